What follows belongs to an exercise in optimizing a design on an open flow for small area and a short achievable clock period; a production flow would make more cautious choices.
Where RTL was checked, it was by simulation tests only, not by an equivalence proof against the original.
Order is by start time. A run may have started before the one above it ended, and the first run may already hold edits.
Some runs may be left out. An edit can pass the tests and still lose a function that they never use.
No functional check of the RTL was part of runs 3 to 6, 9, 10, 12 to 15, 19 to 22, 25 to 30, 34 to 37, 44, 45, 48, 49 and 54.

==> design.v <==
module UnpackFP (
    input  [31:0] FP,
    output [31:0] SIG,
    output [7:0]  EXP,
    output        SIGN,
    output        isNaN,
    output        isINF,
    output        isZ,
    output        isDN
);
    wire [7:0]  exp_int = FP[30:23];
    wire [22:0] sig_int = FP[22:0];
    wire expZ  = (exp_int == 8'h00);
    wire expFF = (exp_int == 8'hFF);
    wire sigZ  = (sig_int == 23'd0);
    assign SIGN  = FP[31];
    assign EXP   = exp_int;
    assign SIG   = {8'h00, ~expZ, sig_int};
    assign isNaN = expFF & ~sigZ;
    assign isINF = expFF & sigZ;
    assign isZ   = expZ & sigZ;
    assign isDN  = expZ & ~sigZ;
endmodule
module PackFP (
    input         SIGN,
    input  [7:0]  EXP,
    input  [22:0] SIG,
    input         isNaN,
    input         isINF,
    input         isZ,
    output reg [31:0] FP
);
    always @* begin
        if (isNaN)
            FP = {SIGN, 8'hFF, 23'h400000};
        else if (isINF)
            FP = {SIGN, 8'hFF, 23'h000000};
        else if (isZ)
            FP = {SIGN, 8'h00, 23'h000000};
        else
            FP = {SIGN, EXP, SIG};
    end
endmodule
module FPswap #(parameter width = 29) (
    input  [width-1:0] A_in,
    input  [width-1:0] B_in,
    input              swap_AB,
    output [width-1:0] A_out,
    output [width-1:0] B_out
);
    assign A_out = swap_AB ? B_in : A_in;
    assign B_out = swap_AB ? A_in : B_in;
endmodule
module FPalign (
    input  [28:0] A_in,
    input  [28:0] B_in,
    input         cin,
    input  [8:0]  diff,
    output [28:0] A_out,
    output reg [28:0] B_out
);
    wire [8:0]  diff_int = (cin && diff[8]) ? (diff + 9'd2) : diff;
    wire [5:0]  shift_B  = diff_int[8] ? ((~diff_int[5:0]) + 6'd1) : diff_int[5:0];
    wire [8:0]  ndiff    = (~diff_int) + 9'd1;
    wire [28:0] B_shift  = B_in >> shift_B;
    assign A_out = A_in;
    always @* begin
        if (diff_int[8])
            B_out = (ndiff > 9'd28) ? 29'd0 : B_shift;
        else
            B_out = (diff_int > 9'd28) ? 29'd0 : B_shift;
    end
endmodule
module FPinvert #(parameter width = 29) (
    input  [width-1:0] A_in,
    input  [width-1:0] B_in,
    input              invert_A,
    input              invert_B,
    output [width-1:0] A_out,
    output [width-1:0] B_out
);
    assign A_out = invert_A ? ~A_in : A_in;
    assign B_out = invert_B ? ~B_in : B_in;
endmodule
module FPselComplement #(parameter SIG_width = 28) (
    input  [SIG_width:0]   SIG_in,
    input  [7:0]           EXP_in,
    output [SIG_width-1:0] SIG_out,
    output [7:0]           EXP_out
);
    assign EXP_out = EXP_in;
    assign SIG_out = SIG_in[SIG_width] ? ((~SIG_in[SIG_width-1:0]) + 1'b1)
                                       : SIG_in[SIG_width-1:0];
endmodule
module FPlzc (
    input  [26:0]    word,
    output reg       zero,
    output reg [4:0] count
);
    integer i;
    always @* begin
        zero  = (word == 27'd0);
        count = 5'd27;
        for (i = 0; i <= 26; i = i + 1)
            if (word[i])
                count = 5'd26 - i[4:0];
    end
endmodule
module FPadd_normalize (
    input  [7:0]  EXP_in,
    input  [27:0] SIG_in,
    output reg [7:0]  EXP_out,
    output reg [27:0] SIG_out,
    output        zero
);
    wire [4:0]  count;
    wire        zero_int;
    wire [27:0] SIG_rshift = {1'b0, SIG_in[27:2], SIG_in[1] & SIG_in[0]};
    wire [7:0]  EXP_rshift = EXP_in + 8'd1;
    wire [7:0]  EXP_lshift = EXP_in - {3'b000, count};
    wire        denormal   = ({3'b000, count} > EXP_in);
    wire [4:0]  lshift_cnt = denormal ? (EXP_in[4:0] - 5'd1) : count;
    wire [27:0] SIG_lshift = SIG_in << lshift_cnt;
    wire        isDN       = ~SIG_in[27] & ~SIG_in[26] & (EXP_in == 8'h01);
    wire        shift_RL   = ~(~SIG_in[27] & ~SIG_in[26] & (EXP_in != 8'h00));
    FPlzc I0 (.word(SIG_in[26:0]), .zero(zero_int), .count(count));
    assign zero = zero_int & ~SIG_in[27];
    always @* begin
        if (isDN) begin
            EXP_out = 8'h00;
            SIG_out = SIG_in;
        end else if (shift_RL) begin
            if (SIG_in[27]) begin
                EXP_out = EXP_rshift;
                SIG_out = SIG_rshift;
            end else begin
                EXP_out = EXP_in;
                SIG_out = SIG_in;
            end
        end else if (denormal) begin
            EXP_out = 8'h00;
            SIG_out = SIG_lshift;
        end else begin
            EXP_out = EXP_lshift;
            SIG_out = SIG_lshift;
        end
    end
endmodule
module FPround #(parameter SIG_width = 28) (
    input  [SIG_width-1:0] SIG_in,
    input  [7:0]           EXP_in,
    output [SIG_width-1:0] SIG_out,
    output [7:0]           EXP_out
);
    assign EXP_out = EXP_in;
    assign SIG_out = SIG_in[2] ? {SIG_in[SIG_width-1:3] + 1'b1, 3'b000} : SIG_in;
endmodule
module FPnormalize #(parameter SIG_width = 28) (
    input  [SIG_width-1:0] SIG_in,
    input  [7:0]           EXP_in,
    output [SIG_width-1:0] SIG_out,
    output [7:0]           EXP_out
);
    assign SIG_out = SIG_in[SIG_width-1] ? {1'b0, SIG_in[SIG_width-1:2], SIG_in[1] & SIG_in[0]} : SIG_in;
    assign EXP_out = SIG_in[SIG_width-1] ? (EXP_in + 8'd1) : EXP_in;
endmodule
module FPadd_stage1 (
    input             ADD_SUB,
    input      [31:0] FP_A,
    input      [31:0] FP_B,
    input             clk,
    output reg        ADD_SUB_out,
    output reg [7:0]  A_EXP,
    output reg        A_SIGN,
    output reg [28:0] A_in,
    output reg        A_isINF,
    output reg        A_isNaN,
    output reg        A_isZ,
    output reg [7:0]  B_EXP,
    output reg        B_XSIGN,
    output reg [28:0] B_in,
    output reg        B_isINF,
    output reg        B_isNaN,
    output reg        B_isZ,
    output reg [8:0]  EXP_diff,
    output reg        cin_sub
);
    wire [31:0] A_SIG, B_SIG;
    wire [7:0]  A_EXP_int, B_EXP_int;
    wire A_SIGN_int, A_isNaN_int, A_isINF_int, A_isZ_int, A_isDN_int;
    wire B_SIGN_int, B_isNaN_int, B_isINF_int, B_isZ_int, B_isDN_int;
    UnpackFP I1 (.FP(FP_A), .SIG(A_SIG), .EXP(A_EXP_int), .SIGN(A_SIGN_int),
                 .isNaN(A_isNaN_int), .isINF(A_isINF_int), .isZ(A_isZ_int), .isDN(A_isDN_int));
    UnpackFP I3 (.FP(FP_B), .SIG(B_SIG), .EXP(B_EXP_int), .SIGN(B_SIGN_int),
                 .isNaN(B_isNaN_int), .isINF(B_isINF_int), .isZ(B_isZ_int), .isDN(B_isDN_int));
    wire        cin_sub_int  = (A_isZ_int | A_isDN_int) ^ (B_isZ_int | B_isDN_int);
    wire [8:0]  EXP_diff_int = {1'b0, A_EXP_int} - {1'b0, B_EXP_int} - {8'd0, cin_sub_int};
    wire        B_XSIGN_int  = ~(B_SIGN_int ^ ADD_SUB);
    always @(posedge clk) begin
        A_SIGN      <= A_SIGN_int;
        B_XSIGN     <= B_XSIGN_int;
        A_in        <= {2'b00, A_SIG[23:0], 3'b000};
        B_in        <= {2'b00, B_SIG[23:0], 3'b000};
        A_EXP       <= A_EXP_int;
        B_EXP       <= B_EXP_int;
        EXP_diff    <= EXP_diff_int;
        A_isZ       <= A_isZ_int;
        B_isZ       <= B_isZ_int;
        A_isINF     <= A_isINF_int;
        B_isINF     <= B_isINF_int;
        A_isNaN     <= A_isNaN_int;
        B_isNaN     <= B_isNaN_int;
        ADD_SUB_out <= ADD_SUB;
        cin_sub     <= cin_sub_int;
    end
endmodule
module FPadd_stage2 (
    input             ADD_SUB_out,
    input      [7:0]  A_EXP,
    input             A_SIGN,
    input      [28:0] A_in,
    input             A_isINF,
    input             A_isNaN,
    input             A_isZ,
    input      [7:0]  B_EXP,
    input             B_XSIGN,
    input      [28:0] B_in,
    input             B_isINF,
    input             B_isNaN,
    input             B_isZ,
    input      [8:0]  EXP_diff,
    input             cin_sub,
    input             clk,
    output reg        A_SIGN_stage2,
    output reg [28:0] A_align,
    output reg        B_XSIGN_stage2,
    output reg [28:0] B_align,
    output reg [7:0]  EXP_base_stage2,
    output reg        cin,
    output reg        invert_A,
    output reg        invert_B,
    output reg        isINF_tab_stage2,
    output reg        isNaN_stage2,
    output reg        isZ_tab_stage2
);
    wire        swap_AB = EXP_diff[8];
    wire [28:0] A_CS, B_CS, A_align_int, B_align_int;
    reg         invert_A_int, invert_B_int;
    reg         isINF_tab_int, isNaN_int, isZ_tab_int;
    always @* begin
        case ({A_SIGN, B_XSIGN, swap_AB})
            3'b010:  begin invert_A_int = 1'b0; invert_B_int = 1'b1; end
            3'b011:  begin invert_A_int = 1'b1; invert_B_int = 1'b0; end
            3'b100:  begin invert_A_int = 1'b1; invert_B_int = 1'b0; end
            3'b101:  begin invert_A_int = 1'b0; invert_B_int = 1'b1; end
            default: begin invert_A_int = 1'b0; invert_B_int = 1'b0; end
        endcase
    end
    always @* begin
        isINF_tab_int = 1'b0;
        isNaN_int     = 1'b0;
        isZ_tab_int   = 1'b0;
        if (A_isNaN)
            isNaN_int = 1'b1;
        else if (B_isNaN)
            isNaN_int = 1'b1;
        else if (ADD_SUB_out && A_isINF && B_isINF)
            isINF_tab_int = 1'b1;
        else if (!ADD_SUB_out && A_isINF && B_isINF)
            isNaN_int = 1'b1;
        else if (A_isINF)
            isINF_tab_int = 1'b1;
        else if (B_isINF)
            isINF_tab_int = 1'b1;
        else if (A_isZ && B_isZ)
            isZ_tab_int = 1'b1;
    end
    wire [7:0] EXP_base_int = swap_AB ? B_EXP : A_EXP;
    wire       cin_int      = invert_B_int | invert_A_int;
    FPswap #(.width(29)) I3 (.A_in(A_in), .B_in(B_in), .swap_AB(swap_AB), .A_out(A_CS), .B_out(B_CS));
    FPalign I4 (.A_in(A_CS), .B_in(B_CS), .cin(cin_sub), .diff(EXP_diff), .A_out(A_align_int), .B_out(B_align_int));
    always @(posedge clk) begin
        cin              <= cin_int;
        invert_A         <= invert_A_int;
        invert_B         <= invert_B_int;
        EXP_base_stage2  <= EXP_base_int;
        A_align          <= A_align_int;
        B_align          <= B_align_int;
        A_SIGN_stage2    <= A_SIGN;
        B_XSIGN_stage2   <= B_XSIGN;
        isINF_tab_stage2 <= isINF_tab_int;
        isNaN_stage2     <= isNaN_int;
        isZ_tab_stage2   <= isZ_tab_int;
    end
endmodule
module FPadd_stage3 (
    input             A_SIGN_stage2,
    input      [28:0] A_align,
    input             B_XSIGN_stage2,
    input      [28:0] B_align,
    input      [7:0]  EXP_base_stage2,
    input             cin,
    input             clk,
    input             invert_A,
    input             invert_B,
    input             isINF_tab_stage2,
    input             isNaN_stage2,
    input             isZ_tab_stage2,
    output reg        A_SIGN_stage3,
    output reg        B_XSIGN_stage3,
    output reg [7:0]  EXP_base,
    output reg [28:0] add_out,
    output reg        isINF_tab_stage3,
    output reg        isNaN_stage3,
    output reg        isZ_tab_stage3
);
    wire [28:0] A_inv, B_inv;
    FPinvert #(.width(29)) I14 (.A_in(A_align), .B_in(B_align), .invert_A(invert_A), .invert_B(invert_B),
                                .A_out(A_inv), .B_out(B_inv));
    wire [28:0] add_out_int = A_inv + B_inv + {28'd0, cin};
    always @(posedge clk) begin
        add_out          <= add_out_int;
        EXP_base         <= EXP_base_stage2;
        A_SIGN_stage3    <= A_SIGN_stage2;
        B_XSIGN_stage3   <= B_XSIGN_stage2;
        isINF_tab_stage3 <= isINF_tab_stage2;
        isNaN_stage3     <= isNaN_stage2;
        isZ_tab_stage3   <= isZ_tab_stage2;
    end
endmodule
module FPadd_stage4 (
    input             A_SIGN_stage3,
    input             B_XSIGN_stage3,
    input      [7:0]  EXP_base,
    input      [28:0] add_out,
    input             clk,
    input             isINF_tab_stage3,
    input             isNaN_stage3,
    input             isZ_tab_stage3,
    output reg [7:0]  EXP_norm,
    output reg        OV_stage4,
    output reg [27:0] SIG_norm,
    output reg        Z_SIGN_stage4,
    output reg        isINF_tab_stage4,
    output reg        isNaN_stage4,
    output reg        isZ_tab_stage4,
    output reg        zero_stage4
);
    reg OV, Z_SIGN;
    always @* begin
        case ({A_SIGN_stage3, B_XSIGN_stage3, add_out[28]})
            3'b001:  begin OV = 1'b1; Z_SIGN = 1'b0; end
            3'b011:  begin OV = 1'b0; Z_SIGN = 1'b1; end
            3'b101:  begin OV = 1'b0; Z_SIGN = 1'b1; end
            3'b110:  begin OV = 1'b0; Z_SIGN = 1'b1; end
            3'b111:  begin OV = 1'b1; Z_SIGN = 1'b1; end
            default: begin OV = 1'b0; Z_SIGN = 1'b0; end
        endcase
    end
    wire [27:0] SIG_selC, SIG_norm_int;
    wire [7:0]  EXP_selC, EXP_norm_int;
    wire        zero;
    FPselComplement #(.SIG_width(28)) I12 (.SIG_in(add_out), .EXP_in(EXP_base), .SIG_out(SIG_selC), .EXP_out(EXP_selC));
    FPadd_normalize I8 (.EXP_in(EXP_selC), .SIG_in(SIG_selC), .EXP_out(EXP_norm_int), .SIG_out(SIG_norm_int), .zero(zero));
    always @(posedge clk) begin
        Z_SIGN_stage4    <= Z_SIGN;
        OV_stage4        <= OV;
        EXP_norm         <= EXP_norm_int;
        SIG_norm         <= SIG_norm_int;
        zero_stage4      <= zero;
        isINF_tab_stage4 <= isINF_tab_stage3;
        isNaN_stage4     <= isNaN_stage3;
        isZ_tab_stage4   <= isZ_tab_stage3;
    end
endmodule
module FPadd_stage5 (
    input      [7:0]  EXP_norm,
    input             OV_stage4,
    input      [27:0] SIG_norm,
    input             Z_SIGN_stage4,
    input             clk,
    input             isINF_tab_stage4,
    input             isNaN_stage4,
    input             isZ_tab_stage4,
    input             zero_stage4,
    output reg        OV,
    output reg [27:0] SIG_norm2,
    output reg [7:0]  Z_EXP,
    output reg        Z_SIGN,
    output reg        isINF_tab,
    output reg        isNaN,
    output reg        isZ_tab,
    output reg        zero
);
    wire [27:0] SIG_round_int, SIG_norm2_int;
    wire [7:0]  EXP_round_int, Z_EXP_int;
    FPround #(.SIG_width(28)) I10 (.SIG_in(SIG_norm), .EXP_in(EXP_norm), .SIG_out(SIG_round_int), .EXP_out(EXP_round_int));
    FPnormalize #(.SIG_width(28)) I11 (.SIG_in(SIG_round_int), .EXP_in(EXP_round_int), .SIG_out(SIG_norm2_int), .EXP_out(Z_EXP_int));
    always @(posedge clk) begin
        Z_EXP     <= Z_EXP_int;
        SIG_norm2 <= SIG_norm2_int;
        Z_SIGN    <= Z_SIGN_stage4;
        OV        <= OV_stage4;
        zero      <= zero_stage4;
        isINF_tab <= isINF_tab_stage4;
        isNaN     <= isNaN_stage4;
        isZ_tab   <= isZ_tab_stage4;
    end
endmodule
module FPadd_stage6 (
    input             OV,
    input      [27:0] SIG_norm2,
    input      [7:0]  Z_EXP,
    input             Z_SIGN,
    input             clk,
    input             isINF_tab,
    input             isNaN,
    input             isZ_tab,
    input             zero,
    output reg [31:0] FP_Z
);
    wire [22:0] Z_SIG = SIG_norm2[25:3];
    wire EXP_isINF = OV | (Z_EXP == 8'hFF);
    wire isINF = EXP_isINF | isINF_tab;
    wire isZ = zero | isZ_tab;
    wire [31:0] FP_Z_int;
    PackFP I2 (.SIGN(Z_SIGN), .EXP(Z_EXP), .SIG(Z_SIG), .isNaN(isNaN), .isINF(isINF), .isZ(isZ), .FP(FP_Z_int));
    always @(posedge clk)
        FP_Z <= FP_Z_int;
endmodule
module FPadd (
    input         ADD_SUB,
    input  [31:0] FP_A,
    input  [31:0] FP_B,
    input         clk,
    output [31:0] FP_Z
);
    wire        ADD_SUB_out, A_SIGN, A_isINF, A_isNaN, A_isZ, B_XSIGN, B_isINF, B_isNaN, B_isZ, cin_sub;
    wire [7:0]  A_EXP, B_EXP;
    wire [28:0] A_in, B_in;
    wire [8:0]  EXP_diff;
    wire        A_SIGN_stage2, B_XSIGN_stage2, cin, invert_A, invert_B;
    wire        isINF_tab_stage2, isNaN_stage2, isZ_tab_stage2;
    wire [28:0] A_align, B_align;
    wire [7:0]  EXP_base_stage2;
    wire        A_SIGN_stage3, B_XSIGN_stage3, isINF_tab_stage3, isNaN_stage3, isZ_tab_stage3;
    wire [7:0]  EXP_base;
    wire [28:0] add_out;
    wire [7:0]  EXP_norm;
    wire        OV_stage4, Z_SIGN_stage4, isINF_tab_stage4, isNaN_stage4, isZ_tab_stage4, zero_stage4;
    wire [27:0] SIG_norm;
    wire        OV, Z_SIGN, isINF_tab, isNaN, isZ_tab, zero;
    wire [27:0] SIG_norm2;
    wire [7:0]  Z_EXP;
    FPadd_stage1 I1 (.ADD_SUB(ADD_SUB), .FP_A(FP_A), .FP_B(FP_B), .clk(clk),
        .ADD_SUB_out(ADD_SUB_out), .A_EXP(A_EXP), .A_SIGN(A_SIGN), .A_in(A_in), .A_isINF(A_isINF),
        .A_isNaN(A_isNaN), .A_isZ(A_isZ), .B_EXP(B_EXP), .B_XSIGN(B_XSIGN), .B_in(B_in),
        .B_isINF(B_isINF), .B_isNaN(B_isNaN), .B_isZ(B_isZ), .EXP_diff(EXP_diff), .cin_sub(cin_sub));
    FPadd_stage2 I2 (.ADD_SUB_out(ADD_SUB_out), .A_EXP(A_EXP), .A_SIGN(A_SIGN), .A_in(A_in),
        .A_isINF(A_isINF), .A_isNaN(A_isNaN), .A_isZ(A_isZ), .B_EXP(B_EXP), .B_XSIGN(B_XSIGN),
        .B_in(B_in), .B_isINF(B_isINF), .B_isNaN(B_isNaN), .B_isZ(B_isZ), .EXP_diff(EXP_diff),
        .cin_sub(cin_sub), .clk(clk),
        .A_SIGN_stage2(A_SIGN_stage2), .A_align(A_align), .B_XSIGN_stage2(B_XSIGN_stage2),
        .B_align(B_align), .EXP_base_stage2(EXP_base_stage2), .cin(cin), .invert_A(invert_A),
        .invert_B(invert_B), .isINF_tab_stage2(isINF_tab_stage2), .isNaN_stage2(isNaN_stage2),
        .isZ_tab_stage2(isZ_tab_stage2));
    FPadd_stage3 I3 (.A_SIGN_stage2(A_SIGN_stage2), .A_align(A_align), .B_XSIGN_stage2(B_XSIGN_stage2),
        .B_align(B_align), .EXP_base_stage2(EXP_base_stage2), .cin(cin), .clk(clk),
        .invert_A(invert_A), .invert_B(invert_B), .isINF_tab_stage2(isINF_tab_stage2),
        .isNaN_stage2(isNaN_stage2), .isZ_tab_stage2(isZ_tab_stage2),
        .A_SIGN_stage3(A_SIGN_stage3), .B_XSIGN_stage3(B_XSIGN_stage3), .EXP_base(EXP_base),
        .add_out(add_out), .isINF_tab_stage3(isINF_tab_stage3), .isNaN_stage3(isNaN_stage3),
        .isZ_tab_stage3(isZ_tab_stage3));
    FPadd_stage4 I4 (.A_SIGN_stage3(A_SIGN_stage3), .B_XSIGN_stage3(B_XSIGN_stage3), .EXP_base(EXP_base),
        .add_out(add_out), .clk(clk), .isINF_tab_stage3(isINF_tab_stage3), .isNaN_stage3(isNaN_stage3),
        .isZ_tab_stage3(isZ_tab_stage3),
        .EXP_norm(EXP_norm), .OV_stage4(OV_stage4), .SIG_norm(SIG_norm), .Z_SIGN_stage4(Z_SIGN_stage4),
        .isINF_tab_stage4(isINF_tab_stage4), .isNaN_stage4(isNaN_stage4), .isZ_tab_stage4(isZ_tab_stage4),
        .zero_stage4(zero_stage4));
    FPadd_stage5 I5 (.EXP_norm(EXP_norm), .OV_stage4(OV_stage4), .SIG_norm(SIG_norm),
        .Z_SIGN_stage4(Z_SIGN_stage4), .clk(clk), .isINF_tab_stage4(isINF_tab_stage4),
        .isNaN_stage4(isNaN_stage4), .isZ_tab_stage4(isZ_tab_stage4), .zero_stage4(zero_stage4),
        .OV(OV), .SIG_norm2(SIG_norm2), .Z_EXP(Z_EXP), .Z_SIGN(Z_SIGN), .isINF_tab(isINF_tab),
        .isNaN(isNaN), .isZ_tab(isZ_tab), .zero(zero));
    FPadd_stage6 I6 (.OV(OV), .SIG_norm2(SIG_norm2), .Z_EXP(Z_EXP), .Z_SIGN(Z_SIGN), .clk(clk),
        .isINF_tab(isINF_tab), .isNaN(isNaN), .isZ_tab(isZ_tab), .zero(zero), .FP_Z(FP_Z));
endmodule
==> run.sh <==
#!/bin/bash
# synth_recipe.tcl (not shown) runs the flow's synth.tcl, then flattens the netlist and writes it again
# the make line also repeats each setting of config.mk as NAME=value (left out here)
make -C /OpenROAD-flow-scripts/flow DESIGN_CONFIG=/design/flow/config.mk WORK_HOME=/design/flow/orfs CLKGATE_MAP_FILE= SYNTH_SCRIPT=/design/flow/synth_recipe.tcl finish
==> config.mk <==
export PLATFORM = sky130hd
export DESIGN_NAME = FPadd
export DESIGN_NICKNAME = FPadd
export VERILOG_FILES = /design/flow/design.v
export SDC_FILE = /design/flow/constraint.sdc
export NUM_CORES = 4
export LEC_CHECK = 0
export CAP_MARGIN = 20
export CORE_MARGIN = 2
export CORE_UTILIZATION = 40
export SLEW_MARGIN = 20
==> constraint.sdc <==
create_clock -name core_clock -period 7.0 [get_ports {clk}]
set_input_delay 1.4000 -clock core_clock [delete_from_list [all_inputs] [get_ports {clk}]]
set_output_delay 1.4000 -clock core_clock [all_outputs]
set_load 0.01 [all_outputs]
==> flow_summary.ini, run 1 <==
[floorplan]
initial_core_util = 0.4073
die_area_sq_mm = 0.04341
row_count = 74
io_pins = 98
die_y_um = 208.4
die_x_um = 208.4
core_region_area_sq_mm = 0.04102

[setup_path]
critPathSlowestCell = or3b_1
path_max_fanout = 23
critPathMaxStageDelay_ns = 0.48
cp_cell_sequence = inv_1 > ha_1 > or3b_1 > or3_1 > buf_4 > o31a_1 > o311a_1 > nor4_4 > o21a_4 > nor2_1 > fa_1 > a21o_1 > a21oi_1 > o21ai_0 > or3_1 > buf_4 > a21o_1 > buf_12 > mux2_4 > mux2i_4 > mux2i_1 > a221oi_1 > a221oi_1
path_class = reg2reg
required_ns = 7.36
start_kind = flip-flop
cp.arrival_ns = 6.96
crit_path_end_kind = flip-flop
r2r_cells = 23

[yosys]
synth_seq_cells = 301
ys_seq_area_frac = 0.3607
synthCells = 1880
ys_types = 99
syn_area_sq_mm = 0.01670
synth_edf_count = 0
synthArstFlopShare = 0
syn_area_per_cell_sq_um = 8.886
syn_nets = 2007
yosys_most_used_dff = dfxtp_1
yosysWarnings = 10

[global_routing]
grt_pass1_vias = 13680
grt_pass1_wl_um = 76560
grt_max_degree = 65
antenna_found_initial = 1
grt_use_total = 0.2216
grt-ovfl-total = 0

[clock_network]
worstSkewPairLatency_ns = 0.54
numClockSinks = 301
cts.clk_slew.worst_paths_ns = 0.07
cts_root_buffer = clkbuf_16
clock_path_buffers = 3
htreeDepth = 2
numCtsBuffers = 34
cts_tree = yes

[layout]
diodes = 0
drive_gt1_frac = 0.1258
fillCellCount = 3938
nets = 2107
area_delta_synth_final_pct = 18.00

[sta]
hold_viol = 0
period_minus_slack_ns = 6.600
final-setup-viol-count = 0
drv_slew = 0
setup_tns_ns = 0
worst_pin_slew_ns = 1.046
fin_crit_sh = 0.9429
fin_skew_ns = 0.02033
fmax_ghz = 0.1515
slew_headroom = 0.2928
grt_setup_unrepaired = false

[route]
wl_um = 48670
vias = 14560
vias_per_cell = 5.742
antenna_left = 0
wl_per_cell_um = 19.20
drc = 0
drtPass1Iterations = 5
drtIter0Drc = 1050

[min_path]
holdPathStages = 0
min_path_type = reg2reg

[placed_design]
port-buffer-count = 97
gp_congestion = 0.9265
detailed_place_hpwl_um = 37410

[run_status]
status = complete, no violations

[flow_run]
drv_cap = 0
==> synthesized netlist by cell type, drive strengths merged (22+ instances only) <==
| master | count | area (sq um) |
|---|---|---|
| o21ai | 73 | 380.4 |
| nor4 | 30 | 193.9 |
| xor2 | 95 | 847.1 |
| nor2 | 135 | 506.7 |
| a211oi | 31 | 247.7 |
| a31oi | 29 | 181.4 |
| nand3 | 61 | 305.3 |
| a21oi | 115 | 579.3 |
| nor3 | 57 | 290.3 |
| mux2 | 45 | 521.8 |
| mux2i | 73 | 755.7 |
| a21o | 22 | 165.2 |
| and2 | 33 | 206.5 |
| dfxtp | 301 | 6026 |
| nand2 | 159 | 606.8 |
| nand4 | 25 | 156.4 |
| clkbuf | 83 | 314.1 |
| ha | 56 | 700.7 |
| buf | 33 | 182.7 |
| inv | 49 | 183.9 |
| xnor2 | 72 | 630.6 |
==> cells in the final DEF (no fill, tap or decap), drive strengths merged, types with 45 or more instances in the layout <==
cell type,count
nor2,135
clkdlybuf4s50,97
xor2,95
nand2,159
o21ai,73
nand3,61
nor3,57
clkbuf,49
inv,52
mux2i,73
mux2,45
xnor2,72
ha,56
buf,83
a21oi,115
dfxtp,301
==> sequential cells by signal, indices dropped and copies added (netlist names), 8 cells and up <==
name,cells
I5.Z_EXP,8
I5.SIG_norm2,23
I1.EXP_diff,9
I4.EXP_norm,8
I2.EXP_base_stage2,8
I3.EXP_base,8
I3.add_out,29
I4.SIG_norm,26
I6.FP_Z,32
I1.A_EXP,8
I1.B_EXP,8
I2.B_align,27
I1.A_in,24
I2.A_align,24
I1.B_in,24
==> critical path, delay by kind of cell (launching register included) <==
kind / cells / cell delay (ns)
fa+ha+maj: 2 / 0.66
flops: 1 / 0.34
mux: 3 / 0.66
buf+inv: 4 / 0.74
simple gates: 5 / 1.89
compound gates: 9 / 2.09
==> cells by family (layout without fill, tap and decap cells) <==
family,Yosys count,after routing,share of synthesized area
DFF,301,301,0.3607
xor gates and xnor gates,167,167,0.08846
buffers and inverters,165,288,0.04075
adders and majority gates,62,62,0.04854
and+or+nand+nor,608,608,0.1810
muxes,136,136,0.1007
AOI/OAI and AO/OA,441,441,0.1798
==> what timing repair did <==
item                                    CTS  global route
setup buffers                             0             1
endpoints found under the setup margin    0            21
resized for setup                         0            10
hold buffers                              0             0
==> final cells by class <==
cell class,count,area (sq um),share of cell area
tap,532,665.6,0.03377
multi-input combinational,1414,10150,0.5149
sequential,301,6028,0.3058
timing repair buffer,180,1607,0.08150
inverter,49,183.9,0.009331
clock buffer,49,978.4,0.04964
clock inverter,10,100.1,0.005078
==> path summary, 6_finish.rpt <==
kind	from	end	slack (ns)
worst max-delay path	I3.add_out[1]	I4.SIG_norm[17]	0.40
worst min register to register	I2.EXP_base_stage2[0]	I3.EXP_base[0]	0.32
worst max register to register	I3.add_out[1]	I4.SIG_norm[17]	0.40
worst min-delay path	I2.EXP_base_stage2[0]	I3.EXP_base[0]	0.32
==> through the flow <==
stage | utilization | worst slack, ns | cells | hold WS [ns] | cell area [sq um]
global placement | 0.4520 | 0.3543 | 2475 | 0.3101 | 18540
CTS | 0.4783 | 0.2222 | 2534 | 0.3185 | 19620
finish | 0.4806 | 0.3996 | 2535 | 0.3180 | 19710
floorplan | - | 0.8851 | 1880 | 0.3096 | 16700
global route | 0.4806 | 0.05189 | 2535 | 0.3242 | 19710
detailed placement | 0.4520 | 0.2818 | 2475 | 0.3121 | 18540
==> layer usage <==
metal  vias up  share of wire  track usage
met1      6944           0.46       0.3011
met4         0          0.027      0.07021
met2       520           0.45       0.3575
met5         -              0            0
met3        76          0.064      0.03864
li1       7017              -            -
Power of run 1 is not shown: the default activity estimate is doubtful for this run.
==> run 2: changes to the inputs <==
==> design.v (replaced) <==
module FPadd (
    input         ADD_SUB,
    input  [31:0] FP_A,
    input  [31:0] FP_B,
    input         clk,
    output reg [31:0] FP_Z
);
    reg [31:0] a1, b1;
    reg        op1;
    always @(posedge clk) begin
        a1  <= FP_A;
        b1  <= FP_B;
        op1 <= ADD_SUB;
    end
    wire [7:0]  eA = a1[30:23], eB = b1[30:23];
    wire        zA = (eA == 8'd0), zB = (eB == 8'd0);
    wire [23:0] mA = {~zA, a1[22:0]}, mB = {~zB, b1[22:0]};
    wire [7:0]  fA = {eA[7:1], eA[0] | zA}, fB = {eB[7:1], eB[0] | zB};
    wire        ffA = (eA == 8'hFF), ffB = (eB == 8'hFF);
    wire        nzA = |a1[22:0], nzB = |b1[22:0];
    wire        nan2 = (ffA & nzA) | (ffB & nzB) | (ffA & ffB & ~op1);
    wire        inf2 = ffA | ffB;
    wire [8:0]  dAB = {1'b0, fA} - {1'b0, fB};
    wire [8:0]  dBA = {1'b0, fB} - {1'b0, fA};
    wire        eq  = (fA == fB);
    wire        swap = dAB[8] | (eq & (mA < mB));
    wire [7:0]  sh   = dAB[8] ? dBA[7:0] : dAB[7:0];
    wire [23:0] mL = swap ? mB : mA;
    wire [23:0] mS = swap ? mA : mB;
    wire [26:0] sal = (sh > 8'd26) ? 27'd0 : ({mS, 3'b000} >> sh[4:0]);
    wire [7:0]  eL = swap ? eB : eA;
    wire        xB = b1[31] ^ ~op1;
    wire        sL = swap ? xB : a1[31];
    reg  [23:0] mL2;
    reg  [26:0] sal2;
    reg  [7:0]  e2;
    reg         sub2, s2, nan2r, inf2r;
    always @(posedge clk) begin
        mL2   <= mL;
        sal2  <= sal;
        e2    <= eL;
        sub2  <= a1[31] ^ xB;
        s2    <= sL;
        nan2r <= nan2;
        inf2r <= inf2;
    end
    wire [27:0] M = sub2 ? ({1'b0, mL2, 3'b000} - {1'b0, sal2})
                         : ({1'b0, mL2, 3'b000} + {1'b0, sal2});
    reg  [4:0]  cnt;
    integer i;
    always @* begin
        cnt = 5'd27;
        for (i = 0; i <= 26; i = i + 1)
            if (M[i]) cnt = 5'd26 - i[4:0];
    end
    wire        zeroM  = ~|M;
    wire        top    = M[27] | M[26];
    wire        isDN   = ~top & (e2 == 8'd1);
    wire        keep   = top | (e2 == 8'd0) | isDN;   
    wire        dnrm   = ({3'b000, cnt} > e2);
    wire [4:0]  lsh    = dnrm ? (e2[4:0] - 5'd1) : cnt;
    wire [7:0]  elsh   = dnrm ? 8'd0 : (e2 - {3'b000, cnt});
    reg  [27:0] M3;
    reg  [4:0]  lsh3;
    reg  [7:0]  e3;
    reg         keep3, s3, nan3, inf3, zero3;
    always @(posedge clk) begin
        M3    <= M;
        lsh3  <= keep ? 5'd0 : lsh;
        e3    <= keep ? (isDN ? 8'd0 : e2) : elsh;
        keep3 <= keep;
        s3    <= s2 & ~(sub2 & zeroM);
        nan3  <= nan2r;
        inf3  <= inf2r;
        zero3 <= zeroM;
    end
    wire        rsh  = M3[27];
    wire [27:0] Ml   = M3 << lsh3;
    wire [24:0] sig4 = rsh ? M3[27:3] : Ml[26:2];
    wire [7:0]  e4   = e3 + {7'd0, rsh};
    reg  [24:0] sig4r;
    reg  [7:0]  e4r;
    reg         s4, nan4, inf4, zero4;
    always @(posedge clk) begin
        sig4r <= sig4;
        e4r   <= e4;
        s4    <= s3;
        nan4  <= nan3;
        inf4  <= inf3;
        zero4 <= zero3;
    end
    wire [24:0] T    = {1'b0, sig4r[24:1]} + {24'd0, sig4r[0]};
    wire [7:0]  ez   = e4r + {7'd0, T[24]};
    wire        infz = inf4 | (ez == 8'hFF);
    reg  [31:0] z;
    always @* begin
        if (nan4)
            z = {s4, 8'hFF, 23'h400000};
        else if (infz)
            z = {s4, 8'hFF, 23'h000000};
        else if (zero4)
            z = {s4, 8'h00, 23'h000000};
        else
            z = {s4, ez, T[22:0]};
    end
    reg  [31:0] z5;
    always @(posedge clk) z5 <= z;
    always @(posedge clk) FP_Z <= z5;
endmodule
==> flow_summary.ini, run 2 <==
[run_status]
status = complete, no violations

[setup_path]
cpMostUsedCell = nor2_1
start_kind = flip-flop
critPathMaxStageDelay_ns = 0.63
cp.arrival_ns = 6.15
critPathSlowestCell = nor2_1
crit_path_end_kind = flip-flop
required_ns = 7.49
cp_cell_sequence = or4_1 > nor2_1 > or2_2 > ha_1 > inv_1 > fa_1 > a21o_1 > a21oi_1 > nor2_1 > nor2_1 > nor2_1 > buf_4 > nor2_2 > buf_4 > o221ai_1 > mux2_2 > a21o_1 > or3_1 > a21oi_1
path_class = reg2reg
path_max_fanout = 21

[route]
wl_um = 40240
drtIter0Drc = 786
vias = 12530
vias_per_cell = 5.531
wl_per_cell_um = 17.76
drtPass1Iterations = 7
drc = 0
antenna_left = 0

[yosys]
yosysMostFrequentCell = dfxtp_1
yosys_most_used_dff = dfxtp_1
syn_nets = 1875
synth_edf_count = 0
yosys.area.top_type = dfxtp_1
ys_top_cells_by_area = dfxtp_1 (37%), ha_1 (8.6%), nand2_1 (4.3%), o21ai_0 (4.0%), mux2i_1 (3.6%)
yosysWarnings = 1
synthArstFlopShare = 0
syn_area_per_cell_sq_um = 8.757
synth_top_cell_area_share = 0.3678
synth_seq_cells = 274
synthCells = 1703
syn_area_sq_mm = 0.01491
ys_types = 98
synthTopCellsByCount = dfxtp_1 (274), nand2_1 (169), nor2_1 (121)
ys_seq_area_frac = 0.3678

[floorplan]
core_region_area_sq_mm = 0.03670
die_x_um = 197.1
initial_core_util = 0.4064
die_area_sq_mm = 0.03884
die_y_um = 197.1
io_pins = 98
row_count = 70

[layout]
area_delta_synth_final_pct = 16.17
diodes = 0
regArea_sq_mm = 0.005485
drive_gt1_frac = 0.08565
fillCellCount = 3602
final_common_cell = dfxtp_1
layout_common_cells = dfxtp_1 (274), nand2_1 (169), nor2_1 (121)
multiInputGateArea_sq_mm = 0.008681
nets = 1947

[sta]
slew_headroom = 0.4149
worst_pin_slew_ns = 0.8767
fin_skew_ns = 0.01166
hold_viol = 0
period_minus_slack_ns = 5.666
fin_ws_ns = 1.334
grt_setup_unrepaired = false
drv_slew = 0
fin_crit_sh = 0.8094
setup_tns_ns = 0
final-setup-viol-count = 0
fmax_ghz = 0.1765

[placed_design]
detailed_place_hpwl_um = 31790
place_ws_ns = 1.409
gp_congestion = 0.9263
port-buffer-count = 97

[flow_run]
drv_cap = 0

[min_path]
min_path_type = reg2reg

[global_routing]
grt_pass1_wl_um = 64010
grt_pass1_vias = 11960
grt_use_total = 0.2052
antenna_found_initial = 0
grt_max_degree = 58
grt-ovfl-total = 0

[clock_network]
cts_setup_buffers = 0
ctsResizeCount = 0
htreeDepth = 1
numCtsBuffers = 30
cts_tree = yes
clock_path_buffers = 3
numClockSinks = 274
cts_root_buffer = clkbuf_16
cts.clk_slew.worst_paths_ns = 0.06
ctsHoldBuffers = 0
worstSkewPairLatency_ns = 0.57
-- run 2: per-stage QoR --
step,cells,cell area (sq um),util,hold slack (ns)
3_5_place_dp,2211,16330,0.4449,0.3121
5_1_grt,2266,17320,0.4721,0.3260
4_1_cts,2266,17320,0.4721,0.3224
2_1_floorplan,1703,14910,-,0.3096
3_3_place_gp,2211,16320,0.4447,0.3099
6_report,2266,17320,0.4721,0.3233
-- run 2: logic make-up (layout without fill, tap and decap cells) --
| family | count (synthesis) | after routing | synth area share |
|---|---|---|---|
| flops | 274 | 274 | 0.3678 |
| simple gates | 527 | 527 | 0.1720 |
| buf+inv | 197 | 292 | 0.05143 |
| mux | 85 | 85 | 0.07031 |
| xor+xnor | 68 | 68 | 0.03994 |
| fa+ha+maj | 106 | 106 | 0.09095 |
| compound gates | 446 | 446 | 0.2076 |
-- run 2: layout make-up --
type / instances / share of cell area
repair buffers: 118 / 0.06515
clock buffers: 42 / 0.05121
inverters: 119 / 0.02578
multi-input cells: 1232 / 0.5011
well taps: 468 / 0.03380
clock inverters: 13 / 0.006356
flip-flops and latches: 274 / 0.3166
-- run 2: worst paths after layout --
kind	from	endpoint	slack (ns)	cells past startpoint
worst max-delay path	b1[25]	sal2[4]	1.33	19
worst min-delay path	inf2r	inf3	0.32	0
worst max register to register	b1[25]	sal2[4]	1.33	19
worst min register to register	inf2r	inf3	0.32	0
-- run 2: layer usage --
| layer | wire length [um] | track usage | up-vias | part of all wire |
|---|---|---|---|---|
| met5 | 0 | 0 | - | 0 |
| met4 | 1741 | 0.08633 | 0 | 0.043 |
| met2 | 19530 | 0.3645 | 369 | 0.49 |
| li1 | - | - | 6254 | - |
| met3 | 1525 | 0.02407 | 90 | 0.038 |
| met1 | 17450 | 0.2514 | 5821 | 0.43 |
-- run 2: worst max-delay path, delay by kind of cell, from the launching register on --
family,cells,cell delay [ns]
mux,1,0.33
simple gates,8,2.74
buf+inv,3,0.66
fa+ha+maj,2,0.52
compound gates,5,0.99
flops,1,0.35
Power of run 2 is not shown: the default activity estimate is doubtful for this run.
==> run 3: changes to the inputs <==
==> design.v (replaced) <==
module FPadd (
    input         ADD_SUB,
    input  [31:0] FP_A,
    input  [31:0] FP_B,
    input         clk,
    output reg [31:0] FP_Z
);
    wire [7:0]  eA = FP_A[30:23], eB = FP_B[30:23];
    wire        zA = ~|eA, zB = ~|eB;
    wire        ffA = &eA, ffB = &eB;
    wire [7:0]  fA = {eA[7:1], eA[0] | zA}, fB = {eB[7:1], eB[0] | zB};
    wire [8:0]  dAB = {1'b0, fA} - {1'b0, fB};
    wire [7:0]  dBA = fB - fA;
    wire        dneg = dAB[8];
    wire        deq  = (fA == fB);
    wire [7:0]  sh   = dneg ? dBA : dAB[7:0];
    wire        xB   = FP_B[31] ^ ~ADD_SUB;
    reg  [22:0] fa1, fb1;
    reg         ha1, hb1, sa1, xb1, dneg1, deq1, shz1, nan1, inf1;
    reg  [4:0]  sh1;
    reg  [7:0]  e1;
    always @(posedge clk) begin
        fa1   <= FP_A[22:0];
        fb1   <= FP_B[22:0];
        ha1   <= ~zA;
        hb1   <= ~zB;
        sa1   <= FP_A[31];
        xb1   <= xB;
        dneg1 <= dneg;
        deq1  <= deq;
        sh1   <= sh[4:0];
        shz1  <= (sh > 8'd26);
        e1    <= dneg ? eB : (deq ? (eA | eB) : eA);
        nan1  <= (ffA & |FP_A[22:0]) | (ffB & |FP_B[22:0]) | (ffA & ffB & ~ADD_SUB);
        inf1  <= ffA | ffB;
    end
    wire [23:0] mA = {ha1, fa1}, mB = {hb1, fb1};
    wire [23:0] L0 = dneg1 ? mB : mA;
    wire [23:0] S0 = dneg1 ? mA : mB;
    wire [26:0] sal = shz1 ? 27'd0 : ({S0, 3'b000} >> sh1);
    reg  [23:0] l2;
    reg  [26:0] s2al;
    reg  [7:0]  e2;
    reg         cmp2, sl2, sub2, nan2, inf2;
    always @(posedge clk) begin
        l2   <= L0;
        s2al <= sal;
        cmp2 <= deq1 & (mA < mB);
        e2   <= e1;
        sl2  <= dneg1 ? xb1 : sa1;
        sub2 <= sa1 ^ xb1;
        nan2 <= nan1;
        inf2 <= inf1;
    end
    wire [26:0] opL = cmp2 ? s2al : {l2, 3'b000};
    wire [26:0] opS = cmp2 ? {l2, 3'b000} : s2al;
    wire [27:0] M   = sub2 ? ({1'b0, opL} - {1'b0, opS}) : ({1'b0, opL} + {1'b0, opS});
    reg  [27:0] m3;
    reg  [7:0]  e3;
    reg         sl3, sub3, nan3, inf3;
    always @(posedge clk) begin
        m3   <= M;
        e3   <= e2;
        sl3  <= sl2 ^ (cmp2 & sub2);
        sub3 <= sub2;
        nan3 <= nan2;
        inf3 <= inf2;
    end
    reg  [4:0]  cnt;
    integer i;
    always @* begin
        cnt = 5'd27;
        for (i = 0; i <= 26; i = i + 1)
            if (m3[i]) cnt = 5'd26 - i[4:0];
    end
    wire        zero = ~|m3;
    wire        top  = m3[27] | m3[26];
    wire        isDN = ~top & (e3 == 8'd1);
    wire        keep = top | (e3 == 8'd0) | isDN;
    wire        dnrm = ({3'b000, cnt} > e3);
    reg  [27:0] m4;
    reg  [4:0]  lsh4;
    reg  [7:0]  e4;
    reg         s4, nan4, inf4, zero4;
    always @(posedge clk) begin
        m4    <= m3;
        lsh4  <= keep ? 5'd0 : (dnrm ? (e3[4:0] - 5'd1) : cnt);
        e4    <= keep ? (isDN ? 8'd0 : (e3 + {7'd0, m3[27]}))
                      : (dnrm ? 8'd0 : (e3 - {3'b000, cnt}));
        s4    <= sl3 & ~(sub3 & zero);
        nan4  <= nan3;
        inf4  <= inf3;
        zero4 <= zero;
    end
    wire [27:0] ml = m4 << lsh4;
    reg  [24:0] sig5;
    reg  [7:0]  e5;
    reg         s5, nan5, inf5, zero5;
    always @(posedge clk) begin
        sig5  <= m4[27] ? m4[27:3] : ml[26:2];
        e5    <= e4;
        s5    <= s4;
        nan5  <= nan4;
        inf5  <= inf4;
        zero5 <= zero4;
    end
    wire [24:0] T    = {1'b0, sig5[24:1]} + {24'd0, sig5[0]};
    wire [7:0]  ez   = e5 + {7'd0, T[24]};
    wire        infz = inf5 | (ez == 8'hFF);
    always @(posedge clk) begin
        if (nan5)
            FP_Z <= {s5, 8'hFF, 23'h400000};
        else if (infz)
            FP_Z <= {s5, 8'hFF, 23'h000000};
        else if (zero5)
            FP_Z <= {s5, 8'h00, 23'h000000};
        else
            FP_Z <= {s5, ez, T[22:0]};
    end
endmodule
--- a/config.mk
+++ b/config.mk
@@ -9,3 +9,4 @@
 export CORE_MARGIN = 2
 export CORE_UTILIZATION = 40
+export SETUP_SLACK_MARGIN = 3.5
 export SLEW_MARGIN = 20
==> flow_summary.ini, run 3 <==
[run_status]
status = complete, no violations

[global_routing]
use_met2 = 0.3143
grt_pass1_wl_um = 55660
grt_use_total = 0.1753
grt_most_used_layer = met2
grt-ovfl-total = 0
use_met3 = 0.02122
grt_pass1_vias = 11200
antenna_found_initial = 0
grt_use_met1 = 0.2166
grt_max_degree = 56

[flow_run]
drv_cap = 0

[yosys]
ys_types = 79
synth_top_cell_area_share = 0.3862
yosys.area.top_type = dfxtp_1
syn_area_sq_mm = 0.01482
ys_seq_area_frac = 0.3862
synthArstFlopShare = 0
syn_area_per_cell_sq_um = 9.365
synth_edf_count = 0
synthTopCellsByCount = dfxtp_1 (286), nor2_1 (149), nand2_1 (120)
ys_top_cells_by_area = dfxtp_1 (39%), ha_1 (7.3%), mux2_2 (6.2%), mux2i_1 (4.9%), nor2_1 (3.8%)
syn_nets = 1738
yosys_most_used_dff = dfxtp_1
synthCells = 1583
synth_seq_cells = 286
yosysWarnings = 1
yosysMostFrequentCell = dfxtp_1

[clock_network]
cts_root_buffer = clkbuf_16
cts_tree = yes
numClockSinks = 286
htreeDepth = 1
cts.clk_slew.worst_paths_ns = 0.06
clock_path_buffers = 3
numCtsBuffers = 31
ctsHoldBuffers = 0
worstSkewPairLatency_ns = 0.58

[layout]
drive_gt1_frac = 0.2045
largest_reg_flops = 32
layout_common_cells = dfxtp_1 (279), nor2_1 (143), nand2_1 (116)
fin_cells = 2215
registers.top_by_ff_count = FP_Z
area_delta_synth_final_pct = 24.06
post-route-util = 0.5036
final_common_cell = dfxtp_1
nets = 1878
design_area_sq_mm = 0.01839
reg_top3 = FP_Z x32, m3 x28, m4 x28
fillCellCount = 3413

[setup_path]
critPathMaxStageDelay_ns = 0.44
required_ns = 7.45
start_kind = flip-flop
r2r_cells = 17
r2r-end = m3[27]
critPathCapture = m3[27]
critPathSlowestCell = a2111oi_4
r2r_slack_ns = 3.36
cp_cell_sequence = buf_12 > nor3_4 > a21oi_2 > buf_4 > nor4_4 > and2_4 > nor2_1 > xor2_1 > ha_4 > a21o_1 > a21oi_4 > o2111ai_4 > a2111oi_4 > nor2_2 > a211oi_2 > a21oi_1 > xnor2_1
path_class = reg2reg
crit_path_end_kind = flip-flop
cp.arrival_ns = 4.09
critPathLaunch = cmp2
path_max_fanout = 10
reg2reg_from = cmp2

[route]
wl_um = 34860
vias_per_cell = 5.215
vias = 11550
wl_per_cell_um = 15.74
drc = 0
drtIter0Drc = 558
antenna_left = 0
drtPass1Iterations = 5

[placed_design]
detailed_place_hpwl_um = 26130
place_ws_ns = 1.845
post_dp_cell_area_sq_mm = 0.01625
gp_congestion = 0.9048
placed_cells = 2092
port-buffer-count = 97

[sta]
grt_setup_unrepaired = true
drv_slew = 0
fin_ws_ns = 3.365
setup_tns_ns = 0
worst_pin_slew_ns = 1.020
period_minus_slack_ns = 3.636
final-setup-viol-count = 0
fin_crit_sh = 0.5194
fin_skew_ns = 0.007424
hold_viol = 0
whs_ns = 0.3246
fmax_ghz = 0.2751
slew_headroom = 0.3193

[floorplan]
die_y_um = 196.5
die_area_sq_mm = 0.03862
core_region_area_sq_mm = 0.03652
initial_core_util = 0.4059
io_pins = 98
row_count = 70
die_x_um = 196.5

[min_path]
min_path_type = reg2reg
[run 3: changes by cell type in the layout (fill, tap and decap cells not counted), moves of 14 or more]
cell             change
mux2_2              +68
nand3_1             -14
buf_4               +47
nor2_1              +22
ha_1                -24
inv_1               -48
nor3_1              -17
clkdlybuf4s50_1     -16
nand2_1             -53
mux2i_1             +14
xor2_1              +24
o21ai_0             -45
[run 3: per-layer routing]
metal	part of all wire	routed length, um
met3	0.029	995
met4	0.036	1251
met1	0.44	15450
met5	0	0
met2	0.49	17160
[run 3: final cells by class]
class | count | area, sq um | area share
sequential | 286 | 5737 | 0.3119
clock buffer | 46 | 942.2 | 0.05123
timing repair buffer | 170 | 1563 | 0.08497
multi-input combinational | 1159 | 9133 | 0.4966
antenna | 1 | 2.502 | 0.0001361
inverter | 75 | 281.5 | 0.01531
tap | 468 | 585.6 | 0.03184
clock inverter | 10 | 147.6 | 0.008028
[run 3: repair_timing]
action                     in CTS  in global routing
resized for setup             136                 67
setup endpoints to repair      72                 59
buffers inserted               39                 25
pin swaps                      48                 42
cloned                          1                  1
[run 3: cells by family after synthesis]
| kind of cell | synth area share |
|---|---|
| adders and majority gates | 0.07664 |
| buffers and inverters | 0.03722 |
| DFF | 0.3862 |
| AOI/OAI and AO/OA | 0.1554 |
| xor gates and xnor gates | 0.05317 |
| and+or+nand+nor | 0.1448 |
| muxes | 0.1465 |
[run 3: worst min path at each step]
stage	from	to	slack, ns	depth (start not counted)
floorplan	s5	FP_Z[31]	0.31	0
detailed placement	e1[1]	e2[1]	0.31	0
finish	inf2	inf3	0.32	0
global placement	nan2	nan3	0.31	0
global route	e1[1]	e2[1]	0.33	0
CTS	e1[1]	e2[1]	0.32	0
[run 3: worst max-delay path, delay by kind of cell, from the launching register on]
kind / cells / cell delay (ns)
DFF: 1 / 0.40
and+or+nand+nor: 5 / 0.80
buffers and inverters: 2 / 0.32
adders and majority gates: 1 / 0.25
xor gates and xnor gates: 2 / 0.36
AOI/OAI and AO/OA: 7 / 1.38
Power of run 3 is not shown: the default activity estimate is doubtful for this run.
==> run 4: changes to the inputs <==
--- a/config.mk
+++ b/config.mk
@@ -9,4 +9,4 @@
 export CORE_MARGIN = 2
 export CORE_UTILIZATION = 40
-export SETUP_SLACK_MARGIN = 3.5
+export SETUP_SLACK_MARGIN = 4.5
 export SLEW_MARGIN = 20
==> flow_summary.ini, run 4 <==
[run_status]
status = complete, no violations

[global_routing]
grt_pass1_wl_um = 59280
grt_pass1_vias = 12020
grt_max_degree = 56
antenna_found_initial = 0
grt-ovfl-total = 0
grt_use_total = 0.1873

[route]
drtIter0Drc = 519
wl_um = 37310
drc = 0
vias = 12070
vias_per_cell = 5.304
antenna_left = 0
drtPass1Iterations = 5
wl_per_cell_um = 16.40

[yosys]
ys_seq_area_frac = 0.3862
synthTopCellsByCount = dfxtp_1 (286), nor2_1 (149), nand2_1 (120)
yosys_most_used_dff = dfxtp_1
syn_area_sq_mm = 0.01482
synthCells = 1583
synth_seq_cells = 286
yosys.area.top_type = dfxtp_1
yosysWarnings = 1
ys_types = 79
syn_nets = 1738
syn_area_per_cell_sq_um = 9.365
synthArstFlopShare = 0
ys_top_cells_by_area = dfxtp_1 (39%), ha_1 (7.3%), mux2_2 (6.2%), mux2i_1 (4.9%), nor2_1 (3.8%)
yosysMostFrequentCell = dfxtp_1
synth_top_cell_area_share = 0.3862
synth_edf_count = 0

[setup_path]
cp.arrival_ns = 4.25
crit_buf_inv = 3
critPathSlowestCell = a2111oi_4
path_class = reg2reg
cp_cell_sequence = buf_6 > buf_12 > o32ai_4 > nand2_2 > nor4_4 > and2_4 > nor2_2 > xor2_1 > ha_2 > a21o_1 > a21oi_4 > buf_4 > a21boi_2 > a2111oi_4 > nor2_2 > a211oi_2 > a21oi_2 > xnor2_1
reg2reg_from = cmp2
path_max_fanout = 6
cpMostUsedCell = nor2_2
critPathCapture = m3[27]
crit_family = compound AO/OA/AOI/OAI gates
crit_path_end_kind = flip-flop
start_kind = flip-flop
r2r-end = m3[27]
r2r_slack_ns = 3.19
critPathMaxStageDelay_ns = 0.41
critPathLaunch = cmp2
r2r_cells = 18
cp.depth = 18
required_ns = 7.44

[floorplan]
die_area_sq_mm = 0.03862
row_count = 70
core_region_area_sq_mm = 0.03652
die_x_um = 196.5
initial_core_util = 0.4059
die_y_um = 196.5
io_pins = 98

[sta]
fin_ws_ns = 3.192
hold_viol = 0
fin_skew_ns = 0.01578
worst_pin_slew_ns = 0.7331
period_minus_slack_ns = 3.808
whs_ns = 0.3176
final-setup-viol-count = 0
setup_tns_ns = 0
drv_slew = 0
fmax_ghz = 0.2626
slew_headroom = 0.5106
grt_setup_unrepaired = true
fin_crit_sh = 0.5440

[layout]
diodes = 0
regArea_sq_mm = 0.005742
registers.top_by_ff_count = FP_Z
reg_top3 = FP_Z x32, m3 x28, m4 x28
fillCellCount = 3210
multiInputGateArea_sq_mm = 0.009804
layout_common_cells = dfxtp_1 (275), nor2_1 (122), nand2_1 (109)
area_delta_synth_final_pct = 32.06
largest_reg_flops = 32
final_common_cell = dfxtp_1
nets = 1942
drive_gt1_frac = 0.3105
fin_cells = 2275

[placed_design]
port-buffer-count = 97
detailed_place_hpwl_um = 26560
place_ws_ns = 1.798
placed_cells = 2093
gp_congestion = 0.9157

[min_path]
min_path_type = reg2reg

[clock_network]
ctsResizeCount = 331
cts_root_buffer = clkbuf_16
worstSkewPairLatency_ns = 0.56
cts_setup_buffers = 87
cts.clk_slew.worst_paths_ns = 0.06
ctsHoldBuffers = 0
clock_path_buffers = 3
cts_tree = yes
numCtsBuffers = 30
numClockSinks = 286
htreeDepth = 1

[flow_run]
drv_cap = 0
## run 4: layout make-up
cell class / count / share of cell area
Multi-Input combinational cell: 1161 / 0.5008
Sequential cell: 286 / 0.2933
Timing Repair Buffer: 233 / 0.1070
Clock buffer: 40 / 0.04442
Tap cell: 468 / 0.02991
Inverter: 75 / 0.01566
Clock inverter: 12 / 0.008884
## run 4: cells by family after synthesis
| family | Yosys count | synth area share |
|---|---|---|
| xor+xnor | 90 | 0.05317 |
| simple gates | 453 | 0.1448 |
| flops | 286 | 0.3862 |
| mux | 178 | 0.1465 |
| fa+ha+maj | 89 | 0.07664 |
| buf+inv | 140 | 0.03722 |
| compound gates | 347 | 0.1554 |
## run 4: per-layer routing
metal	share of wire	global-route usage	vias to the layer above
met2	0.51	0.3503	253
li1	-	-	6066
met1	0.42	0.2165	5652
met5	0	0	-
met4	0.040	0.07323	0
met3	0.031	0.02293	96
## run 4: worst register-to-register path, stage by stage (launching register included)
cell	delay, ns
dfxtp_4	0.36
buf_6	0.13
buf_12	0.13
o32ai_4	0.23
nand2_2	0.12
nor4_4	0.33
and2_4	0.21
nor2_2	0.04
xor2_1	0.15
ha_2	0.32
a21o_1	0.20
a21oi_4	0.20
buf_4	0.15
a21boi_2	0.08
a2111oi_4	0.41
nor2_2	0.09
a211oi_2	0.32
a21oi_2	0.10
xnor2_1	0.12
## run 4: worst min-delay path by stage
stage | slack, ns | depth (start not counted) | startpoint | end
2_1_floorplan | 0.31 | 0 | s5 | FP_Z[31]
3_3_place_gp | 0.31 | 0 | e4[3] | e5[3]
3_5_place_dp | 0.31 | 0 | e2[2] | e3[2]
4_1_cts | 0.32 | 0 | e2[3] | e3[3]
5_1_grt | 0.33 | 0 | e2[2] | e3[2]
6_report | 0.32 | 0 | e2[3] | e3[3]
## run 4: through the flow
| stage | util | cell area (sq um) |
|---|---|---|
| final | 0.5360 | 19580 |
| after global routing | 0.5360 | 19580 |
| after CTS | 0.5165 | 18860 |
| after detailed placement | 0.4508 | 16470 |
| after global placement | 0.4508 | 16470 |
| after floorplan | - | 15200 |
Power of run 4 is not shown: the default activity estimate is doubtful for this run.
==> run 5: changes to the inputs <==
==> design.v (replaced) <==
module FPadd (
    input         ADD_SUB,
    input  [31:0] FP_A,
    input  [31:0] FP_B,
    input         clk,
    output reg [31:0] FP_Z
);
    integer i, l;
    wire [7:0]  eA = FP_A[30:23], eB = FP_B[30:23];
    wire        zA = ~|eA, zB = ~|eB;
    wire        ffA = &eA, ffB = &eB;
    wire [7:0]  fA = {eA[7:1], eA[0] | zA}, fB = {eB[7:1], eB[0] | zB};
    wire [8:0]  dAB = {1'b0, fA} - {1'b0, fB};
    wire [7:0]  dBA = fB - fA;
    wire        dneg = dAB[8];
    wire        deq  = (fA == fB);
    wire        xB   = FP_B[31] ^ ~ADD_SUB;
    reg  [22:0] fa1, fb1;
    reg         ha1, hb1, sa1, xb1, dneg1, deq1, zab1, zba1, nan1, inf1;
    reg  [4:0]  dab1, dba1;
    reg  [7:0]  e1;
    always @(posedge clk) begin
        fa1   <= FP_A[22:0];
        fb1   <= FP_B[22:0];
        ha1   <= ~zA;
        hb1   <= ~zB;
        sa1   <= FP_A[31];
        xb1   <= xB;
        dneg1 <= dneg;
        deq1  <= deq;
        dab1  <= dAB[4:0];
        dba1  <= dBA[4:0];
        zab1  <= |dAB[7:5];
        zba1  <= |dBA[7:5];
        e1    <= (eA < eB) ? eB : eA;
        nan1  <= (ffA & |FP_A[22:0]) | (ffB & |FP_B[22:0]) | (ffA & ffB & ~ADD_SUB);
        inf1  <= ffA | ffB;
    end
    wire [23:0] mA = {ha1, fa1}, mB = {hb1, fb1};
    wire [23:0] L0 = dneg1 ? mB : mA;
    wire [23:0] S0 = dneg1 ? mA : mB;
    wire [4:0]  sh1  = dneg1 ? dba1 : dab1;
    wire        shz1 = dneg1 ? zba1 : zab1;
    wire [26:0] sal = shz1 ? 27'd0 : ({S0, 3'b000} >> sh1);
    reg  [23:0] lt, eqv;
    always @* begin
        lt  = ~mA & mB;
        eqv = ~(mA ^ mB);
        for (l = 0; (1 << l) < 24; l = l + 1)
            for (i = 0; i < 24; i = i + 1)
                if (((i >> l) & 1) == 1) begin
                    lt[i]  = lt[i] | (eqv[i] & lt[((i >> l) << l) - 1]);
                    eqv[i] = eqv[i] & eqv[((i >> l) << l) - 1];
                end
    end
    wire        cmp = deq1 & lt[23];
    wire        sub = sa1 ^ xb1;
    reg  [23:0] l2;
    reg  [26:0] s2al;
    reg  [7:0]  e2;
    reg         sl2, sub2, nan2, inf2;
    always @(posedge clk) begin
        l2    <= cmp ? mB : L0;
        s2al  <= cmp ? {mA, 3'b000} : sal;
        e2    <= e1;
        sl2   <= (dneg1 | cmp) ? xb1 : sa1;
        sub2  <= sub;
        nan2  <= nan1;
        inf2  <= inf1;
    end
    wire [27:0] xo = {1'b0, l2, 3'b000};
    wire [27:0] yo = {1'b0, s2al} ^ {28{sub2}};
    wire        ci = sub2;
    reg  [27:0] g, p;
    always @* begin
        g = xo & yo;
        p = xo ^ yo;
        g[0] = g[0] | (p[0] & ci);
        for (l = 0; (1 << l) < 28; l = l + 1)
            for (i = 0; i < 28; i = i + 1)
                if (((i >> l) & 1) == 1) begin
                    g[i] = g[i] | (p[i] & g[((i >> l) << l) - 1]);
                    p[i] = p[i] & p[((i >> l) << l) - 1];
                end
    end
    wire [27:0] M = (xo ^ yo) ^ {g[26:0], ci};
    reg  [27:0] m3;
    reg  [7:0]  e3;
    reg         sl3, sub3, nan3, inf3;
    always @(posedge clk) begin
        m3   <= M;
        e3   <= e2;
        sl3  <= sl2;
        sub3 <= sub2;
        nan3 <= nan2;
        inf3 <= inf2;
    end
    reg  [4:0]  cnt;
    always @* begin
        cnt = 5'd27;
        for (i = 0; i <= 26; i = i + 1)
            if (m3[i]) cnt = 5'd26 - i[4:0];
    end
    reg  [26:0] msk;
    always @* begin
        for (i = 0; i <= 26; i = i + 1)
            msk[i] = ({1'b0, e3} >= 9'd26 - i);
    end
    wire        zero = ~|m3;
    wire        top  = m3[27] | m3[26];
    wire        isDN = ~top & (e3 == 8'd1);
    wire        keep = top | (e3 == 8'd0) | isDN;
    wire        dnrm = ~|(m3[26:0] & msk);
    reg  [27:0] m4;
    reg  [4:0]  lsh4;
    reg  [7:0]  e4;
    reg         keep4, ez4, s4, nan4, inf4, zero4;
    always @(posedge clk) begin
        m4    <= m3;
        lsh4  <= keep ? 5'd0 : (dnrm ? (e3[4:0] - 5'd1) : cnt);
        e4    <= e3;
        keep4 <= keep;
        ez4   <= isDN | (~keep & dnrm);
        s4    <= sl3 & ~(sub3 & zero);
        nan4  <= nan3;
        inf4  <= inf3;
        zero4 <= zero;
    end
    wire [27:0] ml = m4 << lsh4;
    wire [7:0]  en = ez4 ? 8'd0 : (keep4 ? (e4 + {7'd0, m4[27]}) : (e4 - {3'b000, lsh4}));
    reg  [24:0] sig5;
    reg  [7:0]  e5;
    reg         s5, nan5, inf5, zero5;
    always @(posedge clk) begin
        sig5  <= m4[27] ? m4[27:3] : ml[26:2];
        e5    <= en;
        s5    <= s4;
        nan5  <= nan4;
        inf5  <= inf4;
        zero5 <= zero4;
    end
    reg  [24:0] a;
    always @* begin
        a = sig5;
        for (l = 0; (1 << l) < 25; l = l + 1)
            for (i = 0; i < 25; i = i + 1)
                if (((i >> l) & 1) == 1)
                    a[i] = a[i] & a[((i >> l) << l) - 1];
    end
    wire [22:0] frac = sig5[23:1] ^ a[22:0];
    wire        c    = a[24];
    wire [7:0]  ez   = c ? (e5 + 8'd1) : e5;
    wire        infz = inf5 | (ez == 8'hFF);
    always @(posedge clk) begin
        if (nan5)
            FP_Z <= {s5, 8'hFF, 23'h400000};
        else if (infz)
            FP_Z <= {s5, 8'hFF, 23'h000000};
        else if (zero5)
            FP_Z <= {s5, 8'h00, 23'h000000};
        else
            FP_Z <= {s5, ez, frac};
    end
endmodule
--- a/config.mk
+++ b/config.mk
@@ -9,4 +9,4 @@
 export CORE_MARGIN = 2
 export CORE_UTILIZATION = 40
-export SETUP_SLACK_MARGIN = 4.5
+export SETUP_SLACK_MARGIN = 4.0
 export SLEW_MARGIN = 20
==> flow_summary.ini, run 5 <==
[yosys]
ys_types = 66
yosys.area.top_type = dfxtp_1
synth_seq_cells = 292
synth_edf_count = 0
yosys_most_used_dff = dfxtp_1
syn_area_per_cell_sq_um = 9.552
ys_seq_area_frac = 0.4149
synth_top_cell_area_share = 0.4149
synthArstFlopShare = 0
yosysMostFrequentCell = dfxtp_1
yosysWarnings = 1
syn_area_sq_mm = 0.01409
synthCells = 1475
ys_top_cells_by_area = dfxtp_1 (41%), ha_1 (7.5%), mux4_2 (5.8%), mux2_2 (3.8%), nand2_1 (3.6%)
synthTopCellsByCount = dfxtp_1 (292), nand2_1 (134), nor2_1 (121)
syn_nets = 1631

[sta]
grt_setup_unrepaired = true
fin_crit_sh = 0.4196
fin_skew_ns = 0.03134
setup_tns_ns = 0
fmax_ghz = 0.3405
hold_viol = 0
fin_ws_ns = 4.063
drv_slew = 0
slew_headroom = 0.3096
period_minus_slack_ns = 2.937
whs_ns = 0.3252
worst_pin_slew_ns = 1.007
final-setup-viol-count = 0

[layout]
multiInputGateArea_sq_mm = 0.007889
drive_gt1_frac = 0.1502
fin_cells = 2059
nets = 1736
layout_common_cells = dfxtp_1 (288), nand2_1 (134), nor2_1 (119)
reg_top3 = FP_Z x32, m3 x28, m4 x28
diodes = 0
area_delta_synth_final_pct = 20.98
regArea_sq_mm = 0.005856
fillCellCount = 3258
post-route-util = 0.4922
design_area_sq_mm = 0.01705
registers.top_by_ff_count = FP_Z
final_common_cell = dfxtp_1
largest_reg_flops = 32

[clock_network]
cts_tree = yes
cts_root_buffer = clkbuf_16
ctsHoldBuffers = 0
htreeDepth = 1
clock_path_buffers = 3
numClockSinks = 292
cts.clk_slew.worst_paths_ns = 0.06
worstSkewPairLatency_ns = 0.58
numCtsBuffers = 31

[setup_path]
reg2reg_from = e3[3]
cp.arrival_ns = 3.45
required_ns = 7.51
critPathSlowestCell = fa_2
critPathLaunch = FP_B[24]
cp_cell_sequence = clkbuf_4 > nor4_4 > nand2_1 > nand2b_1 > inv_2 > ha_4 > fa_2 > inv_1 > a21oi_1 > o21bai_2 > buf_4 > buf_4 > xor2_1
path_class = in2reg
r2r-end = lsh4[4]
cpMostUsedCell = buf_4
path_max_fanout = 5
crit_path_end_kind = flip-flop
r2r_cells = 9
critPathMaxStageDelay_ns = 0.36
start_kind = input pin
r2r_slack_ns = 4.12

[global_routing]
grt_max_degree = 47
grt_use_total = 0.1989
antenna_found_initial = 2
grt_pass1_vias = 10760
grt_pass1_wl_um = 57460
grt-ovfl-total = 0

[flow_run]
drv_cap = 0

[placed_design]
placed_cells = 1976
place_ws_ns = 2.925
port-buffer-count = 97
gp_congestion = 0.9312
post_dp_cell_area_sq_mm = 0.01555
detailed_place_hpwl_um = 27830

[floorplan]
die_area_sq_mm = 0.03674
core_region_area_sq_mm = 0.03463
row_count = 68
initial_core_util = 0.4069
die_y_um = 191.7
io_pins = 98
die_x_um = 191.7

[min_path]
hp-start = e2[4]
min_path_type = reg2reg
holdPathStages = 0
hold_end = e3[4]

[route]
vias_per_cell = 5.298
wl_per_cell_um = 17.91
drtIter0Drc = 840
wl_um = 36880
drc = 0
drtPass1Iterations = 5
antenna_left = 0
vias = 10910

[run_status]
status = complete, no violations
==> run 5: cell types whose count changed after synthesis, moves of 13 or more <==
| cell | previous run | this run |
|---|---|---|
| o31ai_1 | 5 | 23 |
| mux2_2 | 82 | 47 |
| mux4_2 | 23 | 36 |
| mux2i_1 | 73 | 46 |
| inv_1 | 70 | 88 |
| nand2_1 | 120 | 134 |
| nor2_1 | 149 | 121 |
==> run 5: cell type report <==
class,count,area share
timing repair buffer,133,0.07443
tap,455,0.03340
inverter,88,0.01982
multi-input combinational,1033,0.4628
sequential,292,0.3435
clock buffer,39,0.05021
clock inverter,18,0.01549
timing repair inverter,1,0.0002936
==> run 5: layer usage <==
| metal | vias up | track usage | part of all wire |
|---|---|---|---|
| met5 | - | 0 | 0 |
| li1 | 5436 | - | - |
| met3 | 90 | 0.02832 | 0.052 |
| met1 | 5044 | 0.2541 | 0.44 |
| met2 | 338 | 0.3359 | 0.47 |
| met4 | 0 | 0.08343 | 0.040 |
==> run 5: critical path, delay by kind of cell <==
family                   cells  cell delay, ns
buffers and inverters        5            0.55
AO/OA/AOI/OAI                2            0.32
XOR/XNOR                     1            0.13
AND/OR/NAND/NOR              3            0.52
adder cells (fa/ha/maj)      2            0.53
==> run 5: cell families (layout without fill, tap and decap cells) <==
group | after synthesis | in the layout | share of synthesized area
adder cells (fa/ha/maj) | 91 | 91 | 0.08383
buffers and inverters | 150 | 279 | 0.04041
AO/OA/AOI/OAI | 310 | 310 | 0.1384
XOR/XNOR | 93 | 93 | 0.05781
flip-flops | 292 | 292 | 0.4149
AND/OR/NAND/NOR | 409 | 409 | 0.1361
multiplexers | 130 | 130 | 0.1286
==> run 5: worst max path at each step <==
stage,end,cells past startpoint,slack (ns)
after floorplan,zab1,14,3.74
after global placement,zab1,15,2.94
after detailed placement,zab1,15,2.92
after CTS,m3[27],11,3.90
after global routing,lsh4[4],9,3.94
final,dba1[4],13,4.06
==> run 5: what timing repair did <==
| item | in CTS | in global routing |
|---|---|---|
| gates cloned | 0 | 4 |
| buffers inserted | 15 | 7 |
| endpoints found under the setup margin | 58 | 73 |
| pin swaps | 8 | 20 |
| gates resized for setup | 43 | 67 |
Power of run 5 is not shown: the default activity estimate is doubtful for this run.
==> run 6: changes to the inputs <==
--- a/config.mk
+++ b/config.mk
@@ -9,4 +9,4 @@
 export CORE_MARGIN = 2
 export CORE_UTILIZATION = 40
-export SETUP_SLACK_MARGIN = 4.0
+export SETUP_SLACK_MARGIN = 4.3
 export SLEW_MARGIN = 20
==> flow_summary.ini, run 6 <==
[clock_network]
cts.clk_slew.worst_paths_ns = 0.06
numCtsBuffers = 34
ctsHoldBuffers = 0
htreeDepth = 2
worstSkewPairLatency_ns = 0.51
cts_tree = yes
clock_path_buffers = 3
numClockSinks = 292
cts_root_buffer = clkbuf_16

[min_path]
min_path_type = reg2reg

[layout]
reg_top3 = FP_Z x32, m3 x28, m4 x28
diodes = 0
nets = 1805
drive_gt1_frac = 0.2319
fillCellCount = 3169
largest_reg_flops = 32
area_delta_synth_final_pct = 29.67
layout_common_cells = dfxtp_1 (268), nand2_1 (130), nor2_1 (110)
final_common_cell = dfxtp_1
registers.top_by_ff_count = FP_Z

[floorplan]
initial_core_util = 0.4069
die_area_sq_mm = 0.03674
io_pins = 98
die_x_um = 191.7
die_y_um = 191.7
row_count = 68
core_region_area_sq_mm = 0.03463

[sta]
final-setup-viol-count = 0
grt_setup_unrepaired = true
period_minus_slack_ns = 2.926
hold_viol = 0
worst_pin_slew_ns = 0.6355
fmax_ghz = 0.3417
slew_headroom = 0.5673
fin_crit_sh = 0.4180
fin_skew_ns = 0.01158
fin_ws_ns = 4.074
setup_tns_ns = 0
drv_slew = 0

[yosys]
yosysMostFrequentCell = dfxtp_1
yosys_most_used_dff = dfxtp_1
synth_edf_count = 0
synth-simple-area-share = 0.1361
syn_nets = 1631
synth_top_family_by_area = compound AO/OA/AOI/OAI gates
syn_area_sq_mm = 0.01409
synthCells = 1475
synthAdderAreaFrac = 0.08383
synthTopCellsByCount = dfxtp_1 (292), nand2_1 (134), nor2_1 (121)
synth_top_cell_area_share = 0.4149
ys_types = 66
synth.area.mux_share = 0.1286
synth_compound_area_frac = 0.1384
yosys.area.top_type = dfxtp_1
synth_seq_cells = 292
syn_area_per_cell_sq_um = 9.552
synthXorXnorAreaFrac = 0.05781
ys_top_cells_by_area = dfxtp_1 (41%), ha_1 (7.5%), mux4_2 (5.8%), mux2_2 (3.8%), nand2_1 (3.6%)
ys_seq_area_frac = 0.4149
yosysWarnings = 1
synthArstFlopShare = 0

[placed_design]
port-buffer-count = 97
gp_congestion = 0.9030
place_ws_ns = 2.799
detailed_place_hpwl_um = 26860

[global_routing]
grt_use_total = 0.2037
grt_pass1_vias = 10850
grt_max_degree = 38
grt-ovfl-total = 0
grt_pass1_wl_um = 58950
antenna_found_initial = 0

[route]
drc = 0
wl_um = 38970
vias = 11430
drtPass1Iterations = 5
vias_per_cell = 5.371
drtIter0Drc = 773
wl_per_cell_um = 18.31
antenna_left = 0

[setup_path]
path_class = in2reg
cp.arrival_ns = 3.31
crit_path_end_kind = flip-flop
required_ns = 7.38
start_kind = input pin
path_max_fanout = 2

[flow_run]
drv_cap = 0

[run_status]
status = complete, no violations
## run 6: cell type report
cell class | count | area [sq um] | share of cell area
clock buffers | 46 | 1020 | 0.05581
flip-flops and latches | 292 | 5901 | 0.3230
repair inverters | 2 | 10.01 | 0.0005479
repair buffers | 195 | 1898 | 0.1039
multi-input cells | 1036 | 8367 | 0.4580
inverters | 88 | 341.6 | 0.01870
clock inverters | 14 | 163.9 | 0.008971
well taps | 455 | 569.3 | 0.03116
## run 6: final timing paths
path / start / end / slack [ns] / depth (start not counted)
worst max register to register: sub2 / m3[27] / 4.24 / 12
worst min register to register: inf2 / inf3 / 0.32 / 0
worst max-delay path: FP_A[30] / zab1 / 4.07 / 15
worst min-delay path: inf2 / inf3 / 0.32 / 0
## run 6: per-stage QoR
step | hold slack, ns | area (sq um) | cells | utilization
finish | 0.3216 | 18270 | 2128 | 0.5276
global route | 0.3286 | 18270 | 2128 | 0.5276
CTS | 0.3222 | 17410 | 2080 | 0.5029
detailed placement | 0.3121 | 15570 | 1976 | 0.4496
global placement | 0.3132 | 15570 | 1976 | 0.4496
floorplan | 0.3096 | 14210 | 1475 | -
## run 6: cells by family (layout without fill, tap and decap cells)
kind of cell,after synthesis,after routing
simple gates,409,411
fa+ha+maj,91,91
mux,130,131
compound gates,310,310
flops,292,292
buf+inv,150,345
xor+xnor,93,93
## run 6: repair_timing
item                       4_1_cts  5_1_grt
cloned                           8        7
buffers inserted                36       41
setup endpoints to repair      151      106
gates resized for setup        187      134
pin swaps                       49       74
## run 6: worst max-delay path, cell delays in order
cell and delay, ns:
buf_8 0.10, nor4_4 0.27, nand2_1 0.10, nand2b_1 0.14
inv_2 0.06, ha_4 0.16, fa_2 0.34, inv_2 0.06
a21oi_2 0.05, o21bai_2 0.21, a211oi_2 0.11, nor2_1 0.09
a21oi_1 0.05, nor2_1 0.10, a22oi_1 0.07
## run 6: per-layer routing
layer | vias up | wire, um | global-route usage
li1 | 5588 | - | -
met1 | 5342 | 15800 | 0.2424
met2 | 395 | 19860 | 0.3721
met3 | 105 | 1712 | 0.02485
met4 | 0 | 1597 | 0.07840
met5 | - | 0 | 0
Power of run 6 is not shown: the default activity estimate is doubtful for this run.
==> run 7: changes to the inputs <==
--- a/design.v
+++ b/design.v
@@ -15,32 +15,5 @@
     wire        dneg = dAB[8];
     wire        deq  = (fA == fB);
-    wire        xB   = FP_B[31] ^ ~ADD_SUB;
-    reg  [22:0] fa1, fb1;
-    reg         ha1, hb1, sa1, xb1, dneg1, deq1, zab1, zba1, nan1, inf1;
-    reg  [4:0]  dab1, dba1;
-    reg  [7:0]  e1;
-    always @(posedge clk) begin
-        fa1   <= FP_A[22:0];
-        fb1   <= FP_B[22:0];
-        ha1   <= ~zA;
-        hb1   <= ~zB;
-        sa1   <= FP_A[31];
-        xb1   <= xB;
-        dneg1 <= dneg;
-        deq1  <= deq;
-        dab1  <= dAB[4:0];
-        dba1  <= dBA[4:0];
-        zab1  <= |dAB[7:5];
-        zba1  <= |dBA[7:5];
-        e1    <= (eA < eB) ? eB : eA;
-        nan1  <= (ffA & |FP_A[22:0]) | (ffB & |FP_B[22:0]) | (ffA & ffB & ~ADD_SUB);
-        inf1  <= ffA | ffB;
-    end
-    wire [23:0] mA = {ha1, fa1}, mB = {hb1, fb1};
-    wire [23:0] L0 = dneg1 ? mB : mA;
-    wire [23:0] S0 = dneg1 ? mA : mB;
-    wire [4:0]  sh1  = dneg1 ? dba1 : dab1;
-    wire        shz1 = dneg1 ? zba1 : zab1;
-    wire [26:0] sal = shz1 ? 27'd0 : ({S0, 3'b000} >> sh1);
+    wire [23:0] mA = {~zA, FP_A[22:0]}, mB = {~zB, FP_B[22:0]};
     reg  [23:0] lt, eqv;
     always @* begin
@@ -54,6 +27,30 @@
                 end
     end
-    wire        cmp = deq1 & lt[23];
-    wire        sub = sa1 ^ xb1;
+    wire        swp = dneg | (deq & lt[23]);
+    wire        xB  = FP_B[31] ^ ~ADD_SUB;
+    reg  [23:0] ma1, mb1;
+    reg         sa1, xb1, dneg1, swp1, zab1, zba1, nan1, inf1;
+    reg  [4:0]  dab1, dba1;
+    reg  [7:0]  e1;
+    always @(posedge clk) begin
+        ma1   <= mA;
+        mb1   <= mB;
+        sa1   <= FP_A[31];
+        xb1   <= xB;
+        dneg1 <= dneg;
+        swp1  <= swp;
+        dab1  <= dAB[4:0];
+        dba1  <= dBA[4:0];
+        zab1  <= |dAB[7:5];
+        zba1  <= |dBA[7:5];
+        e1    <= (eA < eB) ? eB : eA;
+        nan1  <= (ffA & |FP_A[22:0]) | (ffB & |FP_B[22:0]) | (ffA & ffB & ~ADD_SUB);
+        inf1  <= ffA | ffB;
+    end
+    wire [23:0] L0  = swp1 ? mb1 : ma1;
+    wire [23:0] S0  = swp1 ? ma1 : mb1;
+    wire [4:0]  sh  = dneg1 ? dba1 : dab1;
+    wire        shz = dneg1 ? zba1 : zab1;
+    wire [26:0] sal = shz ? 27'd0 : ({S0, 3'b000} >> sh);
     reg  [23:0] l2;
     reg  [26:0] s2al;
@@ -61,9 +58,9 @@
     reg         sl2, sub2, nan2, inf2;
     always @(posedge clk) begin
-        l2    <= cmp ? mB : L0;
-        s2al  <= cmp ? {mA, 3'b000} : sal;
+        l2    <= L0;
+        s2al  <= sal;
         e2    <= e1;
-        sl2   <= (dneg1 | cmp) ? xb1 : sa1;
-        sub2  <= sub;
+        sl2   <= swp1 ? xb1 : sa1;
+        sub2  <= sa1 ^ xb1;
         nan2  <= nan1;
         inf2  <= inf1;
@@ -71,10 +68,9 @@
     wire [27:0] xo = {1'b0, l2, 3'b000};
     wire [27:0] yo = {1'b0, s2al} ^ {28{sub2}};
-    wire        ci = sub2;
     reg  [27:0] g, p;
     always @* begin
         g = xo & yo;
         p = xo ^ yo;
-        g[0] = g[0] | (p[0] & ci);
+        g[0] = g[0] | (p[0] & sub2);
         for (l = 0; (1 << l) < 28; l = l + 1)
             for (i = 0; i < 28; i = i + 1)
@@ -84,5 +80,5 @@
                 end
     end
-    wire [27:0] M = (xo ^ yo) ^ {g[26:0], ci};
+    wire [27:0] M = (xo ^ yo) ^ {g[26:0], sub2};
     reg  [27:0] m3;
     reg  [7:0]  e3;
@@ -96,9 +92,9 @@
         inf3 <= inf2;
     end
-    reg  [4:0]  cnt;
+    reg  [4:0]  cnt1;
     always @* begin
-        cnt = 5'd27;
+        cnt1 = 5'd28;
         for (i = 0; i <= 26; i = i + 1)
-            if (m3[i]) cnt = 5'd26 - i[4:0];
+            if (m3[i]) cnt1 = 5'd27 - i[4:0];
     end
     reg  [26:0] msk;
@@ -113,10 +109,10 @@
     wire        dnrm = ~|(m3[26:0] & msk);
     reg  [27:0] m4;
-    reg  [4:0]  lsh4;
+    reg  [4:0]  k4;
     reg  [7:0]  e4;
     reg         keep4, ez4, s4, nan4, inf4, zero4;
     always @(posedge clk) begin
         m4    <= m3;
-        lsh4  <= keep ? 5'd0 : (dnrm ? (e3[4:0] - 5'd1) : cnt);
+        k4    <= m3[27] ? 5'd0 : keep ? 5'd1 : dnrm ? e3[4:0] : cnt1;
         e4    <= e3;
         keep4 <= keep;
@@ -127,11 +123,11 @@
         zero4 <= zero;
     end
-    wire [27:0] ml = m4 << lsh4;
-    wire [7:0]  en = ez4 ? 8'd0 : (keep4 ? (e4 + {7'd0, m4[27]}) : (e4 - {3'b000, lsh4}));
+    wire [28:0] ml = {m4, 1'b0} << k4;
+    wire [7:0]  en = ez4 ? 8'd0 : (keep4 ? (e4 + {7'd0, m4[27]}) : (e4 + 8'd1 - {3'b000, k4}));
     reg  [24:0] sig5;
     reg  [7:0]  e5;
     reg         s5, nan5, inf5, zero5;
     always @(posedge clk) begin
-        sig5  <= m4[27] ? m4[27:3] : ml[26:2];
+        sig5  <= ml[28:4];
         e5    <= en;
         s5    <= s4;
--- a/config.mk
+++ b/config.mk
@@ -9,4 +9,4 @@
 export CORE_MARGIN = 2
 export CORE_UTILIZATION = 40
-export SETUP_SLACK_MARGIN = 4.3
+export SETUP_SLACK_MARGIN = 4.0
 export SLEW_MARGIN = 20
==> flow_summary.ini, run 7 <==
[setup_path]
crit_buf_inv = 4
cpMostUsedCell = inv_1
critPathCapture = zab1
r2r_cells = 8
path_max_fanout = 6
critPathMaxStageDelay_ns = 0.38
cp.depth = 15
crit_family = simple AND/OR/NAND/NOR gates
path_class = in2reg
reg2reg_from = sig5[0]
critPathLaunch = FP_A[24]
start_kind = input pin
r2r_slack_ns = 4.13
cp_cell_sequence = buf_2 > nor4_2 > and2_1 > inv_1 > nand2b_1 > inv_1 > ha_2 > fa_2 > inv_2 > a21oi_2 > o21bai_2 > a211oi_2 > mux2i_1 > nor2_1 > a22oi_1
required_ns = 7.50
cp.arrival_ns = 3.49
r2r-end = FP_Z[6]
crit_path_end_kind = flip-flop
critPathSlowestCell = fa_2

[sta]
final-setup-viol-count = 0
setup_tns_ns = 0
fin_ws_ns = 4.010
period_minus_slack_ns = 2.990
fin_skew_ns = 0.01582
fin_crit_sh = 0.4271
drv_slew = 0
grt_setup_unrepaired = true
hold_viol = 0
slew_headroom = 0.2891
fmax_ghz = 0.3345
worst_pin_slew_ns = 1.065

[floorplan]
core_region_area_sq_mm = 0.03446
die_x_um = 191.0
initial_core_util = 0.4058
die_area_sq_mm = 0.03647
io_pins = 98
die_y_um = 191.0
row_count = 68

[global_routing]
grt_use_met1 = 0.2347
use_met2 = 0.3392
grt-ovfl-total = 0
grt_pass1_wl_um = 55480
grt_use_total = 0.1922
grt_most_used_layer = met2
grt_max_degree = 51
grt_pass1_vias = 10600
antenna_found_initial = 0
use_met3 = 0.02717

[yosys]
yosys.area.top_type = dfxtp_1
syn_area_sq_mm = 0.01398
syn_nets = 1617
synth_edf_count = 0
yosysMostFrequentCell = dfxtp_1
synthTopCellsByCount = dfxtp_1 (292), nor2_1 (127), nand2_1 (107)
yosysWarnings = 1
ys_seq_area_frac = 0.4181
ys_top_cells_by_area = dfxtp_1 (42%), ha_1 (7.6%), mux4_2 (5.0%), mux2i_1 (3.9%), mux2_2 (3.8%)
synth_seq_cells = 292
synthCells = 1460
synthArstFlopShare = 0
ys_types = 74
synth_top_cell_area_share = 0.4181
syn_area_per_cell_sq_um = 9.577
yosys_most_used_dff = dfxtp_1

[route]
vias_per_cell = 5.304
antenna_left = 0
drtIter0Drc = 493
vias = 10810
wl_um = 35690
drc = 0
drtPass1Iterations = 5
wl_per_cell_um = 17.51

[placed_design]
gp_congestion = 0.9311
placed_cells = 1959
detailed_place_hpwl_um = 26870
port-buffer-count = 97
place_ws_ns = 2.790

[layout]
area_delta_synth_final_pct = 20.17
drive_gt1_frac = 0.1434
reg_top3 = FP_Z x32, m3 x28, m4 x28
nets = 1720
diodes = 0
final_common_cell = dfxtp_1
layout_common_cells = dfxtp_1 (287), nor2_1 (126), nand2_1 (107)
fin_cells = 2038
largest_reg_flops = 32
registers.top_by_ff_count = FP_Z

[clock_network]
cts_root_buffer = clkbuf_16
cts_tree = yes
clock_path_buffers = 3
numClockSinks = 292
worstSkewPairLatency_ns = 0.57
htreeDepth = 1
cts.clk_slew.worst_paths_ns = 0.06
numCtsBuffers = 31
ctsHoldBuffers = 0

[flow_run]
drv_cap = 0

[run_status]
status = complete, no violations

[min_path]
min_path_type = reg2reg
-- run 7: changes by cell type after synthesis, sizes merged, moves of 8 or more --
| cell | previous run | this run |
|---|---|---|
| mux2i | 46 | 54 |
| nor3 | 28 | 36 |
| nand2 | 134 | 107 |
| o21ai | 80 | 72 |
| o31ai | 23 | 1 |
| inv | 88 | 97 |
-- run 7: worst min-delay path by stage --
stage          start       end  slack [ns]  depth (start not counted)
3_3_place_gp   e2[2]     e3[2]        0.31                          0
2_1_floorplan     s5  FP_Z[31]        0.31                          0
6_report        nan2      nan3        0.33                          0
4_1_cts         inf4      inf5        0.33                          0
5_1_grt          sl2       sl3        0.34                          0
3_5_place_dp    nan3      nan4        0.31                          0
-- run 7: per-layer routing --
metal | share of wire | vias up
li1 | - | 5395
met1 | 0.43 | 5064
met4 | 0.035 | 0
met5 | 0 | -
met2 | 0.49 | 270
met3 | 0.040 | 81
-- run 7: layout make-up --
cell class / count / area (sq um)
Tap cell: 455 / 569.3
Inverter: 98 / 379.1
Fill cell: 3274 / 17660
Clock inverter: 6 / 61.31
Multi-Input combinational cell: 1014 / 7807
Clock buffer: 47 / 935.9
Sequential cell: 292 / 5857
Timing Repair Buffer: 125 / 1187
Timing Repair inverter: 1 / 5.005
-- run 7: what timing repair did --
action	in CTS	in global routing
pin swaps	18	21
gates cloned	1	5
resized for setup	65	51
endpoints found under the setup margin	60	53
buffers inserted	11	9
-- run 7: stage by stage --
step | utilization | instance area [sq um] | hold slack [ns]
floorplan | - | 14010 | 0.3096
global placement | 0.4462 | 15380 | 0.3117
detailed placement | 0.4462 | 15380 | 0.3121
CTS | 0.4805 | 16560 | 0.3256
global route | 0.4876 | 16800 | 0.3355
finish | 0.4876 | 16800 | 0.3251
-- run 7: cell families after synthesis --
logic type / synth area share
flops: 0.4181
fa+ha+maj: 0.08537
compound gates: 0.1345
mux: 0.1264
xor+xnor: 0.05262
buf+inv: 0.04358
simple gates: 0.1394
Power of run 7 is not shown: the default activity estimate is doubtful for this run.
==> run 8: changes to the inputs <==
--- a/config.mk
+++ b/config.mk
@@ -9,4 +9,6 @@
 export CORE_MARGIN = 2
 export CORE_UTILIZATION = 40
+export CTS_BUF_LIST = sky130_fd_sc_hd__clkbuf_4 sky130_fd_sc_hd__clkbuf_8
+export CTS_CLUSTER_SIZE = 30
 export SETUP_SLACK_MARGIN = 4.0
 export SLEW_MARGIN = 20
==> flow_summary.ini, run 8 <==
[clock_network]
numCtsBuffers = 48
cts_root_buffer = clkbuf_8
numClockSinks = 292
ctsHoldBuffers = 0
cts.clk_slew.worst_paths_ns = 0.06
clock_path_buffers = 3
cts_tree = yes
htreeDepth = 2
worstSkewPairLatency_ns = 0.60

[placed_design]
gp_congestion = 0.9311
port-buffer-count = 97
detailed_place_hpwl_um = 26870

[yosys]
ys_types = 74
synthArstFlopShare = 0
yosys.area.top_type = dfxtp_1
synthTopCellsByCount = dfxtp_1 (292), nor2_1 (127), nand2_1 (107)
syn_area_sq_mm = 0.01398
synth_edf_count = 0
ys_seq_area_frac = 0.4181
ys_top_cells_by_area = dfxtp_1 (42%), ha_1 (7.6%), mux4_2 (5.0%), mux2i_1 (3.9%), mux2_2 (3.8%)
synth_seq_cells = 292
yosysMostFrequentCell = dfxtp_1
yosysWarnings = 1
syn_area_per_cell_sq_um = 9.577
syn_nets = 1617
yosys_most_used_dff = dfxtp_1
synth_top_cell_area_share = 0.4181
synthCells = 1460

[global_routing]
grt_use_total = 0.1932
grt_pass1_wl_um = 55550
grt_max_degree = 51
grt-ovfl-total = 0
antenna_found_initial = 0
grt_pass1_vias = 10670

[route]
vias = 10850
vias_per_cell = 5.250
wl_um = 35600
drtIter0Drc = 548
drtPass1Iterations = 5
wl_per_cell_um = 17.22
antenna_left = 0
drc = 0

[floorplan]
io_pins = 98
core_region_area_sq_mm = 0.03446
initial_core_util = 0.4058
row_count = 68
die_y_um = 191.0
die_x_um = 191.0
die_area_sq_mm = 0.03647

[setup_path]
cp_cell_sequence = buf_8 > nor4_4 > and2_1 > inv_1 > nand2b_1 > inv_2 > ha_4 > fa_2 > inv_2 > a21oi_2 > o21bai_2 > a211oi_2 > mux2i_1 > nor2_1 > a22oi_1
r2r_cells = 10
critPathSlowestCell = fa_2
crit_path_end_kind = flip-flop
r2r_slack_ns = 4.15
path_class = in2reg
path_max_fanout = 4
cpMostUsedCell = inv_2
r2r-end = m3[17]
cp.arrival_ns = 3.44
start_kind = input pin
required_ns = 7.50
crit_buf_inv = 4
crit_family = simple AND/OR/NAND/NOR gates
critPathMaxStageDelay_ns = 0.37
reg2reg_from = sub2

[layout]
area_delta_synth_final_pct = 20.75
reg_top3 = FP_Z x32, m3 x28, m4 x28
layout_common_cells = dfxtp_1 (287), nor2_1 (126), nand2_1 (107)
regArea_sq_mm = 0.005857
largest_reg_flops = 32
diodes = 0
fillCellCount = 3277
final_common_cell = dfxtp_1
multiInputGateArea_sq_mm = 0.007786
registers.top_by_ff_count = FP_Z
drive_gt1_frac = 0.1638
nets = 1733

[sta]
period_minus_slack_ns = 2.947
grt_setup_unrepaired = true
final-setup-viol-count = 0
setup_tns_ns = 0
fmax_ghz = 0.3394
fin_crit_sh = 0.4210
drv_slew = 0
hold_viol = 0
slew_headroom = 0.2921
worst_pin_slew_ns = 1.060
fin_skew_ns = 0.04644

[flow_run]
drv_cap = 0

[min_path]
min_path_type = reg2reg
holdPathStages = 0
hp-start = nan3
hold_end = nan4

[run_status]
status = complete, no violations
-- run 8: cell count changes in the layout (fill, tap and decap cells not counted), moves of 3 or more --
cell       previous run  this run
clkbuf_8             10        65
clkbuf_16            32         1
clkbuf_1              6         0
clkbuf_4              0         6
clkinv_2              4         8
bufinv_16             1         4
-- run 8: kinds of logic after synthesis --
family / synth area share
AND/OR/NAND/NOR: 0.1394
AO/OA/AOI/OAI: 0.1345
flip-flops: 0.4181
buffers and inverters: 0.04358
multiplexers: 0.1264
adder cells (fa/ha/maj): 0.08537
XOR/XNOR: 0.05262
-- run 8: layout make-up --
cell class,instances,share of cell area
Multi-Input combinational cell,1013,0.4612
Sequential cell,292,0.3469
Timing Repair Buffer,122,0.06825
Clock buffer,71,0.05565
Tap cell,455,0.03372
Inverter,98,0.02245
Clock inverter,15,0.01156
Timing Repair inverter,1,0.0002964
-- run 8: routing by layer --
layer,vias up,GRT usage,routed length [um]
li1,5441,-,-
met1,5052,0.2347,15540
met4,0,0.07394,1027
met2,291,0.3402,17550
met3,67,0.03286,1489
met5,-,0,0
-- run 8: repair_timing --
action / CTS / global route
buffers inserted: 8 / 9
gates cloned: 1 / 4
endpoints found under the setup margin: 58 / 54
gates resized for setup: 61 / 64
pin swaps: 13 / 21
-- run 8: how the worst max path moves through the flow --
stage / from / to / slack, ns / cells past startpoint
floorplan: FP_A[28] / zab1 / 3.65 / 14
global placement: FP_A[28] / zab1 / 2.83 / 15
detailed placement: FP_A[28] / zab1 / 2.79 / 15
CTS: FP_A[30] / zab1 / 3.98 / 15
global route: FP_A[28] / zab1 / 3.93 / 15
finish: FP_A[28] / zab1 / 4.05 / 15
-- run 8: through the flow --
| step | hold slack [ns] | setup slack, ns | cells | utilization | area (sq um) |
|---|---|---|---|---|---|
| after CTS | 0.3232 | 3.975 | 2054 | 0.4828 | 16640 |
| final | 0.3228 | 4.053 | 2067 | 0.4900 | 16880 |
| after detailed placement | 0.3121 | 2.790 | 1959 | 0.4462 | 15380 |
| after floorplan | 0.3096 | 3.645 | 1460 | - | 14010 |
| after global placement | 0.3117 | 2.830 | 1959 | 0.4462 | 15380 |
| after global routing | 0.3270 | 3.927 | 2067 | 0.4900 | 16880 |
Power of run 8 is not shown: the default activity estimate is doubtful for this run.
==> run 9: changes to the inputs <==
--- a/design.v
+++ b/design.v
@@ -10,9 +10,7 @@
     wire        zA = ~|eA, zB = ~|eB;
     wire        ffA = &eA, ffB = &eB;
-    wire [7:0]  fA = {eA[7:1], eA[0] | zA}, fB = {eB[7:1], eB[0] | zB};
-    wire [8:0]  dAB = {1'b0, fA} - {1'b0, fB};
-    wire [7:0]  dBA = fB - fA;
-    wire        dneg = dAB[8];
-    wire        deq  = (fA == fB);
+    wire        lowA = ~|eA[7:1], lowB = ~|eB[7:1];
+    wire        dneg = (eA < eB) & ~lowB;
+    wire        deq  = (eA == eB) | (lowA & lowB);
     wire [23:0] mA = {~zA, FP_A[22:0]}, mB = {~zB, FP_B[22:0]};
     reg  [23:0] lt, eqv;
@@ -30,26 +28,27 @@
     wire        xB  = FP_B[31] ^ ~ADD_SUB;
     reg  [23:0] ma1, mb1;
-    reg         sa1, xb1, dneg1, swp1, zab1, zba1, nan1, inf1;
-    reg  [4:0]  dab1, dba1;
-    reg  [7:0]  e1;
+    reg  [7:0]  ea1, eb1;
+    reg         sa1, xb1, dneg1, deq1, swp1, nan1, inf1;
     always @(posedge clk) begin
         ma1   <= mA;
         mb1   <= mB;
+        ea1   <= eA;
+        eb1   <= eB;
         sa1   <= FP_A[31];
         xb1   <= xB;
         dneg1 <= dneg;
+        deq1  <= deq;
         swp1  <= swp;
-        dab1  <= dAB[4:0];
-        dba1  <= dBA[4:0];
-        zab1  <= |dAB[7:5];
-        zba1  <= |dBA[7:5];
-        e1    <= (eA < eB) ? eB : eA;
         nan1  <= (ffA & |FP_A[22:0]) | (ffB & |FP_B[22:0]) | (ffA & ffB & ~ADD_SUB);
         inf1  <= ffA | ffB;
     end
+    wire [7:0]  fA  = {ea1[7:1], ea1[0] | ~ma1[23]};
+    wire [7:0]  fB  = {eb1[7:1], eb1[0] | ~mb1[23]};
+    wire [7:0]  dAB = fA - fB;
+    wire [7:0]  dBA = fB - fA;
+    wire [4:0]  sh  = dneg1 ? dBA[4:0] : dAB[4:0];
+    wire        shz = dneg1 ? |dBA[7:5] : |dAB[7:5];
     wire [23:0] L0  = swp1 ? mb1 : ma1;
     wire [23:0] S0  = swp1 ? ma1 : mb1;
-    wire [4:0]  sh  = dneg1 ? dba1 : dab1;
-    wire        shz = dneg1 ? zba1 : zab1;
     wire [26:0] sal = shz ? 27'd0 : ({S0, 3'b000} >> sh);
     reg  [23:0] l2;
@@ -60,5 +59,5 @@
         l2    <= L0;
         s2al  <= sal;
-        e2    <= e1;
+        e2    <= dneg1 ? eb1 : (deq1 ? (ea1 | eb1) : ea1);
         sl2   <= swp1 ? xb1 : sa1;
         sub2  <= sa1 ^ xb1;
--- a/config.mk
+++ b/config.mk
@@ -9,6 +9,4 @@
 export CORE_MARGIN = 2
 export CORE_UTILIZATION = 40
-export CTS_BUF_LIST = sky130_fd_sc_hd__clkbuf_4 sky130_fd_sc_hd__clkbuf_8
-export CTS_CLUSTER_SIZE = 30
 export SETUP_SLACK_MARGIN = 4.0
 export SLEW_MARGIN = 20
==> flow_summary.ini, run 9 <==
[sta]
fmax_ghz = 0.3352
worst_pin_slew_ns = 1.048
final-setup-viol-count = 0
drv_slew = 0
hold_viol = 0
slew_headroom = 0.3005
grt_setup_unrepaired = true
period_minus_slack_ns = 2.983
fin_skew_ns = 0.01127
fin_crit_sh = 0.4261
setup_tns_ns = 0

[setup_path]
required_ns = 7.45
critPathMaxStageDelay_ns = 0.49
r2r_cells = 11
crit_path_end_kind = flip-flop
crit_buf_inv = 2
crit_family = compound AO/OA/AOI/OAI gates
r2r-end = m3[20]
path_class = in2reg
r2r_slack_ns = 4.14
critPathSlowestCell = clkdlybuf4s50_1
start_kind = input pin
cp.arrival_ns = 3.43
cp_cell_sequence = clkdlybuf4s50_1 > inv_1 > ha_1 > a21o_1 > a2111oi_2 > o21a_1 > o21ai_0 > a31oi_1 > o21ai_1
path_max_fanout = 3
cp.depth = 9
reg2reg_from = sub2

[yosys]
yosys.area.top_type = dfxtp_1
synthCells = 1494
yosysMostFrequentCell = dfxtp_1
yosysWarnings = 1
synth_seq_cells = 290
synth_top_cell_area_share = 0.4061
synthArstFlopShare = 0
syn_nets = 1665
synth_edf_count = 0
ys_top_cells_by_area = dfxtp_1 (41%), ha_1 (8.7%), mux2i_1 (5.1%), mux4_2 (4.6%), mux2_2 (3.4%)
syn_area_per_cell_sq_um = 9.570
synthTopCellsByCount = dfxtp_1 (290), nand2_1 (125), nor2_1 (119)
ys_types = 77
yosys_most_used_dff = dfxtp_1
syn_area_sq_mm = 0.01430
ys_seq_area_frac = 0.4061

[layout]
design_area_sq_mm = 0.01703
area_delta_synth_final_pct = 19.10
fillCellCount = 3357
drive_gt1_frac = 0.1248
reg_top3 = FP_Z x32, m3 x28, m4 x28
layout_common_cells = dfxtp_1 (283), nand2_1 (125), nor2_1 (118)
registers.top_by_ff_count = FP_Z
final_common_cell = dfxtp_1
nets = 1750
largest_reg_flops = 32
diodes = 0

[route]
wl_um = 33190
vias_per_cell = 5.263
wl_per_cell_um = 16.08
drtPass1Iterations = 5
drc = 0
wl_met2_um = 15700
drt-met1-wl_um = 14890
antenna_left = 0
vias = 10860
drtIter0Drc = 525
met3WireLength_um = 1479
highest_layer = met4

[run_status]
status = complete, no violations

[clock_network]
cts_tree = yes
numCtsBuffers = 31
cts.clk_slew.worst_paths_ns = 0.06
ctsHoldBuffers = 0
cts_root_buffer = clkbuf_16
worstSkewPairLatency_ns = 0.56
htreeDepth = 1
clock_path_buffers = 3
numClockSinks = 290

[global_routing]
grt_use_total = 0.1770
grt-ovfl-total = 0
antenna_found_initial = 1
grt_max_degree = 51
use_met3 = 0.02480
grt_use_met1 = 0.2245
grt_pass1_wl_um = 52990
grt_most_used_layer = met2
grt_pass1_vias = 10460
use_met2 = 0.3034

[min_path]
hp-start = e2[6]
hold_end = e3[6]
min_path_type = reg2reg
holdPathStages = 0

[placed_design]
port-buffer-count = 97
gp_congestion = 0.8991
detailed_place_hpwl_um = 25130
post_dp_cell_area_sq_mm = 0.01563

[floorplan]
initial_core_util = 0.4039
row_count = 69
core_region_area_sq_mm = 0.03540
die_area_sq_mm = 0.03727
die_x_um = 193.1
die_y_um = 193.1
io_pins = 98

[flow_run]
drv_cap = 0
[run 9: changes by cell type in the layout (fill, tap and decap cells not counted), moves of 7 or more]
cell / before / now
buf_4: 23 / 13
clkbuf_16: 1 / 31
clkbuf_2: 8 / 0
clkbuf_8: 65 / 7
clkdlybuf4s50_1: 76 / 93
ha_1: 82 / 98
mux2i_1: 52 / 71
nand2_1: 107 / 125
nor2_1: 126 / 118
nor3_1: 33 / 52
o21ai_0: 67 / 59
o21bai_1: 5 / 12
[run 9: metrics by stage]
step | util | instances | setup slack (ns) | hold WS (ns)
5_1_grt | 0.4811 | 2064 | 3.933 | 0.3309
2_1_floorplan | - | 1494 | 4.069 | 0.3096
4_1_cts | 0.4763 | 2057 | 3.855 | 0.3205
3_3_place_gp | 0.4416 | 1993 | 3.356 | 0.3112
6_report | 0.4811 | 2064 | 4.017 | 0.3220
3_5_place_dp | 0.4416 | 1993 | 3.379 | 0.3121
[run 9: cells by family (layout without fill, tap and decap cells)]
group / count (synthesis) / after routing / synth area share
buffers and inverters: 164 / 272 / 0.04699
XOR/XNOR: 89 / 89 / 0.05452
AND/OR/NAND/NOR: 428 / 428 / 0.1434
flip-flops: 290 / 290 / 0.4061
AO/OA/AOI/OAI: 271 / 271 / 0.1216
multiplexers: 146 / 147 / 0.1317
adder cells (fa/ha/maj): 106 / 106 / 0.09574
[run 9: cell type report]
type,instances,area [sq um],share of cell area
Clock buffer,41,883.3,0.05188
Tap cell,461,576.8,0.03387
Timing Repair Buffer,116,1185,0.06959
Clock inverter,16,201.4,0.01183
Timing Repair inverter,1,5.005,0.0002939
Inverter,98,374.1,0.02197
Sequential cell,290,5819,0.3418
Multi-Input combinational cell,1041,7983,0.4688
[run 9: worst max path at each step]
stage	startpoint	end	slack (ns)
after floorplan	sub2	m3[27]	4.07
after global placement	FP_A[4]	swp1	3.36
after detailed placement	FP_A[4]	swp1	3.38
after CTS	k4[0]	e5[7]	3.86
after global routing	ma1[23]	s2al[8]	3.93
final	FP_A[4]	swp1	4.02
[run 9: timing repair]
action	in CTS	in global routing
gates cloned	2	1
endpoints found under the hold margin	0	0
resized for setup	14	32
buffers inserted	5	6
endpoints found under the setup margin	37	51
pin swaps	3	11
Power of run 9 is not shown: the default activity estimate is doubtful for this run.
==> run 10: changes to the inputs <==
--- a/config.mk
+++ b/config.mk
@@ -9,4 +9,4 @@
 export CORE_MARGIN = 2
 export CORE_UTILIZATION = 40
-export SETUP_SLACK_MARGIN = 4.0
+export SETUP_SLACK_MARGIN = 4.3
 export SLEW_MARGIN = 20
==> flow_summary.ini, run 10 <==
[layout]
diodes = 0
area_delta_synth_final_pct = 26.17
registers.top_by_ff_count = FP_Z
largest_reg_flops = 32
final_common_cell = dfxtp_1
regArea_sq_mm = 0.005844
fin_cells = 2113
reg_top3 = FP_Z x32, m3 x28, m4 x28
fillCellCount = 3246
nets = 1800
drive_gt1_frac = 0.2082
multiInputGateArea_sq_mm = 0.008608
layout_common_cells = dfxtp_1 (275), nand2_1 (124), nor2_1 (110)

[route]
vias_per_cell = 5.276
vias = 11150
drtPass1Iterations = 5
drtIter0Drc = 616
wl_um = 35750
antenna_left = 0
wl_per_cell_um = 16.92
drc = 0

[floorplan]
die_x_um = 193.1
row_count = 69
die_y_um = 193.1
core_region_area_sq_mm = 0.03540
initial_core_util = 0.4039
die_area_sq_mm = 0.03727
io_pins = 98

[setup_path]
r2r-end = s2al[8]
r2r_slack_ns = 4.29
r2r_cells = 15
cp.arrival_ns = 3.16
cpMostUsedCell = inv_2
cp_cell_sequence = inv_2 > nand2_2 > inv_2 > ha_4 > inv_2 > fa_2 > nor2b_4 > o21a_1 > nor3_2 > a21oi_2 > xnor2_1 > buf_4 > mux2_4 > a22oi_2 > nor2_1
path_class = reg2reg
start_kind = flip-flop
reg2reg_from = ea1[0]
critPathMaxStageDelay_ns = 0.41
critPathSlowestCell = fa_2
path_max_fanout = 2
crit_family = adder cells
crit_path_end_kind = flip-flop
required_ns = 7.44
crit_buf_inv = 4

[clock_network]
cts.clk_slew.worst_paths_ns = 0.06
cts_tree = yes
numCtsBuffers = 31
cts_root_buffer = clkbuf_16
ctsHoldBuffers = 0
worstSkewPairLatency_ns = 0.56
clock_path_buffers = 3
numClockSinks = 290
htreeDepth = 1

[yosys]
synth_top_cell_area_share = 0.4061
yosysWarnings = 1
synth_edf_count = 0
yosys_most_used_dff = dfxtp_1
ys_top_cells_by_area = dfxtp_1 (41%), ha_1 (8.7%), mux2i_1 (5.1%), mux4_2 (4.6%), mux2_2 (3.4%)
syn_area_per_cell_sq_um = 9.570
synth_seq_cells = 290
synthCells = 1494
ys_types = 77
synthTopCellsByCount = dfxtp_1 (290), nand2_1 (125), nor2_1 (119)
syn_nets = 1665
ys_seq_area_frac = 0.4061
yosysMostFrequentCell = dfxtp_1
yosys.area.top_type = dfxtp_1
synthArstFlopShare = 0
syn_area_sq_mm = 0.01430

[sta]
final-setup-viol-count = 0
slew_headroom = 0.5366
fmax_ghz = 0.3686
period_minus_slack_ns = 2.713
grt_setup_unrepaired = true
fin_crit_sh = 0.3876
hold_viol = 0
worst_pin_slew_ns = 0.6951
drv_slew = 0
setup_tns_ns = 0
fin_skew_ns = 0.02117

[placed_design]
detailed_place_hpwl_um = 25290
placed_cells = 1994
port-buffer-count = 97
gp_congestion = 0.9040

[min_path]
hold_end = e3[0]
min_path_type = reg2reg
hp-start = e2[0]
holdPathStages = 0

[global_routing]
grt_use_total = 0.1856
antenna_found_initial = 0
grt_pass1_wl_um = 55500
grt_max_degree = 51
grt-ovfl-total = 0
grt_pass1_vias = 10810

[run_status]
status = complete, no violations

[flow_run]
drv_cap = 0
-- run 10: cell count changes in the layout (fill, tap and decap cells not counted), moves of 12 or more --
cell             previous run  this run
clkdlybuf4s50_1            93        44
ha_1                       98        86
a21oi_1                    74        61
a21oi_2                     2        14
dlygate4sd2_1               0        39
buf_4                      13        43
-- run 10: worst max path at each step --
stage / from / end / slack [ns] / cells after the start
6_report: ea1[0] / s2al[8] / 4.29 / 15
4_1_cts: k4[4] / e5[7] / 4.17 / 10
5_1_grt: eb1[0] / s2al[8] / 4.20 / 13
2_1_floorplan: sub2 / m3[27] / 4.26 / 11
3_3_place_gp: k4[0] / e5[7] / 3.51 / 13
3_5_place_dp: k4[0] / e5[7] / 3.44 / 13
-- run 10: kinds of logic (layout without fill, tap and decap cells) --
logic type      after synthesis  after routing  share of synthesized area
buf+inv                     164            317                    0.04699
mux                         146            148                     0.1317
compound gates              271            274                     0.1216
fa+ha+maj                   106            106                    0.09574
xor+xnor                     89             89                    0.05452
flops                       290            290                     0.4061
simple gates                428            428                     0.1434
-- run 10: routing by layer --
layer | wire length, um | track usage | part of all wire
met1 | 15570 | 0.2309 | 0.44
met2 | 17450 | 0.3313 | 0.49
met3 | 1413 | 0.02425 | 0.040
met4 | 1316 | 0.06090 | 0.037
met5 | 0 | 0 | 0
-- run 10: timing repair --
action | in CTS | in global routing
buffers inserted | 24 | 29
gates resized for setup | 139 | 112
gates cloned | 7 | 3
hold endpoints to repair | 0 | 0
setup endpoints to repair | 112 | 75
pin swaps | 28 | 68
-- run 10: layout make-up --
type                       instances  area share
clock buffer                      39     0.04633
clock inverter                    17    0.009156
inverter                          98     0.02116
multi-input combinational       1045      0.4772
sequential                       290      0.3240
tap                              461     0.03198
timing repair buffer             162     0.08989
timing repair inverter             1   0.0002774
-- run 10: per-stage QoR --
step	utilization	worst slack [ns]	instance area [sq um]	hold slack, ns
2_1_floorplan	-	4.259	14340	0.3096
3_3_place_gp	0.4427	3.512	15670	0.3099
3_5_place_dp	0.4427	3.442	15670	0.3121
4_1_cts	0.4894	4.171	17320	0.3120
5_1_grt	0.5096	4.201	18040	0.3224
6_report	0.5096	4.287	18040	0.3153
Power of run 10 is not shown: the default activity estimate is doubtful for this run.
==> run 11: changes to the inputs <==
--- a/design.v
+++ b/design.v
@@ -10,7 +10,9 @@
     wire        zA = ~|eA, zB = ~|eB;
     wire        ffA = &eA, ffB = &eB;
-    wire        lowA = ~|eA[7:1], lowB = ~|eB[7:1];
-    wire        dneg = (eA < eB) & ~lowB;
-    wire        deq  = (eA == eB) | (lowA & lowB);
+    wire [7:0]  fA = {eA[7:1], eA[0] | zA}, fB = {eB[7:1], eB[0] | zB};
+    wire [8:0]  dAB = {1'b0, fA} - {1'b0, fB};
+    wire [7:0]  dBA = fB - fA;
+    wire        dneg = dAB[8];
+    wire        deq  = (fA == fB);
     wire [23:0] mA = {~zA, FP_A[22:0]}, mB = {~zB, FP_B[22:0]};
     reg  [23:0] lt, eqv;
@@ -28,27 +30,26 @@
     wire        xB  = FP_B[31] ^ ~ADD_SUB;
     reg  [23:0] ma1, mb1;
-    reg  [7:0]  ea1, eb1;
-    reg         sa1, xb1, dneg1, deq1, swp1, nan1, inf1;
+    reg         sa1, xb1, dneg1, swp1, zab1, zba1, nan1, inf1;
+    reg  [4:0]  dab1, dba1;
+    reg  [7:0]  e1;
     always @(posedge clk) begin
         ma1   <= mA;
         mb1   <= mB;
-        ea1   <= eA;
-        eb1   <= eB;
         sa1   <= FP_A[31];
         xb1   <= xB;
         dneg1 <= dneg;
-        deq1  <= deq;
         swp1  <= swp;
+        dab1  <= dAB[4:0];
+        dba1  <= dBA[4:0];
+        zab1  <= |dAB[7:5];
+        zba1  <= |dBA[7:5];
+        e1    <= (eA < eB) ? eB : eA;
         nan1  <= (ffA & |FP_A[22:0]) | (ffB & |FP_B[22:0]) | (ffA & ffB & ~ADD_SUB);
         inf1  <= ffA | ffB;
     end
-    wire [7:0]  fA  = {ea1[7:1], ea1[0] | ~ma1[23]};
-    wire [7:0]  fB  = {eb1[7:1], eb1[0] | ~mb1[23]};
-    wire [7:0]  dAB = fA - fB;
-    wire [7:0]  dBA = fB - fA;
-    wire [4:0]  sh  = dneg1 ? dBA[4:0] : dAB[4:0];
-    wire        shz = dneg1 ? |dBA[7:5] : |dAB[7:5];
     wire [23:0] L0  = swp1 ? mb1 : ma1;
     wire [23:0] S0  = swp1 ? ma1 : mb1;
+    wire [4:0]  sh  = dneg1 ? dba1 : dab1;
+    wire        shz = dneg1 ? zba1 : zab1;
     wire [26:0] sal = shz ? 27'd0 : ({S0, 3'b000} >> sh);
     reg  [23:0] l2;
@@ -59,5 +60,5 @@
         l2    <= L0;
         s2al  <= sal;
-        e2    <= dneg1 ? eb1 : (deq1 ? (ea1 | eb1) : ea1);
+        e2    <= e1;
         sl2   <= swp1 ? xb1 : sa1;
         sub2  <= sa1 ^ xb1;
==> flow/run.sh (new file) <==
#!/bin/bash
# The standard layout (standard.sh: the standard ORFS synthesis through
# finish, unchanged) with one difference: the buffers that global placement
# puts on every input and output port are buf_2 cells instead of the cell
# buffer_ports picks by default (clkdlybuf4s50_1, a slow clock-delay cell).
set -euo pipefail
cd "$(dirname "$0")/.."
export BUFFER_PORTS_ARGS="-buffer_cell sky130_fd_sc_hd__buf_2"
bash standard.sh > standard.log 2>&1
==> standard.sh (new file) <==
#!/bin/bash
# synth_recipe.tcl (not shown) runs the flow's synth.tcl, then flattens the netlist and writes it again
# the make line also repeats each setting of config.mk as NAME=value (left out here)
make -C /OpenROAD-flow-scripts/flow DESIGN_CONFIG=/design/flow/config.mk WORK_HOME=/design/flow/orfs CLKGATE_MAP_FILE= SYNTH_SCRIPT=/design/flow/synth_recipe.tcl "${@:-finish}"
--- a/config.mk
+++ b/config.mk
@@ -9,4 +9,4 @@
 export CORE_MARGIN = 2
 export CORE_UTILIZATION = 40
-export SETUP_SLACK_MARGIN = 4.3
+export SETUP_SLACK_MARGIN = 4.0
 export SLEW_MARGIN = 20
removed: run.sh
==> flow_summary.ini, run 11 <==
[global_routing]
grt-ovfl-total = 0
antenna_found_initial = 0
grt_use_total = 0.1878
grt_pass1_wl_um = 54610
grt_max_degree = 51
use_met3 = 0.02662
grt_pass1_vias = 10630
use_met2 = 0.3319
grt_use_met1 = 0.2281
grt_most_used_layer = met2

[sta]
slew_headroom = 0.3387
fin_crit_sh = 0.4379
period_minus_slack_ns = 3.065
fmax_ghz = 0.3262
hold_viol = 0
grt_setup_unrepaired = true
fin_ws_ns = 3.935
worst_pin_slew_ns = 0.9727
final-setup-viol-count = 0
setup_tns_ns = 0
drv_slew = 0
fin_skew_ns = 0.02634

[setup_path]
cp.arrival_ns = 3.49
path_class = in2reg
path_max_fanout = 4
cpMostUsedCell = inv_2
crit_path_end_kind = flip-flop
crit_buf_inv = 4
required_ns = 7.42
start_kind = input pin
cp_cell_sequence = buf_8 > nor4_4 > and2_4 > inv_2 > nand2b_1 > inv_1 > ha_2 > fa_2 > inv_2 > a21oi_2 > o21bai_2 > a211oi_2 > mux2i_1 > nor2_1 > a22oi_1
crit_family = simple AND/OR/NAND/NOR gates
critPathSlowestCell = fa_2
critPathMaxStageDelay_ns = 0.37

[yosys]
yosysWarnings = 1
syn_area_per_cell_sq_um = 9.577
synthArstFlopShare = 0
syn_area_sq_mm = 0.01398
synth_edf_count = 0
synthTopCellsByCount = dfxtp_1 (292), nor2_1 (127), nand2_1 (107)
yosys.area.top_type = dfxtp_1
synthCells = 1460
synth_seq_cells = 292
ys_top_cells_by_area = dfxtp_1 (42%), ha_1 (7.6%), mux4_2 (5.0%), mux2i_1 (3.9%), mux2_2 (3.8%)
ys_types = 74
yosysMostFrequentCell = dfxtp_1
yosys_most_used_dff = dfxtp_1
syn_nets = 1617
ys_seq_area_frac = 0.4181
synth_top_cell_area_share = 0.4181

[clock_network]
cts_root_buffer = clkbuf_16
ctsHoldBuffers = 0
cts.clk_slew.worst_paths_ns = 0.06
ctsResizeCount = 35
cts_tree = yes
numCtsBuffers = 34
numClockSinks = 292
cts_setup_buffers = 19
clock_path_buffers = 3
worstSkewPairLatency_ns = 0.52
htreeDepth = 2

[floorplan]
io_pins = 98
die_y_um = 191.0
core_region_area_sq_mm = 0.03446
initial_core_util = 0.4058
die_x_um = 191.0
die_area_sq_mm = 0.03647
row_count = 68

[layout]
fin_cells = 2047
area_delta_synth_final_pct = 18.53
nets = 1724
design_area_sq_mm = 0.01657
reg_top3 = FP_Z x32, m3 x28, m4 x28
registers.top_by_ff_count = FP_Z
layout_common_cells = dfxtp_1 (285), nor2_1 (127), nand2_1 (106)
largest_reg_flops = 32
diodes = 0
fillCellCount = 3260
drive_gt1_frac = 0.2023
final_common_cell = dfxtp_1

[placed_design]
port-buffer-count = 97
place_ws_ns = 3.143
gp_congestion = 0.9119
placed_cells = 1956
detailed_place_hpwl_um = 26060
post_dp_cell_area_sq_mm = 0.01487

[route]
drt-met1-wl_um = 14860
drtIter0Drc = 590
vias = 10890
drtPass1Iterations = 5
wl_met2_um = 16960
drc = 0
wl_per_cell_um = 16.89
vias_per_cell = 5.321
wl_um = 34580
highest_layer = met4
met3WireLength_um = 1420
antenna_left = 0

[flow_run]
drv_cap = 0

[run_status]
status = complete, no violations

[min_path]
min_path_type = reg2reg
run 11: cell types whose count changed in the layout (fill, tap and decap cells not counted), moves of 17 or more:
| cell | before | now |
|---|---|---|
| buf_2 | 0 | 92 |
| clkdlybuf4s50_1 | 44 | 0 |
| nand2_1 | 124 | 106 |
| a21oi_1 | 61 | 80 |
| nor2_1 | 110 | 127 |
| dlygate4sd2_1 | 39 | 0 |
| o21ai_0 | 51 | 68 |
run 11: path summary, 6_finish.rpt:
kind | endpoint | slack, ns | startpoint | cells past startpoint
setup / recovery | zab1 | 3.93 | FP_A[30] | 15
hold / removal | inf5 | 0.32 | inf4 | 0
setup reg to reg | e5[7] | 4.11 | k4[3] | 10
hold reg to reg | inf5 | 0.32 | inf4 | 0
run 11: cell families (layout without fill, tap and decap cells):
kind of cell	Yosys count	after routing	share of synthesized area
AO/OA/AOI/OAI	297	298	0.1345
buffers and inverters	158	288	0.04358
AND/OR/NAND/NOR	405	405	0.1394
multiplexers	132	133	0.1264
XOR/XNOR	84	84	0.05262
flip-flops	292	292	0.4181
adder cells (fa/ha/maj)	92	92	0.08537
run 11: final cells by class:
class / count / area, sq um / share of cell area
repair inverters: 1 / 5.005 / 0.0003020
clock buffers: 45 / 973.4 / 0.05873
flip-flops and latches: 292 / 5857 / 0.3534
clock inverters: 16 / 227.7 / 0.01374
well taps: 455 / 569.3 / 0.03435
inverters: 98 / 379.1 / 0.02287
repair buffers: 128 / 803.3 / 0.04847
multi-input cells: 1012 / 7759 / 0.4681
run 11: stage by stage:
step	hold slack (ns)	util
4_1_cts	0.3264	0.4742
6_report	0.3230	0.4810
3_3_place_gp	0.3124	0.4315
5_1_grt	0.3363	0.4810
3_5_place_dp	0.3121	0.4315
2_1_floorplan	0.3096	-
run 11: worst reg2reg max path: cells and delay by family (launching register included):
family / cells / cell delay [ns]
and+or+nand+nor: 1 / 0.15
muxes: 1 / 0.27
adders and majority gates: 2 / 0.68
AOI/OAI and AO/OA: 5 / 0.77
DFF: 1 / 0.59
buffers and inverters: 1 / 0.32
Power of run 11 is not shown: the default activity estimate is doubtful for this run.
==> run 12: changes to the inputs <==
--- a/design.v
+++ b/design.v
@@ -30,5 +30,5 @@
     wire        xB  = FP_B[31] ^ ~ADD_SUB;
     reg  [23:0] ma1, mb1;
-    reg         sa1, xb1, dneg1, swp1, zab1, zba1, nan1, inf1;
+    reg         sa1, sub1, dneg1, swp1, zab1, zba1, nan1, inf1;
     reg  [4:0]  dab1, dba1;
     reg  [7:0]  e1;
@@ -37,5 +37,5 @@
         mb1   <= mB;
         sa1   <= FP_A[31];
-        xb1   <= xB;
+        sub1  <= FP_A[31] ^ xB;
         dneg1 <= dneg;
         swp1  <= swp;
@@ -49,8 +49,9 @@
     end
     wire [23:0] L0  = swp1 ? mb1 : ma1;
-    wire [23:0] S0  = swp1 ? ma1 : mb1;
+    wire [23:0] S0  = swp1 ? (ma1 ^ {24{sub1}}) : (mb1 ^ {24{sub1}});
     wire [4:0]  sh  = dneg1 ? dba1 : dab1;
     wire        shz = dneg1 ? zba1 : zab1;
-    wire [26:0] sal = shz ? 27'd0 : ({S0, 3'b000} >> sh);
+    wire [57:0] sw  = {{31{sub1}}, S0, {3{sub1}}} >> sh;
+    wire [26:0] sal = shz ? {27{sub1}} : sw[26:0];
     reg  [23:0] l2;
     reg  [26:0] s2al;
@@ -61,11 +62,11 @@
         s2al  <= sal;
         e2    <= e1;
-        sl2   <= swp1 ? xb1 : sa1;
-        sub2  <= sa1 ^ xb1;
+        sl2   <= sa1 ^ (swp1 & sub1);
+        sub2  <= sub1;
         nan2  <= nan1;
         inf2  <= inf1;
     end
     wire [27:0] xo = {1'b0, l2, 3'b000};
-    wire [27:0] yo = {1'b0, s2al} ^ {28{sub2}};
+    wire [27:0] yo = {sub2, s2al};
     reg  [27:0] g, p;
     always @* begin
@@ -111,10 +112,9 @@
     reg  [4:0]  k4;
     reg  [7:0]  e4;
-    reg         keep4, ez4, s4, nan4, inf4, zero4;
+    reg         ez4, s4, nan4, inf4, zero4;
     always @(posedge clk) begin
         m4    <= m3;
         k4    <= m3[27] ? 5'd0 : keep ? 5'd1 : dnrm ? e3[4:0] : cnt1;
-        e4    <= e3;
-        keep4 <= keep;
+        e4    <= e3 + 8'd1;
         ez4   <= isDN | (~keep & dnrm);
         s4    <= sl3 & ~(sub3 & zero);
@@ -124,5 +124,5 @@
     end
     wire [28:0] ml = {m4, 1'b0} << k4;
-    wire [7:0]  en = ez4 ? 8'd0 : (keep4 ? (e4 + {7'd0, m4[27]}) : (e4 + 8'd1 - {3'b000, k4}));
+    wire [7:0]  en = ez4 ? 8'd0 : (e4 - {3'b000, k4});
     reg  [24:0] sig5;
     reg  [7:0]  e5;
--- a/config.mk
+++ b/config.mk
@@ -9,4 +9,4 @@
 export CORE_MARGIN = 2
 export CORE_UTILIZATION = 40
-export SETUP_SLACK_MARGIN = 4.0
+export SETUP_SLACK_MARGIN = 4.2
 export SLEW_MARGIN = 20
==> flow_summary.ini, run 12 <==
[run_status]
status = complete, no violations

[layout]
nets = 1709
regArea_sq_mm = 0.005839
drive_gt1_frac = 0.2057
final_common_cell = dfxtp_1
area_delta_synth_final_pct = 18.03
largest_reg_flops = 32
diodes = 0
registers.top_by_ff_count = FP_Z
layout_common_cells = dfxtp_1 (284), nand2_1 (124), nor2_1 (116)
reg_top3 = FP_Z x32, m3 x28, m4 x28
multiInputGateArea_sq_mm = 0.007746
fillCellCount = 3265

[global_routing]
grt_use_total = 0.1847
grt_pass1_wl_um = 53730
antenna_found_initial = 1
grt_max_degree = 51
grt_pass1_vias = 10350
grt-ovfl-total = 0

[setup_path]
cp.arrival_ns = 3.53
cpMostUsedCell = buf_4
crit_path_end_kind = flip-flop
path_class = in2reg
path_max_fanout = 2
critPathMaxStageDelay_ns = 0.30
start_kind = input pin
cp_cell_sequence = buf_8 > nor4_4 > nand2_1 > buf_4 > buf_4 > buf_4 > buf_4 > buf_4 > buf_4 > buf_4 > buf_4 > buf_6 > buf_6 > ha_4 > nand2_1 > o21ai_1
critPathSlowestCell = nor4_4
required_ns = 7.50

[floorplan]
die_y_um = 190.7
io_pins = 98
core_region_area_sq_mm = 0.03446
initial_core_util = 0.4045
die_area_sq_mm = 0.03636
row_count = 68
die_x_um = 190.7

[yosys]
yosysMostFrequentCell = dfxtp_1
syn_area_sq_mm = 0.01394
synth_seq_cells = 291
synthTopCellsByCount = dfxtp_1 (291), nand2_1 (125), nor2_1 (116)
synth_top_cell_area_share = 0.4179
syn_nets = 1595
yosysWarnings = 1
synthCells = 1442
ys_seq_area_frac = 0.4179
yosys_most_used_dff = dfxtp_1
synthArstFlopShare = 0
yosys.area.top_type = dfxtp_1
syn_area_per_cell_sq_um = 9.667
ys_top_cells_by_area = dfxtp_1 (42%), ha_1 (7.3%), mux4_2 (5.7%), mux2i_1 (4.7%), xnor2_1 (3.6%)
ys_types = 82
synth_edf_count = 0

[sta]
fmax_ghz = 0.3298
fin_skew_ns = 0.02411
slew_headroom = 0.4719
drv_slew = 0
hold_viol = 0
fin_crit_sh = 0.4332
final-setup-viol-count = 0
grt_setup_unrepaired = true
setup_tns_ns = 0
worst_pin_slew_ns = 0.7839
period_minus_slack_ns = 3.033

[min_path]
min_path_type = reg2reg

[route]
drc = 0
drtIter0Drc = 531
drtPass1Iterations = 8
wl_um = 33800
wl_per_cell_um = 16.61
vias_per_cell = 5.213
vias = 10610
antenna_left = 0

[placed_design]
port-buffer-count = 97
gp_congestion = 0.9320
detailed_place_hpwl_um = 26040

[clock_network]
ctsHoldBuffers = 0
htreeDepth = 1
cts_tree = yes
numCtsBuffers = 31
worstSkewPairLatency_ns = 0.57
clock_path_buffers = 3
cts.clk_slew.worst_paths_ns = 0.06
numClockSinks = 291
cts_root_buffer = clkbuf_16

[flow_run]
drv_cap = 0
[run 12: cell count changes after synthesis, moves of 14 or more]
cell / change
xnor2_1: +25
inv_1: -18
nand2_1: +18
nand3_1: +16
a21oi_1: -14
mux2_2: -14
[run 12: repair_timing]
item                       4_1_cts  5_1_grt
cloned                           1        0
hold endpoints to repair         0        0
resized for setup               37       31
setup endpoints to repair       45       50
pin swaps                       23        9
buffers inserted                25       11
[run 12: final cells by class]
type,count,area share
multi-input combinational,1010,0.4708
clock inverter,19,0.01468
inverter,79,0.01848
clock buffer,38,0.05179
timing repair inverter,1,0.0003042
sequential,291,0.3549
tap,455,0.03460
timing repair buffer,142,0.05445
[run 12: cell families after synthesis]
| family | synth area share |
|---|---|
| adders and majority gates | 0.08132 |
| xor gates and xnor gates | 0.06095 |
| and+or+nand+nor | 0.1403 |
| DFF | 0.4179 |
| buffers and inverters | 0.04030 |
| muxes | 0.1299 |
| AOI/OAI and AO/OA | 0.1293 |
[run 12: per-layer routing]
metal / vias up / share of wire / track usage
li1: 5350 / - / -
met1: 4953 / 0.42 / 0.2182
met2: 232 / 0.50 / 0.3358
met3: 73 / 0.032 / 0.02356
met4: 0 / 0.039 / 0.07692
met5: - / 0 / 0
[run 12: worst paths after layout]
check                              start       to  slack, ns  cells past startpoint
worst min register to register      nan4     nan5       0.32                      0
worst min-delay path                nan4     nan5       0.32                      0
worst max-delay path            FP_B[27]     swp1       3.97                     16
worst max register to register      swp1  s2al[4]       4.30                      7
[run 12: through the flow]
step	cell area [sq um]	worst slack, ns	cells	hold slack [ns]	util
after detailed placement	14860	3.223	1941	0.3121	0.4313
after global routing	16450	3.875	2035	0.3314	0.4775
final	16450	3.967	2035	0.3238	0.4775
after floorplan	13990	3.699	1442	0.3096	-
after CTS	16270	4.033	2024	0.3284	0.4721
after global placement	14860	3.287	1941	0.3120	0.4313
[run 12: critical path: cells and delay by family]
family	cells	cell delay [ns]
and+or+nand+nor	3	0.46
AOI/OAI and AO/OA	1	0.10
adders and majority gates	1	0.26
buffers and inverters	11	1.32
Power of run 12 is not shown: the default activity estimate is doubtful for this run.
==> run 13: changes to the inputs <==
--- a/design.v
+++ b/design.v
@@ -10,9 +10,7 @@
     wire        zA = ~|eA, zB = ~|eB;
     wire        ffA = &eA, ffB = &eB;
-    wire [7:0]  fA = {eA[7:1], eA[0] | zA}, fB = {eB[7:1], eB[0] | zB};
-    wire [8:0]  dAB = {1'b0, fA} - {1'b0, fB};
-    wire [7:0]  dBA = fB - fA;
-    wire        dneg = dAB[8];
-    wire        deq  = (fA == fB);
+    wire        lowA = ~|eA[7:1], lowB = ~|eB[7:1];
+    wire        dneg = (eA < eB) & ~lowB;
+    wire        deq  = (eA == eB) | (lowA & lowB);
     wire [23:0] mA = {~zA, FP_A[22:0]}, mB = {~zB, FP_B[22:0]};
     reg  [23:0] lt, eqv;
@@ -30,26 +28,27 @@
     wire        xB  = FP_B[31] ^ ~ADD_SUB;
     reg  [23:0] ma1, mb1;
-    reg         sa1, sub1, dneg1, swp1, zab1, zba1, nan1, inf1;
-    reg  [4:0]  dab1, dba1;
-    reg  [7:0]  e1;
+    reg  [7:0]  ea1, eb1;
+    reg         sa1, sub1, dneg1, deq1, swp1, nan1, inf1;
     always @(posedge clk) begin
         ma1   <= mA;
         mb1   <= mB;
+        ea1   <= eA;
+        eb1   <= eB;
         sa1   <= FP_A[31];
         sub1  <= FP_A[31] ^ xB;
         dneg1 <= dneg;
+        deq1  <= deq;
         swp1  <= swp;
-        dab1  <= dAB[4:0];
-        dba1  <= dBA[4:0];
-        zab1  <= |dAB[7:5];
-        zba1  <= |dBA[7:5];
-        e1    <= (eA < eB) ? eB : eA;
         nan1  <= (ffA & |FP_A[22:0]) | (ffB & |FP_B[22:0]) | (ffA & ffB & ~ADD_SUB);
         inf1  <= ffA | ffB;
     end
+    wire [7:0]  fA  = {ea1[7:1], ea1[0] | ~ma1[23]};
+    wire [7:0]  fB  = {eb1[7:1], eb1[0] | ~mb1[23]};
+    wire [7:0]  dAB = fA - fB;
+    wire [7:0]  dBA = fB - fA;
+    wire [4:0]  sh  = dneg1 ? dBA[4:0] : dAB[4:0];
+    wire        shz = dneg1 ? |dBA[7:5] : |dAB[7:5];
     wire [23:0] L0  = swp1 ? mb1 : ma1;
     wire [23:0] S0  = swp1 ? (ma1 ^ {24{sub1}}) : (mb1 ^ {24{sub1}});
-    wire [4:0]  sh  = dneg1 ? dba1 : dab1;
-    wire        shz = dneg1 ? zba1 : zab1;
     wire [57:0] sw  = {{31{sub1}}, S0, {3{sub1}}} >> sh;
     wire [26:0] sal = shz ? {27{sub1}} : sw[26:0];
@@ -61,5 +60,5 @@
         l2    <= L0;
         s2al  <= sal;
-        e2    <= e1;
+        e2    <= dneg1 ? eb1 : (deq1 ? (ea1 | eb1) : ea1);
         sl2   <= sa1 ^ (swp1 & sub1);
         sub2  <= sub1;
==> flow_summary.ini, run 13 <==
[run_status]
status = complete, no violations

[clock_network]
htreeDepth = 1
cts.clk_slew.worst_paths_ns = 0.06
worstSkewPairLatency_ns = 0.56
numCtsBuffers = 30
numClockSinks = 289
ctsHoldBuffers = 0
clock_path_buffers = 3
cts_tree = yes
cts_root_buffer = clkbuf_16

[layout]
registers.top_by_ff_count = FP_Z
final_common_cell = dfxtp_1
reg_top3 = FP_Z x32, m3 x28, m4 x28
area_delta_synth_final_pct = 18.55
diodes = 0
design_area_sq_mm = 0.01710
largest_reg_flops = 32
nets = 1749
drive_gt1_frac = 0.2222
layout_common_cells = dfxtp_1 (277), nand2_1 (108), nor2_1 (99), buf_2 (99), ha_1 (91)

[yosys]
yosysWarnings = 1
syn_area_sq_mm = 0.01442
synth_seq_cells = 289
ys_top_cells_by_area = dfxtp_1 (40%), ha_1 (8.2%), mux4_2 (5.5%), mux2i_1 (5.3%), xnor2_1 (4.1%)
yosys.area.top_type = dfxtp_1
yosysMostFrequentCell = dfxtp_1
syn_area_per_cell_sq_um = 9.717
synth_top_cell_area_share = 0.4012
syn_nets = 1651
synthTopCellsByCount = dfxtp_1 (289), nand2_1 (110), nor2_1 (100)
ys_types = 74
ys_seq_area_frac = 0.4012
yosys_most_used_dff = dfxtp_1
synth_edf_count = 0
synthArstFlopShare = 0
synthCells = 1484

[flow_run]
drv_cap = 0

[setup_path]
cpMostUsedCell = inv_2
cp_cell_sequence = nand2b_4 > inv_2 > ha_4 > inv_2 > fa_2 > mux2i_4 > buf_12 > buf_4 > mux2i_2 > xnor2_1 > mux2_2 > mux2i_1 > a211oi_1 > a311o_1
critPathMaxStageDelay_ns = 0.47
cp.arrival_ns = 3.38
start_kind = flip-flop
crit_path_end_kind = flip-flop
crit_family = multiplexers
crit_buf_inv = 4
r2r_slack_ns = 4.06
path_max_fanout = 13
path_class = reg2reg
required_ns = 7.44
critPathSlowestCell = fa_2

[placed_design]
gp_congestion = 0.9174
port-buffer-count = 97
post_dp_cell_area_sq_mm = 0.01538
detailed_place_hpwl_um = 26620

[global_routing]
grt_use_total = 0.1801
grt_pass1_vias = 10710
grt-ovfl-total = 0
grt_pass1_wl_um = 55530
grt_max_degree = 51
antenna_found_initial = 1

[floorplan]
die_x_um = 193.9
row_count = 69
die_area_sq_mm = 0.03759
io_pins = 98
core_region_area_sq_mm = 0.03557
initial_core_util = 0.4054
die_y_um = 193.9

[sta]
fin_skew_ns = 0.01028
fmax_ghz = 0.3398
grt_setup_unrepaired = true
fin_crit_sh = 0.4205
final-setup-viol-count = 0
drv_slew = 0
worst_pin_slew_ns = 0.8435
slew_headroom = 0.4369
hold_viol = 0
setup_tns_ns = 0
period_minus_slack_ns = 2.943

[route]
vias = 11050
wl_um = 35160
drtPass1Iterations = 5
antenna_left = 0
drc = 0
vias_per_cell = 5.357
drtIter0Drc = 559
wl_per_cell_um = 17.04

[min_path]
min_path_type = reg2reg
[run 13: cell count changes after synthesis, sizes merged, moves of 11 or more]
cell	delta
inv	+15
nor2	-15
mux2	+14
nand3	-14
xor2	-15
mux2i	+11
xnor2	+11
ha	+14
nand2	-16
a211oi	+15
[run 13: layer usage]
metal,wire [um],track usage
met2,17530,0.3262
met3,1522,0.02261
met1,14720,0.2172
met5,0,0
met4,1387,0.06874
[run 13: through the flow]
| stage | hold WS, ns | worst slack, ns | cells | utilization |
|---|---|---|---|---|
| floorplan | 0.3096 | 4.195 | 1484 | - |
| global placement | 0.3116 | 3.233 | 1986 | 0.4325 |
| detailed placement | 0.3121 | 3.156 | 1986 | 0.4325 |
| CTS | 0.3254 | 4.071 | 2057 | 0.4727 |
| global route | 0.3292 | 3.972 | 2063 | 0.4806 |
| finish | 0.3246 | 4.057 | 2063 | 0.4806 |
[run 13: cell type report]
cell class | instances | area, sq um
fillers | 3340 | 18470
flip-flops and latches | 289 | 5803
clock inverters | 13 | 246.5
multi-input cells | 1037 | 8458
repair buffers | 129 | 804.5
clock buffers | 39 | 845.8
inverters | 95 | 360.3
well taps | 461 | 576.8
[run 13: worst paths after layout]
kind | end | startpoint | cells after the start
setup reg to reg | s2al[6] | eb1[0] | 14
setup / recovery | s2al[6] | eb1[0] | 14
hold / removal | FP_Z[31] | s5 | 0
hold reg to reg | FP_Z[31] | s5 | 0
[run 13: kinds of logic (layout without fill, tap and decap cells)]
group | count (synthesis) | in the layout | share of synthesized area
compound gates | 285 | 285 | 0.1287
xor+xnor | 93 | 93 | 0.05649
fa+ha+maj | 102 | 102 | 0.09145
buf+inv | 159 | 276 | 0.04382
flops | 289 | 289 | 0.4012
mux | 158 | 159 | 0.1444
simple gates | 398 | 398 | 0.1340
[run 13: timing repair]
item,4_1_cts,5_1_grt
endpoints found under the setup margin,55,34
gates resized for setup,32,61
cloned,1,1
pin swaps,12,6
buffers inserted,18,5
Power of run 13 is not shown: the default activity estimate is doubtful for this run.
==> run 14: changes to the inputs <==
--- a/design.v
+++ b/design.v
@@ -10,7 +10,9 @@
     wire        zA = ~|eA, zB = ~|eB;
     wire        ffA = &eA, ffB = &eB;
-    wire        lowA = ~|eA[7:1], lowB = ~|eB[7:1];
-    wire        dneg = (eA < eB) & ~lowB;
-    wire        deq  = (eA == eB) | (lowA & lowB);
+    wire [7:0]  fA = {eA[7:1], eA[0] | zA}, fB = {eB[7:1], eB[0] | zB};
+    wire [8:0]  dAB = {1'b0, fA} - {1'b0, fB};
+    wire [7:0]  dBA = fB - fA;
+    wire        dneg = dAB[8];
+    wire        deq  = (fA == fB);
     wire [23:0] mA = {~zA, FP_A[22:0]}, mB = {~zB, FP_B[22:0]};
     reg  [23:0] lt, eqv;
@@ -28,27 +30,26 @@
     wire        xB  = FP_B[31] ^ ~ADD_SUB;
     reg  [23:0] ma1, mb1;
-    reg  [7:0]  ea1, eb1;
-    reg         sa1, sub1, dneg1, deq1, swp1, nan1, inf1;
+    reg         sa1, sub1, dneg1, swp1, zab1, zba1, nan1, inf1;
+    reg  [4:0]  dab1, dba1;
+    reg  [7:0]  e1;
     always @(posedge clk) begin
         ma1   <= mA;
         mb1   <= mB;
-        ea1   <= eA;
-        eb1   <= eB;
         sa1   <= FP_A[31];
         sub1  <= FP_A[31] ^ xB;
         dneg1 <= dneg;
-        deq1  <= deq;
         swp1  <= swp;
+        dab1  <= dAB[4:0];
+        dba1  <= dBA[4:0];
+        zab1  <= |dAB[7:5];
+        zba1  <= |dBA[7:5];
+        e1    <= (eA < eB) ? eB : eA;
         nan1  <= (ffA & |FP_A[22:0]) | (ffB & |FP_B[22:0]) | (ffA & ffB & ~ADD_SUB);
         inf1  <= ffA | ffB;
     end
-    wire [7:0]  fA  = {ea1[7:1], ea1[0] | ~ma1[23]};
-    wire [7:0]  fB  = {eb1[7:1], eb1[0] | ~mb1[23]};
-    wire [7:0]  dAB = fA - fB;
-    wire [7:0]  dBA = fB - fA;
-    wire [4:0]  sh  = dneg1 ? dBA[4:0] : dAB[4:0];
-    wire        shz = dneg1 ? |dBA[7:5] : |dAB[7:5];
     wire [23:0] L0  = swp1 ? mb1 : ma1;
     wire [23:0] S0  = swp1 ? (ma1 ^ {24{sub1}}) : (mb1 ^ {24{sub1}});
+    wire [4:0]  sh  = dneg1 ? dba1 : dab1;
+    wire        shz = dneg1 ? zba1 : zab1;
     wire [57:0] sw  = {{31{sub1}}, S0, {3{sub1}}} >> sh;
     wire [26:0] sal = shz ? {27{sub1}} : sw[26:0];
@@ -60,5 +61,5 @@
         l2    <= L0;
         s2al  <= sal;
-        e2    <= dneg1 ? eb1 : (deq1 ? (ea1 | eb1) : ea1);
+        e2    <= e1;
         sl2   <= sa1 ^ (swp1 & sub1);
         sub2  <= sub1;
--- a/config.mk
+++ b/config.mk
@@ -9,4 +9,5 @@
 export CORE_MARGIN = 2
 export CORE_UTILIZATION = 40
+export CTS_BUF_LIST = sky130_fd_sc_hd__clkbuf_4
 export SETUP_SLACK_MARGIN = 4.2
 export SLEW_MARGIN = 20
==> flow_summary.ini, run 14 <==
[sta]
period_minus_slack_ns = 2.896
slew_headroom = 0.5155
fin_crit_sh = 0.4138
whs_ns = 0.3181
fin_skew_ns = 0.05029
worst_pin_slew_ns = 0.7191
fmax_ghz = 0.3453
hold_viol = 0
drv_slew = 0
setup_tns_ns = 0
grt_setup_unrepaired = true
final-setup-viol-count = 0

[yosys]
synthTopCellsByCount = dfxtp_1 (291), nand2_1 (125), nor2_1 (116)
syn_nets = 1595
syn_area_sq_mm = 0.01394
synth_edf_count = 0
synthCells = 1442
synth_seq_cells = 291
yosysWarnings = 1
synth_top_cell_area_share = 0.4179
ys_seq_area_frac = 0.4179
syn_area_per_cell_sq_um = 9.667
yosys_most_used_dff = dfxtp_1
synthArstFlopShare = 0
yosys.area.top_type = dfxtp_1
ys_types = 82
ys_top_cells_by_area = dfxtp_1 (42%), ha_1 (7.3%), mux4_2 (5.7%), mux2i_1 (4.7%), xnor2_1 (3.6%)
yosysMostFrequentCell = dfxtp_1

[floorplan]
die_area_sq_mm = 0.03636
core_region_area_sq_mm = 0.03446
row_count = 68
initial_core_util = 0.4045
die_y_um = 190.7
die_x_um = 190.7
io_pins = 98

[clock_network]
cts_tree = yes
ctsResizeCount = 16
worstSkewPairLatency_ns = 0.74
cts.clk_slew.worst_paths_ns = 0.06
cts_root_buffer = clkbuf_4
cts_setup_buffers = 16
numClockSinks = 291
ctsHoldBuffers = 0
clock_path_buffers = 3
htreeDepth = 3
numCtsBuffers = 76

[route]
drtIter0Drc = 576
drc = 0
vias_per_cell = 5.180
wl_per_cell_um = 16.28
antenna_left = 0
vias = 10840
drtPass1Iterations = 7
wl_um = 34070

[global_routing]
use_met3 = 0.04233
grt_pass1_wl_um = 54350
grt_use_total = 0.1893
grt_pass1_vias = 10670
grt_max_degree = 51
grt_most_used_layer = met2
grt-ovfl-total = 0
use_met2 = 0.3323
grt_use_met1 = 0.2141
antenna_found_initial = 2

[setup_path]
path_class = in2reg
r2r-end = s2al[4]
crit_path_end_kind = flip-flop
start_kind = input pin
required_ns = 7.63
r2r_slack_ns = 4.32
r2r_cells = 7
cp.arrival_ns = 3.52
critPathCapture = zab1
critPathLaunch = FP_A[27]
path_max_fanout = 5
reg2reg_from = swp1

[placed_design]
gp_congestion = 0.9320
detailed_place_hpwl_um = 26040
placed_cells = 1941
port-buffer-count = 97

[layout]
nets = 1742
post-route-util = 0.4710
fin_cells = 2093
fillCellCount = 3348
drive_gt1_frac = 0.2329
reg_top3 = FP_Z x32, m3 x28, m4 x28
layout_common_cells = dfxtp_1 (284), nand2_1 (123), nor2_1 (116)
area_delta_synth_final_pct = 16.43
largest_reg_flops = 32
registers.top_by_ff_count = FP_Z
final_common_cell = dfxtp_1

[flow_run]
drv_cap = 0

[min_path]
hp-start = e2[0]
holdPathStages = 0
min_path_type = reg2reg
hold_end = e3[0]

[run_status]
status = complete, no violations
==> run 14: changes by cell type after synthesis, moves of 8 or more <==
| cell | previous run | this run |
|---|---|---|
| inv_1 | 91 | 78 |
| a211oi_1 | 27 | 12 |
| nor2b_1 | 20 | 11 |
| xor2_1 | 25 | 40 |
| ha_1 | 95 | 81 |
| mux2i_1 | 76 | 65 |
| mux2_2 | 46 | 33 |
| nor2_1 | 100 | 116 |
| nand2_1 | 110 | 125 |
| nand3_1 | 21 | 35 |
| xnor2_1 | 68 | 57 |
| nand4_1 | 26 | 16 |
| a221oi_1 | 9 | 1 |
==> run 14: metrics by stage <==
step | area (sq um) | setup WS (ns)
floorplan | 13990 | 3.699
global placement | 14860 | 3.287
detailed placement | 14860 | 3.223
CTS | 15980 | 4.203
global route | 16230 | 3.980
finish | 16230 | 4.104
==> run 14: logic make-up (layout without fill, tap and decap cells) <==
| kind of cell | after synthesis | after routing | share of synthesized area |
|---|---|---|---|
| simple gates | 411 | 411 | 0.1403 |
| flops | 291 | 291 | 0.4179 |
| compound gates | 282 | 282 | 0.1293 |
| buf+inv | 141 | 335 | 0.04030 |
| mux | 133 | 133 | 0.1299 |
| xor+xnor | 97 | 97 | 0.06095 |
| fa+ha+maj | 87 | 87 | 0.08132 |
| other cells | 0 | 2 | 0 |
==> run 14: worst max-delay path: stages <==
cell      delay, ns
buf_6          0.11
nor4_4         0.28
nand2_1        0.10
nand2b_1       0.14
inv_1          0.07
ha_2           0.19
fa_2           0.35
inv_2          0.06
a21oi_2        0.04
o21bai_2       0.18
a211o_1        0.19
nor3_2         0.05
a31oi_1        0.14
nor2_1         0.05
a22oi_1        0.15
==> run 14: cell type report <==
class	count	area, sq um	share of cell area
multi-input combinational	1010	7764	0.4784
sequential	291	5839	0.3598
clock buffer	108	810.8	0.04996
timing repair buffer	130	803.3	0.04950
tap	455	569.3	0.03508
inverter	79	304.0	0.01873
clock inverter	17	128.9	0.007941
timing repair inverter	1	5.005	0.0003084
antenna	2	5.005	0.0003084
==> run 14: metal layers <==
layer / vias up / share of wire
li1: 5467 / -
met1: 5015 / 0.42
met2: 274 / 0.50
met3: 86 / 0.046
met4: 0 / 0.039
met5: - / 0
Power of run 14 is not shown: the default activity estimate is doubtful for this run.
==> run 15: changes to the inputs <==
--- a/config.mk
+++ b/config.mk
@@ -9,5 +9,5 @@
 export CORE_MARGIN = 2
 export CORE_UTILIZATION = 40
-export CTS_BUF_LIST = sky130_fd_sc_hd__clkbuf_4
+export CTS_BUF_LIST = sky130_fd_sc_hd__clkbuf_8
 export SETUP_SLACK_MARGIN = 4.2
 export SLEW_MARGIN = 20
==> flow_summary.ini, run 15 <==
[route]
wl_um = 34110
drtIter0Drc = 578
wl_per_cell_um = 16.52
vias_per_cell = 5.193
drc = 0
vias = 10720
antenna_left = 0
drtPass1Iterations = 5

[floorplan]
io_pins = 98
die_y_um = 190.7
initial_core_util = 0.4045
row_count = 68
die_area_sq_mm = 0.03636
core_region_area_sq_mm = 0.03446
die_x_um = 190.7

[setup_path]
r2r-end = s2al[4]
crit_path_end_kind = flip-flop
r2r_cells = 7
path_max_fanout = 2
path_class = in2reg
cp.arrival_ns = 3.47
start_kind = input pin
cp_cell_sequence = buf_8 > nor4_4 > nand2_1 > nand2b_1 > inv_1 > ha_2 > fa_2 > inv_1 > a21oi_1 > o21bai_1 > a21oi_1 > nand3b_1 > o311ai_2 > nand2_1
crit_family = simple AND/OR/NAND/NOR gates
critPathSlowestCell = fa_2
reg2reg_from = swp1
r2r_slack_ns = 4.30
critPathMaxStageDelay_ns = 0.35
cp.depth = 14
required_ns = 7.49
crit_buf_inv = 3

[sta]
fmax_ghz = 0.3361
worst_pin_slew_ns = 0.8187
hold_viol = 0
fin_crit_sh = 0.4251
fin_skew_ns = 0.03839
slew_headroom = 0.4484
grt_setup_unrepaired = true
drv_slew = 0
period_minus_slack_ns = 2.975
final-setup-viol-count = 0
setup_tns_ns = 0

[global_routing]
grt_pass1_wl_um = 54250
grt_use_total = 0.1872
grt_pass1_vias = 10550
grt-ovfl-total = 0
grt_max_degree = 51
antenna_found_initial = 1

[placed_design]
detailed_place_hpwl_um = 26040
gp_congestion = 0.9320
port-buffer-count = 97

[yosys]
yosysWarnings = 1
syn_area_per_cell_sq_um = 9.667
syn_area_sq_mm = 0.01394
syn_nets = 1595
yosys.area.top_type = dfxtp_1
synthCells = 1442
synth_seq_cells = 291
synth_edf_count = 0
synthArstFlopShare = 0
yosys_most_used_dff = dfxtp_1
ys_seq_area_frac = 0.4179
yosysMostFrequentCell = dfxtp_1
ys_types = 82
synthTopCellsByCount = dfxtp_1 (291), nand2_1 (125), nor2_1 (116)
ys_top_cells_by_area = dfxtp_1 (42%), ha_1 (7.3%), mux4_2 (5.7%), mux2i_1 (4.7%), xnor2_1 (3.6%)
synth_top_cell_area_share = 0.4179

[clock_network]
cts_root_buffer = clkbuf_8
worstSkewPairLatency_ns = 0.59
cts.clk_slew.worst_paths_ns = 0.07
numCtsBuffers = 50
htreeDepth = 2
cts_tree = yes
numClockSinks = 291
clock_path_buffers = 3

[layout]
final_common_cell = dfxtp_1
regArea_sq_mm = 0.005839
drive_gt1_frac = 0.2224
diodes = 0
fillCellCount = 3280
registers.top_by_ff_count = FP_Z
reg_top3 = FP_Z x32, m3 x28, m4 x28
area_delta_synth_final_pct = 18.67
nets = 1726
layout_common_cells = dfxtp_1 (284), nand2_1 (123), nor2_1 (116)
largest_reg_flops = 32
multiInputGateArea_sq_mm = 0.007764

[min_path]
min_path_type = reg2reg
holdPathStages = 0
hp-start = nan3
hold_end = nan4

[run_status]
status = complete, no violations

[flow_run]
drv_cap = 0
[run 15: cell counts after synthesis]
No cell type changed its count.
[run 15: worst max-delay path by stage]
| stage | from | to | slack [ns] |
|---|---|---|---|
| floorplan | FP_A[26] | zab1 | 3.70 |
| CTS | FP_B[27] | zba1 | 4.07 |
| detailed placement | FP_B[23] | zba1 | 3.22 |
| global route | FP_B[27] | zba1 | 3.88 |
| finish | FP_B[27] | zba1 | 4.02 |
| global placement | FP_B[23] | zba1 | 3.29 |
[run 15: final cells by class]
cell class	count	share of cell area
Clock buffer	65	0.05408
Clock inverter	24	0.01543
Inverter	79	0.01838
Multi-Input combinational cell	1010	0.4693
Sequential cell	291	0.3530
Tap cell	455	0.03441
Timing Repair Buffer	140	0.05506
Timing Repair inverter	1	0.0003025
[run 15: repair_timing]
item	CTS	global route
pin swaps	25	18
buffers inserted	26	8
gates resized for setup	38	41
gates cloned	1	0
hold buffers	0	0
endpoints found under the setup margin	45	45
[run 15: cells by family (layout without fill, tap and decap cells)]
family	Yosys count	count (layout)	share of synthesized area
and+or+nand+nor	411	411	0.1403
DFF	291	291	0.4179
AOI/OAI and AO/OA	282	282	0.1293
buffers and inverters	141	309	0.04030
muxes	133	133	0.1299
xor gates and xnor gates	97	97	0.06095
adders and majority gates	87	87	0.08132
[run 15: metrics by stage]
stage	hold slack [ns]	util	std cells	setup WS, ns	cell area, sq um
2_1_floorplan	0.3096	-	1442	3.699	13990
3_3_place_gp	0.3120	0.4313	1941	3.287	14860
3_5_place_dp	0.3121	0.4313	1941	3.223	14860
4_1_cts	0.3245	0.4742	2057	4.074	16340
5_1_grt	0.3313	0.4801	2065	3.884	16540
6_report	0.3215	0.4801	2065	4.025	16540
[run 15: layer usage]
layer	global-route usage	vias up	routed length, um
met5	0	-	0
met4	0.07633	0	1137
met3	0.02981	79	1286
met2	0.3392	271	17190
met1	0.2191	4982	14490
li1	-	5392	-
Power of run 15 is not shown: the default activity estimate is doubtful for this run.
==> run 16: changes to the inputs <==
--- a/design.v
+++ b/design.v
@@ -10,9 +10,10 @@
     wire        zA = ~|eA, zB = ~|eB;
     wire        ffA = &eA, ffB = &eB;
-    wire [7:0]  fA = {eA[7:1], eA[0] | zA}, fB = {eB[7:1], eB[0] | zB};
-    wire [8:0]  dAB = {1'b0, fA} - {1'b0, fB};
-    wire [7:0]  dBA = fB - fA;
-    wire        dneg = dAB[8];
-    wire        deq  = (fA == fB);
+    wire        lowA = ~|eA[7:1], lowB = ~|eB[7:1];
+    wire        dneg = (eA < eB) & ~lowB;
+    wire        deq  = (eA == eB) | (lowA & lowB);
+    wire [7:0]  dAB = eA - eB;
+    wire [7:0]  dBA = eB - eA;
+    wire        c   = zA ^ zB;
     wire [23:0] mA = {~zA, FP_A[22:0]}, mB = {~zB, FP_B[22:0]};
     reg  [23:0] lt, eqv;
@@ -30,5 +31,5 @@
     wire        xB  = FP_B[31] ^ ~ADD_SUB;
     reg  [23:0] ma1, mb1;
-    reg         sa1, sub1, dneg1, swp1, zab1, zba1, nan1, inf1;
+    reg         sa1, sub1, c1, swp1, zab1, zba1, nan1, inf1;
     reg  [4:0]  dab1, dba1;
     reg  [7:0]  e1;
@@ -38,10 +39,10 @@
         sa1   <= FP_A[31];
         sub1  <= FP_A[31] ^ xB;
-        dneg1 <= dneg;
+        c1    <= c;
         swp1  <= swp;
         dab1  <= dAB[4:0];
         dba1  <= dBA[4:0];
-        zab1  <= |dAB[7:5];
-        zba1  <= |dBA[7:5];
+        zab1  <= (|dAB[7:5]) & ~(c & (dAB == 8'd32));
+        zba1  <= (|dBA[7:5]) & ~(c & (dBA == 8'd32));
         e1    <= (eA < eB) ? eB : eA;
         nan1  <= (ffA & |FP_A[22:0]) | (ffB & |FP_B[22:0]) | (ffA & ffB & ~ADD_SUB);
@@ -50,6 +51,6 @@
     wire [23:0] L0  = swp1 ? mb1 : ma1;
     wire [23:0] S0  = swp1 ? (ma1 ^ {24{sub1}}) : (mb1 ^ {24{sub1}});
-    wire [4:0]  sh  = dneg1 ? dba1 : dab1;
-    wire        shz = dneg1 ? zba1 : zab1;
+    wire [4:0]  sh  = (swp1 ? dba1 : dab1) - {4'd0, c1};
+    wire        shz = swp1 ? zba1 : zab1;
     wire [57:0] sw  = {{31{sub1}}, S0, {3{sub1}}} >> sh;
     wire [26:0] sal = shz ? {27{sub1}} : sw[26:0];
@@ -145,6 +146,6 @@
     end
     wire [22:0] frac = sig5[23:1] ^ a[22:0];
-    wire        c    = a[24];
-    wire [7:0]  ez   = c ? (e5 + 8'd1) : e5;
+    wire        rc   = a[24];
+    wire [7:0]  ez   = rc ? (e5 + 8'd1) : e5;
     wire        infz = inf5 | (ez == 8'hFF);
     always @(posedge clk) begin
--- a/config.mk
+++ b/config.mk
@@ -9,5 +9,5 @@
 export CORE_MARGIN = 2
 export CORE_UTILIZATION = 40
-export CTS_BUF_LIST = sky130_fd_sc_hd__clkbuf_8
+export CTS_BUF_LIST = sky130_fd_sc_hd__clkbuf_4
 export SETUP_SLACK_MARGIN = 4.2
 export SLEW_MARGIN = 20
==> flow_summary.ini, run 16 <==
[clock_network]
worstSkewPairLatency_ns = 0.70
cts_root_buffer = clkbuf_4
cts.clk_slew.worst_paths_ns = 0.07
ctsHoldBuffers = 0
clock_path_buffers = 3
htreeDepth = 3
numCtsBuffers = 76
cts_tree = yes
numClockSinks = 291

[yosys]
syn_area_sq_mm = 0.01404
syn_area_per_cell_sq_um = 9.835
synth_compound_area_frac = 0.1302
yosys_most_used_dff = dfxtp_1
yosysWarnings = 1
ys_types = 79
ys_top_cells_by_area = dfxtp_1 (41%), ha_1 (7.4%), mux2i_1 (5.1%), mux4_2 (5.0%), xnor2_1 (4.4%)
yosys.area.top_type = dfxtp_1
ys_seq_area_frac = 0.4148
syn_nets = 1583
synth_top_cell_area_share = 0.4148
yosysMostFrequentCell = dfxtp_1
synth_seq_cells = 291
synthCells = 1428
synth_top_family_by_area = simple AND/OR/NAND/NOR gates
synthAdderAreaFrac = 0.08249
synthArstFlopShare = 0
synth.area.mux_share = 0.1310
synthTopCellsByCount = dfxtp_1 (291), nor2_1 (110), nand2_1 (94)
synth_edf_count = 0
synthXorXnorAreaFrac = 0.06298
synth-simple-area-share = 0.1342

[min_path]
min_path_type = reg2reg
hold_end = inf3
hp-start = inf2
holdPathStages = 0

[global_routing]
antenna_found_initial = 1
grt_pass1_vias = 10530
grt_pass1_wl_um = 53050
grt_use_total = 0.1810
grt-ovfl-total = 0
grt_max_degree = 36

[setup_path]
r2r_cells = 8
cp_cell_sequence = clkbuf_4 > inv_2 > ha_4 > fa_2 > o21ai_2 > a21oi_2 > xnor2_2 > nor4_2 > nor3_1 > or4_1
reg2reg_from = dba1[0]
cp.arrival_ns = 3.34
path_max_fanout = 3
r2r_slack_ns = 4.34
path_class = in2reg
r2r-end = s2al[1]
start_kind = input pin
critPathSlowestCell = fa_2
required_ns = 7.59
crit_path_end_kind = flip-flop
critPathMaxStageDelay_ns = 0.40

[layout]
final_common_cell = dfxtp_1
fillCellCount = 3366
nets = 1715
multiInputGateArea_sq_mm = 0.007860
largest_reg_flops = 32
drive_gt1_frac = 0.2243
area_delta_synth_final_pct = 15.62
regArea_sq_mm = 0.005834
reg_top3 = FP_Z x32, m3 x28, m4 x28
layout_common_cells = dfxtp_1 (288), nor2_1 (108), clkbuf_4 (102)
registers.top_by_ff_count = FP_Z

[placed_design]
port-buffer-count = 97
place_ws_ns = 3.381
detailed_place_hpwl_um = 25050
gp_congestion = 0.8894

[run_status]
status = complete, no violations

[floorplan]
die_area_sq_mm = 0.03663
io_pins = 98
die_x_um = 191.4
row_count = 68
initial_core_util = 0.4066
die_y_um = 191.4
core_region_area_sq_mm = 0.03454

[sta]
hold_viol = 0
fmax_ghz = 0.3639
final-setup-viol-count = 0
fin_skew_ns = 0.03353
grt_setup_unrepaired = true
worst_pin_slew_ns = 0.7987
fin_ws_ns = 4.252
whs_ns = 0.3031
period_minus_slack_ns = 2.748
fin_crit_sh = 0.3926
slew_headroom = 0.4668
setup_tns_ns = 0
drv_slew = 0

[route]
drtPass1Iterations = 5
vias_per_cell = 5.188
vias = 10740
wl_per_cell_um = 15.94
wl_um = 32990
drc = 0
antenna_left = 0
drtIter0Drc = 445

[flow_run]
drv_cap = 0
run 16: what timing repair did:
item                       CTS  global route
cloned                       2             1
setup endpoints to repair   60            44
pin swaps                    2            10
setup buffers                4             2
gates resized for setup     20            26
run 16: kinds of logic (layout without fill, tap and decap cells):
| group | Yosys count | after routing |
|---|---|---|
| adders and majority gates | 89 | 89 |
| muxes | 140 | 140 |
| xor gates and xnor gates | 101 | 101 |
| AOI/OAI and AO/OA | 279 | 279 |
| other | 0 | 1 |
| buffers and inverters | 144 | 330 |
| DFF | 291 | 291 |
| and+or+nand+nor | 384 | 384 |
run 16: final cells by class:
cell class | instances | area share
timing repair buffer | 113 | 0.04169
inverter | 84 | 0.02003
multi-input combinational | 993 | 0.4840
clock inverter | 31 | 0.01256
antenna | 1 | 0.0001541
sequential | 291 | 0.3593
timing repair inverter | 1 | 0.0004623
clock buffer | 101 | 0.04669
tap | 455 | 0.03506
run 16: metrics by stage:
stage / std cells / area [sq um] / util
floorplan: 1428 / 14160 / -
global placement: 1928 / 14950 / 0.4328
detailed placement: 1928 / 14950 / 0.4328
CTS: 2066 / 16070 / 0.4653
global route: 2070 / 16240 / 0.4701
finish: 2070 / 16240 / 0.4701
run 16: routing by layer:
metal	vias to the layer above	global-route usage	routed length, um
li1	5392	-	-
met4	0	0.09260	1367
met3	91	0.03305	1383
met2	303	0.3235	16550
met1	4954	0.2050	13690
met5	-	0	0
run 16: how the worst max path moves through the flow:
stage / cells after the start / slack (ns) / endpoint / from
final: 10 / 4.25 / zba1 / FP_B[23]
after global routing: 8 / 4.03 / e5[7] / k4[3]
after CTS: 10 / 4.21 / s2al[3] / swp1
after detailed placement: 9 / 3.38 / zba1 / FP_B[29]
after global placement: 9 / 3.39 / zba1 / FP_B[29]
after floorplan: 10 / 3.87 / zab1 / FP_A[30]
run 16: worst max-delay path: cells and delay by family:
kind | cells | cell delay (ns)
simple gates | 3 | 0.76
fa+ha+maj | 2 | 0.56
xor+xnor | 1 | 0.16
buf+inv | 2 | 0.21
compound gates | 2 | 0.23
Power of run 16 is not shown: the default activity estimate is doubtful for this run.
==> run 17: changes to the inputs <==
==> flow/run.sh (replaced) <==
#!/bin/bash
# The standard layout (standard.sh: the standard ORFS synthesis through
# finish, unchanged) with two differences in how the layout is made:
#  - the buffers that global placement puts on every input and output port
#    are buf_2 cells instead of the default pick (clkdlybuf4s50_1, a slow
#    clock-delay cell);
#  - clock tree synthesis inserts no dummy loads.
set -euo pipefail
cd "$(dirname "$0")/.."
export BUFFER_PORTS_ARGS="-buffer_cell sky130_fd_sc_hd__buf_2"
export CTS_ARGS="-sink_clustering_enable -repair_clock_nets -dont_use_dummy_load -buf_list sky130_fd_sc_hd__clkbuf_4"
bash standard.sh > standard.log 2>&1
==> flow_summary.ini, run 17 <==
[layout]
nets = 1715
layout_common_cells = dfxtp_1 (287), nor2_1 (108), nand2_1 (94)
final_common_cell = dfxtp_1
drive_gt1_frac = 0.2080
post-route-util = 0.4590
registers.top_by_ff_count = FP_Z
area_delta_synth_final_pct = 12.90
largest_reg_flops = 32
fillCellCount = 3369
reg_top3 = FP_Z x32, m3 x28, m4 x28

[sta]
fmax_ghz = 0.3620
drv_slew = 0
final-setup-viol-count = 0
grt_setup_unrepaired = true
slew_headroom = 0.4646
worst_pin_slew_ns = 0.8021
fin_skew_ns = 0.07114
hold_viol = 0
fin_crit_sh = 0.3946
period_minus_slack_ns = 2.762
setup_tns_ns = 0

[min_path]
min_path_type = reg2reg

[floorplan]
initial_core_util = 0.4066
row_count = 68
die_area_sq_mm = 0.03663
io_pins = 98
die_y_um = 191.4
core_region_area_sq_mm = 0.03454
die_x_um = 191.4

[yosys]
synth_top_cell_area_share = 0.4148
synthCells = 1428
synthArstFlopShare = 0
synth_edf_count = 0
yosys_most_used_dff = dfxtp_1
ys_top_cells_by_area = dfxtp_1 (41%), ha_1 (7.4%), mux2i_1 (5.1%), mux4_2 (5.0%), xnor2_1 (4.4%)
synth_seq_cells = 291
syn_area_per_cell_sq_um = 9.835
ys_seq_area_frac = 0.4148
yosysWarnings = 1
syn_area_sq_mm = 0.01404
yosysMostFrequentCell = dfxtp_1
syn_nets = 1583
ys_types = 79
yosys.area.top_type = dfxtp_1
synthTopCellsByCount = dfxtp_1 (291), nor2_1 (110), nand2_1 (94)

[route]
drtIter0Drc = 509
antenna_left = 0
wl_um = 32690
vias = 10630
drc = 0
vias_per_cell = 5.279
wl_per_cell_um = 16.23
drtPass1Iterations = 5

[run_status]
status = complete, no violations

[placed_design]
port-buffer-count = 97
gp_congestion = 0.8894
detailed_place_hpwl_um = 25050

[setup_path]
cp_cell_sequence = clkbuf_4 > inv_4 > ha_4 > fa_2 > o21ai_2 > a21oi_2 > xnor2_1 > nor4_2 > nor3_1 > or4_1
r2r_slack_ns = 4.33
path_max_fanout = 4
critPathSlowestCell = or4_1
start_kind = input pin
required_ns = 7.55
cp.arrival_ns = 3.32
critPathMaxStageDelay_ns = 0.39
crit_path_end_kind = flip-flop
path_class = in2reg

[clock_network]
cts_tree = yes
cts.clk_slew.worst_paths_ns = 0.06
numCtsBuffers = 76
clock_path_buffers = 3
htreeDepth = 3
cts_root_buffer = clkbuf_4
worstSkewPairLatency_ns = 0.69
numClockSinks = 291

[global_routing]
grt-ovfl-total = 0
antenna_found_initial = 1
grt_max_degree = 36
grt_use_total = 0.1790
grt_pass1_wl_um = 52460
grt_pass1_vias = 10410

[flow_run]
drv_cap = 0
run 17: layer usage:
| metal | vias up | track usage | share of wire |
|---|---|---|---|
| li1 | 5335 | - | - |
| met1 | 4887 | 0.2038 | 0.41 |
| met2 | 320 | 0.3171 | 0.50 |
| met3 | 90 | 0.03268 | 0.046 |
| met4 | 0 | 0.09527 | 0.043 |
| met5 | - | 0 | 0 |
run 17: worst paths after layout:
kind / from / end / cells after the start
max: FP_A[23] / zab1 / 10
min: inf2 / inf3 / 0
max reg2reg: dba1[0] / s2al[1] / 8
min reg2reg: inf2 / inf3 / 0
run 17: critical path, delay by kind of cell:
kind,cells,cell delay (ns)
AND/OR/NAND/NOR,3,0.74
adder cells (fa/ha/maj),2,0.54
AO/OA/AOI/OAI,2,0.25
buffers and inverters,2,0.21
XOR/XNOR,1,0.17
run 17: logic make-up after synthesis:
| family | Yosys count | synth area share |
|---|---|---|
| and+or+nand+nor | 384 | 0.1342 |
| DFF | 291 | 0.4148 |
| AOI/OAI and AO/OA | 279 | 0.1302 |
| buffers and inverters | 144 | 0.04437 |
| muxes | 140 | 0.1310 |
| xor gates and xnor gates | 101 | 0.06298 |
| adders and majority gates | 89 | 0.08250 |
run 17: area by class of cell:
class,count,area (sq um),share of cell area
Antenna cell,1,2.502,0.0001578
Clock buffer,76,570.5,0.03598
Inverter,84,325.3,0.02052
Multi-Input combinational cell,993,7866,0.4961
Sequential cell,291,5836,0.3680
Tap cell,455,569.3,0.03590
Timing Repair Buffer,112,674.4,0.04253
Timing Repair inverter,2,12.51,0.0007891
run 17: through the flow:
step	worst slack [ns]	hold slack [ns]	instances	area [sq um]
4_1_cts	4.207	0.2945	2009	15670
3_5_place_dp	3.381	0.3121	1928	14950
2_1_floorplan	3.871	0.3096	1428	14160
6_report	4.238	0.2986	2014	15860
3_3_place_gp	3.392	0.3139	1928	14950
5_1_grt	4.064	0.3221	2014	15860
run 17: repair_timing:
item	4_1_cts	5_1_grt
hold buffers	0	0
cloned	2	2
resized for setup	19	32
pin swaps	3	17
buffers inserted	3	2
endpoints found under the setup margin	62	50
Power of run 17 is not shown: the default activity estimate is doubtful for this run.
==> run 18: changes to the inputs <==
--- a/config.mk
+++ b/config.mk
@@ -10,4 +10,4 @@
 export CORE_UTILIZATION = 40
 export CTS_BUF_LIST = sky130_fd_sc_hd__clkbuf_4
-export SETUP_SLACK_MARGIN = 4.2
+export SETUP_SLACK_MARGIN = 4.5
 export SLEW_MARGIN = 20
==> flow_summary.ini, run 18 <==
[layout]
regArea_sq_mm = 0.005868
nets = 1762
largest_reg_flops = 32
multiInputGateArea_sq_mm = 0.008322
area_delta_synth_final_pct = 19.96
registers.top_by_ff_count = FP_Z
fillCellCount = 3288
layout_common_cells = dfxtp_1 (269), nor2_1 (101), nand2_1 (94)
reg_top3 = FP_Z x32, m3 x28, m4 x28
drive_gt1_frac = 0.2760
final_common_cell = dfxtp_1

[setup_path]
path_max_fanout = 4
cp.arrival_ns = 3.28
cp.depth = 10
r2r_slack_ns = 4.48
required_ns = 7.56
crit_family = simple AND/OR/NAND/NOR gates
critPathSlowestCell = fa_2
critPathMaxStageDelay_ns = 0.42
path_class = in2reg
reg2reg_from = s2al[8]
critPathLaunch = FP_A[23]
cp_cell_sequence = buf_12 > inv_12 > ha_4 > fa_2 > o21ai_4 > a21oi_4 > xnor2_2 > nor4_2 > nor3_1 > or4_1
r2r_cells = 10
start_kind = input pin
crit_buf_inv = 2
crit_path_end_kind = flip-flop

[floorplan]
io_pins = 98
row_count = 68
die_x_um = 191.4
die_y_um = 191.4
core_region_area_sq_mm = 0.03454
die_area_sq_mm = 0.03663
initial_core_util = 0.4066

[yosys]
synthXorXnorAreaFrac = 0.06298
synth_top_cell_area_share = 0.4148
synth_top_family_by_area = simple AND/OR/NAND/NOR gates
synth.area.mux_share = 0.1310
syn_nets = 1583
ys_seq_area_frac = 0.4148
synth_edf_count = 0
yosysMostFrequentCell = dfxtp_1
synthTopCellsByCount = dfxtp_1 (291), nor2_1 (110), nand2_1 (94)
synthArstFlopShare = 0
ys_top_cells_by_area = dfxtp_1 (41%), ha_1 (7.4%), mux2i_1 (5.1%), mux4_2 (5.0%), xnor2_1 (4.4%)
synthCells = 1428
yosys.area.top_type = dfxtp_1
synthAdderAreaFrac = 0.08249
synth_compound_area_frac = 0.1302
synth-simple-area-share = 0.1342
syn_area_sq_mm = 0.01404
synth_seq_cells = 291
syn_area_per_cell_sq_um = 9.835
yosysWarnings = 1
yosys_most_used_dff = dfxtp_1
ys_types = 79

[sta]
fmax_ghz = 0.3682
hold_viol = 0
final-setup-viol-count = 0
slew_headroom = 0.5227
period_minus_slack_ns = 2.716
setup_tns_ns = 0
worst_pin_slew_ns = 0.7095
grt_setup_unrepaired = true
fin_crit_sh = 0.3880
drv_slew = 0
fin_skew_ns = 0.07589

[run_status]
status = complete, no violations

[route]
vias = 10820
drc = 0
drtIter0Drc = 436
wl_met2_um = 18140
antenna_left = 0
vias_per_cell = 5.248
highest_layer = met4
drt-met1-wl_um = 14070
wl_um = 34700
drtPass1Iterations = 5
wl_per_cell_um = 16.83
met3WireLength_um = 1274

[min_path]
min_path_type = reg2reg
hp-start = s5
holdPathStages = 0

[placed_design]
gp_congestion = 0.8847
port-buffer-count = 97
detailed_place_hpwl_um = 25380

[clock_network]
cts_root_buffer = clkbuf_4
htreeDepth = 3
numClockSinks = 291
clock_path_buffers = 3
numCtsBuffers = 77
cts.clk_slew.worst_paths_ns = 0.05
ctsHoldBuffers = 0
cts_tree = yes
worstSkewPairLatency_ns = 0.69

[global_routing]
grt_pass1_vias = 10950
antenna_found_initial = 1
grt_pass1_wl_um = 54770
grt_max_degree = 36
grt_use_total = 0.1871
grt-ovfl-total = 0

[flow_run]
drv_cap = 0
run 18: changes by cell type in the layout (fill, tap and decap cells not counted), moves of 7 or more:
| cell | delta |
|---|---|
| a21oi_1 | -8 |
| buf_4 | +36 |
| buf_6 | +9 |
| dfxtp_1 | -18 |
| dfxtp_2 | +14 |
| ha_1 | -11 |
| ha_4 | +9 |
| nor2_1 | -7 |
| o21ai_0 | -8 |
| o21ai_1 | +9 |
run 18: cell type report:
class                   instances  area share
multi-input cells             995      0.4939
flip-flops and latches        291      0.3483
repair buffers                157     0.06877
diodes                          2   0.0002970
inverters                      84     0.02020
well taps                     455     0.03379
repair inverters                1   0.0004456
clock buffers                  77     0.03431
run 18: routing by layer:
| layer | up-vias | track usage |
|---|---|---|
| li1 | 5444 | - |
| met1 | 5029 | 0.2092 |
| met2 | 263 | 0.3425 |
| met3 | 86 | 0.03507 |
| met4 | 0 | 0.08462 |
| met5 | - | 0 |
run 18: through the flow:
step                hold WS (ns)  cells  setup WS, ns  instance area (sq um)  utilization
finish                    0.2714   2062         4.284                  16850       0.4878
global placement          0.3100   1928         3.402                  14970       0.4334
floorplan                 0.3096   1428         3.871                  14190            -
CTS                       0.2703   2043         4.349                  16280       0.4714
detailed placement        0.3121   1928         3.427                  14970       0.4334
global route              0.2634   2062         4.217                  16850       0.4878
run 18: what timing repair did:
item,4_1_cts,5_1_grt
gates cloned,4,2
endpoints found under the hold margin,0,0
setup buffers,34,15
endpoints found under the setup margin,120,101
gates resized for setup,87,93
pin swaps,33,36
run 18: path summary, 6_finish.rpt:
kind	end
max	zab1
min	FP_Z[31]
max reg2reg	m3[27]
min reg2reg	FP_Z[31]
run 18: cells by family (layout without fill, tap and decap cells):
family                     after synthesis  in the layout
and+or+nand+nor                        384            386
muxes                                  140            140
DFF                                    291            291
xor gates and xnor gates               101            101
buffers and inverters                  144            319
other                                    0              2
adders and majority gates               89             89
AOI/OAI and AO/OA                      279            279
run 18: worst register-to-register path: cells and delay by family, from the launching register on:
family | cells | cell delay [ns]
buf+inv | 2 | 0.29
compound gates | 5 | 0.95
simple gates | 2 | 0.56
fa+ha+maj | 1 | 0.24
flops | 1 | 0.36
Power of run 18 is not shown: the default activity estimate is doubtful for this run.
==> run 19: changes to the inputs <==
--- a/design.v
+++ b/design.v
@@ -16,4 +16,11 @@
     wire [7:0]  dBA = eB - eA;
     wire        c   = zA ^ zB;
+    wire [2:0]  hA = eA[7:5], hB = eB[7:5];
+    wire        geAB = (eA[4:0] >= eB[4:0]), geBA = (eB[4:0] >= eA[4:0]);
+    wire        eqL  = (eA[4:0] == eB[4:0]);
+    wire        h2AB = ({1'b0, hA} >= {1'b0, hB} + 4'd2), h2BA = ({1'b0, hB} >= {1'b0, hA} + 4'd2);
+    wire        h1AB = ({1'b0, hA} == {1'b0, hB} + 4'd1), h1BA = ({1'b0, hB} == {1'b0, hA} + 4'd1);
+    wire        zAB  = h2AB | (h1AB & geAB & ~(c & eqL));
+    wire        zBA  = h2BA | (h1BA & geBA & ~(c & eqL));
     wire [23:0] mA = {~zA, FP_A[22:0]}, mB = {~zB, FP_B[22:0]};
     reg  [23:0] lt, eqv;
@@ -43,6 +50,6 @@
         dab1  <= dAB[4:0];
         dba1  <= dBA[4:0];
-        zab1  <= (|dAB[7:5]) & ~(c & (dAB == 8'd32));
-        zba1  <= (|dBA[7:5]) & ~(c & (dBA == 8'd32));
+        zab1  <= zAB;
+        zba1  <= zBA;
         e1    <= (eA < eB) ? eB : eA;
         nan1  <= (ffA & |FP_A[22:0]) | (ffB & |FP_B[22:0]) | (ffA & ffB & ~ADD_SUB);
@@ -113,14 +120,13 @@
     reg  [4:0]  k4;
     reg  [7:0]  e4;
-    reg         ez4, s4, nan4, inf4, zero4;
+    reg         ez4, s4, nan4, inf4;
     always @(posedge clk) begin
         m4    <= m3;
         k4    <= m3[27] ? 5'd0 : keep ? 5'd1 : dnrm ? e3[4:0] : cnt1;
         e4    <= e3 + 8'd1;
-        ez4   <= isDN | (~keep & dnrm);
+        ez4   <= isDN | (~keep & dnrm) | zero;
         s4    <= sl3 & ~(sub3 & zero);
         nan4  <= nan3;
         inf4  <= inf3;
-        zero4 <= zero;
     end
     wire [28:0] ml = {m4, 1'b0} << k4;
@@ -128,5 +134,5 @@
     reg  [24:0] sig5;
     reg  [7:0]  e5;
-    reg         s5, nan5, inf5, zero5;
+    reg         s5, nan5, inf5;
     always @(posedge clk) begin
         sig5  <= ml[28:4];
@@ -135,5 +141,4 @@
         nan5  <= nan4;
         inf5  <= inf4;
-        zero5 <= zero4;
     end
     reg  [24:0] a;
@@ -154,6 +159,4 @@
         else if (infz)
             FP_Z <= {s5, 8'hFF, 23'h000000};
-        else if (zero5)
-            FP_Z <= {s5, 8'h00, 23'h000000};
         else
             FP_Z <= {s5, ez, frac};
--- a/config.mk
+++ b/config.mk
@@ -10,4 +10,4 @@
 export CORE_UTILIZATION = 40
 export CTS_BUF_LIST = sky130_fd_sc_hd__clkbuf_4
-export SETUP_SLACK_MARGIN = 4.5
+export SETUP_SLACK_MARGIN = 4.2
 export SLEW_MARGIN = 20
==> flow_summary.ini, run 19 <==
[layout]
registers.top_by_ff_count = FP_Z
fin_cells = 2038
final_common_cell = dfxtp_1
regArea_sq_mm = 0.005798
nets = 1747
largest_reg_flops = 32
fillCellCount = 3346
multiInputGateArea_sq_mm = 0.007946
design_area_sq_mm = 0.01599
reg_top3 = FP_Z x32, m3 x28, m4 x28
drive_gt1_frac = 0.2095
area_delta_synth_final_pct = 13.80
layout_common_cells = dfxtp_1 (281), nor2_1 (127), nand2_1 (105)
post-route-util = 0.4630

[min_path]
min_path_type = reg2reg
holdPathStages = 0

[setup_path]
path_class = reg2reg
required_ns = 7.57
r2r_cells = 11
cp.arrival_ns = 3.42
start_kind = flip-flop
crit_path_end_kind = flip-flop
path_max_fanout = 6

[run_status]
status = complete, no violations

[global_routing]
grt_use_total = 0.1850
grt_pass1_vias = 10810
grt_max_degree = 50
grt-ovfl-total = 0
antenna_found_initial = 2
grt_pass1_wl_um = 53910

[placed_design]
port-buffer-count = 97
post_dp_cell_area_sq_mm = 0.01498
detailed_place_hpwl_um = 24640
place_ws_ns = 3.442
placed_cells = 1938
gp_congestion = 0.9469

[clock_network]
cts_root_buffer = clkbuf_4
htreeDepth = 3
cts.clk_slew.worst_paths_ns = 0.06
cts_tree = yes
worstSkewPairLatency_ns = 0.69
numCtsBuffers = 74
ctsHoldBuffers = 0
numClockSinks = 289
clock_path_buffers = 3

[floorplan]
io_pins = 98
row_count = 68
core_region_area_sq_mm = 0.03454
initial_core_util = 0.4069
die_area_sq_mm = 0.03665
die_y_um = 191.5
die_x_um = 191.5

[route]
drtIter0Drc = 583
vias = 10820
wl_um = 33220
wl_per_cell_um = 16.30
antenna_left = 0
drc = 0
vias_per_cell = 5.308
drtPass1Iterations = 5

[sta]
grt_setup_unrepaired = true
setup_tns_ns = 0
final-setup-viol-count = 0
slew_headroom = 0.5313
worst_pin_slew_ns = 0.7031
drv_slew = 0
hold_viol = 0
fin_crit_sh = 0.4070
fin_ws_ns = 4.151
fmax_ghz = 0.3510
fin_skew_ns = 0.07014
period_minus_slack_ns = 2.849
whs_ns = 0.3171

[flow_run]
drv_cap = 0

[yosys]
ys_seq_area_frac = 0.4116
ys_top_cells_by_area = dfxtp_1 (41%), ha_1 (8.3%), mux4_2 (5.8%), mux2i_1 (5.1%), xnor2_1 (3.6%)
synth_top_cell_area_share = 0.4116
yosys.area.top_type = dfxtp_1
synth_edf_count = 0
syn_nets = 1604
syn_area_sq_mm = 0.01405
syn_area_per_cell_sq_um = 9.767
yosysWarnings = 1
ys_types = 72
synthArstFlopShare = 0
synthTopCellsByCount = dfxtp_1 (289), nor2_1 (128), nand2_1 (105)
yosys_most_used_dff = dfxtp_1
yosysMostFrequentCell = dfxtp_1
synth_seq_cells = 289
synthCells = 1439
==> run 19: repair_timing <==
action / 4_1_cts / 5_1_grt
endpoints found under the hold margin: 0 / 0
setup endpoints to repair: 68 / 61
gates resized for setup: 30 / 21
gates cloned: 4 / 1
setup buffers: 7 / 11
pin swaps: 7 / 10
==> run 19: final timing paths <==
kind / slack [ns] / end / start
worst max-delay path: 4.15 / k4[0] / e3[1]
worst min-delay path: 0.32 / inf2 / inf1
worst max register to register: 4.15 / k4[0] / e3[1]
worst min register to register: 0.32 / inf2 / inf1
==> run 19: critical path: stages, from the launching register on <==
cell       delay, ns
dfxtp_4         0.35
inv_1           0.08
ha_1            0.21
nand2b_2        0.25
maj3_1          0.37
o32ai_1         0.24
nand4_1         0.18
a2111oi_2       0.42
nand3_2         0.22
buf_4           0.19
mux2i_1         0.10
a21oi_1         0.15
==> run 19: per-layer routing <==
layer / up-vias / wire (um) / global-route usage / share of wire
li1: 5416 / - / - / -
met1: 5005 / 14520 / 0.2215 / 0.44
met2: 322 / 15810 / 0.3149 / 0.48
met3: 74 / 1831 / 0.04094 / 0.055
met4: 0 / 1061 / 0.08639 / 0.032
met5: - / 0 / 0 / 0
==> run 19: area by class of cell <==
class                   count  share of cell area
multi-input cells        1010              0.4968
well taps                 455             0.03559
diodes                      3           0.0004694
repair buffers            128             0.05030
flip-flops and latches    289              0.3625
clock buffers              74             0.03473
repair inverters            1           0.0003129
inverters                  78             0.01924
==> run 19: logic make-up (layout without fill, tap and decap cells) <==
group,after synthesis,count (layout),synth area share
AO/OA/AOI/OAI,257,259,0.1205
XOR/XNOR,104,104,0.06481
adder cells (fa/ha/maj),102,102,0.09348
buffers and inverters,142,281,0.03917
flip-flops,289,289,0.4116
multiplexers,138,138,0.1331
other,0,3,0
AND/OR/NAND/NOR,407,407,0.1373
Power of run 19 is not shown: the default activity estimate is doubtful for this run.
==> run 20: changes to the inputs <==
--- a/flow/run.sh
+++ b/flow/run.sh
@@ -9,4 +9,4 @@
 cd "$(dirname "$0")/.."
 export BUFFER_PORTS_ARGS="-buffer_cell sky130_fd_sc_hd__buf_2"
-export CTS_ARGS="-sink_clustering_enable -repair_clock_nets -dont_use_dummy_load -buf_list sky130_fd_sc_hd__clkbuf_4"
+export CTS_ARGS="-sink_clustering_enable -repair_clock_nets -dont_use_dummy_load -buf_list sky130_fd_sc_hd__clkbuf_8 -sink_clustering_size 20 -sink_clustering_max_diameter 80"
 bash standard.sh > standard.log 2>&1
--- a/config.mk
+++ b/config.mk
@@ -9,5 +9,5 @@
 export CORE_MARGIN = 2
 export CORE_UTILIZATION = 40
-export CTS_BUF_LIST = sky130_fd_sc_hd__clkbuf_4
+export CTS_BUF_LIST = sky130_fd_sc_hd__clkbuf_8
 export SETUP_SLACK_MARGIN = 4.2
 export SLEW_MARGIN = 20
==> flow_summary.ini, run 20 <==
[run_status]
status = complete, no violations

[global_routing]
grt-ovfl-total = 0
use_met2 = 0.3107
grt_use_met1 = 0.2242
antenna_found_initial = 0
grt_max_degree = 50
grt_most_used_layer = met2
grt_use_total = 0.1767
use_met3 = 0.02607
grt_pass1_vias = 10150
grt_pass1_wl_um = 52230

[route]
drtIter0Drc = 534
wl_um = 32630
vias = 10460
drtPass1Iterations = 5
drc = 0
wl_per_cell_um = 16.45
vias_per_cell = 5.272
antenna_left = 0

[setup_path]
reg2reg_from = e3[6]
start_kind = flip-flop
r2r_slack_ns = 4.26
critPathLaunch = e3[6]
cp_cell_sequence = or3_4 > or4_4 > a2111oi_4 > nand4_1 > a2111oi_2 > nand3_2 > buf_6 > mux2i_1 > nor2_1
cp.arrival_ns = 3.19
crit_buf_inv = 1
critPathMaxStageDelay_ns = 0.44
required_ns = 7.45
critPathSlowestCell = or4_4
crit_path_end_kind = flip-flop
path_class = reg2reg
crit_family = simple AND/OR/NAND/NOR gates
path_max_fanout = 4

[clock_network]
cts_root_buffer = clkbuf_8
clock_path_buffers = 3
htreeDepth = 1
cts.clk_slew.worst_paths_ns = 0.12
numClockSinks = 289
cts_tree = yes
ctsHoldBuffers = 0
worstSkewPairLatency_ns = 0.57
numCtsBuffers = 19

[yosys]
yosys.area.top_type = dfxtp_1
syn_area_per_cell_sq_um = 9.767
synth_seq_cells = 289
ys_top_cells_by_area = dfxtp_1 (41%), ha_1 (8.3%), mux4_2 (5.8%), mux2i_1 (5.1%), xnor2_1 (3.6%)
syn_area_sq_mm = 0.01405
synthCells = 1439
synthTopCellsByCount = dfxtp_1 (289), nor2_1 (128), nand2_1 (105)
syn_nets = 1604
yosysWarnings = 1
synth_edf_count = 0
synthArstFlopShare = 0
synth_top_cell_area_share = 0.4116
yosys_most_used_dff = dfxtp_1
ys_types = 72
ys_seq_area_frac = 0.4116
yosysMostFrequentCell = dfxtp_1

[placed_design]
gp_congestion = 0.9469
detailed_place_hpwl_um = 24640
port-buffer-count = 97
place_ws_ns = 3.442

[sta]
fin_ws_ns = 4.258
period_minus_slack_ns = 2.742
fin_skew_ns = 0.06271
drv_slew = 0
worst_pin_slew_ns = 0.7050
final-setup-viol-count = 0
fmax_ghz = 0.3646
grt_setup_unrepaired = true
setup_tns_ns = 0
fin_crit_sh = 0.3918
hold_viol = 0
slew_headroom = 0.5300

[floorplan]
die_area_sq_mm = 0.03665
die_x_um = 191.5
io_pins = 98
initial_core_util = 0.4069
row_count = 68
die_y_um = 191.5
core_region_area_sq_mm = 0.03454

[layout]
area_delta_synth_final_pct = 12.20
largest_reg_flops = 32
layout_common_cells = dfxtp_1 (282), nor2_1 (128), nand2_1 (105)
diodes = 0
drive_gt1_frac = 0.1838
reg_top3 = FP_Z x32, m3 x28, m4 x28
nets = 1696
final_common_cell = dfxtp_1
registers.top_by_ff_count = FP_Z

[flow_run]
drv_cap = 0

[min_path]
hp-start = e2[6]
min_path_type = reg2reg
## run 20: worst reg2reg max path: cells and delay by family, from the launching register on
| family | cells | cell delay, ns |
|---|---|---|
| AO/OA/AOI/OAI | 2 | 0.64 |
| buffers and inverters | 1 | 0.18 |
| flip-flops | 1 | 0.34 |
| multiplexers | 1 | 0.17 |
| AND/OR/NAND/NOR | 5 | 1.31 |
## run 20: cell families (layout without fill, tap and decap cells)
group / after synthesis / count (layout) / synth area share
simple gates: 407 / 407 / 0.1373
buf+inv: 142 / 230 / 0.03917
mux: 138 / 138 / 0.1331
flops: 289 / 289 / 0.4116
compound gates: 257 / 259 / 0.1205
xor+xnor: 104 / 104 / 0.06481
fa+ha+maj: 102 / 102 / 0.09348
## run 20: layout make-up
class | count | area, sq um
flip-flops and latches | 289 | 5797
fillers | 3364 | 18770
multi-input cells | 1010 | 7974
clock buffers | 19 | 261.5
inverters | 78 | 307.8
repair buffers | 132 | 855.8
repair inverters | 1 | 5.005
well taps | 455 | 569.3
## run 20: per-layer routing
layer | up-vias | routed length (um)
met5 | - | 0
met4 | 0 | 745
met1 | 4909 | 14790
met3 | 47 | 1497
li1 | 5265 | -
met2 | 238 | 15600
## run 20: worst paths after layout
path / endpoint / depth (start not counted)
worst max-delay path: k4[3] / 9
worst min-delay path: e3[6] / 0
worst max register to register: k4[3] / 9
worst min register to register: e3[6] / 0
## run 20: stage by stage
step / util / instances / cell area [sq um] / hold WS (ns)
4_1_cts: 0.4489 / 1969 / 15510 / 0.3234
3_3_place_gp: 0.4336 / 1938 / 14980 / 0.3119
3_5_place_dp: 0.4336 / 1938 / 14980 / 0.3121
2_1_floorplan: - / 1439 / 14110 / 0.3096
6_report: 0.4565 / 1984 / 15770 / 0.3242
5_1_grt: 0.4565 / 1984 / 15770 / 0.3351
## run 20: what timing repair did
action | CTS | global route
gates cloned | 3 | 2
resized for setup | 28 | 32
setup endpoints to repair | 78 | 64
pin swaps | 12 | 18
setup buffers | 9 | 13
Power of run 20 is not shown: the default activity estimate is doubtful for this run.
==> run 21: changes to the inputs <==
--- a/design.v
+++ b/design.v
@@ -94,5 +94,5 @@
     reg         sl3, sub3, nan3, inf3;
     always @(posedge clk) begin
-        m3   <= M;
+        m3   <= {M[27:1], 1'b0};
         e3   <= e2;
         sl3  <= sl2;
@@ -101,9 +101,28 @@
         inf3 <= inf2;
     end
+    wire [31:0] w = {1'b0, m3[26:0], 1'b1, 3'b000};
+    reg  [15:0] v1;  reg [15:0] c1l;
+    reg  [7:0]  v2;  reg [15:0] c2l;
+    reg  [3:0]  v3;  reg [11:0] c3l;
+    reg  [1:0]  v4;  reg [7:0]  c4l;
     reg  [4:0]  cnt1;
     always @* begin
-        cnt1 = 5'd28;
-        for (i = 0; i <= 26; i = i + 1)
-            if (m3[i]) cnt1 = 5'd27 - i[4:0];
+        for (i = 0; i < 16; i = i + 1) begin
+            v1[i]  = w[2*i+1] | w[2*i];
+            c1l[i] = ~w[2*i+1];
+        end
+        for (i = 0; i < 8; i = i + 1) begin
+            v2[i] = v1[2*i+1] | v1[2*i];
+            c2l[2*i+:2] = v1[2*i+1] ? {1'b0, c1l[2*i+1]} : {1'b1, c1l[2*i]};
+        end
+        for (i = 0; i < 4; i = i + 1) begin
+            v3[i] = v2[2*i+1] | v2[2*i];
+            c3l[3*i+:3] = v2[2*i+1] ? {1'b0, c2l[2*(2*i+1)+:2]} : {1'b1, c2l[2*(2*i)+:2]};
+        end
+        for (i = 0; i < 2; i = i + 1) begin
+            v4[i] = v3[2*i+1] | v3[2*i];
+            c4l[4*i+:4] = v3[2*i+1] ? {1'b0, c3l[3*(2*i+1)+:3]} : {1'b1, c3l[3*(2*i)+:3]};
+        end
+        cnt1 = v4[1] ? {1'b0, c4l[7:4]} : {1'b1, c4l[3:0]};
     end
     reg  [26:0] msk;
--- a/flow/run.sh
+++ b/flow/run.sh
@@ -9,4 +9,4 @@
 cd "$(dirname "$0")/.."
 export BUFFER_PORTS_ARGS="-buffer_cell sky130_fd_sc_hd__buf_2"
-export CTS_ARGS="-sink_clustering_enable -repair_clock_nets -dont_use_dummy_load -buf_list sky130_fd_sc_hd__clkbuf_8 -sink_clustering_size 20 -sink_clustering_max_diameter 80"
+export CTS_ARGS="-sink_clustering_enable -repair_clock_nets -dont_use_dummy_load -buf_list sky130_fd_sc_hd__clkbuf_8 -sink_clustering_size 16 -sink_clustering_max_diameter 80"
 bash standard.sh > standard.log 2>&1
==> flow_summary.ini, run 21 <==
[run_status]
status = complete, no violations

[clock_network]
ctsHoldBuffers = 0
cts.clk_slew.worst_paths_ns = 0.09
cts_tree = yes
worstSkewPairLatency_ns = 0.58
clock_path_buffers = 3
numCtsBuffers = 23
cts_root_buffer = clkbuf_8
numClockSinks = 287
htreeDepth = 1

[route]
wl_per_cell_um = 16.65
wl_um = 33350
drc = 0
drtIter0Drc = 529
vias = 10680
antenna_left = 0
drtPass1Iterations = 5
vias_per_cell = 5.332

[yosys]
ys_types = 80
synthTopCellsByCount = dfxtp_1 (287), nor2_1 (121), nand2_1 (112)
synth_seq_cells = 287
synth_edf_count = 0
yosys_most_used_dff = dfxtp_1
yosys.area.top_type = dfxtp_1
synthCells = 1461
syn_nets = 1624
yosysWarnings = 1
ys_seq_area_frac = 0.4055
ys_top_cells_by_area = dfxtp_1 (41%), ha_1 (8.0%), mux4_2 (5.2%), mux2i_1 (5.2%), xnor2_1 (4.1%)
synthArstFlopShare = 0
synth_top_cell_area_share = 0.4055
yosysMostFrequentCell = dfxtp_1
syn_area_per_cell_sq_um = 9.697
syn_area_sq_mm = 0.01417

[layout]
diodes = 0
design_area_sq_mm = 0.01579
fillCellCount = 3369
drive_gt1_frac = 0.1725
final_common_cell = dfxtp_1
layout_common_cells = dfxtp_1 (283), nor2_1 (120), nand2_1 (111)
registers.top_by_ff_count = FP_Z
nets = 1713
area_delta_synth_final_pct = 11.42
largest_reg_flops = 32

[floorplan]
initial_core_util = 0.4081
die_x_um = 192.2
core_region_area_sq_mm = 0.03471
die_y_um = 192.2
io_pins = 98
die_area_sq_mm = 0.03694
row_count = 68

[sta]
setup_tns_ns = 0
fin_skew_ns = 0.07852
final-setup-viol-count = 0
grt_setup_unrepaired = false
fin_crit_sh = 0.3884
fmax_ghz = 0.3678
worst_pin_slew_ns = 0.8883
period_minus_slack_ns = 2.719
hold_viol = 0
slew_headroom = 0.4024
drv_slew = 0

[setup_path]
crit_family = compound AO/OA/AOI/OAI gates
cp_cell_sequence = buf_6 > inv_12 > ha_4 > fa_2 > nor2b_2 > o21ai_2 > a21boi_2 > o21a_1 > o21ai_2 > a21oi_4 > buf_12 > mux2i_1
crit_path_end_kind = flip-flop
path_class = in2reg
start_kind = input pin
critPathMaxStageDelay_ns = 0.35
critPathSlowestCell = fa_2
required_ns = 7.50
cp.arrival_ns = 3.22
crit_buf_inv = 3
cpMostUsedCell = o21ai_2
path_max_fanout = 6

[min_path]
min_path_type = reg2reg

[global_routing]
grt_use_total = 0.1841
antenna_found_initial = 0
grt-ovfl-total = 0
grt_pass1_vias = 10520
grt_max_degree = 61
grt_pass1_wl_um = 54080

[placed_design]
gp_congestion = 0.8811
detailed_place_hpwl_um = 25770
post_dp_cell_area_sq_mm = 0.01511
port-buffer-count = 97

[flow_run]
drv_cap = 0
[run 21: final timing paths]
| kind | start | endpoint | slack, ns | cells after the start |
|---|---|---|---|---|
| max | FP_A[23] | e1[4] | 4.28 | 12 |
| min | e1[7] | e2[7] | 0.32 | 0 |
| max reg2reg | swp1 | s2al[16] | 4.32 | 11 |
| min reg2reg | e1[7] | e2[7] | 0.32 | 0 |
[run 21: timing repair]
action                                  in CTS  in global routing
endpoints found under the setup margin      44                 36
pin swaps                                    2                  6
resized for setup                           16                 29
gates cloned                                 2                  0
setup buffers                                4                  7
[run 21: cell type report]
type                    count  area, sq um  share of cell area
multi-input cells        1024         8011              0.5075
flip-flops and latches    287         5753              0.3645
repair buffers            121        769.5             0.04875
well taps                 455        569.3             0.03607
inverters                  93        365.4             0.02315
clock buffers              23        316.6             0.02005
[run 21: worst register-to-register path, stage by stage (launching register included)]
cell and delay, ns:
dfxtp_4 0.38, buf_12 0.14, mux2i_4 0.19, ha_4 0.31, buf_4 0.20, mux4_2 0.34, mux2_2 0.29, nor2_1 0.09
a21oi_1 0.06, xor2_1 0.22, nor2_1 0.09, o31ai_1 0.27
[run 21: metal layers]
layer | routed length, um | part of all wire | GRT usage | vias to the layer above
met1 | 14310 | 0.43 | 0.2237 | 4997
met2 | 16110 | 0.48 | 0.3218 | 275
li1 | - | - | - | 5328
met4 | 1445 | 0.043 | 0.07810 | 0
met3 | 1481 | 0.044 | 0.02942 | 80
met5 | 0 | 0 | 0 | -
[run 21: logic make-up (layout without fill, tap and decap cells)]
logic type | Yosys count | in the layout | synth area share
muxes | 143 | 143 | 0.1336
DFF | 287 | 287 | 0.4055
and+or+nand+nor | 399 | 399 | 0.1352
adders and majority gates | 97 | 97 | 0.08885
buffers and inverters | 150 | 237 | 0.04133
xor gates and xnor gates | 108 | 108 | 0.06677
AOI/OAI and AO/OA | 277 | 277 | 0.1287
[run 21: through the flow]
stage                       util  worst slack [ns]  hold slack, ns  instances
after floorplan                -             3.961          0.3096       1461
after global placement    0.4352             2.932          0.3128       1967
after detailed placement  0.4353             3.085          0.3121       1967
after CTS                 0.4498             4.189          0.3277       1996
after global routing      0.4547             4.200          0.3337       2003
final                     0.4547             4.281          0.3246       2003
Power of run 21 is not shown: the default activity estimate is doubtful for this run.
==> run 22: changes to the inputs <==
--- a/flow/run.sh
+++ b/flow/run.sh
@@ -9,4 +9,4 @@
 cd "$(dirname "$0")/.."
 export BUFFER_PORTS_ARGS="-buffer_cell sky130_fd_sc_hd__buf_2"
-export CTS_ARGS="-sink_clustering_enable -repair_clock_nets -dont_use_dummy_load -buf_list sky130_fd_sc_hd__clkbuf_8 -sink_clustering_size 16 -sink_clustering_max_diameter 80"
+export CTS_ARGS="-sink_clustering_enable -repair_clock_nets -dont_use_dummy_load -buf_list sky130_fd_sc_hd__clkbuf_8 -sink_clustering_size 20 -sink_clustering_max_diameter 80"
 bash standard.sh > standard.log 2>&1
==> flow_summary.ini, run 22 <==
[yosys]
ys_top_cells_by_area = dfxtp_1 (41%), ha_1 (8.0%), mux4_2 (5.2%), mux2i_1 (5.2%), xnor2_1 (4.1%)
ys_seq_area_frac = 0.4055
syn_area_per_cell_sq_um = 9.697
yosys.area.top_type = dfxtp_1
syn_nets = 1624
yosys_most_used_dff = dfxtp_1
syn_area_sq_mm = 0.01417
synthCells = 1461
ys_types = 80
synth_top_cell_area_share = 0.4055
synth_edf_count = 0
yosysWarnings = 1
synthArstFlopShare = 0
synth_seq_cells = 287
yosysMostFrequentCell = dfxtp_1
synthTopCellsByCount = dfxtp_1 (287), nor2_1 (121), nand2_1 (112)

[floorplan]
die_area_sq_mm = 0.03694
die_x_um = 192.2
die_y_um = 192.2
initial_core_util = 0.4081
io_pins = 98
core_region_area_sq_mm = 0.03471
row_count = 68

[layout]
registers.top_by_ff_count = FP_Z
area_delta_synth_final_pct = 10.91
largest_reg_flops = 32
multiInputGateArea_sq_mm = 0.007985
final_common_cell = dfxtp_1
fin_cells = 2002
drive_gt1_frac = 0.1674
diodes = 0
nets = 1712
layout_common_cells = dfxtp_1 (283), nor2_1 (120), nand2_1 (111)
regArea_sq_mm = 0.005753
fillCellCount = 3369
design_area_sq_mm = 0.01571

[setup_path]
critPathLaunch = FP_A[23]
required_ns = 7.47
path_max_fanout = 6
crit_path_end_kind = flip-flop
cp_cell_sequence = buf_6 > inv_12 > ha_4 > fa_2 > nor2b_2 > o21ai_2 > a21boi_2 > o21a_1 > o21ai_2 > a21oi_4 > buf_12 > mux2i_1
crit_buf_inv = 3
start_kind = input pin
cpMostUsedCell = o21ai_2
critPathSlowestCell = fa_2
cp.depth = 12
reg2reg_from = swp1
r2r_cells = 10
r2r_slack_ns = 4.31
critPathMaxStageDelay_ns = 0.35
cp.arrival_ns = 3.17
path_class = in2reg
crit_family = compound AO/OA/AOI/OAI gates

[clock_network]
worstSkewPairLatency_ns = 0.56
cts_root_buffer = clkbuf_8
cts.clk_slew.worst_paths_ns = 0.11
numClockSinks = 287
cts_tree = yes
numCtsBuffers = 20
htreeDepth = 1
clock_path_buffers = 3

[sta]
slew_headroom = 0.3974
period_minus_slack_ns = 2.695
final-setup-viol-count = 0
drv_slew = 0
grt_setup_unrepaired = false
worst_pin_slew_ns = 0.8957
fin_skew_ns = 0.07781
setup_tns_ns = 0
fin_crit_sh = 0.3850
hold_viol = 0
fmax_ghz = 0.3711

[route]
wl_per_cell_um = 16.58
vias = 10660
wl_um = 33190
drc = 0
drtIter0Drc = 561
vias_per_cell = 5.324
antenna_left = 0
drtPass1Iterations = 5

[min_path]
hp-start = inf3
min_path_type = reg2reg
holdPathStages = 0

[placed_design]
post_dp_cell_area_sq_mm = 0.01511
port-buffer-count = 97
placed_cells = 1967
detailed_place_hpwl_um = 25770
gp_congestion = 0.8811

[global_routing]
grt_use_met1 = 0.2253
grt_pass1_wl_um = 53500
grt_use_total = 0.1812
grt_most_used_layer = met2
grt_max_degree = 61
grt-ovfl-total = 0
use_met3 = 0.01992
antenna_found_initial = 0
grt_pass1_vias = 10410
use_met2 = 0.3181

[run_status]
status = complete, no violations

[flow_run]
drv_cap = 0
==> run 22: cell counts after synthesis <==
Identical to the previous run, type by type.
==> run 22: metal layers <==
| metal | up-vias | share of wire |
|---|---|---|
| met5 | - | 0 |
| met4 | 0 | 0.042 |
| met3 | 69 | 0.038 |
| met2 | 260 | 0.49 |
| met1 | 5004 | 0.43 |
| li1 | 5326 | - |
==> run 22: final timing paths <==
kind              to
min             inf4
min reg2reg     inf4
max            e1[1]
max reg2reg  s2al[8]
==> run 22: repair_timing <==
action / in CTS / in global routing
cloned: 1 / 1
pin swaps: 2 / 6
resized for setup: 15 / 24
hold buffers: 0 / 0
buffers inserted: 3 / 10
setup endpoints to repair: 44 / 44
==> run 22: worst reg2reg max path: stages, from the launching register on <==
cell      delay, ns
dfxtp_4        0.38
buf_12         0.14
mux2i_4        0.19
ha_4           0.34
buf_6          0.17
mux4_2         0.35
mux4_2         0.50
xnor2_1        0.20
nand2_1        0.07
o21ai_1        0.08
o221ai_1       0.16
==> run 22: logic make-up after synthesis <==
logic type	share of synthesized area
AND/OR/NAND/NOR	0.1352
multiplexers	0.1336
flip-flops	0.4055
AO/OA/AOI/OAI	0.1287
buffers and inverters	0.04133
XOR/XNOR	0.06677
adder cells (fa/ha/maj)	0.08885
==> run 22: cell type report <==
cell class,instances,area share
sequential,287,0.3661
tap,455,0.03623
inverter,93,0.02325
clock buffer,20,0.01752
timing repair buffer,123,0.04865
multi-input combinational,1024,0.5082
==> run 22: per-stage QoR <==
| stage | worst slack, ns | hold slack, ns | utilization |
|---|---|---|---|
| global route | 4.203 | 0.3339 | 0.4526 |
| detailed placement | 3.085 | 0.3121 | 0.4353 |
| global placement | 2.932 | 0.3128 | 0.4352 |
| floorplan | 3.961 | 0.3096 | - |
| CTS | 4.167 | 0.3314 | 0.4473 |
| finish | 4.305 | 0.3274 | 0.4526 |
Power of run 22 is not shown: the default activity estimate is doubtful for this run.
==> run 23: changes to the inputs <==
--- a/design.v
+++ b/design.v
@@ -38,5 +38,5 @@
     wire        xB  = FP_B[31] ^ ~ADD_SUB;
     reg  [23:0] ma1, mb1;
-    reg         sa1, sub1, c1, swp1, zab1, zba1, nan1, inf1;
+    reg         sa1, sub1, c1, swp1, zab1, zba1, nan1;
     reg  [4:0]  dab1, dba1;
     reg  [7:0]  e1;
@@ -54,5 +54,4 @@
         e1    <= (eA < eB) ? eB : eA;
         nan1  <= (ffA & |FP_A[22:0]) | (ffB & |FP_B[22:0]) | (ffA & ffB & ~ADD_SUB);
-        inf1  <= ffA | ffB;
     end
     wire [23:0] L0  = swp1 ? mb1 : ma1;
@@ -65,5 +64,5 @@
     reg  [26:0] s2al;
     reg  [7:0]  e2;
-    reg         sl2, sub2, nan2, inf2;
+    reg         sl2, sub2, nan2;
     always @(posedge clk) begin
         l2    <= L0;
@@ -73,5 +72,4 @@
         sub2  <= sub1;
         nan2  <= nan1;
-        inf2  <= inf1;
     end
     wire [27:0] xo = {1'b0, l2, 3'b000};
@@ -92,5 +90,5 @@
     reg  [27:0] m3;
     reg  [7:0]  e3;
-    reg         sl3, sub3, nan3, inf3;
+    reg         sl3, sub3, nan3;
     always @(posedge clk) begin
         m3   <= {M[27:1], 1'b0};
@@ -99,5 +97,4 @@
         sub3 <= sub2;
         nan3 <= nan2;
-        inf3 <= inf2;
     end
     wire [31:0] w = {1'b0, m3[26:0], 1'b1, 3'b000};
@@ -147,5 +144,5 @@
         s4    <= sl3 & ~(sub3 & zero);
         nan4  <= nan3;
-        inf4  <= inf3;
+        inf4  <= (e3 == 8'hFF);   
     end
     wire [28:0] ml = {m4, 1'b0} << k4;
--- a/flow/run.sh
+++ b/flow/run.sh
@@ -9,4 +9,4 @@
 cd "$(dirname "$0")/.."
 export BUFFER_PORTS_ARGS="-buffer_cell sky130_fd_sc_hd__buf_2"
-export CTS_ARGS="-sink_clustering_enable -repair_clock_nets -dont_use_dummy_load -buf_list sky130_fd_sc_hd__clkbuf_8 -sink_clustering_size 20 -sink_clustering_max_diameter 80"
+export CTS_ARGS="-sink_clustering_enable -repair_clock_nets -dont_use_dummy_load -buf_list sky130_fd_sc_hd__clkbuf_8 -sink_clustering_size 16 -sink_clustering_max_diameter 80"
 bash standard.sh > standard.log 2>&1
==> flow_summary.ini, run 23 <==
[floorplan]
io_pins = 98
die_area_sq_mm = 0.03605
die_y_um = 189.9
row_count = 68
core_region_area_sq_mm = 0.03429
initial_core_util = 0.4031
die_x_um = 189.9

[route]
wl_per_cell_um = 16.28
vias = 10080
drc = 0
drtPass1Iterations = 5
antenna_left = 0
drtIter0Drc = 421
vias_per_cell = 5.214
wl_um = 31460

[yosys]
yosys.area.top_type = dfxtp_1
syn_area_sq_mm = 0.01382
synthArstFlopShare = 0
ys_seq_area_frac = 0.4114
synth_top_cell_area_share = 0.4114
syn_nets = 1563
yosysMostFrequentCell = dfxtp_1
yosysWarnings = 1
ys_top_cells_by_area = dfxtp_1 (41%), ha_1 (8.3%), mux2i_1 (5.9%), mux4_2 (5.5%), xnor2_1 (4.3%)
synth_seq_cells = 284
yosys_most_used_dff = dfxtp_1
synthTopCellsByCount = dfxtp_1 (284), nor2_1 (118), nand2_1 (93)
synthCells = 1399
syn_area_per_cell_sq_um = 9.879
synth_edf_count = 0
ys_types = 68

[sta]
setup_tns_ns = 0
drv_slew = 0
worst_pin_slew_ns = 0.6745
slew_headroom = 0.5497
grt_setup_unrepaired = false
fmax_ghz = 0.3725
final-setup-viol-count = 0
fin_skew_ns = 0.06943
fin_crit_sh = 0.3835
period_minus_slack_ns = 2.684
hold_viol = 0

[placed_design]
port-buffer-count = 97
gp_congestion = 0.9078
detailed_place_hpwl_um = 24340

[min_path]
holdPathStages = 0
min_path_type = reg2reg

[layout]
final_common_cell = dfxtp_1
registers.top_by_ff_count = FP_Z
fillCellCount = 3304
multiInputGateArea_sq_mm = 0.007831
drive_gt1_frac = 0.1766
diodes = 0
regArea_sq_mm = 0.005693
layout_common_cells = dfxtp_1 (280), nor2_1 (116), buf_2 (97)
largest_reg_flops = 32
area_delta_synth_final_pct = 11.72
nets = 1644

[setup_path]
path_max_fanout = 9
path_class = in2reg
cpMostUsedCell = a21o_1
critPathSlowestCell = fa_2
cp.arrival_ns = 3.18
crit_buf_inv = 2
cp_cell_sequence = buf_2 > inv_2 > ha_4 > fa_2 > nor2b_1 > o21ai_1 > nand2b_1 > a21o_1 > a21o_1 > a21o_1 > a21o_4 > mux2i_1
critPathMaxStageDelay_ns = 0.37
r2r_slack_ns = 4.38
cp.depth = 12
crit_family = compound AO/OA/AOI/OAI gates
r2r_cells = 10
start_kind = input pin
required_ns = 7.50
crit_path_end_kind = flip-flop

[run_status]
status = complete, no violations

[clock_network]
ctsHoldBuffers = 0
numCtsBuffers = 22
htreeDepth = 1
cts_tree = yes
cts.clk_slew.worst_paths_ns = 0.09
clock_path_buffers = 3
numClockSinks = 284
worstSkewPairLatency_ns = 0.56
cts_root_buffer = clkbuf_8

[global_routing]
grt_pass1_vias = 9902
grt-ovfl-total = 0
grt_use_total = 0.1736
antenna_found_initial = 0
grt_pass1_wl_um = 50740
grt_max_degree = 33

[flow_run]
drv_cap = 0
-- run 23: cell types whose count changed after synthesis, sizes merged, moves of 4 or more --
cell / delta
mux2i: +8
inv: -9
nand3: +4
o221ai: -5
xor2: -7
a21o: +5
nand2: -19
a21oi: -4
a211oi: +5
o31ai: +4
o21ai: -20
o211ai: -4
-- run 23: path summary, 6_finish.rpt --
path,startpoint,end
setup reg to reg,swp1,s2al[0]
hold reg to reg,s5,FP_Z[31]
hold / removal,s5,FP_Z[31]
setup / recovery,FP_A[23],e1[4]
-- run 23: per-layer routing --
metal,part of all wire,track usage,wire [um],up-vias
met5,0,0,0,-
met4,0.033,0.05903,1035,0
met3,0.041,0.02269,1303,66
met2,0.48,0.3087,15240,254
met1,0.44,0.2162,13880,4682
li1,-,-,-,5077
-- run 23: repair_timing --
item,4_1_cts,5_1_grt
resized for setup,27,32
setup endpoints to repair,81,61
buffers inserted,2,6
pin swaps,4,10
endpoints found under the hold margin,0,0
cloned,1,2
-- run 23: metrics by stage --
| stage | worst slack (ns) | utilization | instances | area (sq um) | hold WS, ns |
|---|---|---|---|---|---|
| after global placement | 3.571 | 0.4299 | 1900 | 14740 | 0.3126 |
| after global routing | 4.179 | 0.4503 | 1933 | 15440 | 0.3362 |
| after floorplan | 3.956 | - | 1399 | 13880 | 0.3096 |
| after CTS | 4.201 | 0.4438 | 1925 | 15220 | 0.3345 |
| final | 4.316 | 0.4503 | 1933 | 15440 | 0.3295 |
| after detailed placement | 3.468 | 0.4299 | 1900 | 14740 | 0.3121 |
-- run 23: cells by family after synthesis --
| family | synth area share |
|---|---|
| compound gates | 0.1150 |
| xor+xnor | 0.06464 |
| fa+ha+maj | 0.09270 |
| buf+inv | 0.04074 |
| flops | 0.4114 |
| mux | 0.1425 |
| simple gates | 0.1331 |
-- run 23: layout make-up --
| cell class | count | share of cell area |
|---|---|---|
| clock buffers | 22 | 0.01961 |
| well taps | 455 | 0.03687 |
| inverters | 84 | 0.02131 |
| repair buffers | 116 | 0.04635 |
| flip-flops and latches | 284 | 0.3687 |
| multi-input cells | 972 | 0.5072 |
Power of run 23 is not shown: the default activity estimate is doubtful for this run.
==> run 24: changes to the inputs <==
--- a/config.mk
+++ b/config.mk
@@ -10,4 +10,4 @@
 export CORE_UTILIZATION = 40
 export CTS_BUF_LIST = sky130_fd_sc_hd__clkbuf_8
-export SETUP_SLACK_MARGIN = 4.2
+export SETUP_SLACK_MARGIN = 4.3
 export SLEW_MARGIN = 20
==> flow_summary.ini, run 24 <==
[floorplan]
die_area_sq_mm = 0.03605
core_region_area_sq_mm = 0.03429
io_pins = 98
initial_core_util = 0.4031
die_y_um = 189.9
row_count = 68
die_x_um = 189.9

[layout]
diodes = 0
largest_reg_flops = 32
final_common_cell = dfxtp_1
fillCellCount = 3274
drive_gt1_frac = 0.1910
registers.top_by_ff_count = FP_Z
design_area_sq_mm = 0.01562
layout_common_cells = dfxtp_1 (280), nor2_1 (115), buf_2 (95)
fin_cells = 1942
area_delta_synth_final_pct = 13.02
nets = 1653

[route]
wl_um = 31660
vias = 10130
drtPass1Iterations = 5
antenna_left = 0
drc = 0
drtIter0Drc = 581
vias_per_cell = 5.215
wl_per_cell_um = 16.30

[global_routing]
grt_use_total = 0.1732
antenna_found_initial = 0
grt_pass1_vias = 9841
grt-ovfl-total = 0
grt_max_degree = 32
grt_pass1_wl_um = 50660

[sta]
final-setup-viol-count = 0
setup_tns_ns = 0
fin_ws_ns = 4.364
hold_viol = 0
fin_skew_ns = 0.09252
slew_headroom = 0.5519
fin_crit_sh = 0.3766
grt_setup_unrepaired = true
fmax_ghz = 0.3793
period_minus_slack_ns = 2.636
worst_pin_slew_ns = 0.6712
drv_slew = 0

[placed_design]
port-buffer-count = 97
placed_cells = 1900
place_ws_ns = 3.508
post_dp_cell_area_sq_mm = 0.01474
detailed_place_hpwl_um = 24410
gp_congestion = 0.9168

[setup_path]
required_ns = 7.46
cp.arrival_ns = 3.09
reg2reg_from = swp1
r2r_slack_ns = 4.38
path_max_fanout = 4
critPathMaxStageDelay_ns = 0.28
r2r_cells = 10
path_class = in2reg
r2r-end = s2al[8]
cpMostUsedCell = a21o_1
cp_cell_sequence = buf_6 > inv_4 > ha_4 > fa_2 > nor2b_1 > o21ai_1 > nand2b_1 > a21o_1 > a21o_1 > a21o_1 > a21o_2 > mux2i_1
critPathCapture = e1[6]
start_kind = input pin
critPathSlowestCell = a21o_2
crit_path_end_kind = flip-flop
critPathLaunch = FP_A[23]

[clock_network]
cts_root_buffer = clkbuf_8
htreeDepth = 1
ctsHoldBuffers = 0
numClockSinks = 284
numCtsBuffers = 22
worstSkewPairLatency_ns = 0.57
clock_path_buffers = 3
cts_tree = yes
cts.clk_slew.worst_paths_ns = 0.09

[yosys]
synth_seq_cells = 284
synthCells = 1399
syn_nets = 1563
ys_types = 68
syn_area_per_cell_sq_um = 9.879
yosysMostFrequentCell = dfxtp_1
syn_area_sq_mm = 0.01382
ys_seq_area_frac = 0.4114
ys_top_cells_by_area = dfxtp_1 (41%), ha_1 (8.3%), mux2i_1 (5.9%), mux4_2 (5.5%), xnor2_1 (4.3%)
yosys_most_used_dff = dfxtp_1
synth_top_cell_area_share = 0.4114
yosys.area.top_type = dfxtp_1
synthTopCellsByCount = dfxtp_1 (284), nor2_1 (118), nand2_1 (93)
yosysWarnings = 1
synthArstFlopShare = 0
synth_edf_count = 0

[min_path]
holdPathStages = 0
min_path_type = reg2reg

[flow_run]
drv_cap = 0

[run_status]
status = complete, no violations
run 24: cell counts after synthesis:
Identical to the previous run, type by type.
run 24: worst min path at each step:
stage,start,to
finish,e1[4],e2[4]
floorplan,s5,FP_Z[31]
global route,e2[1],e3[1]
detailed placement,e2[3],e3[3]
CTS,e1[4],e2[4]
global placement,e2[1],e3[1]
run 24: metrics by stage:
stage / util / hold slack (ns)
after floorplan: - / 0.3096
after global placement: 0.4299 / 0.3134
after detailed placement: 0.4299 / 0.3121
after CTS: 0.4473 / 0.3356
after global routing: 0.4556 / 0.3419
final: 0.4556 / 0.3321
run 24: routing by layer:
layer | vias to the layer above | track usage | share of wire
met1 | 4761 | 0.2163 | 0.44
met4 | 0 | 0.05874 | 0.029
met3 | 55 | 0.02287 | 0.040
met2 | 219 | 0.3073 | 0.49
li1 | 5093 | - | -
met5 | - | 0 | 0
run 24: final cells by class:
class | count | area, sq um | share of cell area
multi-input cells | 972 | 7911 | 0.5065
clock buffers | 22 | 302.8 | 0.01938
repair buffers | 125 | 809.5 | 0.05183
flip-flops and latches | 284 | 5695 | 0.3646
inverters | 84 | 331.6 | 0.02123
well taps | 455 | 569.3 | 0.03645
run 24: critical path, delay by kind of cell:
family	cells	cell delay, ns
AO/OA/AOI/OAI	5	0.91
adder cells (fa/ha/maj)	2	0.34
buffers and inverters	2	0.16
AND/OR/NAND/NOR	2	0.14
multiplexers	1	0.13
run 24: cells by family (layout without fill, tap and decap cells):
family | count (synthesis) | in the layout | share of synthesized area
AO/OA/AOI/OAI | 241 | 242 | 0.1150
XOR/XNOR | 102 | 102 | 0.06464
adder cells (fa/ha/maj) | 99 | 99 | 0.09270
buffers and inverters | 144 | 231 | 0.04074
flip-flops | 284 | 284 | 0.4114
multiplexers | 150 | 150 | 0.1425
AND/OR/NAND/NOR | 379 | 379 | 0.1331
run 24: timing repair:
item / in CTS / in global routing
pin swaps: 5 / 23
gates cloned: 2 / 2
buffers inserted: 4 / 12
setup endpoints to repair: 85 / 66
gates resized for setup: 40 / 37
Power of run 24 is not shown: the default activity estimate is doubtful for this run.
==> run 25: changes to the inputs <==
--- a/design.v
+++ b/design.v
@@ -11,5 +11,16 @@
     wire        ffA = &eA, ffB = &eB;
     wire        lowA = ~|eA[7:1], lowB = ~|eB[7:1];
-    wire        dneg = (eA < eB) & ~lowB;
+    reg  [7:0]  elt, eeq;
+    always @* begin
+        elt = ~eA & eB;
+        eeq = ~(eA ^ eB);
+        for (l = 0; (1 << l) < 8; l = l + 1)
+            for (i = 0; i < 8; i = i + 1)
+                if (((i >> l) & 1) == 1) begin
+                    elt[i] = elt[i] | (eeq[i] & elt[((i >> l) << l) - 1]);
+                    eeq[i] = eeq[i] & eeq[((i >> l) << l) - 1];
+                end
+    end
+    wire        dneg = elt[7] & ~lowB;
     wire        deq  = (eA == eB) | (lowA & lowB);
     wire [7:0]  dAB = eA - eB;
@@ -52,5 +63,5 @@
         zab1  <= zAB;
         zba1  <= zBA;
-        e1    <= (eA < eB) ? eB : eA;
+        e1    <= elt[7] ? eB : eA;
         nan1  <= (ffA & |FP_A[22:0]) | (ffB & |FP_B[22:0]) | (ffA & ffB & ~ADD_SUB);
     end
==> flow_summary.ini, run 25 <==
[sta]
fin_skew_ns = 0.07441
drv_slew = 0
grt_setup_unrepaired = true
fin_ws_ns = 4.303
final-setup-viol-count = 0
slew_headroom = 0.5649
worst_pin_slew_ns = 0.6458
fin_crit_sh = 0.3853
setup_tns_ns = 0
period_minus_slack_ns = 2.697
fmax_ghz = 0.3707
hold_viol = 0

[run_status]
status = complete, no violations

[route]
wl_um = 32550
drc = 0
wl_per_cell_um = 16.21
drtPass1Iterations = 4
vias = 10380
drtIter0Drc = 468
antenna_left = 0
vias_per_cell = 5.169

[global_routing]
antenna_found_initial = 0
grt_max_degree = 44
grt_use_total = 0.1792
grt_pass1_vias = 10230
grt_pass1_wl_um = 53010
grt-ovfl-total = 0

[setup_path]
r2r_slack_ns = 4.38
cp.arrival_ns = 3.16
path_class = in2reg
crit_path_end_kind = flip-flop
start_kind = input pin
r2r-end = s2al[6]
reg2reg_from = swp1
required_ns = 7.46
path_max_fanout = 5
r2r_cells = 9

[yosys]
ys_types = 75
yosys.area.top_type = dfxtp_1
yosysWarnings = 1
synthTopCellsByCount = dfxtp_1 (284), nor2_1 (127), nand2_1 (126)
synth_seq_cells = 284
syn_area_sq_mm = 0.01403
syn_area_per_cell_sq_um = 9.598
yosysMostFrequentCell = dfxtp_1
syn_nets = 1627
ys_top_cells_by_area = dfxtp_1 (41%), ha_1 (8.3%), mux2i_1 (5.3%), mux4_2 (4.8%), xnor2_1 (4.0%)
ys_seq_area_frac = 0.4052
synthCells = 1462
synthArstFlopShare = 0
synth_edf_count = 0
synth_top_cell_area_share = 0.4052
yosys_most_used_dff = dfxtp_1

[clock_network]
cts.clk_slew.worst_paths_ns = 0.10
worstSkewPairLatency_ns = 0.56
clock_path_buffers = 3
ctsHoldBuffers = 0
cts_root_buffer = clkbuf_8
cts_tree = yes
numCtsBuffers = 23
htreeDepth = 1
numClockSinks = 284

[placed_design]
placed_cells = 1965
place_ws_ns = 3.539
gp_congestion = 0.9133
port-buffer-count = 97
detailed_place_hpwl_um = 25100

[floorplan]
die_x_um = 191.3
die_area_sq_mm = 0.03659
initial_core_util = 0.4062
io_pins = 98
die_y_um = 191.3
row_count = 68
core_region_area_sq_mm = 0.03454

[layout]
nets = 1720
post-route-util = 0.4512
layout_common_cells = dfxtp_1 (278), nor2_1 (127), nand2_1 (126)
final_common_cell = dfxtp_1
drive_gt1_frac = 0.1726
area_delta_synth_final_pct = 11.07
largest_reg_flops = 32
registers.top_by_ff_count = FP_Z
diodes = 0
fin_cells = 2008

[min_path]
hp-start = e2[1]
hold_end = e3[1]
min_path_type = reg2reg
holdPathStages = 0

[flow_run]
drv_cap = 0
## run 25: cell count changes after synthesis, moves of 5 or more
cell	delta
a21oi_1	+7
buf_1	-5
mux2i_1	-7
nand2_1	+33
nand3_1	-6
nor2_1	+9
nor2_4	+10
o21ai_0	+12
o21ai_1	+12
xor2_1	+7
## run 25: worst max path at each step
stage	to	from	cells after the start
6_report	swp1	FP_A[24]	11
5_1_grt	swp1	FP_A[24]	11
4_1_cts	e5[7]	k4[2]	9
3_5_place_dp	s2al[6]	swp1	9
3_3_place_gp	swp1	FP_A[24]	11
2_1_floorplan	e1[6]	FP_A[24]	12
## run 25: cell type report
| class | count | area (sq um) |
|---|---|---|
| fill | 3423 | 18960 |
| multi-input combinational | 1036 | 7888 |
| sequential | 284 | 5698 |
| timing repair buffer | 127 | 787.0 |
| tap | 455 | 569.3 |
| inverter | 83 | 326.6 |
| clock buffer | 23 | 316.6 |
## run 25: critical path: stages
cell        delay (ns)
clkbuf_4          0.15
clkinvlp_4        0.13
ha_4              0.25
a21o_1            0.15
a21o_1            0.16
a21oi_2           0.13
o21ai_1           0.08
a21o_1            0.20
a21o_4            0.26
a211oi_2          0.17
a21oi_1           0.08
## run 25: per-layer routing
layer  vias to the layer above  share of wire  wire [um]  global-route usage
met1                      4767           0.44      14380              0.2222
met5                         -              0          0                   0
li1                       5288              -          -                   -
met2                       252           0.49      15850              0.3214
met3                        73          0.033       1066             0.01781
met4                         0          0.038       1251             0.06420
## run 25: cell families after synthesis
logic type / after synthesis / synth area share
fa+ha+maj: 99 / 0.09149
simple gates: 426 / 0.1480
buf+inv: 144 / 0.04226
xor+xnor: 105 / 0.06554
mux: 136 / 0.1265
compound gates: 268 / 0.1210
flops: 284 / 0.4052
## run 25: metrics by stage
step                hold WS [ns]  area [sq um]
detailed placement        0.3128         14940
CTS                       0.3265         15410
floorplan                 0.3096         14090
global placement          0.3128         14940
global route              0.3370         15580
finish                    0.3251         15580
## run 25: what timing repair did
action | in CTS | in global routing
gates cloned | 2 | 2
buffers inserted | 5 | 11
setup endpoints to repair | 77 | 68
gates resized for setup | 18 | 21
pin swaps | 3 | 8
Power of run 25 is not shown: the default activity estimate is doubtful for this run.
==> run 26: changes to the inputs <==
--- a/design.v
+++ b/design.v
@@ -49,6 +49,6 @@
     wire        xB  = FP_B[31] ^ ~ADD_SUB;
     reg  [23:0] ma1, mb1;
-    reg         sa1, sub1, c1, swp1, zab1, zba1, nan1;
-    reg  [4:0]  dab1, dba1;
+    reg         sa1, sub1, c1, swp1, shz1, nan1;
+    reg  [4:0]  sh1;
     reg  [7:0]  e1;
     always @(posedge clk) begin
@@ -57,10 +57,8 @@
         sa1   <= FP_A[31];
         sub1  <= FP_A[31] ^ xB;
-        c1    <= c;
+        c1    <= c & ~deq;
         swp1  <= swp;
-        dab1  <= dAB[4:0];
-        dba1  <= dBA[4:0];
-        zab1  <= zAB;
-        zba1  <= zBA;
+        sh1   <= deq ? 5'd0 : (elt[7] ? dBA[4:0] : dAB[4:0]);
+        shz1  <= ~deq & (elt[7] ? zBA : zAB);
         e1    <= elt[7] ? eB : eA;
         nan1  <= (ffA & |FP_A[22:0]) | (ffB & |FP_B[22:0]) | (ffA & ffB & ~ADD_SUB);
@@ -68,6 +66,6 @@
     wire [23:0] L0  = swp1 ? mb1 : ma1;
     wire [23:0] S0  = swp1 ? (ma1 ^ {24{sub1}}) : (mb1 ^ {24{sub1}});
-    wire [4:0]  sh  = (swp1 ? dba1 : dab1) - {4'd0, c1};
-    wire        shz = swp1 ? zba1 : zab1;
+    wire [4:0]  sh  = sh1 - {4'd0, c1};
+    wire        shz = shz1;
     wire [57:0] sw  = {{31{sub1}}, S0, {3{sub1}}} >> sh;
     wire [26:0] sal = shz ? {27{sub1}} : sw[26:0];
==> flow_summary.ini, run 26 <==
[yosys]
syn_area_sq_mm = 0.01365
syn_nets = 1590
synthTopCellsByCount = dfxtp_1 (279), nand2_1 (119), nor2_1 (111)
synth_edf_count = 0
synth_top_cell_area_share = 0.4091
yosys_most_used_dff = dfxtp_1
synth_seq_cells = 279
yosysMostFrequentCell = dfxtp_1
ys_types = 69
yosys.area.top_type = dfxtp_1
synthArstFlopShare = 0
yosysWarnings = 1
ys_seq_area_frac = 0.4091
syn_area_per_cell_sq_um = 9.580
ys_top_cells_by_area = dfxtp_1 (41%), ha_1 (8.5%), mux4_2 (5.8%), mux2i_1 (4.7%), nand2_1 (3.3%)
synthCells = 1425

[flow_run]
drv_cap = 0

[route]
drtIter0Drc = 576
vias = 10250
wl_per_cell_um = 16.06
antenna_left = 0
vias_per_cell = 5.235
drc = 0
wl_um = 31440
drtPass1Iterations = 5

[floorplan]
die_area_sq_mm = 0.03562
core_region_area_sq_mm = 0.03353
initial_core_util = 0.4071
io_pins = 98
die_x_um = 188.7
die_y_um = 188.7
row_count = 67

[setup_path]
path_max_fanout = 5
path_class = in2reg
start_kind = input pin
required_ns = 7.48
reg2reg_from = sig5[0]
cp.arrival_ns = 3.23
critPathLaunch = FP_A[24]
crit_path_end_kind = flip-flop

[clock_network]
htreeDepth = 1
numCtsBuffers = 21
cts.clk_slew.worst_paths_ns = 0.09
cts_tree = yes
worstSkewPairLatency_ns = 0.55
ctsHoldBuffers = 0
cts_root_buffer = clkbuf_8
clock_path_buffers = 3
numClockSinks = 279

[sta]
worst_pin_slew_ns = 0.7909
final-setup-viol-count = 0
fin_skew_ns = 0.03076
fmax_ghz = 0.3635
setup_tns_ns = 0
drv_slew = 0
hold_viol = 0
grt_setup_unrepaired = true
whs_ns = 0.3296
period_minus_slack_ns = 2.751
slew_headroom = 0.4723
fin_crit_sh = 0.3930

[min_path]
hp-start = nan3
min_path_type = reg2reg

[layout]
largest_reg_flops = 32
area_delta_synth_final_pct = 11.85
registers.top_by_ff_count = FP_Z
drive_gt1_frac = 0.1715
design_area_sq_mm = 0.01527
final_common_cell = dfxtp_1
layout_common_cells = dfxtp_1 (274), nand2_1 (119), nor2_1 (110)
nets = 1677
diodes = 0
post-route-util = 0.4554

[global_routing]
grt-ovfl-total = 0
grt_max_degree = 51
grt_use_total = 0.1782
antenna_found_initial = 1
grt_pass1_vias = 10210
grt_pass1_wl_um = 51830

[placed_design]
detailed_place_hpwl_um = 24240
post_dp_cell_area_sq_mm = 0.01457
gp_congestion = 0.9040
port-buffer-count = 97

[run_status]
status = complete, no violations
==> run 26: kinds of logic (layout without fill, tap and decap cells) <==
logic type	after synthesis	in the layout	share of synthesized area
mux	130	130	0.1302
buf+inv	145	228	0.04188
flops	279	279	0.4091
simple gates	408	408	0.1433
compound gates	266	268	0.1184
fa+ha+maj	100	100	0.09477
xor+xnor	97	97	0.06223
==> run 26: worst paths after layout <==
kind / to / slack (ns) / cells past startpoint
hold / removal: nan4 / 0.33 / 0
setup / recovery: sh1[4] / 4.25 / 12
setup reg to reg: FP_Z[29] / 4.47 / 10
hold reg to reg: nan4 / 0.33 / 0
==> run 26: stage by stage <==
stage	std cells	worst slack, ns
2_1_floorplan	1425	3.919
3_3_place_gp	1919	3.117
3_5_place_dp	1919	3.093
4_1_cts	1950	4.249
5_1_grt	1958	4.146
6_report	1958	4.249
==> run 26: repair_timing <==
| action | in CTS | in global routing |
|---|---|---|
| gates cloned | 2 | 0 |
| hold endpoints to repair | 0 | 0 |
| pin swaps | 9 | 13 |
| setup buffers | 8 | 8 |
| gates resized for setup | 32 | 24 |
| setup endpoints to repair | 77 | 70 |
==> run 26: routing by layer <==
layer | track usage | part of all wire
met2 | 0.3158 | 0.48
met5 | 0 | 0
met1 | 0.2262 | 0.45
met4 | 0.05829 | 0.029
met3 | 0.01900 | 0.038
==> run 26: layout make-up <==
type / instances / area, sq um
multi-input combinational: 1003 / 7802
fill: 3310 / 18260
inverter: 87 / 334.1
tap: 448 / 560.5
timing repair buffer: 120 / 691.9
sequential: 279 / 5592
clock buffer: 21 / 289.0
==> run 26: critical path, cell delays in order <==
cell        delay (ns)
buf_12            0.10
clkinvlp_4        0.10
ha_4              0.23
a21o_1            0.15
a21o_1            0.15
a21o_1            0.18
a211oi_4          0.21
buf_4             0.15
o21ai_4           0.08
mux2i_1           0.17
o21a_1            0.20
nor3_1            0.11
Power of run 26 is not shown: the default activity estimate is doubtful for this run.
==> run 27: changes to the inputs <==
--- a/config.mk
+++ b/config.mk
@@ -8,5 +8,5 @@
 export CAP_MARGIN = 20
 export CORE_MARGIN = 2
-export CORE_UTILIZATION = 40
+export CORE_UTILIZATION = 55
 export CTS_BUF_LIST = sky130_fd_sc_hd__clkbuf_8
 export SETUP_SLACK_MARGIN = 4.3
==> flow_summary.ini, run 27 <==
[run_status]
status = complete, no violations

[route]
drtPass1Iterations = 4
antenna_left = 0
wl_per_cell_um = 17.55
vias_per_cell = 5.612
vias = 10300
drc = 0
wl_um = 32200
drtIter0Drc = 676

[yosys]
synth_top_cell_area_share = 0.4091
yosysMostFrequentCell = dfxtp_1
yosys.area.top_type = dfxtp_1
ys_top_cells_by_area = dfxtp_1 (41%), ha_1 (8.5%), mux4_2 (5.8%), mux2i_1 (4.7%), nand2_1 (3.3%)
synthArstFlopShare = 0
yosysWarnings = 1
syn_nets = 1590
synthCells = 1425
syn_area_per_cell_sq_um = 9.580
ys_types = 69
synth_seq_cells = 279
synth_edf_count = 0
synthTopCellsByCount = dfxtp_1 (279), nand2_1 (119), nor2_1 (111)
syn_area_sq_mm = 0.01365
yosys_most_used_dff = dfxtp_1
ys_seq_area_frac = 0.4091

[layout]
final_common_cell = dfxtp_1
regArea_sq_mm = 0.005592
registers.top_by_ff_count = FP_Z
largest_reg_flops = 32
fillCellCount = 2134
layout_common_cells = dfxtp_1 (274), nand2_1 (119), nor2_1 (110)
drive_gt1_frac = 0.1727
diodes = 0
multiInputGateArea_sq_mm = 0.007762
nets = 1678
area_delta_synth_final_pct = 10.61

[clock_network]
clock_path_buffers = 3
cts_tree = yes
numCtsBuffers = 21
cts_root_buffer = clkbuf_8
cts.clk_slew.worst_paths_ns = 0.09
worstSkewPairLatency_ns = 0.54
numClockSinks = 279
ctsHoldBuffers = 0
htreeDepth = 1

[setup_path]
critPathMaxStageDelay_ns = 0.28
start_kind = input pin
required_ns = 7.48
critPathSlowestCell = a211oi_4
crit_buf_inv = 3
crit_family = compound AO/OA/AOI/OAI gates
cp_cell_sequence = buf_12 > clkinvlp_4 > ha_4 > a21o_1 > a21o_1 > a21o_1 > a211oi_4 > o21ai_4 > buf_6 > mux2_4 > nor2_1
crit_path_end_kind = flip-flop
cpMostUsedCell = a21o_1
path_class = in2reg
cp.arrival_ns = 3.23
path_max_fanout = 7

[sta]
worst_pin_slew_ns = 0.7264
fmax_ghz = 0.3631
final-setup-viol-count = 0
hold_viol = 0
grt_setup_unrepaired = true
fin_crit_sh = 0.3935
period_minus_slack_ns = 2.754
setup_tns_ns = 0
fin_skew_ns = 0.03476
slew_headroom = 0.5151
drv_slew = 0

[global_routing]
antenna_found_initial = 0
grt_pass1_vias = 10200
grt_pass1_wl_um = 51850
grt-ovfl-total = 0
grt_use_total = 0.2472
grt_max_degree = 51

[floorplan]
initial_core_util = 0.5614
io_pins = 98
die_area_sq_mm = 0.02610
row_count = 57
core_region_area_sq_mm = 0.02432
die_x_um = 161.6
die_y_um = 161.6

[placed_design]
port-buffer-count = 97
gp_congestion = 0.9212
detailed_place_hpwl_um = 25200

[flow_run]
drv_cap = 0

[min_path]
min_path_type = reg2reg
-- run 27: kinds of logic (layout without fill, tap and decap cells) --
kind of cell | after synthesis | after routing | share of synthesized area
AOI/OAI and AO/OA | 266 | 267 | 0.1184
xor gates and xnor gates | 97 | 97 | 0.06223
adders and majority gates | 100 | 100 | 0.09477
muxes | 130 | 130 | 0.1302
DFF | 279 | 279 | 0.4091
buffers and inverters | 145 | 230 | 0.04188
and+or+nand+nor | 408 | 408 | 0.1433
-- run 27: worst register-to-register path: cells and delay by family, from the launching register on --
kind,cells,cell delay (ns)
flops,1,0.64
simple gates,4,0.59
compound gates,3,0.59
buf+inv,2,0.36
fa+ha+maj,1,0.26
-- run 27: metal layers --
layer | global-route usage | wire (um)
met5 | 0 | 0
met3 | 0.03467 | 1342
met4 | 0.1104 | 1398
met2 | 0.4359 | 15790
met1 | 0.3002 | 13660
-- run 27: what timing repair did --
item | 4_1_cts | 5_1_grt
gates cloned | 1 | 0
endpoints found under the hold margin | 0 | 0
setup endpoints to repair | 77 | 64
gates resized for setup | 33 | 21
buffers inserted | 10 | 7
pin swaps | 15 | 13
-- run 27: worst paths after layout --
| kind | start | end | slack, ns | cells after the start |
|---|---|---|---|---|
| min reg2reg | inf4 | inf5 | 0.33 | 0 |
| max | FP_A[24] | sh1[1] | 4.25 | 11 |
| min | inf4 | inf5 | 0.33 | 0 |
| max reg2reg | e3[1] | k4[0] | 4.44 | 10 |
-- run 27: cell type report --
cell class,count,share of cell area
tap,324,0.02685
sequential,279,0.3703
clock buffer,21,0.01914
multi-input combinational,1002,0.5140
inverter,87,0.02212
timing repair buffer,122,0.04756
-- run 27: per-stage QoR --
stage	setup slack (ns)	instance area [sq um]	utilization	hold WS (ns)	cells
2_1_floorplan	3.919	13700	-	0.3096	1425
3_3_place_gp	3.147	14420	0.5928	0.3111	1796
3_5_place_dp	3.058	14420	0.5928	0.3121	1796
4_1_cts	4.253	14950	0.6149	0.3216	1828
5_1_grt	4.090	15100	0.6209	0.3376	1835
6_report	4.246	15100	0.6209	0.3263	1835
Power of run 27 is not shown: the default activity estimate is doubtful for this run.
==> run 28: changes to the inputs <==
--- a/design.v
+++ b/design.v
@@ -29,9 +29,8 @@
     wire [2:0]  hA = eA[7:5], hB = eB[7:5];
     wire        geAB = (eA[4:0] >= eB[4:0]), geBA = (eB[4:0] >= eA[4:0]);
-    wire        eqL  = (eA[4:0] == eB[4:0]);
     wire        h2AB = ({1'b0, hA} >= {1'b0, hB} + 4'd2), h2BA = ({1'b0, hB} >= {1'b0, hA} + 4'd2);
     wire        h1AB = ({1'b0, hA} == {1'b0, hB} + 4'd1), h1BA = ({1'b0, hB} == {1'b0, hA} + 4'd1);
-    wire        zAB  = h2AB | (h1AB & geAB & ~(c & eqL));
-    wire        zBA  = h2BA | (h1BA & geBA & ~(c & eqL));
+    wire        zAB  = h2AB | (h1AB & geAB);
+    wire        zBA  = h2BA | (h1BA & geBA);
     wire [23:0] mA = {~zA, FP_A[22:0]}, mB = {~zB, FP_B[22:0]};
     reg  [23:0] lt, eqv;
@@ -57,8 +56,8 @@
         sa1   <= FP_A[31];
         sub1  <= FP_A[31] ^ xB;
-        c1    <= c & ~deq;
+        c1    <= c;
         swp1  <= swp;
-        sh1   <= deq ? 5'd0 : (elt[7] ? dBA[4:0] : dAB[4:0]);
-        shz1  <= ~deq & (elt[7] ? zBA : zAB);
+        sh1   <= elt[7] ? dBA[4:0] : dAB[4:0];
+        shz1  <= elt[7] ? zBA : zAB;
         e1    <= elt[7] ? eB : eA;
         nan1  <= (ffA & |FP_A[22:0]) | (ffB & |FP_B[22:0]) | (ffA & ffB & ~ADD_SUB);
==> flow_summary.ini, run 28 <==
[yosys]
yosys_most_used_dff = dfxtp_1
ys_top_cells_by_area = dfxtp_1 (41%), ha_1 (8.4%), mux2i_1 (6.0%), xnor2_1 (4.0%), mux4_2 (3.9%)
ys_types = 72
ys_seq_area_frac = 0.4051
synth_top_cell_area_share = 0.4051
synth_edf_count = 0
synthCells = 1449
synthArstFlopShare = 0
yosysWarnings = 1
syn_area_sq_mm = 0.01379
syn_nets = 1614
synthTopCellsByCount = dfxtp_1 (279), nand2_1 (125), nor2_1 (112)
synth_seq_cells = 279
syn_area_per_cell_sq_um = 9.516
yosysMostFrequentCell = dfxtp_1
yosys.area.top_type = dfxtp_1

[sta]
fin_ws_ns = 4.214
final-setup-viol-count = 0
slew_headroom = 0.5220
setup_tns_ns = 0
period_minus_slack_ns = 2.786
fin_crit_sh = 0.3980
grt_setup_unrepaired = true
drv_slew = 0
hold_viol = 0
worst_pin_slew_ns = 0.7115
fin_skew_ns = 0.02651
fmax_ghz = 0.3590

[global_routing]
grt-ovfl-total = 0
grt_pass1_vias = 10100
grt_pass1_wl_um = 51470
grt_use_total = 0.2448
antenna_found_initial = 0
grt_max_degree = 54

[setup_path]
cp_cell_sequence = buf_12 > clkinvlp_4 > ha_4 > a21o_1 > a21o_1 > a21oi_2 > o21ai_2 > a221o_2 > buf_4 > buf_6 > o21a_1
reg2reg_from = e3[7]
required_ns = 7.43
r2r_slack_ns = 4.37
r2r-end = k4[0]
path_max_fanout = 6
critPathLaunch = FP_A[24]
crit_path_end_kind = flip-flop
path_class = in2reg
start_kind = input pin
cpMostUsedCell = a21o_1
r2r_cells = 8
critPathMaxStageDelay_ns = 0.41
critPathSlowestCell = a221o_2
critPathCapture = shz1
cp.arrival_ns = 3.22

[floorplan]
initial_core_util = 0.5637
die_y_um = 162.3
io_pins = 98
die_x_um = 162.3
core_region_area_sq_mm = 0.02446
row_count = 57
die_area_sq_mm = 0.02635

[layout]
final_common_cell = dfxtp_1
area_delta_synth_final_pct = 12.04
registers.top_by_ff_count = FP_Z
drive_gt1_frac = 0.1955
fillCellCount = 2059
diodes = 0
largest_reg_flops = 32
layout_common_cells = dfxtp_1 (261), nand2_1 (122), nor2_1 (112)
nets = 1717
post-route-util = 0.6315

[route]
antenna_left = 0
drtPass1Iterations = 5
wl_per_cell_um = 17.50
drtIter0Drc = 500
wl_um = 32790
vias_per_cell = 5.650
drc = 0
vias = 10590

[clock_network]
numClockSinks = 279
cts_root_buffer = clkbuf_8
htreeDepth = 1
cts.clk_slew.worst_paths_ns = 0.10
numCtsBuffers = 21
clock_path_buffers = 3
worstSkewPairLatency_ns = 0.54
cts_tree = yes
ctsHoldBuffers = 0

[run_status]
status = complete, no violations

[flow_run]
drv_cap = 0

[min_path]
holdPathStages = 0
hp-start = inf4
hold_end = inf5
min_path_type = reg2reg

[placed_design]
port-buffer-count = 97
gp_congestion = 0.9117
place_ws_ns = 3.173
detailed_place_hpwl_um = 25280
[run 28: changes by cell type after synthesis, moves of 5 or more]
| cell | delta |
|---|---|
| mux2i_1 | +19 |
| xnor2_1 | +12 |
| mux4_2 | -11 |
| nand3_1 | -7 |
| inv_1 | -6 |
| nand2_1 | +6 |
| or3_1 | -6 |
| o211ai_1 | +5 |
| xor2_1 | -5 |
[run 28: kinds of logic (layout without fill, tap and decap cells)]
| kind of cell | count (synthesis) | in the layout | share of synthesized area |
|---|---|---|---|
| simple gates | 421 | 421 | 0.1485 |
| xor+xnor | 104 | 104 | 0.06606 |
| compound gates | 264 | 267 | 0.1201 |
| flops | 279 | 279 | 0.4051 |
| buf+inv | 141 | 239 | 0.03993 |
| fa+ha+maj | 99 | 99 | 0.09310 |
| mux | 141 | 141 | 0.1272 |
[run 28: worst max-delay path, delay by kind of cell]
family | cells | cell delay (ns)
buffers and inverters | 4 | 0.47
AO/OA/AOI/OAI | 6 | 1.11
adder cells (fa/ha/maj) | 1 | 0.23
[run 28: through the flow]
stage / hold WS, ns / instances / cell area (sq um)
2_1_floorplan: 0.3096 / 1449 / 13830
3_3_place_gp: 0.3097 / 1823 / 14560
3_5_place_dp: 0.3121 / 1823 / 14560
4_1_cts: 0.3280 / 1859 / 15150
5_1_grt: 0.3302 / 1874 / 15450
6_report: 0.3252 / 1874 / 15450
[run 28: cell type report]
cell class                      instances  area, sq um  area share
Clock buffer                           21        289.0     0.01871
Inverter                               82        316.6     0.02049
Multi-Input combinational cell       1032         7966      0.5157
Sequential cell                       279         5618      0.3637
Tap cell                              324        405.4     0.02624
Timing Repair Buffer                  136        853.3     0.05524
[run 28: repair_timing]
action / CTS / global route
setup buffers: 13 / 14
pin swaps: 24 / 25
cloned: 2 / 1
endpoints found under the setup margin: 73 / 71
resized for setup: 43 / 59
[run 28: layer usage]
layer	up-vias	GRT usage	wire, um	share of wire
met3	82	0.02215	1096	0.033
met1	4947	0.2888	13560	0.41
met4	0	0.1134	1397	0.043
met2	271	0.4495	16740	0.51
li1	5288	-	-	-
met5	-	0	0	0
Power of run 28 is not shown: the default activity estimate is doubtful for this run.
==> run 29: changes to the inputs <==
--- a/config.mk
+++ b/config.mk
@@ -8,5 +8,5 @@
 export CAP_MARGIN = 20
 export CORE_MARGIN = 2
-export CORE_UTILIZATION = 55
+export CORE_UTILIZATION = 40
 export CTS_BUF_LIST = sky130_fd_sc_hd__clkbuf_8
 export SETUP_SLACK_MARGIN = 4.3
==> flow_summary.ini, run 29 <==
[run_status]
status = complete, no violations

[yosys]
synth_edf_count = 0
synthArstFlopShare = 0
synth_top_cell_area_share = 0.4051
syn_area_per_cell_sq_um = 9.516
yosys.area.top_type = dfxtp_1
ys_top_cells_by_area = dfxtp_1 (41%), ha_1 (8.4%), mux2i_1 (6.0%), xnor2_1 (4.0%), mux4_2 (3.9%)
synthTopCellsByCount = dfxtp_1 (279), nand2_1 (125), nor2_1 (112)
yosysMostFrequentCell = dfxtp_1
ys_seq_area_frac = 0.4051
synthCells = 1449
syn_nets = 1614
syn_area_sq_mm = 0.01379
yosysWarnings = 1
synth_seq_cells = 279
ys_types = 72
yosys_most_used_dff = dfxtp_1

[floorplan]
core_region_area_sq_mm = 0.03370
initial_core_util = 0.4091
io_pins = 98
die_area_sq_mm = 0.03597
die_x_um = 189.7
die_y_um = 189.7
row_count = 67

[min_path]
hp-start = e1[0]
hold_end = e2[0]
holdPathStages = 0
min_path_type = reg2reg

[placed_design]
detailed_place_hpwl_um = 25810
place_ws_ns = 3.203
gp_congestion = 0.9304
port-buffer-count = 97

[layout]
area_delta_synth_final_pct = 14.02
largest_reg_flops = 32
drive_gt1_frac = 0.1956
final_common_cell = dfxtp_1
nets = 1716
diodes = 0
registers.top_by_ff_count = FP_Z
layout_common_cells = dfxtp_1 (260), nand2_1 (123), nor2_1 (112)

[clock_network]
numCtsBuffers = 22
cts.clk_slew.worst_paths_ns = 0.10
numClockSinks = 279
ctsHoldBuffers = 0
clock_path_buffers = 3
worstSkewPairLatency_ns = 0.57
htreeDepth = 1
cts_root_buffer = clkbuf_8
cts_tree = yes

[sta]
drv_slew = 0
fin_skew_ns = 0.08094
hold_viol = 0
final-setup-viol-count = 0
fmax_ghz = 0.3594
setup_tns_ns = 0
period_minus_slack_ns = 2.783
worst_pin_slew_ns = 0.7721
slew_headroom = 0.4845
grt_setup_unrepaired = true
whs_ns = 0.3211
fin_crit_sh = 0.3975
fin_ws_ns = 4.217

[setup_path]
required_ns = 7.50
path_max_fanout = 7
r2r_cells = 10
path_class = in2reg
r2r_slack_ns = 4.36
start_kind = input pin
crit_path_end_kind = flip-flop
r2r-end = FP_Z[5]
reg2reg_from = e5[0]
cp.arrival_ns = 3.28

[global_routing]
grt-ovfl-total = 0
use_met2 = 0.3331
grt_use_met1 = 0.2234
grt_max_degree = 54
use_met3 = 0.02084
grt_pass1_wl_um = 53200
grt_use_total = 0.1831
grt_pass1_vias = 10280
grt_most_used_layer = met2
antenna_found_initial = 0

[route]
drtIter0Drc = 440
vias = 10470
wl_per_cell_um = 16.87
vias_per_cell = 5.242
antenna_left = 0
wl_um = 33700
drc = 0
drtPass1Iterations = 5

[flow_run]
drv_cap = 0
## run 29: cell types whose count changed in the layout (fill, tap and decap cells not counted), sizes merged
| cell | previous run | this run |
|---|---|---|
| clkbuf | 22 | 25 |
| buf | 135 | 132 |
| clkinv | 1 | 2 |
| a221o | 8 | 7 |
| inv | 80 | 79 |
## run 29: what timing repair did
action | 4_1_cts | 5_1_grt
pin swaps | 19 | 30
setup endpoints to repair | 82 | 72
gates resized for setup | 41 | 68
gates cloned | 2 | 3
setup buffers | 15 | 10
## run 29: layout make-up
class,count,area [sq um]
fill,3277,17980
multi-input combinational,1031,8005
sequential,279,5617
timing repair buffer,135,920.9
tap,448,560.5
inverter,82,315.3
clock buffer,22,302.8
## run 29: cell families after synthesis
kind of cell / share of synthesized area
AOI/OAI and AO/OA: 0.1201
xor gates and xnor gates: 0.06606
adders and majority gates: 0.09310
buffers and inverters: 0.03993
DFF: 0.4051
muxes: 0.1272
and+or+nand+nor: 0.1485
## run 29: worst max path at each step
stage | from | to | slack, ns | cells after the start
finish | FP_B[24] | sh1[3] | 4.22 | 10
global route | FP_B[24] | sh1[4] | 4.16 | 10
CTS | FP_A[24] | sh1[4] | 4.23 | 11
detailed placement | FP_A[24] | sh1[4] | 3.20 | 11
global placement | FP_A[24] | sh1[4] | 3.21 | 11
floorplan | FP_A[24] | sh1[4] | 3.92 | 10
## run 29: critical path, stage by stage
cell	delay, ns
buf_4	0.15
ha_4	0.24
a21o_1	0.16
a21o_1	0.19
a21oi_2	0.17
o21ai_2	0.08
a221o_2	0.43
buf_4	0.16
mux2i_1	0.17
xnor2_1	0.13
## run 29: routing by layer
layer  vias to the layer above  part of all wire
met5                         -                 0
met1                      4844              0.43
met4                         0             0.034
met2                       269              0.49
li1                       5281                 -
met3                        75             0.041
## run 29: per-stage QoR
stage	cells	util	cell area, sq um
floorplan	1449	-	13830
global placement	1945	0.4362	14700
detailed placement	1945	0.4362	14700
CTS	1984	0.4536	15280
global route	1997	0.4665	15720
finish	1997	0.4665	15720
Power of run 29 is not shown: the default activity estimate is doubtful for this run.
==> run 30: changes to the inputs <==
--- a/design.v
+++ b/design.v
@@ -24,13 +24,4 @@
     wire        dneg = elt[7] & ~lowB;
     wire        deq  = (eA == eB) | (lowA & lowB);
-    wire [7:0]  dAB = eA - eB;
-    wire [7:0]  dBA = eB - eA;
-    wire        c   = zA ^ zB;
-    wire [2:0]  hA = eA[7:5], hB = eB[7:5];
-    wire        geAB = (eA[4:0] >= eB[4:0]), geBA = (eB[4:0] >= eA[4:0]);
-    wire        h2AB = ({1'b0, hA} >= {1'b0, hB} + 4'd2), h2BA = ({1'b0, hB} >= {1'b0, hA} + 4'd2);
-    wire        h1AB = ({1'b0, hA} == {1'b0, hB} + 4'd1), h1BA = ({1'b0, hB} == {1'b0, hA} + 4'd1);
-    wire        zAB  = h2AB | (h1AB & geAB);
-    wire        zBA  = h2BA | (h1BA & geBA);
     wire [23:0] mA = {~zA, FP_A[22:0]}, mB = {~zB, FP_B[22:0]};
     reg  [23:0] lt, eqv;
@@ -48,7 +39,6 @@
     wire        xB  = FP_B[31] ^ ~ADD_SUB;
     reg  [23:0] ma1, mb1;
-    reg         sa1, sub1, c1, swp1, shz1, nan1;
-    reg  [4:0]  sh1;
-    reg  [7:0]  e1;
+    reg  [7:0]  ea1, eb1;
+    reg         sa1, sub1, swp1, nan1;
     always @(posedge clk) begin
         ma1   <= mA;
@@ -56,15 +46,20 @@
         sa1   <= FP_A[31];
         sub1  <= FP_A[31] ^ xB;
-        c1    <= c;
         swp1  <= swp;
-        sh1   <= elt[7] ? dBA[4:0] : dAB[4:0];
-        shz1  <= elt[7] ? zBA : zAB;
-        e1    <= elt[7] ? eB : eA;
+        ea1   <= eA;
+        eb1   <= eB;
         nan1  <= (ffA & |FP_A[22:0]) | (ffB & |FP_B[22:0]) | (ffA & ffB & ~ADD_SUB);
     end
     wire [23:0] L0  = swp1 ? mb1 : ma1;
     wire [23:0] S0  = swp1 ? (ma1 ^ {24{sub1}}) : (mb1 ^ {24{sub1}});
-    wire [4:0]  sh  = sh1 - {4'd0, c1};
-    wire        shz = shz1;
+    wire        c    = ma1[23] ^ mb1[23];
+    wire [4:0]  dAB  = ea1[4:0] - eb1[4:0];
+    wire [4:0]  dBA  = eb1[4:0] - ea1[4:0];
+    wire [4:0]  sh   = (swp1 ? dBA : dAB) - {4'd0, c};
+    wire [2:0]  hA = ea1[7:5], hB = eb1[7:5];
+    wire        geAB = (ea1[4:0] >= eb1[4:0]), geBA = (eb1[4:0] >= ea1[4:0]);
+    wire        h2AB = ({1'b0, hA} >= {1'b0, hB} + 4'd2), h2BA = ({1'b0, hB} >= {1'b0, hA} + 4'd2);
+    wire        h1AB = ({1'b0, hA} == {1'b0, hB} + 4'd1), h1BA = ({1'b0, hB} == {1'b0, hA} + 4'd1);
+    wire        shz  = swp1 ? (h2BA | (h1BA & geBA)) : (h2AB | (h1AB & geAB));
     wire [57:0] sw  = {{31{sub1}}, S0, {3{sub1}}} >> sh;
     wire [26:0] sal = shz ? {27{sub1}} : sw[26:0];
@@ -76,5 +71,5 @@
         l2    <= L0;
         s2al  <= sal;
-        e2    <= e1;
+        e2    <= swp1 ? eb1 : ea1;
         sl2   <= sa1 ^ (swp1 & sub1);
         sub2  <= sub1;
==> flow_summary.ini, run 30 <==
[run_status]
status = complete, no violations

[clock_network]
cts_tree = yes
ctsHoldBuffers = 0
worstSkewPairLatency_ns = 0.58
numClockSinks = 280
cts_root_buffer = clkbuf_8
cts.clk_slew.worst_paths_ns = 0.10
htreeDepth = 1
numCtsBuffers = 21
clock_path_buffers = 3

[floorplan]
row_count = 68
core_region_area_sq_mm = 0.03429
io_pins = 98
die_y_um = 189.9
die_x_um = 189.9
die_area_sq_mm = 0.03607
initial_core_util = 0.4033

[yosys]
synthXorXnorAreaFrac = 0.05764
yosysWarnings = 1
ys_seq_area_frac = 0.4054
synthArstFlopShare = 0
synthTopCellsByCount = dfxtp_1 (280), nand2_1 (136), nor2_1 (98)
syn_nets = 1648
ys_top_cells_by_area = dfxtp_1 (41%), ha_1 (8.5%), mux2i_1 (5.1%), xnor2_1 (3.9%), nand2_1 (3.7%)
synth_edf_count = 0
synth.area.mux_share = 0.1019
synth_top_family_by_area = simple AND/OR/NAND/NOR gates
syn_area_sq_mm = 0.01383
yosysMostFrequentCell = dfxtp_1
yosys.area.top_type = dfxtp_1
synthAdderAreaFrac = 0.09446
yosys_most_used_dff = dfxtp_1
synth_seq_cells = 280
synth_compound_area_frac = 0.1481
synthCells = 1482
syn_area_per_cell_sq_um = 9.331
ys_types = 72
synth_top_cell_area_share = 0.4054
synth-simple-area-share = 0.1485

[setup_path]
crit_buf_inv = 5
path_class = reg2reg
crit_family = adder cells
critPathSlowestCell = fa_2
path_max_fanout = 6
cp.arrival_ns = 3.53
required_ns = 7.48
critPathMaxStageDelay_ns = 0.54
r2r_slack_ns = 3.95
start_kind = flip-flop
cp_cell_sequence = inv_2 > ha_4 > inv_2 > fa_2 > mux2i_4 > ha_4 > clkinvlp_4 > nor2_4 > buf_12 > buf_4 > a22oi_2 > nand2_2 > mux2i_1 > mux2_2 > a221oi_1
crit_path_end_kind = flip-flop

[global_routing]
grt-ovfl-total = 0
grt_pass1_wl_um = 54310
grt_max_degree = 70
grt_use_total = 0.1852
antenna_found_initial = 0
grt_pass1_vias = 10610

[layout]
largest_reg_flops = 32
fillCellCount = 3257
registers.top_by_ff_count = FP_Z
nets = 1758
final_common_cell = dfxtp_1
area_delta_synth_final_pct = 16.80
diodes = 0
layout_common_cells = dfxtp_1 (268), nand2_1 (128), buf_2 (96)
drive_gt1_frac = 0.2308

[sta]
fin_ws_ns = 3.951
fin_skew_ns = 0.07036
drv_slew = 0
setup_tns_ns = 0
final-setup-viol-count = 0
fmax_ghz = 0.3280
worst_pin_slew_ns = 0.9477
fin_crit_sh = 0.4355
hold_viol = 0
period_minus_slack_ns = 3.049
grt_setup_unrepaired = true
slew_headroom = 0.3658

[route]
drc = 0
drtIter0Drc = 607
wl_um = 34140
drtPass1Iterations = 5
vias_per_cell = 5.373
wl_per_cell_um = 16.70
vias = 10990
antenna_left = 0

[placed_design]
place_ws_ns = 3.108
port-buffer-count = 97
detailed_place_hpwl_um = 25460
gp_congestion = 0.8764

[min_path]
min_path_type = reg2reg

[flow_run]
drv_cap = 0
==> run 30: cell types whose count changed after synthesis, moves of 8 or more <==
cell,change
nand2_1,+11
clkbuf_1,+16
and2_1,-8
nor2_4,+10
o211ai_1,-8
nor2_1,-14
mux2i_1,-12
xor2_1,-12
a221oi_1,+10
nor4_1,+9
mux4_2,-11
a22oi_1,+38
==> run 30: path summary, 6_finish.rpt <==
check,start,endpoint,cells after the start
hold reg to reg,e2[1],e3[1],0
setup / recovery,eb1[0],s2al[10],15
hold / removal,e2[1],e3[1],0
setup reg to reg,eb1[0],s2al[10],15
==> run 30: worst reg2reg max path: stages (launching register included) <==
cell and delay, ns:
dfxtp_4 0.37, inv_2 0.06, ha_4 0.12, inv_2 0.04, fa_2 0.54, mux2i_4 0.08, ha_4 0.35, clkinvlp_4 0.13
nor2_4 0.11, buf_12 0.13, buf_4 0.11, a22oi_2 0.07, nand2_2 0.14, mux2i_1 0.12, mux2_2 0.30, a221oi_1 0.29
==> run 30: metal layers <==
layer  vias up  share of wire  track usage
met4         0          0.043      0.07364
met3        96          0.045      0.02343
met5         -              0            0
met2       326           0.50       0.3393
li1       5477              -            -
met1      5089           0.41       0.2186
==> run 30: what timing repair did <==
item,in CTS,in global routing
gates cloned,4,2
gates resized for setup,86,57
buffers inserted,27,17
setup endpoints to repair,68,58
pin swaps,23,34
==> run 30: area by class of cell <==
type	instances	area [sq um]	area share
multi-input combinational	1051	8263	0.5116
tap	455	569.3	0.03525
clock buffer	21	289.0	0.01789
timing repair buffer	151	1054	0.06523
inverter	87	341.6	0.02115
sequential	280	5635	0.3489
==> run 30: stage by stage <==
step,area [sq um],hold WS (ns),instances,utilization
CTS,15760,0.3258,2026,0.4596
finish,16150,0.3264,2045,0.4711
detailed placement,14870,0.3121,1974,0.4338
global route,16150,0.3373,2045,0.4711
floorplan,14110,0.3096,1482,-
global placement,14870,0.3104,1974,0.4337
Power of run 30 is not shown: the default activity estimate is doubtful for this run.
==> run 31: changes to the inputs <==
==> design.v: back to that of run 23 <==
--- a/flow/run.sh
+++ b/flow/run.sh
@@ -8,5 +8,5 @@
 set -euo pipefail
 cd "$(dirname "$0")/.."
-export BUFFER_PORTS_ARGS="-buffer_cell sky130_fd_sc_hd__buf_2"
+export BUFFER_PORTS_ARGS="-buffer_cell sky130_fd_sc_hd__buf_1"
 export CTS_ARGS="-sink_clustering_enable -repair_clock_nets -dont_use_dummy_load -buf_list sky130_fd_sc_hd__clkbuf_8 -sink_clustering_size 16 -sink_clustering_max_diameter 80"
 bash standard.sh > standard.log 2>&1
==> flow_summary.ini, run 31 <==
[sta]
worst_pin_slew_ns = 0.6892
fin_ws_ns = 4.356
fin_crit_sh = 0.3777
fin_skew_ns = 0.08535
setup_tns_ns = 0
final-setup-viol-count = 0
drv_slew = 0
period_minus_slack_ns = 2.644
hold_viol = 0
grt_setup_unrepaired = true
fmax_ghz = 0.3783
slew_headroom = 0.5399

[yosys]
ys_seq_area_frac = 0.4114
yosys.area.top_type = dfxtp_1
syn_area_sq_mm = 0.01382
synthCells = 1399
synth_edf_count = 0
syn_area_per_cell_sq_um = 9.879
ys_types = 68
ys_top_cells_by_area = dfxtp_1 (41%), ha_1 (8.3%), mux2i_1 (5.9%), mux4_2 (5.5%), xnor2_1 (4.3%)
syn_nets = 1563
synth_seq_cells = 284
synth_top_cell_area_share = 0.4114
yosys_most_used_dff = dfxtp_1
yosysWarnings = 1
yosysMostFrequentCell = dfxtp_1
synthArstFlopShare = 0
synthTopCellsByCount = dfxtp_1 (284), nor2_1 (118), nand2_1 (93)

[layout]
largest_reg_flops = 32
post-route-util = 0.4569
layout_common_cells = dfxtp_1 (276), nor2_1 (116), nand2_1 (93)
fillCellCount = 3280
nets = 1661
drive_gt1_frac = 0.1458
diodes = 0
registers.top_by_ff_count = FP_Z
design_area_sq_mm = 0.01567
area_delta_synth_final_pct = 13.34
final_common_cell = dfxtp_1

[global_routing]
antenna_found_initial = 0
grt-ovfl-total = 0
grt_max_degree = 33
grt_use_met1 = 0.2184
grt_pass1_wl_um = 50630
grt_most_used_layer = met2
grt_pass1_vias = 9864
grt_use_total = 0.1732
use_met2 = 0.3052
use_met3 = 0.01955

[route]
wl_um = 31910
drtIter0Drc = 467
drtPass1Iterations = 5
vias = 10140
wl_per_cell_um = 16.36
antenna_left = 0
drc = 0
vias_per_cell = 5.202

[floorplan]
io_pins = 98
die_x_um = 189.9
row_count = 68
die_y_um = 189.9
die_area_sq_mm = 0.03605
core_region_area_sq_mm = 0.03429
initial_core_util = 0.4031

[clock_network]
cts.clk_slew.worst_paths_ns = 0.10
worstSkewPairLatency_ns = 0.56
htreeDepth = 1
ctsHoldBuffers = 0
cts_tree = yes
numClockSinks = 284
cts_root_buffer = clkbuf_8
numCtsBuffers = 22
clock_path_buffers = 3

[placed_design]
port-buffer-count = 97
post_dp_cell_area_sq_mm = 0.01462
detailed_place_hpwl_um = 24200
place_ws_ns = 3.446
gp_congestion = 0.9225

[min_path]
holdPathStages = 0
min_path_type = reg2reg
hp-start = e2[0]

[setup_path]
r2r-end = s2al[0]
reg2reg_from = swp1
crit_path_end_kind = flip-flop
required_ns = 7.44
critPathCapture = zba1
critPathLaunch = FP_A[29]
path_class = in2reg
start_kind = input pin
r2r_slack_ns = 4.42
path_max_fanout = 6
r2r_cells = 10
cp.arrival_ns = 3.08

[run_status]
status = complete, no violations

[flow_run]
drv_cap = 0
run 31: worst min path at each step:
| stage | slack [ns] | to |
|---|---|---|
| 2_1_floorplan | 0.31 | FP_Z[31] |
| 3_3_place_gp | 0.31 | e3[2] |
| 3_5_place_dp | 0.31 | inf5 |
| 4_1_cts | 0.33 | e3[1] |
| 5_1_grt | 0.33 | e3[0] |
| 6_report | 0.32 | e3[0] |
run 31: stage by stage:
step	hold WS (ns)	std cells
6_report	0.3226	1950
5_1_grt	0.3347	1950
4_1_cts	0.3306	1929
3_5_place_dp	0.3121	1900
3_3_place_gp	0.3110	1900
2_1_floorplan	0.3096	1399
run 31: worst max-delay path: stages:
cell and delay [ns]:
buf_1 0.28, inv_1 0.14, ha_1 0.23, and3_1 0.17, ha_1 0.37, o21bai_1 0.12
o32ai_1 0.37
run 31: timing repair:
| action | CTS | global route |
|---|---|---|
| cloned | 2 | 3 |
| setup buffers | 5 | 18 |
| endpoints found under the setup margin | 86 | 75 |
| pin swaps | 5 | 27 |
| resized for setup | 40 | 75 |
run 31: metal layers:
layer	vias to the layer above	share of wire
met4	0	0.033
met1	4699	0.44
met5	-	0
met2	258	0.49
li1	5119	-
met3	68	0.039
run 31: logic make-up (layout without fill, tap and decap cells):
family                     Yosys count  in the layout  synth area share
and+or+nand+nor                    379            380            0.1331
AOI/OAI and AO/OA                  241            242            0.1150
buffers and inverters              144            238           0.04074
adders and majority gates           99             99           0.09270
muxes                              150            150            0.1425
xor gates and xnor gates           102            102           0.06464
DFF                                284            284            0.4114
run 31: area by class of cell:
type                            count  area (sq um)  share of cell area
Sequential cell                   284          5703              0.3641
Clock buffer                       22         302.8             0.01933
Multi-Input combinational cell    973          7983              0.5096
Tap cell                          455         569.3             0.03634
Inverter                           84         340.3             0.02173
Timing Repair Buffer              132         767.0             0.04896
Power of run 31 is not shown: the default activity estimate is doubtful for this run.
==> run 32: changes to the inputs <==
--- a/flow/run.sh
+++ b/flow/run.sh
@@ -8,5 +8,5 @@
 set -euo pipefail
 cd "$(dirname "$0")/.."
-export BUFFER_PORTS_ARGS="-buffer_cell sky130_fd_sc_hd__buf_1"
+export BUFFER_PORTS_ARGS="-buffer_cell sky130_fd_sc_hd__buf_2"
 export CTS_ARGS="-sink_clustering_enable -repair_clock_nets -dont_use_dummy_load -buf_list sky130_fd_sc_hd__clkbuf_8 -sink_clustering_size 16 -sink_clustering_max_diameter 80"
 bash standard.sh > standard.log 2>&1
--- a/config.mk
+++ b/config.mk
@@ -8,5 +8,5 @@
 export CAP_MARGIN = 20
 export CORE_MARGIN = 2
-export CORE_UTILIZATION = 40
+export CORE_UTILIZATION = 55
 export CTS_BUF_LIST = sky130_fd_sc_hd__clkbuf_8
 export SETUP_SLACK_MARGIN = 4.3
==> flow_summary.ini, run 32 <==
[route]
drt-met1-wl_um = 14030
drtIter0Drc = 589
wl_per_cell_um = 18.04
vias_per_cell = 5.632
wl_um = 32770
met3WireLength_um = 1360
vias = 10230
highest_layer = met4
drtPass1Iterations = 5
drc = 0
wl_met2_um = 16660
antenna_left = 0

[setup_path]
start_kind = input pin
required_ns = 7.43
crit_path_end_kind = flip-flop
cp.arrival_ns = 3.09
path_class = in2reg
path_max_fanout = 5

[clock_network]
htreeDepth = 1
numCtsBuffers = 21
worstSkewPairLatency_ns = 0.55
cts_tree = yes
cts.clk_slew.worst_paths_ns = 0.10
ctsHoldBuffers = 0
cts_root_buffer = clkbuf_8
clock_path_buffers = 3
numClockSinks = 284

[global_routing]
grt_max_degree = 33
grt-ovfl-total = 0
grt_use_total = 0.2450
grt_pass1_vias = 9881
grt_pass1_wl_um = 51780
antenna_found_initial = 0

[yosys]
yosysMostFrequentCell = dfxtp_1
syn_area_sq_mm = 0.01382
ys_top_cells_by_area = dfxtp_1 (41%), ha_1 (8.3%), mux2i_1 (5.9%), mux4_2 (5.5%), xnor2_1 (4.3%)
ys_types = 68
yosys.area.top_type = dfxtp_1
syn_nets = 1563
synthArstFlopShare = 0
synthCells = 1399
syn_area_per_cell_sq_um = 9.879
synth_seq_cells = 284
ys_seq_area_frac = 0.4114
synth_edf_count = 0
yosysWarnings = 1
synth_top_cell_area_share = 0.4114
yosys_most_used_dff = dfxtp_1
synthTopCellsByCount = dfxtp_1 (284), nor2_1 (118), nand2_1 (93)

[layout]
registers.top_by_ff_count = FP_Z
layout_common_cells = dfxtp_1 (277), nor2_1 (116), nand2_1 (93), buf_2 (93)
largest_reg_flops = 32
final_common_cell = dfxtp_1
diodes = 0
drive_gt1_frac = 0.1970
area_delta_synth_final_pct = 12.45
nets = 1653

[sta]
grt_setup_unrepaired = true
fin_skew_ns = 0.03820
worst_pin_slew_ns = 0.7411
drv_slew = 0
final-setup-viol-count = 0
hold_viol = 0
slew_headroom = 0.5053
period_minus_slack_ns = 2.665
fmax_ghz = 0.3752
fin_crit_sh = 0.3807
setup_tns_ns = 0

[floorplan]
initial_core_util = 0.5552
core_region_area_sq_mm = 0.02489
die_x_um = 162.5
die_area_sq_mm = 0.02641
io_pins = 98
die_y_um = 162.5
row_count = 58

[placed_design]
gp_congestion = 0.8954
detailed_place_hpwl_um = 25030
port-buffer-count = 97

[min_path]
min_path_type = reg2reg

[flow_run]
drv_cap = 0

[run_status]
status = complete, no violations
==> run 32: cell counts after synthesis <==
No cell type changed its count.
==> run 32: cell families (layout without fill, tap and decap cells) <==
family / Yosys count / after routing / share of synthesized area
XOR/XNOR: 102 / 102 / 0.06464
AO/OA/AOI/OAI: 241 / 242 / 0.1150
AND/OR/NAND/NOR: 379 / 379 / 0.1331
buffers and inverters: 144 / 231 / 0.04074
flip-flops: 284 / 284 / 0.4114
multiplexers: 150 / 150 / 0.1425
adder cells (fa/ha/maj): 99 / 99 / 0.09270
==> run 32: critical path: stages <==
cell	delay [ns]
buf_8	0.10
inv_6	0.05
ha_4	0.13
fa_2	0.22
nor2b_2	0.05
o21ai_2	0.11
nand2b_1	0.08
a21o_1	0.18
a21o_1	0.18
a21o_1	0.20
a21o_4	0.27
mux2i_1	0.13
==> run 32: final timing paths <==
path,startpoint,to,slack (ns),depth (start not counted)
worst max-delay path,FP_A[23],e1[7],4.33,12
worst min register to register,e1[7],e2[7],0.32,0
worst min-delay path,e1[7],e2[7],0.32,0
worst max register to register,e3[7],k4[4],4.42,8
==> run 32: area by class of cell <==
cell class	instances	area [sq um]
clock buffer	21	289.0
fill	2153	9350
inverter	84	340.3
multi-input combinational	972	7964
sequential	284	5702
tap	330	412.9
timing repair buffer	126	833.3
==> run 32: routing by layer <==
layer,GRT usage,vias to the layer above
li1,-,5099
met1,0.3074,4830
met2,0.4493,253
met3,0.02623,52
met4,0.06315,0
met5,0,-
==> run 32: repair_timing <==
action	in CTS	in global routing
gates cloned	2	2
endpoints found under the setup margin	86	76
resized for setup	32	69
buffers inserted	3	13
pin swaps	5	30
==> run 32: stage by stage <==
stage                     setup WS, ns  area (sq um)  instances  hold WS, ns    util
after floorplan                  3.958         13880       1399       0.3096       -
after global placement           3.580         14590       1776       0.3112  0.5862
after detailed placement         3.543         14590       1776       0.3121  0.5862
after CTS                        4.287         15110       1802       0.3243  0.6069
after global routing             4.243         15540       1817       0.3274  0.6244
final                            4.335         15540       1817       0.3221  0.6244
Power of run 32 is not shown: the default activity estimate is doubtful for this run.
==> run 33: changes to the inputs <==
--- a/config.mk
+++ b/config.mk
@@ -8,6 +8,6 @@
 export CAP_MARGIN = 20
 export CORE_MARGIN = 2
-export CORE_UTILIZATION = 55
+export CORE_UTILIZATION = 40
 export CTS_BUF_LIST = sky130_fd_sc_hd__clkbuf_8
-export SETUP_SLACK_MARGIN = 4.3
+export SETUP_SLACK_MARGIN = 4.4
 export SLEW_MARGIN = 20
==> flow_summary.ini, run 33 <==
[sta]
drv_slew = 0
period_minus_slack_ns = 2.621
setup_tns_ns = 0
grt_setup_unrepaired = true
fmax_ghz = 0.3815
hold_viol = 0
slew_headroom = 0.4534
final-setup-viol-count = 0
worst_pin_slew_ns = 0.8168
fin_crit_sh = 0.3745
fin_ws_ns = 4.379
fin_skew_ns = 0.08677

[min_path]
min_path_type = reg2reg

[clock_network]
cts_root_buffer = clkbuf_8
cts.clk_slew.worst_paths_ns = 0.10
numCtsBuffers = 22
htreeDepth = 1
cts_tree = yes
worstSkewPairLatency_ns = 0.57
numClockSinks = 284
clock_path_buffers = 3

[layout]
largest_reg_flops = 32
drive_gt1_frac = 0.2173
nets = 1671
area_delta_synth_final_pct = 15.69
registers.top_by_ff_count = FP_Z
layout_common_cells = dfxtp_1 (274), nor2_1 (116), buf_2 (93)
final_common_cell = dfxtp_1
diodes = 0

[yosys]
syn_area_per_cell_sq_um = 9.879
syn_nets = 1563
yosys.area.top_type = dfxtp_1
yosysWarnings = 1
ys_types = 68
synth_edf_count = 0
synth_top_cell_area_share = 0.4114
yosys_most_used_dff = dfxtp_1
synthTopCellsByCount = dfxtp_1 (284), nor2_1 (118), nand2_1 (93)
ys_seq_area_frac = 0.4114
syn_area_sq_mm = 0.01382
synthCells = 1399
synthArstFlopShare = 0
yosysMostFrequentCell = dfxtp_1
ys_top_cells_by_area = dfxtp_1 (41%), ha_1 (8.3%), mux2i_1 (5.9%), mux4_2 (5.5%), xnor2_1 (4.3%)
synth_seq_cells = 284

[setup_path]
critPathSlowestCell = a2111oi_4
cp.arrival_ns = 3.07
cp_cell_sequence = buf_2 > ha_4 > a2111oi_4 > nand2_1 > o221ai_2 > a31oi_2 > o311ai_1 > o211ai_1
path_max_fanout = 3
path_class = in2reg
crit_path_end_kind = flip-flop
start_kind = input pin
required_ns = 7.45
critPathMaxStageDelay_ns = 0.35

[route]
antenna_left = 0
drc = 0
vias_per_cell = 5.196
drtIter0Drc = 502
vias = 10180
drtPass1Iterations = 5
wl_um = 32470
wl_per_cell_um = 16.57

[global_routing]
grt_pass1_wl_um = 51390
grt_max_degree = 32
grt_pass1_vias = 9998
use_met3 = 0.02214
use_met2 = 0.3139
antenna_found_initial = 1
grt_use_met1 = 0.2181
grt_use_total = 0.1755
grt_most_used_layer = met2
grt-ovfl-total = 0

[run_status]
status = complete, no violations

[placed_design]
detailed_place_hpwl_um = 24210
gp_congestion = 0.9224
port-buffer-count = 97
place_ws_ns = 3.501

[floorplan]
initial_core_util = 0.4031
die_area_sq_mm = 0.03605
io_pins = 98
die_y_um = 189.9
die_x_um = 189.9
core_region_area_sq_mm = 0.03429
row_count = 68

[flow_run]
drv_cap = 0
==> run 33: worst paths after layout <==
path                               from  cells after the start    end  slack [ns]
worst max register to register    e3[6]                      8  k4[3]        4.47
worst min-delay path              e2[1]                      0  e3[1]        0.33
worst max-delay path            FP_B[5]                      8   swp1        4.38
worst min register to register    e2[1]                      0  e3[1]        0.33
==> run 33: final cells by class <==
| type | count | area, sq um |
|---|---|---|
| Tap cell | 455 | 569.3 |
| Clock buffer | 22 | 302.8 |
| Inverter | 84 | 346.6 |
| Sequential cell | 284 | 5708 |
| Fill cell | 3236 | 18300 |
| Multi-Input combinational cell | 974 | 8063 |
| Timing Repair Buffer | 141 | 999.7 |
==> run 33: kinds of logic (layout without fill, tap and decap cells) <==
kind of cell / count (synthesis) / in the layout / synth area share
simple gates: 379 / 381 / 0.1331
flops: 284 / 284 / 0.4114
compound gates: 241 / 242 / 0.1150
mux: 150 / 150 / 0.1425
buf+inv: 144 / 247 / 0.04074
xor+xnor: 102 / 102 / 0.06464
fa+ha+maj: 99 / 99 / 0.09270
==> run 33: critical path, delay by kind of cell <==
family	cells	cell delay, ns
buffers and inverters	1	0.13
AND/OR/NAND/NOR	1	0.11
AO/OA/AOI/OAI	5	1.16
adder cells (fa/ha/maj)	1	0.26
==> run 33: through the flow <==
stage,utilization,cell area (sq um),hold slack (ns),instances
2_1_floorplan,-,13890,0.3096,1399
3_3_place_gp,0.4301,14750,0.3132,1900
3_5_place_dp,0.4301,14750,0.3121,1900
5_1_grt,0.4663,15990,0.3351,1960
6_report,0.4663,15990,0.3296,1960
4_1_cts,0.4518,15490,0.3315,1936
==> run 33: repair_timing <==
action / CTS / global route
endpoints found under the setup margin: 93 / 72
resized for setup: 54 / 69
pin swaps: 14 / 45
hold buffers: 0 / 0
cloned: 4 / 3
setup buffers: 10 / 21
==> run 33: layer usage <==
| metal | routed length, um | vias to the layer above |
|---|---|---|
| met5 | 0 | - |
| met4 | 952 | 0 |
| met3 | 1129 | 65 |
| met2 | 16090 | 223 |
| met1 | 14300 | 4756 |
| li1 | - | 5140 |
Power of run 33 is not shown: the default activity estimate is doubtful for this run.
==> run 34: changes to the inputs <==
--- a/design.v
+++ b/design.v
@@ -13,6 +13,5 @@
     wire        dneg = (eA < eB) & ~lowB;
     wire        deq  = (eA == eB) | (lowA & lowB);
-    wire [7:0]  dAB = eA - eB;
-    wire [7:0]  dBA = eB - eA;
+    wire [4:0]  dAB = eA[4:0] - eB[4:0];
     wire        c   = zA ^ zB;
     wire [2:0]  hA = eA[7:5], hB = eB[7:5];
@@ -39,5 +38,5 @@
     reg  [23:0] ma1, mb1;
     reg         sa1, sub1, c1, swp1, zab1, zba1, nan1;
-    reg  [4:0]  dab1, dba1;
+    reg  [4:0]  dab1;
     reg  [7:0]  e1;
     always @(posedge clk) begin
@@ -49,5 +48,4 @@
         swp1  <= swp;
         dab1  <= dAB[4:0];
-        dba1  <= dBA[4:0];
         zab1  <= zAB;
         zba1  <= zBA;
@@ -57,5 +55,5 @@
     wire [23:0] L0  = swp1 ? mb1 : ma1;
     wire [23:0] S0  = swp1 ? (ma1 ^ {24{sub1}}) : (mb1 ^ {24{sub1}});
-    wire [4:0]  sh  = (swp1 ? dba1 : dab1) - {4'd0, c1};
+    wire [4:0]  sh  = swp1 ? (~dab1 + {4'd0, ~c1}) : (dab1 - {4'd0, c1});
     wire        shz = swp1 ? zba1 : zab1;
     wire [57:0] sw  = {{31{sub1}}, S0, {3{sub1}}} >> sh;
--- a/config.mk
+++ b/config.mk
@@ -10,4 +10,4 @@
 export CORE_UTILIZATION = 40
 export CTS_BUF_LIST = sky130_fd_sc_hd__clkbuf_8
-export SETUP_SLACK_MARGIN = 4.4
+export SETUP_SLACK_MARGIN = 4.3
 export SLEW_MARGIN = 20
==> flow_summary.ini, run 34 <==
[run_status]
status = complete, no violations

[global_routing]
grt_max_degree = 61
grt_pass1_wl_um = 49950
grt-ovfl-total = 0
grt_pass1_vias = 10010
antenna_found_initial = 0
grt_use_total = 0.1713

[yosys]
synthTopCellsByCount = dfxtp_1 (280), nor2_1 (115), nand2_1 (100)
syn_area_per_cell_sq_um = 9.727
yosysMostFrequentCell = dfxtp_1
synth_top_cell_area_share = 0.4128
syn_area_sq_mm = 0.01358
syn_nets = 1555
yosysWarnings = 1
synthCells = 1396
yosys.area.top_type = dfxtp_1
yosys_most_used_dff = dfxtp_1
ys_types = 63
ys_top_cells_by_area = dfxtp_1 (41%), ha_1 (8.1%), mux2i_1 (6.3%), mux4_2 (4.5%), xnor2_1 (4.1%)
synthArstFlopShare = 0
ys_seq_area_frac = 0.4128
synth_edf_count = 0
synth_seq_cells = 280

[placed_design]
place_ws_ns = 3.361
port-buffer-count = 97
detailed_place_hpwl_um = 23810
placed_cells = 1890
gp_congestion = 0.8836

[layout]
registers.top_by_ff_count = FP_Z
diodes = 0
layout_common_cells = dfxtp_1 (273), nor2_1 (113), nand2_1 (97)
drive_gt1_frac = 0.1946
area_delta_synth_final_pct = 12.85
nets = 1646
fin_cells = 1933
largest_reg_flops = 32
final_common_cell = dfxtp_1

[route]
drtIter0Drc = 454
drc = 0
vias_per_cell = 5.198
wl_um = 30730
antenna_left = 0
wl_per_cell_um = 15.90
vias = 10050
drtPass1Iterations = 5

[sta]
fin_skew_ns = 0.04314
slew_headroom = 0.4765
fin_crit_sh = 0.3965
worst_pin_slew_ns = 0.7842
fmax_ghz = 0.3603
period_minus_slack_ns = 2.776
grt_setup_unrepaired = true
final-setup-viol-count = 0
hold_viol = 0
fin_ws_ns = 4.224
setup_tns_ns = 0
drv_slew = 0

[floorplan]
die_area_sq_mm = 0.03544
die_y_um = 188.3
initial_core_util = 0.4060
core_region_area_sq_mm = 0.03345
row_count = 67
io_pins = 98
die_x_um = 188.3

[setup_path]
start_kind = input pin
path_max_fanout = 4
path_class = in2reg
crit_path_end_kind = flip-flop
r2r_cells = 10
critPathLaunch = FP_A[23]
cp.arrival_ns = 3.22
reg2reg_from = dab1[0]
r2r_slack_ns = 4.38
required_ns = 7.45
critPathCapture = e1[3]
r2r-end = s2al[4]

[clock_network]
clock_path_buffers = 3
cts_tree = yes
cts_root_buffer = clkbuf_8
cts.clk_slew.worst_paths_ns = 0.10
htreeDepth = 1
numCtsBuffers = 22
numClockSinks = 280
worstSkewPairLatency_ns = 0.55

[min_path]
min_path_type = reg2reg
hold_end = e3[0]
holdPathStages = 0
hp-start = e2[0]

[flow_run]
drv_cap = 0
run 34: cell count changes in the layout (fill, tap and decap cells not counted), moves of 6 or more:
cell / change
buf_4: -14
o21ai_0: +12
a21o_1: -11
xor2_1: +10
mux4_2: -7
ha_4: -6
nor4_1: +6
o21bai_1: -6
run 34: metrics by stage:
step                  util  instance area (sq um)  hold WS (ns)
floorplan                -                  13630        0.3096
global placement    0.4340                  14520        0.3119
detailed placement  0.4340                  14520        0.3121
CTS                 0.4489                  15020        0.3345
global route        0.4582                  15320        0.3379
finish              0.4582                  15320        0.3295
run 34: what timing repair did:
item	in CTS	in global routing
gates resized for setup	41	48
buffers inserted	7	12
hold buffers	0	0
cloned	0	2
pin swaps	13	20
setup endpoints to repair	73	73
run 34: critical path, stage by stage:
cell and delay (ns):
buf_12 0.09, inv_8 0.03, ha_4 0.15, fa_2 0.34, nor2b_1 0.13, o21ai_1 0.07
nand2b_1 0.10, a21o_1 0.13, a21o_1 0.12, nand2_2 0.06, a21oi_4 0.14, buf_6 0.15
mux2_4 0.29
run 34: kinds of logic (layout without fill, tap and decap cells):
group	Yosys count	count (layout)	synth area share
AO/OA/AOI/OAI	237	237	0.1120
XOR/XNOR	107	107	0.06901
adder cells (fa/ha/maj)	94	94	0.08919
buffers and inverters	137	224	0.03944
flip-flops	280	280	0.4128
multiplexers	154	154	0.1423
AND/OR/NAND/NOR	387	389	0.1354
run 34: cell type report:
type / instances / area [sq um]
multi-input cells: 981 / 7751
clock buffers: 22 / 302.8
fillers: 3223 / 18120
repair buffers: 125 / 787.0
well taps: 448 / 560.5
flip-flops and latches: 280 / 5619
inverters: 77 / 304.0
run 34: layer usage:
layer / routed length, um / vias to the layer above / global-route usage
met2: 15510 / 188 / 0.3163
met3: 984 / 51 / 0.02123
met4: 845 / 0 / 0.05270
li1: - / 5092 / -
met1: 13390 / 4717 / 0.2065
met5: 0 / - / 0
Power of run 34 is not shown: the default activity estimate is doubtful for this run.
==> run 35: changes to the inputs <==
--- a/design.v
+++ b/design.v
@@ -11,5 +11,16 @@
     wire        ffA = &eA, ffB = &eB;
     wire        lowA = ~|eA[7:1], lowB = ~|eB[7:1];
-    wire        dneg = (eA < eB) & ~lowB;
+    reg  [7:0]  elt, eeq;
+    always @* begin
+        elt = ~eA & eB;
+        eeq = ~(eA ^ eB);
+        for (l = 0; (1 << l) < 8; l = l + 1)
+            for (i = 0; i < 8; i = i + 1)
+                if (((i >> l) & 1) == 1) begin
+                    elt[i] = elt[i] | (eeq[i] & elt[((i >> l) << l) - 1]);
+                    eeq[i] = eeq[i] & eeq[((i >> l) << l) - 1];
+                end
+    end
+    wire        dneg = elt[7] & ~lowB;
     wire        deq  = (eA == eB) | (lowA & lowB);
     wire [4:0]  dAB = eA[4:0] - eB[4:0];
@@ -50,5 +61,5 @@
         zab1  <= zAB;
         zba1  <= zBA;
-        e1    <= (eA < eB) ? eB : eA;
+        e1    <= elt[7] ? eB : eA;
         nan1  <= (ffA & |FP_A[22:0]) | (ffB & |FP_B[22:0]) | (ffA & ffB & ~ADD_SUB);
     end
==> flow_summary.ini, run 35 <==
[run_status]
status = complete, no violations

[setup_path]
cp_cell_sequence = buf_2 > inv_1 > ha_1 > a2111oi_0 > o21ai_2 > a2111o_1 > a31oi_1 > nor2_1
crit_buf_inv = 2
critPathLaunch = FP_A[5]
cp.depth = 8
crit_family = compound AO/OA/AOI/OAI gates
critPathSlowestCell = a2111oi_0
critPathMaxStageDelay_ns = 0.51
r2r-end = FP_Z[6]
start_kind = input pin
r2r_cells = 9
path_class = in2reg
r2r_slack_ns = 4.38
required_ns = 7.44
cp.arrival_ns = 3.17
critPathCapture = swp1
crit_path_end_kind = flip-flop
path_max_fanout = 3
reg2reg_from = sig5[0]

[global_routing]
grt_pass1_vias = 9922
grt_use_total = 0.1749
grt_pass1_wl_um = 50980
grt_max_degree = 61
grt-ovfl-total = 0
antenna_found_initial = 0

[sta]
slew_headroom = 0.5332
whs_ns = 0.3157
drv_slew = 0
grt_setup_unrepaired = true
fin_skew_ns = 0.08510
hold_viol = 0
final-setup-viol-count = 0
fmax_ghz = 0.3662
worst_pin_slew_ns = 0.7002
fin_crit_sh = 0.3901
period_minus_slack_ns = 2.731
setup_tns_ns = 0

[yosys]
synthTopCellsByCount = dfxtp_1 (280), nand2_1 (114), nor2_1 (98)
synthArstFlopShare = 0
synth_top_cell_area_share = 0.4085
yosysMostFrequentCell = dfxtp_1
yosys_most_used_dff = dfxtp_1
yosys.area.top_type = dfxtp_1
ys_types = 61
synthCells = 1419
syn_area_per_cell_sq_um = 9.669
ys_top_cells_by_area = dfxtp_1 (41%), ha_1 (8.6%), mux2i_1 (5.9%), xnor2_1 (4.5%), mux4_2 (4.4%)
ys_seq_area_frac = 0.4085
yosysWarnings = 1
synth_seq_cells = 280
synth_edf_count = 0
syn_area_sq_mm = 0.01372
syn_nets = 1584

[layout]
nets = 1674
fillCellCount = 3270
layout_common_cells = dfxtp_1 (274), nand2_1 (112), nor2_1 (97)
drive_gt1_frac = 0.1918
final_common_cell = dfxtp_1
registers.top_by_ff_count = FP_Z
area_delta_synth_final_pct = 12.30
fin_cells = 1955
post-route-util = 0.4584
diodes = 0
largest_reg_flops = 32

[floorplan]
die_x_um = 189.2
core_region_area_sq_mm = 0.03362
row_count = 67
io_pins = 98
die_y_um = 189.2
initial_core_util = 0.4082
die_area_sq_mm = 0.03580

[clock_network]
cts_root_buffer = clkbuf_8
ctsHoldBuffers = 0
numCtsBuffers = 22
cts.clk_slew.worst_paths_ns = 0.09
clock_path_buffers = 3
worstSkewPairLatency_ns = 0.57
numClockSinks = 280
cts_tree = yes
htreeDepth = 1

[min_path]
hp-start = nan1
min_path_type = reg2reg

[route]
drtIter0Drc = 628
wl_per_cell_um = 16.13
vias_per_cell = 5.194
drtPass1Iterations = 5
wl_um = 31540
antenna_left = 0
drc = 0
vias = 10160

[placed_design]
port-buffer-count = 97
detailed_place_hpwl_um = 24220
placed_cells = 1915
gp_congestion = 0.9107

[flow_run]
drv_cap = 0
## run 35: changes by cell type after synthesis, sizes merged, moves of 6 or more
cell / previous run / this run
nor2: 115 / 99
nand2: 100 / 114
inv: 76 / 87
a21oi: 68 / 77
o21ai: 58 / 67
xor2: 43 / 35
xnor2: 64 / 71
ha: 88 / 94
nand4: 22 / 16
## run 35: how the worst min path moves through the flow
stage,to,depth (start not counted)
3_3_place_gp,e3[3],0
3_5_place_dp,e3[4],0
6_report,nan2,0
2_1_floorplan,FP_Z[31],0
5_1_grt,nan2,0
4_1_cts,nan2,0
## run 35: metal layers
metal	track usage	share of wire	vias up
met2	0.3098	0.48	218
met5	0	0	-
li1	-	-	5167
met3	0.02169	0.038	55
met1	0.2251	0.46	4715
met4	0.04417	0.023	0
## run 35: what timing repair did
item,4_1_cts,5_1_grt
gates cloned,1,2
hold endpoints to repair,0,0
pin swaps,2,22
endpoints found under the setup margin,78,62
setup buffers,3,12
resized for setup,28,52
## run 35: cells by family (layout without fill, tap and decap cells)
family / count (synthesis) / count (layout) / share of synthesized area
DFF: 280 / 280 / 0.4085
and+or+nand+nor: 379 / 382 / 0.1331
adders and majority gates: 102 / 102 / 0.09520
AOI/OAI and AO/OA: 259 / 259 / 0.1169
buffers and inverters: 145 / 230 / 0.04204
muxes: 148 / 148 / 0.1365
xor gates and xnor gates: 106 / 106 / 0.06766
## run 35: layout make-up
cell class,count,area (sq um),area share
Clock buffer,22,302.8,0.01965
Tap cell,448,560.5,0.03638
Timing Repair Buffer,120,701.9,0.04555
Inverter,88,344.1,0.02233
Multi-Input combinational cell,997,7884,0.5117
Sequential cell,280,5615,0.3644
## run 35: stage by stage
step | worst slack, ns | area [sq um]
after global placement | 3.633 | 14650
after CTS | 4.278 | 15090
after detailed placement | 3.586 | 14660
after floorplan | 4.057 | 13780
after global routing | 4.243 | 15410
final | 4.269 | 15410
## run 35: worst reg2reg max path: cells and delay by family (launching register included)
family,cells,cell delay [ns]
muxes,1,0.36
and+or+nand+nor,6,1.53
DFF,1,0.34
AOI/OAI and AO/OA,1,0.15
adders and majority gates,1,0.18
Power of run 35 is not shown: the default activity estimate is doubtful for this run.
==> run 36: changes to the inputs <==
--- a/design.v
+++ b/design.v
@@ -10,5 +10,4 @@
     wire        zA = ~|eA, zB = ~|eB;
     wire        ffA = &eA, ffB = &eB;
-    wire        lowA = ~|eA[7:1], lowB = ~|eB[7:1];
     reg  [7:0]  elt, eeq;
     always @* begin
@@ -22,22 +21,19 @@
                 end
     end
-    wire        dneg = elt[7] & ~lowB;
-    wire        deq  = (eA == eB) | (lowA & lowB);
     wire [4:0]  dAB = eA[4:0] - eB[4:0];
     wire        c   = zA ^ zB;
     wire [2:0]  hA = eA[7:5], hB = eB[7:5];
     wire        geAB = (eA[4:0] >= eB[4:0]), geBA = (eB[4:0] >= eA[4:0]);
-    wire        eqL  = (eA[4:0] == eB[4:0]);
     wire        h2AB = ({1'b0, hA} >= {1'b0, hB} + 4'd2), h2BA = ({1'b0, hB} >= {1'b0, hA} + 4'd2);
     wire        h1AB = ({1'b0, hA} == {1'b0, hB} + 4'd1), h1BA = ({1'b0, hB} == {1'b0, hA} + 4'd1);
-    wire        zAB  = h2AB | (h1AB & geAB & ~(c & eqL));
-    wire        zBA  = h2BA | (h1BA & geBA & ~(c & eqL));
+    wire        zAB  = h2AB | (h1AB & geAB);
+    wire        zBA  = h2BA | (h1BA & geBA);
     wire [23:0] mA = {~zA, FP_A[22:0]}, mB = {~zB, FP_B[22:0]};
-    reg  [23:0] lt, eqv;
+    reg  [30:0] lt, eqv;
     always @* begin
-        lt  = ~mA & mB;
-        eqv = ~(mA ^ mB);
-        for (l = 0; (1 << l) < 24; l = l + 1)
-            for (i = 0; i < 24; i = i + 1)
+        lt  = ~FP_A[30:0] & FP_B[30:0];
+        eqv = ~(FP_A[30:0] ^ FP_B[30:0]);
+        for (l = 0; (1 << l) < 31; l = l + 1)
+            for (i = 0; i < 31; i = i + 1)
                 if (((i >> l) & 1) == 1) begin
                     lt[i]  = lt[i] | (eqv[i] & lt[((i >> l) << l) - 1]);
@@ -45,5 +41,5 @@
                 end
     end
-    wire        swp = dneg | (deq & lt[23]);
+    wire        swp = lt[30];
     wire        xB  = FP_B[31] ^ ~ADD_SUB;
     reg  [23:0] ma1, mb1;
==> flow_summary.ini, run 36 <==
[run_status]
status = complete, no violations

[sta]
worst_pin_slew_ns = 1.298
final-setup-viol-count = 0
slew_headroom = 0.1314
fin_crit_sh = 0.3792
period_minus_slack_ns = 2.654
grt_setup_unrepaired = true
fin_skew_ns = 0.09627
fmax_ghz = 0.3768
drv_slew = 0
setup_tns_ns = 0
hold_viol = 0

[route]
highest_layer = met4
wl_um = 31640
antenna_left = 0
wl_per_cell_um = 16.03
vias_per_cell = 5.218
drt-met1-wl_um = 14380
wl_met2_um = 15360
vias = 10300
drc = 0
drtIter0Drc = 546
met3WireLength_um = 1171
drtPass1Iterations = 5

[layout]
multiInputGateArea_sq_mm = 0.008123
fillCellCount = 3236
regArea_sq_mm = 0.005618
registers.top_by_ff_count = FP_Z
nets = 1690
largest_reg_flops = 32
post-route-util = 0.4655
area_delta_synth_final_pct = 14.01
fin_cells = 1974
layout_common_cells = dfxtp_1 (272), nand2_1 (121), nor2_1 (100)
design_area_sq_mm = 0.01569
final_common_cell = dfxtp_1
drive_gt1_frac = 0.2051
diodes = 0

[floorplan]
row_count = 67
io_pins = 98
die_area_sq_mm = 0.03590
core_region_area_sq_mm = 0.03370
initial_core_util = 0.4083
die_x_um = 189.5
die_y_um = 189.5

[min_path]
min_path_type = reg2reg
hold_end = e2[1]
holdPathStages = 0
hp-start = e1[1]

[yosys]
synth_top_family_by_area = simple AND/OR/NAND/NOR gates
syn_area_sq_mm = 0.01376
synth_top_cell_area_share = 0.4074
ys_top_cells_by_area = dfxtp_1 (41%), ha_1 (8.3%), mux2i_1 (5.7%), xnor2_1 (4.9%), mux4_2 (4.3%)
synthTopCellsByCount = dfxtp_1 (280), nand2_1 (121), nor2_1 (109)
synth_edf_count = 0
yosysMostFrequentCell = dfxtp_1
yosysWarnings = 1
yosys_most_used_dff = dfxtp_1
syn_nets = 1592
synth_compound_area_frac = 0.1169
syn_area_per_cell_sq_um = 9.621
synthCells = 1430
synth-simple-area-share = 0.1446
ys_seq_area_frac = 0.4074
yosys.area.top_type = dfxtp_1
synthAdderAreaFrac = 0.09076
ys_types = 68
synth_seq_cells = 280
synthArstFlopShare = 0
synthXorXnorAreaFrac = 0.06684
synth.area.mux_share = 0.1336

[clock_network]
worstSkewPairLatency_ns = 0.57
htreeDepth = 1
cts_tree = yes
cts.clk_slew.worst_paths_ns = 0.10
cts_root_buffer = clkbuf_8
numClockSinks = 280
clock_path_buffers = 3
numCtsBuffers = 22
ctsHoldBuffers = 0

[global_routing]
grt_max_degree = 62
antenna_found_initial = 0
grt-ovfl-total = 0
grt_pass1_wl_um = 51020
grt_pass1_vias = 10090
grt_use_total = 0.1729

[placed_design]
post_dp_cell_area_sq_mm = 0.01473
detailed_place_hpwl_um = 24220
gp_congestion = 0.9570
placed_cells = 1929
port-buffer-count = 97

[setup_path]
r2r_slack_ns = 4.35
path_class = reg2reg
r2r-end = s2al[1]
start_kind = flip-flop
required_ns = 7.41
r2r_cells = 13
cp.arrival_ns = 3.07
crit_path_end_kind = flip-flop
reg2reg_from = dab1[0]
path_max_fanout = 7

[flow_run]
drv_cap = 0
[run 36: changes by cell type after synthesis, moves of 5 or more]
cell / previous run / this run
buf_1: 13 / 6
inv_1: 86 / 81
xnor2_1: 71 / 77
nand2_1: 114 / 121
nand4_1: 16 / 22
a21oi_1: 77 / 68
xor2_1: 35 / 28
o21ai_0: 67 / 62
nor2_1: 98 / 109
a221o_1: 5 / 0
[run 36: worst max-delay path by stage]
stage,start,to,slack (ns),cells after the start
after floorplan,FP_B[9],swp1,4.18,9
after global placement,FP_A[1],swp1,3.63,11
after detailed placement,FP_A[1],swp1,3.60,11
after CTS,c1,s2al[4],4.24,12
after global routing,dab1[0],s2al[1],4.28,13
final,dab1[0],s2al[1],4.35,13
[run 36: metrics by stage]
step           hold WS (ns)  worst slack [ns]
2_1_floorplan        0.3096             4.183
3_3_place_gp         0.3113             3.632
3_5_place_dp         0.3121             3.603
4_1_cts              0.2867             4.240
5_1_grt              0.2912             4.276
6_report             0.2937             4.346
[run 36: layer usage]
metal | vias to the layer above | track usage
met3 | 57 | 0.01983
met4 | 0 | 0.04532
li1 | 5229 | -
met2 | 226 | 0.3070
met1 | 4789 | 0.2226
met5 | - | 0
[run 36: worst max-delay path, cell delays in order (launching register included)]
cell and delay (ns):
dfxtp_2 0.34, inv_2 0.04, ha_1 0.19, ha_1 0.31, nor2_4 0.16, nor2_4 0.06
buf_12 0.14, buf_12 0.15, mux2i_4 0.19, xnor2_2 0.15, mux2_4 0.31, nor2_1 0.09
a211oi_1 0.06, a211o_1 0.29
[run 36: what timing repair did]
item	CTS	global route
setup buffers	2	17
endpoints found under the setup margin	67	49
gates resized for setup	30	72
gates cloned	0	4
pin swaps	2	17
[run 36: final cells by class]
cell class	count	share of cell area
tap	448	0.03573
multi-input combinational	1016	0.5178
clock buffer	22	0.01930
sequential	280	0.3581
inverter	83	0.02042
timing repair buffer	125	0.04858
Power of run 36 is not shown: the default activity estimate is doubtful for this run.
==> run 37: changes to the inputs <==
--- a/config.mk
+++ b/config.mk
@@ -10,4 +10,4 @@
 export CORE_UTILIZATION = 40
 export CTS_BUF_LIST = sky130_fd_sc_hd__clkbuf_8
-export SETUP_SLACK_MARGIN = 4.3
+export SETUP_SLACK_MARGIN = 4.4
 export SLEW_MARGIN = 20
==> flow_summary.ini, run 37 <==
[setup_path]
critPathMaxStageDelay_ns = 0.35
r2r-end = s2al[1]
r2r_cells = 13
cp.arrival_ns = 3.07
reg2reg_from = c1
path_max_fanout = 7
crit_path_end_kind = flip-flop
path_class = reg2reg
required_ns = 7.46
r2r_slack_ns = 4.39
critPathCapture = s2al[1]
critPathLaunch = c1
start_kind = flip-flop
critPathSlowestCell = dfxtp_2
cp_cell_sequence = inv_2 > ha_4 > ha_4 > and2_4 > nor2_4 > buf_6 > buf_16 > buf_6 > mux2i_2 > xnor2_1 > mux2_2 > a211oi_1 > a211o_1

[yosys]
synth_seq_cells = 280
syn_nets = 1592
synth_top_cell_area_share = 0.4074
synthCells = 1430
syn_area_sq_mm = 0.01376
ys_types = 68
yosys.area.top_type = dfxtp_1
syn_area_per_cell_sq_um = 9.621
yosysWarnings = 1
yosysMostFrequentCell = dfxtp_1
synth_edf_count = 0
ys_top_cells_by_area = dfxtp_1 (41%), ha_1 (8.3%), mux2i_1 (5.7%), xnor2_1 (4.9%), mux4_2 (4.3%)
ys_seq_area_frac = 0.4074
synthTopCellsByCount = dfxtp_1 (280), nand2_1 (121), nor2_1 (109)
synthArstFlopShare = 0
yosys_most_used_dff = dfxtp_1

[sta]
fin_ws_ns = 4.392
hold_viol = 0
fin_crit_sh = 0.3726
fmax_ghz = 0.3834
slew_headroom = 0.1418
worst_pin_slew_ns = 1.283
period_minus_slack_ns = 2.608
grt_setup_unrepaired = true
drv_slew = 0
fin_skew_ns = 0.1108
setup_tns_ns = 0
final-setup-viol-count = 0

[placed_design]
gp_congestion = 0.9232
port-buffer-count = 97
detailed_place_hpwl_um = 24330
place_ws_ns = 3.581

[route]
drtIter0Drc = 511
antenna_left = 0
wl_um = 32620
drtPass1Iterations = 5
vias_per_cell = 5.233
drc = 0
wl_per_cell_um = 16.42
vias = 10400

[global_routing]
grt_max_degree = 62
grt-ovfl-total = 0
grt_pass1_wl_um = 51440
antenna_found_initial = 0
grt_pass1_vias = 10010
grt_use_total = 0.1756

[floorplan]
die_y_um = 189.5
die_x_um = 189.5
core_region_area_sq_mm = 0.03370
row_count = 67
initial_core_util = 0.4083
io_pins = 98
die_area_sq_mm = 0.03590

[layout]
layout_common_cells = dfxtp_1 (267), nand2_1 (119), nor2_1 (102)
final_common_cell = dfxtp_1
area_delta_synth_final_pct = 16.47
largest_reg_flops = 32
diodes = 0
nets = 1703
drive_gt1_frac = 0.2300
registers.top_by_ff_count = FP_Z

[clock_network]
cts.clk_slew.worst_paths_ns = 0.10
numClockSinks = 280
htreeDepth = 1
clock_path_buffers = 3
numCtsBuffers = 22
cts_tree = yes
ctsHoldBuffers = 0
cts_root_buffer = clkbuf_8
worstSkewPairLatency_ns = 0.57

[min_path]
hp-start = sl2
min_path_type = reg2reg

[flow_run]
drv_cap = 0

[run_status]
status = complete, no violations
## run 37: worst min path at each step
| stage | slack, ns | cells past startpoint | endpoint |
|---|---|---|---|
| 6_report | 0.33 | 0 | sl3 |
| 5_1_grt | 0.34 | 0 | e2[0] |
| 4_1_cts | 0.33 | 0 | e3[1] |
| 3_5_place_dp | 0.31 | 0 | e2[4] |
| 3_3_place_gp | 0.31 | 0 | FP_Z[31] |
| 2_1_floorplan | 0.31 | 0 | FP_Z[31] |
## run 37: what timing repair did
action                                  in CTS  in global routing
pin swaps                                   10                 36
hold endpoints to repair                     0                  0
cloned                                       2                  4
endpoints found under the setup margin      72                 56
setup buffers                               11                 19
resized for setup                           53                 89
## run 37: critical path, delay by kind of cell (launching register included)
family / cells / cell delay, ns
multiplexers: 2 / 0.51
XOR/XNOR: 1 / 0.12
AND/OR/NAND/NOR: 2 / 0.34
adder cells (fa/ha/maj): 2 / 0.36
buffers and inverters: 4 / 0.45
AO/OA/AOI/OAI: 2 / 0.38
flip-flops: 1 / 0.35
## run 37: final cells by class
cell class / count / area, sq um
fillers: 3221 / 17680
multi-input cells: 1015 / 8209
flip-flops and latches: 280 / 5627
repair buffers: 139 / 983.4
well taps: 448 / 560.5
inverters: 83 / 341.6
clock buffers: 22 / 302.8
## run 37: logic make-up (layout without fill, tap and decap cells)
logic type	after synthesis	count (layout)	share of synthesized area
adder cells (fa/ha/maj)	97	97	0.09076
AND/OR/NAND/NOR	411	413	0.1446
AO/OA/AOI/OAI	254	254	0.1169
XOR/XNOR	105	105	0.06684
buffers and inverters	137	244	0.03992
multiplexers	146	146	0.1336
flip-flops	280	280	0.4074
## run 37: layer usage
layer / routed length, um / part of all wire / GRT usage
met1: 14590 / 0.45 / 0.2223
met2: 15880 / 0.49 / 0.3107
met3: 1087 / 0.033 / 0.01909
met4: 1060 / 0.032 / 0.05993
met5: 0 / 0 / 0
## run 37: metrics by stage
step	utilization	hold slack [ns]	instance area [sq um]	cells
after floorplan	-	0.3096	13920	1430
after global placement	0.4390	0.3114	14800	1929
after detailed placement	0.4390	0.3121	14800	1929
after CTS	0.4595	0.3314	15480	1964
after global routing	0.4755	0.3380	16020	1987
final	0.4755	0.3311	16020	1987
Power of run 37 is not shown: the default activity estimate is doubtful for this run.
==> run 38: changes to the inputs <==
--- a/design.v
+++ b/design.v
@@ -44,5 +44,5 @@
     wire        xB  = FP_B[31] ^ ~ADD_SUB;
     reg  [23:0] ma1, mb1;
-    reg         sa1, sub1, c1, swp1, zab1, zba1, nan1;
+    reg         sa1, sub1, c1, swp1, zab1, zba1, ii1;
     reg  [4:0]  dab1;
     reg  [7:0]  e1;
@@ -58,5 +58,5 @@
         zba1  <= zBA;
         e1    <= elt[7] ? eB : eA;
-        nan1  <= (ffA & |FP_A[22:0]) | (ffB & |FP_B[22:0]) | (ffA & ffB & ~ADD_SUB);
+        ii1   <= ffA & ffB & ~ADD_SUB;   
     end
     wire [23:0] L0  = swp1 ? mb1 : ma1;
@@ -76,5 +76,5 @@
         sl2   <= sa1 ^ (swp1 & sub1);
         sub2  <= sub1;
-        nan2  <= nan1;
+        nan2  <= ii1 | ((e1 == 8'hFF) & |L0[22:0]);
     end
     wire [27:0] xo = {1'b0, l2, 3'b000};
--- a/config.mk
+++ b/config.mk
@@ -10,4 +10,4 @@
 export CORE_UTILIZATION = 40
 export CTS_BUF_LIST = sky130_fd_sc_hd__clkbuf_8
-export SETUP_SLACK_MARGIN = 4.4
+export SETUP_SLACK_MARGIN = 4.3
 export SLEW_MARGIN = 20
==> flow_summary.ini, run 38 <==
[layout]
design_area_sq_mm = 0.01541
nets = 1667
multi_input_area_share = 0.5096
fillCellCount = 3238
multiInputGateArea_sq_mm = 0.007854
regArea_sq_mm = 0.005618
final.clkbuf_count = 22
buf_share = 0.04814
drive_gt1_frac = 0.1956
area_delta_synth_final_pct = 13.17
layout_common_cells = dfxtp_1 (272), nand2_1 (128), nor2_1 (105)
seq_share = 0.3645
non_clock_buffer_count = 124
registers.top_by_ff_count = FP_Z
dominant_cells = multi-input gates
clockNetworkAreaShare = 0.01965
diodes = 0
nFlopsAndLatches = 280
layout.non_clock_inverters = 86
final_common_cell = dfxtp_1
num-multi-input-gates = 991
largest_reg_flops = 32

[sta]
grt_setup_unrepaired = true
worst_pin_slew_ns = 0.7512
drv_slew = 0
fin_skew_ns = 0.03290
fin_crit_sh = 0.3759
final-setup-viol-count = 0
slew_headroom = 0.4946
period_minus_slack_ns = 2.631
fmax_ghz = 0.3801
setup_tns_ns = 0
hold_viol = 0

[yosys]
synthArstFlopShare = 0
synth_seq_cells = 280
synthCells = 1408
ys_seq_area_frac = 0.4116
synthTopCellsByCount = dfxtp_1 (280), nand2_1 (128), nor2_1 (108)
syn_area_sq_mm = 0.01362
yosys.area.top_type = dfxtp_1
synth_top_cell_area_share = 0.4116
syn_area_per_cell_sq_um = 9.673
yosys_most_used_dff = dfxtp_1
yosysWarnings = 1
synth_edf_count = 0
syn_nets = 1570
yosysMostFrequentCell = dfxtp_1
ys_types = 68
ys_top_cells_by_area = dfxtp_1 (41%), ha_1 (8.4%), mux2i_1 (5.7%), xnor2_1 (5.0%), mux4_2 (4.5%)

[route]
wl_um = 31190
drtIter0Drc = 467
wl_per_cell_um = 15.99
vias_per_cell = 5.186
vias = 10120
drc = 0
drtPass1Iterations = 5
antenna_left = 0

[min_path]
min_path_type = reg2reg
holdPathStages = 0
hp-start = e2[5]
hold_end = e3[5]

[setup_path]
critPathSlowestCell = or3_1
r2r-end = s2al[4]
crit_path_end_kind = flip-flop
start_kind = flip-flop
cp.arrival_ns = 3.06
r2r_cells = 12
path_max_fanout = 12
critPathMaxStageDelay_ns = 0.36
reg2reg_from = c1
cp_cell_sequence = inv_1 > ha_4 > ha_1 > and2_1 > nor2_4 > buf_12 > mux2i_4 > xnor2_1 > nor2b_1 > a211oi_2 > a211oi_1 > or3_1
path_class = reg2reg
required_ns = 7.43
r2r_slack_ns = 4.37

[floorplan]
core_region_area_sq_mm = 0.03353
tap_cells = 448
io_pins = 98
row_count = 67
initial_core_util = 0.4062
die_area_sq_mm = 0.03554
die_x_um = 188.5
die_y_um = 188.5

[clock_network]
htreeDepth = 1
numClockSinks = 280
cts_root_buffer = clkbuf_8
cts_tree = yes
clock_path_buffers = 3
worstSkewPairLatency_ns = 0.55
ctsHoldBuffers = 0
numCtsBuffers = 22
cts.clk_slew.worst_paths_ns = 0.09

[global_routing]
grt_use_met1 = 0.2019
grt_most_used_layer = met2
grt_use_total = 0.1705
grt_max_degree = 62
grt-ovfl-total = 0
antenna_found_initial = 0
grt_pass1_wl_um = 49740
use_met2 = 0.3177
grt_pass1_vias = 9820
use_met3 = 0.01918

[placed_design]
port-buffer-count = 97
post_dp_cell_area_sq_mm = 0.01466
detailed_place_hpwl_um = 24210
gp_congestion = 0.9129

[flow_run]
drv_cap = 0

[run_status]
status = complete, no violations
run 38: cell count changes after synthesis, moves of 5 or more:
| cell | before | now |
|---|---|---|
| nand3_1 | 28 | 34 |
| nand2_1 | 121 | 128 |
| or3_1 | 7 | 1 |
| o21ai_0 | 62 | 55 |
| nor3_1 | 29 | 21 |
| clkbuf_1 | 34 | 29 |
run 38: cells by family (layout without fill, tap and decap cells):
logic type	count (synthesis)	after routing	synth area share
simple gates	395	396	0.1377
fa+ha+maj	96	96	0.09095
mux	146	146	0.1360
flops	280	280	0.4116
compound gates	244	244	0.1132
xor+xnor	109	109	0.07010
buf+inv	138	232	0.04051
run 38: routing by layer:
layer / share of wire / wire length [um]
met1: 0.43 / 13330
met4: 0.033 / 1027
met5: 0 / 0
met3: 0.028 / 859
met2: 0.51 / 15980
run 38: worst max-delay path by stage:
stage / startpoint / to / slack, ns / cells after the start
after floorplan: FP_B[9] / swp1 / 4.18 / 9
after global placement: FP_A[1] / swp1 / 3.55 / 11
after detailed placement: FP_B[1] / swp1 / 3.50 / 10
after CTS: c1 / s2al[4] / 4.26 / 12
after global routing: c1 / s2al[4] / 4.26 / 12
final: c1 / s2al[4] / 4.37 / 12
run 38: per-stage QoR:
step	instances	setup slack, ns	hold WS (ns)	util
3_3_place_gp	1912	3.551	0.3140	0.4372
3_5_place_dp	1912	3.501	0.3128	0.4372
4_1_cts	1938	4.260	0.3360	0.4516
2_1_floorplan	1408	4.183	0.3096	-
6_report	1951	4.369	0.3300	0.4596
5_1_grt	1951	4.260	0.3375	0.4596
run 38: what timing repair did:
| item | in CTS | in global routing |
|---|---|---|
| setup buffers | 4 | 11 |
| setup endpoints to repair | 66 | 49 |
| resized for setup | 32 | 36 |
| pin swaps | 7 | 18 |
| gates cloned | 0 | 2 |
run 38: worst max-delay path: cells and delay by family, from the launching register on:
kind,cells,cell delay [ns]
xor+xnor,1,0.09
buf+inv,2,0.23
compound gates,2,0.32
mux,1,0.23
fa+ha+maj,2,0.41
simple gates,4,0.88
flops,1,0.34
Power of run 38 is not shown: the default activity estimate is doubtful for this run.
==> run 39: changes to the inputs <==
--- a/config.mk
+++ b/config.mk
@@ -6,8 +6,8 @@
 export NUM_CORES = 4
 export LEC_CHECK = 0
-export CAP_MARGIN = 20
+export CAP_MARGIN = 0
 export CORE_MARGIN = 2
 export CORE_UTILIZATION = 40
 export CTS_BUF_LIST = sky130_fd_sc_hd__clkbuf_8
 export SETUP_SLACK_MARGIN = 4.3
-export SLEW_MARGIN = 20
+export SLEW_MARGIN = 0
==> flow_summary.ini, run 39 <==
[run_status]
status = complete, no violations

[route]
vias = 10120
wl_per_cell_um = 15.99
drtIter0Drc = 467
wl_um = 31190
drtPass1Iterations = 5
drc = 0
vias_per_cell = 5.186
antenna_left = 0

[sta]
fmax_ghz = 0.3801
fin_crit_sh = 0.3759
drv_slew = 0
period_minus_slack_ns = 2.631
fin_skew_ns = 0.03290
setup_tns_ns = 0
slew_headroom = 0.4946
grt_setup_unrepaired = true
final-setup-viol-count = 0
hold_viol = 0
worst_pin_slew_ns = 0.7512

[setup_path]
crit_buf_inv = 2
cp.arrival_ns = 3.06
required_ns = 7.43
r2r-end = s2al[4]
r2r_slack_ns = 4.37
path_class = reg2reg
critPathLaunch = c1
crit_path_end_kind = flip-flop
crit_family = simple AND/OR/NAND/NOR gates
critPathSlowestCell = or3_1
cp_cell_sequence = inv_1 > ha_4 > ha_1 > and2_1 > nor2_4 > buf_12 > mux2i_4 > xnor2_1 > nor2b_1 > a211oi_2 > a211oi_1 > or3_1
reg2reg_from = c1
start_kind = flip-flop
critPathMaxStageDelay_ns = 0.36
r2r_cells = 12
path_max_fanout = 12

[yosys]
yosysMostFrequentCell = dfxtp_1
synth_seq_cells = 280
yosysWarnings = 1
synthCells = 1408
syn_nets = 1570
syn_area_sq_mm = 0.01362
syn_area_per_cell_sq_um = 9.673
synthArstFlopShare = 0
ys_types = 68
ys_seq_area_frac = 0.4116
yosys.area.top_type = dfxtp_1
synthTopCellsByCount = dfxtp_1 (280), nand2_1 (128), nor2_1 (108)
ys_top_cells_by_area = dfxtp_1 (41%), ha_1 (8.4%), mux2i_1 (5.7%), xnor2_1 (5.0%), mux4_2 (4.5%)
yosys_most_used_dff = dfxtp_1
synth_edf_count = 0
synth_top_cell_area_share = 0.4116

[placed_design]
detailed_place_hpwl_um = 24210
port-buffer-count = 97
gp_congestion = 0.9129
placed_cells = 1912

[layout]
nets = 1667
largest_reg_flops = 32
layout_common_cells = dfxtp_1 (272), nand2_1 (128), nor2_1 (105)
drive_gt1_frac = 0.1956
area_delta_synth_final_pct = 13.17
fin_cells = 1951
final_common_cell = dfxtp_1
registers.top_by_ff_count = FP_Z
fillCellCount = 3238
post-route-util = 0.4596
diodes = 0

[global_routing]
grt-ovfl-total = 0
grt_max_degree = 62
grt_use_total = 0.1705
grt_pass1_vias = 9820
antenna_found_initial = 0
grt_pass1_wl_um = 49740

[min_path]
hp-start = e2[5]
hold_end = e3[5]
min_path_type = reg2reg
holdPathStages = 0

[clock_network]
ctsHoldBuffers = 0
clock_path_buffers = 3
cts.clk_slew.worst_paths_ns = 0.09
htreeDepth = 1
numClockSinks = 280
worstSkewPairLatency_ns = 0.55
cts_tree = yes
cts_root_buffer = clkbuf_8
numCtsBuffers = 22

[floorplan]
core_region_area_sq_mm = 0.03353
die_y_um = 188.5
die_x_um = 188.5
die_area_sq_mm = 0.03554
row_count = 67
initial_core_util = 0.4062
io_pins = 98

[flow_run]
drv_cap = 0
## run 39: layout make-up
class,count,area (sq um),share of cell area
multi-input combinational,991,7854,0.5096
sequential,280,5618,0.3645
timing repair buffer,124,742.0,0.04814
tap,448,560.5,0.03637
inverter,86,335.3,0.02176
clock buffer,22,302.8,0.01965
## run 39: worst max-delay path by stage
stage,slack (ns),to,cells past startpoint
floorplan,4.18,swp1,9
global placement,3.55,swp1,11
detailed placement,3.50,swp1,10
CTS,4.26,s2al[4],12
global route,4.26,s2al[4],12
finish,4.37,s2al[4],12
## run 39: cells by family (layout without fill, tap and decap cells)
group	count (synthesis)	in the layout	share of synthesized area
and+or+nand+nor	395	396	0.1377
DFF	280	280	0.4116
AOI/OAI and AO/OA	244	244	0.1132
muxes	146	146	0.1360
buffers and inverters	138	232	0.04051
xor gates and xnor gates	109	109	0.07010
adders and majority gates	96	96	0.09095
## run 39: repair_timing
action | CTS | global route
pin swaps | 7 | 18
endpoints found under the setup margin | 66 | 49
setup buffers | 4 | 11
cloned | 0 | 2
resized for setup | 32 | 36
## run 39: routing by layer
metal / wire [um] / global-route usage
met1: 13330 / 0.2019
met2: 15980 / 0.3177
met3: 859 / 0.01918
met4: 1027 / 0.05859
met5: 0 / 0
## run 39: per-stage QoR
step / worst slack, ns / hold WS, ns / area, sq um
floorplan: 4.183 / 0.3096 / 13750
global placement: 3.551 / 0.3140 / 14660
detailed placement: 3.501 / 0.3128 / 14660
CTS: 4.260 / 0.3360 / 15140
global route: 4.260 / 0.3375 / 15410
finish: 4.369 / 0.3300 / 15410
## run 39: worst register-to-register path, cell delays in order (launching register included)
cell and delay (ns):
dfxtp_1 0.34, inv_1 0.07, ha_4 0.16, ha_1 0.25, and2_1 0.21, nor2_4 0.15
buf_12 0.16, mux2i_4 0.24, xnor2_1 0.09, nor2b_1 0.16, a211oi_2 0.23, a211oi_1 0.09
or3_1 0.36
Power of run 39 is not shown: the default activity estimate is doubtful for this run.
==> run 40: changes to the inputs <==
--- a/config.mk
+++ b/config.mk
@@ -6,8 +6,8 @@
 export NUM_CORES = 4
 export LEC_CHECK = 0
-export CAP_MARGIN = 0
+export CAP_MARGIN = 20
 export CORE_MARGIN = 2
 export CORE_UTILIZATION = 40
 export CTS_BUF_LIST = sky130_fd_sc_hd__clkbuf_8
-export SETUP_SLACK_MARGIN = 4.3
-export SLEW_MARGIN = 0
+export SETUP_SLACK_MARGIN = 4.35
+export SLEW_MARGIN = 20
==> flow_summary.ini, run 40 <==
[setup_path]
critPathSlowestCell = o41ai_2
path_class = in2reg
r2r-end = FP_Z[7]
cp.arrival_ns = 3.14
start_kind = input pin
crit_buf_inv = 2
critPathMaxStageDelay_ns = 0.43
r2r_cells = 8
required_ns = 7.45
cp_cell_sequence = buf_6 > inv_4 > ha_4 > nand2_2 > o21bai_1 > a21oi_1 > o21ai_1 > o41ai_2 > a21oi_2 > o41ai_2 > a31oi_1
crit_family = compound AO/OA/AOI/OAI gates
reg2reg_from = sig5[9]
r2r_slack_ns = 4.39
crit_path_end_kind = flip-flop
cp.depth = 11
path_max_fanout = 2
cpMostUsedCell = o41ai_2

[sta]
grt_setup_unrepaired = true
final-setup-viol-count = 0
fmax_ghz = 0.3710
slew_headroom = 0.3654
fin_skew_ns = 0.04389
worst_pin_slew_ns = 0.9509
period_minus_slack_ns = 2.695
fin_crit_sh = 0.3850
drv_slew = 0
setup_tns_ns = 0
hold_viol = 0

[layout]
drive_gt1_frac = 0.2282
multiInputGateArea_sq_mm = 0.008127
fillCellCount = 3185
nets = 1680
largest_reg_flops = 32
regArea_sq_mm = 0.005625
diodes = 0
final_common_cell = dfxtp_1
layout_common_cells = dfxtp_1 (270), nand2_1 (127), nor2_1 (104)
registers.top_by_ff_count = FP_Z
area_delta_synth_final_pct = 16.42

[clock_network]
numCtsBuffers = 22
numClockSinks = 280
cts_root_buffer = clkbuf_8
cts.clk_slew.worst_paths_ns = 0.10
worstSkewPairLatency_ns = 0.56
htreeDepth = 1
clock_path_buffers = 3
cts_tree = yes

[global_routing]
antenna_found_initial = 0
grt-ovfl-total = 0
grt_max_degree = 62
grt_pass1_wl_um = 50770
grt_pass1_vias = 9965
grt_use_total = 0.1747

[run_status]
status = complete, no violations

[route]
drtIter0Drc = 522
vias_per_cell = 5.205
wl_um = 32320
drtPass1Iterations = 7
wl_per_cell_um = 16.46
vias = 10220
antenna_left = 0
drc = 0

[floorplan]
die_x_um = 188.5
die_y_um = 188.5
initial_core_util = 0.4062
io_pins = 98
row_count = 67
die_area_sq_mm = 0.03554
core_region_area_sq_mm = 0.03353

[yosys]
ys_top_cells_by_area = dfxtp_1 (41%), ha_1 (8.4%), mux2i_1 (5.7%), xnor2_1 (5.0%), mux4_2 (4.5%)
synth_top_cell_area_share = 0.4116
ys_types = 68
yosys_most_used_dff = dfxtp_1
synthArstFlopShare = 0
synth_seq_cells = 280
ys_seq_area_frac = 0.4116
synthCells = 1408
synth_edf_count = 0
yosysMostFrequentCell = dfxtp_1
syn_area_sq_mm = 0.01362
yosys.area.top_type = dfxtp_1
syn_nets = 1570
syn_area_per_cell_sq_um = 9.673
synthTopCellsByCount = dfxtp_1 (280), nand2_1 (128), nor2_1 (108)
yosysWarnings = 1

[min_path]
holdPathStages = 0
hp-start = e2[0]
hold_end = e3[0]
min_path_type = reg2reg

[placed_design]
detailed_place_hpwl_um = 24380
gp_congestion = 0.8911
port-buffer-count = 97

[flow_run]
drv_cap = 0
[run 40: cell types whose count changed in the layout (fill, tap and decap cells not counted), sizes merged]
| cell | delta |
|---|---|
| clkbuf | +3 |
| or4b | +1 |
| nand2 | +1 |
| buf | +8 |
[run 40: worst max path at each step]
stage	start	endpoint	slack (ns)
4_1_cts	dab1[0]	s2al[7]	4.35
6_report	FP_A[1]	swp1	4.30
5_1_grt	FP_A[1]	swp1	4.20
2_1_floorplan	FP_B[9]	swp1	4.18
3_3_place_gp	FP_B[1]	swp1	3.53
3_5_place_dp	FP_B[1]	swp1	3.46
[run 40: logic make-up (layout without fill, tap and decap cells)]
kind of cell,after synthesis,after routing,share of synthesized area
adders and majority gates,96,96,0.09095
DFF,280,280,0.4116
buffers and inverters,138,243,0.04051
muxes,146,146,0.1360
and+or+nand+nor,395,398,0.1377
AOI/OAI and AO/OA,244,244,0.1132
xor gates and xnor gates,109,109,0.07010
[run 40: metal layers]
metal | vias up | wire (um) | track usage
met2 | 229 | 16230 | 0.3170
li1 | 5162 | - | -
met3 | 70 | 1011 | 0.01956
met5 | - | 0 | 0
met4 | 0 | 1167 | 0.06100
met1 | 4762 | 13920 | 0.2136
[run 40: repair_timing]
action	4_1_cts	5_1_grt
gates cloned	1	6
hold buffers	0	0
setup buffers	7	16
resized for setup	52	78
pin swaps	13	28
setup endpoints to repair	64	59
[run 40: through the flow]
| step | instance area (sq um) | std cells | setup slack (ns) | hold slack [ns] | utilization |
|---|---|---|---|---|---|
| 2_1_floorplan | 13770 | 1408 | 4.183 | 0.3096 | - |
| 3_5_place_dp | 14670 | 1912 | 3.460 | 0.3121 | 0.4374 |
| 5_1_grt | 15860 | 1964 | 4.197 | 0.3323 | 0.4728 |
| 6_report | 15860 | 1964 | 4.305 | 0.3289 | 0.4728 |
| 3_3_place_gp | 14670 | 1912 | 3.532 | 0.3137 | 0.4374 |
| 4_1_cts | 15250 | 1942 | 4.349 | 0.3315 | 0.4548 |
[run 40: layout make-up]
class	count	area share
inverters	86	0.02146
multi-input cells	993	0.5125
clock buffers	22	0.01910
well taps	448	0.03535
repair buffers	135	0.05674
flip-flops and latches	280	0.3548
Power of run 40 is not shown: the default activity estimate is doubtful for this run.
==> run 41: changes to the inputs <==
--- a/flow/run.sh
+++ b/flow/run.sh
@@ -9,4 +9,4 @@
 cd "$(dirname "$0")/.."
 export BUFFER_PORTS_ARGS="-buffer_cell sky130_fd_sc_hd__buf_2"
-export CTS_ARGS="-sink_clustering_enable -repair_clock_nets -dont_use_dummy_load -buf_list sky130_fd_sc_hd__clkbuf_8 -sink_clustering_size 16 -sink_clustering_max_diameter 80"
+export CTS_ARGS="-sink_clustering_enable -repair_clock_nets -dont_use_dummy_load -buf_list sky130_fd_sc_hd__clkbuf_8 -sink_clustering_size 20 -sink_clustering_max_diameter 80"
 bash standard.sh > standard.log 2>&1
--- a/config.mk
+++ b/config.mk
@@ -10,4 +10,4 @@
 export CORE_UTILIZATION = 40
 export CTS_BUF_LIST = sky130_fd_sc_hd__clkbuf_8
-export SETUP_SLACK_MARGIN = 4.35
+export SETUP_SLACK_MARGIN = 4.3
 export SLEW_MARGIN = 20
==> flow_summary.ini, run 41 <==
[placed_design]
post_dp_cell_area_sq_mm = 0.01466
gp_congestion = 0.9129
placed_cells = 1912
detailed_place_hpwl_um = 24210
port-buffer-count = 97
place_ws_ns = 3.501

[floorplan]
die_x_um = 188.5
die_area_sq_mm = 0.03554
core_region_area_sq_mm = 0.03353
initial_core_util = 0.4062
row_count = 67
die_y_um = 188.5
io_pins = 98

[global_routing]
grt_max_degree = 62
grt-ovfl-total = 0
antenna_found_initial = 0
grt_use_total = 0.1705
grt_pass1_vias = 9796
grt_pass1_wl_um = 49690

[layout]
largest_reg_flops = 32
nets = 1669
design_area_sq_mm = 0.01546
registers.top_by_ff_count = FP_Z
layout_common_cells = dfxtp_1 (268), nand2_1 (128), nor2_1 (105)
fin_cells = 1953
drive_gt1_frac = 0.2033
final_common_cell = dfxtp_1
post-route-util = 0.4610
diodes = 0
area_delta_synth_final_pct = 13.50

[clock_network]
cts_root_buffer = clkbuf_8
numCtsBuffers = 19
worstSkewPairLatency_ns = 0.56
cts_tree = yes
cts.clk_slew.worst_paths_ns = 0.12
htreeDepth = 1
numClockSinks = 280
clock_path_buffers = 3

[setup_path]
start_kind = flip-flop
cp.arrival_ns = 3.04
r2r_slack_ns = 4.37
path_max_fanout = 12
reg2reg_from = dab1[0]
critPathSlowestCell = dfxtp_1
crit_family = multiplexers
required_ns = 7.41
r2r_cells = 12
crit_path_end_kind = flip-flop
r2r-end = s2al[10]
path_class = reg2reg
critPathMaxStageDelay_ns = 0.32
crit_buf_inv = 3
cp_cell_sequence = inv_1 > ha_4 > ha_1 > and2_4 > nor2_4 > buf_4 > clkbuf_16 > mux2i_1 > xnor2_1 > mux2_2 > a21oi_1 > o221ai_1

[sta]
worst_pin_slew_ns = 0.7214
fin_crit_sh = 0.3756
final-setup-viol-count = 0
slew_headroom = 0.5146
grt_setup_unrepaired = true
hold_viol = 0
period_minus_slack_ns = 2.629
drv_slew = 0
setup_tns_ns = 0
fin_skew_ns = 0.04455
fmax_ghz = 0.3803
whs_ns = 0.3259
fin_ws_ns = 4.371

[route]
drc = 0
drtIter0Drc = 439
antenna_left = 0
vias_per_cell = 5.200
wl_um = 31370
drtPass1Iterations = 8
vias = 10160
wl_per_cell_um = 16.06

[min_path]
holdPathStages = 0
hold_end = FP_Z[31]
hp-start = s5
min_path_type = reg2reg

[yosys]
ys_top_cells_by_area = dfxtp_1 (41%), ha_1 (8.4%), mux2i_1 (5.7%), xnor2_1 (5.0%), mux4_2 (4.5%)
ys_types = 68
ys_seq_area_frac = 0.4116
yosys.area.top_type = dfxtp_1
synthTopCellsByCount = dfxtp_1 (280), nand2_1 (128), nor2_1 (108)
yosysWarnings = 1
yosys_most_used_dff = dfxtp_1
synthArstFlopShare = 0
synth_edf_count = 0
syn_area_sq_mm = 0.01362
syn_nets = 1570
synth_seq_cells = 280
yosysMostFrequentCell = dfxtp_1
syn_area_per_cell_sq_um = 9.673
synth_top_cell_area_share = 0.4116
synthCells = 1408

[flow_run]
drv_cap = 0

[run_status]
status = complete, no violations
run 41: final cells by class:
cell class | instances | area [sq um]
multi-input combinational | 991 | 7883
inverter | 86 | 335.3
timing repair buffer | 129 | 794.5
clock buffer | 19 | 261.5
tap | 448 | 560.5
sequential | 280 | 5623
fill | 3246 | 18070
run 41: logic make-up after synthesis:
family                   after synthesis  synth area share
adder cells (fa/ha/maj)               96           0.09095
XOR/XNOR                             109           0.07010
AND/OR/NAND/NOR                      395            0.1377
multiplexers                         146            0.1360
buffers and inverters                138           0.04051
AO/OA/AOI/OAI                        244            0.1132
flip-flops                           280            0.4116
run 41: worst max path at each step:
| stage | to | slack, ns | cells after the start | start |
|---|---|---|---|---|
| after floorplan | swp1 | 4.18 | 9 | FP_B[9] |
| after global placement | swp1 | 3.55 | 11 | FP_A[1] |
| after detailed placement | swp1 | 3.50 | 10 | FP_B[1] |
| after CTS | FP_Z[18] | 4.30 | 9 | sig5[0] |
| after global routing | k4[4] | 4.24 | 11 | e3[1] |
| final | s2al[10] | 4.37 | 12 | dab1[0] |
run 41: worst register-to-register path, cell delays in order (launching register included):
cell	delay, ns
dfxtp_1	0.32
inv_1	0.07
ha_4	0.16
ha_1	0.27
and2_4	0.18
nor2_4	0.20
buf_4	0.17
clkbuf_16	0.17
mux2i_1	0.23
xnor2_1	0.10
mux2_2	0.31
a21oi_1	0.16
o221ai_1	0.18
run 41: what timing repair did:
| action | CTS | global route |
|---|---|---|
| cloned | 0 | 4 |
| hold buffers | 0 | 0 |
| pin swaps | 5 | 21 |
| resized for setup | 34 | 45 |
| endpoints found under the setup margin | 66 | 47 |
| endpoints found under the hold margin | 0 | 0 |
| buffers inserted | 6 | 12 |
run 41: metal layers:
| layer | wire, um | global-route usage |
|---|---|---|
| met5 | 0 | 0 |
| met4 | 970 | 0.05769 |
| met1 | 13400 | 0.2025 |
| met2 | 16070 | 0.3186 |
| met3 | 925 | 0.01751 |
Power of run 41 is not shown: the default activity estimate is doubtful for this run.
==> run 42: changes to the inputs <==
--- a/flow/run.sh
+++ b/flow/run.sh
@@ -9,4 +9,4 @@
 cd "$(dirname "$0")/.."
 export BUFFER_PORTS_ARGS="-buffer_cell sky130_fd_sc_hd__buf_2"
-export CTS_ARGS="-sink_clustering_enable -repair_clock_nets -dont_use_dummy_load -buf_list sky130_fd_sc_hd__clkbuf_8 -sink_clustering_size 20 -sink_clustering_max_diameter 80"
+export CTS_ARGS="-sink_clustering_enable -repair_clock_nets -dont_use_dummy_load -buf_list sky130_fd_sc_hd__clkbuf_8 -sink_clustering_size 16 -sink_clustering_max_diameter 80"
 bash standard.sh > standard.log 2>&1
--- a/config.mk
+++ b/config.mk
@@ -10,4 +10,4 @@
 export CORE_UTILIZATION = 40
 export CTS_BUF_LIST = sky130_fd_sc_hd__clkbuf_8
-export SETUP_SLACK_MARGIN = 4.3
+export SETUP_SLACK_MARGIN = 4.2
 export SLEW_MARGIN = 20
==> flow_summary.ini, run 42 <==
[run_status]
status = complete, no violations

[clock_network]
cts_root_buffer = clkbuf_8
clock_path_buffers = 3
numClockSinks = 280
cts_tree = yes
htreeDepth = 1
ctsHoldBuffers = 0
cts.clk_slew.worst_paths_ns = 0.09
numCtsBuffers = 22
worstSkewPairLatency_ns = 0.55

[sta]
whs_ns = 0.3235
setup_tns_ns = 0
fin_crit_sh = 0.3845
worst_pin_slew_ns = 0.7454
fin_skew_ns = 0.06526
fmax_ghz = 0.3716
grt_setup_unrepaired = true
drv_slew = 0
hold_viol = 0
final-setup-viol-count = 0
period_minus_slack_ns = 2.691
slew_headroom = 0.5025

[yosys]
ys_types = 68
synth_edf_count = 0
synthArstFlopShare = 0
yosysMostFrequentCell = dfxtp_1
yosysWarnings = 1
synth_top_cell_area_share = 0.4116
syn_area_per_cell_sq_um = 9.673
synth_seq_cells = 280
synthCells = 1408
yosys.area.top_type = dfxtp_1
ys_seq_area_frac = 0.4116
syn_area_sq_mm = 0.01362
synthTopCellsByCount = dfxtp_1 (280), nand2_1 (128), nor2_1 (108)
syn_nets = 1570
yosys_most_used_dff = dfxtp_1
ys_top_cells_by_area = dfxtp_1 (41%), ha_1 (8.4%), mux2i_1 (5.7%), xnor2_1 (5.0%), mux4_2 (4.5%)

[setup_path]
cp.arrival_ns = 3.11
path_max_fanout = 2
critPathLaunch = FP_A[1]
r2r-end = s2al[4]
r2r_cells = 12
r2r_slack_ns = 4.31
path_class = in2reg
reg2reg_from = c1
required_ns = 7.42
crit_path_end_kind = flip-flop
critPathCapture = swp1
start_kind = input pin

[layout]
area_delta_synth_final_pct = 11.77
registers.top_by_ff_count = FP_Z
final_common_cell = dfxtp_1
largest_reg_flops = 32
fillCellCount = 3299
post-route-util = 0.4540
nets = 1664
multiInputGateArea_sq_mm = 0.007690
diodes = 0
layout_common_cells = dfxtp_1 (273), nand2_1 (128), nor2_1 (104)
drive_gt1_frac = 0.1827
regArea_sq_mm = 0.005617
design_area_sq_mm = 0.01522

[global_routing]
grt_pass1_wl_um = 49860
grt-ovfl-total = 0
grt_most_used_layer = met2
grt_use_met1 = 0.2041
use_met3 = 0.02086
antenna_found_initial = 0
grt_use_total = 0.1711
grt_pass1_vias = 9930
grt_max_degree = 62
use_met2 = 0.3218

[floorplan]
row_count = 67
io_pins = 98
die_y_um = 188.5
die_area_sq_mm = 0.03554
die_x_um = 188.5
initial_core_util = 0.4062
core_region_area_sq_mm = 0.03353

[placed_design]
port-buffer-count = 97
gp_congestion = 0.8828
post_dp_cell_area_sq_mm = 0.01458
detailed_place_hpwl_um = 24060

[route]
vias_per_cell = 5.101
drc = 0
vias = 9936
wl_per_cell_um = 15.75
antenna_left = 0
wl_um = 30670
drtIter0Drc = 358
drtPass1Iterations = 6

[flow_run]
drv_cap = 0

[min_path]
min_path_type = reg2reg
run 42: how the worst min path moves through the flow:
stage	startpoint	to	slack [ns]	cells after the start
2_1_floorplan	s5	FP_Z[31]	0.31	0
6_report	e1[7]	e2[7]	0.32	0
3_5_place_dp	sl2	sl3	0.31	0
3_3_place_gp	sl2	sl3	0.31	0
5_1_grt	e1[7]	e2[7]	0.34	0
4_1_cts	e1[7]	e2[7]	0.32	0
run 42: cell families after synthesis:
group / Yosys count / share of synthesized area
adders and majority gates: 96 / 0.09095
and+or+nand+nor: 395 / 0.1377
xor gates and xnor gates: 109 / 0.07010
muxes: 146 / 0.1360
DFF: 280 / 0.4116
buffers and inverters: 138 / 0.04051
AOI/OAI and AO/OA: 244 / 0.1132
run 42: layer usage:
| layer | part of all wire | up-vias | routed length [um] |
|---|---|---|---|
| li1 | - | 5118 | - |
| met1 | 0.43 | 4582 | 13140 |
| met2 | 0.52 | 194 | 15910 |
| met3 | 0.033 | 42 | 1002 |
| met4 | 0.020 | 0 | 620 |
| met5 | 0 | - | 0 |
run 42: area by class of cell:
| type | instances | share of cell area |
|---|---|---|
| multi-input cells | 990 | 0.5052 |
| repair buffers | 122 | 0.04743 |
| flip-flops and latches | 280 | 0.3690 |
| clock buffers | 22 | 0.01989 |
| inverters | 86 | 0.02170 |
| well taps | 448 | 0.03682 |
run 42: worst max-delay path: stages:
cell and delay [ns]:
buf_2 0.08, inv_1 0.04, ha_1 0.28, nand2_1 0.07
o21bai_1 0.07, a21oi_1 0.17, o21ai_0 0.15, o41ai_2 0.39
a21oi_2 0.14, o41ai_2 0.21, a31oi_1 0.11
run 42: metrics by stage:
stage / std cells / setup WS, ns
final: 1948 / 4.309
after global routing: 1948 / 4.166
after CTS: 1939 / 4.180
after detailed placement: 1913 / 3.525
after global placement: 1913 / 3.555
after floorplan: 1408 / 4.164
run 42: what timing repair did:
action	4_1_cts	5_1_grt
resized for setup	19	34
cloned	0	1
pin swaps	2	7
buffers inserted	4	8
setup endpoints to repair	63	48
Power of run 42 is not shown: the default activity estimate is doubtful for this run.
==> run 43: changes to the inputs <==
--- a/config.mk
+++ b/config.mk
@@ -10,4 +10,4 @@
 export CORE_UTILIZATION = 40
 export CTS_BUF_LIST = sky130_fd_sc_hd__clkbuf_8
-export SETUP_SLACK_MARGIN = 4.2
+export SETUP_SLACK_MARGIN = 4.25
 export SLEW_MARGIN = 20
==> flow_summary.ini, run 43 <==
[run_status]
status = complete, no violations

[yosys]
yosysMostFrequentCell = dfxtp_1
synth_top_cell_area_share = 0.4116
ys_top_cells_by_area = dfxtp_1 (41%), ha_1 (8.4%), mux2i_1 (5.7%), xnor2_1 (5.0%), mux4_2 (4.5%)
synth_seq_cells = 280
synthCells = 1408
ys_types = 68
yosysWarnings = 1
syn_nets = 1570
syn_area_per_cell_sq_um = 9.673
synthArstFlopShare = 0
synthTopCellsByCount = dfxtp_1 (280), nand2_1 (128), nor2_1 (108)
synth_edf_count = 0
yosys_most_used_dff = dfxtp_1
syn_area_sq_mm = 0.01362
yosys.area.top_type = dfxtp_1
ys_seq_area_frac = 0.4116

[sta]
worst_pin_slew_ns = 0.7610
final-setup-viol-count = 0
setup_tns_ns = 0
drv_slew = 0
slew_headroom = 0.4880
grt_setup_unrepaired = true
hold_viol = 0
fmax_ghz = 0.3727
fin_skew_ns = 0.04715
fin_crit_sh = 0.3833
period_minus_slack_ns = 2.683

[clock_network]
cts.clk_slew.worst_paths_ns = 0.10
worstSkewPairLatency_ns = 0.56
cts_root_buffer = clkbuf_8
cts_tree = yes
numClockSinks = 280
ctsHoldBuffers = 0
numCtsBuffers = 21
clock_path_buffers = 3
htreeDepth = 1

[setup_path]
path_class = reg2reg
critPathMaxStageDelay_ns = 0.64
cp.depth = 11
cp_cell_sequence = clkinvlp_4 > ha_2 > or2b_4 > a21oi_1 > o21ai_1 > nand2_1 > nand3_1 > nor4_4 > buf_4 > or4b_2 > a21oi_1
required_ns = 7.50
path_max_fanout = 10
r2r-end = k4[2]
cp.arrival_ns = 3.18
cpMostUsedCell = a21oi_1
critPathCapture = k4[2]
start_kind = flip-flop
critPathLaunch = e3[1]
reg2reg_from = e3[1]
crit_buf_inv = 2
crit_path_end_kind = flip-flop
r2r_slack_ns = 4.32
crit_family = simple AND/OR/NAND/NOR gates
r2r_cells = 11
critPathSlowestCell = or4b_2

[global_routing]
grt_max_degree = 62
grt_pass1_vias = 9951
grt_use_total = 0.1724
antenna_found_initial = 0
grt-ovfl-total = 0
grt_pass1_wl_um = 50250

[floorplan]
die_x_um = 188.5
row_count = 67
core_region_area_sq_mm = 0.03353
io_pins = 98
die_y_um = 188.5
initial_core_util = 0.4062
die_area_sq_mm = 0.03554

[flow_run]
drv_cap = 0

[route]
vias = 9981
wl_per_cell_um = 15.78
drc = 0
wl_um = 30750
drtIter0Drc = 404
antenna_left = 0
drtPass1Iterations = 6
vias_per_cell = 5.121

[layout]
drive_gt1_frac = 0.1885
diodes = 0
area_delta_synth_final_pct = 12.26
layout_common_cells = dfxtp_1 (273), nand2_1 (128), nor2_1 (105)
nets = 1665
registers.top_by_ff_count = FP_Z
final_common_cell = dfxtp_1
largest_reg_flops = 32

[min_path]
min_path_type = reg2reg

[placed_design]
port-buffer-count = 97
detailed_place_hpwl_um = 24100
gp_congestion = 0.8652
-- run 43: cell type report --
class | count | area (sq um)
clock buffers | 21 | 289.0
fillers | 3274 | 18240
inverters | 86 | 339.1
multi-input cells | 990 | 7741
flip-flops and latches | 280 | 5617
well taps | 448 | 560.5
repair buffers | 124 | 742.0
-- run 43: stage by stage --
stage	utilization	std cells	setup WS, ns	instance area [sq um]	hold WS [ns]
after floorplan	-	1408	4.183	13720	0.3096
after global placement	0.4366	1914	3.567	14640	0.3137
after detailed placement	0.4366	1914	3.471	14640	0.3128
after CTS	0.4498	1940	4.254	15080	0.3128
after global routing	0.4559	1949	4.181	15290	0.3094
final	0.4559	1949	4.317	15290	0.3075
-- run 43: repair_timing --
| action | in CTS | in global routing |
|---|---|---|
| setup buffers | 5 | 8 |
| endpoints found under the setup margin | 59 | 47 |
| resized for setup | 27 | 31 |
| pin swaps | 6 | 12 |
| cloned | 0 | 1 |
| hold endpoints to repair | 0 | 0 |
-- run 43: cell families (layout without fill, tap and decap cells) --
logic type               count (synthesis)  after routing  synth area share
buffers and inverters                  138            231           0.04051
adder cells (fa/ha/maj)                 96             96           0.09095
XOR/XNOR                               109            109           0.07010
multiplexers                           146            146            0.1360
AND/OR/NAND/NOR                        395            395            0.1377
AO/OA/AOI/OAI                          244            244            0.1132
flip-flops                             280            280            0.4116
-- run 43: worst min path at each step --
stage,slack [ns],endpoint,startpoint,cells after the start
after global placement,0.31,sl3,sl2,0
after CTS,0.31,e2[6],e1[6],0
after floorplan,0.31,FP_Z[31],s5,0
after global routing,0.31,e3[1],e2[1],0
after detailed placement,0.31,sl3,sl2,0
final,0.31,e3[1],e2[1],0
-- run 43: metal layers --
layer / routed length, um / GRT usage
met5: 0 / 0
met3: 882 / 0.01974
met2: 15680 / 0.3255
met4: 857 / 0.04838
met1: 13330 / 0.2047
Power of run 43 is not shown: the default activity estimate is doubtful for this run.
==> run 44: changes to the inputs <==
--- a/design.v
+++ b/design.v
@@ -44,5 +44,5 @@
     wire        xB  = FP_B[31] ^ ~ADD_SUB;
     reg  [23:0] ma1, mb1;
-    reg         sa1, sub1, c1, swp1, zab1, zba1, ii1;
+    reg         sa1, sub1, c1, swp1, nswp1, zab1, zba1, ii1;
     reg  [4:0]  dab1;
     reg  [7:0]  e1;
@@ -54,4 +54,5 @@
         c1    <= c;
         swp1  <= swp;
+        nswp1 <= ~swp;   
         dab1  <= dAB[4:0];
         zab1  <= zAB;
@@ -61,5 +62,5 @@
     end
     wire [23:0] L0  = swp1 ? mb1 : ma1;
-    wire [23:0] S0  = swp1 ? (ma1 ^ {24{sub1}}) : (mb1 ^ {24{sub1}});
+    wire [23:0] S0  = nswp1 ? (mb1 ^ {24{sub1}}) : (ma1 ^ {24{sub1}});
     wire [4:0]  sh  = swp1 ? (~dab1 + {4'd0, ~c1}) : (dab1 - {4'd0, c1});
     wire        shz = swp1 ? zba1 : zab1;
--- a/config.mk
+++ b/config.mk
@@ -10,4 +10,4 @@
 export CORE_UTILIZATION = 40
 export CTS_BUF_LIST = sky130_fd_sc_hd__clkbuf_8
-export SETUP_SLACK_MARGIN = 4.25
+export SETUP_SLACK_MARGIN = 4.3
 export SLEW_MARGIN = 20
==> flow_summary.ini, run 44 <==
[yosys]
syn_area_per_cell_sq_um = 9.657
synth_top_cell_area_share = 0.4105
synth_seq_cells = 281
syn_area_sq_mm = 0.01370
yosysWarnings = 1
synthTopCellsByCount = dfxtp_1 (281), nand2_1 (115), nor2_1 (107)
yosysMostFrequentCell = dfxtp_1
ys_top_cells_by_area = dfxtp_1 (41%), ha_1 (8.3%), mux2i_1 (6.1%), xnor2_1 (4.3%), mux4_2 (4.3%)
synthArstFlopShare = 0
synth_edf_count = 0
ys_types = 75
yosys_most_used_dff = dfxtp_1
syn_nets = 1581
ys_seq_area_frac = 0.4105
yosys.area.top_type = dfxtp_1
synthCells = 1419

[global_routing]
grt_max_degree = 50
grt_use_total = 0.1659
grt-ovfl-total = 0
antenna_found_initial = 0
grt_pass1_vias = 9839
grt_pass1_wl_um = 49070

[sta]
drv_slew = 0
whs_ns = 0.3008
grt_setup_unrepaired = true
fin_crit_sh = 0.3870
fin_ws_ns = 4.291
setup_tns_ns = 0
fmax_ghz = 0.3692
period_minus_slack_ns = 2.709
slew_headroom = 0.3130
hold_viol = 0
fin_skew_ns = 0.05448
worst_pin_slew_ns = 1.027
final-setup-viol-count = 0

[min_path]
min_path_type = reg2reg

[run_status]
status = complete, no violations

[route]
drtPass1Iterations = 5
drtIter0Drc = 423
wl_per_cell_um = 15.47
antenna_left = 0
wl_um = 30420
vias_per_cell = 5.153
vias = 10130
drc = 0

[floorplan]
initial_core_util = 0.4076
die_y_um = 189.1
die_x_um = 189.1
io_pins = 98
die_area_sq_mm = 0.03576
row_count = 67
core_region_area_sq_mm = 0.03362

[clock_network]
clock_path_buffers = 3
htreeDepth = 1
numCtsBuffers = 22
ctsHoldBuffers = 0
cts_tree = yes
numClockSinks = 281
cts_root_buffer = clkbuf_8
worstSkewPairLatency_ns = 0.57
cts.clk_slew.worst_paths_ns = 0.09

[layout]
area_delta_synth_final_pct = 13.44
multiInputGateArea_sq_mm = 0.007829
registers.top_by_ff_count = FP_Z
post-route-util = 0.4624
diodes = 0
fillCellCount = 3287
largest_reg_flops = 32
regArea_sq_mm = 0.005648
layout_common_cells = dfxtp_1 (271), nand2_1 (114), nor2_1 (104)
drive_gt1_frac = 0.1976
final_common_cell = dfxtp_1
nets = 1682

[placed_design]
place_ws_ns = 3.704
gp_congestion = 0.9026
detailed_place_hpwl_um = 23090
port-buffer-count = 97

[setup_path]
critPathLaunch = c1
critPathCapture = s2al[6]
r2r-end = s2al[6]
r2r_cells = 8
path_class = reg2reg
start_kind = flip-flop
crit_path_end_kind = flip-flop
r2r_slack_ns = 4.29
path_max_fanout = 10
cp.arrival_ns = 3.15
reg2reg_from = c1
required_ns = 7.44

[flow_run]
drv_cap = 0
-- run 44: cells by family after synthesis --
| family | share of synthesized area |
|---|---|
| fa+ha+maj | 0.09186 |
| mux | 0.1353 |
| simple gates | 0.1309 |
| buf+inv | 0.04173 |
| compound gates | 0.1225 |
| xor+xnor | 0.06711 |
| flops | 0.4105 |
-- run 44: per-stage QoR --
stage,cell area (sq um),std cells
final,15540,1966
after global routing,15540,1966
after CTS,15140,1945
after detailed placement,14650,1916
after global placement,14650,1916
after floorplan,13770,1419
-- run 44: worst min-delay path by stage --
stage / from / endpoint / slack (ns) / cells after the start
2_1_floorplan: s5 / FP_Z[31] / 0.31 / 0
3_3_place_gp: sl2 / sl3 / 0.31 / 0
3_5_place_dp: e2[1] / e3[1] / 0.31 / 0
5_1_grt: s4 / s5 / 0.31 / 0
4_1_cts: s4 / s5 / 0.31 / 0
6_report: s4 / s5 / 0.30 / 0
-- run 44: cell type report --
| class | instances | share of cell area |
|---|---|---|
| timing repair buffer | 131 | 0.05570 |
| multi-input combinational | 996 | 0.5036 |
| clock buffer | 22 | 0.01948 |
| sequential | 281 | 0.3633 |
| inverter | 88 | 0.02181 |
| tap | 448 | 0.03606 |
-- run 44: layer usage --
layer | global-route usage | part of all wire | vias to the layer above | wire length, um
li1 | - | - | 5173 | -
met1 | 0.1999 | 0.43 | 4694 | 13060
met2 | 0.3057 | 0.51 | 204 | 15400
met3 | 0.02002 | 0.033 | 59 | 996
met4 | 0.05319 | 0.032 | 0 | 966
met5 | 0 | 0 | - | 0
-- run 44: critical path: stages, from the launching register on --
cell and delay (ns):
dfxtp_2 0.33, ha_1 0.21, ha_1 0.33, o21ai_2 0.48, mux2i_1 0.26, mux2i_1 0.13, o21ai_0 0.47, nand2_1 0.10
a221o_1 0.31
-- run 44: repair_timing --
| action | 4_1_cts | 5_1_grt |
|---|---|---|
| endpoints found under the setup margin | 55 | 55 |
| gates resized for setup | 31 | 58 |
| setup buffers | 5 | 18 |
| pin swaps | 6 | 21 |
| gates cloned | 2 | 3 |
Power of run 44 is not shown: the default activity estimate is doubtful for this run.
==> run 45: changes to the inputs <==
--- a/config.mk
+++ b/config.mk
@@ -10,4 +10,4 @@
 export CORE_UTILIZATION = 40
 export CTS_BUF_LIST = sky130_fd_sc_hd__clkbuf_8
-export SETUP_SLACK_MARGIN = 4.3
+export SETUP_SLACK_MARGIN = 4.2
 export SLEW_MARGIN = 20
==> flow_summary.ini, run 45 <==
[placed_design]
placed_cells = 1917
port-buffer-count = 97
detailed_place_hpwl_um = 22850
gp_congestion = 0.8887

[global_routing]
grt-ovfl-total = 0
grt_pass1_wl_um = 47840
antenna_found_initial = 0
grt_pass1_vias = 9518
grt_max_degree = 50
grt_use_total = 0.1622

[yosys]
ys_types = 75
synth_edf_count = 0
synthArstFlopShare = 0
yosys.area.top_type = dfxtp_1
yosysMostFrequentCell = dfxtp_1
synthCells = 1419
ys_top_cells_by_area = dfxtp_1 (41%), ha_1 (8.3%), mux2i_1 (6.1%), xnor2_1 (4.3%), mux4_2 (4.3%)
synth_seq_cells = 281
syn_area_sq_mm = 0.01370
synthTopCellsByCount = dfxtp_1 (281), nand2_1 (115), nor2_1 (107)
ys_seq_area_frac = 0.4105
yosysWarnings = 1
syn_nets = 1581
syn_area_per_cell_sq_um = 9.657
yosys_most_used_dff = dfxtp_1
synth_top_cell_area_share = 0.4105

[floorplan]
row_count = 67
core_region_area_sq_mm = 0.03362
die_x_um = 189.1
initial_core_util = 0.4076
die_area_sq_mm = 0.03576
die_y_um = 189.1
io_pins = 98

[layout]
registers.top_by_ff_count = FP_Z
area_delta_synth_final_pct = 11.25
largest_reg_flops = 32
fillCellCount = 3269
final_common_cell = dfxtp_1
diodes = 0
multiInputGateArea_sq_mm = 0.007735
fin_cells = 1950
regArea_sq_mm = 0.005638
drive_gt1_frac = 0.1771
post-route-util = 0.4535
nets = 1666
layout_common_cells = dfxtp_1 (275), nand2_1 (115), nor2_1 (105)

[sta]
slew_headroom = 0.4354
worst_pin_slew_ns = 0.8438
final-setup-viol-count = 0
setup_tns_ns = 0
whs_ns = 0.3187
drv_slew = 0
hold_viol = 0
period_minus_slack_ns = 2.750
fin_crit_sh = 0.3929
fmax_ghz = 0.3636
fin_skew_ns = 0.02799
grt_setup_unrepaired = true

[route]
wl_per_cell_um = 15.19
drc = 0
drtIter0Drc = 530
vias = 9953
drtPass1Iterations = 4
vias_per_cell = 5.104
wl_um = 29610
antenna_left = 0

[setup_path]
critPathMaxStageDelay_ns = 0.34
critPathSlowestCell = dfxtp_2
cpMostUsedCell = ha_1
critPathLaunch = c1
required_ns = 7.40
start_kind = flip-flop
r2r_cells = 12
r2r-end = s2al[10]
critPathCapture = s2al[10]
cp.depth = 12
cp.arrival_ns = 3.15
cp_cell_sequence = inv_1 > ha_1 > ha_1 > and2_4 > nor2_4 > buf_12 > buf_4 > mux2i_2 > xnor2_2 > mux2_2 > a21oi_1 > o221ai_2
crit_path_end_kind = flip-flop
path_class = reg2reg
reg2reg_from = c1
crit_buf_inv = 3
crit_family = multiplexers
r2r_slack_ns = 4.25
path_max_fanout = 6

[clock_network]
htreeDepth = 1
numClockSinks = 281
clock_path_buffers = 3
cts.clk_slew.worst_paths_ns = 0.09
cts_tree = yes
numCtsBuffers = 21
worstSkewPairLatency_ns = 0.55
ctsHoldBuffers = 0
cts_root_buffer = clkbuf_8

[min_path]
min_path_type = reg2reg

[flow_run]
drv_cap = 0

[run_status]
status = complete, no violations
run 45: cell types whose count changed in the layout (fill, tap and decap cells not counted), sizes merged:
cell / delta
buf: -15
clkinvlp: -1
inv: +1
nand2b: -1
run 45: repair_timing:
| action | 4_1_cts | 5_1_grt |
|---|---|---|
| setup buffers | 2 | 6 |
| pin swaps | 2 | 11 |
| resized for setup | 8 | 45 |
| gates cloned | 0 | 4 |
| setup endpoints to repair | 42 | 51 |
run 45: cells by family (layout without fill, tap and decap cells):
family,Yosys count,count (layout),synth area share
AO/OA/AOI/OAI,267,267,0.1225
XOR/XNOR,105,105,0.06711
adder cells (fa/ha/maj),98,98,0.09186
buffers and inverters,145,226,0.04173
flip-flops,281,281,0.4105
multiplexers,148,148,0.1353
AND/OR/NAND/NOR,375,377,0.1309
run 45: how the worst min path moves through the flow:
stage / slack, ns / cells after the start / end / from
2_1_floorplan: 0.31 / 0 / FP_Z[31] / s5
3_3_place_gp: 0.31 / 0 / e3[7] / e2[7]
3_5_place_dp: 0.31 / 0 / e3[3] / e2[3]
4_1_cts: 0.32 / 0 / e3[3] / e2[3]
5_1_grt: 0.33 / 0 / e3[1] / e2[1]
6_report: 0.32 / 0 / e3[1] / e2[1]
run 45: layout make-up:
cell class,count,area share
flip-flops and latches,281,0.3698
clock buffers,21,0.01896
multi-input cells,995,0.5074
inverters,88,0.02200
well taps,448,0.03677
repair buffers,117,0.04506
run 45: per-layer routing:
| layer | wire length [um] | GRT usage | share of wire | vias to the layer above |
|---|---|---|---|---|
| met4 | 1033 | 0.06010 | 0.035 | 0 |
| met1 | 12850 | 0.1979 | 0.43 | 4546 |
| met2 | 14720 | 0.2902 | 0.50 | 204 |
| met3 | 1005 | 0.02187 | 0.034 | 58 |
| li1 | - | - | - | 5145 |
| met5 | 0 | 0 | 0 | - |
run 45: metrics by stage:
stage          cell area, sq um  setup WS (ns)
2_1_floorplan             13740          4.152
3_3_place_gp              14640          3.727
3_5_place_dp              14640          3.702
4_1_cts                   14970          4.200
5_1_grt                   15240          4.177
6_report                  15240          4.250
Power of run 45 is not shown: the default activity estimate is doubtful for this run.
==> run 46: changes to the inputs <==
--- a/design.v
+++ b/design.v
@@ -44,5 +44,5 @@
     wire        xB  = FP_B[31] ^ ~ADD_SUB;
     reg  [23:0] ma1, mb1;
-    reg         sa1, sub1, c1, swp1, nswp1, zab1, zba1, ii1;
+    reg         sa1, sub1, c1, swp1, zab1, zba1, ii1;
     reg  [4:0]  dab1;
     reg  [7:0]  e1;
@@ -54,5 +54,4 @@
         c1    <= c;
         swp1  <= swp;
-        nswp1 <= ~swp;   
         dab1  <= dAB[4:0];
         zab1  <= zAB;
@@ -62,5 +61,5 @@
     end
     wire [23:0] L0  = swp1 ? mb1 : ma1;
-    wire [23:0] S0  = nswp1 ? (mb1 ^ {24{sub1}}) : (ma1 ^ {24{sub1}});
+    wire [23:0] S0  = swp1 ? (ma1 ^ {24{sub1}}) : (mb1 ^ {24{sub1}});
     wire [4:0]  sh  = swp1 ? (~dab1 + {4'd0, ~c1}) : (dab1 - {4'd0, c1});
     wire        shz = swp1 ? zba1 : zab1;
--- a/config.mk
+++ b/config.mk
@@ -10,4 +10,5 @@
 export CORE_UTILIZATION = 40
 export CTS_BUF_LIST = sky130_fd_sc_hd__clkbuf_8
-export SETUP_SLACK_MARGIN = 4.2
+export PLACE_DENSITY = 0.75
+export SETUP_SLACK_MARGIN = 4.3
 export SLEW_MARGIN = 20
==> flow_summary.ini, run 46 <==
[run_status]
status = complete, no violations

[route]
drc = 0
wl_per_cell_um = 15.61
vias_per_cell = 5.226
wl_um = 30550
drtPass1Iterations = 6
antenna_left = 0
drtIter0Drc = 671
vias = 10230

[sta]
worst_pin_slew_ns = 0.9077
slew_headroom = 0.3926
drv_slew = 0
period_minus_slack_ns = 2.719
hold_viol = 0
grt_setup_unrepaired = true
final-setup-viol-count = 0
fin_skew_ns = 0.04075
fmax_ghz = 0.3678
fin_crit_sh = 0.3884
whs_ns = 0.3255
setup_tns_ns = 0

[placed_design]
placed_cells = 1909
gp_congestion = 0.9226
port-buffer-count = 97
detailed_place_hpwl_um = 23420

[setup_path]
cp.arrival_ns = 3.17
start_kind = flip-flop
required_ns = 7.45
path_class = reg2reg
crit_path_end_kind = flip-flop
path_max_fanout = 12

[flow_run]
drv_cap = 0

[yosys]
yosysMostFrequentCell = dfxtp_1
yosysWarnings = 1
ys_types = 68
synth_edf_count = 0
syn_area_per_cell_sq_um = 9.673
synth_seq_cells = 280
synth_top_cell_area_share = 0.4116
ys_top_cells_by_area = dfxtp_1 (41%), ha_1 (8.4%), mux2i_1 (5.7%), xnor2_1 (5.0%), mux4_2 (4.5%)
ys_seq_area_frac = 0.4116
yosys.area.top_type = dfxtp_1
synthCells = 1408
syn_area_sq_mm = 0.01362
synthArstFlopShare = 0
syn_nets = 1570
synthTopCellsByCount = dfxtp_1 (280), nand2_1 (128), nor2_1 (108)
yosys_most_used_dff = dfxtp_1

[layout]
regArea_sq_mm = 0.005622
nets = 1673
area_delta_synth_final_pct = 14.11
registers.top_by_ff_count = FP_Z
largest_reg_flops = 32
layout_common_cells = dfxtp_1 (271), nand2_1 (128), nor2_1 (103)
multiInputGateArea_sq_mm = 0.007918
final_common_cell = dfxtp_1
drive_gt1_frac = 0.2094
fillCellCount = 3159
post-route-util = 0.4635
fin_cells = 1957
diodes = 0

[clock_network]
numCtsBuffers = 21
ctsHoldBuffers = 0
cts.clk_slew.worst_paths_ns = 0.11
worstSkewPairLatency_ns = 0.55
numClockSinks = 280
cts_root_buffer = clkbuf_8
cts_tree = yes
htreeDepth = 1
clock_path_buffers = 3

[global_routing]
grt_pass1_vias = 10100
grt-ovfl-total = 0
grt_max_degree = 49
grt_pass1_wl_um = 49290
grt_use_total = 0.1676
antenna_found_initial = 0

[floorplan]
core_region_area_sq_mm = 0.03353
die_area_sq_mm = 0.03554
die_y_um = 188.5
initial_core_util = 0.4062
io_pins = 98
row_count = 67
die_x_um = 188.5

[min_path]
min_path_type = reg2reg
[run 46: metal layers]
layer / vias to the layer above / part of all wire / global-route usage
met5: - / 0 / 0
met4: 0 / 0.045 / 0.07752
met3: 79 / 0.035 / 0.01956
met2: 273 / 0.49 / 0.2978
met1: 4737 / 0.43 / 0.2022
li1: 5139 / - / -
[run 46: cell families after synthesis]
kind of cell	after synthesis	synth area share
compound gates	244	0.1132
xor+xnor	109	0.07010
fa+ha+maj	96	0.09095
buf+inv	138	0.04051
flops	280	0.4116
mux	146	0.1360
simple gates	395	0.1377
[run 46: through the flow]
| stage | setup slack, ns | area [sq um] |
|---|---|---|
| finish | 4.281 | 15540 |
| global route | 4.141 | 15540 |
| CTS | 4.156 | 15110 |
| detailed placement | 3.555 | 14640 |
| global placement | 3.580 | 14640 |
| floorplan | 4.183 | 13750 |
[run 46: layout make-up]
cell class | instances | share of cell area
Timing Repair Buffer | 132 | 0.05241
Inverter | 86 | 0.02174
Clock buffer | 21 | 0.01860
Sequential cell | 280 | 0.3617
Tap cell | 448 | 0.03607
Multi-Input combinational cell | 990 | 0.5095
[run 46: path summary, 6_finish.rpt]
check        cells past startpoint  startpoint       to  slack [ns]
min reg2reg                      0         sl2      sl3        0.33
max reg2reg                     12          c1  s2al[4]        4.28
max                             12          c1  s2al[4]        4.28
min                              0         sl2      sl3        0.33
[run 46: repair_timing]
action / CTS / global route
endpoints found under the setup margin: 70 / 65
hold endpoints to repair: 0 / 0
pin swaps: 6 / 15
gates resized for setup: 32 / 58
cloned: 0 / 2
setup buffers: 7 / 18
[run 46: critical path: stages (launching register included)]
cell and delay [ns]:
dfxtp_2 0.34, inv_1 0.06, ha_4 0.16, ha_1 0.27, and2_2 0.24, nor2_4 0.15, buf_12 0.18, mux2i_1 0.24
xnor2_1 0.13, nor2b_1 0.17, a211oi_1 0.24, a211oi_1 0.08, or3_1 0.34
Power of run 46 is not shown: the default activity estimate is doubtful for this run.
==> run 47: changes to the inputs <==
--- a/config.mk
+++ b/config.mk
@@ -10,5 +10,5 @@
 export CORE_UTILIZATION = 40
 export CTS_BUF_LIST = sky130_fd_sc_hd__clkbuf_8
-export PLACE_DENSITY = 0.75
+export PLACE_DENSITY = 0.45
 export SETUP_SLACK_MARGIN = 4.3
 export SLEW_MARGIN = 20
==> flow_summary.ini, run 47 <==
[run_status]
status = complete, no violations

[global_routing]
use_met3 = 0.02030
grt_pass1_vias = 10000
grt_pass1_wl_um = 54500
use_met2 = 0.3491
grt_use_met1 = 0.2342
grt-ovfl-total = 0
antenna_found_initial = 0
grt_most_used_layer = met2
grt_use_total = 0.1916
grt_max_degree = 62

[sta]
whs_ns = 0.3274
setup_tns_ns = 0
fin_crit_sh = 0.3765
slew_headroom = 0.4067
grt_setup_unrepaired = true
worst_pin_slew_ns = 0.8889
fin_ws_ns = 4.365
final-setup-viol-count = 0
hold_viol = 0
period_minus_slack_ns = 2.635
fin_skew_ns = 0.05879
drv_slew = 0
fmax_ghz = 0.3795

[setup_path]
crit_buf_inv = 2
cp_cell_sequence = buf_2 > inv_6 > ha_4 > a21o_1 > a21o_1 > a211oi_2 > o21bai_1 > a31oi_1 > a21oi_2 > o41ai_2 > a31oi_1
reg2reg_from = sig5[12]
cp.depth = 11
r2r-end = FP_Z[3]
path_max_fanout = 2
critPathSlowestCell = o41ai_2
critPathMaxStageDelay_ns = 0.32
critPathCapture = swp1
r2r_slack_ns = 4.39
critPathLaunch = FP_A[9]
crit_family = compound AO/OA/AOI/OAI gates
cp.arrival_ns = 3.06
path_class = in2reg
crit_path_end_kind = flip-flop
required_ns = 7.43
start_kind = input pin
r2r_cells = 7

[yosys]
synth_top_cell_area_share = 0.4116
yosysWarnings = 1
synth_seq_cells = 280
yosys.area.top_type = dfxtp_1
synthArstFlopShare = 0
yosysMostFrequentCell = dfxtp_1
ys_seq_area_frac = 0.4116
synthTopCellsByCount = dfxtp_1 (280), nand2_1 (128), nor2_1 (108)
syn_area_per_cell_sq_um = 9.673
yosys_most_used_dff = dfxtp_1
synth_edf_count = 0
synthCells = 1408
ys_top_cells_by_area = dfxtp_1 (41%), ha_1 (8.4%), mux2i_1 (5.7%), xnor2_1 (5.0%), mux4_2 (4.5%)
syn_area_sq_mm = 0.01362
ys_types = 68
syn_nets = 1570

[placed_design]
port-buffer-count = 97
detailed_place_hpwl_um = 26830
place_ws_ns = 3.343
gp_congestion = 0.8502
post_dp_cell_area_sq_mm = 0.01467

[floorplan]
io_pins = 98
initial_core_util = 0.4062
row_count = 67
die_y_um = 188.5
die_x_um = 188.5
core_region_area_sq_mm = 0.03353
die_area_sq_mm = 0.03554

[clock_network]
cts_root_buffer = clkbuf_8
clock_path_buffers = 3
numCtsBuffers = 23
numClockSinks = 280
htreeDepth = 1
cts.clk_slew.worst_paths_ns = 0.09
worstSkewPairLatency_ns = 0.57
cts_tree = yes

[route]
drc = 0
vias_per_cell = 5.171
vias = 10120
wl_um = 34720
wl_per_cell_um = 17.73
drtPass1Iterations = 5
antenna_left = 0
drtIter0Drc = 361

[layout]
area_delta_synth_final_pct = 15.64
layout_common_cells = dfxtp_1 (266), nand2_1 (127), nor2_1 (102)
drive_gt1_frac = 0.2285
diodes = 0
final_common_cell = dfxtp_1
largest_reg_flops = 32
design_area_sq_mm = 0.01575
registers.top_by_ff_count = FP_Z
nets = 1674

[flow_run]
drv_cap = 0

[min_path]
holdPathStages = 0
min_path_type = reg2reg
==> run 47: worst min path at each step <==
stage | from | end | slack (ns)
after floorplan | s5 | FP_Z[31] | 0.31
after global placement | s5 | FP_Z[31] | 0.31
after detailed placement | nan4 | nan5 | 0.31
after CTS | nan3 | nan4 | 0.33
after global routing | e2[3] | e3[3] | 0.33
final | e2[5] | e3[5] | 0.33
==> run 47: routing by layer <==
metal | up-vias | wire [um]
met5 | - | 0
met4 | 0 | 1131
met3 | 63 | 1041
met2 | 193 | 17530
met1 | 4721 | 15020
li1 | 5147 | -
==> run 47: final cells by class <==
cell class | instances | area, sq um
fillers | 3289 | 17780
multi-input cells | 991 | 8054
flip-flops and latches | 280 | 5630
repair buffers | 130 | 847.1
well taps | 448 | 560.5
inverters | 86 | 340.3
clock buffers | 23 | 316.6
==> run 47: cell families after synthesis <==
group                      synth area share
xor gates and xnor gates            0.07010
buffers and inverters               0.04051
DFF                                  0.4116
adders and majority gates           0.09095
muxes                                0.1360
AOI/OAI and AO/OA                    0.1132
and+or+nand+nor                      0.1377
==> run 47: per-stage QoR <==
step,util,cells
3_3_place_gp,0.4372,1912
3_5_place_dp,0.4376,1913
4_1_cts,0.4534,1943
2_1_floorplan,-,1408
5_1_grt,0.4697,1958
6_report,0.4697,1958
==> run 47: timing repair <==
action	CTS	global route
hold buffers	0	0
endpoints found under the hold margin	0	0
setup endpoints to repair	65	63
setup buffers	6	12
cloned	1	3
pin swaps	6	26
gates resized for setup	39	89
==> run 47: worst reg2reg max path: stages, from the launching register on <==
cell     delay, ns
dfxtp_2       0.39
nand4_1       0.19
nor4_2        0.30
nand4_1       0.23
nor2_4        0.15
mux2_2        0.34
or4b_4        0.67
and3_4        0.24
Power of run 47 is not shown: the default activity estimate is doubtful for this run.
==> run 48: changes to the inputs <==
--- a/design.v
+++ b/design.v
@@ -21,12 +21,8 @@
                 end
     end
-    wire [4:0]  dAB = eA[4:0] - eB[4:0];
+    wire [8:0]  dAB = {1'b0, eA} - {1'b0, eB};
     wire        c   = zA ^ zB;
-    wire [2:0]  hA = eA[7:5], hB = eB[7:5];
-    wire        geAB = (eA[4:0] >= eB[4:0]), geBA = (eB[4:0] >= eA[4:0]);
-    wire        h2AB = ({1'b0, hA} >= {1'b0, hB} + 4'd2), h2BA = ({1'b0, hB} >= {1'b0, hA} + 4'd2);
-    wire        h1AB = ({1'b0, hA} == {1'b0, hB} + 4'd1), h1BA = ({1'b0, hB} == {1'b0, hA} + 4'd1);
-    wire        zAB  = h2AB | (h1AB & geAB);
-    wire        zBA  = h2BA | (h1BA & geBA);
+    wire        zAB = ~dAB[8] & |dAB[7:5];
+    wire        zBA = dAB[8] & ~(&dAB[7:5] & |dAB[4:0]);
     wire [23:0] mA = {~zA, FP_A[22:0]}, mB = {~zB, FP_B[22:0]};
     reg  [30:0] lt, eqv;
--- a/config.mk
+++ b/config.mk
@@ -10,5 +10,4 @@
 export CORE_UTILIZATION = 40
 export CTS_BUF_LIST = sky130_fd_sc_hd__clkbuf_8
-export PLACE_DENSITY = 0.45
 export SETUP_SLACK_MARGIN = 4.3
 export SLEW_MARGIN = 20
==> flow_summary.ini, run 48 <==
[run_status]
status = complete, no violations

[setup_path]
required_ns = 7.44
path_max_fanout = 6
crit_path_end_kind = flip-flop
path_class = in2reg
start_kind = input pin
cp.arrival_ns = 3.10

[layout]
diodes = 0
area_delta_synth_final_pct = 11.55
layout_common_cells = dfxtp_1 (275), nand2_1 (115), nor2_1 (97)
nets = 1663
registers.top_by_ff_count = FP_Z
design_area_sq_mm = 0.01532
largest_reg_flops = 32
final_common_cell = dfxtp_1
drive_gt1_frac = 0.1879

[clock_network]
cts_root_buffer = clkbuf_8
htreeDepth = 1
cts.clk_slew.worst_paths_ns = 0.09
cts_tree = yes
clock_path_buffers = 3
worstSkewPairLatency_ns = 0.56
numCtsBuffers = 21
ctsHoldBuffers = 0
numClockSinks = 280

[floorplan]
die_y_um = 189.3
core_region_area_sq_mm = 0.03370
die_x_um = 189.3
initial_core_util = 0.4075
io_pins = 98
row_count = 67
die_area_sq_mm = 0.03583

[yosys]
yosys.area.top_type = dfxtp_1
yosysWarnings = 1
synthTopCellsByCount = dfxtp_1 (280), nand2_1 (117), nor2_1 (98)
syn_nets = 1578
yosysMostFrequentCell = dfxtp_1
ys_types = 74
ys_seq_area_frac = 0.4082
synth_top_cell_area_share = 0.4082
syn_area_per_cell_sq_um = 9.651
syn_area_sq_mm = 0.01373
synth_edf_count = 0
synthCells = 1423
yosys_most_used_dff = dfxtp_1
synthArstFlopShare = 0
ys_top_cells_by_area = dfxtp_1 (41%), ha_1 (7.7%), mux2i_1 (5.8%), xnor2_1 (4.3%), mux4_2 (4.3%)
synth_seq_cells = 280

[sta]
drv_slew = 0
hold_viol = 0
setup_tns_ns = 0
slew_headroom = 0.5403
period_minus_slack_ns = 2.657
worst_pin_slew_ns = 0.6896
final-setup-viol-count = 0
fmax_ghz = 0.3763
grt_setup_unrepaired = true
fin_skew_ns = 0.02639
whs_ns = 0.3330
fin_crit_sh = 0.3796

[route]
vias = 10060
vias_per_cell = 5.149
wl_um = 30720
drtIter0Drc = 516
drc = 0
wl_per_cell_um = 15.72
antenna_left = 0
drtPass1Iterations = 5

[global_routing]
grt_pass1_wl_um = 49400
grt_use_total = 0.1679
grt_use_met1 = 0.2049
grt_pass1_vias = 9663
grt_most_used_layer = met2
use_met3 = 0.02020
grt_max_degree = 61
antenna_found_initial = 0
use_met2 = 0.2977
grt-ovfl-total = 0

[placed_design]
post_dp_cell_area_sq_mm = 0.01463
port-buffer-count = 97
gp_congestion = 0.8917
detailed_place_hpwl_um = 23770

[flow_run]
drv_cap = 0

[min_path]
min_path_type = reg2reg
run 48: cell count changes in the layout (fill, tap and decap cells not counted), sizes merged, moves of 7 or more:
| cell | delta |
|---|---|
| a21oi | +14 |
| and2 | +7 |
| buf | -8 |
| ha | -7 |
| nand2 | -13 |
| nor3 | +8 |
| o21ai | +11 |
| or3 | +7 |
| xnor2 | -11 |
run 48: critical path: stages:
cell and delay [ns]:
buf_2 0.11, inv_1 0.06, ha_1 0.38, or3_1 0.39, o21ai_0 0.11, a21oi_2 0.07
xnor2_2 0.15, a2111oi_2 0.35, nor2b_1 0.08
run 48: final timing paths:
path | start | end | slack, ns | depth (start not counted)
worst max-delay path | FP_A[28] | zba1 | 4.34 | 9
worst min-delay path | e2[1] | e3[1] | 0.33 | 0
worst max register to register | dab1[0] | s2al[6] | 4.40 | 11
worst min register to register | e2[1] | e3[1] | 0.33 | 0
run 48: repair_timing:
| action | in CTS | in global routing |
|---|---|---|
| cloned | 1 | 2 |
| hold endpoints to repair | 0 | 0 |
| buffers inserted | 1 | 14 |
| pin swaps | 2 | 13 |
| resized for setup | 19 | 37 |
| endpoints found under the setup margin | 53 | 58 |
run 48: area by class of cell:
type                       instances  area (sq um)
sequential                       280          5612
multi-input combinational       1004          7807
inverter                          80         321.6
timing repair buffer             121         729.5
tap                              448         560.5
clock buffer                      21         289.0
fill                            3303         18380
run 48: cell families after synthesis:
group                      Yosys count  share of synthesized area
muxes                              144                     0.1321
AOI/OAI and AO/OA                  262                     0.1186
and+or+nand+nor                    404                     0.1472
DFF                                280                     0.4082
buffers and inverters              141                    0.04437
xor gates and xnor gates           103                    0.06569
adders and majority gates           89                    0.08382
run 48: stage by stage:
stage / setup WS [ns] / utilization / cells
after CTS: 4.291 / 0.4461 / 1938
after global placement: 3.597 / 0.4341 / 1915
final: 4.343 / 0.4546 / 1954
after detailed placement: 3.579 / 0.4342 / 1915
after floorplan: 3.948 / - / 1423
after global routing: 4.255 / 0.4546 / 1954
run 48: routing by layer:
metal | vias up | routed length (um)
met5 | - | 0
met4 | 0 | 1338
met3 | 73 | 963
met2 | 208 | 15210
met1 | 4625 | 13200
li1 | 5155 | -
Power of run 48 is not shown: the default activity estimate is doubtful for this run.
==> run 49: changes to the inputs <==
--- a/config.mk
+++ b/config.mk
@@ -10,4 +10,4 @@
 export CORE_UTILIZATION = 40
 export CTS_BUF_LIST = sky130_fd_sc_hd__clkbuf_8
-export SETUP_SLACK_MARGIN = 4.3
+export SETUP_SLACK_MARGIN = 4.2
 export SLEW_MARGIN = 20
==> flow_summary.ini, run 49 <==
[route]
vias = 10040
antenna_left = 0
wl_per_cell_um = 15.54
drtIter0Drc = 396
drc = 0
vias_per_cell = 5.148
wl_um = 30300
drtPass1Iterations = 5

[yosys]
synthArstFlopShare = 0
synth.area.mux_share = 0.1321
yosys.area.top_type = dfxtp_1
syn_area_per_cell_sq_um = 9.651
yosysWarnings = 1
syn_area_sq_mm = 0.01373
yosysMostFrequentCell = dfxtp_1
synth_top_cell_area_share = 0.4082
synthTopCellsByCount = dfxtp_1 (280), nand2_1 (117), nor2_1 (98)
synth_seq_cells = 280
synth_edf_count = 0
ys_top_cells_by_area = dfxtp_1 (41%), ha_1 (7.7%), mux2i_1 (5.8%), xnor2_1 (4.3%), mux4_2 (4.3%)
ys_types = 74
synth_top_family_by_area = simple AND/OR/NAND/NOR gates
synthCells = 1423
synth_compound_area_frac = 0.1186
ys_seq_area_frac = 0.4082
yosys_most_used_dff = dfxtp_1
syn_nets = 1578
synthXorXnorAreaFrac = 0.06569
synthAdderAreaFrac = 0.08382
synth-simple-area-share = 0.1472

[clock_network]
cts.clk_slew.worst_paths_ns = 0.10
clock_path_buffers = 3
htreeDepth = 1
worstSkewPairLatency_ns = 0.55
cts_root_buffer = clkbuf_8
numCtsBuffers = 21
cts_tree = yes
numClockSinks = 280

[setup_path]
r2r_cells = 12
required_ns = 7.45
path_class = in2reg
crit_path_end_kind = flip-flop
cp.depth = 11
crit_buf_inv = 2
cpMostUsedCell = nor2b_1
cp.arrival_ns = 3.21
crit_family = compound AO/OA/AOI/OAI gates
r2r-end = s2al[4]
critPathMaxStageDelay_ns = 0.36
critPathSlowestCell = a2111oi_2
r2r_slack_ns = 4.32
start_kind = input pin
cp_cell_sequence = buf_2 > inv_1 > ha_1 > nor2b_1 > o21ai_1 > a21boi_2 > o21ai_2 > a21oi_1 > xnor2_1 > a2111oi_2 > nor2b_1
reg2reg_from = dab1[0]
path_max_fanout = 4

[min_path]
hp-start = e2[7]
hold_end = e3[7]
min_path_type = reg2reg
holdPathStages = 0

[global_routing]
antenna_found_initial = 0
grt_use_total = 0.1674
grt-ovfl-total = 0
grt_pass1_vias = 9786
grt_pass1_wl_um = 49220
grt_max_degree = 61

[placed_design]
gp_congestion = 0.9305
detailed_place_hpwl_um = 23510
port-buffer-count = 97
placed_cells = 1916

[floorplan]
core_region_area_sq_mm = 0.03370
io_pins = 98
die_y_um = 189.3
initial_core_util = 0.4075
die_area_sq_mm = 0.03583
row_count = 67
die_x_um = 189.3

[sta]
worst_pin_slew_ns = 1.021
final-setup-viol-count = 0
slew_headroom = 0.3171
period_minus_slack_ns = 2.764
fmax_ghz = 0.3618
hold_viol = 0
setup_tns_ns = 0
whs_ns = 0.3330
fin_crit_sh = 0.3949
fin_skew_ns = 0.05523
grt_setup_unrepaired = true
drv_slew = 0

[layout]
nets = 1659
final_common_cell = dfxtp_1
drive_gt1_frac = 0.1751
fin_cells = 1950
registers.top_by_ff_count = FP_Z
largest_reg_flops = 32
layout_common_cells = dfxtp_1 (277), nand2_1 (115), nor2_1 (98)
area_delta_synth_final_pct = 10.82
fillCellCount = 3350
diodes = 0

[flow_run]
drv_cap = 0

[run_status]
status = complete, no violations
-- run 49: how the worst max path moves through the flow --
stage	endpoint	slack, ns	start
finish	zba1	4.24	FP_A[24]
global placement	swp1	3.60	FP_A[1]
CTS	s2al[7]	4.22	c1
detailed placement	zba1	3.57	FP_A[23]
floorplan	zba1	3.95	FP_A[23]
global route	zba1	4.10	FP_A[24]
-- run 49: timing repair --
item	4_1_cts	5_1_grt
endpoints found under the setup margin	35	58
hold buffers	0	0
pin swaps	1	4
cloned	1	1
buffers inserted	1	10
resized for setup	12	27
-- run 49: cell families (layout without fill, tap and decap cells) --
group,Yosys count,count (layout)
xor gates and xnor gates,103,103
DFF,280,280
adders and majority gates,89,89
AOI/OAI and AO/OA,262,262
and+or+nand+nor,404,404
muxes,144,144
buffers and inverters,141,220
-- run 49: per-stage QoR --
stage,setup slack (ns),utilization,cell area [sq um]
floorplan,3.948,-,13770
global placement,3.597,0.4331,14590
detailed placement,3.569,0.4332,14600
CTS,4.222,0.4442,14970
global route,4.099,0.4516,15220
finish,4.236,0.4516,15220
-- run 49: per-layer routing --
layer	track usage	wire length, um	vias up
met5	0	0	-
met4	0.06052	1101	0
met3	0.01761	1050	70
met2	0.3045	14960	236
met1	0.2040	13190	4594
li1	-	-	5138
-- run 49: area by class of cell --
type | instances | area (sq um) | share of cell area
flip-flops and latches | 280 | 5609 | 0.3685
repair buffers | 119 | 742.0 | 0.04875
multi-input cells | 1002 | 7706 | 0.5063
well taps | 448 | 560.5 | 0.03683
inverters | 80 | 312.8 | 0.02055
clock buffers | 21 | 289.0 | 0.01899
Power of run 49 is not shown: the default activity estimate is doubtful for this run.
==> run 50: changes to the inputs <==
--- a/design.v
+++ b/design.v
@@ -21,8 +21,12 @@
                 end
     end
-    wire [8:0]  dAB = {1'b0, eA} - {1'b0, eB};
+    wire [4:0]  dAB = eA[4:0] - eB[4:0];
     wire        c   = zA ^ zB;
-    wire        zAB = ~dAB[8] & |dAB[7:5];
-    wire        zBA = dAB[8] & ~(&dAB[7:5] & |dAB[4:0]);
+    wire [2:0]  hA = eA[7:5], hB = eB[7:5];
+    wire        geAB = (eA[4:0] >= eB[4:0]), geBA = (eB[4:0] >= eA[4:0]);
+    wire        h2AB = ({1'b0, hA} >= {1'b0, hB} + 4'd2), h2BA = ({1'b0, hB} >= {1'b0, hA} + 4'd2);
+    wire        h1AB = ({1'b0, hA} == {1'b0, hB} + 4'd1), h1BA = ({1'b0, hB} == {1'b0, hA} + 4'd1);
+    wire        zAB  = h2AB | (h1AB & geAB);
+    wire        zBA  = h2BA | (h1BA & geBA);
     wire [23:0] mA = {~zA, FP_A[22:0]}, mB = {~zB, FP_B[22:0]};
     reg  [30:0] lt, eqv;
--- a/flow/run.sh
+++ b/flow/run.sh
@@ -5,5 +5,9 @@
 #    are buf_2 cells instead of the default pick (clkdlybuf4s50_1, a slow
 #    clock-delay cell);
-#  - clock tree synthesis inserts no dummy loads.
+#  - clock tree synthesis builds the tree from clkbuf_8 cells, clusters up to
+#    16 flip-flops within 80 um on each leaf buffer, and inserts no dummy
+#    loads.
+# standard.sh's output goes to standard.log here; ORFS keeps each step's full
+# log under orfs/logs/.
 set -euo pipefail
 cd "$(dirname "$0")/.."
--- a/config.mk
+++ b/config.mk
@@ -10,4 +10,4 @@
 export CORE_UTILIZATION = 40
 export CTS_BUF_LIST = sky130_fd_sc_hd__clkbuf_8
-export SETUP_SLACK_MARGIN = 4.2
+export SETUP_SLACK_MARGIN = 4.3
 export SLEW_MARGIN = 20
==> flow_summary.ini, run 50 <==
[yosys]
syn_area_sq_mm = 0.01362
synth_seq_cells = 280
synthAdderAreaFrac = 0.09095
ys_types = 68
ys_seq_area_frac = 0.4116
synth_edf_count = 0
synth_top_family_by_area = simple AND/OR/NAND/NOR gates
yosysMostFrequentCell = dfxtp_1
synthTopCellsByCount = dfxtp_1 (280), nand2_1 (128), nor2_1 (108)
syn_nets = 1570
synth-simple-area-share = 0.1377
synth.area.mux_share = 0.1360
yosys.area.top_type = dfxtp_1
syn_area_per_cell_sq_um = 9.673
synthCells = 1408
synthXorXnorAreaFrac = 0.07010
yosys_most_used_dff = dfxtp_1
ys_top_cells_by_area = dfxtp_1 (41%), ha_1 (8.4%), mux2i_1 (5.7%), xnor2_1 (5.0%), mux4_2 (4.5%)
synthArstFlopShare = 0
synth_compound_area_frac = 0.1132
yosysWarnings = 1
synth_top_cell_area_share = 0.4116

[floorplan]
die_area_sq_mm = 0.03554
row_count = 67
io_pins = 98
die_y_um = 188.5
initial_core_util = 0.4062
die_x_um = 188.5
core_region_area_sq_mm = 0.03353

[global_routing]
use_met3 = 0.01918
grt_pass1_wl_um = 49740
grt_pass1_vias = 9820
use_met2 = 0.3177
grt-ovfl-total = 0
grt_use_total = 0.1705
grt_max_degree = 62
grt_use_met1 = 0.2019
grt_most_used_layer = met2
antenna_found_initial = 0

[sta]
period_minus_slack_ns = 2.631
grt_setup_unrepaired = true
drv_slew = 0
fmax_ghz = 0.3801
hold_viol = 0
setup_tns_ns = 0
fin_skew_ns = 0.03290
worst_pin_slew_ns = 0.7512
final-setup-viol-count = 0
fin_crit_sh = 0.3759
slew_headroom = 0.4946

[route]
wl_met2_um = 15980
wl_um = 31190
drtIter0Drc = 467
antenna_left = 0
highest_layer = met4
met3WireLength_um = 859
vias = 10120
vias_per_cell = 5.186
wl_per_cell_um = 15.99
drtPass1Iterations = 5
drc = 0
drt-met1-wl_um = 13330

[setup_path]
path_class = reg2reg
path_max_fanout = 12
cp.arrival_ns = 3.06
required_ns = 7.43
start_kind = flip-flop
crit_path_end_kind = flip-flop

[layout]
drive_gt1_frac = 0.1956
fillCellCount = 3238
registers.top_by_ff_count = FP_Z
final_common_cell = dfxtp_1
layout_common_cells = dfxtp_1 (272), nand2_1 (128), nor2_1 (105)
largest_reg_flops = 32
diodes = 0
nets = 1667
area_delta_synth_final_pct = 13.17

[run_status]
status = complete, no violations

[clock_network]
cts_tree = yes
numCtsBuffers = 22
clock_path_buffers = 3
cts.clk_slew.worst_paths_ns = 0.09
numClockSinks = 280
htreeDepth = 1
worstSkewPairLatency_ns = 0.55
cts_root_buffer = clkbuf_8

[placed_design]
gp_congestion = 0.9129
detailed_place_hpwl_um = 24210
port-buffer-count = 97

[min_path]
min_path_type = reg2reg

[flow_run]
drv_cap = 0
==> run 50: cell types whose count changed after synthesis, moves of 9 or more <==
cell	before	now
a21oi_1	83	69
nand2_1	117	128
nor2_1	98	108
nor2_4	10	0
o21ai_1	11	2
or3_1	10	1
xnor2_1	67	78
==> run 50: layout make-up <==
class                      count  area (sq um)  area share
clock buffer                  22         302.8     0.01965
sequential                   280          5618      0.3645
timing repair buffer         124         742.0     0.04814
tap                          448         560.5     0.03637
inverter                      86         335.3     0.02176
multi-input combinational    991          7854      0.5096
==> run 50: worst paths after layout <==
kind | from | endpoint | slack [ns] | cells after the start
hold reg to reg | e2[5] | e3[5] | 0.33 | 0
setup / recovery | c1 | s2al[4] | 4.37 | 12
hold / removal | e2[5] | e3[5] | 0.33 | 0
setup reg to reg | c1 | s2al[4] | 4.37 | 12
==> run 50: stage by stage <==
| stage | utilization | setup slack (ns) | hold slack, ns | cell area [sq um] | std cells |
|---|---|---|---|---|---|
| 6_report | 0.4596 | 4.369 | 0.3300 | 15410 | 1951 |
| 5_1_grt | 0.4596 | 4.260 | 0.3375 | 15410 | 1951 |
| 4_1_cts | 0.4516 | 4.260 | 0.3360 | 15140 | 1938 |
| 3_5_place_dp | 0.4372 | 3.501 | 0.3128 | 14660 | 1912 |
| 3_3_place_gp | 0.4372 | 3.551 | 0.3140 | 14660 | 1912 |
| 2_1_floorplan | - | 4.183 | 0.3096 | 13750 | 1408 |
==> run 50: worst max-delay path, cell delays in order (launching register included) <==
cell	delay, ns
dfxtp_1	0.34
inv_1	0.07
ha_4	0.16
ha_1	0.25
and2_1	0.21
nor2_4	0.15
buf_12	0.16
mux2i_4	0.23
xnor2_1	0.09
nor2b_1	0.16
a211oi_2	0.23
a211oi_1	0.09
or3_1	0.36
==> run 50: cells by family after synthesis <==
kind of cell	Yosys count
and+or+nand+nor	395
buffers and inverters	138
adders and majority gates	96
DFF	280
xor gates and xnor gates	109
muxes	146
AOI/OAI and AO/OA	244
==> run 50: what timing repair did <==
item / 4_1_cts / 5_1_grt
cloned: 0 / 2
endpoints found under the setup margin: 66 / 49
buffers inserted: 4 / 11
pin swaps: 7 / 18
hold buffers: 0 / 0
gates resized for setup: 32 / 36
Power of run 50 is not shown: the default activity estimate is doubtful for this run.
==> run 51: changes to the inputs <==
==> flow/run.sh (replaced) <==
#!/bin/bash
# The standard layout (standard.sh: the standard ORFS synthesis through
# finish, unchanged) with two differences in how the layout is made:
#  - the buffers that global placement puts on every input and output port
#    are buf_2 cells instead of the default pick (clkdlybuf4s50_1, a slow
#    clock-delay cell);
#  - clock tree synthesis inserts no dummy loads.
set -euo pipefail
cd "$(dirname "$0")/.."
export BUFFER_PORTS_ARGS="-buffer_cell sky130_fd_sc_hd__buf_2"
export CTS_ARGS="-sink_clustering_enable -repair_clock_nets -dont_use_dummy_load -buf_list sky130_fd_sc_hd__clkbuf_8 -sink_clustering_size 12 -sink_clustering_max_diameter 80"
bash standard.sh > standard.log 2>&1
==> flow_summary.ini, run 51 <==
[run_status]
status = complete, no violations

[layout]
area_delta_synth_final_pct = 15.39
diodes = 0
registers.top_by_ff_count = FP_Z
largest_reg_flops = 32
final_common_cell = dfxtp_1
drive_gt1_frac = 0.2189
fin_cells = 1969
nets = 1685
layout_common_cells = dfxtp_1 (270), nand2_1 (128), nor2_1 (104)

[setup_path]
crit_family = simple AND/OR/NAND/NOR gates
critPathSlowestCell = or4b_4
crit_buf_inv = 0
crit_path_end_kind = flip-flop
critPathMaxStageDelay_ns = 0.61
path_max_fanout = 9
cp_cell_sequence = nand4_1 > nor4_2 > nand4_1 > nor2_4 > mux2_2 > or4b_4 > nand2_8 > nor2_1
start_kind = flip-flop
cpMostUsedCell = nand4_1
cp.arrival_ns = 3.06
required_ns = 7.39
path_class = reg2reg

[sta]
final-setup-viol-count = 0
grt_setup_unrepaired = true
hold_viol = 0
fmax_ghz = 0.3745
fin_crit_sh = 0.3815
period_minus_slack_ns = 2.671
worst_pin_slew_ns = 0.7081
drv_slew = 0
slew_headroom = 0.5236
fin_skew_ns = 0.08959
setup_tns_ns = 0

[floorplan]
die_area_sq_mm = 0.03554
core_region_area_sq_mm = 0.03353
die_y_um = 188.5
row_count = 67
io_pins = 98
die_x_um = 188.5
initial_core_util = 0.4062

[route]
vias_per_cell = 5.209
drc = 0
drtPass1Iterations = 7
drtIter0Drc = 501
wl_um = 31870
antenna_left = 0
wl_per_cell_um = 16.19
vias = 10260

[yosys]
synthArstFlopShare = 0
yosys_most_used_dff = dfxtp_1
yosys.area.top_type = dfxtp_1
ys_seq_area_frac = 0.4116
synthTopCellsByCount = dfxtp_1 (280), nand2_1 (128), nor2_1 (108)
synthCells = 1408
synth_edf_count = 0
syn_area_sq_mm = 0.01362
synth_top_cell_area_share = 0.4116
yosysWarnings = 1
synth_seq_cells = 280
ys_types = 68
ys_top_cells_by_area = dfxtp_1 (41%), ha_1 (8.4%), mux2i_1 (5.7%), xnor2_1 (5.0%), mux4_2 (4.5%)
yosysMostFrequentCell = dfxtp_1
syn_area_per_cell_sq_um = 9.673
syn_nets = 1570

[global_routing]
grt_pass1_wl_um = 50480
antenna_found_initial = 0
grt_use_total = 0.1732
grt_pass1_vias = 9929
grt_max_degree = 62
grt-ovfl-total = 0

[clock_network]
htreeDepth = 1
cts_tree = yes
clock_path_buffers = 3
cts.clk_slew.worst_paths_ns = 0.08
cts_root_buffer = clkbuf_8
ctsHoldBuffers = 0
numCtsBuffers = 28
numClockSinks = 280
worstSkewPairLatency_ns = 0.59

[placed_design]
port-buffer-count = 97
placed_cells = 1912
detailed_place_hpwl_um = 24210
gp_congestion = 0.9129

[flow_run]
drv_cap = 0

[min_path]
min_path_type = reg2reg
==> run 51: cell counts after synthesis <==
Identical to the previous run, type by type.
==> run 51: logic make-up (layout without fill, tap and decap cells) <==
group                      count (synthesis)  in the layout  synth area share
adders and majority gates                 96             96           0.09095
muxes                                    146            146            0.1360
buffers and inverters                    138            249           0.04051
AOI/OAI and AO/OA                        244            244            0.1132
xor gates and xnor gates                 109            109           0.07010
DFF                                      280            280            0.4116
and+or+nand+nor                          395            397            0.1377
==> run 51: stage by stage <==
stage | hold slack (ns) | worst slack, ns | utilization | cell area [sq um]
global placement | 0.3140 | 3.551 | 0.4372 | 14660
finish | 0.3257 | 4.329 | 0.4687 | 15720
detailed placement | 0.3128 | 3.501 | 0.4372 | 14660
global route | 0.3319 | 4.221 | 0.4687 | 15720
CTS | 0.3281 | 4.297 | 0.4562 | 15300
floorplan | 0.3096 | 4.183 | - | 13750
==> run 51: repair_timing <==
action | 4_1_cts | 5_1_grt
setup endpoints to repair | 66 | 47
cloned | 0 | 4
resized for setup | 40 | 53
buffers inserted | 9 | 16
pin swaps | 11 | 19
==> run 51: layout make-up <==
class / instances / area, sq um
repair buffers: 135 / 850.8
well taps: 448 / 560.5
flip-flops and latches: 280 / 5623
multi-input cells: 992 / 7960
fillers: 3216 / 17820
inverters: 86 / 335.3
clock buffers: 28 / 385.4
==> run 51: per-layer routing <==
| layer | track usage | vias to the layer above | part of all wire |
|---|---|---|---|
| met4 | 0.05379 | 0 | 0.028 |
| met5 | 0 | - | 0 |
| met2 | 0.3244 | 192 | 0.52 |
| met3 | 0.01974 | 65 | 0.031 |
| met1 | 0.2057 | 4848 | 0.43 |
| li1 | - | 5152 | - |
==> run 51: path summary, 6_finish.rpt <==
path | startpoint | endpoint | slack [ns] | cells past startpoint
max | sig5[12] | FP_Z[18] | 4.33 | 8
min | nan3 | nan4 | 0.33 | 0
max reg2reg | sig5[12] | FP_Z[18] | 4.33 | 8
min reg2reg | nan3 | nan4 | 0.33 | 0
Power of run 51 is not shown: the default activity estimate is doubtful for this run.
==> run 52: changes to the inputs <==
==> flow/run.sh (replaced) <==
#!/bin/bash
# The standard layout (standard.sh: the standard ORFS synthesis through
# finish, unchanged) with two differences in how the layout is made:
#  - the buffers that global placement puts on every input and output port
#    are buf_2 cells instead of the default pick (clkdlybuf4s50_1, a slow
#    clock-delay cell);
#  - clock tree synthesis builds the tree from clkbuf_8 cells, clusters up to
#    16 flip-flops within 80 um on each leaf buffer, and inserts no dummy
#    loads.
# standard.sh's output goes to standard.log here; ORFS keeps each step's full
# log under orfs/logs/.
set -euo pipefail
cd "$(dirname "$0")/.."
export BUFFER_PORTS_ARGS="-buffer_cell sky130_fd_sc_hd__buf_2"
export CTS_ARGS="-sink_clustering_enable -repair_clock_nets -dont_use_dummy_load -buf_list sky130_fd_sc_hd__clkbuf_8 -sink_clustering_size 16 -sink_clustering_max_diameter 80"
bash standard.sh > standard.log 2>&1
--- a/config.mk
+++ b/config.mk
@@ -10,4 +10,5 @@
 export CORE_UTILIZATION = 40
 export CTS_BUF_LIST = sky130_fd_sc_hd__clkbuf_8
+export GPL_TIMING_DRIVEN = 0
 export SETUP_SLACK_MARGIN = 4.3
 export SLEW_MARGIN = 20
==> flow_summary.ini, run 52 <==
[yosys]
yosysMostFrequentCell = dfxtp_1
synth_top_cell_area_share = 0.4116
synth_seq_cells = 280
ys_top_cells_by_area = dfxtp_1 (41%), ha_1 (8.4%), mux2i_1 (5.7%), xnor2_1 (5.0%), mux4_2 (4.5%)
yosysWarnings = 1
syn_area_per_cell_sq_um = 9.673
synthCells = 1408
synthTopCellsByCount = dfxtp_1 (280), nand2_1 (128), nor2_1 (108)
synthArstFlopShare = 0
synth_edf_count = 0
syn_nets = 1570
ys_seq_area_frac = 0.4116
yosys_most_used_dff = dfxtp_1
yosys.area.top_type = dfxtp_1
syn_area_sq_mm = 0.01362
ys_types = 68

[sta]
hold_viol = 0
setup_tns_ns = 0
fin_crit_sh = 0.3881
worst_pin_slew_ns = 0.7105
final-setup-viol-count = 0
fin_skew_ns = 0.07684
slew_headroom = 0.5264
period_minus_slack_ns = 2.717
grt_setup_unrepaired = true
whs_ns = 0.3140
drv_slew = 0
fmax_ghz = 0.3681

[layout]
largest_reg_flops = 32
fillCellCount = 3141
layout_common_cells = dfxtp_1 (266), nand2_1 (125), buf_2 (104)
multiInputGateArea_sq_mm = 0.008123
regArea_sq_mm = 0.005625
diodes = 0
area_delta_synth_final_pct = 19.69
final_common_cell = dfxtp_1
nets = 1741
registers.top_by_ff_count = FP_Z
drive_gt1_frac = 0.2581

[route]
drtPass1Iterations = 5
wl_um = 34670
drtIter0Drc = 464
wl_per_cell_um = 17.12
drc = 0
vias_per_cell = 5.175
antenna_left = 0
vias = 10480

[placed_design]
port-buffer-count = 97
detailed_place_hpwl_um = 26820
gp_congestion = 0.9118

[global_routing]
grt-ovfl-total = 0
grt_use_total = 0.1923
antenna_found_initial = 0
grt_pass1_wl_um = 55080
grt_pass1_vias = 10680
grt_max_degree = 17

[clock_network]
numCtsBuffers = 22
numClockSinks = 280
cts_root_buffer = clkbuf_8
cts.clk_slew.worst_paths_ns = 0.10
ctsHoldBuffers = 0
htreeDepth = 1
cts_tree = yes
worstSkewPairLatency_ns = 0.58
clock_path_buffers = 3

[setup_path]
path_class = reg2reg
cp.arrival_ns = 3.14
crit_path_end_kind = flip-flop
path_max_fanout = 6
r2r_cells = 12
start_kind = flip-flop
required_ns = 7.42

[run_status]
status = complete, no violations

[floorplan]
die_area_sq_mm = 0.03554
die_y_um = 188.5
die_x_um = 188.5
io_pins = 98
row_count = 67
core_region_area_sq_mm = 0.03353
initial_core_util = 0.4062

[flow_run]
drv_cap = 0

[min_path]
holdPathStages = 0
min_path_type = reg2reg
## run 52: cell type report
type,count,share of cell area
Sequential cell,280,0.3451
Buffer,52,0.02717
Timing Repair Buffer,147,0.05611
Multi-Input combinational cell,990,0.4983
Tap cell,448,0.03439
Clock buffer,22,0.01858
Inverter,86,0.02034
## run 52: final timing paths
kind / to / slack [ns] / start
max: s2al[4] / 4.28 / c1
max reg2reg: s2al[4] / 4.28 / c1
min reg2reg: nan3 / 0.31 / nan2
min: nan3 / 0.31 / nan2
## run 52: per-layer routing
layer,wire length (um),GRT usage,vias to the layer above
li1,-,-,5276
met1,14300,0.2166,4878
met2,17840,0.3641,237
met3,1253,0.02552,89
met4,1272,0.07572,0
met5,0,0,-
## run 52: logic make-up after synthesis
group | count (synthesis) | synth area share
flops | 280 | 0.4116
mux | 146 | 0.1360
xor+xnor | 109 | 0.07010
compound gates | 244 | 0.1132
buf+inv | 138 | 0.04051
fa+ha+maj | 96 | 0.09095
simple gates | 395 | 0.1377
## run 52: per-stage QoR
step           area (sq um)    util  setup WS (ns)  instances
3_5_place_dp          14800  0.4413          3.039       1953
2_1_floorplan         13750       -          4.183       1408
4_1_cts               15780  0.4707          4.234       2007
5_1_grt               16300  0.4861          4.196       2025
3_3_place_gp          14800  0.4413          3.086       1953
6_report              16300  0.4861          4.283       2025
## run 52: what timing repair did
item                                    in CTS  in global routing
cloned                                       3                  1
setup buffers                               29                 17
endpoints found under the setup margin      93                 48
resized for setup                          114                 92
pin swaps                                   21                 32
## run 52: worst max-delay path, cell delays in order (launching register included)
cell and delay (ns):
dfxtp_2 0.37, inv_2 0.05, ha_4 0.17, ha_4 0.20, and2_4 0.17, nor2_4 0.24
buf_6 0.17, buf_16 0.13, mux2i_4 0.24, xnor2_2 0.10, mux2i_2 0.23, a211oi_2 0.11
or3_4 0.38
Power of run 52 is not shown: the default activity estimate is doubtful for this run.
==> run 53: changes to the inputs <==
--- a/config.mk
+++ b/config.mk
@@ -6,9 +6,9 @@
 export NUM_CORES = 4
 export LEC_CHECK = 0
+export ABC_AREA = 1
 export CAP_MARGIN = 20
 export CORE_MARGIN = 2
 export CORE_UTILIZATION = 40
 export CTS_BUF_LIST = sky130_fd_sc_hd__clkbuf_8
-export GPL_TIMING_DRIVEN = 0
 export SETUP_SLACK_MARGIN = 4.3
 export SLEW_MARGIN = 20
==> flow_summary.ini, run 53 <==
[placed_design]
place_ws_ns = 3.849
detailed_place_hpwl_um = 29200
gp_congestion = 0.8981
port-buffer-count = 97

[yosys]
yosysMostFrequentCell = nand2_1
syn_area_per_cell_sq_um = 7.175
ys_seq_area_frac = 0.3877
yosysWarnings = 1
synth_edf_count = 0
synth_seq_cells = 280
syn_area_sq_mm = 0.01446
synthCells = 2015
syn_nets = 2177
ys_types = 52
synthArstFlopShare = 0
yosys_most_used_dff = dfxtp_1
ys_top_cells_by_area = dfxtp_1 (39%), nand2_1 (15%), nand3_1 (10%), ha_1 (7.9%), inv_1 (5.6%)
yosys.area.top_type = dfxtp_1
synthTopCellsByCount = nand2_1 (562), nand3_1 (298), dfxtp_1 (280)
synth_top_cell_area_share = 0.3877

[global_routing]
grt_pass1_vias = 11980
grt_max_degree = 74
grt_pass1_wl_um = 59860
antenna_found_initial = 0
grt-ovfl-total = 0
grt_use_total = 0.1928

[sta]
grt_setup_unrepaired = false
hold_viol = 0
fin_ws_ns = 4.552
fin_skew_ns = 0.04969
worst_pin_slew_ns = 0.9303
final-setup-viol-count = 0
drv_slew = 0
fmax_ghz = 0.4084
slew_headroom = 0.3740
setup_tns_ns = 0
fin_crit_sh = 0.3498
period_minus_slack_ns = 2.448

[setup_path]
path_max_fanout = 16
reg2reg_from = k4[1]
required_ns = 7.46
start_kind = input pin
path_class = in2reg
crit_path_end_kind = flip-flop
critPathLaunch = FP_A[26]
cp.arrival_ns = 2.91

[layout]
area_delta_synth_final_pct = 8.395
fillCellCount = 3698
registers.top_by_ff_count = FP_Z
nets = 2245
drive_gt1_frac = 0.09707
layout_common_cells = nand2_1 (560), nand3_1 (298), dfxtp_1 (277)
largest_reg_flops = 32
final_common_cell = nand2_1

[clock_network]
ctsHoldBuffers = 0
htreeDepth = 1
numClockSinks = 280
cts_root_buffer = clkbuf_8
cts_tree = yes
numCtsBuffers = 22
cts.clk_slew.worst_paths_ns = 0.10
worstSkewPairLatency_ns = 0.59
clock_path_buffers = 3

[floorplan]
initial_core_util = 0.4065
row_count = 69
die_area_sq_mm = 0.03768
die_y_um = 194.1
core_region_area_sq_mm = 0.03557
io_pins = 98
die_x_um = 194.1

[min_path]
hp-start = nan3
min_path_type = reg2reg

[run_status]
status = complete, no violations

[route]
vias_per_cell = 4.974
wl_um = 36730
wl_per_cell_um = 14.44
antenna_left = 0
drc = 0
drtIter0Drc = 601
drtPass1Iterations = 5
vias = 12650

[flow_run]
drv_cap = 0
-- run 53: per-stage QoR --
stage	util	cells	hold slack, ns	instance area (sq um)
after detailed placement	0.4296	2515	0.3136	15280
after floorplan	-	2015	0.3096	14470
final	0.4406	2543	0.3347	15670
after global placement	0.4296	2515	0.3126	15280
after global routing	0.4405	2542	0.3377	15670
after CTS	0.4391	2539	0.3323	15620
-- run 53: worst paths after layout --
| kind | end | slack (ns) | cells past startpoint |
|---|---|---|---|
| setup / recovery | e1[4] | 4.55 | 8 |
| hold / removal | nan4 | 0.33 | 0 |
| setup reg to reg | e5[7] | 4.56 | 10 |
| hold reg to reg | nan4 | 0.33 | 0 |
-- run 53: repair_timing --
action	in CTS	in global routing
gates cloned	2	0
setup buffers	0	3
gates resized for setup	9	9
endpoints found under the setup margin	33	30
-- run 53: layer usage --
layer  part of all wire  up-vias  track usage  routed length, um
li1                   -     6666            -                  -
met1               0.44     5660       0.2341              16090
met2               0.49      252       0.3506              18130
met3              0.035       71      0.02383               1283
met4              0.033        0      0.06510               1227
met5                  0        -            0                  0
-- run 53: kinds of logic (layout without fill, tap and decap cells) --
| family | count (synthesis) | after routing | synth area share |
|---|---|---|---|
| other | 0 | 1 | 0 |
| multiplexers | 3 | 3 | 0.002077 |
| flip-flops | 280 | 280 | 0.3877 |
| XOR/XNOR | 51 | 51 | 0.03219 |
| AO/OA/AOI/OAI | 226 | 226 | 0.08957 |
| buffers and inverters | 290 | 356 | 0.08023 |
| AND/OR/NAND/NOR | 1069 | 1069 | 0.3225 |
| adder cells (fa/ha/maj) | 96 | 96 | 0.08568 |
-- run 53: cell type report --
class	count	area (sq um)	share of cell area
Clock buffer	22	302.8	0.01932
Antenna cell	1	2.502	0.0001597
Multi-Input combinational cell	1445	7722	0.4928
Tap cell	461	576.8	0.03681
Timing Repair Buffer	108	584.3	0.03729
Inverter	224	860.8	0.05493
Sequential cell	280	5609	0.3579
Timing Repair inverter	2	12.51	0.0007984
-- run 53: worst max-delay path: stages --
cell     delay (ns)
buf_2          0.11
inv_1          0.07
ha_1           0.37
nand2_1        0.09
o21ai_0        0.17
a21oi_1        0.10
o21ai_2        0.43
o21ai_0        0.17
Power of run 53 is not shown: the default activity estimate is doubtful for this run.
==> run 54: changes to the inputs <==
--- a/design.v
+++ b/design.v
@@ -21,12 +21,8 @@
                 end
     end
-    wire [4:0]  dAB = eA[4:0] - eB[4:0];
+    wire [8:0]  dAB = {1'b0, eA} - {1'b0, eB};
     wire        c   = zA ^ zB;
-    wire [2:0]  hA = eA[7:5], hB = eB[7:5];
-    wire        geAB = (eA[4:0] >= eB[4:0]), geBA = (eB[4:0] >= eA[4:0]);
-    wire        h2AB = ({1'b0, hA} >= {1'b0, hB} + 4'd2), h2BA = ({1'b0, hB} >= {1'b0, hA} + 4'd2);
-    wire        h1AB = ({1'b0, hA} == {1'b0, hB} + 4'd1), h1BA = ({1'b0, hB} == {1'b0, hA} + 4'd1);
-    wire        zAB  = h2AB | (h1AB & geAB);
-    wire        zBA  = h2BA | (h1BA & geBA);
+    wire        zAB = ~dAB[8] & |dAB[7:5];
+    wire        zBA = dAB[8] & ~(&dAB[7:5] & |dAB[4:0]);
     wire [23:0] mA = {~zA, FP_A[22:0]}, mB = {~zB, FP_B[22:0]};
     reg  [30:0] lt, eqv;
==> flow_summary.ini, run 54 <==
[run_status]
status = complete, no violations

[sta]
drv_slew = 0
worst_pin_slew_ns = 0.8195
fin_crit_sh = 0.3537
hold_viol = 0
fmax_ghz = 0.4039
period_minus_slack_ns = 2.476
final-setup-viol-count = 0
setup_tns_ns = 0
fin_skew_ns = 0.02248
grt_setup_unrepaired = false
slew_headroom = 0.4487

[floorplan]
die_x_um = 193.8
row_count = 69
die_y_um = 193.8
initial_core_util = 0.4053
core_region_area_sq_mm = 0.03557
die_area_sq_mm = 0.03757
io_pins = 98

[min_path]
holdPathStages = 0
min_path_type = reg2reg

[setup_path]
path_class = in2reg
path_max_fanout = 3
cp.arrival_ns = 2.93
start_kind = input pin
r2r_cells = 16
crit_path_end_kind = flip-flop
required_ns = 7.46
r2r_slack_ns = 4.58

[clock_network]
cts_tree = yes
cts.clk_slew.worst_paths_ns = 0.09
htreeDepth = 1
cts_root_buffer = clkbuf_8
clock_path_buffers = 3
numCtsBuffers = 22
numClockSinks = 280
ctsHoldBuffers = 0
worstSkewPairLatency_ns = 0.57

[yosys]
yosys.area.top_type = dfxtp_1
syn_area_per_cell_sq_um = 7.258
ys_top_cells_by_area = dfxtp_1 (39%), nand2_1 (14%), nand3_1 (9.9%), ha_1 (7.3%), inv_1 (5.7%)
yosysMostFrequentCell = nand2_1
yosys_most_used_dff = dfxtp_1
synth_seq_cells = 280
ys_seq_area_frac = 0.3889
synthArstFlopShare = 0
synthTopCellsByCount = nand2_1 (530), nand3_1 (286), dfxtp_1 (280)
synthCells = 1986
syn_area_sq_mm = 0.01442
synth_top_cell_area_share = 0.3889
synth_edf_count = 0
syn_nets = 2141
ys_types = 52
yosysWarnings = 1

[layout]
registers.top_by_ff_count = FP_Z
largest_reg_flops = 32
drive_gt1_frac = 0.1010
area_delta_synth_final_pct = 9.001
diodes = 0
nets = 2206
layout_common_cells = nand2_1 (527), nand3_1 (285), dfxtp_1 (278)
final_common_cell = nand2_1

[global_routing]
grt-ovfl-total = 0
grt_max_degree = 78
antenna_found_initial = 0
grt_use_total = 0.1928
grt_pass1_wl_um = 59970
grt_pass1_vias = 11820

[route]
wl_per_cell_um = 14.58
vias_per_cell = 4.965
vias = 12460
drtIter0Drc = 601
drtPass1Iterations = 7
antenna_left = 0
drc = 0
wl_um = 36590

[placed_design]
detailed_place_hpwl_um = 28980
gp_congestion = 0.9504
port-buffer-count = 97

[flow_run]
drv_cap = 0
==> run 54: worst paths after layout <==
| path | startpoint | end |
|---|---|---|
| max | FP_A[23] | zba1 |
| max reg2reg | c1 | s2al[10] |
| min | s4 | s5 |
| min reg2reg | s4 | s5 |
==> run 54: area by class of cell <==
type | count | area (sq um)
fillers | 3708 | 19860
repair inverters | 2 | 12.51
repair buffers | 107 | 570.5
multi-input cells | 1408 | 7746
inverters | 230 | 893.4
well taps | 461 | 576.8
flip-flops and latches | 280 | 5610
clock buffers | 22 | 302.8
==> run 54: per-layer routing <==
metal	wire [um]	global-route usage
met2	18070	0.3534
met1	16260	0.2403
met4	1084	0.05219
met5	0	0
met3	1182	0.01913
==> run 54: critical path: stages <==
cell and delay (ns):
buf_2 0.14, inv_4 0.06, ha_4 0.16, fa_2 0.37
nor2_2 0.12, nor2_1 0.07, xnor2_1 0.22, nor2_1 0.06
a21oi_1 0.15, nand3_1 0.09, nand2_1 0.07, inv_1 0.03
==> run 54: kinds of logic after synthesis <==
logic type | Yosys count | synth area share
flip-flops | 280 | 0.3889
XOR/XNOR | 46 | 0.02847
adder cells (fa/ha/maj) | 89 | 0.07985
buffers and inverters | 298 | 0.08228
AO/OA/AOI/OAI | 246 | 0.09817
AND/OR/NAND/NOR | 1021 | 0.3182
multiplexers | 6 | 0.004166
==> run 54: timing repair <==
action,4_1_cts,5_1_grt
gates resized for setup,8,11
setup endpoints to repair,31,30
cloned,1,1
setup buffers,0,2
pin swaps,0,0
==> run 54: stage by stage <==
step	instance area, sq um	std cells	util	setup slack (ns)	hold WS, ns
5_1_grt	15710	2510	0.4417	4.310	0.3442
2_1_floorplan	14530	1986	-	4.283	0.3096
4_1_cts	15660	2507	0.4402	4.308	0.3356
3_3_place_gp	15330	2484	0.4310	3.827	0.3114
3_5_place_dp	15330	2484	0.4310	3.820	0.3121
6_report	15710	2510	0.4417	4.524	0.3336
Power of run 54 is not shown: the default activity estimate is doubtful for this run.
==> run 55: changes to the inputs <==
--- a/design.v
+++ b/design.v
@@ -21,8 +21,12 @@
                 end
     end
-    wire [8:0]  dAB = {1'b0, eA} - {1'b0, eB};
+    wire [4:0]  dAB = eA[4:0] - eB[4:0];
     wire        c   = zA ^ zB;
-    wire        zAB = ~dAB[8] & |dAB[7:5];
-    wire        zBA = dAB[8] & ~(&dAB[7:5] & |dAB[4:0]);
+    wire [2:0]  hA = eA[7:5], hB = eB[7:5];
+    wire        geAB = (eA[4:0] >= eB[4:0]), geBA = (eB[4:0] >= eA[4:0]);
+    wire        h2AB = ({1'b0, hA} >= {1'b0, hB} + 4'd2), h2BA = ({1'b0, hB} >= {1'b0, hA} + 4'd2);
+    wire        h1AB = ({1'b0, hA} == {1'b0, hB} + 4'd1), h1BA = ({1'b0, hB} == {1'b0, hA} + 4'd1);
+    wire        zAB  = h2AB | (h1AB & geAB);
+    wire        zBA  = h2BA | (h1BA & geBA);
     wire [23:0] mA = {~zA, FP_A[22:0]}, mB = {~zB, FP_B[22:0]};
     reg  [30:0] lt, eqv;
--- a/config.mk
+++ b/config.mk
@@ -11,4 +11,4 @@
 export CORE_UTILIZATION = 40
 export CTS_BUF_LIST = sky130_fd_sc_hd__clkbuf_8
-export SETUP_SLACK_MARGIN = 4.3
+export SETUP_SLACK_MARGIN = 4.1
 export SLEW_MARGIN = 20
==> flow_summary.ini, run 55 <==
[run_status]
status = complete, no violations

[setup_path]
required_ns = 7.54
path_max_fanout = 29
start_kind = flip-flop
cp.arrival_ns = 3.23
crit_path_end_kind = flip-flop
path_class = reg2reg

[sta]
worst_pin_slew_ns = 0.8897
fmax_ghz = 0.3718
drv_slew = 0
fin_skew_ns = 0.06580
period_minus_slack_ns = 2.690
fin_ws_ns = 4.310
grt_setup_unrepaired = false
final-setup-viol-count = 0
slew_headroom = 0.4047
setup_tns_ns = 0
hold_viol = 0
fin_crit_sh = 0.3842

[placed_design]
port-buffer-count = 97
place_ws_ns = 3.606
gp_congestion = 0.9221
detailed_place_hpwl_um = 28520
placed_cells = 2513

[route]
wl_per_cell_um = 14.13
antenna_left = 0
highest_layer = met4
drc = 0
vias_per_cell = 4.971
wl_met2_um = 17910
vias = 12650
wl_um = 35960
drtPass1Iterations = 5
met3WireLength_um = 1213
drt-met1-wl_um = 15570
drtIter0Drc = 652

[layout]
layout_common_cells = nand2_1 (562), nand3_1 (298), dfxtp_1 (277)
nets = 2247
registers.top_by_ff_count = FP_Z
fin_cells = 2544
area_delta_synth_final_pct = 8.481
largest_reg_flops = 32
diodes = 0
final_common_cell = nand2_1
drive_gt1_frac = 0.09554

[yosys]
yosys_most_used_dff = dfxtp_1
synthCells = 2015
syn_area_sq_mm = 0.01446
synthTopCellsByCount = nand2_1 (562), nand3_1 (298), dfxtp_1 (280)
ys_top_cells_by_area = dfxtp_1 (39%), nand2_1 (15%), nand3_1 (10%), ha_1 (7.9%), inv_1 (5.6%)
syn_area_per_cell_sq_um = 7.175
synth_seq_cells = 280
yosysMostFrequentCell = nand2_1
synth_edf_count = 0
synth_top_cell_area_share = 0.3877
synthArstFlopShare = 0
yosys.area.top_type = dfxtp_1
ys_seq_area_frac = 0.3877
ys_types = 52
syn_nets = 2177
yosysWarnings = 1

[clock_network]
htreeDepth = 1
clock_path_buffers = 3
numCtsBuffers = 23
cts_root_buffer = clkbuf_8
numClockSinks = 280
cts_tree = yes
cts.clk_slew.worst_paths_ns = 0.11
worstSkewPairLatency_ns = 0.60

[floorplan]
die_area_sq_mm = 0.03768
io_pins = 98
die_x_um = 194.1
die_y_um = 194.1
initial_core_util = 0.4065
core_region_area_sq_mm = 0.03557
row_count = 69

[global_routing]
grt_pass1_vias = 11940
grt_max_degree = 74
grt_use_met1 = 0.2242
grt-ovfl-total = 0
use_met2 = 0.3451
grt_pass1_wl_um = 58860
use_met3 = 0.02453
grt_most_used_layer = met2
antenna_found_initial = 0
grt_use_total = 0.1877

[flow_run]
drv_cap = 0

[min_path]
min_path_type = reg2reg
-- run 55: changes by cell type after synthesis, moves of 5 or more --
cell,delta
a21o_1,-5
buf_1,-5
ha_1,+7
nand2_1,+32
nand3_1,+12
nor2_2,+21
nor2_4,-20
o21ai_0,-9
or2_2,+6
-- run 55: final cells by class --
| cell class | instances | area (sq um) |
|---|---|---|
| fill | 3704 | 19890 |
| multi-input combinational | 1446 | 7727 |
| sequential | 280 | 5609 |
| inverter | 224 | 855.8 |
| timing repair buffer | 108 | 588.1 |
| tap | 461 | 576.8 |
| clock buffer | 23 | 316.6 |
| timing repair inverter | 2 | 10.01 |
-- run 55: critical path, cell delays in order (launching register included) --
cell and delay [ns]:
dfxtp_1 0.34, inv_1 0.04, ha_1 0.20, ha_1 0.27, nand2_1 0.06, o21ai_2 0.07
buf_4 0.32, clkinvlp_2 0.52, nand3_1 0.30, nand3_1 0.16, nand3_1 0.11, nand3_1 0.12
nand3_1 0.12
-- run 55: kinds of logic (layout without fill, tap and decap cells) --
logic type,count (synthesis),after routing,share of synthesized area
and+or+nand+nor,1069,1069,0.3225
muxes,3,3,0.002077
DFF,280,280,0.3877
adders and majority gates,96,96,0.08568
buffers and inverters,290,357,0.08023
xor gates and xnor gates,51,52,0.03219
AOI/OAI and AO/OA,226,226,0.08957
-- run 55: path summary, 6_finish.rpt --
check             start      end  slack, ns  cells after the start
setup / recovery     c1  s2al[9]       4.31                     12
hold / removal      sl2      sl3       0.33                      0
setup reg to reg     c1  s2al[9]       4.31                     12
hold reg to reg     sl2      sl3       0.33                      0
-- run 55: per-stage QoR --
stage	instance area, sq um	util	hold slack [ns]
after floorplan	14460	-	0.3096
after global routing	15680	0.4409	0.3395
after detailed placement	15250	0.4289	0.3121
after CTS	15600	0.4387	0.3320
after global placement	15250	0.4289	0.3116
final	15680	0.4409	0.3282
-- run 55: repair_timing --
action | 4_1_cts | 5_1_grt
gates resized for setup | 4 | 8
hold buffers | 0 | 0
cloned | 1 | 2
endpoints found under the setup margin | 27 | 40
buffers inserted | 0 | 5
pin swaps | 1 | 1
Power of run 55 is not shown: the default activity estimate is doubtful for this run.
==> run 56: changes to the inputs <==
--- a/config.mk
+++ b/config.mk
@@ -11,4 +11,4 @@
 export CORE_UTILIZATION = 40
 export CTS_BUF_LIST = sky130_fd_sc_hd__clkbuf_8
-export SETUP_SLACK_MARGIN = 4.1
+export SETUP_SLACK_MARGIN = 4.45
 export SLEW_MARGIN = 20
==> flow_summary.ini, run 56 <==
[run_status]
status = complete, no violations

[setup_path]
cp.arrival_ns = 1.02
critPathCapture = FP_Z[5]
path_class = reg2out
required_ns = 5.60
critPathMaxStageDelay_ns = 0.32
crit_path_end_kind = output pin
critPathLaunch = FP_Z[5]
reg2reg_from = k4[0]
start_kind = flip-flop
r2r-end = sig5[18]
cp_cell_sequence = buf_2
r2r_slack_ns = 4.62
critPathSlowestCell = dfxtp_1
path_max_fanout = 1
cp.depth = 1
crit_buf_inv = 1
r2r_cells = 6
crit_family = flip-flops

[yosys]
synth_seq_cells = 280
yosysMostFrequentCell = nand2_1
synth_top_cell_area_share = 0.3877
ys_types = 52
syn_nets = 2177
synth_edf_count = 0
synthTopCellsByCount = nand2_1 (562), nand3_1 (298), dfxtp_1 (280)
yosys_most_used_dff = dfxtp_1
ys_seq_area_frac = 0.3877
yosys.area.top_type = dfxtp_1
synthArstFlopShare = 0
ys_top_cells_by_area = dfxtp_1 (39%), nand2_1 (15%), nand3_1 (10%), ha_1 (7.9%), inv_1 (5.6%)
syn_area_per_cell_sq_um = 7.175
syn_area_sq_mm = 0.01446
synthCells = 2015
yosysWarnings = 1

[floorplan]
core_region_area_sq_mm = 0.03557
die_y_um = 194.1
io_pins = 98
die_area_sq_mm = 0.03768
die_x_um = 194.1
row_count = 69
initial_core_util = 0.4065

[placed_design]
detailed_place_hpwl_um = 29140
gp_congestion = 0.9264
port-buffer-count = 97

[global_routing]
grt_max_degree = 74
grt_pass1_wl_um = 60580
antenna_found_initial = 0
grt_use_total = 0.1942
grt_pass1_vias = 12050
grt-ovfl-total = 0

[layout]
area_delta_synth_final_pct = 9.459
layout_common_cells = nand2_1 (559), nand3_1 (298), dfxtp_1 (276)
registers.top_by_ff_count = FP_Z
multiInputGateArea_sq_mm = 0.007814
nets = 2249
drive_gt1_frac = 0.1065
diodes = 0
regArea_sq_mm = 0.005610
fillCellCount = 3712
final_common_cell = nand2_1
largest_reg_flops = 32

[route]
vias_per_cell = 4.982
drtIter0Drc = 675
wl_um = 37020
wl_per_cell_um = 14.54
antenna_left = 0
drtPass1Iterations = 5
drc = 0
vias = 12680

[sta]
final-setup-viol-count = 0
fin_skew_ns = 0.03440
hold_viol = 0
setup_tns_ns = 0
slew_headroom = 0.3451
fmax_ghz = 0.4130
period_minus_slack_ns = 2.421
fin_crit_sh = 0.3459
worst_pin_slew_ns = 0.9733
grt_setup_unrepaired = false
drv_slew = 0

[clock_network]
cts_root_buffer = clkbuf_8
htreeDepth = 1
cts_tree = yes
clock_path_buffers = 3
cts.clk_slew.worst_paths_ns = 0.10
numCtsBuffers = 23
worstSkewPairLatency_ns = 0.59
numClockSinks = 280

[flow_run]
drv_cap = 0

[min_path]
hp-start = inf4
min_path_type = reg2reg
[run 56: timing repair]
action                     CTS  global route
gates resized for setup     13            14
cloned                       2             2
hold buffers                 0             0
setup endpoints to repair   34            35
setup buffers                2             1
[run 56: how the worst min path moves through the flow]
stage               endpoint  slack (ns)  depth (start not counted)
detailed placement      inf5        0.31                          0
global route              s5        0.34                          0
finish                  inf5        0.33                          0
CTS                      sl3        0.33                          0
floorplan           FP_Z[31]        0.31                          0
global placement          s5        0.31                          0
[run 56: cell type report]
type                       instances  share of cell area
multi-input combinational       1445              0.4938
sequential                       280              0.3545
inverter                         224             0.05487
timing repair buffer             109             0.03898
tap                              461             0.03645
clock buffer                      23             0.02000
timing repair inverter             4            0.001423
[run 56: kinds of logic (layout without fill, tap and decap cells)]
| kind of cell | Yosys count | count (layout) | synth area share |
|---|---|---|---|
| fa+ha+maj | 96 | 96 | 0.08568 |
| flops | 280 | 280 | 0.3877 |
| mux | 3 | 3 | 0.002077 |
| compound gates | 226 | 226 | 0.08957 |
| buf+inv | 290 | 360 | 0.08023 |
| simple gates | 1069 | 1069 | 0.3225 |
| xor+xnor | 51 | 51 | 0.03219 |
[run 56: per-layer routing]
| layer | vias to the layer above | track usage | share of wire |
|---|---|---|---|
| met5 | - | 0 | 0 |
| met4 | 0 | 0.05696 | 0.030 |
| met3 | 68 | 0.02540 | 0.038 |
| met2 | 253 | 0.3602 | 0.50 |
| met1 | 5705 | 0.2323 | 0.43 |
| li1 | 6657 | - | - |
[run 56: through the flow]
| stage | setup WS (ns) | hold WS (ns) | util | area, sq um | cells |
|---|---|---|---|---|---|
| 3_5_place_dp | 3.772 | 0.3121 | 0.4320 | 15370 | 2516 |
| 2_1_floorplan | 4.437 | 0.3096 | - | 14560 | 2015 |
| 3_3_place_gp | 3.869 | 0.3141 | 0.4320 | 15370 | 2516 |
| 6_report | 4.579 | 0.3326 | 0.4449 | 15830 | 2546 |
| 5_1_grt | 4.456 | 0.3417 | 0.4449 | 15830 | 2546 |
| 4_1_cts | 4.465 | 0.3334 | 0.4431 | 15760 | 2543 |
Power of run 56 is not shown: the default activity estimate is doubtful for this run.

[static timing again, ports no longer ideal]
Ports are ideal in the flow. The routed layouts listed here were re-timed in OpenROAD. Step 1 (the two cells are an assumption about what drives the block):
set clk [get_ports {clk}]
set_driving_cell -lib_cell sky130_fd_sc_hd__clkbuf_16 $clk
set_driving_cell -lib_cell sky130_fd_sc_hd__buf_2 [delete_from_list [all_inputs] $clk]
Step 2 also shifts input and output timing later by t, the mid clock arrival at the registers, as if the neighbouring blocks saw the same clock. a / b / c = ideal / step 1 / step 2; a / b = the first two.
run	t, ns	slack for setup (ns)	hold WS [ns]
run 1	0.589	0.400 / 0.400 / 0.400	0.318 / 0.318 / 0.318
run 2	0.611	1.334 / 1.334 / 1.334	0.323 / 0.323 / 0.323
run 3	0.625	3.365 / 3.365 / 2.844	0.325 / 0.325 / 0.325
run 4	0.601	3.192 / 3.192 / 2.882	0.318 / 0.318 / 0.318
run 5	0.619	4.063 / 4.090 / 3.472	0.325 / 0.325 / 0.325
run 6	0.552	4.074 / 4.084 / 3.532	0.322 / 0.322 / 0.322
run 7	0.616	4.010 / 4.034 / 3.418	0.325 / 0.325 / 0.325
run 8	0.627	4.053 / 4.050 / 3.423	0.323 / 0.323 / 0.323
run 9	0.611	4.017 / 4.046 / 3.434	0.322 / 0.322 / 0.322
run 10	0.609	4.287 / 4.287 / 3.821	0.315 / 0.315 / 0.315
run 11	0.558	3.935 / 3.933 / 3.375	0.323 / 0.323 / 0.323
run 12	0.610	3.967 / 3.983 / 3.373	0.324 / 0.324 / 0.324
run 13	0.611	4.057 / 4.057 / 3.765	0.325 / 0.325 / 0.325
run 14	0.769	4.104 / 4.116 / 3.347	0.318 / 0.318 / 0.318
run 15	0.625	4.025 / 4.035 / 3.409	0.321 / 0.321 / 0.321
run 16	0.733	4.252 / 4.276 / 3.543	0.303 / 0.303 / 0.303
run 17	0.700	4.238 / 4.264 / 3.564	0.299 / 0.299 / 0.299
run 18	0.702	4.284 / 4.262 / 3.560	0.271 / 0.271 / 0.271
run 19	0.705	4.151 / 4.151 / 3.695	0.317 / 0.317 / 0.317
run 20	0.583	4.258 / 4.258 / 3.724	0.324 / 0.324 / 0.324
run 21	0.593	4.281 / 4.285 / 3.692	0.325 / 0.325 / 0.325
run 22	0.562	4.305 / 4.305 / 3.744	0.327 / 0.327 / 0.327
run 23	0.582	4.316 / 4.342 / 3.760	0.330 / 0.330 / 0.330
run 24	0.570	4.364 / 4.375 / 3.806	0.332 / 0.332 / 0.332
run 25	0.570	4.303 / 4.324 / 3.754	0.325 / 0.325 / 0.325
run 26	0.583	4.249 / 4.233 / 3.650	0.330 / 0.330 / 0.330
run 27	0.567	4.246 / 4.207 / 3.641	0.326 / 0.326 / 0.326
run 28	0.575	4.214 / 4.193 / 3.618	0.325 / 0.325 / 0.325
run 29	0.578	4.217 / 4.218 / 3.641	0.321 / 0.321 / 0.321
run 30	0.588	3.951 / 3.951 / 3.762	0.326 / 0.326 / 0.326
run 31	0.569	4.356 / 4.365 / 3.796	0.323 / 0.323 / 0.323
run 32	0.580	4.335 / 4.339 / 3.759	0.322 / 0.322 / 0.322
run 33	0.577	4.379 / 4.376 / 3.799	0.330 / 0.330 / 0.330
run 34	0.579	4.224 / 4.216 / 3.637	0.329 / 0.329 / 0.329
run 35	0.573	4.269 / 4.294 / 3.722	0.316 / 0.316 / 0.316
run 36	0.564	4.346 / 4.346 / 3.860	0.294 / 0.294 / 0.294
run 37	0.557	4.392 / 4.392 / 3.914	0.331 / 0.331 / 0.331
run 38	0.583	4.369 / 4.369 / 3.832	0.330 / 0.330 / 0.330
run 39	0.583	4.369 / 4.369 / 3.832	0.330 / 0.330 / 0.330
run 40	0.588	4.305 / 4.318 / 3.730	0.329 / 0.329 / 0.329
run 41	0.585	4.371 / 4.371 / 3.817	0.326 / 0.326 / 0.326
run 42	0.569	4.309 / 4.312 / 3.763	0.323 / 0.323 / 0.323
run 43	0.584	4.317 / 4.317 / 3.883	0.308 / 0.308 / 0.308
run 44	0.591	4.291 / 4.291 / 3.748	0.301 / 0.301 / 0.301
run 45	0.583	4.250 / 4.250 / 3.758	0.319 / 0.319 / 0.319
run 46	0.576	4.281 / 4.281 / 3.842	0.325 / 0.325 / 0.325
run 47	0.590	4.365 / 4.377 / 3.787	0.327 / 0.327 / 0.327
run 48	0.589	4.343 / 4.361 / 3.772	0.333 / 0.333 / 0.333
run 49	0.576	4.236 / 4.252 / 3.676	0.333 / 0.333 / 0.333
run 50	0.583	4.369 / 4.369 / 3.832	0.330 / 0.330 / 0.330
run 51	0.587	4.329 / 4.329 / 3.866	0.326 / 0.326 / 0.326
run 52	0.592	4.283 / 4.283 / 3.838	0.314 / 0.314 / 0.314
run 53	0.612	4.552 / 4.545 / 3.959	0.335 / 0.335 / 0.335
run 54	0.607	4.524 / 4.548 / 3.940	0.334 / 0.334 / 0.334
run 55	0.616	4.310 / 4.310 / 3.869	0.328 / 0.328 / 0.328
run 56	0.625	4.579 / 4.530 / 4.022	0.333 / 0.333 / 0.333
After both steps setup and hold are still met in every run listed. For run 14, which loses most, drivers alone change the setup slack by +0.012 ns; drivers and shift together by -0.757 ns.
